Context: an optimization exercise on an open-source flow, tuned for small area, a short achievable clock period and few clock cycles. The choices shown serve that exercise and are no tape-out recipe. At most, simulation tests tie the RTL to the original design; equivalence was not proved. Order is by start time. A run may have started before the one above it ended, and the first run may already hold edits. The series may have gaps, and a smaller design here may also do less where the tests do not look. Function not checked in runs 4, 5, 7, 9, 10, 12, 16, 21 to 24, 27, 28 and 41: the RTL went through the layout flow alone. Power is estimated from default activity; no workload was simulated.

==> flow/design.v <==
module JAM (
    input CLK,
    input RST,
    output reg [2:0] W,
    output reg [2:0] J,
    input [6:0] Cost,
    output reg [3:0] MatchCount,
    output reg [9:0] MinCost,
    output reg Valid );
reg [2:0] state;
parameter FindPivot = 0, MinusCost = 1, Change = 2, Flip = 3, CountCost = 4;
reg [2:0] arrange [0:7];
reg [2:0] findCount;
reg [2:0] pivot;
reg findPivot;
reg [2:0] minusCount;
reg [2:0] changeIndex;
reg [3:0] flipCount;
wire [2:0] flipBound;
assign flipBound = ((7 - pivot) >> 1) + 1;
reg [9:0] currCost;
reg [3:0] costCount;
always@(*) begin
    if (state == CountCost) begin
        W = costCount;
        J = arrange[costCount];  
    end
    else if (state == MinusCost) begin
        W = minusCount;
        J = arrange[minusCount];  
    end
    else begin
        W = 0;
        J = 0;
    end
end
always@(posedge CLK, posedge RST)begin
    if (RST) begin
        state <= CountCost;
        arrange[0] <= 0;
        arrange[1] <= 1;
        arrange[2] <= 2;
        arrange[3] <= 3;
        arrange[4] <= 4;
        arrange[5] <= 5;
        arrange[6] <= 6;
        arrange[7] <= 7;
        currCost <= 0;
        costCount <= 0;
        pivot <= 0;
        MatchCount <= 0;
        MinCost <= 10'd1023;
        Valid <= 0;
    end
    else if (state == CountCost) begin
        if (costCount <= 7) begin
            currCost <= currCost + Cost;
            costCount <= costCount + 1;
        end
        else begin
            state <= FindPivot;
            findCount <= 7;
            findPivot <= 0;
            if (currCost < MinCost) begin
                MinCost <= currCost;
                MatchCount <= 1;
            end
            else if (currCost == MinCost) begin
                MatchCount <= MatchCount + 1;
            end
        end
    end
    else if (state == FindPivot) begin
        if (findCount > 0) begin
            if (arrange[findCount] > arrange[findCount - 1]) begin
                state <= MinusCost;
                minusCount <= findCount - 1;
                pivot <= findCount - 1;
                changeIndex <= findCount;
                findCount <= 7;
            end
            else begin
                findCount <= findCount - 1;
            end
        end
        else begin
            Valid <= 1;
        end
    end 
    else if (state == MinusCost) begin
        if (minusCount < 7) begin
            currCost <= currCost - Cost;
            minusCount <= minusCount + 1;
        end
        else begin
            currCost <= currCost - Cost;
            state <= Change;
        end
    end  
    else if (state == Change) begin
        if (findCount > pivot) begin
            findCount <= findCount - 1;
            if (arrange[findCount] > arrange[pivot] && arrange[findCount] < arrange[changeIndex]) begin
                changeIndex <= findCount;
            end
        end
        else begin
            state <= Flip;
            flipCount <= 1;
            arrange[pivot] <= arrange[changeIndex];
            arrange[changeIndex] <= arrange[pivot];
        end
    end
    else if (state == Flip) begin
        if (flipCount < flipBound) begin
            arrange[pivot + flipCount] <= arrange[7 - flipCount + 1];
            arrange[7 - flipCount + 1] <= arrange[pivot + flipCount];
            flipCount <= flipCount + 1;
        end
        else begin
            state <= CountCost;
            costCount <= pivot;
        end
    end
end
endmodule
==> flow/run.sh <==
#!/bin/bash
# synth_recipe.tcl (not shown) runs the flow's synth.tcl, then flattens the netlist and writes it again
# the make line also repeats each setting of config.mk as NAME=value (left out here)
make -C /OpenROAD-flow-scripts/flow DESIGN_CONFIG=/design/flow/config.mk WORK_HOME=/design/flow/orfs CLKGATE_MAP_FILE= SYNTH_SCRIPT=/design/flow/synth_recipe.tcl finish
==> flow/config.mk <==
export PLATFORM = sky130hd
export DESIGN_NAME = JAM
export DESIGN_NICKNAME = JAM
export VERILOG_FILES = /design/flow/design.v
export SDC_FILE = /design/flow/constraint.sdc
export NUM_CORES = 4
export LEC_CHECK = 0
export CAP_MARGIN = 20
export CORE_MARGIN = 2
export CORE_UTILIZATION = 40
export PLACE_DENSITY = 0.6
export SLEW_MARGIN = 20
==> flow/constraint.sdc <==
create_clock -name core_clock -period 10.0 [get_ports {CLK}]
set_input_delay 2.0000 -clock core_clock [delete_from_list [all_inputs] [get_ports {CLK}]]
set_output_delay 2.0000 -clock core_clock [all_outputs]
set_load 0.01 [all_outputs]
==> flow_metrics.env, run 1 <==
export IMPL_insertion_delay_ps=350
export IMPL_syn_inst=901
export IMPL_synth_nets=971
export IMPL_drt_initial_drc_count=757
export IMPL_ys_warn_count=2
export IMPL_endpoint_kind="output pin"
export IMPL_slew_limit_headroom=0.379
export IMPL_drv_cap=0
export IMPL_final_cell_mix="nand2_1, nor2_1, ha_1"
export IMPL_postCtsSetupBuffers=0
export IMPL_grtUsageTotal=0.257
export IMPL_arrival_ps=3020
export IMPL_antenna_found_initial=0
export IMPL_cts_buffers=9
export IMPL_area_growth_pct=6.82
export IMPL_async_reset_ff_frac=0.819
export IMPL_drive_gt1_frac=0.118
export IMPL_crit_path_start_kind="register"
export IMPL_place_congestion=0.978
export IMPL_grt_overflow_total=0
export IMPL_io_buffers=29
export IMPL_fp_dieW_microns=142
export IMPL_grt_max_degree=49
export IMPL_fmax_mhz=199
export IMPL_status="finished clean"
export IMPL_clk_pin_slew_ps=60
export IMPL_clock_path_buffers=2
export IMPL_cts_sinks=72
export IMPL_synth_edf_count=13
export IMPL_dr_total_vias=7257
export IMPL_cts_htree_levels=3
export IMPL_setup_viol=0
export IMPL_wl_per_cell_microns=22.8
export IMPL_ys_seq_area_frac=0.249
export IMPL_worstPathRequired_ps=8000
export IMPL_synth_flop_cell="dfrtp_1"
export IMPL_worstSetupPathType="register to output pin"
export IMPL_cp_max_fo=11
export IMPL_grt_pass1_wl_microns=39800
export IMPL_syn_area_sq_um=7620
export IMPL_antenna_cells=0
export IMPL_hold_violations=0
export IMPL_core_sq_um=18700
export IMPL_nFillCells=1895
export IMPL_viasPerCell=6.51
export IMPL_yosysUniqueCellTypes=98
export IMPL_dr_pass1_iters=6
export IMPL_start_util=0.407
export IMPL_die_area_sq_um=20200
export IMPL_grt_pass1_vias=6804
export IMPL_dp_final_hpwl_microns=17900
export IMPL_slew_viol_final=0
export IMPL_rsz0062_at_grt="no"
export IMPL_min_period_over_period=0.502
export IMPL_ctsResizeCount=0
export IMPL_finalClockSkew_ps=7.02
export IMPL_worst_slew_pin_slew_ps=925
export IMPL_antenna_left=0
export IMPL_layout_nets=945
export IMPL_cts_tree="built"
export IMPL_final_common_cell="nand2_1"
export IMPL_fin_crit_ps=5020
export IMPL_drc=0
export IMPL_fin_setup_tns_ps=0
export IMPL_hold_buffers=0
export IMPL_chipHeight_microns=142
export IMPL_clk_root_buffer_cell="clkbuf_16"
export IMPL_io_pins=30
export IMPL_min_path_type="register to register"
export IMPL_routed_wl_microns=25500
export IMPL_syn_avg_cell_area_sq_um=8.46
export IMPL_num_rows=50
export IMPL_ys_ff_latch=72
## synthesized netlist by cell type (all sizes together), types with 18 or more instances
cell	count	area share
a21oi	47	0.031
a221oi	21	0.025
a22oi	18	0.018
buf	30	0.024
clkbuf	43	0.029
dfrtp	36	0.12
dfstp	23	0.079
ha	59	0.097
inv	50	0.025
mux2	23	0.034
mux2i	19	0.025
nand2	80	0.040
nand3	27	0.018
nor2	68	0.034
nor3	24	0.018
o21ai	56	0.038
## layer usage
layer / vias to the layer above / global-route usage / wire length (microns)
met5: - / 0 / 0
met4: 0 / 0.119 / 1190
met1: 3430 / 0.364 / 11300
met2: 412 / 0.376 / 10700
li1: 3331 / - / -
met3: 84 / 0.0498 / 2320
## cell families after synthesis
group                    share of synthesized area
AND/OR/NAND/NOR                              0.196
AO/OA/AOI/OAI                                0.273
buffers and inverters                       0.0793
flip-flops                                   0.249
adder cells (fa/ha/maj)                      0.102
multiplexers                                0.0678
XOR/XNOR                                    0.0324
## state kept, by name, summed over array words and instances, names as in the netlist
signal,flops
MatchCount,4
MinCost,10
Valid,1
arrange,24
changeIndex,3
costCount,4
currCost,10
findCount,3
flipCount,4
minusCount,3
pivot,3
state,3
## area by class of cell
cell class,count,area [sq um],share of cell area
inverter,50,188,0.0231
timing repair buffer,37,350,0.0431
multi-input combinational,705,5120,0.629
clock buffer,12,236,0.0291
clock inverter,4,55.1,0.00677
tap,234,293,0.0360
sequential,72,1900,0.233
## critical path, cell delays in order, from the launching register on
cell and delay [ps]:
edfxtp_1 570, inv_1 160, ha_1 270, or4_1 520, a21oi_1 220, a211oi_1 110
o22ai_1 240, clkdlybuf4s50_1 580
## per-stage QoR
stage          utilization  setup slack, ps  hold slack (ps)  std cells  area, sq um
2_1_floorplan            -             5990              471        901         7620
3_3_place_gp         0.419             5300              455       1098         7850
3_5_place_dp         0.419             5250              457       1098         7850
4_1_cts              0.435             5030              477       1114         8140
5_1_grt              0.435             4800              492       1114         8140
6_report             0.435             4980              478       1114         8140
## worst paths after layout
kind | startpoint | endpoint | slack [ps] | depth (start not counted)
worst max-delay path | minusCount[2]$_DFFE_PP_ | J[1] | 4980 | 7
max in group asynchronous | RST | MatchCount[0]$_DFFE_PP0P_ | 6880 | 3
worst min-delay path | Valid$_DFFE_PP0P_ | Valid$_DFFE_PP0P_ | 480 | 1
worst max register to register | pivot[2]$_DFFE_PP0P_ | changeIndex[2]$_DFFE_PP_ | 5670 | 10
min in group asynchronous | RST | pivot[2]$_DFFE_PP0P_ | 2160 | 2
worst min register to register | Valid$_DFFE_PP0P_ | Valid$_DFFE_PP0P_ | 480 | 1
Testbench counts, summed over its fixed seeds: cycles 6,007,164.
Power of run 1 is not shown: the default activity estimate is doubtful for this run.
==> inputs of run 2 (changes only) <==
==> flow/design.v (replaced) <==
module JAM (
    input CLK,
    input RST,
    output [2:0] W,
    output [2:0] J,
    input [6:0] Cost,
    output [3:0] MatchCount,
    output [9:0] MinCost,
    output reg Valid );
localparam SCAN1 = 2'd0, SCAN2 = 2'd1, SUM = 2'd2, DFS = 2'd3;
reg [1:0] state;
reg [2:0] d, cj;
reg [6:0] v [0:7];
reg [6:0] u [0:7];
reg [2:0] a [0:7];
reg [9:0] R [0:7];
reg [2:0] p [0:6];
reg [7:0] used;
reg adv;
reg [9:0] best;
reg [3:0] cnt;
assign W = d;
assign J = cj;
assign MinCost = best;
assign MatchCount = cnt;
function [3:0] lowest;           
    input [7:0] m;
    begin
        casez (m)
            8'b???????1: lowest = 4'b1000;
            8'b??????10: lowest = 4'b1001;
            8'b?????100: lowest = 4'b1010;
            8'b????1000: lowest = 4'b1011;
            8'b???10000: lowest = 4'b1100;
            8'b??100000: lowest = 4'b1101;
            8'b?1000000: lowest = 4'b1110;
            8'b10000000: lowest = 4'b1111;
            default:     lowest = 4'b0000;
        endcase
    end
endfunction
function [7:0] above;
    input [2:0] k;
    begin
        above = 8'hFE << k;
    end
endfunction
function [3:0] next_job;         
    input [7:0] fr;              
    input [2:0] s;
    input [2:0] cur;
    reg [7:0] lo, hi;
    reg [3:0] l1, l2;
    begin
        lo = ~(8'hFF << s);      
        if (cur >= s) begin
            hi = fr & above(cur);
            l1 = lowest(hi);
            l2 = lowest(fr & lo);
            next_job = l1[3] ? l1 : l2;
        end else begin
            next_job = lowest(fr & above(cur) & lo);
        end
    end
endfunction
function [3:0] first_job;
    input [7:0] fr;
    input [2:0] s;
    reg [3:0] l1, l2;
    begin
        l1 = lowest(fr & (8'hFF << s));
        l2 = lowest(fr);
        first_job = l1[3] ? l1 : l2;
    end
endfunction
wire [2:0] dm1 = d - 3'd1;
wire [2:0] dp1 = d + 3'd1;
wire [9:0] K = R[d] - {3'd0, u[d]} - {3'd0, v[cj]};
wire [9:0] S = K + {3'd0, Cost};
wire leaf = (d == 3'd7);
wire le = (S <= best);
wire lt = (S < best);
wire push = !adv && !leaf && le;
wire [7:0] bitcj = 8'd1 << cj;
wire [7:0] used_push = used | bitcj;
wire [3:0] f_push = first_job(~used_push, a[dp1]);
wire [3:0] n_here = next_job(~used, a[d], cj);
wire [7:0] used_pop = used & ~(8'd1 << p[dm1]);
wire [3:0] n_pop = next_job(~used_pop, a[dm1], p[dm1]);
wire [6:0] vc = v[cj];
wire [6:0] vmin = (d == 3'd0 || Cost < vc) ? Cost : vc;
wire [6:0] x = Cost - vc;
wire [6:0] ud = u[d];
wire [6:0] ud1 = u[dm1];
wire [9:0] addend = (d == 3'd0) ? {3'd0, vc} : (cj == 3'd0) ? {3'd0, ud1} : 10'd0;
integer i;
always @(posedge CLK or posedge RST) begin
    if (RST) begin
        state <= SCAN1;
        d <= 3'd0;
        cj <= 3'd0;
        best <= 10'h3FF;
        cnt <= 4'd0;
        Valid <= 1'b0;
        adv <= 1'b0;
        used <= 8'd0;
    end else begin
        case (state)
        SCAN1: begin
            v[cj] <= vmin;
            d <= dp1;
            if (d == 3'd7) begin
                cj <= cj + 3'd1;
                if (cj == 3'd7) state <= SCAN2;
            end
        end
        SCAN2: begin
            if (cj == 3'd0 || x < ud) begin
                u[d] <= x;
                a[d] <= cj;
            end
            R[0] <= ((d == 3'd0 && cj == 3'd0) ? 10'd0 : R[0]) + addend;
            cj <= cj + 3'd1;
            if (cj == 3'd7) begin
                d <= dp1;
                if (d == 3'd7) state <= SUM;
            end
        end
        SUM: begin
            R[0] <= R[0] + {3'd0, u[7]};
            state <= DFS;
            cj <= a[0];
            used <= 8'd0;
        end
        DFS: if (!Valid) begin
            if (!adv && leaf) begin
                if (lt) begin
                    best <= S;
                    cnt <= 4'd1;
                end else if (S == best) begin
                    cnt <= cnt + 4'd1;
                end
            end
            adv <= 1'b0;
            if (push) begin
                p[d] <= cj;
                for (i = 1; i < 8; i = i + 1)
                    if (dp1 == i) R[i] <= S;
                used <= used_push;
                d <= dp1;
                cj <= f_push[2:0];
            end else if (n_here[3]) begin
                cj <= n_here[2:0];
            end else if (d == 3'd0) begin
                Valid <= 1'b1;
            end else begin
                d <= dm1;
                used <= used_pop;
                if (n_pop[3]) begin
                    cj <= n_pop[2:0];
                end else begin
                    cj <= p[dm1];
                    adv <= 1'b1;
                end
            end
        end
        endcase
    end
end
endmodule
==> run 2 against run 1 <==
Effect of this change:
- still clean
- via count is 61% higher
- setup slack worse by 3800 ps
- maximum frequency decreased by 43%
- utilization increased by 2.0 points
- clock skew is 9.8 ps higher
- final area grew 110%
- non-clock buffer count grew 17
- critical endpoint is now R[6][0]$_DFFE_PP_
- largest cell class is now flip-flops and latches
- highest routed layer unchanged
==> flow_metrics.env, run 2 <==
export IMPL_rsz0062_at_grt="no"
export IMPL_async_reset_ff_frac=0.119
export IMPL_syn_inst=1381
export IMPL_cts_sinks=269
export IMPL_postCtsSetupBuffers=0
export IMPL_yosysUniqueCellTypes=97
export IMPL_drc=0
export IMPL_worstPathRequired_ps=10200
export IMPL_layout_nets=1497
export IMPL_yosysTopAreaCell="edfxtp_1"
export IMPL_dr_total_vias=11700
export IMPL_synth_top_area_share=0.461
export IMPL_status="finished clean"
export IMPL_fp_dieW_microns=200
export IMPL_synthXorXnorAreaFrac=0.0181
export IMPL_final_cell_mix="edfxtp_1, nand2_1, inv_1"
export IMPL_r2r_slack_ps=1140
export IMPL_ys_seq_area_frac=0.514
export IMPL_fmax_mhz=113
export IMPL_synth_nets=1483
export IMPL_dr_pass1_iters=9
export IMPL_worst_slew_pin_slew_ps=1080
export IMPL_clock_path_buffers=3
export IMPL_cp_slowest_stage_delay_ps=710
export IMPL_drt_initial_drc_count=1376
export IMPL_dp_cells=1874
export IMPL_clk_pin_slew_ps=60
export IMPL_worstSetupPathType="register to register"
export IMPL_synth_adder_area_share=0.0832
export IMPL_min_period_over_period=0.886
export IMPL_io_buffers=29
export IMPL_clk_root_buffer_cell="clkbuf_16"
export IMPL_wl_met3_microns=2990
export IMPL_routed_wl_met2_microns=21200
export IMPL_dp_final_hpwl_microns=32100
export IMPL_fin_util=0.455
export IMPL_cp_slowest_cell="ha_1"
export IMPL_setup_viol=0
export IMPL_hold_violations=0
export IMPL_synth_area_leaders="edfxtp_1, ha_1, dfrtp_1"
export IMPL_place_congestion=0.922
export IMPL_synthMuxAreaShare=0.0455
export IMPL_fin_crit_ps=8860
export IMPL_antenna_cells=0
export IMPL_core_sq_um=37800
export IMPL_arrival_ps=9060
export IMPL_endpoint_kind="register"
export IMPL_synth_commonest_cells="edfxtp_1, nand2_1, inv_1"
export IMPL_synth_flop_cell="edfxtp_1"
export IMPL_cts_htree_levels=1
export IMPL_synth_most_common_cell="edfxtp_1"
export IMPL_route_layer_met1_wl_microns=19000
export IMPL_reg_top3="R (80), u (56), v (56)"
export IMPL_grt_overflow_total=0
export IMPL_final_common_cell="edfxtp_1"
export IMPL_largest_reg_flops=80
export IMPL_antenna_found_initial=0
export IMPL_powerDensity_nw_per_um2=161
export IMPL_insertion_delay_ps=580
export IMPL_antenna_left=0
export IMPL_start_util=0.408
export IMPL_cp_common_cell="ha_1"
export IMPL_fin_cells=1929
export IMPL_routed_top_layer="met4"
export IMPL_routed_wl_microns=44800
export IMPL_syn_avg_cell_area_sq_um=11.2
export IMPL_io_pins=30
export IMPL_whs_ps=523
export IMPL_finalClockSkew_ps=16.9
export IMPL_wl_per_cell_microns=23.2
export IMPL_grtUsageTotal=0.220
export IMPL_drive_gt1_frac=0.123
export IMPL_vdd_drop_max_uv=144
export IMPL_ys_ff_latch=269
export IMPL_cts_buffers=30
export IMPL_hold_buffers=0
export IMPL_min_path_type="register to register"
export IMPL_chipHeight_microns=200
export IMPL_area_growth_pct=11.7
export IMPL_num_rows=71
export IMPL_fin_setup_tns_ps=0
export IMPL_crit_path_start_kind="register"
export IMPL_largest_register="R"
export IMPL_drv_cap=0
export IMPL_synth_edf_count=237
export IMPL_synth_compound_area_share=0.181
export IMPL_die_area_sq_um=40100
export IMPL_slew_limit_headroom=0.280
export IMPL_grt_pass1_wl_microns=69000
export IMPL_synth_top_family_by_area="compound AO/OA/AOI/OAI gates"
export IMPL_grt_max_degree=50
export IMPL_ys_warn_count=6
export IMPL_cts_tree="built"
export IMPL_syn_area_sq_um=15400
export IMPL_leakage_nw=6.41
export IMPL_cp_max_fo=40
export IMPL_viasPerCell=6.05
export IMPL_yosys_area_share_simple=0.111
export IMPL_fin_ws_ps=1140
export IMPL_ctsResizeCount=0
export IMPL_grt_pass1_vias=11500
export IMPL_dp_worst_setup_slack_ps=1250
export IMPL_slew_viol_final=0
run 2: changes by cell type in the layout (fill, tap and decap cells not counted), sizes merged, moves of 25 or more:
cell    change
edfxtp    +224
nand2      +66
inv        +46
o21ai      +36
a21oi      +27
a222oi     +25
mux2       +25
run 2: worst max-delay path, delay by kind of cell, from the launching register on:
kind,cells,cell delay (ps)
xor+xnor,2,490
flops,1,450
simple gates,9,2500
compound gates,11,2080
fa+ha+maj,7,2850
buf+inv,2,100
run 2: layer usage:
layer / up-vias / track usage
met5: - / 0
met4: 0 / 0.0788
met3: 99 / 0.0260
met2: 507 / 0.364
met1: 5767 / 0.299
li1: 5290 / -
run 2: through the flow:
step                      total power, mW  instance area [sq um]
after floorplan                      1.52                  15400
final                                2.77                  17200
after detailed placement             1.65                  16200
after global placement               1.64                  16200
after global routing                 2.88                  17200
after CTS                            2.79                  17200
run 2: path summary, 6_finish.rpt:
kind,startpoint,endpoint,depth (start not counted)
min in group asynchronous,RST,cj[0]$_DFFE_PP0P_,3
worst min-delay path,best[5]$_DFFE_PP1P_,best[5]$_DFFE_PP1P_,2
worst max-delay path,d[0]$_DFFE_PP0P_,R[6][0]$_DFFE_PP_,31
max in group asynchronous,RST,cj[2]$_DFFE_PP0P_,3
worst max register to register,d[0]$_DFFE_PP0P_,R[6][0]$_DFFE_PP_,31
worst min register to register,best[5]$_DFFE_PP1P_,best[5]$_DFFE_PP1P_,2
run 2: final cells by class:
class                      instances  area [sq um]
clock inverter                    20           254
inverter                          96           365
sequential                       269          7930
multi-input combinational        944          6790
timing repair buffer              54           478
fill                            3562         20600
tap                              511           639
clock buffer                      35           769
run 2: report_power, final:
group,internal (mW),switching (mW)
registers,1.29,0.00853
clock network,0.681,0.463
logic,0.116,0.219
total,2.08,0.690
run 2: cell families (layout without fill, tap and decap cells):
logic type,after synthesis,count (layout)
fa+ha+maj,93,93
buf+inv,168,205
compound gates,397,397
flops,269,269
mux,63,63
xor+xnor,31,31
simple gates,360,360
Testbench counts for the RTL of run 2, summed over its fixed seeds: cycles 6,802.
==> inputs of run 3 (changes only) <==
==> flow/design.v (replaced) <==
module JAM (
    input CLK,
    input RST,
    output [2:0] W,
    output [2:0] J,
    input [6:0] Cost,
    output [3:0] MatchCount,
    output [9:0] MinCost,
    output reg Valid );
localparam ROUND = 3'd0, SEL = 3'd1, FIN = 3'd2, UPASS = 3'd3, DFS = 3'd4;
reg [2:0] state;
reg [2:0] r;             
reg [2:0] i0;            
reg [2:0] cj;            
reg [3:0] j0;            
reg [8:0] base;           
reg first;
reg [7:0] mind;
reg [2:0] jmin;
reg [7:0] S;             
reg [7:0] dval;
reg [7:0] colFree;
reg [6:0] vp [0:7];
reg [7:0] dst [0:7];     
reg [3:0] way [0:7];
reg [2:0] rowOf [0:7];   
reg [3:0] ja;
reg augdone;
reg adv;
reg [9:0] mc;
reg [3:0] cnt;
assign MinCost = mc;
assign MatchCount = cnt;
function [3:0] lowest;           
    input [7:0] m;
    begin
        casez (m)
            8'b???????1: lowest = 4'b1000;
            8'b??????10: lowest = 4'b1001;
            8'b?????100: lowest = 4'b1010;
            8'b????1000: lowest = 4'b1011;
            8'b???10000: lowest = 4'b1100;
            8'b??100000: lowest = 4'b1101;
            8'b?1000000: lowest = 4'b1110;
            8'b10000000: lowest = 4'b1111;
            default:     lowest = 4'b0000;
        endcase
    end
endfunction
function [7:0] above;            
    input [2:0] k;
    begin
        above = 8'hFE << k;
    end
endfunction
wire [2:0] row_jmin = rowOf[jmin];
wire [2:0] row_cj = rowOf[cj];
assign W = (state == SEL) ? row_jmin : (state == UPASS) ? row_cj : i0;
assign J = (state == SEL) ? jmin : cj;
wire [6:0] vp_cj = colFree[cj] ? 7'd0 : vp[cj];
wire [6:0] vp_jmin = colFree[jmin] ? 7'd0 : vp[jmin];
wire [9:0] bv = {base[8], base} + {3'd0, vp_cj};
wire [9:0] cur_full = bv + {3'd0, Cost};
wire over = cur_full[9:8] != 2'b00;
wire [7:0] cur8 = over ? 8'd255 : cur_full[7:0];
wire [7:0] dst_cj = dst[cj];
wire better = !dval[cj] || (!over && cur_full[7:0] < dst_cj);
wire cur_lt_min = !over && cur_full[7:0] < mind;
wire dst_lt_min = dst_cj < mind;
wire take = first || (better ? cur_lt_min : dst_lt_min);
wire [7:0] nd = better ? cur8 : dst_cj;
wire [3:0] nxt_round = lowest(~S & above(cj));
wire [7:0] S_sel = S | (8'd1 << jmin);
wire [3:0] first_round = lowest(~S_sel);
wire [3:0] lS = lowest(S);
wire [2:0] ju = lS[2:0];
wire [7:0] dst_ju = dst[ju];
wire [3:0] j1 = way[ja[2:0]];
wire [7:0] S_fin = S & (S - 8'd1);
wire aug_last = j1[3];
wire [7:0] tsum = {1'b0, Cost} + {1'b0, vp_cj};
wire tight = !adv && (tsum == dst[i0]);
wire leaf = (i0 == 3'd7);
wire push = tight && !leaf;
wire [2:0] dm1 = i0 - 3'd1;
wire [7:0] used_push = S | (8'd1 << cj);
wire [3:0] f_push = lowest(~used_push);
wire [3:0] n_here = lowest(~S & above(cj));
wire [2:0] pd = rowOf[dm1];
wire [7:0] used_pop = S & ~(8'd1 << pd);
wire [3:0] n_pop = lowest(~used_pop & above(pd));
always @(posedge CLK or posedge RST) begin
    if (RST) begin
        state <= ROUND;
        r <= 3'd0;
        i0 <= 3'd0;
        cj <= 3'd0;
        j0 <= 4'd8;
        base <= 9'd0;
        first <= 1'b1;
        S <= 8'd0;
        dval <= 8'd0;
        colFree <= 8'hFF;
        mc <= 10'd0;
        cnt <= 4'd0;
        Valid <= 1'b0;
        adv <= 1'b0;
        augdone <= 1'b0;
    end else begin
        case (state)
        ROUND: begin
            if (better) begin
                dst[cj] <= cur8;
                way[cj] <= j0;
                dval[cj] <= 1'b1;
            end
            if (take) begin
                mind <= nd;
                jmin <= cj;
            end
            first <= 1'b0;
            if (nxt_round[3])
                cj <= nxt_round[2:0];
            else
                state <= SEL;
        end
        SEL: begin
            if (colFree[jmin]) begin
                mc <= mc + {2'd0, mind};
                colFree[jmin] <= 1'b0;
                vp[jmin] <= 7'd0;
                ja <= {1'b0, jmin};
                augdone <= 1'b0;
                state <= FIN;
            end else begin
                S <= S_sel;
                j0 <= {1'b0, jmin};
                i0 <= row_jmin;
                base <= {1'b0, mind} - {2'd0, Cost} - {2'd0, vp_jmin};
                cj <= first_round[2:0];
                first <= 1'b1;
                state <= ROUND;
            end
        end
        FIN: begin
            if (lS[3]) begin
                vp[ju] <= vp[ju] + (mind[6:0] - dst_ju[6:0]);
                S <= S_fin;
            end
            if (!augdone) begin
                if (aug_last) begin
                    rowOf[ja[2:0]] <= r;
                    augdone <= 1'b1;
                end else begin
                    rowOf[ja[2:0]] <= rowOf[j1[2:0]];
                    ja <= j1;
                end
            end
            if (S_fin == 8'd0 && (augdone || aug_last)) begin
                if (r == 3'd7) begin
                    state <= UPASS;
                    cj <= 3'd0;
                end else begin
                    state <= ROUND;
                    r <= r + 3'd1;
                    i0 <= r + 3'd1;
                    j0 <= 4'd8;
                    base <= 9'd0;
                    dval <= 8'd0;
                    cj <= 3'd0;
                    first <= 1'b1;
                end
            end
        end
        UPASS: begin
            dst[row_cj] <= tsum;
            cj <= cj + 3'd1;
            if (cj == 3'd7) begin
                state <= DFS;
                i0 <= 3'd0;
                S <= 8'd0;
                adv <= 1'b0;
            end
        end
        DFS: if (!Valid) begin
            if (tight && leaf)
                cnt <= cnt + 4'd1;
            adv <= 1'b0;
            if (push) begin
                rowOf[i0] <= cj;
                S <= used_push;
                i0 <= i0 + 3'd1;
                cj <= f_push[2:0];
            end else if (n_here[3]) begin
                cj <= n_here[2:0];
            end else if (i0 == 3'd0) begin
                Valid <= 1'b1;
            end else begin
                i0 <= dm1;
                S <= used_pop;
                if (n_pop[3]) begin
                    cj <= n_pop[2:0];
                end else begin
                    cj <= pd;
                    adv <= 1'b1;
                end
            end
        end
        default: state <= ROUND;
        endcase
    end
end
endmodule
==> run 3 against run 2 <==
Effect of this change:
- global-route usage rose by 6.7 points
- sequential share of layout area fell by 6.4 points
- via count rose by 26%
- final area rose by 8.3%
- register-to-register slack improved by 880 ps
- final cell count rose by 15%
- first-iteration DRC count rose by 73%
- area after synthesis rose by 9.1%
==> flow_metrics.env, run 3 <==
export IMPL_final_common_cell="edfxtp_1"
export IMPL_min_period_over_period=0.798
export IMPL_setup_viol=0
export IMPL_start_util=0.403
export IMPL_synth_top_family_by_area="compound AO/OA/AOI/OAI gates"
export IMPL_io_pins=30
export IMPL_clk_pin_slew_ps=60
export IMPL_viasPerCell=6.64
export IMPL_hold_violations=0
export IMPL_hold_buffers=0
export IMPL_drt_initial_drc_count=2385
export IMPL_grtUsageTotal=0.287
export IMPL_cp_slowest_cell="a211oi_2"
export IMPL_core_sq_um=41800
export IMPL_drc=0
export IMPL_cp_max_fo=16
export IMPL_synth_adder_area_share=0.0956
export IMPL_wl_per_cell_microns=28.6
export IMPL_grt_pass1_wl_microns=94000
export IMPL_ctsResizeCount=0
export IMPL_insertion_delay_ps=580
export IMPL_synth_commonest_cells="edfxtp_1, nand2_1, nor2_1"
export IMPL_cts_htree_levels=1
export IMPL_status="finished clean"
export IMPL_crit_chain="inv_1, ha_1, inv_1, nor2_1, a22oi_1, nand4_1, o21ai_0, nor2_1, fa_1, fa_1, a21o_1, a21oi_1, o21bai_1, a21oi_1, xnor2_1, ha_1, o2111ai_1, o21ai_0, o21ai_0, a21oi_1, a21oi_1, a211oi_2"
export IMPL_io_buffers=29
export IMPL_ys_ff_latch=257
export IMPL_grt_util_met2=0.444
export IMPL_worstPathRequired_ps=10200
export IMPL_routed_wl_microns=63400
export IMPL_chipHeight_microns=209
export IMPL_critPathTopFamily="compound AO/OA/AOI/OAI gates"
export IMPL_cts_tree="built"
export IMPL_endpoint_kind="register"
export IMPL_slew_limit_headroom=0.174
export IMPL_clock_path_buffers=3
export IMPL_fin_setup_tns_ps=0
export IMPL_cp_slowest_stage_delay_ps=830
export IMPL_whs_ps=463
export IMPL_antenna_left=0
export IMPL_cp_common_cell="a21oi_1"
export IMPL_synthXorXnorAreaFrac=0.0223
export IMPL_yosys_area_share_simple=0.121
export IMPL_crit_path_start_kind="register"
export IMPL_yosysUniqueCellTypes=77
export IMPL_fin_cells=2217
export IMPL_fin_util=0.447
export IMPL_dr_pass1_iters=9
export IMPL_clk_root_buffer_cell="clkbuf_16"
export IMPL_final_cell_mix="edfxtp_1, nand2_1, nor2_1"
export IMPL_dr_total_vias=14700
export IMPL_min_path_type="register to register"
export IMPL_worst_slew_pin_slew_ps=1230
export IMPL_worstSetupPathType="register to register"
export IMPL_postCtsSetupBuffers=0
export IMPL_slew_viol_final=0
export IMPL_area_growth_pct=10.9
export IMPL_grt_overflow_total=0
export IMPL_dp_final_hpwl_microns=46000
export IMPL_syn_area_sq_um=16800
export IMPL_synth_edf_count=190
export IMPL_rsz0062_at_grt="no"
export IMPL_ys_seq_area_frac=0.439
export IMPL_largest_reg_flops=64
export IMPL_synth_compound_area_share=0.223
export IMPL_fp_dieW_microns=209
export IMPL_grt_max_degree=70
export IMPL_synth_top_area_share=0.339
export IMPL_grt_use_met3=0.0627
export IMPL_largest_register="dst"
export IMPL_finalClockSkew_ps=18.7
export IMPL_reg_top3="dst (64), vp (56), way (32)"
export IMPL_syn_avg_cell_area_sq_um=10.2
export IMPL_fin_crit_ps=7980
export IMPL_grtUsageMet1=0.381
export IMPL_drive_gt1_frac=0.0954
export IMPL_grt_pass1_vias=14200
export IMPL_place_congestion=0.966
export IMPL_async_reset_ff_frac=0.261
export IMPL_cts_buffers=29
export IMPL_ys_warn_count=5
export IMPL_yosysTopAreaCell="edfxtp_1"
export IMPL_num_rows=75
export IMPL_antenna_found_initial=2
export IMPL_arrival_ps=8180
export IMPL_busiest_layer="met2"
export IMPL_synth_area_leaders="edfxtp_1, dfrtp_1, ha_1"
export IMPL_cts_sinks=257
export IMPL_synthMuxAreaShare=0.0575
export IMPL_layout_nets=1778
export IMPL_syn_inst=1656
export IMPL_synth_flop_cell="edfxtp_1"
export IMPL_synth_nets=1779
export IMPL_dp_cells=2163
export IMPL_synth_most_common_cell="edfxtp_1"
export IMPL_die_area_sq_um=43700
export IMPL_path_buf_inv=2
export IMPL_drv_cap=0
export IMPL_fmax_mhz=125
## run 3: cell types whose count changed after synthesis, moves of 19 or more
| cell | delta |
|---|---|
| nor2_1 | +56 |
| dfrtp_1 | +35 |
| clkbuf_1 | +33 |
| o21ai_0 | +25 |
| mux2i_1 | +31 |
| edfxtp_1 | -47 |
| a21oi_1 | +36 |
| a22o_1 | +19 |
## run 3: logic make-up after synthesis
kind of cell / after synthesis
adder cells (fa/ha/maj): 115
AND/OR/NAND/NOR: 446
multiplexers: 83
buffers and inverters: 176
AO/OA/AOI/OAI: 537
flip-flops: 257
XOR/XNOR: 42
## run 3: area by class of cell
cell class / instances / area (sq um)
sequential: 257 / 7390
timing repair buffer: 66 / 568
clock inverter: 15 / 110
multi-input combinational: 1223 / 8810
tap: 539 / 674
fill: 3927 / 23100
inverter: 78 / 293
antenna: 1 / 2.50
clock buffer: 38 / 801
## run 3: worst paths after layout
check	startpoint	slack [ps]	end	depth (start not counted)
setup / recovery	cj[1]$_DFFE_PP0P_	2020	mind[1]$_DFFE_PP_	22
hold / removal	colFree[0]$_DFFE_PP1P_	460	colFree[0]$_DFFE_PP1P_	2
setup reg to reg	cj[1]$_DFFE_PP0P_	2020	mind[1]$_DFFE_PP_	22
hold reg to reg	colFree[0]$_DFFE_PP1P_	460	colFree[0]$_DFFE_PP1P_	2
max in group asynchronous	RST	6930	base[2]$_DFFE_PP0P_	3
min in group asynchronous	RST	2460	S[6]$_DFFE_PP0P_	3
## run 3: per-layer routing
| metal | up-vias | routed length (microns) | share of wire |
|---|---|---|---|
| li1 | 6347 | - | - |
| met1 | 7153 | 25100 | 0.40 |
| met2 | 967 | 27900 | 0.44 |
| met3 | 250 | 6530 | 0.10 |
| met4 | 0 | 3890 | 0.061 |
| met5 | - | 0 | 0 |
## run 3: through the flow
| step | setup slack [ps] | cell area [sq um] |
|---|---|---|
| after detailed placement | 2170 | 17700 |
| final | 2020 | 18700 |
| after floorplan | 2940 | 16800 |
| after CTS | 2120 | 18600 |
| after global placement | 2360 | 17700 |
| after global routing | 1620 | 18700 |
## run 3: tightest hold or removal path: cells and delay by family, from the launching register on
| family | cells | cell delay, ps |
|---|---|---|
| flip-flops | 1 | 380 |
| buffers and inverters | 1 | 50 |
| AO/OA/AOI/OAI | 1 | 40 |
Testbench counts for the RTL of run 3, summed over its fixed seeds: cycles 3,413.
Power of run 3 is not shown: the default activity estimate is doubtful for this run.
==> inputs of run 4 (changes only) <==
==> flow/design.v (replaced) <==
module JAM (
    input CLK,
    input RST,
    output [2:0] W,
    output [2:0] J,
    input [6:0] Cost,
    output [3:0] MatchCount,
    output [9:0] MinCost,
    output reg Valid );
localparam ROUND = 3'd0, SEL = 3'd1, FIN = 3'd2, UPASS = 3'd3, DFS = 3'd4, PREP = 3'd5;
reg [2:0] state;
reg [2:0] r;             
reg [2:0] i0;            
reg [2:0] cj;            
reg [3:0] j0;            
reg [8:0] base;          
reg [9:0] bvr;           
reg first;
reg [7:0] mind;
reg [2:0] jmin;
reg [7:0] S;             
reg [7:0] dval;
reg [7:0] colFree;
reg [6:0] vp [0:7];
reg [7:0] dst [0:7];     
reg [3:0] way [0:7];
reg [2:0] rowOf [0:7];   
reg [3:0] ja;
reg augdone;
reg adv;
reg [9:0] mc;
reg [3:0] cnt;
assign MinCost = mc;
assign MatchCount = cnt;
function [3:0] lowest;           
    input [7:0] m;
    begin
        casez (m)
            8'b???????1: lowest = 4'b1000;
            8'b??????10: lowest = 4'b1001;
            8'b?????100: lowest = 4'b1010;
            8'b????1000: lowest = 4'b1011;
            8'b???10000: lowest = 4'b1100;
            8'b??100000: lowest = 4'b1101;
            8'b?1000000: lowest = 4'b1110;
            8'b10000000: lowest = 4'b1111;
            default:     lowest = 4'b0000;
        endcase
    end
endfunction
function [11:0] fadd;
    input [11:0] a;
    input [11:0] b;
    input cin;
    reg [12:0] g, p, G, P;
    integer i, l;
    begin
        g = {a & b, cin};
        p = {a ^ b, 1'b0};
        G = g;
        P = p;
        for (l = 1; l < 13; l = l * 2)
            for (i = 12; i >= l; i = i - 1) begin
                G[i] = G[i] | (P[i] & G[i-l]);
                P[i] = P[i] & P[i-l];
            end
        fadd = p[12:1] ^ G[11:0];
    end
endfunction
function flt8;
    input [7:0] a;
    input [7:0] b;
    reg [7:0] gt, lt;
    integer i, l;
    begin
        lt = ~a & b;
        gt = a & ~b;
        for (l = 1; l < 8; l = l * 2)
            for (i = 0; i < 8 - l; i = i + 1) begin
                lt[i] = lt[i+l] | (~gt[i+l] & lt[i]);
                gt[i] = gt[i+l] | (~lt[i+l] & gt[i]);
            end
        flt8 = lt[0];
    end
endfunction
function lt7;
    input [6:0] c;
    input [10:0] t;
    begin
        if (t[10])
            lt7 = 1'b0;
        else if (t[9:7] != 3'd0)
            lt7 = 1'b1;
        else
            lt7 = flt8({1'b0, c}, {1'b0, t[6:0]});
    end
endfunction
function [7:0] above;            
    input [2:0] k;
    begin
        above = 8'hFE << k;
    end
endfunction
wire [2:0] row_jmin = rowOf[jmin];
wire [2:0] row_cj = rowOf[cj];
assign W = (state == SEL) ? row_jmin : (state == UPASS) ? row_cj : i0;
assign J = (state == SEL) ? jmin : cj;
wire [6:0] vp_cj = colFree[cj] ? 7'd0 : vp[cj];
wire [6:0] vp_jmin = colFree[jmin] ? 7'd0 : vp[jmin];
wire [11:0] cur_f12 = fadd({{2{bvr[9]}}, bvr}, {5'd0, Cost}, 1'b0);
wire [9:0] cur_full = cur_f12[9:0];
wire over = cur_full[9:8] != 2'b00;
wire [7:0] cur8 = over ? 8'd255 : cur_full[7:0];
wire [7:0] dst_cj = dst[cj];
wire [11:0] thr_d12 = fadd({4'd0, dst_cj}, ~{{2{bvr[9]}}, bvr}, 1'b1);
wire [11:0] thr_m12 = fadd({4'd0, mind}, ~{{2{bvr[9]}}, bvr}, 1'b1);
wire [10:0] thr_d = thr_d12[10:0];
wire [10:0] thr_m = thr_m12[10:0];
wire better = !dval[cj] || lt7(Cost, thr_d);
wire cur_lt_min = lt7(Cost, thr_m);
wire dst_lt_min = flt8(dst_cj, mind);
wire take = first || (better ? cur_lt_min : dst_lt_min);
wire [3:0] nxt_round = lowest(~S & above(cj));
wire [2:0] nx = nxt_round[2:0];
wire [6:0] vp_nx = colFree[nx] ? 7'd0 : vp[nx];
wire [11:0] bvr_nx12 = fadd({{3{base[8]}}, base}, {5'd0, vp_nx}, 1'b0);
wire [9:0] bvr_nx = bvr_nx12[9:0];
wire [11:0] bvr_cur12 = fadd({{3{base[8]}}, base}, {5'd0, vp_cj}, 1'b0);
wire [9:0] bvr_nx_cur = bvr_cur12[9:0];
wire [7:0] S_sel = S | (8'd1 << jmin);
wire [3:0] first_round = lowest(~S_sel);
wire [11:0] mv12 = fadd({4'd0, mind}, ~{5'd0, vp_jmin}, 1'b1);
wire [11:0] base_sel12 = fadd(mv12, ~{5'd0, Cost}, 1'b1);
wire [8:0] base_sel = base_sel12[8:0];
wire [3:0] lS = lowest(S);
wire [2:0] ju = lS[2:0];
wire [7:0] dst_ju = dst[ju];
wire [3:0] j1 = way[ja[2:0]];
wire [7:0] S_fin = S & (S - 8'd1);
wire aug_last = j1[3];
wire [6:0] vp_upd = vp[ju] + (mind[6:0] - dst_ju[6:0]);
wire fin_done = (S_fin == 8'd0) && (augdone || aug_last);
wire [7:0] tsum = {1'b0, Cost} + {1'b0, vp_cj};
wire [11:0] tdiff12 = fadd({4'd0, dst[i0]}, ~{5'd0, vp_cj}, 1'b1);
wire [7:0] tdiff = tdiff12[7:0];
wire tight = !adv && !tdiff[7] && (tdiff[6:0] == Cost);
wire leaf = (i0 == 3'd7);
wire push = tight && !leaf;
wire [2:0] dm1 = i0 - 3'd1;
wire [7:0] used_push = S | (8'd1 << cj);
wire [3:0] f_push = lowest(~used_push);
wire [3:0] n_here = nxt_round;
wire [2:0] pd = rowOf[dm1];
wire [7:0] used_pop = S & ~(8'd1 << pd);
wire [3:0] n_pop = lowest(~used_pop & above(pd));
wire done_dfs = !n_here[3] && (i0 == 3'd0);
wire [2:0] adv_cj = n_here[3] ? n_here[2:0] : n_pop[3] ? n_pop[2:0] : pd;
wire [2:0] adv_i0 = n_here[3] ? i0 : dm1;
wire [7:0] adv_S = n_here[3] ? S : used_pop;
wire adv_adv = !n_here[3] && !n_pop[3];
always @(posedge CLK or posedge RST) begin
    if (RST) begin
        state <= ROUND;
        r <= 3'd0;
        i0 <= 3'd0;
        cj <= 3'd0;
        j0 <= 4'd8;
        base <= 9'd0;
        bvr <= 10'd0;
        first <= 1'b1;
        S <= 8'd0;
        dval <= 8'd0;
        colFree <= 8'hFF;
        mc <= 10'd0;
        cnt <= 4'd0;
        Valid <= 1'b0;
        adv <= 1'b0;
        augdone <= 1'b0;
    end else begin
        case (state)
        ROUND: begin
            if (better)
                dval[cj] <= 1'b1;
            first <= 1'b0;
            bvr <= bvr_nx;
            if (nxt_round[3])
                cj <= nx;
            else
                state <= SEL;
        end
        SEL: begin
            if (colFree[jmin]) begin
                mc <= mc + {2'd0, mind};
                colFree[jmin] <= 1'b0;
                augdone <= 1'b0;
                state <= FIN;
            end else begin
                S <= S_sel;
                j0 <= {1'b0, jmin};
                i0 <= row_jmin;
                base <= base_sel;
                cj <= first_round[2:0];
                first <= 1'b1;
                state <= PREP;
            end
        end
        PREP: begin
            bvr <= bvr_nx_cur;
            state <= ROUND;
        end
        FIN: begin
            if (lS[3])
                S <= S_fin;
            if (!augdone && aug_last)
                augdone <= 1'b1;
            if (fin_done) begin
                if (r == 3'd7) begin
                    state <= UPASS;
                    cj <= 3'd0;
                end else begin
                    state <= PREP;
                    r <= r + 3'd1;
                    i0 <= r + 3'd1;
                    j0 <= 4'd8;
                    base <= 9'd0;
                    dval <= 8'd0;
                    cj <= 3'd0;
                    first <= 1'b1;
                end
            end
        end
        UPASS: begin
            cj <= cj + 3'd1;
            if (cj == 3'd7) begin
                state <= DFS;
                i0 <= 3'd0;
                S <= 8'd0;
                adv <= 1'b0;
            end
        end
        DFS: if (!Valid) begin
            if (tight && leaf)
                cnt <= cnt + 4'd1;
            if (push) begin
                S <= used_push;
                i0 <= i0 + 3'd1;
                cj <= f_push[2:0];
                adv <= 1'b0;
            end else begin
                S <= adv_S;
                i0 <= adv_i0;
                cj <= adv_cj;
                adv <= adv_adv;
                if (done_dfs)
                    Valid <= 1'b1;
            end
        end
        default: state <= ROUND;
        endcase
    end
end
always @(posedge CLK) begin
    if (state == ROUND && take) begin
        mind <= better ? cur8 : dst_cj;
        jmin <= cj;
    end
    if (state == ROUND && better) begin
        dst[cj] <= cur8;
        way[cj] <= j0;
    end
    if (state == UPASS)
        dst[row_cj] <= tsum;
    if (state == SEL)
        ja <= {1'b0, jmin};
    if (state == SEL && colFree[jmin])
        vp[jmin] <= 7'd0;
    if (state == FIN && lS[3])
        vp[ju] <= vp_upd;
    if (state == FIN && !augdone) begin
        rowOf[ja[2:0]] <= aug_last ? r : rowOf[j1[2:0]];
        if (!aug_last)
            ja <= j1;
    end
    if (state == DFS && !Valid && push)
        rowOf[i0] <= cj;
end
endmodule
--- a/flow/config.mk
+++ b/flow/config.mk
@@ -9,4 +9,5 @@
 export CORE_MARGIN = 2
 export CORE_UTILIZATION = 40
 export PLACE_DENSITY = 0.6
+export SETUP_SLACK_MARGIN = 5
 export SLEW_MARGIN = 20
==> run 4 against run 3 <==
Effect of this change:
- wire length is 10% higher
- synthesized cell count is 13% higher
- clock skew is 1.6 ps higher
- final area is 24% higher
- via count is 13% higher
==> flow_metrics.env, run 4 <==
export IMPL_io_pins=30
export IMPL_worstSetupPathType="register to register"
export IMPL_fin_setup_tns_ps=0
export IMPL_grt_max_degree=56
export IMPL_largest_register="dst"
export IMPL_final_common_cell="edfxtp_1"
export IMPL_ys_seq_area_frac=0.385
export IMPL_cts_sinks=270
export IMPL_syn_area_sq_um=19900
export IMPL_syn_inst=1868
export IMPL_yosysUniqueCellTypes=99
export IMPL_dr_total_vias=16600
export IMPL_drv_cap=0
export IMPL_worstPathRequired_ps=10290
export IMPL_min_path_type="register to register"
export IMPL_cp_max_fo=14
export IMPL_grt_pass1_wl_microns=102000
export IMPL_setup_viol=0
export IMPL_rsz0062_at_grt="yes"
export IMPL_synth_nets=1996
export IMPL_arrival_ps=5230
export IMPL_dr_pass1_iters=5
export IMPL_fp_dieW_microns=227
export IMPL_finalClockSkew_ps=20.3
export IMPL_endpoint_kind="register"
export IMPL_die_area_sq_um=51600
export IMPL_synth_most_common_cell="edfxtp_1"
export IMPL_core_sq_um=49100
export IMPL_hold_violations=0
export IMPL_cp_slowest_cell="dfrtp_4"
export IMPL_drc=0
export IMPL_crit_chain="clkbuf_16, and2_4, o2bb2ai_1, a221o_2, or2_2, ha_1, o21a_1, nor2_1, xnor2_1, nor4_1, nand4_1, nor3_4, buf_12, and2_4, a31oi_1, nor2_2"
export IMPL_drt_initial_drc_count=2032
export IMPL_cp_slowest_stage_delay_ps=570
export IMPL_worst_slew_pin_slew_ps=1350
export IMPL_viasPerCell=6.36
export IMPL_grt_overflow_total=0
export IMPL_reg_top3="dst (64), vp (56), way (32)"
export IMPL_synth_flop_cell="edfxtp_1"
export IMPL_grt_pass1_vias=15600
export IMPL_antenna_found_initial=0
export IMPL_insertion_delay_ps=600
export IMPL_clk_pin_slew_ps=70
export IMPL_grtUsageTotal=0.265
export IMPL_largest_reg_flops=64
export IMPL_yosysTopAreaCell="edfxtp_1"
export IMPL_min_period_over_period=0.494
export IMPL_clock_path_buffers=3
export IMPL_syn_avg_cell_area_sq_um=10.7
export IMPL_chipHeight_microns=227
export IMPL_final_cell_mix="edfxtp_1, nand2_1, nor2_1"
export IMPL_synth_commonest_cells="edfxtp_1, nand2_1, nor2_1"
export IMPL_cts_buffers=31
export IMPL_layout_nets=2057
export IMPL_ys_ff_latch=270
export IMPL_slew_viol_final=0
export IMPL_ys_warn_count=1
export IMPL_start_util=0.406
export IMPL_slew_limit_headroom=0.0901
export IMPL_synth_edf_count=187
export IMPL_synth_top_area_share=0.282
export IMPL_cts_tree="built"
export IMPL_wl_per_cell_microns=26.6
export IMPL_synth_area_leaders="edfxtp_1, mux4_2, dfrtp_1"
export IMPL_hold_buffers=0
export IMPL_fin_crit_ps=4940
export IMPL_num_rows=81
export IMPL_fmax_mhz=203
export IMPL_cp_common_cell="and2_4"
export IMPL_cts_htree_levels=1
export IMPL_area_growth_pct=16.3
export IMPL_hold_path_startpoint="colFree[1]$_DFFE_PP1P_"
export IMPL_routed_wl_microns=69800
export IMPL_io_buffers=29
export IMPL_crit_path_start_kind="register"
export IMPL_place_congestion=0.956
export IMPL_status="finished clean"
export IMPL_antenna_left=0
export IMPL_async_reset_ff_frac=0.285
export IMPL_crit_path_start="cj[1]$_DFFE_PP0P_"
export IMPL_dp_final_hpwl_microns=49000
export IMPL_clk_root_buffer_cell="clkbuf_16"
export IMPL_r2r_start="cj[1]$_DFFE_PP0P_"
export IMPL_drive_gt1_frac=0.225
## run 4: path summary, 6_finish.rpt
path / cells after the start / slack, ps / end
worst max-delay path: 16 / 5060 / rowOf[6][1]$_DFFE_PP_
worst min-delay path: 2 / 470 / colFree[1]$_DFFE_PP1P_
worst max register to register: 16 / 5060 / rowOf[6][1]$_DFFE_PP_
worst min register to register: 2 / 470 / colFree[1]$_DFFE_PP1P_
max in group asynchronous: 3 / 7050 / cj[2]$_DFFE_PP0P_
min in group asynchronous: 2 / 1720 / S[1]$_DFFE_PP0P_
## run 4: timing repair
item,4_1_cts,5_1_grt
cloned,5,5
setup endpoints to repair,282,232
pin swaps,7,16
gates resized for setup,100,72
buffers inserted,18,42
## run 4: through the flow
| step | util | cells | cell area [sq um] | worst slack [ps] | hold slack (ps) |
|---|---|---|---|---|---|
| 2_1_floorplan | - | 1868 | 19900 | 5020 | 433 |
| 3_3_place_gp | 0.424 | 2488 | 20800 | 3910 | 450 |
| 3_5_place_dp | 0.424 | 2489 | 20800 | 3820 | 449 |
| 4_1_cts | 0.458 | 2570 | 22500 | 4920 | 460 |
| 5_1_grt | 0.472 | 2618 | 23200 | 4830 | 481 |
| 6_report | 0.472 | 2619 | 23200 | 5060 | 466 |
## run 4: per-layer routing
layer | track usage | wire [microns] | vias to the layer above
met4 | 0.107 | 3290 | 0
met5 | 0 | 0 | -
li1 | - | - | 7224
met1 | 0.379 | 29100 | 8271
met2 | 0.399 | 30400 | 963
met3 | 0.0467 | 7050 | 187
## run 4: cell families (layout without fill, tap and decap cells)
kind of cell               count (synthesis)  count (layout)  synth area share
and+or+nand+nor                          498             500             0.117
buffers and inverters                    196             280            0.0422
other                                      0               1                 0
adders and majority gates                124             124            0.0816
xor gates and xnor gates                  68              68            0.0310
AOI/OAI and AO/OA                        503             503             0.170
muxes                                    209             209             0.172
DFF                                      270             270             0.385
## run 4: worst max-delay path: cells and delay by family, from the launching register on
family | cells | cell delay [ps]
buffers and inverters | 2 | 410
adders and majority gates | 1 | 360
AOI/OAI and AO/OA | 4 | 880
DFF | 1 | 570
and+or+nand+nor | 8 | 2260
xor gates and xnor gates | 1 | 110
## run 4: cell type report
| type | count | area [sq um] |
|---|---|---|
| Antenna cell | 1 | 2.50 |
| Clock buffer | 35 | 791 |
| Clock inverter | 23 | 221 |
| Fill cell | 4553 | 25900 |
| Inverter | 95 | 365 |
| Multi-Input combinational cell | 1404 | 11900 |
| Sequential cell | 270 | 7700 |
| Tap cell | 664 | 831 |
| Timing Repair Buffer | 126 | 1350 |
| Timing Repair inverter | 1 | 7.51 |
Power of run 4 is left out: the tool's default activity adds up to more than one toggle a clock period on the data nets, which glitch-free logic cannot reach.
==> inputs of run 5 (changes only) <==
--- a/flow/design.v
+++ b/flow/design.v
@@ -48,41 +48,6 @@
         endcase
     end
 endfunction
-function [11:0] fadd;
-    input [11:0] a;
-    input [11:0] b;
-    input cin;
-    reg [12:0] g, p, G, P;
-    integer i, l;
-    begin
-        g = {a & b, cin};
-        p = {a ^ b, 1'b0};
-        G = g;
-        P = p;
-        for (l = 1; l < 13; l = l * 2)
-            for (i = 12; i >= l; i = i - 1) begin
-                G[i] = G[i] | (P[i] & G[i-l]);
-                P[i] = P[i] & P[i-l];
-            end
-        fadd = p[12:1] ^ G[11:0];
-    end
-endfunction
-function flt8;
-    input [7:0] a;
-    input [7:0] b;
-    reg [7:0] gt, lt;
-    integer i, l;
-    begin
-        lt = ~a & b;
-        gt = a & ~b;
-        for (l = 1; l < 8; l = l * 2)
-            for (i = 0; i < 8 - l; i = i + 1) begin
-                lt[i] = lt[i+l] | (~gt[i+l] & lt[i]);
-                gt[i] = gt[i+l] | (~lt[i+l] & gt[i]);
-            end
-        flt8 = lt[0];
-    end
-endfunction
 function lt7;
     input [6:0] c;
     input [10:0] t;
@@ -92,7 +57,7 @@
         else if (t[9:7] != 3'd0)
             lt7 = 1'b1;
         else
-            lt7 = flt8({1'b0, c}, {1'b0, t[6:0]});
+            lt7 = c < t[6:0];
     end
 endfunction
 function [7:0] above;            
@@ -107,31 +72,24 @@
 assign J = (state == SEL) ? jmin : cj;
 wire [6:0] vp_cj = colFree[cj] ? 7'd0 : vp[cj];
 wire [6:0] vp_jmin = colFree[jmin] ? 7'd0 : vp[jmin];
-wire [11:0] cur_f12 = fadd({{2{bvr[9]}}, bvr}, {5'd0, Cost}, 1'b0);
-wire [9:0] cur_full = cur_f12[9:0];
+wire [9:0] cur_full = bvr + {3'd0, Cost};
 wire over = cur_full[9:8] != 2'b00;
 wire [7:0] cur8 = over ? 8'd255 : cur_full[7:0];
 wire [7:0] dst_cj = dst[cj];
-wire [11:0] thr_d12 = fadd({4'd0, dst_cj}, ~{{2{bvr[9]}}, bvr}, 1'b1);
-wire [11:0] thr_m12 = fadd({4'd0, mind}, ~{{2{bvr[9]}}, bvr}, 1'b1);
-wire [10:0] thr_d = thr_d12[10:0];
-wire [10:0] thr_m = thr_m12[10:0];
+wire [10:0] thr_d = {3'd0, dst_cj} - {bvr[9], bvr};
+wire [10:0] thr_m = {3'd0, mind} - {bvr[9], bvr};
 wire better = !dval[cj] || lt7(Cost, thr_d);
 wire cur_lt_min = lt7(Cost, thr_m);
-wire dst_lt_min = flt8(dst_cj, mind);
+wire dst_lt_min = dst_cj < mind;
 wire take = first || (better ? cur_lt_min : dst_lt_min);
 wire [3:0] nxt_round = lowest(~S & above(cj));
 wire [2:0] nx = nxt_round[2:0];
 wire [6:0] vp_nx = colFree[nx] ? 7'd0 : vp[nx];
-wire [11:0] bvr_nx12 = fadd({{3{base[8]}}, base}, {5'd0, vp_nx}, 1'b0);
-wire [9:0] bvr_nx = bvr_nx12[9:0];
-wire [11:0] bvr_cur12 = fadd({{3{base[8]}}, base}, {5'd0, vp_cj}, 1'b0);
-wire [9:0] bvr_nx_cur = bvr_cur12[9:0];
+wire [9:0] bvr_nx = {base[8], base} + {3'd0, vp_nx};
+wire [9:0] bvr_nx_cur = {base[8], base} + {3'd0, vp_cj};
 wire [7:0] S_sel = S | (8'd1 << jmin);
 wire [3:0] first_round = lowest(~S_sel);
-wire [11:0] mv12 = fadd({4'd0, mind}, ~{5'd0, vp_jmin}, 1'b1);
-wire [11:0] base_sel12 = fadd(mv12, ~{5'd0, Cost}, 1'b1);
-wire [8:0] base_sel = base_sel12[8:0];
+wire [8:0] base_sel = {1'b0, mind} - {2'd0, vp_jmin} - {2'd0, Cost};
 wire [3:0] lS = lowest(S);
 wire [2:0] ju = lS[2:0];
 wire [7:0] dst_ju = dst[ju];
@@ -141,8 +99,7 @@
 wire [6:0] vp_upd = vp[ju] + (mind[6:0] - dst_ju[6:0]);
 wire fin_done = (S_fin == 8'd0) && (augdone || aug_last);
 wire [7:0] tsum = {1'b0, Cost} + {1'b0, vp_cj};
-wire [11:0] tdiff12 = fadd({4'd0, dst[i0]}, ~{5'd0, vp_cj}, 1'b1);
-wire [7:0] tdiff = tdiff12[7:0];
+wire [7:0] tdiff = dst[i0] - {1'b0, vp_cj};
 wire tight = !adv && !tdiff[7] && (tdiff[6:0] == Cost);
 wire leaf = (i0 == 3'd7);
 wire push = tight && !leaf;
==> run 5 against run 4 <==
Effect of this change:
- via count shrank 3.2%
- clock-buffer cell count down 2
- die area down 1.9%
- largest cell class unchanged
==> flow_metrics.env, run 5 <==
export IMPL_antenna_left=0
export IMPL_fin_setup_tns_ps=0
export IMPL_ys_warn_count=1
export IMPL_fin_crit_ps=4960
export IMPL_critPathTopFamily="compound AO/OA/AOI/OAI gates"
export IMPL_syn_avg_cell_area_sq_um=10.9
export IMPL_ff2ff_path_depth=18
export IMPL_holdPathEnd="cnt[3]$_DFFE_PP0P_"
export IMPL_syn_area_sq_um=19500
export IMPL_cts_buffers=31
export IMPL_clock_path_buffers=3
export IMPL_dp_final_hpwl_microns=47800
export IMPL_fin_cells=2514
export IMPL_rr_endpoint="dst[3][4]$_DFFE_PP_"
export IMPL_hold_violations=0
export IMPL_synth_nets=1939
export IMPL_insertion_delay_ps=600
export IMPL_core_sq_um=47900
export IMPL_status="finished clean"
export IMPL_r2r_slack_ps=5040
export IMPL_ys_seq_area_frac=0.393
export IMPL_synth_flop_cell="edfxtp_1"
export IMPL_syn_inst=1799
export IMPL_viasPerCell=6.41
export IMPL_endpoint_kind="register"
export IMPL_cts_htree_levels=1
export IMPL_yosysTopAreaCell="edfxtp_1"
export IMPL_drt_initial_drc_count=1911
export IMPL_largest_register="dst"
export IMPL_r2r_start="cj[2]$_DFFE_PP0P_"
export IMPL_grtUsageTotal=0.269
export IMPL_crit_path_start_kind="register"
export IMPL_min_path_type="register to register"
export IMPL_area_growth_pct=18.8
export IMPL_worstPathRequired_ps=10280
export IMPL_wl_per_cell_microns=27.3
export IMPL_chipHeight_microns=225
export IMPL_dr_pass1_iters=8
export IMPL_fin_util=0.484
export IMPL_synth_most_common_cell="edfxtp_1"
export IMPL_path_buf_inv=2
export IMPL_cp_slowest_stage_delay_ps=530
export IMPL_fmax_mhz=202
export IMPL_grt_max_degree=47
export IMPL_slew_viol_final=0
export IMPL_dp_cells=2374
export IMPL_grt_overflow_total=0
export IMPL_setup_viol=0
export IMPL_crit_chain="buf_12, mux2i_1, mux4_2, and2_4, ha_4, inv_1, fa_2, xnor2_1, ha_1, o21ai_0, a21oi_1, a2111o_1, a31oi_4, a211oi_2, o32ai_4, and2b_4, a22oi_2, nor2_4"
export IMPL_clk_pin_slew_ps=70
export IMPL_grt_pass1_wl_microns=101000
export IMPL_final_common_cell="edfxtp_1"
export IMPL_slew_limit_headroom=0.262
export IMPL_num_rows=80
export IMPL_layout_nets=2013
export IMPL_synth_area_leaders="edfxtp_1, mux4_2, dfrtp_1"
export IMPL_min_path_cells=1
export IMPL_grt_pass1_vias=15400
export IMPL_fp_dieW_microns=225
export IMPL_routed_wl_microns=68700
export IMPL_start_util=0.407
export IMPL_drive_gt1_frac=0.253
export IMPL_worst_slew_pin_slew_ps=1100
export IMPL_synth_edf_count=187
export IMPL_cts_sinks=270
export IMPL_worstSetupPathType="register to register"
export IMPL_reg_top3="dst (64), vp (56), way (32)"
export IMPL_finalClockSkew_ps=13.9
export IMPL_rsz0062_at_grt="yes"
export IMPL_crit_path_start="cj[2]$_DFFE_PP0P_"
export IMPL_yosysUniqueCellTypes=94
export IMPL_cp_max_fo=12
export IMPL_place_congestion=1.00
export IMPL_clk_root_buffer_cell="clkbuf_16"
export IMPL_drc=0
export IMPL_arrival_ps=5240
export IMPL_min_period_over_period=0.496
export IMPL_cts_tree="built"
export IMPL_drv_cap=0
export IMPL_synth_commonest_cells="edfxtp_1, nand2_1, nor2_1"
export IMPL_io_buffers=29
export IMPL_final_cell_mix="edfxtp_1, nand2_1, nor2_1"
export IMPL_cp_slowest_cell="dfrtp_4"
export IMPL_die_area_sq_um=50600
export IMPL_synth_top_area_share=0.288
export IMPL_io_pins=30
export IMPL_dr_total_vias=16100
export IMPL_async_reset_ff_frac=0.285
export IMPL_hold_path_startpoint="cnt[3]$_DFFE_PP0P_"
export IMPL_largest_reg_flops=64
export IMPL_antenna_found_initial=1
export IMPL_ys_ff_latch=270
## run 5: cells by family (layout without fill, tap and decap cells)
group / count (synthesis) / after routing / share of synthesized area
adder cells (fa/ha/maj): 131 / 131 / 0.0916
flip-flops: 270 / 270 / 0.393
multiplexers: 223 / 223 / 0.179
AND/OR/NAND/NOR: 466 / 466 / 0.108
AO/OA/AOI/OAI: 460 / 460 / 0.159
other: 0 / 1 / 0
buffers and inverters: 183 / 282 / 0.0393
XOR/XNOR: 66 / 66 / 0.0300
## run 5: how the worst max path moves through the flow
stage / cells after the start / endpoint
floorplan: 22 / dst[1][0]$_DFFE_PP_
global placement: 20 / dst[1][6]$_DFFE_PP_
detailed placement: 20 / way[2][0]$_DFFE_PP_
CTS: 19 / dst[1][5]$_DFFE_PP_
global route: 18 / rowOf[0][0]$_DFFE_PP_
finish: 18 / dst[3][4]$_DFFE_PP_
## run 5: cell type report
cell class / count / area, sq um
Clock inverter: 25 / 338
Clock buffer: 33 / 783
Multi-Input combinational cell: 1346 / 11800
Inverter: 87 / 348
Timing Repair Buffer: 137 / 1500
Sequential cell: 270 / 7690
Antenna cell: 1 / 2.50
Fill cell: 4251 / 24700
Tap cell: 615 / 769
## run 5: timing repair
action,4_1_cts,5_1_grt
pin swaps,13,28
hold buffers,0,0
gates cloned,6,1
setup endpoints to repair,305,250
gates resized for setup,122,67
buffers inserted,35,39
hold endpoints to repair,0,0
## run 5: per-stage QoR
stage	hold WS [ps]	worst slack, ps	area (sq um)
finish	476	5040	23200
CTS	473	4950	22600
detailed placement	465	3260	20500
global route	498	4900	23200
floorplan	432	5040	19700
global placement	456	3440	20500
## run 5: metal layers
| layer | wire [microns] | vias up | global-route usage |
|---|---|---|---|
| met5 | 0 | - | 0 |
| met4 | 3550 | 0 | 0.105 |
| met3 | 7680 | 248 | 0.0611 |
| met2 | 30400 | 1069 | 0.418 |
| met1 | 27100 | 7870 | 0.366 |
| li1 | - | 6933 | - |
Power of run 5 is not shown: the default activity estimate is doubtful for this run.
==> inputs of run 6 (changes only) <==
==> flow/design.v: back to that of run 3 <==
--- a/flow/config.mk
+++ b/flow/config.mk
@@ -9,5 +9,5 @@
 export CORE_MARGIN = 2
 export CORE_UTILIZATION = 40
 export PLACE_DENSITY = 0.6
-export SETUP_SLACK_MARGIN = 5
+export SETUP_SLACK_MARGIN = 4
 export SLEW_MARGIN = 20
==> run 6 against run 5 <==
Effect of this change:
- final area fell by 16%
- critical path type unchanged
- utilization fell by 1.6 points
- critical endpoint is now mind[3]$_DFFE_PP_
- wire length fell by 5.3%
- setup slack got worse by 1000 ps
- clock skew rose by 7.4 ps
- clock-buffer cell count rose by 4
- final cell count fell by 10%
- global-route usage rose by 2.1 points
==> flow_metrics.env, run 6 <==
export IMPL_seqCellArea_sq_um=7400
export IMPL_clk_pin_slew_ps=60
export IMPL_cp_slowest_cell="fa_1"
export IMPL_path_buf_inv=5
export IMPL_cts_buffers=30
export IMPL_die_area_sq_um=43700
export IMPL_rsz0062_at_grt="no"
export IMPL_worstSetupPathType="register to register"
export IMPL_rr_endpoint="mind[3]$_DFFE_PP_"
export IMPL_synth_top_area_share=0.339
export IMPL_drt_initial_drc_count=2657
export IMPL_syn_inst=1656
export IMPL_yosysUniqueCellTypes=77
export IMPL_grtUsageTotal=0.290
export IMPL_cts_htree_levels=1
export IMPL_place_congestion=0.981
export IMPL_dp_final_hpwl_microns=45800
export IMPL_r2r_start="cj[2]$_DFFE_PP0P_"
export IMPL_synth_commonest_cells="edfxtp_1, nand2_1, nor2_1"
export IMPL_r2r_slack_ps=4040
export IMPL_synth_nets=1779
export IMPL_slew_viol_final=0
export IMPL_core_sq_um=41800
export IMPL_grt_max_degree=69
export IMPL_critPathTopFamily="compound AO/OA/AOI/OAI gates"
export IMPL_grt_pass1_vias=14300
export IMPL_grt_use_met3=0.0562
export IMPL_drc=0
export IMPL_slew_limit_headroom=0.266
export IMPL_drv_cap=0
export IMPL_synth_most_common_cell="edfxtp_1"
export IMPL_dr_total_vias=15000
export IMPL_clk_root_buffer_cell="clkbuf_16"
export IMPL_clock_path_buffers=3
export IMPL_chipHeight_microns=209
export IMPL_area_growth_pct=16.0
export IMPL_fin_setup_tns_ps=0
export IMPL_fp_dieW_microns=209
export IMPL_viasPerCell=6.64
export IMPL_cp_slowest_stage_delay_ps=510
export IMPL_min_period_over_period=0.596
export IMPL_nFillCells=3810
export IMPL_status="finished clean"
export IMPL_arrival_ps=6260
export IMPL_ys_seq_area_frac=0.439
export IMPL_io_pins=30
export IMPL_drive_gt1_frac=0.149
export IMPL_crit_path_start_kind="register"
export IMPL_cp_max_fo=18
export IMPL_holdPathEnd="first$_DFFE_PP1P_"
export IMPL_ys_warn_count=5
export IMPL_endpoint_kind="register"
export IMPL_ys_ff_latch=257
export IMPL_ff2ff_path_depth=24
export IMPL_syn_avg_cell_area_sq_um=10.2
export IMPL_grt_pass1_wl_microns=94400
export IMPL_fin_crit_ps=5960
export IMPL_largest_reg_flops=64
export IMPL_synth_flop_cell="edfxtp_1"
export IMPL_start_util=0.403
export IMPL_multi_input_area_sq_um=9110
export IMPL_antenna_found_initial=2
export IMPL_busiest_layer="met2"
export IMPL_syn_area_sq_um=16800
export IMPL_largest_register="dst"
export IMPL_async_reset_ff_frac=0.261
export IMPL_min_path_cells=2
export IMPL_fmax_mhz=168
export IMPL_finalClockSkew_ps=21.3
export IMPL_grt_util_met2=0.466
export IMPL_hold_violations=0
export IMPL_wl_per_cell_microns=28.8
export IMPL_grt_overflow_total=0
export IMPL_num_rows=75
export IMPL_yosysTopAreaCell="edfxtp_1"
export IMPL_final_common_cell="edfxtp_1"
export IMPL_synth_area_leaders="edfxtp_1, dfrtp_1, ha_1"
export IMPL_worst_slew_pin_slew_ps=1100
export IMPL_reg_top3="dst (64), vp (56), way (32)"
export IMPL_setup_viol=0
export IMPL_cts_sinks=257
export IMPL_min_path_type="register to register"
export IMPL_crit_chain="buf_12, clkinvlp_4, buf_4, ha_1, buf_12, a222oi_1, o221ai_1, mux2i_2, nor2_2, fa_1, ha_4, a21oi_2, o21bai_1, a21oi_1, xnor2_1, ha_1, a21o_1, a21oi_2, nand2_1, o21ai_2, nor2_1, or4_4, a211oi_4, clkbuf_16"
export IMPL_final_cell_mix="edfxtp_1, nand2_1, nor2_1"
export IMPL_routed_wl_microns=65100
export IMPL_dr_pass1_iters=8
export IMPL_antenna_left=0
export IMPL_layout_nets=1822
export IMPL_antenna_cells=0
export IMPL_worstPathRequired_ps=10300
export IMPL_hold_path_startpoint="first$_DFFE_PP1P_"
export IMPL_grtUsageMet1=0.382
export IMPL_insertion_delay_ps=590
export IMPL_cts_tree="built"
export IMPL_synth_edf_count=190
export IMPL_io_buffers=29
run 6: changes by cell type after synthesis, sizes merged, moves of 16 or more:
cell,previous run,this run
a22oi,8,45
nand3,16,32
mux4,95,8
ha,111,91
nand2,169,148
clkbuf,47,75
xnor2,46,28
nor2,159,138
o211ai,27,9
mux2i,78,45
mux2,50,30
a222oi,0,53
buf,49,23
run 6: how the worst max path moves through the flow:
stage / to / startpoint / cells after the start / slack [ps]
3_5_place_dp: jmin[2]$_DFFE_PP_ / cj[0]$_DFFE_PP0P_ / 23 / 2370
5_1_grt: mind[5]$_DFFE_PP_ / cj[2]$_DFFE_PP0P_ / 24 / 3910
4_1_cts: jmin[2]$_DFFE_PP_ / cj[0]$_DFFE_PP0P_ / 24 / 4010
6_report: mind[3]$_DFFE_PP_ / cj[2]$_DFFE_PP0P_ / 24 / 4040
3_3_place_gp: way[2][0]$_DFFE_PP_ / cj[1]$_DFFE_PP0P_ / 23 / 2540
2_1_floorplan: jmin[0]$_DFFE_PP_ / cj[1]$_DFFE_PP0P_ / 25 / 4000
run 6: kinds of logic after synthesis:
| kind of cell | Yosys count | synth area share |
|---|---|---|
| multiplexers | 83 | 0.0575 |
| flip-flops | 257 | 0.439 |
| AO/OA/AOI/OAI | 537 | 0.223 |
| AND/OR/NAND/NOR | 446 | 0.121 |
| buffers and inverters | 176 | 0.0407 |
| adder cells (fa/ha/maj) | 115 | 0.0956 |
| XOR/XNOR | 42 | 0.0223 |
run 6: cell type report:
class,count,area share
clock inverters,18,0.00993
well taps,539,0.0345
clock buffers,37,0.0409
repair buffers,109,0.0536
flip-flops and latches,257,0.379
inverters,78,0.0159
multi-input cells,1223,0.466
run 6: what timing repair did:
item,CTS,global route
pin swaps,8,28
setup endpoints to repair,250,148
setup buffers,18,28
hold endpoints to repair,0,0
gates resized for setup,46,38
cloned,1,2
hold buffers,0,0
run 6: worst min-delay path: cells and delay by family (launching register included):
family           cells  cell delay (ps)
AND/OR/NAND/NOR      2              100
flip-flops           1              370
run 6: stage by stage:
stage               setup slack [ps]   util  instance area [sq um]  hold WS, ps  std cells
finish                          4040  0.468                  19500          467       2261
global route                    3910  0.468                  19500          484       2261
CTS                             4010  0.457                  19100          466       2231
detailed placement              2370  0.425                  17700          455       2157
global placement                2540  0.425                  17700          450       2157
floorplan                       4000      -                  16900          425       1656
run 6: routing by layer:
| metal | part of all wire | up-vias | wire [microns] |
|---|---|---|---|
| li1 | - | 6436 | - |
| met5 | 0.00018 | - | 12 |
| met2 | 0.46 | 1016 | 29800 |
| met1 | 0.39 | 7350 | 25100 |
| met4 | 0.050 | 2 | 3240 |
| met3 | 0.11 | 208 | 6920 |
Testbench counts for the RTL of run 6, summed over its fixed seeds: cycles 3,413.
Power of run 6 is not shown: the default activity estimate is doubtful for this run.
==> inputs of run 7 (changes only) <==
==> flow/design.v (replaced) <==
module JAM (
    input CLK,
    input RST,
    output [2:0] W,
    output [2:0] J,
    input [6:0] Cost,
    output [3:0] MatchCount,
    output [9:0] MinCost,
    output reg Valid );
localparam ROUND = 3'd0, TAIL = 3'd1, SEL = 3'd2, FIN = 3'd3, UPASS = 3'd4,
           UTAIL = 3'd5, DFS = 3'd6, DTAIL = 3'd7;
localparam EX_NONE = 2'd0, EX_RELAX = 2'd1, EX_U = 2'd2, EX_T = 2'd3;
reg [2:0] state;
reg [2:0] r;             
reg [2:0] i0;            
reg [2:0] cj;            
reg [3:0] j0;            
reg [8:0] base;          
reg fsel;                
reg [9:0] mvf;           
reg [8:0] mv;            
reg first;
reg [7:0] mind;
reg [2:0] jmin;
reg [7:0] S;             
reg [7:0] dval;
reg [7:0] colFree;
reg [6:0] vp [0:7];
reg [7:0] dst [0:7];     
reg [3:0] way [0:7];
reg [2:0] rowOf [0:7];   
reg [3:0] ja;
reg augdone;
reg adv;
reg [9:0] mc;
reg [3:0] cnt;
reg sbase;               
reg [6:0] costr;
reg [1:0] ek;
reg [2:0] ej;
reg [2:0] ed;
reg [9:0] ebvr;
reg efirst;
reg [7:0] etd;           
reg [7:0] eused;
assign MinCost = mc;
assign MatchCount = cnt;
function [3:0] lowest;           
    input [7:0] m;
    begin
        casez (m)
            8'b???????1: lowest = 4'b1000;
            8'b??????10: lowest = 4'b1001;
            8'b?????100: lowest = 4'b1010;
            8'b????1000: lowest = 4'b1011;
            8'b???10000: lowest = 4'b1100;
            8'b??100000: lowest = 4'b1101;
            8'b?1000000: lowest = 4'b1110;
            8'b10000000: lowest = 4'b1111;
            default:     lowest = 4'b0000;
        endcase
    end
endfunction
function [11:0] fadd;
    input [11:0] a;
    input [11:0] b;
    input cin;
    reg [12:0] g, p, G, P;
    integer i, l;
    begin
        g = {a & b, cin};
        p = {a ^ b, 1'b0};
        G = g;
        P = p;
        for (l = 1; l < 13; l = l * 2)
            for (i = 12; i >= l; i = i - 1) begin
                G[i] = G[i] | (P[i] & G[i-l]);
                P[i] = P[i] & P[i-l];
            end
        fadd = p[12:1] ^ G[11:0];
    end
endfunction
function flt8;
    input [7:0] a;
    input [7:0] b;
    reg [7:0] gt, lt;
    integer i, l;
    begin
        lt = ~a & b;
        gt = a & ~b;
        for (l = 1; l < 8; l = l * 2)
            for (i = 0; i < 8 - l; i = i + 1) begin
                lt[i] = lt[i+l] | (~gt[i+l] & lt[i]);
                gt[i] = gt[i+l] | (~lt[i+l] & gt[i]);
            end
        flt8 = lt[0];
    end
endfunction
function [7:0] above;            
    input [2:0] k;
    begin
        above = 8'hFE << k;
    end
endfunction
wire [2:0] row_jmin = rowOf[jmin];
wire [2:0] row_cj = rowOf[cj];
assign W = (state == SEL) ? row_jmin : (state == UPASS) ? row_cj : i0;
assign J = (state == SEL) ? jmin : cj;
wire [6:0] vp_cj = colFree[cj] ? 7'd0 : vp[cj];
wire [6:0] vp_jmin = colFree[jmin] ? 7'd0 : vp[jmin];
wire [11:0] cur12 = fadd({{2{ebvr[9]}}, ebvr}, {5'd0, costr}, 1'b0);
wire [9:0] cur_full = cur12[9:0];
wire over = cur_full[9:8] != 2'b00;
wire [7:0] cur8 = over ? 8'd255 : cur_full[7:0];
wire [7:0] dst_ej = dst[ej];
wire better = !dval[ej] || (!over && flt8(cur_full[7:0], dst_ej));
wire cur_lt_min = !over && flt8(cur_full[7:0], mind);
wire dst_lt_min = flt8(dst_ej, mind);
wire take = efirst || (better ? cur_lt_min : dst_lt_min);
wire x_relax = (ek == EX_RELAX);
wire [11:0] u12 = fadd({5'd0, costr}, {5'd0, vp[ej]}, 1'b0);
wire tight = (ek == EX_T) && !etd[7] && (etd[6:0] == costr);
wire tleaf = (ed == 3'd7);
wire redirect = tight && !tleaf;
wire [11:0] base12 = fadd({{3{mv[8]}}, mv}, ~{5'd0, costr}, 1'b1);
wire [11:0] bsel12 = fadd({{2{mvf[9]}}, mvf}, ~{5'd0, costr}, 1'b1);
wire [11:0] bvr12 = fadd({{3{base[8]}}, base}, {5'd0, vp_cj}, 1'b0);
wire [9:0] bvr_cj = fsel ? bsel12[9:0] : bvr12[9:0];
wire [3:0] nxt_round = lowest(~S & above(cj));
wire [7:0] S_sel = S | (8'd1 << jmin);
wire [3:0] first_round = lowest(~S_sel);
wire [2:0] fr = first_round[2:0];
wire [6:0] vp_fr = colFree[fr] ? 7'd0 : vp[fr];
wire [11:0] mv12 = fadd({4'd0, mind}, ~{5'd0, vp_jmin}, 1'b1);
wire [11:0] mvf12 = fadd(mv12, {5'd0, vp_fr}, 1'b0);
wire [3:0] lS = lowest(S);
wire [2:0] ju = lS[2:0];
wire [7:0] dst_ju = dst[ju];
wire [3:0] j1 = way[ja[2:0]];
wire [7:0] S_fin = S & (S - 8'd1);
wire aug_last = j1[3];
wire [6:0] vp_upd = vp[ju] + (mind[6:0] - dst_ju[6:0]);
wire fin_done = (S_fin == 8'd0) && (augdone || aug_last);
wire [11:0] td12 = fadd({4'd0, dst[i0]}, ~{5'd0, vp_cj}, 1'b1);
wire [2:0] dm1 = i0 - 3'd1;
wire [3:0] n_here = nxt_round;
wire [2:0] pd = rowOf[dm1];
wire [7:0] used_pop = S & ~(8'd1 << pd);
wire [3:0] n_pop = lowest(~used_pop & above(pd));
wire done_dfs = !adv ? (!n_here[3] && i0 == 3'd0) : (!n_here[3] && i0 == 3'd0);
wire [7:0] used_push = eused | (8'd1 << ej);
wire [3:0] f_push = lowest(~used_push);
always @(posedge CLK or posedge RST) begin
    if (RST) begin
        state <= ROUND;
        r <= 3'd0;
        i0 <= 3'd0;
        cj <= 3'd0;
        j0 <= 4'd8;
        base <= 9'd0;
        fsel <= 1'b0;
        first <= 1'b1;
        S <= 8'd0;
        dval <= 8'd0;
        colFree <= 8'hFF;
        mc <= 10'd0;
        cnt <= 4'd0;
        Valid <= 1'b0;
        adv <= 1'b0;
        augdone <= 1'b0;
        ek <= EX_NONE;
        sbase <= 1'b0;
    end else begin
        ek <= EX_NONE;
        sbase <= 1'b0;
        if (x_relax && better)
            dval[ej] <= 1'b1;
        if (sbase)
            base <= base12[8:0];
        case (state)
        ROUND: begin
            ek <= EX_RELAX;
            fsel <= 1'b0;
            first <= 1'b0;
            if (nxt_round[3])
                cj <= nxt_round[2:0];
            else
                state <= TAIL;
        end
        TAIL: state <= SEL;
        SEL: begin
            if (colFree[jmin]) begin
                mc <= mc + {2'd0, mind};
                colFree[jmin] <= 1'b0;
                augdone <= 1'b0;
                state <= FIN;
            end else begin
                sbase <= 1'b1;
                S <= S_sel;
                j0 <= {1'b0, jmin};
                i0 <= row_jmin;
                cj <= fr;
                fsel <= 1'b1;
                first <= 1'b1;
                state <= ROUND;
            end
        end
        FIN: begin
            if (lS[3])
                S <= S_fin;
            if (!augdone && aug_last)
                augdone <= 1'b1;
            if (fin_done) begin
                if (r == 3'd7) begin
                    state <= UPASS;
                    cj <= 3'd0;
                end else begin
                    state <= ROUND;
                    r <= r + 3'd1;
                    i0 <= r + 3'd1;
                    j0 <= 4'd8;
                    base <= 9'd0;
                    dval <= 8'd0;
                    cj <= 3'd0;
                    first <= 1'b1;
                end
            end
        end
        UPASS: begin
            ek <= EX_U;
            cj <= cj + 3'd1;
            if (cj == 3'd7)
                state <= UTAIL;
        end
        UTAIL: begin
            state <= DFS;
            i0 <= 3'd0;
            S <= 8'd0;
            adv <= 1'b0;
        end
        DFS, DTAIL: begin
            if (tight && tleaf)
                cnt <= cnt + 4'd1;
            if (redirect) begin
                state <= DFS;
                S <= used_push;
                i0 <= ed + 3'd1;
                cj <= f_push[2:0];
                adv <= 1'b0;
            end else if (state == DTAIL) begin
                Valid <= 1'b1;
            end else begin
                if (!adv)
                    ek <= EX_T;
                if (n_here[3]) begin
                    cj <= n_here[2:0];
                    adv <= 1'b0;
                end else if (i0 == 3'd0) begin
                    state <= DTAIL;
                end else begin
                    i0 <= dm1;
                    S <= used_pop;
                    cj <= n_pop[3] ? n_pop[2:0] : pd;
                    adv <= !n_pop[3];
                end
            end
        end
        endcase
    end
end
always @(posedge CLK) begin
    costr <= Cost;
    ej <= cj;
    ed <= (state == UPASS) ? row_cj : i0;
    ebvr <= bvr_cj;
    efirst <= first;
    etd <= td12[7:0];
    eused <= S;
    if (state == SEL) begin
        mv <= mv12[8:0];
        mvf <= mvf12[9:0];
    end
    if (x_relax && take) begin
        mind <= better ? cur8 : dst_ej;
        jmin <= ej;
    end
    if (x_relax && better) begin
        dst[ej] <= cur8;
        way[ej] <= j0;
    end
    if (ek == EX_U)
        dst[ed] <= u12[7:0];
    if (state == SEL)
        ja <= {1'b0, jmin};
    if (state == SEL && colFree[jmin])
        vp[jmin] <= 7'd0;
    if (state == FIN && lS[3])
        vp[ju] <= vp_upd;
    if (state == FIN && !augdone) begin
        rowOf[ja[2:0]] <= aug_last ? r : rowOf[j1[2:0]];
        if (!aug_last)
            ja <= j1;
    end
    if ((state == DFS || state == DTAIL) && redirect)
        rowOf[ed] <= ej;
end
endmodule
--- a/flow/config.mk
+++ b/flow/config.mk
@@ -9,5 +9,5 @@
 export CORE_MARGIN = 2
 export CORE_UTILIZATION = 40
 export PLACE_DENSITY = 0.6
-export SETUP_SLACK_MARGIN = 4
+export SETUP_SLACK_MARGIN = 5
 export SLEW_MARGIN = 20
==> run 7 against run 6 <==
Effect of this change:
- sequential share of layout area is 0.64 points higher
- utilization decreased by 1.6 points
- clock-buffer cell count grew 9
- setup slack gained 1100 ps
- critical path depth is 20 lower
- largest cell class unchanged
- final cell count up 13%
- wire length down 0.51%
- maximum frequency up 22%
==> flow_metrics.env, run 7 <==
export IMPL_status="finished clean"
export IMPL_fin_crit_ps=4900
export IMPL_cts_sinks=323
export IMPL_synth_commonest_cells="edfxtp_1, nor2_1, nand2_1"
export IMPL_final_cell_mix="edfxtp_1, nor2_1, nand2_1"
export IMPL_wl_per_cell_microns=25.2
export IMPL_finalClockSkew_ps=26.8
export IMPL_fin_setup_tns_ps=0
export IMPL_largest_register="dst"
export IMPL_layout_nets=1978
export IMPL_syn_avg_cell_area_sq_um=11.2
export IMPL_core_sq_um=51200
export IMPL_grt_pass1_vias=15400
export IMPL_yosysTopAreaCell="edfxtp_1"
export IMPL_syn_inst=1841
export IMPL_cts_buffers=37
export IMPL_synth_area_leaders="edfxtp_1, mux4_2, dfrtp_1"
export IMPL_place_congestion=0.934
export IMPL_dr_total_vias=15700
export IMPL_slew_limit_headroom=0.294
export IMPL_ys_warn_count=1
export IMPL_routed_wl_microns=64700
export IMPL_io_pins=30
export IMPL_place_area_sq_um=21700
export IMPL_cts_htree_levels=2
export IMPL_cts_tree="built"
export IMPL_dp_final_hpwl_microns=47000
export IMPL_synth_flop_cell="edfxtp_1"
export IMPL_worstSetupPathType="register to output pin"
export IMPL_final_area_sq_um=23100
export IMPL_synth_top_area_share=0.300
export IMPL_synth_nets=1961
export IMPL_die_area_sq_um=53400
export IMPL_ys_ff_latch=323
export IMPL_chipHeight_microns=231
export IMPL_slew_viol_final=0
export IMPL_start_util=0.403
export IMPL_rsz0062_at_grt="yes"
export IMPL_drt_initial_drc_count=1722
export IMPL_cp_max_fo=7
export IMPL_syn_area_sq_um=20600
export IMPL_crit_path_start_kind="register"
export IMPL_dr_pass1_iters=5
export IMPL_viasPerCell=6.12
export IMPL_num_rows=83
export IMPL_synth_edf_count=206
export IMPL_drv_cap=0
export IMPL_grtUsageTotal=0.243
export IMPL_worst_slew_pin_slew_ps=1050
export IMPL_arrival_ps=2900
export IMPL_grt_max_degree=72
export IMPL_antenna_found_initial=1
export IMPL_reg_top3="dst (64), vp (56), way (32)"
export IMPL_grt_pass1_wl_microns=97300
export IMPL_async_reset_ff_frac=0.220
export IMPL_clk_pin_slew_ps=60
export IMPL_antenna_left=0
export IMPL_ys_seq_area_frac=0.431
export IMPL_hold_violations=0
export IMPL_final_common_cell="edfxtp_1"
export IMPL_fp_dieW_microns=231
export IMPL_drive_gt1_frac=0.168
export IMPL_synth_most_common_cell="edfxtp_1"
export IMPL_drc=0
export IMPL_min_path_type="register to register"
export IMPL_clk_root_buffer_cell="clkbuf_16"
export IMPL_clock_path_buffers=3
export IMPL_setup_viol=0
export IMPL_grt_overflow_total=0
export IMPL_area_growth_pct=12.1
export IMPL_fin_util=0.452
export IMPL_endpoint_kind="output pin"
export IMPL_min_period_over_period=0.490
export IMPL_fmax_mhz=204
export IMPL_whs_ps=432
export IMPL_yosysUniqueCellTypes=73
export IMPL_largest_reg_flops=64
export IMPL_insertion_delay_ps=580
export IMPL_worstPathRequired_ps=8000
export IMPL_io_buffers=29
## run 7: area by class of cell
type                    count  area [sq um]
inverters                  99           399
fillers                  4715         28100
multi-input cells        1331         11100
clock buffers              46           960
diodes                      1          2.50
clock inverters            20           239
well taps                 680           851
flip-flops and latches    323          8910
repair buffers             66           626
## run 7: path summary, 6_finish.rpt
kind	startpoint	end	slack, ps	cells after the start
worst max-delay path	register	W[2]	5100	4
worst min-delay path	first$_DFFE_PP1P_	efirst$_DFF_P_	430	0
worst max register to register	jmin[1]$_DFFE_PP_	mvf[8]$_DFFE_PP_	5230	22
worst min register to register	first$_DFFE_PP1P_	efirst$_DFF_P_	430	0
max in group asynchronous	RST	colFree[6]$_DFFE_PP1P_	7600	4
min in group asynchronous	RST	cnt[2]$_DFFE_PP0P_	1780	3
## run 7: cell families (layout without fill, tap and decap cells)
family / after synthesis / in the layout / synth area share
AO/OA/AOI/OAI: 458 / 458 / 0.142
AND/OR/NAND/NOR: 448 / 448 / 0.0952
flip-flops: 323 / 323 / 0.431
multiplexers: 231 / 231 / 0.190
buffers and inverters: 187 / 231 / 0.0349
adder cells (fa/ha/maj): 116 / 116 / 0.0738
XOR/XNOR: 78 / 78 / 0.0331
other: 0 / 1 / 0
## run 7: per-layer routing
metal,global-route usage,up-vias,share of wire
li1,-,6975,-
met1,0.338,7797,0.42
met2,0.374,799,0.45
met3,0.0416,143,0.083
met4,0.104,0,0.044
met5,0,-,0
## run 7: timing repair
item / 4_1_cts / 5_1_grt
cloned: 0 / 1
gates resized for setup: 15 / 18
endpoints found under the setup margin: 41 / 85
hold buffers: 0 / 0
buffers inserted: 2 / 4
pin swaps: 0 / 3
## run 7: per-stage QoR
stage          setup slack, ps  std cells
2_1_floorplan             5150       1841
3_3_place_gp              4730       2490
3_5_place_dp              4680       2490
4_1_cts                   5000       2558
5_1_grt                   4980       2565
6_report                  5100       2566
## run 7: critical path, stage by stage (launching register included)
cell	delay (ps)
dfxtp_1	660
mux4_2	580
mux2_2	310
mux2_2	290
clkdlybuf4s50_1	480
Power of run 7 is not shown: the default activity estimate is doubtful for this run.
==> inputs of run 8 (changes only) <==
==> flow/design.v: back to that of run 3 <==
==> run 8 against run 7 <==
Effect of this change:
- wire length rose by 2.6%
- area after synthesis decreased by 18%
- clock-buffer cell count is 13 lower
- utilization up 5.1 points
- final cell count shrank 8.9%
- largest cell class unchanged
- highest routed layer unchanged
==> flow_metrics.env, run 8 <==
export IMPL_status="finished clean"
export IMPL_dp_cells=2163
export IMPL_ys_warn_count=5
export IMPL_drt_initial_drc_count=2675
export IMPL_worst_slew_pin_slew_ps=1060
export IMPL_synth_commonest_cells="edfxtp_1, nand2_1, nor2_1"
export IMPL_worstSetupPathType="register to register"
export IMPL_fin_setup_tns_ps=0
export IMPL_slew_viol_final=0
export IMPL_largest_reg_flops=64
export IMPL_synth_edf_count=190
export IMPL_layout_nets=1897
export IMPL_ys_ff_latch=257
export IMPL_hold_path_startpoint="colFree[0]$_DFFE_PP1P_"
export IMPL_synth_top_area_share=0.339
export IMPL_dp_final_hpwl_microns=45600
export IMPL_finalClockSkew_ps=25.8
export IMPL_final_area_sq_um=21000
export IMPL_syn_avg_cell_area_sq_um=10.2
export IMPL_min_path_cells=2
export IMPL_synth_most_common_cell="edfxtp_1"
export IMPL_min_period_over_period=0.571
export IMPL_dr_total_vias=15400
export IMPL_async_reset_ff_frac=0.261
export IMPL_synth_flop_cell="edfxtp_1"
export IMPL_final_common_cell="edfxtp_1"
export IMPL_cts_tree="built"
export IMPL_viasPerCell=6.58
export IMPL_largest_register="dst"
export IMPL_r2r_start="cj[0]$_DFFE_PP0P_"
export IMPL_drive_gt1_frac=0.244
export IMPL_cp_common_cell="a21oi_2"
export IMPL_reg_top3="dst (64), vp (56), way (32)"
export IMPL_cp_max_fo=8
export IMPL_fp_dieW_microns=209
export IMPL_grt_pass1_vias=14800
export IMPL_clk_root_buffer_cell="clkbuf_16"
export IMPL_clk_pin_slew_ps=60
export IMPL_place_congestion=0.970
export IMPL_worstSetupPathDepth=25
export IMPL_fin_crit_ps=5710
export IMPL_worstPathRequired_ps=10270
export IMPL_path_buf_inv=4
export IMPL_crit_path_start_kind="register"
export IMPL_endpoint_kind="register"
export IMPL_antenna_found_initial=0
export IMPL_setup_viol=0
export IMPL_num_rows=75
export IMPL_cts_htree_levels=1
export IMPL_final_cell_mix="edfxtp_1, nand2_1, nor2_1"
export IMPL_critPathTopFamily="compound AO/OA/AOI/OAI gates"
export IMPL_cts_sinks=257
export IMPL_syn_area_sq_um=16800
export IMPL_syn_inst=1656
export IMPL_area_growth_pct=24.7
export IMPL_yosysUniqueCellTypes=77
export IMPL_yosysTopAreaCell="edfxtp_1"
export IMPL_die_area_sq_um=43700
export IMPL_wl_per_cell_microns=28.4
export IMPL_chipHeight_microns=209
export IMPL_grtUsageTotal=0.296
export IMPL_drc=0
export IMPL_arrival_ps=5980
export IMPL_fin_cells=2337
export IMPL_io_pins=30
export IMPL_synth_nets=1779
export IMPL_place_area_sq_um=17900
export IMPL_antenna_left=0
export IMPL_ys_seq_area_frac=0.439
export IMPL_antenna_cells=0
export IMPL_rsz0062_at_grt="yes"
export IMPL_drv_cap=0
export IMPL_fmax_mhz=175
export IMPL_clock_path_buffers=3
export IMPL_hold_violations=0
export IMPL_routed_wl_microns=66400
export IMPL_synth_area_leaders="edfxtp_1, dfrtp_1, ha_1"
export IMPL_insertion_delay_ps=600
export IMPL_cp_slowest_stage_delay_ps=490
export IMPL_cts_buffers=30
export IMPL_min_path_type="register to register"
export IMPL_io_buffers=29
export IMPL_grt_pass1_wl_microns=96700
export IMPL_grt_overflow_total=0
export IMPL_ff2ff_path_depth=25
export IMPL_dr_pass1_iters=10
export IMPL_crit_path_start="cj[0]$_DFFE_PP0P_"
export IMPL_whs_ps=461
export IMPL_grt_max_degree=69
export IMPL_core_sq_um=41800
export IMPL_start_util=0.403
export IMPL_slew_limit_headroom=0.294
export IMPL_cp_slowest_cell="fa_1"
==> run 8: layout make-up <==
class | instances | area [sq um]
Timing Repair Buffer | 184 | 1810
Inverter | 78 | 320
Clock inverter | 23 | 243
Multi-Input combinational cell | 1223 | 9750
Sequential cell | 257 | 7410
Fill cell | 3696 | 20800
Clock buffer | 33 | 793
Tap cell | 539 | 674
==> run 8: through the flow <==
stage          setup WS [ps]  utilization
6_report                4290        0.503
5_1_grt                 4160        0.503
4_1_cts                 4400        0.487
3_5_place_dp            2710        0.430
3_3_place_gp            2930        0.430
2_1_floorplan           4180            -
==> run 8: tightest hold or removal path: stages (launching register included) <==
cell and delay, ps:
dfstp_2 380, inv_1 50, a31oi_1 30
==> run 8: final timing paths <==
path                                                to  slack [ps]
worst max-delay path               dst[0][4]$_DFFE_PP_        4290
worst min-delay path            colFree[0]$_DFFE_PP1P_         460
worst max register to register     dst[0][4]$_DFFE_PP_        4290
worst min register to register  colFree[0]$_DFFE_PP1P_         460
max in group asynchronous             S[1]$_DFFE_PP0P_        6960
min in group asynchronous             S[7]$_DFFE_PP0P_        2310
==> run 8: what timing repair did <==
item                       4_1_cts  5_1_grt
cloned                           5        1
pin swaps                       53       59
gates resized for setup        184       80
hold buffers                     0        0
setup buffers                   75       37
setup endpoints to repair      277      244
==> run 8: logic make-up after synthesis <==
logic type                 after synthesis  synth area share
AOI/OAI and AO/OA                      537             0.223
and+or+nand+nor                        446             0.121
DFF                                    257             0.439
buffers and inverters                  176            0.0407
adders and majority gates              115            0.0956
muxes                                   83            0.0575
xor gates and xnor gates                42            0.0223
==> run 8: routing by layer <==
layer / up-vias / wire [microns] / GRT usage
li1: 6607 / - / -
met1: 7396 / 25000 / 0.382
met5: - / 0 / 0
met2: 1074 / 29800 / 0.470
met3: 302 / 6890 / 0.0601
met4: 0 / 4720 / 0.163
Testbench counts for the RTL of run 8, summed over its fixed seeds: cycles 3,413.
Power of run 8 is not shown: the default activity estimate is doubtful for this run.
==> inputs of run 9 (changes only) <==
--- a/flow/design.v
+++ b/flow/design.v
@@ -12,19 +12,19 @@
 reg [2:0] r;             
 reg [2:0] i0;            
 reg [2:0] cj;            
-reg [3:0] j0;            
+reg [2:0] j0;            
 reg [8:0] base;           
 reg first;
 reg [7:0] mind;
 reg [2:0] jmin;
 reg [7:0] S;             
-reg [7:0] dval;
+reg rootr;               
 reg [7:0] colFree;
 reg [6:0] vp [0:7];
 reg [7:0] dst [0:7];     
-reg [3:0] way [0:7];
+reg [2:0] way [0:7];     
 reg [2:0] rowOf [0:7];   
-reg [3:0] ja;
+reg [2:0] ja;
 reg augdone;
 reg adv;
 reg [9:0] mc;
@@ -64,7 +64,7 @@
 wire over = cur_full[9:8] != 2'b00;
 wire [7:0] cur8 = over ? 8'd255 : cur_full[7:0];
 wire [7:0] dst_cj = dst[cj];
-wire better = !dval[cj] || (!over && cur_full[7:0] < dst_cj);
+wire better = rootr || (!over && cur_full[7:0] < dst_cj);
 wire cur_lt_min = !over && cur_full[7:0] < mind;
 wire dst_lt_min = dst_cj < mind;
 wire take = first || (better ? cur_lt_min : dst_lt_min);
@@ -75,9 +75,9 @@
 wire [3:0] lS = lowest(S);
 wire [2:0] ju = lS[2:0];
 wire [7:0] dst_ju = dst[ju];
-wire [3:0] j1 = way[ja[2:0]];
+wire [2:0] j1 = way[ja];
 wire [7:0] S_fin = S & (S - 8'd1);
-wire aug_last = j1[3];
+wire aug_last = (j1 == ja);
 wire [7:0] tsum = {1'b0, Cost} + {1'b0, vp_cj};
 wire tight = !adv && (tsum == dst[i0]);
 wire leaf = (i0 == 3'd7);
@@ -95,11 +95,11 @@
         r <= 3'd0;
         i0 <= 3'd0;
         cj <= 3'd0;
-        j0 <= 4'd8;
+        j0 <= 3'd0;
         base <= 9'd0;
         first <= 1'b1;
         S <= 8'd0;
-        dval <= 8'd0;
+        rootr <= 1'b1;
         colFree <= 8'hFF;
         mc <= 10'd0;
         cnt <= 4'd0;
@@ -111,8 +111,7 @@
         ROUND: begin
             if (better) begin
                 dst[cj] <= cur8;
-                way[cj] <= j0;
-                dval[cj] <= 1'b1;
+                way[cj] <= rootr ? cj : j0;
             end
             if (take) begin
                 mind <= nd;
@@ -129,12 +128,13 @@
                 mc <= mc + {2'd0, mind};
                 colFree[jmin] <= 1'b0;
                 vp[jmin] <= 7'd0;
-                ja <= {1'b0, jmin};
+                ja <= jmin;
                 augdone <= 1'b0;
                 state <= FIN;
             end else begin
                 S <= S_sel;
-                j0 <= {1'b0, jmin};
+                j0 <= jmin;
+                rootr <= 1'b0;
                 i0 <= row_jmin;
                 base <= {1'b0, mind} - {2'd0, Cost} - {2'd0, vp_jmin};
                 cj <= first_round[2:0];
@@ -149,10 +149,10 @@
             end
             if (!augdone) begin
                 if (aug_last) begin
-                    rowOf[ja[2:0]] <= r;
+                    rowOf[ja] <= r;
                     augdone <= 1'b1;
                 end else begin
-                    rowOf[ja[2:0]] <= rowOf[j1[2:0]];
+                    rowOf[ja] <= rowOf[j1];
                     ja <= j1;
                 end
             end
@@ -164,9 +164,8 @@
                     state <= ROUND;
                     r <= r + 3'd1;
                     i0 <= r + 3'd1;
-                    j0 <= 4'd8;
                     base <= 9'd0;
-                    dval <= 8'd0;
+                    rootr <= 1'b1;
                     cj <= 3'd0;
                     first <= 1'b1;
                 end
--- a/flow/config.mk
+++ b/flow/config.mk
@@ -9,5 +9,5 @@
 export CORE_MARGIN = 2
 export CORE_UTILIZATION = 40
 export PLACE_DENSITY = 0.6
-export SETUP_SLACK_MARGIN = 5
+export SETUP_SLACK_MARGIN = 4
 export SLEW_MARGIN = 20
==> run 9 against run 8 <==
Effect of this change:
- still clean
- maximum frequency down 5.2%
- setup slack worse by 310 ps
- sequential cell count down 16
- first-iteration DRC count about the same
- clock skew up 5.9 ps
- register-to-register slack worse by 310 ps
- global-route usage about the same
- hold slack better by 3.7 ps
- area after synthesis down 1.6%
- critical path type unchanged
==> flow_metrics.env, run 9 <==
export IMPL_rsz0062_at_grt="yes"
export IMPL_reg_top3="dst (64), vp (56)"
export IMPL_arrival_ps=6320
export IMPL_hold_violations=0
export IMPL_syn_avg_cell_area_sq_um=9.93
export IMPL_final_common_cell="edfxtp_1"
export IMPL_synth_edf_count=182
export IMPL_worstPathRequired_ps=10300
export IMPL_hold_buffers=0
export IMPL_synth_most_common_cell="edfxtp_1"
export IMPL_num_rows=74
export IMPL_viasPerCell=6.69
export IMPL_grt_pass1_wl_microns=96200
export IMPL_core_sq_um=40800
export IMPL_fp_dieW_microns=208
export IMPL_drc=0
export IMPL_fin_crit_ps=6020
export IMPL_clk_root_buffer_cell="clkbuf_16"
export IMPL_cts_htree_levels=1
export IMPL_ys_ff_latch=241
export IMPL_clk_pin_slew_ps=70
export IMPL_synth_top_area_share=0.330
export IMPL_fin_setup_tns_ps=0
export IMPL_min_period_over_period=0.602
export IMPL_layout_nets=1829
export IMPL_routed_wl_microns=66000
export IMPL_endpoint_kind="register"
export IMPL_synth_flop_cell="edfxtp_1"
export IMPL_place_congestion=1.08
export IMPL_antenna_left=0
export IMPL_largest_register="dst"
export IMPL_grt_overflow_total=0
export IMPL_slew_viol_final=0
export IMPL_ys_warn_count=5
export IMPL_synth_area_leaders="edfxtp_1, dfrtp_1, ha_1"
export IMPL_insertion_delay_ps=600
export IMPL_cts_sinks=241
export IMPL_drive_gt1_frac=0.172
export IMPL_status="finished clean"
export IMPL_worst_slew_pin_slew_ps=1090
export IMPL_grtUsageTotal=0.297
export IMPL_setup_viol=0
export IMPL_yosysTopAreaCell="edfxtp_1"
export IMPL_cts_buffers=29
export IMPL_min_path_type="register to register"
export IMPL_cp_max_fo=12
export IMPL_synth_commonest_cells="edfxtp_1, nand2_1, nor2_1"
export IMPL_final_cell_mix="edfxtp_1, nand2_1, nor2_1"
export IMPL_multi_input_area_sq_um=9340
export IMPL_nFillCells=3726
export IMPL_area_growth_pct=17.2
export IMPL_start_util=0.406
export IMPL_io_pins=30
export IMPL_seqCellArea_sq_um=6960
export IMPL_drv_cap=0
export IMPL_largest_reg_flops=64
export IMPL_dr_total_vias=15200
export IMPL_dp_final_hpwl_microns=46500
export IMPL_grt_max_degree=60
export IMPL_fmax_mhz=166
export IMPL_chipHeight_microns=208
export IMPL_cp_slowest_stage_delay_ps=540
export IMPL_ys_seq_area_frac=0.420
export IMPL_crit_path_start_kind="register"
export IMPL_grt_pass1_vias=14200
export IMPL_drt_initial_drc_count=2677
export IMPL_cp_slowest_cell="fa_1"
export IMPL_yosysUniqueCellTypes=91
export IMPL_antenna_found_initial=0
export IMPL_syn_area_sq_um=16600
export IMPL_worstSetupPathType="register to register"
export IMPL_dr_pass1_iters=9
export IMPL_antenna_cells=0
export IMPL_finalClockSkew_ps=31.7
export IMPL_wl_per_cell_microns=29.1
export IMPL_cts_tree="built"
export IMPL_io_buffers=29
export IMPL_clock_path_buffers=3
export IMPL_syn_inst=1669
export IMPL_synth_nets=1787
export IMPL_async_reset_ff_frac=0.245
export IMPL_slew_limit_headroom=0.273
export IMPL_die_area_sq_um=43100
[run 9: worst max-delay path: cells and delay by family, from the launching register on]
family	cells	cell delay [ps]
AO/OA/AOI/OAI	8	1590
XOR/XNOR	1	160
adder cells (fa/ha/maj)	4	1430
buffers and inverters	5	800
flip-flops	1	500
AND/OR/NAND/NOR	7	1240
[run 9: timing repair]
| action | in CTS | in global routing |
|---|---|---|
| pin swaps | 16 | 21 |
| endpoints found under the setup margin | 226 | 143 |
| resized for setup | 61 | 24 |
| buffers inserted | 34 | 27 |
| cloned | 2 | 1 |
[run 9: logic make-up after synthesis]
logic type | count (synthesis) | synth area share
compound gates | 531 | 0.229
simple gates | 480 | 0.138
flops | 241 | 0.420
buf+inv | 192 | 0.0455
fa+ha+maj | 110 | 0.0933
mux | 69 | 0.0498
xor+xnor | 46 | 0.0248
[run 9: area by class of cell]
type / count / area share
clock buffer: 33 / 0.0381
clock inverter: 20 / 0.0115
inverter: 79 / 0.0157
multi-input combinational: 1237 / 0.481
sequential: 241 / 0.358
tap: 532 / 0.0343
timing repair buffer: 123 / 0.0611
[run 9: stage by stage]
stage               hold slack [ps]  setup slack [ps]  instances  cell area, sq um   util
floorplan                       425              4000       1669             16800      -
global placement                454              2610       2148             17500  0.428
detailed placement              454              2380       2148             17500  0.428
CTS                             463              4000       2237             19100  0.467
global route                    482              3800       2265             19400  0.476
finish                          465              3980       2265             19400  0.476
[run 9: worst paths after layout]
kind / start / to / slack [ps] / depth (start not counted)
max: cj[2]$_DFFE_PP0P_ / jmin[2]$_DFFE_PP_ / 3980 / 25
min: colFree[3]$_DFFE_PP1P_ / colFree[3]$_DFFE_PP1P_ / 460 / 2
max reg2reg: cj[2]$_DFFE_PP0P_ / jmin[2]$_DFFE_PP_ / 3980 / 25
min reg2reg: colFree[3]$_DFFE_PP1P_ / colFree[3]$_DFFE_PP1P_ / 460 / 2
max in group asynchronous: RST / cj[2]$_DFFE_PP0P_ / 6640 / 3
min in group asynchronous: RST / r[0]$_DFFE_PP0P_ / 2680 / 3
[run 9: metal layers]
metal  vias up  GRT usage  wire, microns  share of wire
met3       246     0.0590           7550           0.11
met5         -          0              0              0
met2      1160      0.462          29300           0.44
met4         0      0.135           3490          0.053
met1      7298      0.400          25600           0.39
li1       6446          -              -              -
Power of run 9 is left out: the tool's default activity adds up to more than one toggle a clock period on the data nets, which glitch-free logic cannot reach.
==> inputs of run 10 (changes only) <==
--- a/flow/config.mk
+++ b/flow/config.mk
@@ -7,7 +7,7 @@
 export LEC_CHECK = 0
 export CAP_MARGIN = 20
 export CORE_MARGIN = 2
-export CORE_UTILIZATION = 40
-export PLACE_DENSITY = 0.6
+export CORE_UTILIZATION = 65
+export PLACE_DENSITY = 0.75
 export SETUP_SLACK_MARGIN = 4
 export SLEW_MARGIN = 20
==> run 10 against run 9 <==
Effect of this change:
- first-iteration DRC count up 26%
- critical path depth down 16
- clock skew down 10 ps
- final cell count down 9.5%
- setup slack better by 89 ps
- non-clock buffer count down 8
- wire length down 6.2%
- critical path type is now register to output pin
- highest routed layer unchanged
==> flow_metrics.env, run 10 <==
export IMPL_grtUsageMet1=0.623
export IMPL_drive_gt1_frac=0.165
export IMPL_fmax_mhz=169
export IMPL_slew_limit_headroom=0.269
export IMPL_start_util=0.660
export IMPL_dr_total_vias=15700
export IMPL_antenna_cells=0
export IMPL_reg_top3="dst (64), vp (56)"
export IMPL_final_common_cell="edfxtp_1"
export IMPL_clk_pin_slew_ps=60
export IMPL_syn_avg_cell_area_sq_um=9.93
export IMPL_arrival_ps=3930
export IMPL_io_buffers=29
export IMPL_yosysUniqueCellTypes=91
export IMPL_hold_buffers=0
export IMPL_fp_dieW_microns=164
export IMPL_setup_viol=0
export IMPL_num_rows=58
export IMPL_synth_nets=1787
export IMPL_grt_use_met3=0.128
export IMPL_yosysTopAreaCell="edfxtp_1"
export IMPL_synth_most_common_cell="edfxtp_1"
export IMPL_grt_pass1_vias=14700
export IMPL_drt_initial_drc_count=3378
export IMPL_worstSetupPathType="register to output pin"
export IMPL_nFillCells=1737
export IMPL_syn_area_sq_um=16600
export IMPL_core_sq_um=25100
export IMPL_layout_nets=1818
export IMPL_area_growth_pct=14.2
export IMPL_final_cell_mix="edfxtp_1, nand2_1, nor2_1"
export IMPL_cp_max_fo=15
export IMPL_dp_final_hpwl_microns=42400
export IMPL_status="finished clean"
export IMPL_crit_path_start_kind="register"
export IMPL_synth_adder_area_share=0.0933
export IMPL_grt_util_met2=0.660
export IMPL_drv_cap=0
export IMPL_io_pins=30
export IMPL_synth_commonest_cells="edfxtp_1, nand2_1, nor2_1"
export IMPL_synth_flop_cell="edfxtp_1"
export IMPL_fin_crit_ps=5930
export IMPL_antenna_left=0
export IMPL_finalClockSkew_ps=21.4
export IMPL_synth_edf_count=182
export IMPL_seqCellArea_sq_um=6960
export IMPL_worst_slew_pin_slew_ps=1090
export IMPL_worstPathRequired_ps=8000
export IMPL_synth_top_area_share=0.330
export IMPL_async_reset_ff_frac=0.245
export IMPL_synthMuxAreaShare=0.0498
export IMPL_syn_inst=1669
export IMPL_synth_top_family_by_area="compound AO/OA/AOI/OAI gates"
export IMPL_dr_pass1_iters=13
export IMPL_cts_htree_levels=1
export IMPL_fin_setup_tns_ps=0
export IMPL_clk_root_buffer_cell="clkbuf_16"
export IMPL_hold_violations=0
export IMPL_cts_sinks=241
export IMPL_clock_path_buffers=3
export IMPL_ys_warn_count=5
export IMPL_min_period_over_period=0.593
export IMPL_ys_ff_latch=241
export IMPL_grtUsageTotal=0.459
export IMPL_ys_seq_area_frac=0.420
export IMPL_endpoint_kind="output pin"
export IMPL_largest_register="dst"
export IMPL_viasPerCell=7.65
export IMPL_synth_compound_area_share=0.229
export IMPL_multi_input_area_sq_um=9270
export IMPL_grt_overflow_total=0
export IMPL_largest_reg_flops=64
export IMPL_synth_area_leaders="edfxtp_1, dfrtp_1, ha_1"
export IMPL_cts_tree="built"
export IMPL_grt_max_degree=60
export IMPL_place_congestion=1.03
export IMPL_drc=0
export IMPL_wl_per_cell_microns=30.2
export IMPL_grt_pass1_wl_microns=91300
export IMPL_yosys_area_share_simple=0.138
export IMPL_cts_buffers=26
export IMPL_busiest_layer="met2"
export IMPL_routed_wl_microns=61900
export IMPL_synthXorXnorAreaFrac=0.0248
export IMPL_insertion_delay_ps=550
export IMPL_slew_viol_final=0
export IMPL_die_area_sq_um=26800
export IMPL_min_path_type="register to register"
export IMPL_chipHeight_microns=164
export IMPL_rsz0062_at_grt="yes"
export IMPL_antenna_found_initial=0
==> run 10: cells by family after synthesis <==
group / Yosys count
AND/OR/NAND/NOR: 480
buffers and inverters: 192
adder cells (fa/ha/maj): 110
XOR/XNOR: 46
flip-flops: 241
AO/OA/AOI/OAI: 531
multiplexers: 69
==> run 10: critical path: stages (launching register included) <==
cell and delay (ps):
edfxtp_1 610, inv_1 190, ha_1 260, ha_1 190
buf_4 240, or4_1 650, a21oi_1 310, nor2_1 90
a31oi_1 260, clkdlybuf4s50_1 590
==> run 10: cell type report <==
| type | count | share of cell area |
|---|---|---|
| Timing Repair Buffer | 115 | 0.0552 |
| Multi-Input combinational cell | 1237 | 0.490 |
| Sequential cell | 241 | 0.368 |
| Inverter | 79 | 0.0161 |
| Tap cell | 330 | 0.0218 |
| Clock buffer | 35 | 0.0408 |
| Clock inverter | 13 | 0.00826 |
==> run 10: final timing paths <==
path	depth (start not counted)	start	slack [ps]	endpoint
worst max-delay path	9	jmin[1]$_DFFE_PP_	4070	W[2]
max in group asynchronous	3	RST	6730	cj[2]$_DFFE_PP0P_
worst max register to register	24	cj[0]$_DFFE_PP0P_	4080	way[0][0]$_DFFE_PP_
worst min-delay path	2	colFree[1]$_DFFE_PP1P_	480	colFree[1]$_DFFE_PP1P_
worst min register to register	2	colFree[1]$_DFFE_PP1P_	480	colFree[1]$_DFFE_PP1P_
min in group asynchronous	3	RST	2590	j0[0]$_DFFE_PP0P_
==> run 10: metal layers <==
layer,up-vias,part of all wire
met5,-,0
met4,0,0.079
met3,416,0.15
met2,1496,0.42
met1,7352,0.36
li1,6427,-
==> run 10: repair_timing <==
item                       4_1_cts  5_1_grt
resized for setup               53       20
setup buffers                   27       23
gates cloned                     1        0
pin swaps                       14       20
setup endpoints to repair      217      146
==> run 10: metrics by stage <==
| stage | hold WS [ps] | worst slack, ps | util | instances | instance area [sq um] |
|---|---|---|---|---|---|
| global placement | 438 | 2820 | 0.687 | 1951 | 17200 |
| CTS | 458 | 4020 | 0.743 | 2027 | 18700 |
| finish | 475 | 4070 | 0.754 | 2050 | 18900 |
| detailed placement | 447 | 2620 | 0.687 | 1951 | 17200 |
| floorplan | 425 | 4000 | - | 1669 | 16800 |
| global route | 484 | 3920 | 0.754 | 2050 | 18900 |
Power of run 10 is left out for the same reason.
==> inputs of run 11 (changes only) <==
--- a/flow/design.v
+++ b/flow/design.v
@@ -7,7 +7,7 @@
     output [3:0] MatchCount,
     output [9:0] MinCost,
     output reg Valid );
-localparam ROUND = 3'd0, SEL = 3'd1, FIN = 3'd2, UPASS = 3'd3, DFS = 3'd4;
+localparam ROUND = 3'd0, SEL = 3'd1, FIN = 3'd2, BUILD = 3'd3, COUNT = 3'd4;
 reg [2:0] state;
 reg [2:0] r;             
 reg [2:0] i0;            
@@ -26,7 +26,6 @@
 reg [2:0] rowOf [0:7];   
 reg [2:0] ja;
 reg augdone;
-reg adv;
 reg [9:0] mc;
 reg [3:0] cnt;
 assign MinCost = mc;
@@ -55,7 +54,7 @@
 endfunction
 wire [2:0] row_jmin = rowOf[jmin];
 wire [2:0] row_cj = rowOf[cj];
-assign W = (state == SEL) ? row_jmin : (state == UPASS) ? row_cj : i0;
+assign W = (state == SEL) ? row_jmin : i0;
 assign J = (state == SEL) ? jmin : cj;
 wire [6:0] vp_cj = colFree[cj] ? 7'd0 : vp[cj];
 wire [6:0] vp_jmin = colFree[jmin] ? 7'd0 : vp[jmin];
@@ -78,17 +77,32 @@
 wire [2:0] j1 = way[ja];
 wire [7:0] S_fin = S & (S - 8'd1);
 wire aug_last = (j1 == ja);
-wire [7:0] tsum = {1'b0, Cost} + {1'b0, vp_cj};
-wire tight = !adv && (tsum == dst[i0]);
-wire leaf = (i0 == 3'd7);
-wire push = tight && !leaf;
+wire cur_eq_min = (cur_full[7:0] == mind);
+wire [7:0] bitcj = 8'd1 << cj;
+wire newmin = (cj == 3'd0) || cur_lt_min;
+wire [7:0] tmask = newmin ? bitcj : cur_eq_min ? (S | bitcj) : S;
+wire [7:0] adj = dst[i0];
 wire [2:0] dm1 = i0 - 3'd1;
-wire [7:0] used_push = S | (8'd1 << cj);
-wire [3:0] f_push = lowest(~used_push);
-wire [3:0] n_here = lowest(~S & above(cj));
+wire [7:0] cand = adj & ~S & (first ? 8'hFF : above(rowOf[i0]));
+wire [3:0] lj = lowest(cand);
+wire [7:0] u2 = S | (8'd1 << lj[2:0]);
+reg ok;
+integer k;
+always @(*) begin
+    ok = 1'b1;
+    for (k = 1; k < 8; k = k + 1)
+        if (k > i0 && (dst[k] & ~u2) == 8'd0)
+            ok = 1'b0;
+end
+wire d6 = first && (i0 == 3'd6);
+wire [7:0] fx = ~S;
+wire [7:0] flo = fx & (~fx + 8'd1);
+wire [7:0] fhi = fx ^ flo;
+wire [7:0] m6 = dst[6] & fx;
+wire [7:0] m7 = dst[7] & fx;
+wire c1 = (|(m6 & flo)) && (|(m7 & fhi));
+wire c2 = (|(m6 & fhi)) && (|(m7 & flo));
 wire [2:0] pd = rowOf[dm1];
-wire [7:0] used_pop = S & ~(8'd1 << pd);
-wire [3:0] n_pop = lowest(~used_pop & above(pd));
 always @(posedge CLK or posedge RST) begin
     if (RST) begin
         state <= ROUND;
@@ -104,7 +118,6 @@
         mc <= 10'd0;
         cnt <= 4'd0;
         Valid <= 1'b0;
-        adv <= 1'b0;
         augdone <= 1'b0;
     end else begin
         case (state)
@@ -158,8 +171,10 @@
             end
             if (S_fin == 8'd0 && (augdone || aug_last)) begin
                 if (r == 3'd7) begin
-                    state <= UPASS;
+                    state <= BUILD;
+                    i0 <= 3'd0;
                     cj <= 3'd0;
+                    base <= 9'd0;
                 end else begin
                     state <= ROUND;
                     r <= r + 3'd1;
@@ -171,38 +186,42 @@
                 end
             end
         end
-        UPASS: begin
-            dst[row_cj] <= tsum;
+        BUILD: begin
+            S <= tmask;
+            if (newmin)
+                mind <= cur8;
             cj <= cj + 3'd1;
             if (cj == 3'd7) begin
-                state <= DFS;
-                i0 <= 3'd0;
-                S <= 8'd0;
-                adv <= 1'b0;
-            end
-        end
-        DFS: if (!Valid) begin
-            if (tight && leaf)
-                cnt <= cnt + 4'd1;
-            adv <= 1'b0;
-            if (push) begin
-                rowOf[i0] <= cj;
-                S <= used_push;
+                dst[i0] <= tmask;
                 i0 <= i0 + 3'd1;
-                cj <= f_push[2:0];
-            end else if (n_here[3]) begin
-                cj <= n_here[2:0];
+                if (i0 == 3'd7) begin
+                    state <= COUNT;
+                    S <= 8'd0;
+                    first <= 1'b1;
+                end
+            end
+        end
+        COUNT: if (!Valid) begin
+            if (d6) begin
+                cnt <= cnt + {3'd0, c1} + {3'd0, c2};
+                i0 <= dm1;
+                S <= S & ~(8'd1 << pd);
+                first <= 1'b0;
+            end else if (lj[3]) begin
+                rowOf[i0] <= lj[2:0];
+                if (ok) begin
+                    S <= u2;
+                    i0 <= i0 + 3'd1;
+                    first <= 1'b1;
+                end else begin
+                    first <= 1'b0;
+                end
             end else if (i0 == 3'd0) begin
                 Valid <= 1'b1;
             end else begin
                 i0 <= dm1;
-                S <= used_pop;
-                if (n_pop[3]) begin
-                    cj <= n_pop[2:0];
-                end else begin
-                    cj <= pd;
-                    adv <= 1'b1;
-                end
+                S <= S & ~(8'd1 << pd);
+                first <= 1'b0;
             end
         end
         default: state <= ROUND;
--- a/flow/config.mk
+++ b/flow/config.mk
@@ -7,7 +7,7 @@
 export LEC_CHECK = 0
 export CAP_MARGIN = 20
 export CORE_MARGIN = 2
-export CORE_UTILIZATION = 65
-export PLACE_DENSITY = 0.75
+export CORE_UTILIZATION = 40
+export PLACE_DENSITY = 0.6
 export SETUP_SLACK_MARGIN = 4
 export SLEW_MARGIN = 20
==> run 11 against run 10 <==
Effect of this change:
- utilization decreased by 28 points
- final area rose by 4.9%
- via count up 2.0%
- clock skew increased by 7.8 ps
- area after synthesis is 2.7% higher
- clock-buffer cell count down 1
- die area grew 65%
- wire length up 13%
- register-to-register slack hardly changed
- synthesized cell count up 4.1%
- setup slack improved by 17 ps
- global-route usage fell by 15 points
==> flow_metrics.env, run 11 <==
export IMPL_status="finished clean"
export IMPL_powerDensity_nw_per_um2=188
export IMPL_arrival_ps=6200
export IMPL_slew_limit_headroom=0.246
export IMPL_clk_pin_slew_ps=60
export IMPL_routed_wl_microns=69800
export IMPL_reg_top3="dst (64), vp (56)"
export IMPL_synth_commonest_cells="edfxtp_1, nand2_1, nor2_1"
export IMPL_cts_sinks=240
export IMPL_ys_warn_count=5
export IMPL_synth_top_area_share=0.321
export IMPL_syn_area_sq_um=17000
export IMPL_nFillCells=3870
export IMPL_num_rows=75
export IMPL_fin_util=0.473
export IMPL_largest_register="dst"
export IMPL_insertion_delay_ps=590
export IMPL_synth_top_family_by_area="compound AO/OA/AOI/OAI gates"
export IMPL_synth_nets=1849
export IMPL_endpoint_kind="register"
export IMPL_drive_gt1_frac=0.171
export IMPL_fp_dieW_microns=210
export IMPL_clock_path_buffers=3
export IMPL_cts_htree_levels=1
export IMPL_ys_ff_latch=240
export IMPL_drv_cap=0
export IMPL_worstPathRequired_ps=10290
export IMPL_cp_slowest_stage_delay_ps=440
export IMPL_synth_edf_count=182
export IMPL_ys_seq_area_frac=0.407
export IMPL_clk_root_buffer_cell="clkbuf_16"
export IMPL_layout_nets=1890
export IMPL_synthXorXnorAreaFrac=0.0170
export IMPL_chipHeight_microns=210
export IMPL_drt_initial_drc_count=2705
export IMPL_worst_slew_pin_slew_ps=1130
export IMPL_yosysUniqueCellTypes=91
export IMPL_antenna_found_initial=0
export IMPL_hold_buffers=0
export IMPL_die_area_sq_um=44200
export IMPL_final_common_cell="edfxtp_1"
export IMPL_dr_total_vias=16000
export IMPL_hold_violations=0
export IMPL_syn_inst=1738
export IMPL_dp_final_hpwl_microns=49400
export IMPL_cp_max_fo=12
export IMPL_dr_pass1_iters=10
export IMPL_cp_slowest_cell="dfrtp_2"
export IMPL_cts_buffers=28
export IMPL_rsz0062_at_grt="yes"
export IMPL_fin_crit_ps=5920
export IMPL_wl_per_cell_microns=29.9
export IMPL_slew_viol_final=0
export IMPL_grt_max_degree=59
export IMPL_min_path_type="register to register"
export IMPL_vdd_drop_max_uv=133
export IMPL_grt_overflow_total=0
export IMPL_grtUsageTotal=0.306
export IMPL_leakage_nw=7.50
export IMPL_async_reset_ff_frac=0.242
export IMPL_io_pins=30
export IMPL_fin_setup_tns_ps=0
export IMPL_place_congestion=0.996
export IMPL_synth_compound_area_share=0.248
export IMPL_drc=0
export IMPL_io_buffers=29
export IMPL_final_cell_mix="edfxtp_1, nand2_1, nor2_1, a21oi_1, o21ai_0"
export IMPL_antenna_cells=0
export IMPL_cts_tree="built"
export IMPL_start_util=0.406
export IMPL_core_sq_um=41900
export IMPL_grt_pass1_vias=15000
export IMPL_antenna_left=0
export IMPL_min_period_over_period=0.592
export IMPL_synth_flop_cell="edfxtp_1"
export IMPL_viasPerCell=6.85
export IMPL_fmax_mhz=169
export IMPL_crit_path_start_kind="register"
export IMPL_yosysTopAreaCell="edfxtp_1"
export IMPL_synth_adder_area_share=0.0863
export IMPL_setup_viol=0
export IMPL_grt_pass1_wl_microns=101000
export IMPL_worstSetupPathType="register to register"
export IMPL_yosys_area_share_simple=0.144
export IMPL_synth_area_leaders="edfxtp_1, dfrtp_1, ha_1"
export IMPL_finalClockSkew_ps=29.2
export IMPL_synthMuxAreaShare=0.0537
export IMPL_syn_avg_cell_area_sq_um=9.79
export IMPL_area_growth_pct=16.7
export IMPL_largest_reg_flops=64
-- run 11: cell count changes in the layout (fill, tap and decap cells not counted), sizes merged, moves of 11 or more --
cell,previous run,this run
nand2,156,182
a22oi,39,14
o211ai,4,22
nand3,17,34
nor2,140,123
mux2,37,52
a222oi,52,66
nor3,41,29
a22o,13,24
buf,86,97
xnor2,34,23
-- run 11: where the power goes --
part	total [mW]	switching, mW	internal [mW]
clock network	0.971	0.449	0.523
logic	1.42	0.786	0.634
registers	1.35	0.108	1.24
total	3.74	1.34	2.40
-- run 11: cell families (layout without fill, tap and decap cells) --
kind of cell             Yosys count  count (layout)
adder cells (fa/ha/maj)          104             104
XOR/XNOR                          33              33
flip-flops                       240             240
AO/OA/AOI/OAI                    584             584
multiplexers                      76              76
buffers and inverters            191             251
AND/OR/NAND/NOR                  510             510
-- run 11: stage by stage --
step | worst slack, ps | area [sq um] | power (mW) | cells | hold WS, ps
3_5_place_dp | 3050 | 18100 | 2.65 | 2240 | 472
4_1_cts | 4000 | 19400 | 3.68 | 2309 | 481
2_1_floorplan | 4000 | 17200 | 2.27 | 1738 | 458
3_3_place_gp | 3190 | 18100 | 2.63 | 2240 | 461
6_report | 4080 | 19900 | 3.74 | 2337 | 475
5_1_grt | 3870 | 19900 | 3.94 | 2337 | 503
-- run 11: cell type report --
| type | instances | area (sq um) | share of cell area |
|---|---|---|---|
| repair buffers | 129 | 1250 | 0.0629 |
| clock buffers | 34 | 723 | 0.0364 |
| well taps | 539 | 674 | 0.0340 |
| clock inverters | 15 | 128 | 0.00643 |
| inverters | 73 | 278 | 0.0140 |
| multi-input cells | 1307 | 9870 | 0.497 |
| flip-flops and latches | 240 | 6940 | 0.349 |
-- run 11: routing by layer --
| metal | up-vias | GRT usage | wire, microns |
|---|---|---|---|
| met5 | - | 0 | 0 |
| met4 | 0 | 0.154 | 4060 |
| met3 | 264 | 0.0685 | 8530 |
| met2 | 1209 | 0.468 | 30400 |
| met1 | 7703 | 0.410 | 26800 |
| li1 | 6830 | - | - |
-- run 11: path summary, 6_finish.rpt --
check	slack (ps)	from	end	depth (start not counted)
min in group asynchronous	1920	RST	mc[9]$_DFFE_PP0P_	2
setup reg to reg	4080	cj[0]$_DFFE_PP0P_	dst[4][2]$_DFFE_PP_	26
max in group asynchronous	6980	RST	cj[0]$_DFFE_PP0P_	3
hold / removal	480	mc[9]$_DFFE_PP0P_	mc[9]$_DFFE_PP0P_	1
setup / recovery	4080	cj[0]$_DFFE_PP0P_	dst[4][2]$_DFFE_PP_	26
hold reg to reg	480	mc[9]$_DFFE_PP0P_	mc[9]$_DFFE_PP0P_	1
-- run 11: what timing repair did --
action,4_1_cts,5_1_grt
cloned,1,2
pin swaps,13,27
endpoints found under the setup margin,213,194
gates resized for setup,46,42
buffers inserted,19,26
-- run 11: critical path, delay by kind of cell, from the launching register on --
kind | cells | cell delay [ps]
xor+xnor | 1 | 160
buf+inv | 4 | 880
compound gates | 8 | 1500
fa+ha+maj | 5 | 1640
simple gates | 8 | 950
flops | 1 | 440
Testbench counts for the RTL of run 11, summed over its fixed seeds: cycles 2,845.
==> inputs of run 12 (changes only) <==
--- a/flow/design.v
+++ b/flow/design.v
@@ -17,6 +17,8 @@
 reg first;
 reg [7:0] mind;
 reg [2:0] jmin;
+reg [6:0] vpc;           
+reg [6:0] vpj;           
 reg [7:0] S;             
 reg rootr;               
 reg [7:0] colFree;
@@ -52,38 +54,59 @@
         above = 8'hFE << k;
     end
 endfunction
-wire [2:0] row_jmin = rowOf[jmin];
-wire [2:0] row_cj = rowOf[cj];
-assign W = (state == SEL) ? row_jmin : i0;
-assign J = (state == SEL) ? jmin : cj;
-wire [6:0] vp_cj = colFree[cj] ? 7'd0 : vp[cj];
-wire [6:0] vp_jmin = colFree[jmin] ? 7'd0 : vp[jmin];
+wire [2:0] j1 = way[ja];
+wire [2:0] aR = (state == FIN) ? j1 : (state == COUNT) ? i0 : cj;
+wire [2:0] rA = rowOf[aR];
+assign W = (state == SEL) ? rA : i0;
+assign J = cj;
+wire [6:0] vpA = vpc;
+wire [6:0] vp_cj = vpc;
+wire [2:0] aD = (state == COUNT) ? i0 : cj;
+wire [7:0] dA = dst[aD];
+function lt7;
+    input [6:0] c;
+    input [10:0] t;
+    begin
+        if (t[10])
+            lt7 = 1'b0;
+        else if (t[9:7] != 3'd0)
+            lt7 = 1'b1;
+        else
+            lt7 = c < t[6:0];
+    end
+endfunction
 wire [9:0] bv = {base[8], base} + {3'd0, vp_cj};
 wire [9:0] cur_full = bv + {3'd0, Cost};
 wire over = cur_full[9:8] != 2'b00;
 wire [7:0] cur8 = over ? 8'd255 : cur_full[7:0];
-wire [7:0] dst_cj = dst[cj];
-wire better = rootr || (!over && cur_full[7:0] < dst_cj);
-wire cur_lt_min = !over && cur_full[7:0] < mind;
+wire [7:0] dst_cj = dA;
+wire [10:0] thr_d = {3'd0, dst_cj} - {bv[9], bv};
+wire [10:0] thr_m = {3'd0, mind} - {bv[9], bv};
+wire better = rootr || lt7(Cost, thr_d);
+wire cur_lt_min = lt7(Cost, thr_m);
 wire dst_lt_min = dst_cj < mind;
 wire take = first || (better ? cur_lt_min : dst_lt_min);
 wire [7:0] nd = better ? cur8 : dst_cj;
 wire [3:0] nxt_round = lowest(~S & above(cj));
-wire [7:0] S_sel = S | (8'd1 << jmin);
+wire [7:0] bitcj = 8'd1 << cj;
+wire [7:0] S_sel = S | bitcj;
 wire [3:0] first_round = lowest(~S_sel);
 wire [3:0] lS = lowest(S);
-wire [2:0] ju = lS[2:0];
-wire [7:0] dst_ju = dst[ju];
-wire [2:0] j1 = way[ja];
-wire [7:0] S_fin = S & (S - 8'd1);
+wire [7:0] S_fin = S & ~bitcj;
+wire [3:0] lSf = lowest(S_fin);
 wire aug_last = (j1 == ja);
-wire cur_eq_min = (cur_full[7:0] == mind);
-wire [7:0] bitcj = 8'd1 << cj;
+wire cur_eq_min = (thr_m[10:7] == 4'd0) && (thr_m[6:0] == Cost);
 wire newmin = (cj == 3'd0) || cur_lt_min;
 wire [7:0] tmask = newmin ? bitcj : cur_eq_min ? (S | bitcj) : S;
-wire [7:0] adj = dst[i0];
+wire [2:0] ncol = (state == ROUND) ? nxt_round[2:0] :
+                  (state == SEL) ? (colFree[cj] ? lS[2:0] : first_round[2:0]) :
+                  (state == FIN) ? lSf[2:0] : cj + 3'd1;
+wire [6:0] vpn = colFree[ncol] ? 7'd0 : vp[ncol];
+wire [6:0] vp_upd = vpc + (mind[6:0] - dA[6:0]);
+wire [6:0] vp0 = colFree[0] ? 7'd0 : vp[0];
+wire [7:0] adj = dA;
 wire [2:0] dm1 = i0 - 3'd1;
-wire [7:0] cand = adj & ~S & (first ? 8'hFF : above(rowOf[i0]));
+wire [7:0] cand = adj & ~S & (first ? 8'hFF : above(rA));
 wire [3:0] lj = lowest(cand);
 wire [7:0] u2 = S | (8'd1 << lj[2:0]);
 reg ok;
@@ -114,6 +137,7 @@
         first <= 1'b1;
         S <= 8'd0;
         rootr <= 1'b1;
+        vpc <= 7'd0;
         colFree <= 8'hFF;
         mc <= 10'd0;
         cnt <= 4'd0;
@@ -129,47 +153,60 @@
             if (take) begin
                 mind <= nd;
                 jmin <= cj;
+                vpj <= vpc;
             end
             first <= 1'b0;
-            if (nxt_round[3])
+            if (nxt_round[3]) begin
                 cj <= nxt_round[2:0];
-            else
+                vpc <= vpn;
+            end else begin
                 state <= SEL;
+                if (!take) begin
+                    cj <= jmin;
+                    vpc <= vpj;
+                end
+            end
         end
         SEL: begin
-            if (colFree[jmin]) begin
+            if (colFree[cj]) begin
                 mc <= mc + {2'd0, mind};
-                colFree[jmin] <= 1'b0;
-                vp[jmin] <= 7'd0;
-                ja <= jmin;
+                colFree[cj] <= 1'b0;
+                vp[cj] <= 7'd0;
+                ja <= cj;
+                cj <= lS[2:0];
+                vpc <= vpn;
                 augdone <= 1'b0;
                 state <= FIN;
             end else begin
                 S <= S_sel;
-                j0 <= jmin;
+                j0 <= cj;
                 rootr <= 1'b0;
-                i0 <= row_jmin;
-                base <= {1'b0, mind} - {2'd0, Cost} - {2'd0, vp_jmin};
+                i0 <= rA;
+                base <= {1'b0, mind} - {2'd0, Cost} - {2'd0, vpA};
                 cj <= first_round[2:0];
+                vpc <= vpn;
                 first <= 1'b1;
                 state <= ROUND;
             end
         end
         FIN: begin
-            if (lS[3]) begin
-                vp[ju] <= vp[ju] + (mind[6:0] - dst_ju[6:0]);
+            if (S != 8'd0) begin
+                vp[cj] <= vp_upd;
                 S <= S_fin;
+                cj <= lSf[2:0];
+                vpc <= vpn;
             end
             if (!augdone) begin
                 if (aug_last) begin
                     rowOf[ja] <= r;
                     augdone <= 1'b1;
                 end else begin
-                    rowOf[ja] <= rowOf[j1];
+                    rowOf[ja] <= rA;
                     ja <= j1;
                 end
             end
             if (S_fin == 8'd0 && (augdone || aug_last)) begin
+                vpc <= (S != 8'd0 && cj == 3'd0) ? vp_upd : vp0;
                 if (r == 3'd7) begin
                     state <= BUILD;
                     i0 <= 3'd0;
@@ -191,6 +228,7 @@
             if (newmin)
                 mind <= cur8;
             cj <= cj + 3'd1;
+            vpc <= vpn;
             if (cj == 3'd7) begin
                 dst[i0] <= tmask;
                 i0 <= i0 + 3'd1;
==> flow/config.mk (replaced) <==
export PLATFORM = sky130hd
export DESIGN_NAME = JAM
export DESIGN_NICKNAME = JAM
export VERILOG_FILES = /design/flow/design.v
export SDC_FILE = /design/flow/constraint.sdc
export NUM_CORES = 4
export LEC_CHECK = 0
export ABC_AREA = 1
export CAP_MARGIN = 20
export CORE_MARGIN = 2
export CORE_UTILIZATION = 50
export PLACE_DENSITY = 0.65
export SETUP_SLACK_MARGIN = 5
export SLEW_MARGIN = 20
==> run 12 against run 11 <==
Effect of this change:
- still clean
- hold slack worse by 10 ps
- final cell count increased by 17%
- maximum frequency rose by 15%
- global-route usage grew 2.1 points
- non-clock buffer count rose by 12
- critical path type unchanged
- largest cell class unchanged
==> flow_metrics.env, run 12 <==
export IMPL_status="finished clean"
export IMPL_ys_ff_latch=254
export IMPL_fin_setup_tns_ps=0
export IMPL_area_growth_pct=18.8
export IMPL_syn_avg_cell_area_sq_um=8.26
export IMPL_place_congestion=1.03
export IMPL_yosysTopAreaCell="edfxtp_1"
export IMPL_grt_pass1_vias=15300
export IMPL_slew_limit_headroom=0.297
export IMPL_cp_common_cell="inv_2"
export IMPL_synth_nets=2246
export IMPL_arrival_ps=5380
export IMPL_largest_reg_flops=64
export IMPL_synth_commonest_cells="nand2_1, inv_1, nor2_1"
export IMPL_syn_area_sq_um=17500
export IMPL_final_area_sq_um=20800
export IMPL_syn_inst=2120
export IMPL_cp_slowest_cell="dfrtp_2"
export IMPL_antenna_left=0
export IMPL_synth_top_area_share=0.324
export IMPL_worstPathRequired_ps=10230
export IMPL_cts_htree_levels=1
export IMPL_synth_most_common_cell="nand2_1"
export IMPL_cts_tree="built"
export IMPL_slew_viol_final=0
export IMPL_yosysUniqueCellTypes=70
export IMPL_insertion_delay_ps=590
export IMPL_cts_sinks=254
export IMPL_wl_per_cell_microns=22.1
export IMPL_fmax_mhz=194
export IMPL_drive_gt1_frac=0.170
export IMPL_die_area_sq_um=36500
export IMPL_dr_total_vias=16300
export IMPL_place_area_sq_um=18200
export IMPL_final_cell_mix="nand2_1, inv_1, edfxtp_1"
export IMPL_worstSetupPathType="register to register"
export IMPL_grt_max_degree=40
export IMPL_layout_nets=2372
export IMPL_path_buf_inv=6
export IMPL_ff2ff_path_depth=30
export IMPL_fin_cells=2725
export IMPL_hold_violations=0
export IMPL_crit_path_start_kind="register"
export IMPL_antenna_found_initial=0
export IMPL_cp_max_fo=8
export IMPL_cp_slowest_stage_delay_ps=450
export IMPL_grt_pass1_wl_microns=90300
export IMPL_drt_initial_drc_count=1817
export IMPL_cts_buffers=30
export IMPL_drv_cap=0
export IMPL_synth_edf_count=189
export IMPL_finalClockSkew_ps=21.5
export IMPL_fin_ws_ps=4850
export IMPL_worst_slew_pin_slew_ps=1050
export IMPL_io_pins=30
export IMPL_dr_pass1_iters=6
export IMPL_reg_top3="dst (64), vp (56)"
export IMPL_core_sq_um=34500
export IMPL_num_rows=68
export IMPL_grtUsageTotal=0.327
export IMPL_min_path_cells=1
export IMPL_clk_pin_slew_ps=60
export IMPL_grt_overflow_total=0
export IMPL_ys_warn_count=5
export IMPL_clock_path_buffers=3
export IMPL_dp_final_hpwl_microns=44500
export IMPL_viasPerCell=5.97
export IMPL_drc=0
export IMPL_min_period_over_period=0.515
export IMPL_rsz0062_at_grt="yes"
export IMPL_routed_wl_microns=60200
export IMPL_setup_viol=0
export IMPL_synth_area_leaders="edfxtp_1, nand2_1, dfrtp_1"
export IMPL_nFillCells=3086
export IMPL_chipHeight_microns=191
export IMPL_min_path_type="register to register"
export IMPL_worstSetupPathDepth=30
export IMPL_clk_root_buffer_cell="clkbuf_16"
export IMPL_fp_dieW_microns=191
export IMPL_antenna_cells=0
export IMPL_io_buffers=29
export IMPL_largest_register="dst"
export IMPL_dp_cells=2568
export IMPL_synth_flop_cell="edfxtp_1"
export IMPL_endpoint_kind="register"
export IMPL_critPathTopFamily="simple AND/OR/NAND/NOR gates"
export IMPL_start_util=0.507
export IMPL_ys_seq_area_frac=0.418
export IMPL_hold_buffers=0
export IMPL_fin_crit_ps=5150
export IMPL_async_reset_ff_frac=0.256
export IMPL_dp_worst_setup_slack_ps=3710
export IMPL_final_common_cell="nand2_1"
run 12: kinds of logic after synthesis:
kind of cell | count (synthesis) | synth area share
AOI/OAI and AO/OA | 401 | 0.138
and+or+nand+nor | 937 | 0.242
adders and majority gates | 117 | 0.0918
buffers and inverters | 361 | 0.0860
muxes | 2 | 0.00129
DFF | 254 | 0.418
xor gates and xnor gates | 48 | 0.0240
run 12: final timing paths:
check | startpoint | endpoint | slack [ps]
setup / recovery | state[0]$_DFFE_PP0P_ | dst[3][2]$_DFFE_PP_ | 4850
hold / removal | cnt[3]$_DFFE_PP0P_ | cnt[3]$_DFFE_PP0P_ | 470
setup reg to reg | state[0]$_DFFE_PP0P_ | dst[3][2]$_DFFE_PP_ | 4850
hold reg to reg | cnt[3]$_DFFE_PP0P_ | cnt[3]$_DFFE_PP0P_ | 470
max in group asynchronous | RST | mc[8]$_DFFE_PP0P_ | 6810
min in group asynchronous | RST | augdone$_DFFE_PP0P_ | 2130
run 12: final cells by class:
type	count	area (sq um)	area share
timing repair buffer	141	1230	0.0593
multi-input combinational	1510	9430	0.454
sequential	254	7330	0.352
clock buffer	42	877	0.0422
tap	455	569	0.0274
inverter	309	1200	0.0578
clock inverter	14	158	0.00758
run 12: through the flow:
| stage | hold slack [ps] | util |
|---|---|---|
| 2_1_floorplan | 443 | - |
| 3_3_place_gp | 459 | 0.526 |
| 6_report | 465 | 0.602 |
| 3_5_place_dp | 459 | 0.526 |
| 5_1_grt | 480 | 0.602 |
| 4_1_cts | 468 | 0.587 |
run 12: worst reg2reg max path: cells and delay by family (launching register included):
kind / cells / cell delay, ps
AND/OR/NAND/NOR: 10 / 1380
AO/OA/AOI/OAI: 10 / 1220
buffers and inverters: 6 / 700
adder cells (fa/ha/maj): 3 / 870
XOR/XNOR: 1 / 170
flip-flops: 1 / 450
run 12: what timing repair did:
item	4_1_cts	5_1_grt
gates cloned	4	2
pin swaps	32	19
resized for setup	150	63
setup buffers	64	31
endpoints found under the hold margin	0	0
endpoints found under the setup margin	254	254
run 12: routing by layer:
layer  wire length [microns]  up-vias  GRT usage  share of wire
met1                   25200     7744      0.446           0.42
met2                   27400      800      0.522           0.45
met4                    2900        0      0.138          0.048
li1                        -     7531          -              -
met5                       0        -          0              0
met3                    4760      185     0.0463          0.079
Power of run 12 is left out: the tool's default activity adds up to more than one toggle a clock period on the data nets, which glitch-free logic cannot reach.
==> inputs of run 13 (changes only) <==
--- a/flow/design.v
+++ b/flow/design.v
@@ -132,7 +132,6 @@
         r <= 3'd0;
         i0 <= 3'd0;
         cj <= 3'd0;
-        j0 <= 3'd0;
         base <= 9'd0;
         first <= 1'b1;
         S <= 8'd0;
@@ -146,15 +145,6 @@
     end else begin
         case (state)
         ROUND: begin
-            if (better) begin
-                dst[cj] <= cur8;
-                way[cj] <= rootr ? cj : j0;
-            end
-            if (take) begin
-                mind <= nd;
-                jmin <= cj;
-                vpj <= vpc;
-            end
             first <= 1'b0;
             if (nxt_round[3]) begin
                 cj <= nxt_round[2:0];
@@ -171,15 +161,12 @@
             if (colFree[cj]) begin
                 mc <= mc + {2'd0, mind};
                 colFree[cj] <= 1'b0;
-                vp[cj] <= 7'd0;
-                ja <= cj;
                 cj <= lS[2:0];
                 vpc <= vpn;
                 augdone <= 1'b0;
                 state <= FIN;
             end else begin
                 S <= S_sel;
-                j0 <= cj;
                 rootr <= 1'b0;
                 i0 <= rA;
                 base <= {1'b0, mind} - {2'd0, Cost} - {2'd0, vpA};
@@ -191,20 +178,12 @@
         end
         FIN: begin
             if (S != 8'd0) begin
-                vp[cj] <= vp_upd;
                 S <= S_fin;
                 cj <= lSf[2:0];
                 vpc <= vpn;
             end
-            if (!augdone) begin
-                if (aug_last) begin
-                    rowOf[ja] <= r;
-                    augdone <= 1'b1;
-                end else begin
-                    rowOf[ja] <= rA;
-                    ja <= j1;
-                end
-            end
+            if (!augdone && aug_last)
+                augdone <= 1'b1;
             if (S_fin == 8'd0 && (augdone || aug_last)) begin
                 vpc <= (S != 8'd0 && cj == 3'd0) ? vp_upd : vp0;
                 if (r == 3'd7) begin
@@ -225,12 +204,9 @@
         end
         BUILD: begin
             S <= tmask;
-            if (newmin)
-                mind <= cur8;
             cj <= cj + 3'd1;
             vpc <= vpn;
             if (cj == 3'd7) begin
-                dst[i0] <= tmask;
                 i0 <= i0 + 3'd1;
                 if (i0 == 3'd7) begin
                     state <= COUNT;
@@ -246,7 +222,6 @@
                 S <= S & ~(8'd1 << pd);
                 first <= 1'b0;
             end else if (lj[3]) begin
-                rowOf[i0] <= lj[2:0];
                 if (ok) begin
                     S <= u2;
                     i0 <= i0 + 3'd1;
@@ -266,4 +241,45 @@
         endcase
     end
 end
+always @(posedge CLK) begin
+    case (state)
+    ROUND: begin
+        if (better) begin
+            dst[cj] <= cur8;
+            way[cj] <= rootr ? cj : j0;
+        end
+        if (take) begin
+            mind <= nd;
+            jmin <= cj;
+            vpj <= vpc;
+        end
+    end
+    SEL: begin
+        j0 <= cj;
+        ja <= cj;
+        if (colFree[cj])
+            vp[cj] <= 7'd0;
+    end
+    FIN: begin
+        if (S != 8'd0)
+            vp[cj] <= vp_upd;
+        if (!augdone) begin
+            rowOf[ja] <= aug_last ? r : rA;
+            if (!aug_last)
+                ja <= j1;
+        end
+    end
+    BUILD: begin
+        if (newmin)
+            mind <= cur8;
+        if (cj == 3'd7)
+            dst[i0] <= tmask;
+    end
+    COUNT: begin
+        if (!Valid && !d6 && lj[3])
+            rowOf[i0] <= lj[2:0];
+    end
+    default: ;
+    endcase
+end
 endmodule
--- a/flow/config.mk
+++ b/flow/config.mk
@@ -10,5 +10,5 @@
 export CORE_MARGIN = 2
 export CORE_UTILIZATION = 50
 export PLACE_DENSITY = 0.65
-export SETUP_SLACK_MARGIN = 5
+export SETUP_SLACK_MARGIN = 4
 export SLEW_MARGIN = 20
==> run 13 against run 12 <==
Effect of this change:
- still clean on timing, DRC and antenna
- via count is 5.6% lower
- final cell count is 5.3% lower
- register-to-register slack got worse by 520 ps
- critical path depth decreased by 21
- area after synthesis fell by 2.5%
- global-route usage decreased by 1.8 points
- die area shrank 2.4%
- wire length decreased by 8.7%
- hold slack better by 4.6 ps
- setup slack worse by 730 ps
- clock skew decreased by 5.9 ps
- maximum frequency down 12%
==> flow_metrics.env, run 13 <==
export IMPL_status="finished clean"
export IMPL_synth_edf_count=192
export IMPL_layout_nets=2232
export IMPL_final_common_cell="nand2_1"
export IMPL_viasPerCell=5.95
export IMPL_largest_register="dst"
export IMPL_antenna_found_initial=0
export IMPL_drive_gt1_frac=0.0689
export IMPL_synth_area_leaders="edfxtp_1, nand2_1, dfrtp_1"
export IMPL_worst_slew_pin_slew_ps=1200
export IMPL_drt_initial_drc_count=1481
export IMPL_dr_total_vias=15300
export IMPL_crit_chain="inv_1, a21oi_2, inv_2, o21ai_2, inv_2, nand3_1, nand2_1, o21ai_0, clkdlybuf4s50_1"
export IMPL_multi_input_area_sq_um=8620
export IMPL_start_util=0.508
export IMPL_antenna_cells=0
export IMPL_cp_slowest_cell="dfrtp_2"
export IMPL_r2r_start="cj[2]$_DFFE_PP0P_"
export IMPL_wl_per_cell_microns=21.3
export IMPL_ys_ff_latch=257
export IMPL_syn_area_sq_um=17100
export IMPL_cp_common_cell="inv_2"
export IMPL_yosysUniqueCellTypes=61
export IMPL_async_reset_ff_frac=0.241
export IMPL_io_buffers=29
export IMPL_finalClockSkew_ps=15.6
export IMPL_yosysTopAreaCell="edfxtp_1"
export IMPL_antenna_left=0
export IMPL_cts_sinks=257
export IMPL_cts_buffers=28
export IMPL_cts_tree="built"
export IMPL_clock_path_buffers=3
export IMPL_reg_top3="dst (64), vp (56)"
export IMPL_endpoint_kind="output pin"
export IMPL_ys_warn_count=1
export IMPL_drc=0
export IMPL_place_congestion=1.00
export IMPL_arrival_ps=3880
export IMPL_rsz0062_at_grt="no"
export IMPL_routed_wl_microns=55000
export IMPL_worstPathRequired_ps=8000
export IMPL_grt_overflow_total=0
export IMPL_cp_max_fo=16
export IMPL_synth_flop_cell="edfxtp_1"
export IMPL_worstSetupPathType="register to output pin"
export IMPL_core_sq_um=33600
export IMPL_dp_final_hpwl_microns=41000
export IMPL_insertion_delay_ps=580
export IMPL_slew_limit_headroom=0.191
export IMPL_hold_path_startpoint="cnt[3]$_DFFE_PP0P_"
export IMPL_fmax_mhz=170
export IMPL_area_growth_pct=10.6
export IMPL_fin_crit_ps=5880
export IMPL_die_area_sq_um=35600
export IMPL_synth_most_common_cell="nand2_1"
export IMPL_setup_viol=0
export IMPL_hold_buffers=0
export IMPL_dp_cells=2523
export IMPL_grt_pass1_vias=14700
export IMPL_grtUsageTotal=0.309
export IMPL_drv_cap=0
export IMPL_final_cell_mix="nand2_1, inv_1, nor2_1"
export IMPL_hold_violations=0
export IMPL_fin_setup_tns_ps=0
export IMPL_nFillCells=3148
export IMPL_num_rows=67
export IMPL_syn_inst=2092
export IMPL_min_period_over_period=0.588
export IMPL_synth_top_area_share=0.338
export IMPL_syn_avg_cell_area_sq_um=8.16
export IMPL_io_pins=30
export IMPL_fin_util=0.562
export IMPL_crit_path_start_kind="register"
export IMPL_fin_cells=2580
export IMPL_fp_dieW_microns=189
export IMPL_min_path_type="register to register"
export IMPL_synth_nets=2214
export IMPL_synth_commonest_cells="nand2_1, inv_1, nor2_1"
export IMPL_seqCellArea_sq_um=7390
export IMPL_slew_viol_final=0
export IMPL_vdd_drop_max_uv=168
export IMPL_cts_htree_levels=1
export IMPL_cp_slowest_stage_delay_ps=580
export IMPL_grt_max_degree=63
export IMPL_crit_path_start="cj[2]$_DFFE_PP0P_"
export IMPL_clk_pin_slew_ps=60
export IMPL_chipHeight_microns=189
export IMPL_largest_reg_flops=64
export IMPL_leakage_nw=7.96
export IMPL_whs_ps=470
export IMPL_grt_pass1_wl_microns=84700
export IMPL_dr_pass1_iters=6
export IMPL_ys_seq_area_frac=0.433
export IMPL_powerDensity_nw_per_um2=253
export IMPL_clk_root_buffer_cell="clkbuf_16"
==> run 13: critical path, delay by kind of cell (launching register included) <==
kind                   cells  cell delay, ps
AOI/OAI and AO/OA          3            1150
buffers and inverters      4            1290
DFF                        1             580
and+or+nand+nor            2             270
==> run 13: layout make-up <==
type	instances	area share
Tap cell	448	0.0297
Clock buffer	42	0.0415
Multi-Input combinational cell	1530	0.457
Clock inverter	10	0.00769
Timing Repair Buffer	46	0.0228
Inverter	247	0.0500
Sequential cell	257	0.392
==> run 13: final timing paths <==
| path | cells after the start | slack [ps] | end |
|---|---|---|---|
| min in group asynchronous | 3 | 1990 | mc[9]$_DFFE_PP0P_ |
| setup reg to reg | 24 | 4330 | dst[6][5]$_DFFE_PP_ |
| hold / removal | 1 | 470 | cnt[3]$_DFFE_PP0P_ |
| max in group asynchronous | 3 | 7390 | cj[2]$_DFFE_PP0P_ |
| hold reg to reg | 1 | 470 | cnt[3]$_DFFE_PP0P_ |
| setup / recovery | 9 | 4120 | W[1] |
==> run 13: report_power, final <==
part           switching (mW)  total (mW)  internal [mW]
clock network           0.444        1.06          0.620
registers              0.0704        1.42           1.35
logic                    1.48        2.30          0.826
total                    1.99        4.78           2.79
==> run 13: metrics by stage <==
stage                     power, mW  cell area [sq um]  setup slack [ps]
after CTS                      4.75              18800              4060
final                          4.78              18900              4120
after floorplan                3.02              17100              5070
after global placement         3.61              17800              3320
after global routing           5.15              18900              3970
after detailed placement       3.66              17800              3080
==> run 13: metal layers <==
layer	GRT usage	wire length (microns)	share of wire	up-vias
met5	0	0	0	-
met4	0.121	2310	0.042	0
met3	0.0406	3900	0.071	139
met2	0.504	25400	0.46	662
met1	0.419	23300	0.42	7335
li1	-	-	-	7209
==> run 13: logic make-up (layout without fill, tap and decap cells) <==
group / after synthesis / in the layout / share of synthesized area
adder cells (fa/ha/maj): 113 / 113 / 0.0912
flip-flops: 257 / 257 / 0.433
multiplexers: 6 / 6 / 0.00396
AND/OR/NAND/NOR: 971 / 971 / 0.240
AO/OA/AOI/OAI: 396 / 397 / 0.140
XOR/XNOR: 43 / 43 / 0.0221
buffers and inverters: 306 / 345 / 0.0702
==> run 13: repair_timing <==
item	CTS	global route
setup buffers	4	0
pin swaps	2	1
endpoints found under the setup margin	127	149
resized for setup	24	17
gates cloned	1	0
Testbench counts for the RTL of run 13, summed over its fixed seeds: cycles 2,845.
==> inputs of run 14 (changes only) <==
--- a/flow/config.mk
+++ b/flow/config.mk
@@ -10,5 +10,5 @@
 export CORE_MARGIN = 2
 export CORE_UTILIZATION = 50
 export PLACE_DENSITY = 0.65
-export SETUP_SLACK_MARGIN = 4
+export SETUP_SLACK_MARGIN = 5
 export SLEW_MARGIN = 20
==> run 14 against run 13 <==
Effect of this change:
- still clean on timing, DRC and antenna
- clock power is essentially flat
- power rose by 11%
- sequential cell count unchanged
- utilization increased by 3.3 points
- area after synthesis unchanged
- critical path depth grew 25
- critical endpoint is now vpc[4]$_DFFE_PP0P_
==> flow_metrics.env, run 14 <==
export IMPL_synth_flop_cell="edfxtp_1"
export IMPL_synth_commonest_cells="nand2_1, inv_1, nor2_1"
export IMPL_rsz0062_at_grt="yes"
export IMPL_final_cell_mix="nand2_1, inv_1, nor2_1"
export IMPL_setup_viol=0
export IMPL_io_pins=30
export IMPL_slew_viol_final=0
export IMPL_area_growth_pct=17.0
export IMPL_grt_pass1_vias=15100
export IMPL_clk_pin_slew_ps=60
export IMPL_place_congestion=1.00
export IMPL_reg_top3="dst (64), vp (56)"
export IMPL_io_buffers=29
export IMPL_cts_sinks=257
export IMPL_drc=0
export IMPL_antenna_found_initial=0
export IMPL_holdPathEnd="cnt[3]$_DFFE_PP0P_"
export IMPL_slew_limit_headroom=0.292
export IMPL_fmax_mhz=202
export IMPL_powerDensity_nw_per_um2=266
export IMPL_num_rows=67
export IMPL_largest_reg_flops=64
export IMPL_min_period_over_period=0.496
export IMPL_largest_register="dst"
export IMPL_drt_initial_drc_count=1672
export IMPL_place_area_sq_um=17800
export IMPL_core_sq_um=33600
export IMPL_layout_nets=2301
export IMPL_min_path_type="register to register"
export IMPL_grt_overflow_total=0
export IMPL_dr_pass1_iters=6
export IMPL_arrival_ps=5400
export IMPL_min_path_cells=1
export IMPL_ys_warn_count=1
export IMPL_crit_path_start_kind="register"
export IMPL_drv_cap=0
export IMPL_rr_endpoint="vpc[4]$_DFFE_PP0P_"
export IMPL_cts_buffers=28
export IMPL_drive_gt1_frac=0.133
export IMPL_ff2ff_path_depth=34
export IMPL_status="finished clean"
export IMPL_antenna_cells=0
export IMPL_endpoint_kind="register"
export IMPL_dp_worst_setup_slack_ps=3080
export IMPL_dr_total_vias=15900
export IMPL_clk_root_buffer_cell="clkbuf_16"
export IMPL_clock_path_buffers=3
export IMPL_finalClockSkew_ps=18.6
export IMPL_cts_htree_levels=1
export IMPL_final_area_sq_um=20000
export IMPL_r2r_slack_ps=5040
export IMPL_hold_violations=0
export IMPL_synth_nets=2214
export IMPL_dp_final_hpwl_microns=41000
export IMPL_yosysTopAreaCell="edfxtp_1"
export IMPL_final_common_cell="nand2_1"
export IMPL_worst_slew_pin_slew_ps=1050
export IMPL_hold_path_startpoint="cnt[3]$_DFFE_PP0P_"
export IMPL_grt_max_degree=63
export IMPL_ys_seq_area_frac=0.433
export IMPL_leakage_nw=8.42
export IMPL_yosysUniqueCellTypes=61
export IMPL_r2r_start="state[0]$_DFFE_PP0P_"
export IMPL_vdd_drop_max_uv=197
export IMPL_cts_tree="built"
export IMPL_syn_avg_cell_area_sq_um=8.16
export IMPL_fin_crit_ps=4960
export IMPL_syn_area_sq_um=17100
export IMPL_worstPathRequired_ps=10450
export IMPL_cp_slowest_stage_delay_ps=430
export IMPL_chipHeight_microns=189
export IMPL_grtUsageTotal=0.317
export IMPL_die_area_sq_um=35600
export IMPL_ys_ff_latch=257
export IMPL_syn_inst=2092
export IMPL_viasPerCell=5.99
export IMPL_synth_top_area_share=0.338
export IMPL_antenna_left=0
export IMPL_fin_setup_tns_ps=0
export IMPL_synth_area_leaders="edfxtp_1, nand2_1, dfrtp_1"
export IMPL_start_util=0.508
export IMPL_grt_pass1_wl_microns=86800
export IMPL_fp_dieW_microns=189
export IMPL_worstSetupPathType="register to register"
export IMPL_fin_ws_ps=5040
export IMPL_cp_max_fo=8
export IMPL_synth_most_common_cell="nand2_1"
export IMPL_wl_per_cell_microns=21.6
export IMPL_insertion_delay_ps=580
export IMPL_synth_edf_count=192
export IMPL_routed_wl_microns=57100
export IMPL_cp_slowest_cell="dfrtp_2"
export IMPL_async_reset_ff_frac=0.241
## run 14: cell count changes in the layout (fill, tap and decap cells not counted), moves of 13 or more
| cell | previous run | this run |
|---|---|---|
| nand2_1 | 494 | 481 |
| inv_1 | 227 | 214 |
| o21ai_0 | 142 | 114 |
| buf_4 | 16 | 71 |
| o21ai_1 | 13 | 28 |
## run 14: timing repair
action / CTS / global route
buffers inserted: 31 / 36
endpoints found under the setup margin: 274 / 224
gates resized for setup: 119 / 84
pin swaps: 18 / 34
hold buffers: 0 / 0
gates cloned: 6 / 1
endpoints found under the hold margin: 0 / 0
## run 14: power by group
part           internal [mW]  total (mW)  switching (mW)
logic                   1.10        2.84            1.75
registers               1.34        1.41          0.0697
clock network          0.619        1.06           0.445
## run 14: layout make-up
type                            instances  area (sq um)
Timing Repair Buffer                  110           988
Multi-Input combinational cell       1532          9100
Fill cell                            3034         13600
Clock buffer                           42           783
Clock inverter                         10           145
Tap cell                              448           561
Sequential cell                       257          7400
Inverter                              247           981
Timing Repair inverter                  3          20.0
## run 14: per-stage QoR
stage	hold slack (ps)	utilization	std cells	power [mW]
floorplan	441	-	2092	3.02
global placement	455	0.528	2523	3.61
detailed placement	455	0.528	2523	3.66
CTS	465	0.578	2612	4.97
global route	492	0.594	2649	5.68
finish	470	0.594	2649	5.32
## run 14: cell families after synthesis
group           after synthesis  synth area share
fa+ha+maj                   113            0.0912
buf+inv                     306            0.0702
xor+xnor                     43            0.0221
flops                       257             0.433
simple gates                971             0.240
compound gates              396             0.140
mux                           6           0.00396
## run 14: worst max path at each step
stage	from	endpoint	slack, ps	depth (start not counted)
floorplan	state[0]$_DFFE_PP0P_	dst[4][0]$_DFFE_PP_	5070	31
global placement	state[0]$_DFFE_PP0P_	dst[6][1]$_DFFE_PP_	3320	29
detailed placement	state[0]$_DFFE_PP0P_	dst[6][1]$_DFFE_PP_	3080	29
CTS	state[1]$_DFFE_PP0P_	vpc[2]$_DFFE_PP0P_	5010	33
global route	state[0]$_DFFE_PP0P_	vpc[3]$_DFFE_PP0P_	4780	34
finish	state[0]$_DFFE_PP0P_	vpc[4]$_DFFE_PP0P_	5040	34
## run 14: worst max-delay path, delay by kind of cell (launching register included)
family | cells | cell delay (ps)
AO/OA/AOI/OAI | 12 | 1590
XOR/XNOR | 1 | 140
adder cells (fa/ha/maj) | 3 | 840
flip-flops | 1 | 430
AND/OR/NAND/NOR | 13 | 1340
buffers and inverters | 5 | 460
## run 14: layer usage
layer,vias to the layer above,part of all wire,routed length [microns],GRT usage
met5,-,0,0,0
met4,0,0.052,2980,0.145
met3,165,0.072,4130,0.0421
met2,752,0.46,26000,0.509
met1,7594,0.42,24000,0.428
li1,7352,-,-,-
==> inputs of run 15 (changes only) <==
==> flow/flow/run.sh (new file) <==
#!/bin/bash
# The standard layout (standard.sh: the standard synthesis, then ORFS to the
# final layout), with timing repair aiming at 6 ns of setup slack instead of
# config.mk's 5, so that it works further on the paths it shortens.
set -euo pipefail
sed 's/SETUP_SLACK_MARGIN=[0-9.]*/SETUP_SLACK_MARGIN=6/' standard.sh > standard_margin.sh
bash standard_margin.sh > standard.log 2>&1
==> flow/standard.sh (new file) <==
#!/bin/bash
# synth_recipe.tcl (not shown) runs the flow's synth.tcl, then flattens the netlist and writes it again
# the make line also repeats each setting of config.mk as NAME=value (left out here)
make -C /OpenROAD-flow-scripts/flow DESIGN_CONFIG=/design/flow/config.mk WORK_HOME=/design/flow/orfs CLKGATE_MAP_FILE= SYNTH_SCRIPT=/design/flow/synth_recipe.tcl "${@:-finish}"
removed: flow/run.sh
==> run 15 against run 14 <==
Effect of this change:
- sequential share of layout area down 3.6 points
- clock-buffer cell count down 10
- largest power group unchanged
- hold slack improved by 1.7 ps
- final cell count grew 3.2%
- die area unchanged
- wire length rose by 4.1%
- sequential cell count did not move
- synthesized cell count stayed put
- critical path depth increased by 2
- area after synthesis stayed put
- register-to-register slack lost 50 ps
- maximum frequency shrank 0.92%
==> flow_metrics.env, run 15 <==
export IMPL_arrival_ps=5470
export IMPL_drv_cap=0
export IMPL_grtUsageTotal=0.325
export IMPL_insertion_delay_ps=590
export IMPL_synth_area_leaders="edfxtp_1, nand2_1, dfrtp_1"
export IMPL_setup_viol=0
export IMPL_endpoint_kind="register"
export IMPL_yosysTopAreaCell="edfxtp_1"
export IMPL_largest_register="dst"
export IMPL_ys_warn_count=1
export IMPL_synth_commonest_cells="nand2_1, inv_1, nor2_1"
export IMPL_drc=0
export IMPL_grt_pass1_vias=15600
export IMPL_synth_edf_count=192
export IMPL_hold_buffers=0
export IMPL_yosysUniqueCellTypes=61
export IMPL_antenna_cells=0
export IMPL_leakage_nw=9.11
export IMPL_async_reset_ff_frac=0.241
export IMPL_min_path_cells=1
export IMPL_cts_tree="built"
export IMPL_wl_per_cell_microns=21.8
export IMPL_worstSetupPathType="register to register"
export IMPL_grt_max_degree=63
export IMPL_antenna_left=0
export IMPL_cp_max_fo=6
export IMPL_syn_inst=2092
export IMPL_syn_avg_cell_area_sq_um=8.16
export IMPL_viasPerCell=6.00
export IMPL_antenna_found_initial=0
export IMPL_seqCellArea_sq_um=7410
export IMPL_clk_pin_slew_ps=70
export IMPL_multi_input_area_sq_um=10200
export IMPL_fin_crit_ps=5000
export IMPL_vdd_drop_max_uv=199
export IMPL_fp_dieW_microns=189
export IMPL_ys_seq_area_frac=0.433
export IMPL_cts_buffers=30
export IMPL_slew_limit_headroom=0.319
export IMPL_grt_pass1_wl_microns=89300
export IMPL_ys_ff_latch=257
export IMPL_cp_slowest_cell="dfrtp_1"
export IMPL_fin_setup_tns_ps=0
export IMPL_core_sq_um=33600
export IMPL_num_rows=67
export IMPL_finalClockSkew_ps=17.5
export IMPL_min_path_type="register to register"
export IMPL_routed_wl_microns=59500
export IMPL_syn_area_sq_um=17100
export IMPL_reg_top3="dst (64), vp (56)"
export IMPL_status="finished clean"
export IMPL_area_growth_pct=29.6
export IMPL_cts_htree_levels=1
export IMPL_powerDensity_nw_per_um2=285
export IMPL_largest_reg_flops=64
export IMPL_io_pins=30
export IMPL_final_cell_mix="nand2_1, inv_1, edfxtp_1"
export IMPL_drive_gt1_frac=0.253
export IMPL_die_area_sq_um=35600
export IMPL_ff2ff_path_depth=36
export IMPL_cts_sinks=257
export IMPL_slew_viol_final=0
export IMPL_synth_top_area_share=0.338
export IMPL_clk_root_buffer_cell="clkbuf_16"
export IMPL_crit_path_start_kind="register"
export IMPL_start_util=0.508
export IMPL_hold_violations=0
export IMPL_place_congestion=0.981
export IMPL_synth_flop_cell="edfxtp_1"
export IMPL_dp_cells=2520
export IMPL_fmax_mhz=200
export IMPL_min_period_over_period=0.500
export IMPL_dp_final_hpwl_microns=41200
export IMPL_synth_most_common_cell="nand2_1"
export IMPL_layout_nets=2383
export IMPL_rsz0062_at_grt="yes"
export IMPL_dr_total_vias=16400
export IMPL_fin_cells=2733
export IMPL_dr_pass1_iters=6
export IMPL_worstPathRequired_ps=10470
export IMPL_cp_slowest_stage_delay_ps=420
export IMPL_io_buffers=29
export IMPL_worst_slew_pin_slew_ps=1020
export IMPL_nFillCells=2746
export IMPL_chipHeight_microns=189
export IMPL_clock_path_buffers=3
export IMPL_final_common_cell="nand2_1"
export IMPL_synth_nets=2214
export IMPL_grt_overflow_total=0
export IMPL_drt_initial_drc_count=1559
[run 15: kinds of logic after synthesis]
logic type / after synthesis / share of synthesized area
fa+ha+maj: 113 / 0.0912
buf+inv: 306 / 0.0702
xor+xnor: 43 / 0.0221
simple gates: 971 / 0.240
flops: 257 / 0.433
compound gates: 396 / 0.140
mux: 6 / 0.00396
[run 15: layer usage]
layer  wire [microns]  global-route usage
met1            24500               0.434
met2            27600               0.524
met3             4560              0.0469
met4             2800               0.150
met5                0                   0
[run 15: layout make-up]
class	count	share of cell area
Clock buffer	32	0.0343
Tap cell	448	0.0253
Timing Repair inverter	4	0.00164
Clock inverter	24	0.0109
Timing Repair Buffer	186	0.0833
Inverter	247	0.0468
Multi-Input combinational cell	1535	0.463
Sequential cell	257	0.335
[run 15: power by group]
group	leakage [nW]	internal [mW]	switching, mW
combinational	6.34	1.66	2.11
clock	0.488	0.635	0.476
sequential	2.29	1.34	0.0758
[run 15: critical path: cells and delay by family (launching register included)]
family	cells	cell delay, ps
and+or+nand+nor	12	1230
adders and majority gates	3	830
AOI/OAI and AO/OA	12	1430
buffers and inverters	8	790
DFF	1	420
xor gates and xnor gates	1	140
[run 15: worst paths after layout]
| path | start | endpoint | slack, ps |
|---|---|---|---|
| setup / recovery | state[1]$_DFFE_PP0P_ | vpc[4]$_DFFE_PP0P_ | 5000 |
| hold / removal | mc[9]$_DFFE_PP0P_ | mc[9]$_DFFE_PP0P_ | 470 |
| setup reg to reg | state[1]$_DFFE_PP0P_ | vpc[4]$_DFFE_PP0P_ | 5000 |
| hold reg to reg | mc[9]$_DFFE_PP0P_ | mc[9]$_DFFE_PP0P_ | 470 |
| max in group asynchronous | RST | S[2]$_DFFE_PP0P_ | 7320 |
| min in group asynchronous | RST | mc[9]$_DFFE_PP0P_ | 1990 |
[run 15: repair_timing]
action | CTS | global route
pin swaps | 54 | 100
gates cloned | 10 | 4
buffers inserted | 91 | 52
endpoints found under the setup margin | 304 | 289
gates resized for setup | 278 | 178
[run 15: metrics by stage]
step / utilization / setup WS [ps] / power (mW) / hold WS [ps] / cell area (sq um)
global route: 0.658 / 4610 / 6.68 / 489 / 22100
global placement: 0.537 / 3960 / 3.77 / 459 / 18000
finish: 0.658 / 5000 / 6.30 / 471 / 22100
CTS: 0.623 / 5140 / 5.89 / 473 / 21000
floorplan: - / 5530 / 3.21 / 441 / 17400
detailed placement: 0.537 / 3770 / 3.82 / 460 / 18000
==> inputs of run 16 (changes only) <==
--- a/flow/design.v
+++ b/flow/design.v
@@ -19,6 +19,7 @@
 reg [2:0] jmin;
 reg [6:0] vpc;           
 reg [6:0] vpj;           
+reg [7:0] dcj;           
 reg [7:0] S;             
 reg rootr;               
 reg [7:0] colFree;
@@ -55,14 +56,13 @@
     end
 endfunction
 wire [2:0] j1 = way[ja];
-wire [2:0] aR = (state == FIN) ? j1 : (state == COUNT) ? i0 : cj;
+wire [2:0] aR = (state == FIN) ? j1 : (state == COUNT) ? i0 : jmin;
 wire [2:0] rA = rowOf[aR];
 assign W = (state == SEL) ? rA : i0;
-assign J = cj;
+assign J = (state == SEL) ? jmin : cj;
 wire [6:0] vpA = vpc;
 wire [6:0] vp_cj = vpc;
-wire [2:0] aD = (state == COUNT) ? i0 : cj;
-wire [7:0] dA = dst[aD];
+wire [7:0] dA = dst[i0];
 function lt7;
     input [6:0] c;
     input [10:0] t;
@@ -79,7 +79,7 @@
 wire [9:0] cur_full = bv + {3'd0, Cost};
 wire over = cur_full[9:8] != 2'b00;
 wire [7:0] cur8 = over ? 8'd255 : cur_full[7:0];
-wire [7:0] dst_cj = dA;
+wire [7:0] dst_cj = dcj;
 wire [10:0] thr_d = {3'd0, dst_cj} - {bv[9], bv};
 wire [10:0] thr_m = {3'd0, mind} - {bv[9], bv};
 wire better = rootr || lt7(Cost, thr_d);
@@ -89,7 +89,7 @@
 wire [7:0] nd = better ? cur8 : dst_cj;
 wire [3:0] nxt_round = lowest(~S & above(cj));
 wire [7:0] bitcj = 8'd1 << cj;
-wire [7:0] S_sel = S | bitcj;
+wire [7:0] S_sel = S | (8'd1 << jmin);
 wire [3:0] first_round = lowest(~S_sel);
 wire [3:0] lS = lowest(S);
 wire [7:0] S_fin = S & ~bitcj;
@@ -99,10 +99,11 @@
 wire newmin = (cj == 3'd0) || cur_lt_min;
 wire [7:0] tmask = newmin ? bitcj : cur_eq_min ? (S | bitcj) : S;
 wire [2:0] ncol = (state == ROUND) ? nxt_round[2:0] :
-                  (state == SEL) ? (colFree[cj] ? lS[2:0] : first_round[2:0]) :
+                  (state == SEL) ? (colFree[jmin] ? lS[2:0] : first_round[2:0]) :
                   (state == FIN) ? lSf[2:0] : cj + 3'd1;
 wire [6:0] vpn = colFree[ncol] ? 7'd0 : vp[ncol];
-wire [6:0] vp_upd = vpc + (mind[6:0] - dA[6:0]);
+wire [6:0] vp_upd = vpc + (mind[6:0] - dcj[6:0]);
+wire [7:0] dstn = dst[ncol];
 wire [6:0] vp0 = colFree[0] ? 7'd0 : vp[0];
 wire [7:0] adj = dA;
 wire [2:0] dm1 = i0 - 3'd1;
@@ -149,29 +150,28 @@
             if (nxt_round[3]) begin
                 cj <= nxt_round[2:0];
                 vpc <= vpn;
+                dcj <= dstn;
             end else begin
                 state <= SEL;
-                if (!take) begin
-                    cj <= jmin;
-                    vpc <= vpj;
-                end
             end
         end
         SEL: begin
-            if (colFree[cj]) begin
+            if (colFree[jmin]) begin
                 mc <= mc + {2'd0, mind};
-                colFree[cj] <= 1'b0;
+                colFree[jmin] <= 1'b0;
                 cj <= lS[2:0];
                 vpc <= vpn;
+                dcj <= dstn;
                 augdone <= 1'b0;
                 state <= FIN;
             end else begin
                 S <= S_sel;
                 rootr <= 1'b0;
                 i0 <= rA;
-                base <= {1'b0, mind} - {2'd0, Cost} - {2'd0, vpA};
+                base <= {1'b0, mind} - {2'd0, Cost} - {2'd0, vpj};
                 cj <= first_round[2:0];
                 vpc <= vpn;
+                dcj <= dstn;
                 first <= 1'b1;
                 state <= ROUND;
             end
@@ -181,11 +181,13 @@
                 S <= S_fin;
                 cj <= lSf[2:0];
                 vpc <= vpn;
+                dcj <= dstn;
             end
             if (!augdone && aug_last)
                 augdone <= 1'b1;
             if (S_fin == 8'd0 && (augdone || aug_last)) begin
                 vpc <= (S != 8'd0 && cj == 3'd0) ? vp_upd : vp0;
+                dcj <= dst[0];
                 if (r == 3'd7) begin
                     state <= BUILD;
                     i0 <= 3'd0;
@@ -206,6 +208,7 @@
             S <= tmask;
             cj <= cj + 3'd1;
             vpc <= vpn;
+            dcj <= dstn;
             if (cj == 3'd7) begin
                 i0 <= i0 + 3'd1;
                 if (i0 == 3'd7) begin
@@ -255,10 +258,10 @@
         end
     end
     SEL: begin
-        j0 <= cj;
-        ja <= cj;
-        if (colFree[cj])
-            vp[cj] <= 7'd0;
+        j0 <= jmin;
+        ja <= jmin;
+        if (colFree[jmin])
+            vp[jmin] <= 7'd0;
     end
     FIN: begin
         if (S != 8'd0)
==> flow/run.sh (new file) <==
#!/bin/bash
# synth_recipe.tcl (not shown) runs the flow's synth.tcl, then flattens the netlist and writes it again
# the make line also repeats each setting of config.mk as NAME=value (left out here)
make -C /OpenROAD-flow-scripts/flow DESIGN_CONFIG=/design/flow/config.mk WORK_HOME=/design/flow/orfs CLKGATE_MAP_FILE= SYNTH_SCRIPT=/design/flow/synth_recipe.tcl finish
removed: flow/flow/run.sh
removed: flow/standard.sh
==> run 16 against run 15 <==
Effect of this change:
- sequential power hardly changed
- clock skew is 6.8 ps higher
- final cell count is 0.73% lower
- maximum frequency is 2.8% higher
- combinational power is about 50% lower
==> flow_metrics.env, run 16 <==
export IMPL_status="finished clean"
export IMPL_async_reset_ff_frac=0.234
export IMPL_dr_pass1_iters=6
export IMPL_synth_area_leaders="edfxtp_1, nand2_1, dfrtp_1"
export IMPL_viasPerCell=5.92
export IMPL_clockPowerShare=0.262
export IMPL_io_pins=30
export IMPL_num_rows=69
export IMPL_power_switching_mw=1.71
export IMPL_start_util=0.504
export IMPL_fin_crit_ps=4870
export IMPL_min_path_cells=2
export IMPL_final_common_cell="nand2_1"
export IMPL_wl_per_cell_microns=20.9
export IMPL_r2r_start="base[0]$_DFFE_PP0P_"
export IMPL_cts_sinks=265
export IMPL_dp_final_hpwl_microns=41300
export IMPL_cts_buffers=30
export IMPL_cts_tree="built"
export IMPL_hold_path_startpoint="colFree[5]$_DFFE_PP1P_"
export IMPL_synth_top_area_share=0.337
export IMPL_holdPathEnd="colFree[5]$_DFFE_PP1P_"
export IMPL_worst_slew_pin_slew_ps=1020
export IMPL_ys_seq_area_frac=0.428
export IMPL_syn_inst=2186
export IMPL_place_area_sq_um=18500
export IMPL_clk_pin_slew_ps=60
export IMPL_fmax_mhz=206
export IMPL_yosysTopAreaCell="edfxtp_1"
export IMPL_rsz0062_at_grt="yes"
export IMPL_fin_util=0.569
export IMPL_antenna_found_initial=0
export IMPL_swShare=0.379
export IMPL_drc=0
export IMPL_slew_limit_headroom=0.319
export IMPL_min_path_type="register to register"
export IMPL_vdd_drop_max_uv=195
export IMPL_syn_avg_cell_area_sq_um=8.15
export IMPL_synth_commonest_cells="nand2_1, inv_1, o21ai_0"
export IMPL_die_area_sq_um=37100
export IMPL_ff2ff_path_depth=18
export IMPL_r2r_slack_ps=5230
export IMPL_synth_most_common_cell="nand2_1"
export IMPL_grt_max_degree=80
export IMPL_layout_nets=2353
export IMPL_setup_viol=0
export IMPL_insertion_delay_ps=610
export IMPL_dr_total_vias=16100
export IMPL_drv_cap=0
export IMPL_largest_reg_flops=64
export IMPL_endpoint_kind="output pin"
export IMPL_syn_area_sq_um=17800
export IMPL_hold_violations=0
export IMPL_p_seq_frac=0.318
export IMPL_clock_path_buffers=3
export IMPL_grt_pass1_vias=14900
export IMPL_p_comb_frac=0.421
export IMPL_grt_pass1_wl_microns=85300
export IMPL_drt_initial_drc_count=1587
export IMPL_fin_setup_tns_ps=0
export IMPL_core_sq_um=35300
export IMPL_clk_root_buffer_cell="clkbuf_16"
export IMPL_min_period_over_period=0.487
export IMPL_ys_warn_count=1
export IMPL_synth_edf_count=200
export IMPL_ys_ff_latch=265
export IMPL_finalClockSkew_ps=24.2
export IMPL_crit_path_start_kind="register"
export IMPL_routed_wl_microns=56700
export IMPL_area_growth_pct=12.8
export IMPL_final_area_sq_um=20100
export IMPL_synth_flop_cell="edfxtp_1"
export IMPL_drive_gt1_frac=0.0906
export IMPL_fp_dieW_microns=193
export IMPL_reg_top3="dst (64), vp (56)"
export IMPL_grtUsageTotal=0.302
export IMPL_rr_endpoint="dst[1][7]$_DFFE_PP_"
export IMPL_worstPathRequired_ps=8000
export IMPL_cp_max_fo=11
export IMPL_leakage_nw=8.60
export IMPL_grt_overflow_total=0
export IMPL_largest_register="dst"
export IMPL_whs_ps=463
export IMPL_p_int_mw=2.80
export IMPL_arrival_ps=2870
export IMPL_antenna_cells=0
export IMPL_yosysUniqueCellTypes=65
export IMPL_powerDensity_nw_per_um2=224
export IMPL_place_congestion=0.982
export IMPL_cts_htree_levels=1
export IMPL_antenna_left=0
export IMPL_io_buffers=29
export IMPL_worstSetupPathType="register to output pin"
export IMPL_slew_viol_final=0
export IMPL_final_cell_mix="nand2_1, inv_1, edfxtp_1"
export IMPL_chipHeight_microns=193
export IMPL_synth_nets=2311
==> run 16: kinds of logic (layout without fill, tap and decap cells) <==
kind of cell	count (synthesis)	in the layout	synth area share
and+or+nand+nor	854	856	0.204
AOI/OAI and AO/OA	538	539	0.173
buffers and inverters	362	425	0.0797
DFF	265	265	0.428
adders and majority gates	116	116	0.0895
xor gates and xnor gates	47	47	0.0231
muxes	4	4	0.00253
==> run 16: power groups by stage <==
stage	clock, mW	combinational [mW]	sequential (mW)
CTS	1.19	1.76	1.43
floorplan	0	1.30	1.42
detailed placement	0	1.72	1.45
global placement	0	1.68	1.45
finish	1.18	1.90	1.43
global route	1.23	2.11	1.44
==> run 16: per-stage QoR <==
step | std cells | setup slack (ps) | total power [mW]
global placement | 2620 | 4160 | 3.13
floorplan | 2186 | 5360 | 2.73
CTS | 2690 | 4970 | 4.38
global route | 2713 | 4990 | 4.78
detailed placement | 2620 | 4140 | 3.17
finish | 2713 | 5130 | 4.51
==> run 16: repair_timing <==
item,4_1_cts,5_1_grt
pin swaps,5,10
buffers inserted,12,21
gates cloned,2,2
hold buffers,0,0
gates resized for setup,36,36
setup endpoints to repair,131,205
==> run 16: worst max path at each step <==
stage | from | to | slack, ps | cells after the start
after floorplan | Cost[2] | dst[0][0]$_DFFE_PP_ | 5360 | 16
after global placement | Cost[1] | dst[6][0]$_DFFE_PP_ | 4160 | 17
after detailed placement | Cost[1] | dst[0][0]$_DFFE_PP_ | 4140 | 17
after CTS | state[1]$_DFFE_PP0P_ | W[1] | 4970 | 12
after global routing | base[0]$_DFFE_PP0P_ | dst[3][3]$_DFFE_PP_ | 4990 | 22
final | state[2]$_DFFE_PP0P_ | W[2] | 5130 | 13
==> run 16: layer usage <==
metal  vias to the layer above  global-route usage  share of wire  routed length, microns
li1                       7530                   -              -                       -
met1                      7598               0.424           0.43                   24200
met2                       799               0.476           0.45                   25500
met3                       135              0.0511          0.092                    5250
met4                         0              0.0954          0.032                    1800
met5                         -                   0              0                       0
==> run 16: critical path, stage by stage (launching register included) <==
cell,delay [ps]
dfrtp_2,440
inv_2,140
nand3_4,180
inv_12,160
a21oi_4,60
o21ai_4,150
buf_4,180
nand3_1,80
nand3_1,110
nand2_1,60
nand2_1,70
nand2_2,120
o21ai_0,190
dlygate4sd2_1,290
==> run 16: area by class of cell <==
class,count,area (sq um)
clock buffer,33,762
timing repair inverter,1,8.76
fill,3194,15200
tap,461,577
sequential,265,7640
multi-input combinational,1562,8990
clock inverter,23,290
inverter,292,1130
timing repair buffer,76,702
==> inputs of run 17 (changes only) <==
--- a/flow/design.v
+++ b/flow/design.v
@@ -49,20 +49,6 @@
         endcase
     end
 endfunction
-function [7:0] above;            
-    input [2:0] k;
-    begin
-        above = 8'hFE << k;
-    end
-endfunction
-wire [2:0] j1 = way[ja];
-wire [2:0] aR = (state == FIN) ? j1 : (state == COUNT) ? i0 : jmin;
-wire [2:0] rA = rowOf[aR];
-assign W = (state == SEL) ? rA : i0;
-assign J = (state == SEL) ? jmin : cj;
-wire [6:0] vpA = vpc;
-wire [6:0] vp_cj = vpc;
-wire [7:0] dA = dst[i0];
 function lt7;
     input [6:0] c;
     input [10:0] t;
@@ -75,10 +61,28 @@
             lt7 = c < t[6:0];
     end
 endfunction
+function [7:0] above;            
+    input [2:0] k;
+    begin
+        above = 8'hFE << k;
+    end
+endfunction
+wire [2:0] j1 = way[ja];
+wire [2:0] aR = (state == FIN) ? j1 : (state == COUNT) ? i0 : jmin;
+wire [2:0] rA = rowOf[aR];
+assign W = (state == SEL) ? rA : i0;
+assign J = (state == SEL) ? jmin : cj;
+wire [6:0] vpA = vpc;
+wire [6:0] vp_cj = vpc;
+wire [7:0] dA = dst[i0];
 wire [9:0] bv = {base[8], base} + {3'd0, vp_cj};
-wire [9:0] cur_full = bv + {3'd0, Cost};
-wire over = cur_full[9:8] != 2'b00;
-wire [7:0] cur8 = over ? 8'd255 : cur_full[7:0];
+wire [10:0] thr_o = 11'd256 - {bv[9], bv};
+wire over = !lt7(Cost, thr_o);
+wire [4:0] cur_lo = {1'b0, bv[3:0]} + {1'b0, Cost[3:0]};
+wire [3:0] cur_h0 = bv[7:4] + {1'b0, Cost[6:4]};
+wire [3:0] cur_h1 = bv[7:4] + {1'b0, Cost[6:4]} + 4'd1;
+wire [7:0] cur_b = {cur_lo[4] ? cur_h1 : cur_h0, cur_lo[3:0]};
+wire [7:0] cur8 = over ? 8'd255 : cur_b;
 wire [7:0] dst_cj = dcj;
 wire [10:0] thr_d = {3'd0, dst_cj} - {bv[9], bv};
 wire [10:0] thr_m = {3'd0, mind} - {bv[9], bv};
==> run 17 against run 16 <==
Effect of this change:
- sequential share of layout area about the same
- setup slack lost 68 ps
- register-to-register slack improved by 100 ps
- final area about the same
- via count fell by 0.34%
- sequential power increased by 4%
- maximum frequency shrank 1.4%
- clock skew down 7.0 ps
- utilization fell by 0.093 points
- critical path type unchanged
- largest power group unchanged
==> flow_metrics.env, run 17 <==
export IMPL_final_common_cell="nand2_1"
export IMPL_crit_path_start_kind="register"
export IMPL_hold_path_startpoint="cnt[3]$_DFFE_PP0P_"
export IMPL_cp_slowest_stage_delay_ps=370
export IMPL_area_growth_pct=12.5
export IMPL_start_util=0.505
export IMPL_chipHeight_microns=193
export IMPL_fin_setup_tns_ps=0
export IMPL_yosysTopAreaCell="edfxtp_1"
export IMPL_die_area_sq_um=37300
export IMPL_rr_endpoint="dst[4][3]$_DFFE_PP_"
export IMPL_cts_tree="built"
export IMPL_slew_viol_final=0
export IMPL_setup_viol=0
export IMPL_vdd_drop_max_uv=202
export IMPL_routed_wl_microns=56700
export IMPL_drt_initial_drc_count=1876
export IMPL_synth_most_common_cell="nand2_1"
export IMPL_crit_chain="inv_4, nand2_1, nand2_1, nand2_1, nand3_1, nand3_4, buf_2, buf_4, buf_4, nand3_1, nand3_1, nand2_1, nand2_1, nand2_2, o21ai_0, dlygate4sd2_1"
export IMPL_rsz0062_at_grt="yes"
export IMPL_ff2ff_path_depth=21
export IMPL_holdPathEnd="cnt[3]$_DFFE_PP0P_"
export IMPL_leakage_nw=8.40
export IMPL_antenna_left=0
export IMPL_dr_total_vias=16000
export IMPL_num_rows=69
export IMPL_r2r_slack_ps=5330
export IMPL_fin_ws_ps=5070
export IMPL_synth_edf_count=200
export IMPL_synth_area_leaders="edfxtp_1, nand2_1, ha_1"
export IMPL_worstSetupPathType="register to output pin"
export IMPL_grt_max_degree=81
export IMPL_cts_sinks=265
export IMPL_syn_area_sq_um=17900
export IMPL_viasPerCell=5.93
export IMPL_dr_pass1_iters=8
export IMPL_drv_cap=0
export IMPL_r2r_start="vpc[0]$_DFFE_PP0P_"
export IMPL_place_congestion=0.977
export IMPL_insertion_delay_ps=570
export IMPL_final_cell_mix="nand2_1, inv_1, o21ai_0"
export IMPL_cp_common_cell="nand2_1"
export IMPL_synth_nets=2306
export IMPL_endpoint_kind="output pin"
export IMPL_grt_pass1_vias=15400
export IMPL_drc=0
export IMPL_hold_violations=0
export IMPL_drive_gt1_frac=0.0894
export IMPL_yosysUniqueCellTypes=59
export IMPL_cp_slowest_cell="dfxtp_4"
export IMPL_synth_top_area_share=0.336
export IMPL_grt_pass1_wl_microns=86900
export IMPL_clk_root_buffer_cell="clkbuf_16"
export IMPL_cts_htree_levels=1
export IMPL_clk_pin_slew_ps=70
export IMPL_async_reset_ff_frac=0.234
export IMPL_synth_flop_cell="edfxtp_1"
export IMPL_min_path_cells=1
export IMPL_reg_top3="dst (64), vp (56)"
export IMPL_ys_warn_count=1
export IMPL_worstPathRequired_ps=8000
export IMPL_min_period_over_period=0.493
export IMPL_io_buffers=29
export IMPL_grt_overflow_total=0
export IMPL_layout_nets=2348
export IMPL_finalClockSkew_ps=17.2
export IMPL_slew_limit_headroom=0.344
export IMPL_powerDensity_nw_per_um2=244
export IMPL_cts_buffers=30
export IMPL_fin_crit_ps=4930
export IMPL_nFillCells=3253
export IMPL_fmax_mhz=203
export IMPL_ys_ff_latch=265
export IMPL_largest_register="dst"
export IMPL_syn_avg_cell_area_sq_um=8.23
export IMPL_dp_final_hpwl_microns=42200
export IMPL_place_area_sq_um=18600
export IMPL_p_total_mw=4.91
export IMPL_wl_per_cell_microns=21.0
export IMPL_cp_max_fo=10
export IMPL_arrival_ps=2930
export IMPL_final_area_sq_um=20100
export IMPL_antenna_found_initial=0
export IMPL_largest_reg_flops=64
export IMPL_dp_worst_setup_slack_ps=4390
export IMPL_antenna_cells=0
export IMPL_fp_dieW_microns=193
export IMPL_ys_seq_area_frac=0.427
export IMPL_status="finished clean"
export IMPL_syn_inst=2171
export IMPL_core_sq_um=35400
export IMPL_synth_commonest_cells="nand2_1, inv_1, o21ai_0"
export IMPL_worst_slew_pin_slew_ps=974
export IMPL_clock_path_buffers=3
export IMPL_min_path_type="register to register"
export IMPL_hold_buffers=0
export IMPL_io_pins=30
export IMPL_grtUsageTotal=0.306
run 17: changes by cell type after synthesis, sizes merged, moves of 11 or more:
cell | previous run | this run
nand2 | 464 | 443
a22o | 11 | 0
o21ai | 225 | 238
o211ai | 16 | 28
a21oi | 190 | 169
inv | 286 | 261
run 17: cells by family (layout without fill, tap and decap cells):
logic type	Yosys count	in the layout	share of synthesized area
compound gates	542	543	0.174
xor+xnor	52	52	0.0255
fa+ha+maj	126	126	0.0966
buf+inv	335	400	0.0731
flops	265	265	0.427
mux	5	5	0.00315
simple gates	846	846	0.201
run 17: timing repair:
action	in CTS	in global routing
pin swaps	3	7
resized for setup	39	41
setup endpoints to repair	119	188
cloned	1	0
buffers inserted	17	13
run 17: power by group:
part / switching (mW) / internal, mW / total [mW] / leakage [nW]
clock network: 0.471 / 0.632 / 1.10 / 0.473
registers: 0.0763 / 1.41 / 1.49 / 2.54
logic: 1.42 / 0.893 / 2.32 / 5.39
total: 1.97 / 2.94 / 4.91 / 8.40
run 17: worst max-delay path: cells and delay by family (launching register included):
family / cells / cell delay [ps]
simple gates: 10 / 1010
buf+inv: 5 / 890
flops: 1 / 370
compound gates: 1 / 100
run 17: how the worst max path moves through the flow:
| stage | start | endpoint | cells past startpoint |
|---|---|---|---|
| floorplan | base[0]$_DFFE_PP0P_ | mind[0]$_DFFE_PP_ | 21 |
| global placement | Cost[6] | dst[0][0]$_DFFE_PP_ | 11 |
| detailed placement | Cost[2] | dst[0][6]$_DFFE_PP_ | 13 |
| CTS | state[1]$_DFFE_PP0P_ | W[0] | 12 |
| global route | register | W[1] | 16 |
| finish | register | W[2] | 16 |
run 17: routing by layer:
| metal | share of wire | global-route usage |
|---|---|---|
| met1 | 0.43 | 0.427 |
| met4 | 0.038 | 0.110 |
| met5 | 0 | 0 |
| met2 | 0.46 | 0.495 |
| met3 | 0.074 | 0.0349 |
run 17: area by class of cell:
cell class	instances	area [sq um]	area share
multi-input cells	1572	9190	0.457
clock inverters	16	160	0.00796
well taps	461	577	0.0287
flip-flops and latches	265	7640	0.380
inverters	270	1050	0.0520
repair buffers	74	679	0.0338
clock buffers	40	820	0.0407
run 17: metrics by stage:
stage | hold slack, ps | util | cells
2_1_floorplan | 429 | - | 2171
3_3_place_gp | 454 | 0.524 | 2611
3_5_place_dp | 460 | 0.525 | 2611
4_1_cts | 469 | 0.560 | 2685
5_1_grt | 500 | 0.568 | 2698
6_report | 467 | 0.568 | 2698
Testbench counts for the RTL of run 17, summed over its fixed seeds: cycles 2,845.
==> inputs of run 18 (changes only) <==
==> flow/flow/run.sh (new file) <==
#!/bin/bash
# The standard layout (standard.sh: the standard synthesis, then ORFS to the
# final layout), with timing repair aiming at 6.5 ns of setup slack instead of
# config.mk's 5, so that it works further on the paths it shortens.
set -euo pipefail
sed 's/SETUP_SLACK_MARGIN=[0-9.]*/SETUP_SLACK_MARGIN=6.5/' standard.sh > standard_margin.sh
bash standard_margin.sh > standard.log 2>&1
==> flow/standard.sh (new file) <==
#!/bin/bash
# synth_recipe.tcl (not shown) runs the flow's synth.tcl, then flattens the netlist and writes it again
# the make line also repeats each setting of config.mk as NAME=value (left out here)
make -C /OpenROAD-flow-scripts/flow DESIGN_CONFIG=/design/flow/config.mk WORK_HOME=/design/flow/orfs CLKGATE_MAP_FILE= SYNTH_SCRIPT=/design/flow/synth_recipe.tcl "${@:-finish}"
removed: flow/run.sh
==> run 18 against run 17 <==
Effect of this change:
- still clean on timing, DRC and antenna
- global-route usage is 6.0 points higher
- sequential share of layout area is 6.3 points lower
- final area is 20% higher
- wire length is 25% higher
- first-iteration DRC count is 16% higher
- critical endpoint is now W[0]
==> flow_metrics.env, run 18 <==
export IMPL_dp_final_hpwl_microns=45400
export IMPL_synth_area_leaders="edfxtp_1, nand2_1, ha_1"
export IMPL_nFillCells=2807
export IMPL_fin_setup_tns_ps=0
export IMPL_place_congestion=1.02
export IMPL_area_growth_pct=35.1
export IMPL_finalClockSkew_ps=28.6
export IMPL_cp_max_fo=8
export IMPL_endpoint_kind="output pin"
export IMPL_final_area_sq_um=24200
export IMPL_grt_overflow_total=0
export IMPL_syn_inst=2171
export IMPL_grt_pass1_vias=17000
export IMPL_synth_edf_count=200
export IMPL_layout_nets=2561
export IMPL_yosysTopAreaCell="edfxtp_1"
export IMPL_reg_top3="dst (64), vp (56)"
export IMPL_grtUsageTotal=0.366
export IMPL_io_pins=30
export IMPL_ys_warn_count=1
export IMPL_grt_pass1_wl_microns=102000
export IMPL_rsz0062_at_grt="yes"
export IMPL_drc=0
export IMPL_arrival_ps=2500
export IMPL_fin_crit_ps=4500
export IMPL_setup_viol=0
export IMPL_p_total_mw=5.70
export IMPL_num_rows=69
export IMPL_yosysUniqueCellTypes=59
export IMPL_wl_per_cell_microns=24.4
export IMPL_fin_cells=2911
export IMPL_status="finished clean"
export IMPL_fp_dieW_microns=193
export IMPL_drive_gt1_frac=0.296
export IMPL_syn_area_sq_um=17900
export IMPL_leakage_nw=10.0
export IMPL_die_area_sq_um=37300
export IMPL_synth_flop_cell="edfxtp_1"
export IMPL_clock_path_buffers=3
export IMPL_io_buffers=29
export IMPL_min_path_type="register to register"
export IMPL_synth_most_common_cell="nand2_1"
export IMPL_synth_top_area_share=0.336
export IMPL_fin_util=0.682
export IMPL_slew_viol_final=0
export IMPL_cts_sinks=265
export IMPL_largest_register="dst"
export IMPL_chipHeight_microns=193
export IMPL_worstPathRequired_ps=8000
export IMPL_synth_nets=2306
export IMPL_cts_htree_levels=1
export IMPL_synth_commonest_cells="nand2_1, inv_1, o21ai_0"
export IMPL_slew_limit_headroom=0.252
export IMPL_dp_cells=2612
export IMPL_worst_slew_pin_slew_ps=1110
export IMPL_drt_initial_drc_count=2181
export IMPL_clk_pin_slew_ps=60
export IMPL_antenna_cells=0
export IMPL_powerDensity_nw_per_um2=236
export IMPL_min_period_over_period=0.450
export IMPL_grt_max_degree=63
export IMPL_fmax_mhz=222
export IMPL_cts_buffers=31
export IMPL_async_reset_ff_frac=0.234
export IMPL_syn_avg_cell_area_sq_um=8.23
export IMPL_dr_pass1_iters=6
export IMPL_dr_total_vias=18200
export IMPL_cts_tree="built"
export IMPL_drv_cap=0
export IMPL_start_util=0.505
export IMPL_ys_ff_latch=265
export IMPL_final_common_cell="nand2_1"
export IMPL_largest_reg_flops=64
export IMPL_r2r_slack_ps=5570
export IMPL_vdd_drop_max_uv=311
export IMPL_place_area_sq_um=19000
export IMPL_viasPerCell=6.25
export IMPL_final_cell_mix="nand2_1, inv_1, edfxtp_1"
export IMPL_core_sq_um=35400
export IMPL_routed_wl_microns=71000
export IMPL_hold_buffers=0
export IMPL_hold_violations=0
export IMPL_crit_path_start_kind="register"
export IMPL_ys_seq_area_frac=0.427
export IMPL_clk_root_buffer_cell="clkbuf_16"
export IMPL_antenna_found_initial=0
export IMPL_insertion_delay_ps=620
export IMPL_antenna_left=0
export IMPL_worstSetupPathType="register to output pin"
## run 18: cell types whose count changed in the layout (fill, tap and decap cells not counted), moves of 26 or more
cell     change
nand2_2     +32
buf_4      +112
nand2_1     -66
nor2_4      +31
nor2_1      -56
nand2_4     +33
a21oi_2     +29
o21ai_0     -48
a21oi_1     -35
buf_6       +62
nand3_1     -26
inv_1       -27
## run 18: cell families after synthesis
kind of cell             after synthesis  synth area share
buffers and inverters                335            0.0731
AO/OA/AOI/OAI                        542             0.174
flip-flops                           265             0.427
XOR/XNOR                              52            0.0255
multiplexers                           5           0.00315
AND/OR/NAND/NOR                      846             0.201
adder cells (fa/ha/maj)              126            0.0966
## run 18: critical path, stage by stage, from the launching register on
cell and delay (ps):
dfxtp_4 410, buf_6 150, nand2_1 60, nand2_1 70
nand2_1 90, nand3_4 130, nand3_4 180, buf_12 190
nand3_1 80, nand3_2 90, nand2_1 80, nand2_1 80
nand2_4 100, o21ai_2 50, buf_2 130
## run 18: area by class of cell
cell class | count | area [sq um] | area share
Multi-Input combinational cell | 1577 | 11000 | 0.454
Sequential cell | 265 | 7660 | 0.317
Timing Repair Buffer | 276 | 2790 | 0.115
Inverter | 270 | 1120 | 0.0466
Clock buffer | 37 | 798 | 0.0330
Tap cell | 461 | 577 | 0.0239
Clock inverter | 20 | 194 | 0.00803
Timing Repair inverter | 5 | 45.0 | 0.00186
## run 18: final timing paths
path                                         start                  to  cells after the start
worst max-delay path                      register                W[0]                     14
worst min-delay path             mc[9]$_DFFE_PP0P_   mc[9]$_DFFE_PP0P_                      1
worst max register to register  vpc[0]$_DFFE_PP0P_    vpj[0]$_DFFE_PP_                     21
worst min register to register   mc[9]$_DFFE_PP0P_   mc[9]$_DFFE_PP0P_                      1
max in group asynchronous                      RST   i0[0]$_DFFE_PP0P_                      3
min in group asynchronous                      RST  vpc[4]$_DFFE_PP0P_                      3
## run 18: layer usage
layer  part of all wire  global-route usage  wire, microns
met5                  0                   0              0
met4              0.057               0.172           4060
met3               0.12              0.0943           8610
met2               0.43               0.553          30600
met1               0.39               0.494          27800
## run 18: repair_timing
action / in CTS / in global routing
resized for setup: 382 / 242
buffers inserted: 165 / 62
cloned: 14 / 1
setup endpoints to repair: 356 / 348
pin swaps: 113 / 130
## run 18: power by group
group | switching, mW | total, mW | internal [mW]
combinational | 1.75 | 3.08 | 1.34
clock | 0.485 | 1.13 | 0.647
sequential | 0.0673 | 1.48 | 1.41
## run 18: metrics by stage
| stage | worst slack, ps | hold slack, ps |
|---|---|---|
| global route | 5330 | 488 |
| finish | 5500 | 468 |
| global placement | 4920 | 453 |
| detailed placement | 4940 | 463 |
| floorplan | 6130 | 429 |
| CTS | 5530 | 470 |
==> inputs of run 19 (changes only) <==
==> flow/flow/run.sh (replaced) <==
#!/bin/bash
# The standard layout (standard.sh: the standard synthesis, then ORFS to the
# final layout), with timing repair aiming at 6 ns of setup slack instead of
# config.mk's 5, so that it works further on the paths it shortens.
set -euo pipefail
sed 's/SETUP_SLACK_MARGIN=[0-9.]*/SETUP_SLACK_MARGIN=6/' standard.sh > standard_margin.sh
bash standard_margin.sh > standard.log 2>&1
==> run 19 against run 18 <==
Effect of this change:
- still clean on timing, DRC and antenna
- wire length decreased by 13%
- critical path depth fell by 2
- first-iteration DRC count shrank 10%
- synthesized cell count is the same
- setup slack gained 65 ps
- die area is the same
- power increased by 2.7%
- global-route usage down 4.4 points
- final area shrank 6.9%
- critical endpoint is now W[2]
==> flow_metrics.env, run 19 <==
export IMPL_hold_buffers=0
export IMPL_io_pins=30
export IMPL_viasPerCell=6.10
export IMPL_drive_gt1_frac=0.223
export IMPL_vdd_drop_max_uv=236
export IMPL_largest_reg_flops=64
export IMPL_final_cell_mix="nand2_1, inv_1, edfxtp_1"
export IMPL_dr_total_vias=17100
export IMPL_die_area_sq_um=37300
export IMPL_io_buffers=29
export IMPL_yosysTopAreaCell="edfxtp_1"
export IMPL_fp_dieW_microns=193
export IMPL_cts_buffers=29
export IMPL_hold_violations=0
export IMPL_largest_register="dst"
export IMPL_drc=0
export IMPL_p_total_mw=5.85
export IMPL_worstSetupPathType="register to output pin"
export IMPL_reg_top3="dst (64), vp (56)"
export IMPL_min_period_over_period=0.443
export IMPL_worstPathRequired_ps=8000
export IMPL_clk_root_buffer_cell="clkbuf_16"
export IMPL_insertion_delay_ps=600
export IMPL_endpoint="W[2]"
export IMPL_min_path_type="register to register"
export IMPL_async_reset_ff_frac=0.234
export IMPL_synth_nets=2306
export IMPL_synth_most_common_cell="nand2_1"
export IMPL_slew_viol_final=0
export IMPL_setup_viol=0
export IMPL_final_common_cell="nand2_1"
export IMPL_dr_pass1_iters=6
export IMPL_synth_area_leaders="edfxtp_1, nand2_1, ha_1"
export IMPL_grt_overflow_total=0
export IMPL_syn_area_sq_um=17900
export IMPL_ys_warn_count=1
export IMPL_num_rows=69
export IMPL_crit_path_start="state[2]$_DFFE_PP0P_"
export IMPL_seqCellArea_sq_um=7650
export IMPL_layout_nets=2449
export IMPL_grt_pass1_wl_microns=91600
export IMPL_fin_setup_tns_ps=0
export IMPL_dp_final_hpwl_microns=42600
export IMPL_drt_initial_drc_count=1952
export IMPL_routed_wl_microns=61900
export IMPL_dp_worst_setup_slack_ps=4780
export IMPL_cts_tree="built"
export IMPL_antenna_left=0
export IMPL_cts_sinks=265
export IMPL_fmax_mhz=226
export IMPL_whs_ps=464
export IMPL_area_growth_pct=25.8
export IMPL_r2r_slack_ps=5690
export IMPL_clock_path_buffers=3
export IMPL_rsz0062_at_grt="yes"
export IMPL_ys_seq_area_frac=0.427
export IMPL_place_congestion=1.01
export IMPL_grt_max_degree=74
export IMPL_grtUsageTotal=0.323
export IMPL_ff2ff_path_depth=24
export IMPL_nFillCells=2906
export IMPL_fin_ws_ps=5570
export IMPL_rr_endpoint="dst[7][6]$_DFFE_PP_"
export IMPL_clk_pin_slew_ps=60
export IMPL_powerDensity_nw_per_um2=260
export IMPL_antenna_found_initial=0
export IMPL_worst_slew_pin_slew_ps=1010
export IMPL_start_util=0.505
export IMPL_chipHeight_microns=193
export IMPL_crit_path_start_kind="register"
export IMPL_r2r_start="vpc[2]$_DFFE_PP0P_"
export IMPL_finalClockSkew_ps=15.9
export IMPL_syn_inst=2171
export IMPL_multi_input_area_sq_um=10500
export IMPL_yosysUniqueCellTypes=59
export IMPL_arrival_ps=2430
export IMPL_wl_per_cell_microns=22.1
export IMPL_synth_top_area_share=0.336
export IMPL_slew_limit_headroom=0.320
export IMPL_leakage_nw=9.25
export IMPL_core_sq_um=35400
export IMPL_cp_max_fo=7
export IMPL_cts_htree_levels=1
export IMPL_synth_edf_count=200
export IMPL_syn_avg_cell_area_sq_um=8.23
export IMPL_ys_ff_latch=265
export IMPL_drv_cap=0
export IMPL_status="finished clean"
export IMPL_endpoint_kind="output pin"
export IMPL_antenna_cells=0
export IMPL_grt_pass1_vias=16000
export IMPL_synth_flop_cell="edfxtp_1"
export IMPL_fin_crit_ps=4430
export IMPL_synth_commonest_cells="nand2_1, inv_1, o21ai_0"
[run 19: cell counts after synthesis]
Identical to the previous run, type by type.
[run 19: power by group]
group | switching [mW] | total, mW | internal [mW]
clock network | 0.462 | 1.06 | 0.602
logic | 1.84 | 3.30 | 1.45
registers | 0.0760 | 1.49 | 1.41
total | 2.38 | 5.85 | 3.47
[run 19: stage by stage]
step	cells	area [sq um]	util
after floorplan	2171	18000	-
after global routing	2798	22500	0.635
after global placement	2608	18700	0.527
after detailed placement	2608	18700	0.527
final	2798	22500	0.635
after CTS	2746	21200	0.600
[run 19: repair_timing]
action / 4_1_cts / 5_1_grt
gates resized for setup: 269 / 207
setup buffers: 80 / 50
endpoints found under the setup margin: 332 / 331
cloned: 4 / 2
pin swaps: 79 / 115
[run 19: area by class of cell]
cell class	count	share of cell area
clock buffers	40	0.0350
repair buffers	172	0.0744
clock inverters	14	0.00590
repair inverters	1	0.000334
flip-flops and latches	265	0.340
multi-input cells	1575	0.468
inverters	270	0.0501
well taps	461	0.0257
[run 19: metal layers]
layer / up-vias / wire [microns] / track usage
met3: 188 / 5460 / 0.0471
li1: 7797 / - / -
met5: - / 0 / 0
met4: 0 / 2230 / 0.114
met2: 887 / 28500 / 0.518
met1: 8205 / 25800 / 0.447
[run 19: how the worst min path moves through the flow]
stage | depth (start not counted) | end | startpoint | slack [ps]
5_1_grt | 2 | colFree[5]$_DFFE_PP1P_ | colFree[5]$_DFFE_PP1P_ | 480
3_5_place_dp | 2 | colFree[5]$_DFFE_PP1P_ | colFree[5]$_DFFE_PP1P_ | 450
4_1_cts | 2 | colFree[5]$_DFFE_PP1P_ | colFree[5]$_DFFE_PP1P_ | 460
3_3_place_gp | 2 | colFree[5]$_DFFE_PP1P_ | colFree[5]$_DFFE_PP1P_ | 450
2_1_floorplan | 2 | colFree[5]$_DFFE_PP1P_ | colFree[5]$_DFFE_PP1P_ | 430
6_report | 2 | colFree[5]$_DFFE_PP1P_ | colFree[5]$_DFFE_PP1P_ | 460
[run 19: cells by family (layout without fill, tap and decap cells)]
group,after synthesis,count (layout),synth area share
compound gates,542,543,0.174
flops,265,265,0.427
xor+xnor,52,52,0.0255
buf+inv,335,497,0.0731
mux,5,5,0.00315
simple gates,846,849,0.201
fa+ha+maj,126,126,0.0966
[run 19: worst max-delay path, cell delays in order (launching register included)]
cell and delay, ps:
dfrtp_2 440, inv_2 90, nand3_4 110, inv_8 110, buf_4 170, nand2_1 130, o21ai_4 160, nand3_2 150
nand2_2 100, nand2_2 60, nand2_4 110, o21ai_2 50, buf_2 140
==> inputs of run 20 (changes only) <==
==> flow/flow/run.sh (replaced) <==
#!/bin/bash
# The standard layout (standard.sh: the standard synthesis, then ORFS to the
# final layout), with timing repair aiming at 5.6 ns of setup slack instead of
# config.mk's 5, so that it works further on the paths it shortens.
set -euo pipefail
sed 's/SETUP_SLACK_MARGIN=[0-9.]*/SETUP_SLACK_MARGIN=5.6/' standard.sh > standard_margin.sh
bash standard_margin.sh > standard.log 2>&1
==> run 20 against run 19 <==
Effect of this change:
- still clean on timing, DRC and antenna
- via count decreased by 2.6%
- clock skew grew 0.78 ps
- area after synthesis did not move
- non-clock buffer count shrank 40
- clock-buffer cell count shrank 3
- wire length is 2.9% lower
- highest routed layer is now met5
==> flow_metrics.env, run 20 <==
export IMPL_num_rows=69
export IMPL_p_total_mw=5.38
export IMPL_drc=0
export IMPL_cts_buffers=30
export IMPL_setup_viol=0
export IMPL_dp_cells=2611
export IMPL_grtUsageMet1=0.434
export IMPL_largest_reg_flops=64
export IMPL_hold_violations=0
export IMPL_fin_cells=2755
export IMPL_syn_inst=2171
export IMPL_worst_slew_pin_slew_ps=928
export IMPL_clock_path_buffers=3
export IMPL_rsz0062_at_grt="yes"
export IMPL_grt_util_met2=0.507
export IMPL_dr_total_vias=16600
export IMPL_busiest_layer="met2"
export IMPL_grt_use_met3=0.0518
export IMPL_antenna_left=0
export IMPL_syn_avg_cell_area_sq_um=8.23
export IMPL_synth_top_area_share=0.336
export IMPL_cp_slowest_stage_delay_ps=440
export IMPL_yosysUniqueCellTypes=59
export IMPL_status="finished clean"
export IMPL_endpoint_kind="output pin"
export IMPL_final_common_cell="nand2_1"
export IMPL_fin_util=0.601
export IMPL_cts_htree_levels=1
export IMPL_async_reset_ff_frac=0.234
export IMPL_clk_pin_slew_ps=60
export IMPL_worstSetupPathType="register to output pin"
export IMPL_slew_viol_final=0
export IMPL_yosysTopAreaCell="edfxtp_1"
export IMPL_wl_per_cell_microns=21.8
export IMPL_syn_area_sq_um=17900
export IMPL_min_period_over_period=0.449
export IMPL_slew_limit_headroom=0.375
export IMPL_grt_pass1_vias=15600
export IMPL_cts_sinks=265
export IMPL_core_sq_um=35400
export IMPL_arrival_ps=2490
export IMPL_synth_area_leaders="edfxtp_1, nand2_1, ha_1"
export IMPL_powerDensity_nw_per_um2=253
export IMPL_dp_final_hpwl_microns=42700
export IMPL_synth_adder_area_share=0.0966
export IMPL_ys_ff_latch=265
export IMPL_fmax_mhz=223
export IMPL_place_congestion=0.996
export IMPL_antenna_cells=0
export IMPL_drive_gt1_frac=0.160
export IMPL_grt_max_degree=80
export IMPL_io_buffers=29
export IMPL_antenna_found_initial=1
export IMPL_leakage_nw=8.96
export IMPL_reg_top3="dst (64), vp (56)"
export IMPL_ys_seq_area_frac=0.427
export IMPL_viasPerCell=6.04
export IMPL_cts_tree="built"
export IMPL_synthXorXnorAreaFrac=0.0255
export IMPL_hold_buffers=0
export IMPL_whs_ps=465
export IMPL_crit_path_start_kind="register"
export IMPL_synth_compound_area_share=0.174
export IMPL_synth_edf_count=200
export IMPL_synth_most_common_cell="nand2_1"
export IMPL_chipHeight_microns=193
export IMPL_synth_top_family_by_area="simple AND/OR/NAND/NOR gates"
export IMPL_routed_wl_microns=60100
export IMPL_die_area_sq_um=37300
export IMPL_vdd_drop_max_uv=175
export IMPL_synth_nets=2306
export IMPL_min_path_type="register to register"
export IMPL_cp_common_cell="buf_6"
export IMPL_layout_nets=2406
export IMPL_drt_initial_drc_count=1710
export IMPL_dr_pass1_iters=6
export IMPL_drv_cap=0
export IMPL_yosys_area_share_simple=0.201
export IMPL_io_pins=30
export IMPL_fin_crit_ps=4490
export IMPL_final_cell_mix="nand2_1, inv_1, edfxtp_1"
export IMPL_cp_slowest_cell="dfrtp_2"
export IMPL_cp_max_fo=6
export IMPL_synthMuxAreaShare=0.00315
export IMPL_ys_warn_count=1
export IMPL_grtUsageTotal=0.314
export IMPL_grt_overflow_total=0
export IMPL_synth_flop_cell="edfxtp_1"
export IMPL_insertion_delay_ps=590
export IMPL_crit_chain="buf_6, nand3_4, inv_8, a21oi_4, o21ai_4, nand2_4, buf_6, buf_6, nand2_2, nand3_2, nand2_1, nand2_1, nand2_2, o21ai_1, buf_2"
export IMPL_area_growth_pct=18.9
export IMPL_worstPathRequired_ps=8000
export IMPL_start_util=0.505
export IMPL_grt_pass1_wl_microns=89400
export IMPL_fin_setup_tns_ps=0
export IMPL_largest_register="dst"
export IMPL_finalClockSkew_ps=16.7
export IMPL_fp_dieW_microns=193
export IMPL_synth_commonest_cells="nand2_1, inv_1, o21ai_0"
export IMPL_clk_root_buffer_cell="clkbuf_16"
run 20: area by class of cell:
class | count | area [sq um]
fill | 3092 | 14100
multi-input combinational | 1572 | 9680
sequential | 265 | 7650
timing repair buffer | 132 | 1280
inverter | 270 | 1050
clock buffer | 37 | 787
tap | 461 | 577
clock inverter | 18 | 239
run 20: layer usage:
layer  part of all wire  routed length (microns)  vias up
li1                   -                        -     7687
met1               0.42                    25300     7955
met2               0.46                    27500      831
met3              0.085                     5120      162
met4              0.035                     2110        2
met5            0.00015                        9        -
run 20: timing repair:
action	CTS	global route
cloned	1	1
endpoints found under the setup margin	252	252
pin swaps	24	67
buffers inserted	45	42
resized for setup	113	145
run 20: per-stage QoR:
stage | area [sq um] | setup slack [ps]
after CTS | 20400 | 5450
after floorplan | 17900 | 5530
after detailed placement | 18600 | 4580
after global placement | 18600 | 4550
final | 21300 | 5510
after global routing | 21300 | 5420
run 20: logic make-up after synthesis:
group,Yosys count
adder cells (fa/ha/maj),126
AO/OA/AOI/OAI,542
multiplexers,5
AND/OR/NAND/NOR,846
flip-flops,265
buffers and inverters,335
XOR/XNOR,52
run 20: path summary, 6_finish.rpt:
kind                                         from                     end  slack, ps  cells after the start
min in group asynchronous                     RST      vpc[6]$_DFFE_PP0P_       2020                      3
hold reg to reg            colFree[5]$_DFFE_PP1P_  colFree[5]$_DFFE_PP1P_        460                      2
setup / recovery             state[1]$_DFFE_PP0P_                    W[0]       5510                     15
hold / removal             colFree[5]$_DFFE_PP1P_  colFree[5]$_DFFE_PP1P_        460                      2
max in group asynchronous                     RST       i0[0]$_DFFE_PP0P_       7200                      3
setup reg to reg               vpc[0]$_DFFE_PP0P_     dst[0][7]$_DFFE_PP_       5660                     22
run 20: critical path, delay by kind of cell, from the launching register on:
family | cells | cell delay [ps]
buffers and inverters | 5 | 550
AOI/OAI and AO/OA | 3 | 420
DFF | 1 | 440
and+or+nand+nor | 7 | 510
run 20: power breakdown:
group          internal [mW]  switching (mW)  total (mW)
logic                   1.15            1.58        2.74
registers               1.41          0.0743        1.49
clock network          0.689           0.473        1.16
total                   3.25            2.13        5.38
==> inputs of run 21 (changes only) <==
--- a/flow/design.v
+++ b/flow/design.v
@@ -20,6 +20,7 @@
 reg [6:0] vpc;           
 reg [6:0] vpj;           
 reg [7:0] dcj;           
+reg [2:0] rj;            
 reg [7:0] S;             
 reg rootr;               
 reg [7:0] colFree;
@@ -68,9 +69,9 @@
     end
 endfunction
 wire [2:0] j1 = way[ja];
-wire [2:0] aR = (state == FIN) ? j1 : (state == COUNT) ? i0 : jmin;
+wire [2:0] aR = (state == ROUND) ? cj : (state == FIN) ? j1 : i0;
 wire [2:0] rA = rowOf[aR];
-assign W = (state == SEL) ? rA : i0;
+assign W = (state == SEL) ? rj : i0;
 assign J = (state == SEL) ? jmin : cj;
 wire [6:0] vpA = vpc;
 wire [6:0] vp_cj = vpc;
@@ -171,7 +172,7 @@
             end else begin
                 S <= S_sel;
                 rootr <= 1'b0;
-                i0 <= rA;
+                i0 <= rj;
                 base <= {1'b0, mind} - {2'd0, Cost} - {2'd0, vpj};
                 cj <= first_round[2:0];
                 vpc <= vpn;
@@ -259,6 +260,7 @@
             mind <= nd;
             jmin <= cj;
             vpj <= vpc;
+            rj <= rA;
         end
     end
     SEL: begin
==> run 21 against run 20 <==
Effect of this change:
- still clean
- clock-buffer cell count is 1 lower
- synthesized cell count hardly changed
- final area decreased by 0.98%
- clock skew increased by 7.2 ps
- critical path type unchanged
- critical endpoint is now J[0]
- largest cell class unchanged
==> flow_metrics.env, run 21 <==
export IMPL_status="finished clean"
export IMPL_synth_area_leaders="edfxtp_1, nand2_1, ha_1"
export IMPL_clk_root_buffer_cell="clkbuf_16"
export IMPL_synth_nets=2307
export IMPL_grt_max_degree=82
export IMPL_synth_adder_area_share=0.0957
export IMPL_place_congestion=1.01
export IMPL_slew_viol_final=0
export IMPL_clk_pin_slew_ps=60
export IMPL_cts_htree_levels=1
export IMPL_yosysTopAreaCell="edfxtp_1"
export IMPL_fmax_mhz=229
export IMPL_setup_viol=0
export IMPL_arrival_ps=2370
export IMPL_insertion_delay_ps=580
export IMPL_num_rows=69
export IMPL_dp_final_hpwl_microns=43600
export IMPL_largest_register="dst"
export IMPL_synth_compound_area_share=0.170
export IMPL_layout_nets=2366
export IMPL_die_area_sq_um=37600
export IMPL_chipHeight_microns=194
export IMPL_worstPathRequired_ps=8000
export IMPL_async_reset_ff_frac=0.231
export IMPL_grt_pass1_vias=15400
export IMPL_syn_inst=2172
export IMPL_cts_buffers=30
export IMPL_cts_sinks=268
export IMPL_synth_top_area_share=0.338
export IMPL_routed_wl_microns=59100
export IMPL_io_pins=30
export IMPL_final_common_cell="nand2_1"
export IMPL_antenna_found_initial=0
export IMPL_grt_overflow_total=0
export IMPL_min_path_type="register to register"
export IMPL_ys_warn_count=1
export IMPL_min_period_over_period=0.437
export IMPL_ys_seq_area_frac=0.428
export IMPL_drive_gt1_frac=0.142
export IMPL_wl_per_cell_microns=21.8
export IMPL_grt_util_met2=0.488
export IMPL_worst_slew_pin_slew_ps=1130
export IMPL_crit_path_start_kind="register"
export IMPL_largest_reg_flops=64
export IMPL_syn_avg_cell_area_sq_um=8.31
export IMPL_start_util=0.507
export IMPL_cp_max_fo=16
export IMPL_drc=0
export IMPL_fin_crit_ps=4370
export IMPL_synth_flop_cell="edfxtp_1"
export IMPL_antenna_cells=0
export IMPL_viasPerCell=5.96
export IMPL_clock_path_buffers=3
export IMPL_busiest_layer="met2"
export IMPL_endpoint_kind="output pin"
export IMPL_synth_top_family_by_area="simple AND/OR/NAND/NOR gates"
export IMPL_hold_violations=0
export IMPL_syn_area_sq_um=18000
export IMPL_reg_top3="dst (64), vp (56)"
export IMPL_fp_dieW_microns=194
export IMPL_rsz0062_at_grt="yes"
export IMPL_antenna_left=0
export IMPL_io_buffers=29
export IMPL_ys_ff_latch=268
export IMPL_worstSetupPathType="register to output pin"
export IMPL_area_growth_pct=16.7
export IMPL_fin_setup_tns_ps=0
export IMPL_drt_initial_drc_count=1810
export IMPL_whs_ps=471
export IMPL_yosysUniqueCellTypes=60
export IMPL_synth_commonest_cells="nand2_1, inv_1, nor2_1"
export IMPL_synth_edf_count=203
export IMPL_yosys_area_share_simple=0.202
export IMPL_cts_tree="built"
export IMPL_grtUsageTotal=0.309
export IMPL_final_cell_mix="nand2_1, inv_1, edfxtp_1"
export IMPL_slew_limit_headroom=0.248
export IMPL_dr_pass1_iters=5
export IMPL_grt_use_met3=0.0529
export IMPL_finalClockSkew_ps=23.9
export IMPL_synth_most_common_cell="nand2_1"
export IMPL_grtUsageMet1=0.440
export IMPL_synthXorXnorAreaFrac=0.0248
export IMPL_core_sq_um=35600
export IMPL_drv_cap=0
export IMPL_grt_pass1_wl_microns=90400
export IMPL_dr_total_vias=16200
export IMPL_synthMuxAreaShare=0.00562
## run 21: cell families (layout without fill, tap and decap cells)
family                     Yosys count  after routing
DFF                                268            268
and+or+nand+nor                    851            852
xor gates and xnor gates            51             51
adders and majority gates          126            126
AOI/OAI and AO/OA                  528            528
buffers and inverters              339            420
muxes                                9              9
## run 21: critical path, cell delays in order, from the launching register on
cell and delay, ps:
dfrtp_1 400, buf_4 150, nor3_2 210, buf_6 210
nand2_1 60, o21ai_1 160, clkdlybuf4s50_1 610
## run 21: routing by layer
layer / wire length (microns) / vias to the layer above / part of all wire
met1: 25200 / 7675 / 0.43
met3: 5500 / 151 / 0.093
met2: 26500 / 761 / 0.45
li1: - / 7582 / -
met4: 1890 / 0 / 0.032
met5: 0 / - / 0
## run 21: final cells by class
cell class / instances / area (sq um)
clock inverter: 19 / 241
tap: 461 / 577
clock buffer: 36 / 805
sequential: 268 / 7730
multi-input combinational: 1566 / 9740
fill: 3141 / 14500
inverter: 268 / 1050
timing repair buffer: 97 / 903
## run 21: per-stage QoR
step | cells | area, sq um | utilization | setup slack, ps
floorplan | 2172 | 18000 | - | 5560
global placement | 2604 | 18700 | 0.526 | 4480
detailed placement | 2604 | 18700 | 0.526 | 4320
CTS | 2680 | 20400 | 0.574 | 5610
global route | 2715 | 21100 | 0.592 | 5430
finish | 2715 | 21100 | 0.592 | 5630
## run 21: final timing paths
check / endpoint / slack [ps] / start / cells after the start
worst max-delay path: J[0] / 5630 / state[1]$_DFFE_PP0P_ / 6
worst min register to register: colFree[4]$_DFFE_PP1P_ / 470 / colFree[4]$_DFFE_PP1P_ / 2
worst min-delay path: colFree[4]$_DFFE_PP1P_ / 470 / colFree[4]$_DFFE_PP1P_ / 2
worst max register to register: dst[5][5]$_DFFE_PP_ / 5660 / vpc[2]$_DFFE_PP0P_ / 20
min in group asynchronous: vpc[6]$_DFFE_PP0P_ / 2120 / RST / 3
max in group asynchronous: i0[1]$_DFFE_PP0P_ / 7200 / RST / 3
## run 21: timing repair
action	in CTS	in global routing
gates cloned	1	0
hold buffers	0	0
pin swaps	25	42
endpoints found under the hold margin	0	0
setup endpoints to repair	307	266
resized for setup	111	89
buffers inserted	20	35
Power of run 21 is left out: the tool's default activity adds up to more than one toggle a clock period on the data nets, which glitch-free logic cannot reach.
==> inputs of run 22 (changes only) <==
==> flow/flow/run.sh (replaced) <==
#!/bin/bash
# The standard layout (standard.sh: the standard synthesis, then ORFS to the
# final layout), with timing repair aiming at 5.3 ns of setup slack instead of
# config.mk's 5, so that it works further on the paths it shortens.
set -euo pipefail
sed 's/SETUP_SLACK_MARGIN=[0-9.]*/SETUP_SLACK_MARGIN=5.3/' standard.sh > standard_margin.sh
bash standard_margin.sh > standard.log 2>&1
==> run 22 against run 21 <==
Effect of this change:
- maximum frequency fell by 5.1%
- clock skew rose by 33 ps
- first-iteration DRC count rose by 6.3%
- utilization fell by 2.1 points
- non-clock buffer count fell by 31
- setup slack got worse by 230 ps
- area after synthesis did not move
- final cell count fell by 1.1%
- hold slack improved by 4.8 ps
- register-to-register slack got worse by 260 ps
- final area fell by 3.5%
- critical path type unchanged
- critical endpoint is now J[2]
==> flow_metrics.env, run 22 <==
export IMPL_syn_area_sq_um=18000
export IMPL_async_reset_ff_frac=0.231
export IMPL_ff2ff_path_depth=11
export IMPL_drv_cap=0
export IMPL_worstSetupPathType="register to output pin"
export IMPL_routed_wl_met2_microns=26700
export IMPL_dr_pass1_iters=6
export IMPL_grtUsageTotal=0.309
export IMPL_grt_pass1_wl_microns=90200
export IMPL_worstSetupPathDepth=3
export IMPL_drive_gt1_frac=0.109
export IMPL_start_util=0.507
export IMPL_route_layer_met1_wl_microns=25300
export IMPL_r2r_slack_ps=5400
export IMPL_fp_dieW_microns=194
export IMPL_synth_adder_area_share=0.0957
export IMPL_cts_buffers=30
export IMPL_cts_sinks=268
export IMPL_synth_edf_count=203
export IMPL_place_congestion=0.990
export IMPL_fin_util=0.571
export IMPL_reg_top3="dst (64), vp (56)"
export IMPL_synthMuxAreaShare=0.00562
export IMPL_r2r_start="jmin[1]$_DFFE_PP_"
export IMPL_endpoint="J[2]"
export IMPL_arrival_ps=2600
export IMPL_synth_nets=2307
export IMPL_antenna_left=0
export IMPL_fmax_mhz=217
export IMPL_ys_seq_area_frac=0.428
export IMPL_drt_initial_drc_count=1924
export IMPL_die_area_sq_um=37600
export IMPL_synth_area_leaders="edfxtp_1, nand2_1, ha_1"
export IMPL_min_period_over_period=0.460
export IMPL_drc=0
export IMPL_synth_top_area_share=0.338
export IMPL_grt_pass1_vias=15300
export IMPL_crit_chain="inv_1, o21ai_1, clkdlybuf4s50_1"
export IMPL_antenna_found_initial=0
export IMPL_ys_warn_count=1
export IMPL_clock_path_buffers=3
export IMPL_dp_cells=2603
export IMPL_synth_top_family_by_area="simple AND/OR/NAND/NOR gates"
export IMPL_rsz0062_at_grt="yes"
export IMPL_io_buffers=29
export IMPL_grt_overflow_total=0
export IMPL_synth_flop_cell="edfxtp_1"
export IMPL_status="finished clean"
export IMPL_core_sq_um=35600
export IMPL_num_rows=69
export IMPL_cts_htree_levels=1
export IMPL_clk_pin_slew_ps=70
export IMPL_io_pins=30
export IMPL_rr_endpoint="vp[6][5]$_DFFE_PP_"
export IMPL_path_buf_inv=2
export IMPL_fin_crit_ps=4600
export IMPL_syn_inst=2172
export IMPL_fin_setup_tns_ps=0
export IMPL_slew_limit_headroom=0.287
export IMPL_synth_commonest_cells="nand2_1, inv_1, nor2_1"
export IMPL_crit_path_start="cj[2]$_DFFE_PP0P_"
export IMPL_largest_reg_flops=64
export IMPL_cp_slowest_stage_delay_ps=670
export IMPL_area_growth_pct=12.6
export IMPL_hold_violations=0
export IMPL_slew_viol_final=0
export IMPL_setup_viol=0
export IMPL_worstPathRequired_ps=8000
export IMPL_final_cell_mix="nand2_1, inv_1, edfxtp_1"
export IMPL_dr_total_vias=16300
export IMPL_ys_ff_latch=268
export IMPL_synthXorXnorAreaFrac=0.0248
export IMPL_cp_slowest_cell="dfrtp_1"
export IMPL_insertion_delay_ps=610
export IMPL_routed_wl_microns=59000
export IMPL_cts_tree="built"
export IMPL_worst_slew_pin_slew_ps=1060
export IMPL_whs_ps=476
export IMPL_endpoint_kind="output pin"
export IMPL_syn_avg_cell_area_sq_um=8.31
export IMPL_yosysUniqueCellTypes=60
export IMPL_synth_most_common_cell="nand2_1"
export IMPL_fin_cells=2684
export IMPL_finalClockSkew_ps=56.6
export IMPL_critPathTopFamily="buffers and inverters"
export IMPL_wl_met3_microns=5050
export IMPL_hold_buffers=0
export IMPL_synth_compound_area_share=0.170
export IMPL_chipHeight_microns=194
export IMPL_yosys_area_share_simple=0.202
export IMPL_clk_root_buffer_cell="clkbuf_16"
export IMPL_grt_max_degree=82
export IMPL_routed_top_layer="met4"
export IMPL_crit_path_start_kind="register"
export IMPL_wl_per_cell_microns=22.0
export IMPL_largest_register="dst"
export IMPL_dp_final_hpwl_microns=44000
export IMPL_yosysTopAreaCell="edfxtp_1"
export IMPL_cp_max_fo=13
export IMPL_viasPerCell=6.07
export IMPL_final_common_cell="nand2_1"
export IMPL_min_path_type="register to register"
export IMPL_antenna_cells=0
export IMPL_layout_nets=2334
[run 22: cell counts after synthesis]
No cell type changed its count.
[run 22: through the flow]
| step | area [sq um] | setup slack [ps] |
|---|---|---|
| global route | 20300 | 5200 |
| finish | 20300 | 5400 |
| detailed placement | 18700 | 4350 |
| global placement | 18700 | 4410 |
| CTS | 20000 | 5300 |
| floorplan | 18000 | 5450 |
[run 22: cells by family after synthesis]
family	after synthesis
AND/OR/NAND/NOR	851
AO/OA/AOI/OAI	528
buffers and inverters	339
flip-flops	268
adder cells (fa/ha/maj)	126
XOR/XNOR	51
multiplexers	9
[run 22: timing repair]
action                                  4_1_cts  5_1_grt
setup buffers                                 7       16
pin swaps                                     8       14
endpoints found under the setup margin      238      267
resized for setup                            58       51
[run 22: tightest hold or removal path, stage by stage, from the launching register on]
cell	delay (ps)
dfstp_2	370
inv_1	60
a31oi_1	40
[run 22: metal layers]
| layer | global-route usage | up-vias |
|---|---|---|
| li1 | - | 7502 |
| met1 | 0.446 | 7802 |
| met2 | 0.487 | 835 |
| met3 | 0.0395 | 147 |
| met4 | 0.0943 | 0 |
| met5 | 0 | - |
[run 22: worst min path at each step]
stage / startpoint / to / slack [ps] / depth (start not counted)
after global routing: colFree[5]$_DFFE_PP1P_ / colFree[5]$_DFFE_PP1P_ / 480 / 2
final: colFree[5]$_DFFE_PP1P_ / colFree[5]$_DFFE_PP1P_ / 480 / 2
after global placement: colFree[4]$_DFFE_PP1P_ / colFree[4]$_DFFE_PP1P_ / 450 / 2
after floorplan: colFree[4]$_DFFE_PP1P_ / colFree[4]$_DFFE_PP1P_ / 440 / 2
after detailed placement: vpc[0]$_DFFE_PP0P_ / vpj[0]$_DFFE_PP_ / 460 / 0
after CTS: colFree[5]$_DFFE_PP1P_ / colFree[5]$_DFFE_PP1P_ / 470 / 2
[run 22: area by class of cell]
type	count	area (sq um)
flip-flops and latches	268	7730
well taps	461	577
repair buffers	66	601
clock inverters	21	220
inverters	268	1020
clock buffers	35	769
multi-input cells	1565	9400
fillers	3251	15300
Power of run 22 is left out for the same reason.
==> inputs of run 23 (changes only) <==
==> flow/flow/run.sh (replaced) <==
#!/bin/bash
# The standard layout (standard.sh: the standard synthesis, then ORFS to the
# final layout), with timing repair aiming at 5.9 ns of setup slack instead of
# config.mk's 5, so that it works further on the paths it shortens.
set -euo pipefail
sed 's/SETUP_SLACK_MARGIN=[0-9.]*/SETUP_SLACK_MARGIN=5.9/' standard.sh > standard_margin.sh
bash standard_margin.sh > standard.log 2>&1
==> run 23 against run 22 <==
Effect of this change:
- non-clock buffer count grew 93
- clock skew decreased by 41 ps
- clock-buffer cell count increased by 3
- wire length rose by 3.5%
- final cell count grew 3.6%
- setup slack improved by 270 ps
- die area did not move
- sequential share of layout area fell by 3.1 points
- first-iteration DRC count shrank 5.5%
- register-to-register slack improved by 270 ps
- critical path type is now register to register
==> flow_metrics.env, run 23 <==
export IMPL_grtUsageTotal=0.312
export IMPL_cts_buffers=31
export IMPL_synth_commonest_cells="nand2_1, inv_1, nor2_1"
export IMPL_drive_gt1_frac=0.195
export IMPL_antenna_found_initial=0
export IMPL_slew_viol_final=0
export IMPL_cp_slowest_cell="fa_2"
export IMPL_min_period_over_period=0.433
export IMPL_routed_wl_microns=61100
export IMPL_rsz0062_at_grt="yes"
export IMPL_synth_top_area_share=0.338
export IMPL_arrival_ps=4680
export IMPL_async_reset_ff_frac=0.231
export IMPL_clk_root_buffer_cell="clkbuf_16"
export IMPL_core_sq_um=35600
export IMPL_dr_total_vias=16700
export IMPL_ys_warn_count=1
export IMPL_crit_path_start_kind="register"
export IMPL_synth_nets=2307
export IMPL_fin_setup_tns_ps=0
export IMPL_final_cell_mix="nand2_1, inv_1, edfxtp_1"
export IMPL_syn_avg_cell_area_sq_um=8.31
export IMPL_synth_area_leaders="edfxtp_1, nand2_1, ha_1"
export IMPL_antenna_left=0
export IMPL_io_buffers=29
export IMPL_chipHeight_microns=194
export IMPL_drv_cap=0
export IMPL_insertion_delay_ps=600
export IMPL_grt_max_degree=82
export IMPL_ys_ff_latch=268
export IMPL_largest_reg_flops=64
export IMPL_min_path_type="register to register"
export IMPL_drc=0
export IMPL_clock_path_buffers=3
export IMPL_syn_inst=2172
export IMPL_io_pins=30
export IMPL_grt_pass1_wl_microns=91300
export IMPL_cts_sinks=268
export IMPL_fmax_mhz=231
export IMPL_start_util=0.507
export IMPL_synth_edf_count=203
export IMPL_reg_top3="dst (64), vp (56)"
export IMPL_syn_area_sq_um=18000
export IMPL_fp_dieW_microns=194
export IMPL_dr_pass1_iters=7
export IMPL_ys_seq_area_frac=0.428
export IMPL_crit_chain="buf_6, fa_2, xor2_4, inv_2, ha_4, buf_4, a21oi_2, o21ai_2, a21oi_2, o21bai_1, buf_4, xor2_1, ha_1, a21oi_2, o221ai_2, nand2_2, nand2_4, buf_4, nand2_1, nand2_1, nor2_1, a31oi_4, buf_12"
export IMPL_slew_limit_headroom=0.253
export IMPL_endpoint_kind="register"
export IMPL_place_congestion=1.03
export IMPL_grt_pass1_vias=15600
export IMPL_cp_slowest_stage_delay_ps=450
export IMPL_largest_register="dst"
export IMPL_num_rows=69
export IMPL_clk_pin_slew_ps=60
export IMPL_drt_initial_drc_count=1819
export IMPL_finalClockSkew_ps=15.6
export IMPL_hold_buffers=0
export IMPL_final_common_cell="nand2_1"
export IMPL_yosysTopAreaCell="edfxtp_1"
export IMPL_area_growth_pct=22.8
export IMPL_synth_most_common_cell="nand2_1"
export IMPL_hold_violations=0
export IMPL_fin_crit_ps=4330
export IMPL_synth_flop_cell="edfxtp_1"
export IMPL_cp_max_fo=8
export IMPL_cts_htree_levels=1
export IMPL_wl_per_cell_microns=22.0
export IMPL_dp_final_hpwl_microns=43400
export IMPL_grt_overflow_total=0
export IMPL_antenna_cells=0
export IMPL_viasPerCell=5.99
export IMPL_yosysUniqueCellTypes=60
export IMPL_status="finished clean"
export IMPL_worst_slew_pin_slew_ps=1110
export IMPL_worstPathRequired_ps=10350
export IMPL_layout_nets=2430
export IMPL_die_area_sq_um=37600
export IMPL_worstSetupPathType="register to register"
export IMPL_setup_viol=0
export IMPL_cts_tree="built"
[run 23: cell counts after synthesis]
Identical to the previous run, type by type.
[run 23: final timing paths]
kind	startpoint	endpoint	depth (start not counted)	slack (ps)
worst max-delay path	base[1]$_DFFE_PP0P_	dst[7][0]$_DFFE_PP_	23	5670
worst min-delay path	colFree[4]$_DFFE_PP1P_	colFree[4]$_DFFE_PP1P_	2	470
worst max register to register	base[1]$_DFFE_PP0P_	dst[7][0]$_DFFE_PP_	23	5670
max in group asynchronous	RST	i0[1]$_DFFE_PP0P_	3	7180
min in group asynchronous	RST	S[2]$_DFFE_PP0P_	3	2130
worst min register to register	colFree[4]$_DFFE_PP1P_	colFree[4]$_DFFE_PP1P_	2	470
[run 23: cells by family after synthesis]
logic type	share of synthesized area
DFF	0.428
and+or+nand+nor	0.202
AOI/OAI and AO/OA	0.170
adders and majority gates	0.0957
buffers and inverters	0.0737
muxes	0.00562
xor gates and xnor gates	0.0248
[run 23: through the flow]
| stage | hold slack [ps] | worst slack (ps) | cells | area, sq um | util |
|---|---|---|---|---|---|
| finish | 466 | 5670 | 2781 | 22200 | 0.623 |
| floorplan | 435 | 5900 | 2172 | 18100 | - |
| global route | 491 | 5540 | 2781 | 22200 | 0.623 |
| CTS | 462 | 5640 | 2723 | 21100 | 0.592 |
| global placement | 453 | 4760 | 2604 | 18800 | 0.527 |
| detailed placement | 453 | 4660 | 2604 | 18800 | 0.527 |
[run 23: layout make-up]
type                    instances  area [sq um]
well taps                     461           577
multi-input cells            1566         10100
inverters                     268          1060
flip-flops and latches        268          7740
fillers                      3035         13400
repair buffers                159          1530
clock inverters                20           265
repair inverters                1          11.3
clock buffers                  38           832
[run 23: what timing repair did]
action	in CTS	in global routing
pin swaps	44	79
cloned	1	1
endpoints found under the hold margin	0	0
resized for setup	169	155
buffers inserted	60	55
setup endpoints to repair	272	270
[run 23: per-layer routing]
metal,routed length [microns],global-route usage,vias up,part of all wire
li1,-,-,7719,-
met1,25800,0.440,7964,0.42
met2,27200,0.484,812,0.45
met3,5590,0.0564,163,0.091
met4,2510,0.115,0,0.041
met5,0,0,-,0
[run 23: worst max-delay path, delay by kind of cell, from the launching register on]
kind	cells	cell delay, ps
AOI/OAI and AO/OA	7	790
adders and majority gates	3	1030
and+or+nand+nor	5	600
DFF	1	440
buffers and inverters	6	860
xor gates and xnor gates	2	340
Power of run 23 is left out for the same reason.
==> inputs of run 24 (changes only) <==
==> flow/flow/run.sh (replaced) <==
#!/bin/bash
# The standard layout (standard.sh: the standard synthesis, then ORFS to the
# final layout), with timing repair aiming at 5.6 ns of setup slack instead of
# config.mk's 5, so that it works further on the paths it shortens.
set -euo pipefail
sed 's/SETUP_SLACK_MARGIN=[0-9.]*/SETUP_SLACK_MARGIN=5.6/' standard.sh > standard_margin.sh
bash standard_margin.sh > standard.log 2>&1
--- a/flow/config.mk
+++ b/flow/config.mk
@@ -8,7 +8,7 @@
 export ABC_AREA = 1
 export CAP_MARGIN = 20
 export CORE_MARGIN = 2
-export CORE_UTILIZATION = 50
-export PLACE_DENSITY = 0.65
+export CORE_UTILIZATION = 60
+export PLACE_DENSITY = 0.72
 export SETUP_SLACK_MARGIN = 5
 export SLEW_MARGIN = 20
==> run 24 against run 23 <==
Effect of this change:
- via count is 0.54% lower
- non-clock buffer count is 70 lower
- global-route usage is 5.3 points higher
- clock-buffer cell count is 4 lower
- final area is 6.1% lower
==> flow_metrics.env, run 24 <==
export IMPL_status="finished clean"
export IMPL_die_area_sq_um=31500
export IMPL_chipHeight_microns=177
export IMPL_worst_slew_pin_slew_ps=1120
export IMPL_hold_violations=0
export IMPL_slew_limit_headroom=0.248
export IMPL_drv_cap=0
export IMPL_largest_reg_flops=64
export IMPL_routed_wl_microns=58000
export IMPL_cts_buffers=29
export IMPL_nFillCells=2362
export IMPL_synth_top_area_share=0.338
export IMPL_synth_area_leaders="edfxtp_1, nand2_1, ha_1"
export IMPL_r2r_slack_ps=5620
export IMPL_cp_slowest_cell="dfrtp_2"
export IMPL_grt_pass1_wl_microns=88000
export IMPL_slew_viol_final=0
export IMPL_ff2ff_path_depth=21
export IMPL_hold_path_startpoint="colFree[5]$_DFFE_PP1P_"
export IMPL_cts_sinks=268
export IMPL_final_cell_mix="nand2_1, inv_1, edfxtp_1"
export IMPL_final_common_cell="nand2_1"
export IMPL_fin_setup_tns_ps=0
export IMPL_yosysUniqueCellTypes=60
export IMPL_ys_warn_count=1
export IMPL_synth_nets=2307
export IMPL_synth_edf_count=203
export IMPL_min_period_over_period=0.438
export IMPL_antenna_cells=0
export IMPL_syn_avg_cell_area_sq_um=8.31
export IMPL_cp_max_fo=8
export IMPL_worstPathRequired_ps=10240
export IMPL_clk_root_buffer_cell="clkbuf_16"
export IMPL_io_pins=30
export IMPL_largest_register="dst"
export IMPL_fin_crit_ps=4380
export IMPL_start_util=0.609
export IMPL_io_buffers=29
export IMPL_reg_top3="dst (64), vp (56)"
export IMPL_clock_path_buffers=3
export IMPL_num_rows=63
export IMPL_r2r_start="base[1]$_DFFE_PP0P_"
export IMPL_arrival_ps=4630
export IMPL_cts_tree="built"
export IMPL_wl_per_cell_microns=22.0
export IMPL_finalClockSkew_ps=16.8
export IMPL_area_growth_pct=15.4
export IMPL_crit_path_start_kind="register"
export IMPL_synth_flop_cell="edfxtp_1"
export IMPL_layout_nets=2358
export IMPL_drive_gt1_frac=0.136
export IMPL_insertion_delay_ps=570
export IMPL_crit_chain="buf_6, fa_2, xor2_2, inv_2, ha_4, nand2_2, o21ai_2, a21oi_2, o21bai_1, xnor2_1, ha_1, a21oi_1, o21ai_1, o2111ai_1, o21ai_1, nand2_1, inv_2, o21ai_4, buf_12, nand3_4, nor2_4"
export IMPL_fmax_mhz=228
export IMPL_rsz0062_at_grt="yes"
export IMPL_dp_final_hpwl_microns=42000
export IMPL_grt_pass1_vias=15600
export IMPL_min_path_cells=2
export IMPL_synth_commonest_cells="nand2_1, inv_1, nor2_1"
export IMPL_drc=0
export IMPL_antenna_left=0
export IMPL_hold_buffers=0
export IMPL_drt_initial_drc_count=2124
export IMPL_grt_max_degree=82
export IMPL_endpoint_kind="register"
export IMPL_min_path_type="register to register"
export IMPL_grtUsageTotal=0.365
export IMPL_holdPathEnd="colFree[5]$_DFFE_PP1P_"
export IMPL_dr_pass1_iters=6
export IMPL_setup_viol=0
export IMPL_viasPerCell=6.29
export IMPL_rr_endpoint="dst[5][1]$_DFFE_PP_"
export IMPL_cp_slowest_stage_delay_ps=440
export IMPL_synth_most_common_cell="nand2_1"
export IMPL_antenna_found_initial=0
export IMPL_clk_pin_slew_ps=60
export IMPL_syn_inst=2172
export IMPL_yosysTopAreaCell="edfxtp_1"
export IMPL_ys_ff_latch=268
export IMPL_core_sq_um=29600
export IMPL_fp_dieW_microns=177
export IMPL_async_reset_ff_frac=0.231
export IMPL_grt_overflow_total=0
export IMPL_worstSetupPathType="register to register"
export IMPL_dr_total_vias=16600
export IMPL_ys_seq_area_frac=0.428
export IMPL_syn_area_sq_um=18000
export IMPL_place_congestion=1.06
export IMPL_cts_htree_levels=1
-- run 24: changes by cell type in the layout (fill, tap and decap cells not counted), sizes merged, moves of 4 or more --
| cell | delta |
|---|---|
| buf | -70 |
| dlygate4sd2 | -8 |
| clkdlybuf4s50 | +7 |
| clkbuf | -4 |
-- run 24: kinds of logic (layout without fill, tap and decap cells) --
logic type,Yosys count,count (layout),share of synthesized area
buffers and inverters,339,411,0.0737
muxes,9,9,0.00562
AOI/OAI and AO/OA,528,528,0.170
and+or+nand+nor,851,853,0.202
adders and majority gates,126,126,0.0957
xor gates and xnor gates,51,51,0.0248
DFF,268,268,0.428
-- run 24: what timing repair did --
| item | in CTS | in global routing |
|---|---|---|
| endpoints found under the setup margin | 262 | 267 |
| pin swaps | 21 | 31 |
| gates resized for setup | 83 | 109 |
| hold endpoints to repair | 0 | 0 |
| cloned | 0 | 2 |
| buffers inserted | 22 | 24 |
-- run 24: final cells by class --
class	instances	area, sq um	area share
well taps	390	488	0.0234
clock inverters	20	244	0.0117
flip-flops and latches	268	7730	0.372
repair buffers	89	845	0.0406
inverters	268	1040	0.0498
clock buffers	34	744	0.0358
multi-input cells	1567	9720	0.467
-- run 24: critical path: cells and delay by family (launching register included) --
| family | cells | cell delay (ps) |
|---|---|---|
| adders and majority gates | 3 | 1000 |
| and+or+nand+nor | 4 | 530 |
| buffers and inverters | 4 | 490 |
| DFF | 1 | 440 |
| AOI/OAI and AO/OA | 8 | 1180 |
| xor gates and xnor gates | 2 | 410 |
-- run 24: worst max-delay path by stage --
stage / end / depth (start not counted) / start
final: dst[5][1]$_DFFE_PP_ / 21 / base[1]$_DFFE_PP0P_
after global routing: dst[5][1]$_DFFE_PP_ / 21 / base[1]$_DFFE_PP0P_
after CTS: vpc[2]$_DFFE_PP0P_ / 22 / cj[0]$_DFFE_PP0P_
after detailed placement: dst[5][7]$_DFFE_PP_ / 20 / vpc[0]$_DFFE_PP0P_
after global placement: dst[4][0]$_DFFE_PP_ / 11 / Cost[6]
after floorplan: dst[4][0]$_DFFE_PP_ / 20 / base[0]$_DFFE_PP0P_
-- run 24: per-stage QoR --
stage	worst slack (ps)	instance area, sq um	hold WS (ps)	utilization	instances
3_3_place_gp	4590	18600	455	0.628	2533
4_1_cts	5600	20200	468	0.680	2609
2_1_floorplan	5560	18000	435	-	2172
6_report	5620	20800	472	0.702	2636
5_1_grt	5480	20800	493	0.702	2636
3_5_place_dp	4360	18600	457	0.628	2533
-- run 24: routing by layer --
layer  share of wire  wire (microns)  track usage  up-vias
met4           0.049            2810        0.150        0
li1                -               -            -     7571
met3            0.10            6020       0.0638      206
met1            0.40           23300        0.506     7816
met2            0.44           25800        0.572      975
met5               0               0            0        -
Power of run 24 is left out for the same reason.
==> inputs of run 25 (changes only) <==
--- a/flow/design.v
+++ b/flow/design.v
@@ -13,7 +13,7 @@
 reg [2:0] i0;            
 reg [2:0] cj;            
 reg [2:0] j0;            
-reg [8:0] base;           
+reg [8:0] base;          
 reg first;
 reg [7:0] mind;
 reg [2:0] jmin;
@@ -73,7 +73,6 @@
 wire [2:0] rA = rowOf[aR];
 assign W = (state == SEL) ? rj : i0;
 assign J = (state == SEL) ? jmin : cj;
-wire [6:0] vpA = vpc;
 wire [6:0] vp_cj = vpc;
 wire [7:0] dA = dst[i0];
 wire [9:0] bv = {base[8], base} + {3'd0, vp_cj};
--- a/flow/config.mk
+++ b/flow/config.mk
@@ -8,7 +8,7 @@
 export ABC_AREA = 1
 export CAP_MARGIN = 20
 export CORE_MARGIN = 2
-export CORE_UTILIZATION = 60
-export PLACE_DENSITY = 0.72
+export CORE_UTILIZATION = 50
+export PLACE_DENSITY = 0.65
 export SETUP_SLACK_MARGIN = 5
 export SLEW_MARGIN = 20
==> run 25 against run 24 <==
Effect of this change:
- setup slack better by 35 ps
- area after synthesis did not move
- clock-buffer cell count rose by 2
- first-iteration DRC count is 9.8% lower
- critical path type is now register to output pin
- highest routed layer unchanged
==> flow_metrics.env, run 25 <==
export IMPL_path_buf_inv=3
export IMPL_yosysUniqueCellTypes=60
export IMPL_cts_buffers=30
export IMPL_antenna_left=0
export IMPL_crit_chain="buf_4, nor3_2, buf_6, nand2_1, o21ai_0, clkdlybuf4s50_1"
export IMPL_place_congestion=1.01
export IMPL_hold_buffers=0
export IMPL_drv_cap=0
export IMPL_cts_htree_levels=1
export IMPL_status="finished clean"
export IMPL_cts_tree="built"
export IMPL_final_area_sq_um=21100
export IMPL_grt_pass1_vias=15400
export IMPL_drive_gt1_frac=0.142
export IMPL_area_growth_pct=16.7
export IMPL_grt_overflow_total=0
export IMPL_syn_inst=2172
export IMPL_worstSetupPathType="register to output pin"
export IMPL_clk_root_buffer_cell="clkbuf_16"
export IMPL_arrival_ps=2350
export IMPL_fin_setup_tns_ps=0
export IMPL_fin_crit_ps=4350
export IMPL_min_period_over_period=0.435
export IMPL_synth_commonest_cells="nand2_1, inv_1, nor2_1"
export IMPL_synth_area_leaders="edfxtp_1, nand2_1, ha_1"
export IMPL_critPathTopFamily="buffers and inverters"
export IMPL_slew_viol_final=0
export IMPL_syn_avg_cell_area_sq_um=8.31
export IMPL_clock_path_buffers=3
export IMPL_viasPerCell=5.94
export IMPL_min_path_type="register to register"
export IMPL_largest_reg_flops=64
export IMPL_grt_max_degree=82
export IMPL_cp_slowest_cell="clkdlybuf4s50_1"
export IMPL_final_cell_mix="nand2_1, inv_1, edfxtp_1"
export IMPL_die_area_sq_um=37600
export IMPL_wl_per_cell_microns=21.7
export IMPL_synth_flop_cell="edfxtp_1"
export IMPL_yosysTopAreaCell="edfxtp_1"
export IMPL_fmax_mhz=230
export IMPL_rsz0062_at_grt="yes"
export IMPL_final_common_cell="nand2_1"
export IMPL_synth_top_area_share=0.338
export IMPL_routed_wl_microns=59000
export IMPL_drc=0
export IMPL_synth_edf_count=203
export IMPL_grtUsageTotal=0.309
export IMPL_worst_slew_pin_slew_ps=1110
export IMPL_antenna_cells=0
export IMPL_place_area_sq_um=18700
export IMPL_cp_max_fo=16
export IMPL_io_buffers=29
export IMPL_cp_slowest_stage_delay_ps=610
export IMPL_endpoint_kind="output pin"
export IMPL_ys_warn_count=1
export IMPL_finalClockSkew_ps=29.7
export IMPL_worstPathRequired_ps=8000
export IMPL_async_reset_ff_frac=0.231
export IMPL_num_rows=69
export IMPL_syn_area_sq_um=18000
export IMPL_cts_sinks=268
export IMPL_dr_pass1_iters=7
export IMPL_dp_worst_setup_slack_ps=4320
export IMPL_core_sq_um=35600
export IMPL_start_util=0.507
export IMPL_fin_ws_ps=5650
export IMPL_dp_final_hpwl_microns=43600
export IMPL_ys_seq_area_frac=0.428
export IMPL_antenna_found_initial=0
export IMPL_insertion_delay_ps=590
export IMPL_synth_most_common_cell="nand2_1"
export IMPL_synth_nets=2307
export IMPL_grt_pass1_wl_microns=90400
export IMPL_crit_path_start_kind="register"
export IMPL_fp_dieW_microns=194
export IMPL_ys_ff_latch=268
export IMPL_largest_register="dst"
export IMPL_setup_viol=0
export IMPL_io_pins=30
export IMPL_layout_nets=2366
export IMPL_clk_pin_slew_ps=60
export IMPL_drt_initial_drc_count=1915
export IMPL_chipHeight_microns=194
export IMPL_reg_top3="dst (64), vp (56)"
export IMPL_dr_total_vias=16100
export IMPL_hold_violations=0
export IMPL_slew_limit_headroom=0.257
## run 25: changes by cell type in the layout (fill, tap and decap cells not counted), sizes merged
| cell | delta |
|---|---|
| buf | +8 |
| clkbuf | +2 |
| clkdlybuf4s50 | -1 |
| clkinv | -1 |
| clkinvlp | +3 |
| dlygate4sd2 | +1 |
| inv | -3 |
| nand2 | -1 |
## run 25: final timing paths
kind / startpoint / endpoint / slack [ps] / depth (start not counted)
setup reg to reg: vpc[2]$_DFFE_PP0P_ / dst[5][5]$_DFFE_PP_ / 5670 / 20
hold reg to reg: colFree[4]$_DFFE_PP1P_ / colFree[4]$_DFFE_PP1P_ / 470 / 2
hold / removal: colFree[4]$_DFFE_PP1P_ / colFree[4]$_DFFE_PP1P_ / 470 / 2
max in group asynchronous: RST / i0[2]$_DFFE_PP0P_ / 7210 / 3
setup / recovery: state[1]$_DFFE_PP0P_ / W[2] / 5650 / 6
min in group asynchronous: RST / vpc[4]$_DFFE_PP0P_ / 2100 / 3
## run 25: metal layers
metal / vias up / GRT usage / share of wire
met5: - / 0 / 0
met4: 0 / 0.0881 / 0.034
met3: 159 / 0.0529 / 0.092
met2: 767 / 0.488 / 0.45
met1: 7639 / 0.440 / 0.42
li1: 7575 / - / -
## run 25: logic make-up after synthesis
kind of cell | after synthesis | synth area share
simple gates | 851 | 0.202
compound gates | 528 | 0.170
buf+inv | 339 | 0.0737
xor+xnor | 51 | 0.0248
fa+ha+maj | 126 | 0.0957
flops | 268 | 0.428
mux | 9 | 0.00562
## run 25: timing repair
action                                 4_1_cts  5_1_grt
pin swaps                                   25       42
endpoints found under the hold margin        0        0
gates resized for setup                    111       89
cloned                                       1        0
setup endpoints to repair                  307      266
setup buffers                               20       35
## run 25: cell type report
class | count | area (sq um)
Timing Repair Buffer | 97 | 903
Tap cell | 461 | 577
Sequential cell | 268 | 7730
Clock buffer | 36 | 805
Multi-Input combinational cell | 1566 | 9740
Inverter | 268 | 1050
Fill cell | 3141 | 14500
Clock inverter | 19 | 241
## run 25: stage by stage
step	instances	hold slack (ps)	util
2_1_floorplan	2172	435	-
3_3_place_gp	2604	455	0.526
3_5_place_dp	2604	462	0.526
4_1_cts	2680	471	0.574
5_1_grt	2715	502	0.592
6_report	2715	475	0.592
## run 25: worst register-to-register path, delay by kind of cell (launching register included)
family	cells	cell delay [ps]
AOI/OAI and AO/OA	6	860
and+or+nand+nor	9	1320
DFF	1	440
muxes	1	350
adders and majority gates	3	900
xor gates and xnor gates	1	160
Testbench counts for the RTL of run 25, summed over its fixed seeds: cycles 2,845.
Power of run 25 is left out for the same reason.
==> inputs of run 26 (changes only) <==
--- a/flow/config.mk
+++ b/flow/config.mk
@@ -9,6 +9,7 @@
 export CAP_MARGIN = 20
 export CORE_MARGIN = 2
 export CORE_UTILIZATION = 50
+export CTS_CLUSTER_SIZE = 28
 export PLACE_DENSITY = 0.65
 export SETUP_SLACK_MARGIN = 5
 export SLEW_MARGIN = 20
==> run 26 against run 25 <==
Effect of this change:
- still clean
- register-to-register slack about the same
- wire length unchanged
- maximum frequency unchanged
- critical path depth unchanged
- critical endpoint unchanged
==> flow_metrics.env, run 26 <==
export IMPL_crit_chain="buf_4, nor3_2, buf_6, nand2_1, o21ai_0, clkdlybuf4s50_1"
export IMPL_final_common_cell="nand2_1"
export IMPL_io_pins=30
export IMPL_cts_htree_levels=1
export IMPL_cts_sinks=268
export IMPL_area_growth_pct=16.7
export IMPL_hold_buffers=0
export IMPL_ys_warn_count=1
export IMPL_slew_viol_final=0
export IMPL_drive_gt1_frac=0.142
export IMPL_drt_initial_drc_count=1915
export IMPL_cp_max_fo=16
export IMPL_min_period_over_period=0.435
export IMPL_min_path_type="register to register"
export IMPL_die_area_sq_um=37600
export IMPL_setup_viol=0
export IMPL_r2r_slack_ps=5670
export IMPL_grtUsageMet1=0.440
export IMPL_slew_limit_headroom=0.257
export IMPL_cts_tree="built"
export IMPL_multi_input_area_sq_um=9740
export IMPL_grt_pass1_vias=15400
export IMPL_min_path_cells=2
export IMPL_antenna_cells=0
export IMPL_synth_most_common_cell="nand2_1"
export IMPL_clock_path_buffers=3
export IMPL_dr_total_vias=16100
export IMPL_clk_root_buffer_cell="clkbuf_16"
export IMPL_insertion_delay_ps=590
export IMPL_dp_final_hpwl_microns=43600
export IMPL_fmax_mhz=230
export IMPL_synth_top_area_share=0.338
export IMPL_yosysUniqueCellTypes=60
export IMPL_grt_overflow_total=0
export IMPL_busiest_layer="met2"
export IMPL_fin_ws_ps=5650
export IMPL_worstPathRequired_ps=8000
export IMPL_cts_buffers=30
export IMPL_grt_use_met3=0.0529
export IMPL_dr_pass1_iters=7
export IMPL_largest_reg_flops=64
export IMPL_syn_avg_cell_area_sq_um=8.31
export IMPL_fin_setup_tns_ps=0
export IMPL_worst_slew_pin_slew_ps=1110
export IMPL_nFillCells=3141
export IMPL_ff2ff_path_depth=20
export IMPL_grt_util_met2=0.488
export IMPL_place_congestion=1.01
export IMPL_num_rows=69
export IMPL_drv_cap=0
export IMPL_syn_inst=2172
export IMPL_yosysTopAreaCell="edfxtp_1"
export IMPL_start_util=0.507
export IMPL_synth_edf_count=203
export IMPL_hold_violations=0
export IMPL_ys_seq_area_frac=0.428
export IMPL_fin_crit_ps=4350
export IMPL_cp_slowest_cell="clkdlybuf4s50_1"
export IMPL_chipHeight_microns=194
export IMPL_async_reset_ff_frac=0.231
export IMPL_io_buffers=29
export IMPL_holdPathEnd="colFree[4]$_DFFE_PP1P_"
export IMPL_grt_pass1_wl_microns=90400
export IMPL_path_buf_inv=3
export IMPL_wl_per_cell_microns=21.7
export IMPL_layout_nets=2366
export IMPL_syn_area_sq_um=18000
export IMPL_grt_max_degree=82
export IMPL_synth_flop_cell="edfxtp_1"
export IMPL_finalClockSkew_ps=29.7
export IMPL_viasPerCell=5.94
export IMPL_core_sq_um=35600
export IMPL_cp_slowest_stage_delay_ps=610
export IMPL_drc=0
export IMPL_routed_wl_microns=59000
export IMPL_endpoint_kind="output pin"
export IMPL_arrival_ps=2350
export IMPL_dp_worst_setup_slack_ps=4320
export IMPL_clk_pin_slew_ps=60
export IMPL_rr_endpoint="dst[5][5]$_DFFE_PP_"
export IMPL_antenna_left=0
export IMPL_critPathTopFamily="buffers and inverters"
export IMPL_r2r_start="vpc[2]$_DFFE_PP0P_"
export IMPL_crit_path_start_kind="register"
export IMPL_synth_area_leaders="edfxtp_1, nand2_1, ha_1"
export IMPL_hold_path_startpoint="colFree[4]$_DFFE_PP1P_"
export IMPL_ys_ff_latch=268
export IMPL_final_cell_mix="nand2_1, inv_1, edfxtp_1"
export IMPL_seqCellArea_sq_um=7730
export IMPL_status="finished clean"
export IMPL_synth_commonest_cells="nand2_1, inv_1, nor2_1"
export IMPL_fp_dieW_microns=194
export IMPL_reg_top3="dst (64), vp (56)"
export IMPL_rsz0062_at_grt="yes"
export IMPL_antenna_found_initial=0
export IMPL_largest_register="dst"
export IMPL_synth_nets=2307
export IMPL_grtUsageTotal=0.309
export IMPL_worstSetupPathType="register to output pin"
[run 26: per-layer routing]
| metal | routed length [microns] | up-vias | part of all wire |
|---|---|---|---|
| li1 | - | 7575 | - |
| met1 | 25000 | 7639 | 0.42 |
| met2 | 26500 | 767 | 0.45 |
| met3 | 5420 | 159 | 0.092 |
| met4 | 2030 | 0 | 0.034 |
| met5 | 0 | - | 0 |
[run 26: kinds of logic (layout without fill, tap and decap cells)]
family | count (synthesis) | after routing | synth area share
DFF | 268 | 268 | 0.428
adders and majority gates | 126 | 126 | 0.0957
muxes | 9 | 9 | 0.00562
buffers and inverters | 339 | 420 | 0.0737
and+or+nand+nor | 851 | 852 | 0.202
AOI/OAI and AO/OA | 528 | 528 | 0.170
xor gates and xnor gates | 51 | 51 | 0.0248
[run 26: area by class of cell]
cell class / count / area share
inverters: 268 / 0.0500
clock buffers: 36 / 0.0382
flip-flops and latches: 268 / 0.367
well taps: 461 / 0.0274
clock inverters: 19 / 0.0115
repair buffers: 97 / 0.0429
multi-input cells: 1566 / 0.463
[run 26: worst min-delay path, delay by kind of cell, from the launching register on]
family / cells / cell delay [ps]
flops: 1 / 370
compound gates: 1 / 40
buf+inv: 1 / 60
[run 26: worst max-delay path by stage]
stage | depth (start not counted) | slack, ps | from | endpoint
2_1_floorplan | 20 | 5560 | base[0]$_DFFE_PP0P_ | dst[4][0]$_DFFE_PP_
3_3_place_gp | 20 | 4480 | vpc[0]$_DFFE_PP0P_ | dst[0][2]$_DFFE_PP_
3_5_place_dp | 20 | 4320 | base[0]$_DFFE_PP0P_ | dst[0][7]$_DFFE_PP_
4_1_cts | 5 | 5610 | state[2]$_DFFE_PP0P_ | J[0]
5_1_grt | 23 | 5430 | vpc[2]$_DFFE_PP0P_ | dst[4][1]$_DFFE_PP_
6_report | 6 | 5650 | state[1]$_DFFE_PP0P_ | W[2]
[run 26: through the flow]
step / hold WS (ps) / utilization / std cells / area [sq um]
2_1_floorplan: 435 / - / 2172 / 18000
3_3_place_gp: 455 / 0.526 / 2604 / 18700
3_5_place_dp: 462 / 0.526 / 2604 / 18700
4_1_cts: 471 / 0.574 / 2680 / 20400
5_1_grt: 502 / 0.592 / 2715 / 21100
6_report: 475 / 0.592 / 2715 / 21100
[run 26: what timing repair did]
action / 4_1_cts / 5_1_grt
resized for setup: 111 / 89
cloned: 1 / 0
pin swaps: 25 / 42
endpoints found under the setup margin: 307 / 266
setup buffers: 20 / 35
Power of run 26 is left out for the same reason.
==> inputs of run 27 (changes only) <==
--- a/flow/design.v
+++ b/flow/design.v
@@ -71,8 +71,8 @@
 wire [2:0] j1 = way[ja];
 wire [2:0] aR = (state == ROUND) ? cj : (state == FIN) ? j1 : i0;
 wire [2:0] rA = rowOf[aR];
-assign W = (state == SEL) ? rj : i0;
-assign J = (state == SEL) ? jmin : cj;
+assign W = i0;
+assign J = cj;
 wire [6:0] vp_cj = vpc;
 wire [7:0] dA = dst[i0];
 wire [9:0] bv = {base[8], base} + {3'd0, vp_cj};
@@ -157,6 +157,9 @@
                 dcj <= dstn;
             end else begin
                 state <= SEL;
+                i0 <= take ? rA : rj;
+                if (!take)
+                    cj <= jmin;
             end
         end
         SEL: begin
@@ -171,7 +174,6 @@
             end else begin
                 S <= S_sel;
                 rootr <= 1'b0;
-                i0 <= rj;
                 base <= {1'b0, mind} - {2'd0, Cost} - {2'd0, vpj};
                 cj <= first_round[2:0];
                 vpc <= vpn;
--- a/flow/config.mk
+++ b/flow/config.mk
@@ -9,7 +9,6 @@
 export CAP_MARGIN = 20
 export CORE_MARGIN = 2
 export CORE_UTILIZATION = 50
-export CTS_CLUSTER_SIZE = 28
 export PLACE_DENSITY = 0.65
 export SETUP_SLACK_MARGIN = 5
 export SLEW_MARGIN = 20
==> run 27 against run 26 <==
Effect of this change:
- wire length is 0.49% higher
- via count increased by 1.9%
- area after synthesis up 0.10%
- die area rose by 0.10%
- critical endpoint is now mind[1]$_DFFE_PP_
- maximum frequency is 1.3% lower
- clock-buffer cell count is 8 higher
- utilization rose by 0.056 points
- synthesized cell count rose by 2.1%
- final area about the same
- still clean on timing, DRC and antenna
==> flow_metrics.env, run 27 <==
export IMPL_cts_tree="built"
export IMPL_crit_chain="ha_1, a21oi_2, nand2_1, nand2_2, nand2_1, a21oi_2, xor2_2, ha_4, a21oi_2, o21ai_2, xnor2_1, ha_1, a21oi_2, o221ai_2, nand4_1, o21ai_1, and2_4, or2_4, nand3_4, inv_8, buf_4, o21ai_4"
export IMPL_grt_max_degree=87
export IMPL_syn_area_sq_um=18100
export IMPL_worstPathRequired_ps=10280
export IMPL_fin_setup_tns_ps=0
export IMPL_largest_reg_flops=64
export IMPL_insertion_delay_ps=600
export IMPL_viasPerCell=5.95
export IMPL_min_path_type="register to register"
export IMPL_dr_pass1_iters=8
export IMPL_slew_limit_headroom=0.318
export IMPL_drive_gt1_frac=0.136
export IMPL_fp_dieW_microns=194
export IMPL_cp_max_fo=8
export IMPL_clk_pin_slew_ps=70
export IMPL_crit_path_start_kind="register"
export IMPL_arrival_ps=4680
export IMPL_setup_viol=0
export IMPL_slew_viol_final=0
export IMPL_final_cell_mix="nand2_1, inv_1, edfxtp_1"
export IMPL_ys_ff_latch=268
export IMPL_synth_area_leaders="edfxtp_1, nand2_1, ha_1"
export IMPL_yosysUniqueCellTypes=62
export IMPL_clk_root_buffer_cell="clkbuf_16"
export IMPL_path_buf_inv=2
export IMPL_antenna_left=0
export IMPL_async_reset_ff_frac=0.231
export IMPL_reg_top3="dst (64), vp (56)"
export IMPL_drt_initial_drc_count=1769
export IMPL_cts_buffers=30
export IMPL_worstSetupPathType="register to register"
export IMPL_hold_buffers=0
export IMPL_ys_seq_area_frac=0.428
export IMPL_cts_htree_levels=1
export IMPL_rsz0062_at_grt="yes"
export IMPL_clock_path_buffers=3
export IMPL_layout_nets=2414
export IMPL_hold_violations=0
export IMPL_cp_slowest_cell="dfrtp_1"
export IMPL_fin_cells=2764
export IMPL_dp_cells=2655
export IMPL_io_buffers=29
export IMPL_min_period_over_period=0.440
export IMPL_chipHeight_microns=194
export IMPL_seqCellArea_sq_um=7730
export IMPL_synth_flop_cell="edfxtp_1"
export IMPL_synth_most_common_cell="nand2_1"
export IMPL_worst_slew_pin_slew_ps=1020
export IMPL_multi_input_area_sq_um=9650
export IMPL_die_area_sq_um=37700
export IMPL_synth_nets=2353
export IMPL_synth_edf_count=203
export IMPL_core_sq_um=35600
export IMPL_dr_total_vias=16500
export IMPL_endpoint_kind="register"
export IMPL_yosysTopAreaCell="edfxtp_1"
export IMPL_grt_pass1_vias=15400
export IMPL_synth_top_area_share=0.338
export IMPL_cp_slowest_stage_delay_ps=430
export IMPL_dp_final_hpwl_microns=42600
export IMPL_start_util=0.508
export IMPL_grt_pass1_wl_microns=89600
export IMPL_drv_cap=0
export IMPL_ys_warn_count=1
export IMPL_grt_overflow_total=0
export IMPL_syn_avg_cell_area_sq_um=8.14
export IMPL_critPathTopFamily="compound AO/OA/AOI/OAI gates"
export IMPL_wl_per_cell_microns=21.4
export IMPL_nFillCells=3146
export IMPL_syn_inst=2218
export IMPL_largest_register="dst"
export IMPL_antenna_cells=0
export IMPL_grtUsageTotal=0.306
export IMPL_synth_commonest_cells="nand2_1, inv_1, edfxtp_1"
export IMPL_fin_crit_ps=4400
export IMPL_routed_wl_microns=59300
export IMPL_r2r_slack_ps=5600
export IMPL_fmax_mhz=227
export IMPL_io_pins=30
export IMPL_finalClockSkew_ps=28.5
export IMPL_area_growth_pct=16.7
export IMPL_cts_sinks=268
export IMPL_num_rows=69
export IMPL_status="finished clean"
export IMPL_place_congestion=1.02
export IMPL_drc=0
export IMPL_antenna_found_initial=1
export IMPL_cp_common_cell="a21oi_2"
export IMPL_final_common_cell="nand2_1"
[run 27: worst register-to-register path, stage by stage, from the launching register on]
cell      delay [ps]
dfrtp_1          430
ha_1             260
a21oi_2          160
nand2_1          100
nand2_2           80
nand2_1           80
a21oi_2          220
xor2_2           300
ha_4             270
a21oi_2          150
o21ai_2           80
xnor2_1          130
ha_1             340
a21oi_2          160
o221ai_2         100
nand4_1           80
o21ai_1           80
and2_4           170
or2_4            240
nand3_4          150
inv_8             80
buf_4            150
o21ai_4          280
[run 27: final timing paths]
path	startpoint	to	depth (start not counted)
max reg2reg	base[1]$_DFFE_PP0P_	mind[1]$_DFFE_PP_	22
min in group asynchronous	RST	base[3]$_DFFE_PP0P_	3
max in group asynchronous	RST	cj[1]$_DFFE_PP0P_	3
min reg2reg	cnt[3]$_DFFE_PP0P_	cnt[3]$_DFFE_PP0P_	1
min	cnt[3]$_DFFE_PP0P_	cnt[3]$_DFFE_PP0P_	1
max	base[1]$_DFFE_PP0P_	mind[1]$_DFFE_PP_	22
[run 27: layer usage]
metal  global-route usage  share of wire  vias up
li1                     -              -     7660
met1                0.423           0.42     7768
met2                0.479           0.45      851
met3               0.0444          0.087      175
met4                0.135          0.048        0
met5                    0              0        -
[run 27: through the flow]
step	setup WS [ps]	utilization	hold WS (ps)	cell area (sq um)
3_3_place_gp	4460	0.527	454	18700
3_5_place_dp	4430	0.527	461	18700
2_1_floorplan	5630	-	443	18100
6_report	5600	0.592	468	21100
5_1_grt	5360	0.592	503	21100
4_1_cts	5580	0.570	469	20300
[run 27: cell families (layout without fill, tap and decap cells)]
kind of cell | after synthesis | after routing | synth area share
AND/OR/NAND/NOR | 884 | 885 | 0.205
adder cells (fa/ha/maj) | 126 | 126 | 0.0956
multiplexers | 6 | 6 | 0.00374
buffers and inverters | 365 | 449 | 0.0789
AO/OA/AOI/OAI | 519 | 519 | 0.165
flip-flops | 268 | 268 | 0.428
XOR/XNOR | 50 | 50 | 0.0243
[run 27: timing repair]
action / CTS / global route
pin swaps: 6 / 34
endpoints found under the setup margin: 253 / 249
hold endpoints to repair: 0 / 0
gates resized for setup: 84 / 121
setup buffers: 16 / 35
gates cloned: 0 / 1
[run 27: cell type report]
cell class                 count  area share
multi-input combinational   1586       0.458
tap                          461      0.0274
timing repair buffer          96      0.0419
clock inverter                12     0.00689
sequential                   268       0.367
inverter                     297      0.0550
clock buffer                  44      0.0439
Power of run 27 is left out for the same reason.
==> inputs of run 28 (changes only) <==
--- a/flow/design.v
+++ b/flow/design.v
@@ -99,6 +99,7 @@
 wire [7:0] S_fin = S & ~bitcj;
 wire [3:0] lSf = lowest(S_fin);
 wire aug_last = (j1 == ja);
+wire sel_done = (S == 8'd0) && (way[jmin] == jmin);
 wire cur_eq_min = (thr_m[10:7] == 4'd0) && (thr_m[6:0] == Cost);
 wire newmin = (cj == 3'd0) || cur_lt_min;
 wire [7:0] tmask = newmin ? bitcj : cur_eq_min ? (S | bitcj) : S;
@@ -163,7 +164,26 @@
             end
         end
         SEL: begin
-            if (colFree[jmin]) begin
+            if (colFree[jmin] && sel_done) begin
+                mc <= mc + {2'd0, mind};
+                colFree[jmin] <= 1'b0;
+                vpc <= vp0;
+                dcj <= dst[0];
+                if (r == 3'd7) begin
+                    state <= BUILD;
+                    i0 <= 3'd0;
+                    cj <= 3'd0;
+                    base <= 9'd0;
+                end else begin
+                    state <= ROUND;
+                    r <= r + 3'd1;
+                    i0 <= r + 3'd1;
+                    base <= 9'd0;
+                    rootr <= 1'b1;
+                    cj <= 3'd0;
+                    first <= 1'b1;
+                end
+            end else if (colFree[jmin]) begin
                 mc <= mc + {2'd0, mind};
                 colFree[jmin] <= 1'b0;
                 cj <= lS[2:0];
@@ -269,6 +289,8 @@
         ja <= jmin;
         if (colFree[jmin])
             vp[jmin] <= 7'd0;
+        if (colFree[jmin] && sel_done)
+            rowOf[jmin] <= r;
     end
     FIN: begin
         if (S != 8'd0)
==> run 28 against run 27 <==
Effect of this change:
- via count rose by 4.6%
- non-clock buffer count rose by 17
- die area rose by 2.7%
- setup slack got worse by 9.2 ps
- final area rose by 4.1%
- largest cell class unchanged
- sequential cell count rose by 3
- wire length rose by 6.8%
- clock-buffer cell count fell by 4
- highest routed layer unchanged
- hold slack got worse by 3.3 ps
- still clean on timing, DRC and antenna
- clock skew fell by 15 ps
- area after synthesis rose by 2.8%
- first-iteration DRC count rose by 18%
==> flow_metrics.env, run 28 <==
export IMPL_io_pins=30
export IMPL_synth_commonest_cells="nand2_1, inv_1, o21ai_0"
export IMPL_start_util=0.507
export IMPL_drt_initial_drc_count=2090
export IMPL_place_area_sq_um=19300
export IMPL_grt_overflow_total=0
export IMPL_num_rows=70
export IMPL_rr_endpoint="vpj[2]$_DFFE_PP_"
export IMPL_min_path_cells=1
export IMPL_fin_setup_tns_ps=0
export IMPL_slew_limit_headroom=0.300
export IMPL_worstSetupPathType="register to register"
export IMPL_ys_seq_area_frac=0.419
export IMPL_syn_inst=2274
export IMPL_clock_path_buffers=3
export IMPL_ff2ff_path_depth=20
export IMPL_holdPathEnd="cnt[3]$_DFFE_PP0P_"
export IMPL_fin_util=0.599
export IMPL_synth_top_area_share=0.328
export IMPL_insertion_delay_ps=550
export IMPL_synth_most_common_cell="nand2_1"
export IMPL_fmax_mhz=227
export IMPL_min_period_over_period=0.441
export IMPL_dr_total_vias=17200
export IMPL_cts_htree_levels=2
export IMPL_cts_tree="built"
export IMPL_io_buffers=29
export IMPL_reg_top3="dst (64), vp (56)"
export IMPL_nFillCells=3202
export IMPL_min_path_type="register to register"
export IMPL_drv_cap=0
export IMPL_dr_pass1_iters=8
export IMPL_slew_viol_final=0
export IMPL_drc=0
export IMPL_ys_warn_count=1
export IMPL_hold_path_startpoint="cnt[3]$_DFFE_PP0P_"
export IMPL_antenna_found_initial=0
export IMPL_chipHeight_microns=197
export IMPL_yosysTopAreaCell="edfxtp_1"
export IMPL_status="finished clean"
export IMPL_ys_ff_latch=271
export IMPL_grt_pass1_vias=16400
export IMPL_syn_avg_cell_area_sq_um=8.16
export IMPL_final_common_cell="nand2_1"
export IMPL_dp_final_hpwl_microns=45500
export IMPL_final_area_sq_um=21900
export IMPL_multi_input_area_sq_um=10200
export IMPL_r2r_slack_ps=5590
export IMPL_rsz0062_at_grt="yes"
export IMPL_synth_area_leaders="edfxtp_1, nand2_1, ha_1"
export IMPL_yosysUniqueCellTypes=68
export IMPL_syn_area_sq_um=18600
export IMPL_layout_nets=2488
export IMPL_cp_max_fo=7
export IMPL_viasPerCell=6.04
export IMPL_synth_nets=2409
export IMPL_hold_violations=0
export IMPL_synth_flop_cell="edfxtp_1"
export IMPL_largest_register="dst"
export IMPL_crit_path_start="vpc[0]$_DFFE_PP0P_"
export IMPL_die_area_sq_um=38700
export IMPL_fp_dieW_microns=197
export IMPL_fin_crit_ps=4410
export IMPL_endpoint_kind="register"
export IMPL_area_growth_pct=18.2
export IMPL_antenna_left=0
export IMPL_cts_buffers=34
export IMPL_clk_pin_slew_ps=60
export IMPL_core_sq_um=36600
export IMPL_setup_viol=0
export IMPL_grt_pass1_wl_microns=94900
export IMPL_grt_max_degree=78
export IMPL_seqCellArea_sq_um=7790
export IMPL_wl_per_cell_microns=22.3
export IMPL_worstPathRequired_ps=10270
export IMPL_finalClockSkew_ps=13.5
export IMPL_place_congestion=1.01
export IMPL_largest_reg_flops=64
export IMPL_cts_sinks=271
export IMPL_synth_edf_count=203
export IMPL_clk_root_buffer_cell="clkbuf_16"
export IMPL_grtUsageTotal=0.323
export IMPL_async_reset_ff_frac=0.229
export IMPL_routed_wl_microns=63300
export IMPL_antenna_cells=0
export IMPL_arrival_ps=4680
export IMPL_worst_slew_pin_slew_ps=1040
export IMPL_drive_gt1_frac=0.146
export IMPL_crit_path_start_kind="register"
export IMPL_final_cell_mix="nand2_1, inv_1, edfxtp_1"
export IMPL_hold_buffers=0
export IMPL_r2r_start="vpc[0]$_DFFE_PP0P_"
[run 28: changes by cell type after synthesis, sizes merged, moves of 12 or more]
cell    change
inv        -12
nor2       +12
nand2      -16
a21oi      -20
nor3       +12
o21ai      +18
o211ai     +32
[run 28: cell type report]
| cell class | instances | area share |
|---|---|---|
| Timing Repair Buffer | 113 | 0.0534 |
| Timing Repair inverter | 1 | 0.000285 |
| Sequential cell | 271 | 0.355 |
| Tap cell | 468 | 0.0267 |
| Clock inverter | 21 | 0.00918 |
| Multi-Input combinational cell | 1640 | 0.464 |
| Inverter | 292 | 0.0512 |
| Clock buffer | 40 | 0.0403 |
[run 28: logic make-up (layout without fill, tap and decap cells)]
family | Yosys count | in the layout | share of synthesized area
adders and majority gates | 126 | 126 | 0.0930
xor gates and xnor gates | 55 | 55 | 0.0260
AOI/OAI and AO/OA | 557 | 557 | 0.176
buffers and inverters | 364 | 467 | 0.0761
DFF | 271 | 271 | 0.419
muxes | 6 | 6 | 0.00364
and+or+nand+nor | 895 | 896 | 0.206
[run 28: metal layers]
| metal | wire (microns) | vias up | global-route usage |
|---|---|---|---|
| li1 | - | 7974 | - |
| met1 | 26800 | 8226 | 0.446 |
| met3 | 5630 | 177 | 0.0575 |
| met5 | 0 | - | 0 |
| met4 | 2740 | 0 | 0.144 |
| met2 | 28100 | 826 | 0.501 |
[run 28: repair_timing]
item                                    in CTS  in global routing
cloned                                       2                  2
endpoints found under the hold margin        0                  0
buffers inserted                            36                 29
endpoints found under the setup margin     259                269
pin swaps                                   40                 42
resized for setup                          108                108
[run 28: how the worst max path moves through the flow]
stage                                endpoint  cells past startpoint
after detailed placement  dst[7][1]$_DFFE_PP_                     12
after CTS                   i0[1]$_DFFE_PP0P_                     26
after global routing         vpj[2]$_DFFE_PP_                     25
after floorplan           dst[6][0]$_DFFE_PP_                     20
after global placement    dst[2][1]$_DFFE_PP_                     12
final                        vpj[2]$_DFFE_PP_                     20
[run 28: critical path, stage by stage (launching register included)]
cell	delay, ps
dfrtp_1	420
ha_4	180
fa_2	410
nand3_2	110
nand3_4	90
a21oi_2	150
o21bai_2	110
xor2_2	240
buf_4	160
buf_4	120
ha_4	200
xor2_2	180
ha_1	320
a21o_1	230
o21ai_4	200
nand2_1	100
or2_4	300
nand2_8	120
clkinvlp_4	140
nor2_4	180
buf_12	160
[run 28: through the flow]
step	hold slack, ps	std cells	setup slack (ps)
floorplan	441	2274	5550
global placement	456	2715	4100
detailed placement	462	2715	4020
CTS	469	2814	5530
global route	493	2846	5370
finish	465	2846	5590
Power of run 28 is left out for the same reason.
==> inputs of run 29 (changes only) <==
--- a/flow/design.v
+++ b/flow/design.v
@@ -71,8 +71,8 @@
 wire [2:0] j1 = way[ja];
 wire [2:0] aR = (state == ROUND) ? cj : (state == FIN) ? j1 : i0;
 wire [2:0] rA = rowOf[aR];
-assign W = i0;
-assign J = cj;
+assign W = (state == SEL) ? rj : i0;
+assign J = (state == SEL) ? jmin : cj;
 wire [6:0] vp_cj = vpc;
 wire [7:0] dA = dst[i0];
 wire [9:0] bv = {base[8], base} + {3'd0, vp_cj};
@@ -99,7 +99,6 @@
 wire [7:0] S_fin = S & ~bitcj;
 wire [3:0] lSf = lowest(S_fin);
 wire aug_last = (j1 == ja);
-wire sel_done = (S == 8'd0) && (way[jmin] == jmin);
 wire cur_eq_min = (thr_m[10:7] == 4'd0) && (thr_m[6:0] == Cost);
 wire newmin = (cj == 3'd0) || cur_lt_min;
 wire [7:0] tmask = newmin ? bitcj : cur_eq_min ? (S | bitcj) : S;
@@ -158,32 +157,10 @@
                 dcj <= dstn;
             end else begin
                 state <= SEL;
-                i0 <= take ? rA : rj;
-                if (!take)
-                    cj <= jmin;
             end
         end
         SEL: begin
-            if (colFree[jmin] && sel_done) begin
-                mc <= mc + {2'd0, mind};
-                colFree[jmin] <= 1'b0;
-                vpc <= vp0;
-                dcj <= dst[0];
-                if (r == 3'd7) begin
-                    state <= BUILD;
-                    i0 <= 3'd0;
-                    cj <= 3'd0;
-                    base <= 9'd0;
-                end else begin
-                    state <= ROUND;
-                    r <= r + 3'd1;
-                    i0 <= r + 3'd1;
-                    base <= 9'd0;
-                    rootr <= 1'b1;
-                    cj <= 3'd0;
-                    first <= 1'b1;
-                end
-            end else if (colFree[jmin]) begin
+            if (colFree[jmin]) begin
                 mc <= mc + {2'd0, mind};
                 colFree[jmin] <= 1'b0;
                 cj <= lS[2:0];
@@ -194,6 +171,7 @@
             end else begin
                 S <= S_sel;
                 rootr <= 1'b0;
+                i0 <= rj;
                 base <= {1'b0, mind} - {2'd0, Cost} - {2'd0, vpj};
                 cj <= first_round[2:0];
                 vpc <= vpn;
@@ -289,8 +267,6 @@
         ja <= jmin;
         if (colFree[jmin])
             vp[jmin] <= 7'd0;
-        if (colFree[jmin] && sel_done)
-            rowOf[jmin] <= r;
     end
     FIN: begin
         if (S != 8'd0)
--- a/flow/config.mk
+++ b/flow/config.mk
@@ -9,6 +9,6 @@
 export CAP_MARGIN = 20
 export CORE_MARGIN = 2
 export CORE_UTILIZATION = 50
-export PLACE_DENSITY = 0.65
+export PLACE_DENSITY = 0.75
 export SETUP_SLACK_MARGIN = 5
 export SLEW_MARGIN = 20
==> run 29 against run 28 <==
Effect of this change:
- sequential cell count decreased by 3
- first-iteration DRC count increased by 6.0%
- area after synthesis decreased by 2.8%
- clock skew increased by 17 ps
- critical path depth increased by 2
- final area decreased by 3.5%
- register-to-register slack got worse by 120 ps
- synthesized cell count decreased by 4.5%
- sequential share of layout area increased by 1.0 points
- non-clock buffer count decreased by 11
- clock-buffer cell count decreased by 9
- critical path type unchanged
==> flow_metrics.env, run 29 <==
export IMPL_layout_nets=2369
export IMPL_synth_flop_cell="edfxtp_1"
export IMPL_hold_violations=0
export IMPL_area_growth_pct=17.4
export IMPL_drive_gt1_frac=0.149
export IMPL_routed_wl_microns=59000
export IMPL_synth_edf_count=203
export IMPL_start_util=0.507
export IMPL_reg_top3="dst (64), vp (56)"
export IMPL_crit_path_start_kind="register"
export IMPL_ys_ff_latch=268
export IMPL_viasPerCell=6.12
export IMPL_arrival_ps=4770
export IMPL_num_rows=69
export IMPL_grt_max_degree=82
export IMPL_final_cell_mix="nand2_1, inv_1, edfxtp_1"
export IMPL_grtUsageTotal=0.303
export IMPL_synth_area_leaders="edfxtp_1, nand2_1, ha_1"
export IMPL_finalClockSkew_ps=30.5
export IMPL_r2r_slack_ps=5460
export IMPL_cp_max_fo=8
export IMPL_wl_per_cell_microns=21.7
export IMPL_yosysTopAreaCell="edfxtp_1"
export IMPL_worstSetupPathType="register to register"
export IMPL_setup_viol=0
export IMPL_ys_warn_count=1
export IMPL_cts_htree_levels=1
export IMPL_syn_area_sq_um=18000
export IMPL_synth_nets=2307
export IMPL_syn_avg_cell_area_sq_um=8.31
export IMPL_dr_total_vias=16600
export IMPL_nFillCells=2984
export IMPL_antenna_cells=0
export IMPL_io_buffers=29
export IMPL_final_common_cell="nand2_1"
export IMPL_io_pins=30
export IMPL_clk_root_buffer_cell="clkbuf_16"
export IMPL_worstPathRequired_ps=10240
export IMPL_drv_cap=0
export IMPL_yosysUniqueCellTypes=60
export IMPL_fmax_mhz=220
export IMPL_drc=0
export IMPL_hold_buffers=0
export IMPL_syn_inst=2172
export IMPL_ys_seq_area_frac=0.428
export IMPL_insertion_delay_ps=580
export IMPL_seqCellArea_sq_um=7740
export IMPL_cts_buffers=28
export IMPL_antenna_left=0
export IMPL_slew_limit_headroom=0.308
export IMPL_largest_reg_flops=64
export IMPL_clock_path_buffers=3
export IMPL_fin_crit_ps=4540
export IMPL_fp_dieW_microns=194
export IMPL_cts_tree="built"
export IMPL_grt_util_met2=0.485
export IMPL_dr_pass1_iters=6
export IMPL_endpoint_kind="register"
export IMPL_clk_pin_slew_ps=70
export IMPL_dp_final_hpwl_microns=42200
export IMPL_place_congestion=1.06
export IMPL_core_sq_um=35600
export IMPL_min_period_over_period=0.454
export IMPL_async_reset_ff_frac=0.231
export IMPL_drt_initial_drc_count=2216
export IMPL_die_area_sq_um=37600
export IMPL_cts_sinks=268
export IMPL_slew_viol_final=0
export IMPL_synth_top_area_share=0.338
export IMPL_antenna_found_initial=0
export IMPL_busiest_layer="met2"
export IMPL_status="finished clean"
export IMPL_fin_setup_tns_ps=0
export IMPL_chipHeight_microns=194
export IMPL_worst_slew_pin_slew_ps=1030
export IMPL_multi_input_area_sq_um=9860
export IMPL_synth_most_common_cell="nand2_1"
export IMPL_grt_overflow_total=0
export IMPL_synth_commonest_cells="nand2_1, inv_1, nor2_1"
export IMPL_rsz0062_at_grt="yes"
export IMPL_whs_ps=465
export IMPL_grt_pass1_vias=15700
export IMPL_grtUsageMet1=0.412
export IMPL_largest_register="dst"
export IMPL_min_path_type="register to register"
export IMPL_grt_pass1_wl_microns=89600
export IMPL_grt_use_met3=0.0485
run 29: changes by cell type in the layout (fill, tap and decap cells not counted), sizes merged, moves of 7 or more:
cell,previous run,this run
inv,283,258
nor2,212,227
o211ai,55,30
o21ai,225,216
nand2,488,442
clkbuf,42,32
nor3,32,20
o221ai,3,12
buf,82,72
clkinv,25,18
run 29: timing repair:
action | in CTS | in global routing
resized for setup | 107 | 104
setup buffers | 32 | 28
setup endpoints to repair | 308 | 251
pin swaps | 26 | 51
cloned | 1 | 0
run 29: path summary, 6_finish.rpt:
| kind | from | end | cells past startpoint |
|---|---|---|---|
| worst max-delay path | base[1]$_DFFE_PP0P_ | dst[4][5]$_DFFE_PP_ | 22 |
| worst min-delay path | colFree[5]$_DFFE_PP1P_ | colFree[5]$_DFFE_PP1P_ | 2 |
| worst max register to register | base[1]$_DFFE_PP0P_ | dst[4][5]$_DFFE_PP_ | 22 |
| worst min register to register | colFree[5]$_DFFE_PP1P_ | colFree[5]$_DFFE_PP1P_ | 2 |
| max in group asynchronous | RST | i0[1]$_DFFE_PP0P_ | 3 |
| min in group asynchronous | RST | vpc[5]$_DFFE_PP0P_ | 3 |
run 29: critical path: stages (launching register included):
cell	delay, ps
dfrtp_1	410
buf_4	170
fa_2	420
a21oi_2	170
o21ai_2	110
xor2_1	140
buf_4	160
buf_4	140
ha_4	270
a21oi_2	60
o21bai_1	250
xnor2_1	180
ha_1	300
a21oi_2	130
o21ai_1	80
o2111ai_2	210
o21ai_2	120
nand2_2	100
inv_4	70
o21ai_4	150
buf_12	170
nand3_4	100
nor2_4	280
run 29: logic make-up after synthesis:
logic type / Yosys count / synth area share
AOI/OAI and AO/OA: 528 / 0.170
DFF: 268 / 0.428
xor gates and xnor gates: 51 / 0.0248
muxes: 9 / 0.00562
buffers and inverters: 339 / 0.0737
and+or+nand+nor: 851 / 0.202
adders and majority gates: 126 / 0.0957
run 29: cell type report:
type                       instances  area share
timing repair buffer             102      0.0456
inverter                         268      0.0501
tap                              461      0.0272
clock inverter                    21      0.0121
multi-input combinational       1566       0.466
clock buffer                      31      0.0336
sequential                       268       0.365
run 29: per-stage QoR:
| stage | util | std cells | setup WS, ps | cell area [sq um] |
|---|---|---|---|---|
| 4_1_cts | 0.575 | 2687 | 5590 | 20400 |
| 6_report | 0.595 | 2717 | 5460 | 21200 |
| 5_1_grt | 0.595 | 2717 | 5320 | 21200 |
| 3_3_place_gp | 0.525 | 2602 | 4590 | 18700 |
| 3_5_place_dp | 0.525 | 2602 | 4370 | 18700 |
| 2_1_floorplan | - | 2172 | 5560 | 18000 |
run 29: per-layer routing:
layer | part of all wire | wire (microns)
met3 | 0.10 | 5930
met5 | 0 | 0
met4 | 0.047 | 2770
met1 | 0.39 | 23300
met2 | 0.46 | 27000
Testbench counts for the RTL of run 29, summed over its fixed seeds: cycles 2,845.
Power of run 29 is left out for the same reason.
==> inputs of run 30 (changes only) <==
--- a/flow/config.mk
+++ b/flow/config.mk
@@ -5,10 +5,10 @@
 export SDC_FILE = /design/flow/constraint.sdc
 export NUM_CORES = 4
 export LEC_CHECK = 0
-export ABC_AREA = 1
+export ABC_AREA = 0
 export CAP_MARGIN = 20
 export CORE_MARGIN = 2
 export CORE_UTILIZATION = 50
-export PLACE_DENSITY = 0.75
+export PLACE_DENSITY = 0.65
 export SETUP_SLACK_MARGIN = 5
 export SLEW_MARGIN = 20
==> run 30 against run 29 <==
Effect of this change:
- global-route usage fell by 0.15 points
- register-to-register slack got worse by 350 ps
- wire length rose by 1.7%
- clock-buffer cell count rose by 9
- critical path type unchanged
- critical endpoint is now S[5]$_DFFE_PP0P_
==> flow_metrics.env, run 30 <==
export IMPL_final_common_cell="edfxtp_1"
export IMPL_nFillCells=2978
export IMPL_fp_dieW_microns=197
export IMPL_ys_warn_count=1
export IMPL_drive_gt1_frac=0.263
export IMPL_wl_per_cell_microns=24.6
export IMPL_finalClockSkew_ps=14.3
export IMPL_clk_root_buffer_cell="clkbuf_16"
export IMPL_cts_buffers=29
export IMPL_synth_nets=1971
export IMPL_min_path_type="register to register"
export IMPL_dr_total_vias=15800
export IMPL_arrival_ps=5340
export IMPL_dr_pass1_iters=8
export IMPL_hold_buffers=0
export IMPL_synth_commonest_cells="edfxtp_1, nor2_1, a21oi_1"
export IMPL_multi_input_area_sq_um=11500
export IMPL_syn_inst=1836
export IMPL_ff2ff_path_depth=17
export IMPL_ys_ff_latch=268
export IMPL_worst_slew_pin_slew_ps=1050
export IMPL_drc=0
export IMPL_hold_path_startpoint="colFree[3]$_DFFE_PP1P_"
export IMPL_synth_top_area_share=0.327
export IMPL_area_growth_pct=22.0
export IMPL_largest_reg_flops=64
export IMPL_cts_htree_levels=1
export IMPL_endpoint_kind="register"
export IMPL_viasPerCell=6.47
export IMPL_min_path_cells=2
export IMPL_chipHeight_microns=197
export IMPL_reg_top3="dst (64), vp (56)"
export IMPL_slew_limit_headroom=0.294
export IMPL_fin_crit_ps=4880
export IMPL_antenna_left=0
export IMPL_cp_max_fo=6
export IMPL_io_pins=30
export IMPL_syn_area_sq_um=18600
export IMPL_cts_sinks=268
export IMPL_async_reset_ff_frac=0.231
export IMPL_die_area_sq_um=38800
export IMPL_drt_initial_drc_count=1832
export IMPL_place_congestion=0.982
export IMPL_holdPathEnd="colFree[3]$_DFFE_PP1P_"
export IMPL_worstSetupPathType="register to register"
export IMPL_clk_pin_slew_ps=60
export IMPL_antenna_found_initial=0
export IMPL_antenna_cells=0
export IMPL_grt_pass1_wl_microns=90200
export IMPL_fmax_mhz=205
export IMPL_dp_final_hpwl_microns=42600
export IMPL_grtUsageTotal=0.302
export IMPL_start_util=0.509
export IMPL_crit_path_start_kind="register"
export IMPL_insertion_delay_ps=580
export IMPL_yosysUniqueCellTypes=96
export IMPL_setup_viol=0
export IMPL_cts_tree="built"
export IMPL_status="finished clean"
export IMPL_core_sq_um=36600
export IMPL_rr_endpoint="S[5]$_DFFE_PP0P_"
export IMPL_layout_nets=2084
export IMPL_hold_violations=0
export IMPL_syn_avg_cell_area_sq_um=10.1
export IMPL_synth_flop_cell="edfxtp_1"
export IMPL_largest_register="dst"
export IMPL_grt_overflow_total=0
export IMPL_io_buffers=29
export IMPL_min_period_over_period=0.488
export IMPL_synth_area_leaders="edfxtp_1, ha_1, dfrtp_1"
export IMPL_worstPathRequired_ps=10460
export IMPL_final_cell_mix="edfxtp_1, nand2_1, nor2_1"
export IMPL_grt_max_degree=68
export IMPL_ys_seq_area_frac=0.414
export IMPL_seqCellArea_sq_um=7740
export IMPL_fin_setup_tns_ps=0
export IMPL_synth_edf_count=203
export IMPL_r2r_slack_ps=5120
export IMPL_synth_most_common_cell="edfxtp_1"
export IMPL_clock_path_buffers=3
export IMPL_drv_cap=0
export IMPL_num_rows=70
export IMPL_rsz0062_at_grt="yes"
export IMPL_slew_viol_final=0
export IMPL_routed_wl_microns=59900
export IMPL_yosysTopAreaCell="edfxtp_1"
export IMPL_grt_pass1_vias=15000
## run 30: worst max path at each step
| stage | end | startpoint |
|---|---|---|
| after CTS | S[5]$_DFFE_PP0P_ | register |
| after global routing | S[5]$_DFFE_PP0P_ | register |
| final | S[5]$_DFFE_PP0P_ | register |
| after global placement | dst[2][7]$_DFFE_PP_ | Cost[1] |
| after floorplan | dst[0][4]$_DFFE_PP_ | vpc[0]$_DFFE_PP0P_ |
| after detailed placement | dst[0][0]$_DFFE_PP_ | Cost[1] |
## run 30: cell type report
| type | count | area share |
|---|---|---|
| inverters | 115 | 0.0200 |
| well taps | 468 | 0.0258 |
| repair buffers | 166 | 0.0694 |
| clock buffers | 40 | 0.0351 |
| multi-input cells | 1369 | 0.505 |
| clock inverters | 13 | 0.00451 |
| flip-flops and latches | 268 | 0.341 |
## run 30: kinds of logic after synthesis
| logic type | share of synthesized area |
|---|---|
| xor gates and xnor gates | 0.0259 |
| adders and majority gates | 0.0927 |
| AOI/OAI and AO/OA | 0.188 |
| and+or+nand+nor | 0.126 |
| buffers and inverters | 0.0428 |
| DFF | 0.414 |
| muxes | 0.110 |
## run 30: timing repair
item                       in CTS  in global routing
setup endpoints to repair     263                253
resized for setup             172                128
setup buffers                  74                 44
pin swaps                      44                 65
gates cloned                    2                  3
## run 30: worst max-delay path, cell delays in order, from the launching register on
cell and delay (ps):
dfxtp_4 380, buf_6 140, mux2i_1 110, mux4_2 520, a221oi_4 420, and3b_4 290, a22oi_2 300, buf_4 190
a31oi_4 100, o21ai_2 260, and3_4 300, o21ai_4 80, and3_4 190, or4b_4 530, nand3_2 90, and4b_2 300
a21bo_4 270, mux2_4 300
## run 30: through the flow
stage / hold WS, ps / area, sq um / setup WS (ps) / utilization / cells
final: 456 / 22700 / 5120 / 0.621 / 2439
after global routing: 473 / 22700 / 5020 / 0.621 / 2439
after CTS: 452 / 21700 / 5220 / 0.594 / 2392
after detailed placement: 442 / 19600 / 4060 / 0.535 / 2263
after global placement: 442 / 19600 / 4140 / 0.535 / 2263
after floorplan: 426 / 18900 / 5540 / - / 1836
## run 30: routing by layer
| metal | track usage | wire length (microns) | vias up |
|---|---|---|---|
| met1 | 0.434 | 26100 | 7800 |
| met3 | 0.0522 | 5060 | 157 |
| met2 | 0.461 | 26600 | 773 |
| met4 | 0.107 | 2220 | 0 |
| li1 | - | - | 7056 |
| met5 | 0 | 0 | - |
Power of run 30 is left out for the same reason.
==> inputs of run 31 (changes only) <==
==> flow/flow/run.sh (replaced) <==
#!/bin/bash
# The standard layout (standard.sh: the standard synthesis, then ORFS to the
# final layout), with timing repair aiming at 5.5 ns of setup slack instead of
# config.mk's 5, so that it works further on the paths it shortens.
set -euo pipefail
sed 's/SETUP_SLACK_MARGIN=[0-9.]*/SETUP_SLACK_MARGIN=5.5/' standard.sh > standard_margin.sh
bash standard_margin.sh > standard.log 2>&1
--- a/flow/config.mk
+++ b/flow/config.mk
@@ -5,7 +5,7 @@
 export SDC_FILE = /design/flow/constraint.sdc
 export NUM_CORES = 4
 export LEC_CHECK = 0
-export ABC_AREA = 0
+export ABC_AREA = 1
 export CAP_MARGIN = 20
 export CORE_MARGIN = 2
 export CORE_UTILIZATION = 50
==> run 31 against run 30 <==
Effect of this change:
- highest routed layer unchanged
- wire length is essentially flat
- final cell count rose by 11%
- hold slack improved by 13 ps
- critical endpoint is now W[1]
- critical path type is now register to output pin
- register-to-register slack better by 460 ps
- global-route usage increased by 0.93 points
==> flow_metrics.env, run 31 <==
export IMPL_fp_dieW_microns=194
export IMPL_grtUsageTotal=0.311
export IMPL_routed_wl_microns=60000
export IMPL_ys_seq_area_frac=0.428
export IMPL_final_common_cell="nand2_1"
export IMPL_grt_pass1_wl_microns=90900
export IMPL_clock_path_buffers=3
export IMPL_arrival_ps=2450
export IMPL_syn_area_sq_um=18000
export IMPL_dp_worst_setup_slack_ps=4280
export IMPL_area_growth_pct=15.8
export IMPL_async_reset_ff_frac=0.231
export IMPL_synth_flop_cell="edfxtp_1"
export IMPL_crit_path_start_kind="register"
export IMPL_antenna_left=0
export IMPL_drt_initial_drc_count=1879
export IMPL_cp_slowest_cell="dfrtp_2"
export IMPL_drv_cap=0
export IMPL_final_cell_mix="nand2_1, inv_1, edfxtp_1"
export IMPL_synth_area_leaders="edfxtp_1, nand2_1, ha_1"
export IMPL_insertion_delay_ps=590
export IMPL_whs_ps=469
export IMPL_ys_warn_count=1
export IMPL_die_area_sq_um=37600
export IMPL_syn_inst=2172
export IMPL_hold_violations=0
export IMPL_antenna_cells=0
export IMPL_syn_avg_cell_area_sq_um=8.31
export IMPL_setup_viol=0
export IMPL_clk_pin_slew_ps=60
export IMPL_chipHeight_microns=194
export IMPL_worst_slew_pin_slew_ps=1080
export IMPL_yosysUniqueCellTypes=60
export IMPL_drive_gt1_frac=0.138
export IMPL_cp_max_fo=13
export IMPL_cts_htree_levels=1
export IMPL_fin_crit_ps=4450
export IMPL_place_congestion=1.01
export IMPL_viasPerCell=6.04
export IMPL_antenna_found_initial=0
export IMPL_endpoint_kind="output pin"
export IMPL_min_period_over_period=0.445
export IMPL_cts_buffers=29
export IMPL_drc=0
export IMPL_largest_register="dst"
export IMPL_ys_ff_latch=268
export IMPL_hold_path_startpoint="mc[9]$_DFFE_PP0P_"
export IMPL_layout_nets=2363
export IMPL_r2r_start="vpc[0]$_DFFE_PP0P_"
export IMPL_grt_pass1_vias=15600
export IMPL_start_util=0.507
export IMPL_cp_slowest_stage_delay_ps=580
export IMPL_min_path_type="register to register"
export IMPL_dr_pass1_iters=5
export IMPL_grt_max_degree=82
export IMPL_reg_top3="dst (64), vp (56)"
export IMPL_clk_root_buffer_cell="clkbuf_16"
export IMPL_synth_most_common_cell="nand2_1"
export IMPL_slew_limit_headroom=0.273
export IMPL_synth_nets=2307
export IMPL_worstPathRequired_ps=8000
export IMPL_dp_final_hpwl_microns=44200
export IMPL_yosysTopAreaCell="edfxtp_1"
export IMPL_io_pins=30
export IMPL_worstSetupPathType="register to output pin"
export IMPL_rsz0062_at_grt="yes"
export IMPL_fin_setup_tns_ps=0
export IMPL_wl_per_cell_microns=22.1
export IMPL_slew_viol_final=0
export IMPL_crit_path_start="i0[1]$_DFFE_PP0P_"
export IMPL_cts_sinks=268
export IMPL_largest_reg_flops=64
export IMPL_synth_top_area_share=0.338
export IMPL_io_buffers=29
export IMPL_cts_tree="built"
export IMPL_num_rows=69
export IMPL_finalClockSkew_ps=19.2
export IMPL_crit_chain="inv_1, o21ai_0, clkdlybuf4s50_1"
export IMPL_grt_overflow_total=0
export IMPL_dr_total_vias=16400
export IMPL_synth_commonest_cells="nand2_1, inv_1, nor2_1"
export IMPL_fmax_mhz=225
export IMPL_fin_ws_ps=5550
export IMPL_synth_edf_count=203
export IMPL_core_sq_um=35600
export IMPL_status="finished clean"
## run 31: cell count changes in the layout (fill, tap and decap cells not counted), sizes merged, moves of 26 or more
cell    before  now
o21ai      112  216
buf        136   65
mux4        26    0
mux2i       73    0
nand2      147  442
mux2        64    9
nor2       162  228
a21o        32    4
nand2b      26    0
nand3       30  114
inv        108  263
nor2b       39    0
## run 31: through the flow
stage               cells  utilization  area, sq um
floorplan            2172            -        18000
global placement     2603        0.525        18700
detailed placement   2604        0.525        18700
CTS                  2678        0.567        20200
global route         2712        0.587        20900
finish               2712        0.587        20900
## run 31: final timing paths
check	cells after the start	endpoint	slack, ps
max in group asynchronous	3	i0[1]$_DFFE_PP0P_	7230
min in group asynchronous	3	vpc[6]$_DFFE_PP0P_	2100
worst max-delay path	3	W[1]	5550
worst min register to register	1	mc[9]$_DFFE_PP0P_	470
worst max register to register	19	dst[2][5]$_DFFE_PP_	5580
worst min-delay path	1	mc[9]$_DFFE_PP0P_	470
## run 31: layer usage
metal | global-route usage | routed length (microns) | vias up
met3 | 0.0511 | 5870 | 164
met4 | 0.104 | 2200 | 0
met1 | 0.438 | 24900 | 7831
met5 | 0 | 0 | -
li1 | - | - | 7579
met2 | 0.492 | 27000 | 807
## run 31: timing repair
item | CTS | global route
buffers inserted | 20 | 30
hold buffers | 0 | 0
endpoints found under the hold margin | 0 | 0
endpoints found under the setup margin | 305 | 266
pin swaps | 19 | 47
gates resized for setup | 88 | 102
cloned | 0 | 3
## run 31: final cells by class
class	count	area, sq um
clock buffer	32	737
fill	3214	14700
inverter	268	1030
multi-input combinational	1567	9740
clock inverter	22	218
timing repair buffer	94	852
tap	461	577
sequential	268	7730
## run 31: worst max-delay path, delay by kind of cell, from the launching register on
kind | cells | cell delay [ps]
buf+inv | 2 | 950
flops | 1 | 580
compound gates | 1 | 330
## run 31: logic make-up (layout without fill, tap and decap cells)
logic type / Yosys count / after routing / share of synthesized area
compound gates: 528 / 528 / 0.170
xor+xnor: 51 / 51 / 0.0248
fa+ha+maj: 126 / 126 / 0.0957
buf+inv: 339 / 416 / 0.0737
flops: 268 / 268 / 0.428
mux: 9 / 9 / 0.00562
simple gates: 851 / 853 / 0.202
Power of run 31 is left out for the same reason.
==> inputs of run 32 (changes only) <==
==> flow/flow/run.sh (replaced) <==
#!/bin/bash
# The standard layout (standard.sh: the standard synthesis, then ORFS to the
# final layout), with timing repair aiming at 5.7 ns of setup slack instead of
# config.mk's 5, so that it works further on the paths it shortens.
set -euo pipefail
sed 's/SETUP_SLACK_MARGIN=[0-9.]*/SETUP_SLACK_MARGIN=5.7/' standard.sh > standard_margin.sh
bash standard_margin.sh > standard.log 2>&1
==> run 32 against run 31 <==
Effect of this change:
- still clean
- maximum frequency grew 1.5%
- synthesized cell count is the same
- setup slack gained 64 ps
- final area grew 2.2%
- sequential cell count is the same
- die area is the same
- area after synthesis is the same
- wire length grew 0.82%
- final cell count grew 0.77%
- non-clock buffer count grew 21
- highest routed layer unchanged
==> flow_metrics.env, run 32 <==
export IMPL_status="finished clean"
export IMPL_fin_crit_ps=4380
export IMPL_ys_seq_area_frac=0.428
export IMPL_finalClockSkew_ps=27.0
export IMPL_crit_path_start_kind="input pin"
export IMPL_slew_viol_final=0
export IMPL_final_common_cell="nand2_1"
export IMPL_worstPathRequired_ps=10300
export IMPL_clk_root_buffer_cell="clkbuf_16"
export IMPL_syn_area_sq_um=18000
export IMPL_yosysTopAreaCell="edfxtp_1"
export IMPL_clk_pin_slew_ps=60
export IMPL_ff2ff_path_depth=22
export IMPL_drive_gt1_frac=0.161
export IMPL_routed_wl_microns=60500
export IMPL_synth_flop_cell="edfxtp_1"
export IMPL_grtUsageTotal=0.314
export IMPL_layout_nets=2384
export IMPL_drc=0
export IMPL_num_rows=69
export IMPL_worst_slew_pin_slew_ps=1080
export IMPL_dp_final_hpwl_microns=43900
export IMPL_io_pins=30
export IMPL_worstSetupPathType="input pin to register"
export IMPL_antenna_cells=0
export IMPL_cts_htree_levels=1
export IMPL_insertion_delay_ps=590
export IMPL_min_period_over_period=0.438
export IMPL_antenna_found_initial=0
export IMPL_endpoint_kind="register"
export IMPL_syn_inst=2172
export IMPL_synth_top_area_share=0.338
export IMPL_synth_most_common_cell="nand2_1"
export IMPL_crit_path_start="Cost[4]"
export IMPL_rsz0062_at_grt="yes"
export IMPL_grt_pass1_vias=15500
export IMPL_viasPerCell=5.95
export IMPL_r2r_start="vpc[2]$_DFFE_PP0P_"
export IMPL_area_growth_pct=18.4
export IMPL_cts_tree="built"
export IMPL_grt_pass1_wl_microns=91600
export IMPL_hold_violations=0
export IMPL_arrival_ps=4690
export IMPL_clock_path_buffers=3
export IMPL_ys_ff_latch=268
export IMPL_dr_pass1_iters=6
export IMPL_core_sq_um=35600
export IMPL_cts_buffers=30
export IMPL_synth_nets=2307
export IMPL_final_cell_mix="nand2_1, inv_1, edfxtp_1"
export IMPL_yosysUniqueCellTypes=60
export IMPL_cp_max_fo=8
export IMPL_reg_top3="dst (64), vp (56)"
export IMPL_synth_area_leaders="edfxtp_1, nand2_1, ha_1"
export IMPL_grt_overflow_total=0
export IMPL_die_area_sq_um=37600
export IMPL_ys_warn_count=1
export IMPL_antenna_left=0
export IMPL_rr_endpoint="dst[4][3]$_DFFE_PP_"
export IMPL_dr_total_vias=16300
export IMPL_wl_per_cell_microns=22.1
export IMPL_place_congestion=0.993
export IMPL_grt_max_degree=82
export IMPL_largest_reg_flops=64
export IMPL_fin_setup_tns_ps=0
export IMPL_r2r_slack_ps=5720
export IMPL_cts_sinks=268
export IMPL_hold_buffers=0
export IMPL_synth_commonest_cells="nand2_1, inv_1, nor2_1"
export IMPL_min_path_type="register to register"
export IMPL_synth_edf_count=203
export IMPL_io_buffers=29
export IMPL_fp_dieW_microns=194
export IMPL_drv_cap=0
export IMPL_setup_viol=0
export IMPL_start_util=0.507
export IMPL_syn_avg_cell_area_sq_um=8.31
export IMPL_endpoint="dst[4][7]$_DFFE_PP_"
export IMPL_slew_limit_headroom=0.272
export IMPL_drt_initial_drc_count=1586
export IMPL_chipHeight_microns=194
export IMPL_fmax_mhz=228
export IMPL_async_reset_ff_frac=0.231
export IMPL_largest_register="dst"
[run 32: cell count changes in the layout (fill, tap and decap cells not counted), moves of 6 or more]
cell        change
nor2_4         +14
buf_4          +11
buf_6          +10
inv_1           -8
nor2_1          -8
nor2_2          -7
clkinvlp_4      +6
[run 32: cells by family (layout without fill, tap and decap cells)]
group,after synthesis,after routing,synth area share
simple gates,851,852,0.202
compound gates,528,528,0.170
buf+inv,339,438,0.0737
flops,268,268,0.428
fa+ha+maj,126,126,0.0957
xor+xnor,51,51,0.0248
mux,9,9,0.00562
[run 32: cell type report]
cell class / count / area [sq um]
Fill cell: 3139 / 14200
Timing Repair Buffer: 115 / 1070
Tap cell: 461 / 577
Clock inverter: 19 / 156
Inverter: 268 / 1070
Multi-Input combinational cell: 1566 / 9940
Clock buffer: 36 / 803
Sequential cell: 268 / 7740
[run 32: worst min-delay path by stage]
stage	startpoint	to	slack, ps	cells after the start
floorplan	colFree[4]$_DFFE_PP1P_	colFree[4]$_DFFE_PP1P_	440	2
global placement	colFree[4]$_DFFE_PP1P_	colFree[4]$_DFFE_PP1P_	450	2
detailed placement	colFree[4]$_DFFE_PP1P_	colFree[4]$_DFFE_PP1P_	450	2
CTS	colFree[5]$_DFFE_PP1P_	colFree[5]$_DFFE_PP1P_	470	2
global route	colFree[4]$_DFFE_PP1P_	colFree[4]$_DFFE_PP1P_	490	2
finish	colFree[5]$_DFFE_PP1P_	colFree[5]$_DFFE_PP1P_	470	2
[run 32: critical path, stage by stage]
cell             delay, ps
clkdlybuf4s50_1        550
ha_1                   300
fa_1                   610
inv_1                   90
nor3_1                 210
nand2_1                120
xnor2_2                170
xnor2_2                260
nand3_1                130
o21a_2                 260
[run 32: metrics by stage]
step           worst slack [ps]  area, sq um  utilization  instances  hold WS (ps)
6_report                   5620        21400        0.600       2733           471
5_1_grt                    5500        21400        0.600       2733           491
4_1_cts                    5510        20600        0.580       2703           471
3_5_place_dp               4430        18700        0.526       2603           454
3_3_place_gp               4520        18700        0.526       2603           455
2_1_floorplan              5610        18100            -       2172           435
[run 32: metal layers]
layer | GRT usage | share of wire
met5 | 0 | 0
met4 | 0.109 | 0.038
met3 | 0.0503 | 0.091
met2 | 0.490 | 0.45
met1 | 0.448 | 0.43
[run 32: timing repair]
item	CTS	global route
endpoints found under the setup margin	312	257
gates resized for setup	150	115
pin swaps	48	44
setup buffers	43	29
cloned	2	0
Power of run 32 is left out for the same reason.
==> inputs of run 33 (changes only) <==
--- a/flow/design.v
+++ b/flow/design.v
@@ -71,12 +71,13 @@
 wire [2:0] j1 = way[ja];
 wire [2:0] aR = (state == ROUND) ? cj : (state == FIN) ? j1 : i0;
 wire [2:0] rA = rowOf[aR];
-assign W = (state == SEL) ? rj : i0;
-assign J = (state == SEL) ? jmin : cj;
+assign W = i0;
+assign J = cj;
 wire [6:0] vp_cj = vpc;
 wire [7:0] dA = dst[i0];
 wire [9:0] bv = {base[8], base} + {3'd0, vp_cj};
-wire [10:0] thr_o = 11'd256 - {bv[9], bv};
+wire [10:0] base11 = {{2{base[8]}}, base};
+wire [10:0] thr_o = 11'd256 - base11 - {4'd0, vp_cj};
 wire over = !lt7(Cost, thr_o);
 wire [4:0] cur_lo = {1'b0, bv[3:0]} + {1'b0, Cost[3:0]};
 wire [3:0] cur_h0 = bv[7:4] + {1'b0, Cost[6:4]};
@@ -84,8 +85,8 @@
 wire [7:0] cur_b = {cur_lo[4] ? cur_h1 : cur_h0, cur_lo[3:0]};
 wire [7:0] cur8 = over ? 8'd255 : cur_b;
 wire [7:0] dst_cj = dcj;
-wire [10:0] thr_d = {3'd0, dst_cj} - {bv[9], bv};
-wire [10:0] thr_m = {3'd0, mind} - {bv[9], bv};
+wire [10:0] thr_d = {3'd0, dst_cj} - base11 - {4'd0, vp_cj};
+wire [10:0] thr_m = {3'd0, mind} - base11 - {4'd0, vp_cj};
 wire better = rootr || lt7(Cost, thr_d);
 wire cur_lt_min = lt7(Cost, thr_m);
 wire dst_lt_min = dst_cj < mind;
@@ -157,6 +158,9 @@
                 dcj <= dstn;
             end else begin
                 state <= SEL;
+                i0 <= take ? rA : rj;
+                if (!take)
+                    cj <= jmin;
             end
         end
         SEL: begin
@@ -171,7 +175,6 @@
             end else begin
                 S <= S_sel;
                 rootr <= 1'b0;
-                i0 <= rj;
                 base <= {1'b0, mind} - {2'd0, Cost} - {2'd0, vpj};
                 cj <= first_round[2:0];
                 vpc <= vpn;
==> flow/flow/run.sh (replaced) <==
#!/bin/bash
# The standard layout (standard.sh: the standard synthesis, then ORFS to the
# final layout), with timing repair aiming at 5.6 ns of setup slack instead of
# config.mk's 5, so that it works further on the paths it shortens.
set -euo pipefail
sed 's/SETUP_SLACK_MARGIN=[0-9.]*/SETUP_SLACK_MARGIN=5.6/' standard.sh > standard_margin.sh
bash standard_margin.sh > standard.log 2>&1
==> run 33 against run 32 <==
Effect of this change:
- setup slack better by 140 ps
- still clean on timing, DRC and antenna
- critical path depth is 8 higher
- register-to-register slack better by 30 ps
- sequential cell count stayed put
- utilization is 2.5 points lower
- sequential share of layout area is 0.46 points higher
- maximum frequency is 3.2% higher
- wire length is 1.8% higher
==> flow_metrics.env, run 33 <==
export IMPL_synth_compound_area_share=0.164
export IMPL_dp_final_hpwl_microns=46100
export IMPL_viasPerCell=6.00
export IMPL_fmax_mhz=235
export IMPL_antenna_left=0
export IMPL_critPathTopFamily="compound AO/OA/AOI/OAI gates"
export IMPL_wl_per_cell_microns=22.2
export IMPL_reg_top3="dst (64), vp (56)"
export IMPL_worstPathRequired_ps=10350
export IMPL_endpoint_kind="register"
export IMPL_rsz0062_at_grt="yes"
export IMPL_synthMuxAreaShare=0.00303
export IMPL_slew_limit_headroom=0.311
export IMPL_synth_top_family_by_area="simple AND/OR/NAND/NOR gates"
export IMPL_fp_dieW_microns=197
export IMPL_worst_slew_pin_slew_ps=1030
export IMPL_seqCellArea_sq_um=7730
export IMPL_clock_path_buffers=3
export IMPL_finalClockSkew_ps=14.5
export IMPL_nFillCells=3250
export IMPL_drc=0
export IMPL_syn_area_sq_um=18600
export IMPL_antenna_found_initial=1
export IMPL_worstSetupPathType="register to register"
export IMPL_cp_max_fo=9
export IMPL_cp_slowest_stage_delay_ps=510
export IMPL_hold_path_startpoint="colFree[6]$_DFFE_PP1P_"
export IMPL_io_buffers=29
export IMPL_setup_viol=0
export IMPL_cts_tree="built"
export IMPL_drt_initial_drc_count=1692
export IMPL_insertion_delay_ps=600
export IMPL_fin_setup_tns_ps=0
export IMPL_whs_ps=480
export IMPL_slew_viol_final=0
export IMPL_yosys_area_share_simple=0.197
export IMPL_final_cell_mix="nand2_1, inv_1, edfxtp_1"
export IMPL_synthXorXnorAreaFrac=0.0231
export IMPL_ys_warn_count=1
export IMPL_die_area_sq_um=38800
export IMPL_path_buf_inv=1
export IMPL_crit_path_start="mind[2]$_DFFE_PP_"
export IMPL_routed_wl_microns=61600
export IMPL_min_path_type="register to register"
export IMPL_dp_worst_setup_slack_ps=4380
export IMPL_fin_ws_ps=5750
export IMPL_grt_pass1_vias=15700
export IMPL_hold_violations=0
export IMPL_ys_ff_latch=268
export IMPL_clk_pin_slew_ps=70
export IMPL_crit_chain="fa_1, ha_1, nand3_1, nand2_1, a21oi_1, o21ai_0, a21o_1, a21oi_1, xor2_1, nor3_2, o21ai_0, nand2_1, nand2_4, a21oi_4, o22ai_1, nor2_1, a31oi_4, buf_12"
export IMPL_synth_adder_area_share=0.122
export IMPL_grtUsageTotal=0.315
export IMPL_place_congestion=0.990
export IMPL_syn_avg_cell_area_sq_um=8.27
export IMPL_drv_cap=0
export IMPL_ys_seq_area_frac=0.415
export IMPL_cts_sinks=268
export IMPL_num_rows=70
export IMPL_start_util=0.508
export IMPL_yosysTopAreaCell="edfxtp_1"
export IMPL_drive_gt1_frac=0.105
export IMPL_synth_nets=2421
export IMPL_yosysUniqueCellTypes=60
export IMPL_chipHeight_microns=197
export IMPL_min_period_over_period=0.425
export IMPL_synth_top_area_share=0.328
export IMPL_final_common_cell="nand2_1"
export IMPL_largest_reg_flops=64
export IMPL_cts_htree_levels=1
export IMPL_synth_area_leaders="edfxtp_1, nand2_1, ha_1"
export IMPL_dr_total_vias=16700
export IMPL_status="finished clean"
export IMPL_fin_crit_ps=4250
export IMPL_multi_input_area_sq_um=9810
export IMPL_async_reset_ff_frac=0.231
export IMPL_cp_slowest_cell="edfxtp_1"
export IMPL_largest_register="dst"
export IMPL_io_pins=30
export IMPL_layout_nets=2455
export IMPL_antenna_cells=0
export IMPL_arrival_ps=4590
export IMPL_crit_path_start_kind="register"
export IMPL_area_growth_pct=13.2
export IMPL_syn_inst=2251
export IMPL_grt_max_degree=63
export IMPL_grt_overflow_total=0
export IMPL_synth_commonest_cells="nand2_1, inv_1, o21ai_0"
export IMPL_dr_pass1_iters=6
export IMPL_clk_root_buffer_cell="clkbuf_16"
export IMPL_core_sq_um=36600
export IMPL_grt_pass1_wl_microns=93200
export IMPL_synth_edf_count=203
export IMPL_cts_buffers=31
export IMPL_r2r_start="mind[2]$_DFFE_PP_"
export IMPL_synth_flop_cell="edfxtp_1"
export IMPL_synth_most_common_cell="nand2_1"
[run 33: timing repair]
action,CTS,global route
pin swaps,4,8
setup endpoints to repair,212,263
cloned,1,0
gates resized for setup,67,56
hold buffers,0,0
buffers inserted,12,14
[run 33: cell type report]
class / count / area share
repair buffers: 70 / 0.0312
multi-input cells: 1617 / 0.466
clock inverters: 25 / 0.0165
flip-flops and latches: 268 / 0.367
repair inverters: 1 / 0.000238
clock buffers: 33 / 0.0372
inverters: 296 / 0.0544
well taps: 468 / 0.0278
[run 33: stage by stage]
step           instance area [sq um]   util  cells
5_1_grt                        21100  0.575   2778
6_report                       21100  0.575   2778
3_5_place_dp                   19300  0.527   2693
2_1_floorplan                  18600      -   2251
4_1_cts                        20700  0.566   2764
3_3_place_gp                   19300  0.527   2693
[run 33: routing by layer]
layer	track usage	wire (microns)
met1	0.439	26100
met2	0.507	28100
met3	0.0539	5400
met4	0.0947	1900
met5	0	0
[run 33: cell families (layout without fill, tap and decap cells)]
kind of cell,count (synthesis),after routing
flops,268,268
mux,5,5
buf+inv,366,425
simple gates,868,868
compound gates,534,534
fa+ha+maj,161,161
xor+xnor,49,49
[run 33: path summary, 6_finish.rpt]
kind,endpoint,slack [ps],depth (start not counted)
setup / recovery,dst[3][6]$_DFFE_PP_,5750,18
hold / removal,colFree[6]$_DFFE_PP1P_,480,2
setup reg to reg,dst[3][6]$_DFFE_PP_,5750,18
hold reg to reg,colFree[6]$_DFFE_PP1P_,480,2
max in group asynchronous,cj[1]$_DFFE_PP0P_,7130,3
min in group asynchronous,S[6]$_DFFE_PP0P_,2190,3
[run 33: worst min-delay path: stages, from the launching register on]
cell and delay [ps]:
dfstp_2 360, inv_1 70, a21oi_1 50
Testbench counts for the RTL of run 33, summed over its fixed seeds: cycles 2,845.
Power of run 33 is left out for the same reason.
==> inputs of run 34 (changes only) <==
==> flow/flow/run.sh (replaced) <==
#!/bin/bash
# The standard layout (standard.sh: the standard synthesis, then ORFS to the
# final layout), with timing repair aiming at 6.3 ns of setup slack instead of
# config.mk's 5, so that it works further on the paths it shortens.
set -euo pipefail
sed 's/SETUP_SLACK_MARGIN=[0-9.]*/SETUP_SLACK_MARGIN=6.3/' standard.sh > standard_margin.sh
bash standard_margin.sh > standard.log 2>&1
==> run 34 against run 33 <==
Effect of this change:
- die area unchanged
- first-iteration DRC count up 10%
- still clean
- register-to-register slack better by 270 ps
- sequential cell count unchanged
- largest cell class unchanged
- global-route usage up 1.5 points
==> flow_metrics.env, run 34 <==
export IMPL_status="finished clean"
export IMPL_syn_avg_cell_area_sq_um=8.27
export IMPL_ys_seq_area_frac=0.415
export IMPL_viasPerCell=6.10
export IMPL_worst_slew_pin_slew_ps=1020
export IMPL_fin_crit_ps=3980
export IMPL_io_pins=30
export IMPL_synth_top_area_share=0.328
export IMPL_async_reset_ff_frac=0.231
export IMPL_endpoint_kind="register"
export IMPL_final_cell_mix="nand2_1, inv_1, edfxtp_1"
export IMPL_slew_limit_headroom=0.322
export IMPL_grtUsageTotal=0.331
export IMPL_fmax_mhz=251
export IMPL_ff2ff_path_depth=23
export IMPL_dr_pass1_iters=6
export IMPL_min_path_cells=1
export IMPL_cts_tree="built"
export IMPL_arrival_ps=4510
export IMPL_synth_most_common_cell="nand2_1"
export IMPL_num_rows=70
export IMPL_slew_viol_final=0
export IMPL_yosysTopAreaCell="edfxtp_1"
export IMPL_reg_top3="dst (64), vp (56)"
export IMPL_fp_dieW_microns=197
export IMPL_cp_max_fo=6
export IMPL_dp_final_hpwl_microns=44900
export IMPL_grt_overflow_total=0
export IMPL_multi_input_area_sq_um=11000
export IMPL_largest_register="dst"
export IMPL_dr_total_vias=17600
export IMPL_rsz0062_at_grt="yes"
export IMPL_drive_gt1_frac=0.226
export IMPL_wl_per_cell_microns=22.9
export IMPL_syn_inst=2251
export IMPL_place_congestion=1.01
export IMPL_synth_area_leaders="edfxtp_1, nand2_1, ha_1"
export IMPL_clock_path_buffers=3
export IMPL_area_growth_pct=25.1
export IMPL_min_path_type="register to register"
export IMPL_clk_root_buffer_cell="clkbuf_16"
export IMPL_grt_max_degree=63
export IMPL_synth_commonest_cells="nand2_1, inv_1, o21ai_0"
export IMPL_chipHeight_microns=197
export IMPL_synth_nets=2421
export IMPL_nFillCells=3029
export IMPL_worstSetupPathType="register to register"
export IMPL_antenna_left=0
export IMPL_syn_area_sq_um=18600
export IMPL_finalClockSkew_ps=29.3
export IMPL_cts_sinks=268
export IMPL_cts_htree_levels=1
export IMPL_worstPathRequired_ps=10530
export IMPL_ys_warn_count=1
export IMPL_die_area_sq_um=38800
export IMPL_largest_reg_flops=64
export IMPL_synth_flop_cell="edfxtp_1"
export IMPL_routed_wl_microns=66100
export IMPL_clk_pin_slew_ps=60
export IMPL_drv_cap=0
export IMPL_hold_violations=0
export IMPL_crit_path_start_kind="register"
export IMPL_grt_pass1_wl_microns=97500
export IMPL_insertion_delay_ps=600
export IMPL_final_common_cell="nand2_1"
export IMPL_seqCellArea_sq_um=7740
export IMPL_cts_buffers=31
export IMPL_min_period_over_period=0.398
export IMPL_synth_edf_count=203
export IMPL_setup_viol=0
export IMPL_layout_nets=2562
export IMPL_ys_ff_latch=268
export IMPL_fin_setup_tns_ps=0
export IMPL_io_buffers=29
export IMPL_grt_pass1_vias=16500
export IMPL_drc=0
export IMPL_drt_initial_drc_count=1866
export IMPL_start_util=0.508
export IMPL_antenna_found_initial=1
export IMPL_yosysUniqueCellTypes=60
export IMPL_core_sq_um=36600
==> run 34: cell counts after synthesis <==
Identical to the previous run, type by type.
==> run 34: worst max-delay path: stages, from the launching register on <==
cell and delay [ps]:
edfxtp_1 470, fa_1 550, ha_4 340, nand2_2 60
o21ai_2 130, nand2_1 70, nand2_1 80, a21oi_2 80
xor2_1 170, ha_1 280, a21o_1 130, a21oi_2 70
o32ai_2 320, nand2_1 160, buf_6 150, nand2_4 80
nand3_4 160, inv_8 160, nand2_4 50, o21ai_2 60
nor2_1 50, a21oi_1 140, nand3_1 100, nand2_1 80
==> run 34: kinds of logic after synthesis <==
kind of cell | synth area share
AO/OA/AOI/OAI | 0.164
XOR/XNOR | 0.0231
adder cells (fa/ha/maj) | 0.122
buffers and inverters | 0.0765
flip-flops | 0.415
multiplexers | 0.00303
AND/OR/NAND/NOR | 0.197
==> run 34: final timing paths <==
| kind | startpoint | end | slack, ps |
|---|---|---|---|
| worst max register to register | dcj[2]$_DFFE_PP_ | i0[2]$_DFFE_PP0P_ | 6020 |
| min in group asynchronous | RST | base[0]$_DFFE_PP0P_ | 2070 |
| worst max-delay path | dcj[2]$_DFFE_PP_ | i0[2]$_DFFE_PP0P_ | 6020 |
| worst min-delay path | mc[9]$_DFFE_PP0P_ | mc[9]$_DFFE_PP0P_ | 470 |
| max in group asynchronous | RST | cj[1]$_DFFE_PP0P_ | 7160 |
| worst min register to register | mc[9]$_DFFE_PP0P_ | mc[9]$_DFFE_PP0P_ | 470 |
==> run 34: through the flow <==
| stage | setup slack, ps | area, sq um | hold slack [ps] | instances | utilization |
|---|---|---|---|---|---|
| 2_1_floorplan | 6130 | 18900 | 443 | 2251 | - |
| 3_3_place_gp | 4990 | 19600 | 454 | 2689 | 0.535 |
| 3_5_place_dp | 4900 | 19600 | 464 | 2689 | 0.535 |
| 4_1_cts | 6110 | 22100 | 475 | 2823 | 0.605 |
| 5_1_grt | 5800 | 23300 | 484 | 2881 | 0.636 |
| 6_report | 6020 | 23300 | 466 | 2882 | 0.636 |
==> run 34: layout make-up <==
type	count	area share
multi-input cells	1622	0.473
flip-flops and latches	268	0.333
repair buffers	171	0.0760
inverters	296	0.0514
clock buffers	36	0.0341
well taps	468	0.0252
clock inverters	18	0.00720
repair inverters	2	0.000591
diodes	1	0.000108
==> run 34: what timing repair did <==
item	4_1_cts	5_1_grt
setup endpoints to repair	337	345
gates cloned	11	2
pin swaps	67	67
setup buffers	69	56
hold buffers	0	0
resized for setup	247	175
==> run 34: per-layer routing <==
layer  routed length (microns)  global-route usage  vias to the layer above
met2                     29900               0.524                      997
met4                      3350               0.144                        0
met5                         0                   0                        -
li1                          -                   -                     7997
met3                      6260              0.0515                      235
met1                     26600               0.452                     8356
Power of run 34 is left out for the same reason.
==> inputs of run 35 (changes only) <==
==> flow/flow/run.sh (replaced) <==
#!/bin/bash
# The standard layout (standard.sh: the standard synthesis, then ORFS to the
# final layout), with timing repair aiming at 6.0 ns of setup slack instead of
# config.mk's 5, so that it works further on the paths it shortens.
set -euo pipefail
sed 's/SETUP_SLACK_MARGIN=[0-9.]*/SETUP_SLACK_MARGIN=6.0/' standard.sh > standard_margin.sh
bash standard_margin.sh > standard.log 2>&1
==> run 35 against run 34 <==
Effect of this change:
- area after synthesis did not move
- hold slack barely moved
- utilization fell by 3.6 points
- sequential share of layout area rose by 2.0 points
- non-clock buffer count fell by 62
- critical endpoint is now dst[1][6]$_DFFE_PP_
- largest cell class unchanged
==> flow_metrics.env, run 35 <==
export IMPL_syn_area_sq_um=18600
export IMPL_drv_cap=0
export IMPL_grt_pass1_wl_microns=93100
export IMPL_fin_setup_tns_ps=0
export IMPL_dr_total_vias=17000
export IMPL_grtUsageTotal=0.313
export IMPL_synth_area_leaders="edfxtp_1, nand2_1, ha_1"
export IMPL_fin_crit_ps=3990
export IMPL_setup_viol=0
export IMPL_async_reset_ff_frac=0.231
export IMPL_die_area_sq_um=38800
export IMPL_finalClockSkew_ps=20.5
export IMPL_antenna_left=0
export IMPL_cts_htree_levels=1
export IMPL_clock_path_buffers=3
export IMPL_area_growth_pct=17.9
export IMPL_cts_sinks=268
export IMPL_cp_slowest_stage_delay_ps=590
export IMPL_final_cell_mix="nand2_1, inv_1, edfxtp_1"
export IMPL_viasPerCell=6.05
export IMPL_synth_edf_count=203
export IMPL_cts_tree="built"
export IMPL_num_rows=70
export IMPL_yosysTopAreaCell="edfxtp_1"
export IMPL_slew_viol_final=0
export IMPL_ys_ff_latch=268
export IMPL_fmax_mhz=251
export IMPL_cp_max_fo=5
export IMPL_drc=0
export IMPL_cp_slowest_cell="fa_1"
export IMPL_fin_cells=2814
export IMPL_core_sq_um=36600
export IMPL_reg_top3="dst (64), vp (56)"
export IMPL_io_pins=30
export IMPL_min_period_over_period=0.399
export IMPL_endpoint_kind="register"
export IMPL_worstSetupPathType="register to register"
export IMPL_io_buffers=29
export IMPL_grt_pass1_vias=16000
export IMPL_worst_slew_pin_slew_ps=1090
export IMPL_grt_overflow_total=0
export IMPL_yosysUniqueCellTypes=60
export IMPL_crit_path_start_kind="register"
export IMPL_synth_top_area_share=0.328
export IMPL_layout_nets=2492
export IMPL_slew_limit_headroom=0.269
export IMPL_synth_flop_cell="edfxtp_1"
export IMPL_dp_cells=2691
export IMPL_drt_initial_drc_count=1869
export IMPL_wl_per_cell_microns=21.8
export IMPL_clk_root_buffer_cell="clkbuf_16"
export IMPL_fp_dieW_microns=197
export IMPL_insertion_delay_ps=590
export IMPL_status="finished clean"
export IMPL_syn_inst=2251
export IMPL_ys_warn_count=1
export IMPL_grt_max_degree=71
export IMPL_largest_reg_flops=64
export IMPL_nFillCells=3171
export IMPL_final_common_cell="nand2_1"
export IMPL_r2r_slack_ps=6010
export IMPL_dr_pass1_iters=6
export IMPL_cts_buffers=30
export IMPL_synth_nets=2421
export IMPL_crit_chain="fa_1, ha_4, a21oi_4, o21ai_2, nand2_1, nand2_2, a21oi_4, xor2_2, ha_1, a21o_1, a21oi_2, o32ai_2, nand2_1, inv_2, o21ai_4, nand2_4, nor2_4, buf_12"
export IMPL_whs_ps=466
export IMPL_clk_pin_slew_ps=60
export IMPL_syn_avg_cell_area_sq_um=8.27
export IMPL_place_congestion=1.00
export IMPL_fin_util=0.599
export IMPL_hold_buffers=0
export IMPL_routed_wl_microns=61500
export IMPL_arrival_ps=4290
export IMPL_antenna_cells=0
export IMPL_min_path_type="register to register"
export IMPL_hold_violations=0
export IMPL_chipHeight_microns=197
export IMPL_synth_most_common_cell="nand2_1"
export IMPL_antenna_found_initial=0
export IMPL_worstPathRequired_ps=10300
export IMPL_largest_register="dst"
export IMPL_ys_seq_area_frac=0.415
export IMPL_dp_final_hpwl_microns=44300
export IMPL_drive_gt1_frac=0.158
export IMPL_start_util=0.508
export IMPL_rsz0062_at_grt="yes"
export IMPL_synth_commonest_cells="nand2_1, inv_1, o21ai_0"
-- run 35: cell count changes in the layout (fill, tap and decap cells not counted), moves of 8 or more --
cell	before	now
a21oi_1	149	165
a21oi_2	26	13
buf_12	21	10
buf_4	100	53
ha_1	108	116
inv_1	251	262
nand2_1	402	434
nand2_2	47	27
nand2_4	33	16
nand3_1	127	135
nor2_1	140	153
nor2_4	34	23
o21ai_0	165	178
-- run 35: cell type report --
cell class                      instances  area, sq um  share of cell area
Clock buffer                           42          856              0.0390
Tap cell                              468          586              0.0267
Sequential cell                       268         7740               0.353
Timing Repair Buffer                  109         1080              0.0492
Inverter                              296         1160              0.0529
Clock inverter                         14          149             0.00679
Multi-Input combinational cell       1617        10400               0.473
-- run 35: repair_timing --
action	CTS	global route
pin swaps	19	42
setup endpoints to repair	306	271
gates cloned	0	1
gates resized for setup	141	149
endpoints found under the hold margin	0	0
setup buffers	38	28
-- run 35: through the flow --
stage          setup slack (ps)  area, sq um
2_1_floorplan              5990        18700
3_3_place_gp               4600        19300
3_5_place_dp               4490        19300
4_1_cts                    5980        21200
5_1_grt                    5820        21900
6_report                   6010        21900
-- run 35: critical path: cells and delay by family (launching register included) --
kind                     cells  cell delay, ps
AO/OA/AOI/OAI                7            1130
XOR/XNOR                     1             180
adder cells (fa/ha/maj)      3            1070
buffers and inverters        2             230
flip-flops                   1             480
AND/OR/NAND/NOR              5             600
-- run 35: worst paths after layout --
| check | from | end | cells past startpoint |
|---|---|---|---|
| setup / recovery | dcj[2]$_DFFE_PP_ | dst[1][6]$_DFFE_PP_ | 18 |
| hold / removal | mc[9]$_DFFE_PP0P_ | mc[9]$_DFFE_PP0P_ | 1 |
| setup reg to reg | dcj[2]$_DFFE_PP_ | dst[1][6]$_DFFE_PP_ | 18 |
| hold reg to reg | mc[9]$_DFFE_PP0P_ | mc[9]$_DFFE_PP0P_ | 1 |
| max in group asynchronous | RST | cj[1]$_DFFE_PP0P_ | 3 |
| min in group asynchronous | RST | base[0]$_DFFE_PP0P_ | 2 |
-- run 35: cells by family (layout without fill, tap and decap cells) --
logic type	after synthesis	count (layout)	share of synthesized area
buffers and inverters	366	461	0.0765
xor gates and xnor gates	49	49	0.0231
and+or+nand+nor	868	868	0.197
DFF	268	268	0.415
AOI/OAI and AO/OA	534	534	0.164
adders and majority gates	161	161	0.122
muxes	5	5	0.00303
-- run 35: routing by layer --
metal	global-route usage	wire length, microns
met1	0.441	25900
met4	0.113	2220
met3	0.0450	5450
met5	0	0
met2	0.493	27900
Power of run 35 is left out for the same reason.
==> inputs of run 36 (changes only) <==
--- a/flow/config.mk
+++ b/flow/config.mk
@@ -8,7 +8,7 @@
 export ABC_AREA = 1
 export CAP_MARGIN = 20
 export CORE_MARGIN = 2
-export CORE_UTILIZATION = 50
-export PLACE_DENSITY = 0.65
+export CORE_UTILIZATION = 60
+export PLACE_DENSITY = 0.72
 export SETUP_SLACK_MARGIN = 5
 export SLEW_MARGIN = 20
==> run 36 against run 35 <==
Effect of this change:
- still clean on timing, DRC and antenna
- die area decreased by 16%
- sequential share of layout area increased by 0.17 points
- maximum frequency decreased by 1.4%
- register-to-register slack got worse by 50 ps
- critical path depth decreased by 7
==> flow_metrics.env, run 36 <==
export IMPL_hold_violations=0
export IMPL_reg_top3="dst (64), vp (56)"
export IMPL_antenna_left=0
export IMPL_synth_most_common_cell="nand2_1"
export IMPL_synth_area_leaders="edfxtp_1, nand2_1, ha_1"
export IMPL_dr_total_vias=17200
export IMPL_synth_flop_cell="edfxtp_1"
export IMPL_antenna_found_initial=1
export IMPL_layout_nets=2496
export IMPL_ys_warn_count=1
export IMPL_cts_buffers=29
export IMPL_setup_viol=0
export IMPL_grt_max_degree=73
export IMPL_dp_final_hpwl_microns=44500
export IMPL_async_reset_ff_frac=0.231
export IMPL_slew_limit_headroom=0.283
export IMPL_viasPerCell=6.29
export IMPL_clk_root_buffer_cell="clkbuf_16"
export IMPL_synth_compound_area_share=0.164
export IMPL_route_layer_met1_wl_microns=25100
export IMPL_yosysTopAreaCell="edfxtp_1"
export IMPL_min_path_cells=1
export IMPL_ys_ff_latch=268
export IMPL_worstSetupPathType="register to register"
export IMPL_start_util=0.608
export IMPL_fin_crit_ps=4050
export IMPL_yosys_area_share_simple=0.197
export IMPL_io_pins=30
export IMPL_routed_wl_microns=62400
export IMPL_yosysUniqueCellTypes=60
export IMPL_crit_path_start_kind="register"
export IMPL_cp_slowest_cell="o21ai_0"
export IMPL_finalClockSkew_ps=27.1
export IMPL_hold_buffers=0
export IMPL_chipHeight_microns=180
export IMPL_wl_per_cell_microns=22.8
export IMPL_largest_reg_flops=64
export IMPL_clock_path_buffers=3
export IMPL_synth_top_area_share=0.328
export IMPL_fin_setup_tns_ps=0
export IMPL_place_congestion=0.998
export IMPL_wl_met3_microns=6800
export IMPL_whs_ps=470
export IMPL_final_cell_mix="nand2_1, inv_1, edfxtp_1"
export IMPL_min_period_over_period=0.405
export IMPL_synth_top_family_by_area="simple AND/OR/NAND/NOR gates"
export IMPL_status="finished clean"
export IMPL_cts_tree="built"
export IMPL_rsz0062_at_grt="yes"
export IMPL_clk_pin_slew_ps=60
export IMPL_synthXorXnorAreaFrac=0.0231
export IMPL_r2r_slack_ps=5950
export IMPL_slew_viol_final=0
export IMPL_insertion_delay_ps=600
export IMPL_io_buffers=29
export IMPL_ff2ff_path_depth=11
export IMPL_arrival_ps=4390
export IMPL_cts_htree_levels=1
export IMPL_drv_cap=0
export IMPL_dr_pass1_iters=7
export IMPL_drc=0
export IMPL_cp_max_fo=15
export IMPL_syn_inst=2251
export IMPL_syn_area_sq_um=18600
export IMPL_largest_register="dst"
export IMPL_syn_avg_cell_area_sq_um=8.27
export IMPL_cp_common_cell="inv_1"
export IMPL_cts_sinks=268
export IMPL_num_rows=64
export IMPL_fmax_mhz=247
export IMPL_drt_initial_drc_count=1988
export IMPL_core_sq_um=30600
export IMPL_cp_slowest_stage_delay_ps=840
export IMPL_endpoint_kind="register"
export IMPL_min_path_type="register to register"
export IMPL_fin_util=0.713
export IMPL_synth_commonest_cells="nand2_1, inv_1, o21ai_0"
export IMPL_routed_top_layer="met4"
export IMPL_antenna_cells=0
export IMPL_ys_seq_area_frac=0.415
export IMPL_drive_gt1_frac=0.157
export IMPL_synthMuxAreaShare=0.00303
export IMPL_worst_slew_pin_slew_ps=1080
export IMPL_synth_nets=2421
export IMPL_area_growth_pct=17.2
export IMPL_worstPathRequired_ps=10350
export IMPL_grt_pass1_wl_microns=92200
export IMPL_crit_chain="buf_4, nor2_1, buf_4, inv_1, nor2_1, inv_1, o21ai_0, inv_1, nand2_4, nor2_4, buf_12"
export IMPL_grt_pass1_vias=16100
export IMPL_grtUsageTotal=0.366
export IMPL_synth_edf_count=203
export IMPL_die_area_sq_um=32400
export IMPL_final_common_cell="nand2_1"
export IMPL_grt_overflow_total=0
export IMPL_fp_dieW_microns=180
export IMPL_routed_wl_met2_microns=27700
export IMPL_synth_adder_area_share=0.122
==> run 36: cell counts after synthesis <==
Identical to the previous run, type by type.
==> run 36: through the flow <==
step | cell area [sq um] | std cells | worst slack [ps]
3_3_place_gp | 19300 | 2623 | 4750
6_report | 21800 | 2741 | 5950
3_5_place_dp | 19300 | 2623 | 4550
5_1_grt | 21800 | 2741 | 5850
4_1_cts | 21000 | 2703 | 5940
2_1_floorplan | 18700 | 2251 | 5990
==> run 36: cells by family after synthesis <==
logic type	count (synthesis)
AOI/OAI and AO/OA	534
DFF	268
adders and majority gates	161
xor gates and xnor gates	49
muxes	5
buffers and inverters	366
and+or+nand+nor	868
==> run 36: cell type report <==
class                   count  area, sq um
flip-flops and latches    268         7730
repair buffers            111         1100
multi-input cells        1620        10300
fillers                  2353         8780
well taps                 396          495
clock inverters            19          231
clock buffers              31          733
inverters                 296         1180
==> run 36: final timing paths <==
| path | from | end |
|---|---|---|
| max | state[2]$_DFFE_PP0P_ | dst[2][6]$_DFFE_PP_ |
| min | cnt[3]$_DFFE_PP0P_ | cnt[3]$_DFFE_PP0P_ |
| max reg2reg | state[2]$_DFFE_PP0P_ | dst[2][6]$_DFFE_PP_ |
| min reg2reg | cnt[3]$_DFFE_PP0P_ | cnt[3]$_DFFE_PP0P_ |
| max in group asynchronous | RST | cj[1]$_DFFE_PP0P_ |
| min in group asynchronous | RST | base[1]$_DFFE_PP0P_ |
==> run 36: repair_timing <==
item                                    CTS  global route
pin swaps                                22            48
endpoints found under the hold margin     0             0
gates resized for setup                 134           147
endpoints found under the setup margin  273           266
cloned                                    0             5
buffers inserted                         30            33
==> run 36: worst max-delay path: cells and delay by family, from the launching register on <==
kind                   cells  cell delay, ps
and+or+nand+nor            4            1030
AOI/OAI and AO/OA          1             840
buffers and inverters      6            1460
DFF                        1             450
==> run 36: layer usage <==
metal	vias to the layer above	global-route usage
li1	7837	-
met1	8170	0.514
met2	1032	0.572
met3	199	0.0667
met4	0	0.136
met5	-	0
Power of run 36 is left out for the same reason.
==> inputs of run 37 (changes only) <==
==> flow/flow/run.sh (replaced) <==
#!/bin/bash
# The standard layout (standard.sh: the standard synthesis, then ORFS to the
# final layout), with timing repair aiming at 5.8 ns of setup slack instead of
# config.mk's 5, so that it works further on the paths it shortens.
set -euo pipefail
sed 's/SETUP_SLACK_MARGIN=[0-9.]*/SETUP_SLACK_MARGIN=5.8/' standard.sh > standard_margin.sh
bash standard_margin.sh > standard.log 2>&1
--- a/flow/config.mk
+++ b/flow/config.mk
@@ -8,7 +8,7 @@
 export ABC_AREA = 1
 export CAP_MARGIN = 20
 export CORE_MARGIN = 2
-export CORE_UTILIZATION = 60
-export PLACE_DENSITY = 0.72
+export CORE_UTILIZATION = 50
+export PLACE_DENSITY = 0.65
 export SETUP_SLACK_MARGIN = 5
 export SLEW_MARGIN = 20
==> run 37 against run 36 <==
Effect of this change:
- final area fell by 1.7%
- clock skew fell by 11 ps
- final cell count rose by 1.7%
- critical path depth rose by 17
- register-to-register slack got worse by 60 ps
- sequential cell count did not move
- hold slack improved by 8.8 ps
- die area rose by 20%
==> flow_metrics.env, run 37 <==
export IMPL_drt_initial_drc_count=1807
export IMPL_finalClockSkew_ps=16.5
export IMPL_crit_path_start="state[1]$_DFFE_PP0P_"
export IMPL_worst_slew_pin_slew_ps=1040
export IMPL_fp_dieW_microns=197
export IMPL_dp_final_hpwl_microns=46100
export IMPL_dr_pass1_iters=6
export IMPL_grt_use_met3=0.0486
export IMPL_cts_sinks=268
export IMPL_synth_commonest_cells="nand2_1, inv_1, o21ai_0"
export IMPL_rr_endpoint="rowOf[0][0]$_DFFE_PP_"
export IMPL_cp_slowest_cell="dfrtp_1"
export IMPL_ys_ff_latch=268
export IMPL_synth_nets=2421
export IMPL_crit_path_start_kind="register"
export IMPL_synth_flop_cell="edfxtp_1"
export IMPL_r2r_slack_ps=5900
export IMPL_cp_common_cell="nand2_1"
export IMPL_viasPerCell=6.06
export IMPL_num_rows=70
export IMPL_grtUsageTotal=0.317
export IMPL_syn_avg_cell_area_sq_um=8.27
export IMPL_busiest_layer="met2"
export IMPL_io_buffers=29
export IMPL_cts_htree_levels=1
export IMPL_grt_pass1_vias=15800
export IMPL_ys_seq_area_frac=0.415
export IMPL_largest_reg_flops=64
export IMPL_endpoint="rowOf[0][0]$_DFFE_PP_"
export IMPL_fin_crit_ps=4100
export IMPL_routed_wl_microns=62300
export IMPL_setup_viol=0
export IMPL_cts_tree="built"
export IMPL_grt_pass1_wl_microns=93600
export IMPL_wl_per_cell_microns=22.3
export IMPL_grt_max_degree=63
export IMPL_synth_area_leaders="edfxtp_1, nand2_1, ha_1"
export IMPL_status="finished clean"
export IMPL_rsz0062_at_grt="yes"
export IMPL_hold_violations=0
export IMPL_antenna_left=0
export IMPL_yosysTopAreaCell="edfxtp_1"
export IMPL_final_cell_mix="nand2_1, inv_1, edfxtp_1"
export IMPL_antenna_found_initial=1
export IMPL_chipHeight_microns=197
export IMPL_synth_edf_count=203
export IMPL_async_reset_ff_frac=0.231
export IMPL_insertion_delay_ps=600
export IMPL_drive_gt1_frac=0.121
export IMPL_core_sq_um=36600
export IMPL_fmax_mhz=244
export IMPL_ff2ff_path_depth=28
export IMPL_grtUsageMet1=0.444
export IMPL_slew_limit_headroom=0.307
export IMPL_io_pins=30
export IMPL_synth_top_area_share=0.328
export IMPL_cts_buffers=31
export IMPL_slew_viol_final=0
export IMPL_syn_area_sq_um=18600
export IMPL_whs_ps=479
export IMPL_area_growth_pct=15.2
export IMPL_clk_root_buffer_cell="clkbuf_16"
export IMPL_grt_util_met2=0.512
export IMPL_drv_cap=0
export IMPL_clk_pin_slew_ps=60
export IMPL_ys_warn_count=1
export IMPL_cp_slowest_stage_delay_ps=400
export IMPL_endpoint_kind="register"
export IMPL_synth_most_common_cell="nand2_1"
export IMPL_layout_nets=2463
export IMPL_cp_max_fo=24
export IMPL_r2r_start="state[1]$_DFFE_PP0P_"
export IMPL_clock_path_buffers=3
export IMPL_grt_overflow_total=0
export IMPL_start_util=0.508
export IMPL_min_period_over_period=0.410
export IMPL_worstPathRequired_ps=10310
export IMPL_syn_inst=2251
export IMPL_worstSetupPathType="register to register"
export IMPL_final_common_cell="nand2_1"
export IMPL_largest_register="dst"
export IMPL_die_area_sq_um=38800
export IMPL_reg_top3="dst (64), vp (56)"
export IMPL_dr_total_vias=16900
export IMPL_place_congestion=0.990
export IMPL_drc=0
export IMPL_arrival_ps=4410
export IMPL_yosysUniqueCellTypes=60
export IMPL_min_path_type="register to register"
export IMPL_fin_setup_tns_ps=0
run 37: cell counts after synthesis:
No cell type changed its count.
run 37: per-stage QoR:
step / instances / area [sq um] / setup WS, ps / util
2_1_floorplan: 2251 / 18600 / 5810 / -
3_3_place_gp: 2693 / 19300 / 4130 / 0.527
3_5_place_dp: 2693 / 19300 / 4380 / 0.527
4_1_cts: 2771 / 20900 / 5800 / 0.572
5_1_grt: 2786 / 21400 / 5620 / 0.585
6_report: 2787 / 21400 / 5900 / 0.585
run 37: area by class of cell:
type | count | area, sq um
Timing Repair inverter | 1 | 5.00
Clock inverter | 25 | 347
Sequential cell | 268 | 7740
Fill cell | 3200 | 15200
Tap cell | 468 | 586
Clock buffer | 33 | 783
Timing Repair Buffer | 78 | 817
Multi-Input combinational cell | 1617 | 10000
Inverter | 296 | 1160
Antenna cell | 1 | 2.50
run 37: what timing repair did:
| action | in CTS | in global routing |
|---|---|---|
| gates cloned | 1 | 0 |
| resized for setup | 93 | 96 |
| setup buffers | 19 | 15 |
| hold buffers | 0 | 0 |
| pin swaps | 9 | 12 |
| setup endpoints to repair | 261 | 265 |
run 37: cells by family (layout without fill, tap and decap cells):
logic type / Yosys count / in the layout / synth area share
fa+ha+maj: 161 / 161 / 0.122
xor+xnor: 49 / 49 / 0.0231
mux: 5 / 5 / 0.00303
simple gates: 868 / 868 / 0.197
buf+inv: 366 / 433 / 0.0765
compound gates: 534 / 534 / 0.164
flops: 268 / 268 / 0.415
other cells: 0 / 1 / 0
run 37: routing by layer:
metal | routed length [microns] | up-vias
met5 | 0 | -
met1 | 26000 | 8075
li1 | - | 7776
met3 | 5630 | 156
met2 | 28600 | 891
met4 | 2020 | 0
run 37: how the worst min path moves through the flow:
stage                                start                      to  slack [ps]  depth (start not counted)
floorplan           colFree[1]$_DFFE_PP1P_  colFree[1]$_DFFE_PP1P_         440                          2
global placement        cnt[3]$_DFFE_PP0P_      cnt[3]$_DFFE_PP0P_         450                          1
detailed placement  colFree[6]$_DFFE_PP1P_  colFree[6]$_DFFE_PP1P_         470                          2
CTS                 colFree[6]$_DFFE_PP1P_  colFree[6]$_DFFE_PP1P_         480                          2
global route        colFree[6]$_DFFE_PP1P_  colFree[6]$_DFFE_PP1P_         500                          2
finish                   mc[9]$_DFFE_PP0P_       mc[9]$_DFFE_PP0P_         480                          1
run 37: critical path: cells and delay by family (launching register included):
| family | cells | cell delay (ps) |
|---|---|---|
| AO/OA/AOI/OAI | 2 | 280 |
| buffers and inverters | 6 | 740 |
| flip-flops | 1 | 400 |
| AND/OR/NAND/NOR | 20 | 2330 |
Power of run 37 is left out for the same reason.
==> inputs of run 38 (changes only) <==
==> flow/flow/run.sh (replaced) <==
#!/bin/bash
# The standard layout (standard.sh: the standard synthesis, then ORFS to the
# final layout), with timing repair aiming at 6.15 ns of setup slack instead of
# config.mk's 5, so that it works further on the paths it shortens.
set -euo pipefail
sed 's/SETUP_SLACK_MARGIN=[0-9.]*/SETUP_SLACK_MARGIN=6.15/' standard.sh > standard_margin.sh
bash standard_margin.sh > standard.log 2>&1
==> run 38 against run 37 <==
Effect of this change:
- clock-buffer cell count down 2
- die area unchanged
- setup slack better by 93 ps
- critical path type unchanged
- critical endpoint is now dst[5][3]$_DFFE_PP_
- highest routed layer unchanged
==> flow_metrics.env, run 38 <==
export IMPL_status="finished clean"
export IMPL_wl_per_cell_microns=22.3
export IMPL_largest_reg_flops=64
export IMPL_worstPathRequired_ps=10290
export IMPL_area_growth_pct=23.8
export IMPL_chipHeight_microns=197
export IMPL_grt_pass1_vias=16000
export IMPL_rsz0062_at_grt="yes"
export IMPL_drive_gt1_frac=0.210
export IMPL_hold_violations=0
export IMPL_reg_top3="dst (64), vp (56)"
export IMPL_dp_worst_setup_slack_ps=4940
export IMPL_syn_avg_cell_area_sq_um=8.27
export IMPL_ys_warn_count=1
export IMPL_arrival_ps=4300
export IMPL_grt_pass1_wl_microns=93800
export IMPL_grtUsageTotal=0.318
export IMPL_io_buffers=29
export IMPL_synth_flop_cell="edfxtp_1"
export IMPL_viasPerCell=6.00
export IMPL_cp_max_fo=7
export IMPL_grt_overflow_total=0
export IMPL_synth_top_area_share=0.328
export IMPL_final_cell_mix="nand2_1, inv_1, edfxtp_1"
export IMPL_hold_buffers=0
export IMPL_clock_path_buffers=3
export IMPL_routed_wl_microns=63900
export IMPL_yosysTopAreaCell="edfxtp_1"
export IMPL_core_sq_um=36600
export IMPL_synth_area_leaders="edfxtp_1, nand2_1, ha_1"
export IMPL_clk_root_buffer_cell="clkbuf_16"
export IMPL_fp_dieW_microns=197
export IMPL_fin_crit_ps=4010
export IMPL_nFillCells=3082
export IMPL_place_congestion=0.981
export IMPL_synth_edf_count=203
export IMPL_largest_register="dst"
export IMPL_crit_path_start_kind="register"
export IMPL_antenna_found_initial=1
export IMPL_syn_inst=2251
export IMPL_yosysUniqueCellTypes=60
export IMPL_final_common_cell="nand2_1"
export IMPL_finalClockSkew_ps=10.5
export IMPL_endpoint_kind="register"
export IMPL_drv_cap=0
export IMPL_fin_ws_ps=5990
export IMPL_io_pins=30
export IMPL_layout_nets=2547
export IMPL_slew_limit_headroom=0.275
export IMPL_min_period_over_period=0.401
export IMPL_synth_nets=2421
export IMPL_fin_util=0.629
export IMPL_dp_final_hpwl_microns=44800
export IMPL_min_path_type="register to register"
export IMPL_setup_viol=0
export IMPL_cts_tree="built"
export IMPL_antenna_left=0
export IMPL_syn_area_sq_um=18600
export IMPL_drc=0
export IMPL_synth_most_common_cell="nand2_1"
export IMPL_cts_sinks=268
export IMPL_async_reset_ff_frac=0.231
export IMPL_fmax_mhz=250
export IMPL_dr_total_vias=17200
export IMPL_start_util=0.508
export IMPL_cts_buffers=30
export IMPL_worstSetupPathType="register to register"
export IMPL_insertion_delay_ps=580
export IMPL_synth_commonest_cells="nand2_1, inv_1, o21ai_0"
export IMPL_drt_initial_drc_count=1834
export IMPL_fin_setup_tns_ps=0
export IMPL_dr_pass1_iters=6
export IMPL_worst_slew_pin_slew_ps=1090
export IMPL_ys_ff_latch=268
export IMPL_grt_max_degree=73
export IMPL_ys_seq_area_frac=0.415
export IMPL_cts_htree_levels=1
export IMPL_clk_pin_slew_ps=60
export IMPL_num_rows=70
export IMPL_die_area_sq_um=38800
export IMPL_slew_viol_final=0
run 38: changes by cell type in the layout (fill, tap and decap cells not counted), sizes merged:
cell,delta
buf,+80
clkinv,+4
nand2,+4
dlymetal6s2s,-3
clkdlybuf4s50,-2
bufinv,-1
clkbuf,-1
clkdlybuf4s15,+1
dlygate4sd2,+1
inv,-1
nand3,+1
run 38: cell type report:
type                            count  area [sq um]  share of cell area
Multi-Input combinational cell   1622         10900               0.471
Sequential cell                   268          7740               0.336
Timing Repair Buffer              156          1560              0.0678
Inverter                          296          1170              0.0509
Clock buffer                       31           764              0.0332
Tap cell                          468           586              0.0254
Clock inverter                     25           327              0.0142
Timing Repair inverter              3          18.8            0.000815
Antenna cell                        1          2.50            0.000109
run 38: path summary, 6_finish.rpt:
path,start,to,slack [ps],depth (start not counted)
hold reg to reg,cnt[3]$_DFFE_PP0P_,cnt[3]$_DFFE_PP0P_,470,1
setup reg to reg,dcj[2]$_DFFE_PP_,dst[5][3]$_DFFE_PP_,5990,19
hold / removal,cnt[3]$_DFFE_PP0P_,cnt[3]$_DFFE_PP0P_,470,1
min in group asynchronous,RST,vpc[0]$_DFFE_PP0P_,2090,3
setup / recovery,dcj[2]$_DFFE_PP_,dst[5][3]$_DFFE_PP_,5990,19
max in group asynchronous,RST,cj[1]$_DFFE_PP0P_,7150,3
run 38: per-layer routing:
| metal | vias up | global-route usage | part of all wire |
|---|---|---|---|
| met2 | 921 | 0.507 | 0.46 |
| met5 | - | 0 | 0 |
| met4 | 0 | 0.110 | 0.043 |
| met3 | 187 | 0.0483 | 0.089 |
| met1 | 8178 | 0.445 | 0.41 |
| li1 | 7946 | - | - |
run 38: worst max-delay path, stage by stage, from the launching register on:
cell	delay [ps]
edfxtp_1	470
fa_1	560
ha_4	220
buf_4	140
nand3_1	80
nand3_2	100
xnor2_1	140
ha_1	300
a21oi_1	130
nand2_1	70
a21o_1	190
a21oi_2	170
o32ai_2	130
nand2_2	110
buf_6	120
inv_6	40
o21ai_4	280
nand2_4	140
nor2_4	170
buf_12	140
run 38: repair_timing:
action,CTS,global route
pin swaps,49,76
setup endpoints to repair,334,325
resized for setup,212,192
setup buffers,53,57
gates cloned,5,5
run 38: metrics by stage:
stage / hold slack (ps) / instances / cell area [sq um]
finish: 475 / 2870 / 23000
floorplan: 443 / 2251 / 18800
global route: 502 / 2869 / 23000
global placement: 460 / 2693 / 19500
CTS: 481 / 2807 / 21700
detailed placement: 458 / 2693 / 19500
run 38: logic make-up after synthesis:
group	share of synthesized area
adders and majority gates	0.122
muxes	0.00303
DFF	0.415
AOI/OAI and AO/OA	0.164
buffers and inverters	0.0765
and+or+nand+nor	0.197
xor gates and xnor gates	0.0231
Power of run 38 is left out for the same reason.
==> inputs of run 39 (changes only) <==
==> flow/flow/run.sh (replaced) <==
#!/bin/bash
# The standard layout (standard.sh: the standard synthesis, then ORFS to the
# final layout), with timing repair aiming at 6.0 ns of setup slack instead of
# config.mk's 5, so that it works further on the paths it shortens.
set -euo pipefail
sed 's/SETUP_SLACK_MARGIN=[0-9.]*/SETUP_SLACK_MARGIN=6.0/' standard.sh > standard_margin.sh
bash standard_margin.sh > standard.log 2>&1
--- a/flow/config.mk
+++ b/flow/config.mk
@@ -9,6 +9,7 @@
 export CAP_MARGIN = 20
 export CORE_MARGIN = 2
 export CORE_UTILIZATION = 50
+export GPL_ROUTABILITY_DRIVEN = 0
 export PLACE_DENSITY = 0.65
 export SETUP_SLACK_MARGIN = 5
 export SLEW_MARGIN = 20
==> run 39 against run 38 <==
Effect of this change:
- sequential cell count did not move
- maximum frequency is 0.97% lower
- global-route usage decreased by 1.0 points
- critical path depth unchanged
==> flow_metrics.env, run 39 <==
export IMPL_min_period_over_period=0.405
export IMPL_ys_warn_count=1
export IMPL_fin_setup_tns_ps=0
export IMPL_cts_htree_levels=1
export IMPL_nFillCells=3113
export IMPL_cts_buffers=29
export IMPL_fmax_mhz=247
export IMPL_synth_most_common_cell="nand2_1"
export IMPL_clock_path_buffers=3
export IMPL_grt_overflow_total=0
export IMPL_routed_wl_microns=62100
export IMPL_hold_violations=0
export IMPL_die_area_sq_um=38800
export IMPL_endpoint_kind="register"
export IMPL_io_buffers=29
export IMPL_io_pins=30
export IMPL_status="finished clean"
export IMPL_final_cell_mix="nand2_1, inv_1, edfxtp_1"
export IMPL_syn_area_sq_um=18600
export IMPL_yosysTopAreaCell="edfxtp_1"
export IMPL_drv_cap=0
export IMPL_ys_ff_latch=268
export IMPL_fin_cells=2837
export IMPL_finalClockSkew_ps=27.1
export IMPL_grt_pass1_wl_microns=91800
export IMPL_grt_max_degree=71
export IMPL_arrival_ps=4290
export IMPL_clk_root_buffer_cell="clkbuf_16"
export IMPL_antenna_cells=0
export IMPL_largest_register="dst"
export IMPL_cts_sinks=268
export IMPL_synth_area_leaders="edfxtp_1, nand2_1, ha_1"
export IMPL_dr_pass1_iters=8
export IMPL_antenna_found_initial=1
export IMPL_synth_top_area_share=0.328
export IMPL_antenna_left=0
export IMPL_grtUsageTotal=0.308
export IMPL_syn_avg_cell_area_sq_um=8.27
export IMPL_wl_per_cell_microns=21.9
export IMPL_drt_initial_drc_count=1999
export IMPL_whs_ps=471
export IMPL_synth_nets=2421
export IMPL_grt_pass1_vias=15900
export IMPL_min_path_type="register to register"
export IMPL_synth_edf_count=203
export IMPL_insertion_delay_ps=590
export IMPL_clk_pin_slew_ps=60
export IMPL_chipHeight_microns=197
export IMPL_cp_max_fo=8
export IMPL_area_growth_pct=19.9
export IMPL_slew_viol_final=0
export IMPL_num_rows=70
export IMPL_viasPerCell=6.09
export IMPL_fp_dieW_microns=197
export IMPL_ys_seq_area_frac=0.415
export IMPL_r2r_slack_ps=5950
export IMPL_final_common_cell="nand2_1"
export IMPL_drive_gt1_frac=0.177
export IMPL_cts_tree="built"
export IMPL_core_sq_um=36600
export IMPL_rsz0062_at_grt="yes"
export IMPL_dp_cells=2689
export IMPL_slew_limit_headroom=0.285
export IMPL_fin_crit_ps=4050
export IMPL_yosysUniqueCellTypes=60
export IMPL_setup_viol=0
export IMPL_async_reset_ff_frac=0.231
export IMPL_worst_slew_pin_slew_ps=1070
export IMPL_layout_nets=2516
export IMPL_syn_inst=2251
export IMPL_dp_final_hpwl_microns=43400
export IMPL_dr_total_vias=17300
export IMPL_largest_reg_flops=64
export IMPL_crit_path_start_kind="register"
export IMPL_reg_top3="dst (64), vp (56)"
export IMPL_worstPathRequired_ps=10240
export IMPL_hold_buffers=0
export IMPL_start_util=0.508
export IMPL_drc=0
export IMPL_synth_commonest_cells="nand2_1, inv_1, o21ai_0"
export IMPL_worstSetupPathType="register to register"
export IMPL_fin_util=0.609
export IMPL_synth_flop_cell="edfxtp_1"
[run 39: layout make-up]
type                       instances  area (sq um)  area share
clock buffer                      38           779      0.0349
clock inverter                    16           186     0.00836
inverter                         296          1180      0.0528
multi-input combinational       1621         10600       0.476
sequential                       268          7740       0.347
tap                              468           586      0.0262
timing repair buffer             129          1220      0.0545
timing repair inverter             1          11.3    0.000505
[run 39: final timing paths]
| path | startpoint | endpoint | cells after the start |
|---|---|---|---|
| max | vpc[2]$_DFFE_PP0P_ | mind[7]$_DFFE_PP_ | 19 |
| min in group asynchronous | RST | base[0]$_DFFE_PP0P_ | 3 |
| max reg2reg | vpc[2]$_DFFE_PP0P_ | mind[7]$_DFFE_PP_ | 19 |
| min reg2reg | cnt[3]$_DFFE_PP0P_ | cnt[3]$_DFFE_PP0P_ | 1 |
| min | cnt[3]$_DFFE_PP0P_ | cnt[3]$_DFFE_PP0P_ | 1 |
| max in group asynchronous | RST | cj[1]$_DFFE_PP0P_ | 3 |
[run 39: through the flow]
step                setup WS (ps)  area, sq um
floorplan                    5990        18700
global placement             4660        19300
detailed placement           4530        19300
CTS                          5970        21000
global route                 5840        22300
finish                       5950        22300
[run 39: routing by layer]
layer,global-route usage,share of wire,vias up
li1,-,-,7882
met1,0.424,0.40,8174
met2,0.477,0.44,986
met3,0.0541,0.10,222
met4,0.139,0.051,2
met5,0,0.00021,-
[run 39: timing repair]
| item | in CTS | in global routing |
|---|---|---|
| setup buffers | 27 | 61 |
| endpoints found under the setup margin | 330 | 272 |
| gates resized for setup | 126 | 206 |
| gates cloned | 2 | 4 |
| pin swaps | 21 | 68 |
[run 39: critical path, stage by stage, from the launching register on]
cell and delay (ps):
dfrtp_1 360, inv_2 60, buf_6 130, fa_1 580
ha_4 230, a21oi_2 150, o21ai_1 100, a21oi_2 210
xor2_1 170, ha_1 280, a21oi_2 200, o22ai_4 100
o21ai_2 140, nand2_2 120, inv_1 100, nand2_2 100
nand3_4 190, inv_8 80, buf_12 130, o21ai_4 280
[run 39: kinds of logic (layout without fill, tap and decap cells)]
| kind of cell | after synthesis | in the layout | share of synthesized area |
|---|---|---|---|
| AOI/OAI and AO/OA | 534 | 534 | 0.164 |
| muxes | 5 | 5 | 0.00303 |
| xor gates and xnor gates | 49 | 49 | 0.0231 |
| adders and majority gates | 161 | 161 | 0.122 |
| DFF | 268 | 268 | 0.415 |
| buffers and inverters | 366 | 480 | 0.0765 |
| and+or+nand+nor | 868 | 872 | 0.197 |
Power of run 39 is left out for the same reason.
==> inputs of run 40 (changes only) <==
--- a/flow/config.mk
+++ b/flow/config.mk
@@ -8,8 +8,7 @@
 export ABC_AREA = 1
 export CAP_MARGIN = 20
 export CORE_MARGIN = 2
-export CORE_UTILIZATION = 50
-export GPL_ROUTABILITY_DRIVEN = 0
-export PLACE_DENSITY = 0.65
+export CORE_UTILIZATION = 45
+export PLACE_DENSITY = 0.6
 export SETUP_SLACK_MARGIN = 5
 export SLEW_MARGIN = 20
==> run 40 against run 39 <==
Effect of this change:
- final area up 1.2%
- synthesized cell count stayed put
- critical endpoint is now S[7]$_DFFE_PP0P_
- critical path type unchanged
- area after synthesis unchanged
- critical path depth is 6 higher
==> flow_metrics.env, run 40 <==
export IMPL_drv_cap=0
export IMPL_ys_warn_count=1
export IMPL_io_pins=30
export IMPL_synth_flop_cell="edfxtp_1"
export IMPL_syn_avg_cell_area_sq_um=8.27
export IMPL_ff2ff_path_depth=25
export IMPL_ys_ff_latch=268
export IMPL_clock_path_buffers=3
export IMPL_cts_sinks=268
export IMPL_largest_reg_flops=64
export IMPL_finalClockSkew_ps=49.9
export IMPL_chipHeight_microns=207
export IMPL_hold_buffers=0
export IMPL_hold_violations=0
export IMPL_setup_viol=0
export IMPL_rr_endpoint="S[7]$_DFFE_PP0P_"
export IMPL_syn_area_sq_um=18600
export IMPL_ys_seq_area_frac=0.415
export IMPL_crit_path_start="cj[0]$_DFFE_PP0P_"
export IMPL_grt_overflow_total=0
export IMPL_worst_slew_pin_slew_ps=948
export IMPL_r2r_start="cj[0]$_DFFE_PP0P_"
export IMPL_dr_total_vias=17100
export IMPL_start_util=0.456
export IMPL_synth_most_common_cell="nand2_1"
export IMPL_synth_top_area_share=0.328
export IMPL_drc=0
export IMPL_io_buffers=29
export IMPL_viasPerCell=5.88
export IMPL_status="finished clean"
export IMPL_cts_tree="built"
export IMPL_worstPathRequired_ps=10500
export IMPL_min_period_over_period=0.396
export IMPL_endpoint_kind="register"
export IMPL_arrival_ps=4460
export IMPL_synth_commonest_cells="nand2_1, inv_1, o21ai_0"
export IMPL_drt_initial_drc_count=1960
export IMPL_dr_pass1_iters=5
export IMPL_fin_util=0.553
export IMPL_slew_limit_headroom=0.368
export IMPL_core_sq_um=40800
export IMPL_layout_nets=2520
export IMPL_synth_area_leaders="edfxtp_1, nand2_1, ha_1"
export IMPL_slew_viol_final=0
export IMPL_insertion_delay_ps=610
export IMPL_antenna_left=0
export IMPL_r2r_slack_ps=6040
export IMPL_antenna_found_initial=1
export IMPL_fin_ws_ps=6040
export IMPL_rsz0062_at_grt="yes"
export IMPL_grtUsageTotal=0.288
export IMPL_clk_root_buffer_cell="clkbuf_16"
export IMPL_grt_pass1_vias=16200
export IMPL_yosysUniqueCellTypes=60
export IMPL_synth_nets=2421
export IMPL_whs_ps=468
export IMPL_area_growth_pct=21.3
export IMPL_synth_edf_count=203
export IMPL_cts_buffers=31
export IMPL_clk_pin_slew_ps=60
export IMPL_num_rows=74
export IMPL_fin_setup_tns_ps=0
export IMPL_reg_top3="dst (64), vp (56)"
export IMPL_die_area_sq_um=43000
export IMPL_drive_gt1_frac=0.181
export IMPL_grt_pass1_wl_microns=96000
export IMPL_final_common_cell="nand2_1"
export IMPL_worstSetupPathType="register to register"
export IMPL_async_reset_ff_frac=0.231
export IMPL_endpoint="S[7]$_DFFE_PP0P_"
export IMPL_fmax_mhz=252
export IMPL_final_cell_mix="nand2_1, inv_1, edfxtp_1"
export IMPL_fin_crit_ps=3960
export IMPL_yosysTopAreaCell="edfxtp_1"
export IMPL_fp_dieW_microns=207
export IMPL_largest_register="dst"
export IMPL_min_path_type="register to register"
export IMPL_cp_max_fo=14
export IMPL_place_congestion=1.02
export IMPL_routed_wl_microns=65100
export IMPL_cts_htree_levels=1
export IMPL_dp_final_hpwl_microns=46900
export IMPL_crit_path_start_kind="register"
export IMPL_syn_inst=2251
export IMPL_grt_max_degree=63
export IMPL_wl_per_cell_microns=22.4
export IMPL_dp_worst_setup_slack_ps=4470
==> run 40: cell count changes in the layout (fill, tap and decap cells not counted), moves of 5 or more <==
cell        before  now
buf_6            6   19
clkinvlp_4       3   13
o21ai_0        176  168
nor2_4          26   33
buf_4           77   71
clkbuf_16       29   35
o21ai_1         23   29
clkinv_1         7    2
nor2_2          16   11
==> run 40: routing by layer <==
metal / up-vias / part of all wire / global-route usage
met5: - / 0 / 0
met4: 0 / 0.053 / 0.133
met3: 192 / 0.10 / 0.0490
met2: 940 / 0.44 / 0.440
met1: 8083 / 0.41 / 0.399
li1: 7878 / - / -
==> run 40: worst max-delay path: stages, from the launching register on <==
cell	delay, ps
dfrtp_1	320
buf_4	270
clkinvlp_4	300
buf_4	230
nand2_4	160
nand2_4	130
nand2_1	90
nand3_1	70
nand3_1	150
nand2_4	120
nor2_4	130
nand2_1	70
nand2_2	120
nand2_4	80
nor2_8	220
nand2_2	140
nand2_2	170
o21ai_1	80
nor2_1	170
nand4_1	110
nand2_1	140
nand2_2	120
nand3_4	130
nand2_2	130
nand3_1	90
nand2_1	70
==> run 40: worst min-delay path by stage <==
stage,to,slack [ps],start,cells past startpoint
floorplan,colFree[1]$_DFFE_PP1P_,440,colFree[1]$_DFFE_PP1P_,2
global placement,cnt[3]$_DFFE_PP0P_,460,cnt[3]$_DFFE_PP0P_,1
detailed placement,cnt[3]$_DFFE_PP0P_,460,cnt[3]$_DFFE_PP0P_,1
CTS,cnt[3]$_DFFE_PP0P_,470,cnt[3]$_DFFE_PP0P_,1
global route,cnt[3]$_DFFE_PP0P_,480,cnt[3]$_DFFE_PP0P_,1
finish,mc[9]$_DFFE_PP0P_,470,mc[9]$_DFFE_PP0P_,1
==> run 40: final cells by class <==
class | count | area (sq um)
clock buffers | 34 | 787
repair buffers | 134 | 1330
clock inverters | 24 | 310
multi-input cells | 1619 | 10600
well taps | 532 | 666
flip-flops and latches | 268 | 7730
inverters | 296 | 1170
fillers | 3701 | 18300
diodes | 2 | 5.00
==> run 40: repair_timing <==
item | 4_1_cts | 5_1_grt
resized for setup | 167 | 183
gates cloned | 1 | 5
buffers inserted | 44 | 36
endpoints found under the hold margin | 0 | 0
endpoints found under the setup margin | 273 | 271
pin swaps | 31 | 55
==> run 40: cells by family (layout without fill, tap and decap cells) <==
| kind of cell | count (synthesis) | count (layout) | share of synthesized area |
|---|---|---|---|
| and+or+nand+nor | 868 | 870 | 0.197 |
| buffers and inverters | 366 | 488 | 0.0765 |
| other | 0 | 2 | 0 |
| muxes | 5 | 5 | 0.00303 |
| AOI/OAI and AO/OA | 534 | 534 | 0.164 |
| xor gates and xnor gates | 49 | 49 | 0.0231 |
| DFF | 268 | 268 | 0.415 |
| adders and majority gates | 161 | 161 | 0.122 |
==> run 40: through the flow <==
stage	instance area, sq um	instances
finish	22600	2909
global route	22600	2907
CTS	21500	2866
detailed placement	19500	2763
global placement	19500	2762
floorplan	18700	2251
Power of run 40 is left out for the same reason.
==> inputs of run 41 (changes only) <==
--- a/flow/design.v
+++ b/flow/design.v
@@ -68,8 +68,11 @@
         above = 8'hFE << k;
     end
 endfunction
-wire [2:0] j1 = way[ja];
-wire [2:0] aR = (state == ROUND) ? cj : (state == FIN) ? j1 : i0;
+wire fins = (state == FIN) || (state == SEL && colFree[jmin]);
+wire [2:0] jax = (state == SEL) ? jmin : ja;
+wire augd = (state == SEL) ? 1'b0 : augdone;
+wire [2:0] j1 = way[jax];
+wire [2:0] aR = (state == ROUND) ? cj : (state == FIN || state == SEL) ? j1 : i0;
 wire [2:0] rA = rowOf[aR];
 assign W = i0;
 assign J = cj;
@@ -97,14 +100,15 @@
 wire [7:0] S_sel = S | (8'd1 << jmin);
 wire [3:0] first_round = lowest(~S_sel);
 wire [3:0] lS = lowest(S);
-wire [7:0] S_fin = S & ~bitcj;
+wire [7:0] S_fin = S & (S - 8'd1);
 wire [3:0] lSf = lowest(S_fin);
-wire aug_last = (j1 == ja);
+wire aug_last = (j1 == jax);
+wire fin_exit = (S_fin == 8'd0) && (augd || aug_last);
 wire cur_eq_min = (thr_m[10:7] == 4'd0) && (thr_m[6:0] == Cost);
 wire newmin = (cj == 3'd0) || cur_lt_min;
 wire [7:0] tmask = newmin ? bitcj : cur_eq_min ? (S | bitcj) : S;
-wire [2:0] ncol = (state == ROUND) ? nxt_round[2:0] :
-                  (state == SEL) ? (colFree[jmin] ? lS[2:0] : first_round[2:0]) :
+wire [2:0] ncol = (state == ROUND) ? (nxt_round[3] ? nxt_round[2:0] : lS[2:0]) :
+                  (state == SEL) ? (colFree[jmin] ? lSf[2:0] : first_round[2:0]) :
                   (state == FIN) ? lSf[2:0] : cj + 3'd1;
 wire [6:0] vpn = colFree[ncol] ? 7'd0 : vp[ncol];
 wire [6:0] vp_upd = vpc + (mind[6:0] - dcj[6:0]);
@@ -161,15 +165,14 @@
                 i0 <= take ? rA : rj;
                 if (!take)
                     cj <= jmin;
+                vpc <= vpn;
+                dcj <= dstn;
             end
         end
         SEL: begin
             if (colFree[jmin]) begin
                 mc <= mc + {2'd0, mind};
                 colFree[jmin] <= 1'b0;
-                cj <= lS[2:0];
-                vpc <= vpn;
-                dcj <= dstn;
                 augdone <= 1'b0;
                 state <= FIN;
             end else begin
@@ -183,17 +186,18 @@
                 state <= ROUND;
             end
         end
-        FIN: begin
-            if (S != 8'd0) begin
-                S <= S_fin;
-                cj <= lSf[2:0];
-                vpc <= vpn;
-                dcj <= dstn;
-            end
-            if (!augdone && aug_last)
+        FIN, BUILD, COUNT: ;
+        default: state <= ROUND;
+        endcase
+        if (fins) begin
+            S <= S_fin;
+            cj <= lSf[2:0];
+            vpc <= vpn;
+            dcj <= dstn;
+            if (!augd && aug_last)
                 augdone <= 1'b1;
-            if (S_fin == 8'd0 && (augdone || aug_last)) begin
-                vpc <= (S != 8'd0 && cj == 3'd0) ? vp_upd : vp0;
+            if (fin_exit) begin
+                vpc <= (S != 8'd0 && lS[2:0] == 3'd0) ? vp_upd : vp0;
                 dcj <= dst[0];
                 if (r == 3'd7) begin
                     state <= BUILD;
@@ -211,6 +215,7 @@
                 end
             end
         end
+        case (state)
         BUILD: begin
             S <= tmask;
             cj <= cj + 3'd1;
@@ -247,7 +252,7 @@
                 first <= 1'b0;
             end
         end
-        default: state <= ROUND;
+        default: ;
         endcase
     end
 end
@@ -265,21 +270,22 @@
             rj <= rA;
         end
     end
-    SEL: begin
+    SEL:
         j0 <= jmin;
-        ja <= jmin;
-        if (colFree[jmin])
-            vp[jmin] <= 7'd0;
-    end
-    FIN: begin
+    default: ;
+    endcase
+    if (state == ROUND && colFree[cj])
+        vp[cj] <= 7'd0;
+    if (fins) begin
         if (S != 8'd0)
-            vp[cj] <= vp_upd;
-        if (!augdone) begin
-            rowOf[ja] <= aug_last ? r : rA;
+            vp[lS[2:0]] <= vp_upd;
+        if (!augd) begin
+            rowOf[jax] <= aug_last ? r : rA;
             if (!aug_last)
                 ja <= j1;
         end
     end
+    case (state)
     BUILD: begin
         if (newmin)
             mind <= cur8;
--- a/flow/config.mk
+++ b/flow/config.mk
@@ -8,7 +8,7 @@
 export ABC_AREA = 1
 export CAP_MARGIN = 20
 export CORE_MARGIN = 2
-export CORE_UTILIZATION = 45
-export PLACE_DENSITY = 0.6
+export CORE_UTILIZATION = 50
+export PLACE_DENSITY = 0.65
 export SETUP_SLACK_MARGIN = 5
 export SLEW_MARGIN = 20
==> run 41 against run 40 <==
Effect of this change:
- hold slack gained 11 ps
- register-to-register slack lost 490 ps
- maximum frequency shrank 11%
- final cell count grew 4.3%
- global-route usage grew 4.5 points
- wire length grew 3.3%
- largest cell class unchanged
- setup slack lost 490 ps
- clock-buffer cell count grew 1
- non-clock buffer count grew 37
- area after synthesis grew 3.0%
- final area grew 6.3%
==> flow_metrics.env, run 41 <==
export IMPL_rr_endpoint="i0[2]$_DFF_PP0_"
export IMPL_cts_sinks=265
export IMPL_min_path_cells=1
export IMPL_io_pins=30
export IMPL_dp_final_hpwl_microns=46100
export IMPL_synth_flop_cell="edfxtp_1"
export IMPL_place_congestion=0.992
export IMPL_syn_inst=2370
export IMPL_final_common_cell="nand2_1"
export IMPL_insertion_delay_ps=580
export IMPL_ys_seq_area_frac=0.395
export IMPL_setup_viol=0
export IMPL_grt_pass1_vias=17500
export IMPL_synth_area_leaders="edfxtp_1, nand2_1, ha_1"
export IMPL_grt_pass1_wl_microns=101000
export IMPL_io_buffers=29
export IMPL_antenna_left=0
export IMPL_r2r_slack_ps=5550
export IMPL_start_util=0.509
export IMPL_crit_path_start_kind="register"
export IMPL_clk_pin_slew_ps=60
export IMPL_dr_pass1_iters=8
export IMPL_cp_slowest_stage_delay_ps=580
export IMPL_synth_nets=2540
export IMPL_worst_slew_pin_slew_ps=991
export IMPL_cp_max_fo=8
export IMPL_num_rows=71
export IMPL_drv_cap=0
export IMPL_ys_ff_latch=265
export IMPL_wl_per_cell_microns=22.2
export IMPL_r2r_start="dcj[2]$_DFFE_PP_"
export IMPL_largest_reg_flops=64
export IMPL_cts_buffers=30
export IMPL_grt_max_degree=82
export IMPL_arrival_ps=4910
export IMPL_async_reset_ff_frac=0.234
export IMPL_status="finished clean"
export IMPL_synth_top_area_share=0.306
export IMPL_holdPathEnd="cnt[3]$_DFFE_PP0P_"
export IMPL_synth_edf_count=195
export IMPL_fin_setup_tns_ps=0
export IMPL_hold_violations=0
export IMPL_dr_total_vias=18400
export IMPL_whs_ps=479
export IMPL_yosysUniqueCellTypes=64
export IMPL_drc=0
export IMPL_die_area_sq_um=39900
export IMPL_syn_avg_cell_area_sq_um=8.09
export IMPL_synth_commonest_cells="nand2_1, inv_1, o21ai_0"
export IMPL_synth_most_common_cell="nand2_1"
export IMPL_min_path_type="register to register"
export IMPL_area_growth_pct=25.2
export IMPL_fp_dieW_microns=200
export IMPL_ys_warn_count=1
export IMPL_final_area_sq_um=24000
export IMPL_endpoint_kind="register"
export IMPL_core_sq_um=37700
export IMPL_worstPathRequired_ps=10460
export IMPL_cp_slowest_cell="fa_1"
export IMPL_slew_limit_headroom=0.333
export IMPL_worstSetupPathType="register to register"
export IMPL_reg_top3="dst (64), vp (56)"
export IMPL_grtUsageTotal=0.332
export IMPL_drt_initial_drc_count=1948
export IMPL_finalClockSkew_ps=11.2
export IMPL_slew_viol_final=0
export IMPL_layout_nets=2669
export IMPL_hold_buffers=0
export IMPL_place_area_sq_um=20000
export IMPL_fmax_mhz=225
export IMPL_min_period_over_period=0.445
export IMPL_cp_common_cell="nand2_1"
export IMPL_routed_wl_microns=67300
export IMPL_chipHeight_microns=200
export IMPL_grt_overflow_total=0
export IMPL_largest_register="dst"
export IMPL_viasPerCell=6.06
export IMPL_fin_util=0.637
export IMPL_clk_root_buffer_cell="clkbuf_16"
export IMPL_fin_crit_ps=4450
export IMPL_syn_area_sq_um=19200
export IMPL_antenna_cells=0
export IMPL_cts_tree="built"
export IMPL_yosysTopAreaCell="edfxtp_1"
export IMPL_antenna_found_initial=1
export IMPL_drive_gt1_frac=0.215
export IMPL_hold_path_startpoint="cnt[3]$_DFFE_PP0P_"
export IMPL_clock_path_buffers=3
export IMPL_rsz0062_at_grt="yes"
export IMPL_cts_htree_levels=1
export IMPL_final_cell_mix="nand2_1, inv_1, edfxtp_1"
export IMPL_ff2ff_path_depth=27
==> run 41: cell types whose count changed in the layout (fill, tap and decap cells not counted), sizes merged, moves of 8 or more <==
| cell | delta |
|---|---|
| nand2 | +20 |
| o21ai | +18 |
| buf | +37 |
| edfxtp | -8 |
| nor2 | +33 |
| o211ai | +29 |
| a22oi | -8 |
| clkinv | +10 |
| a21oi | -30 |
==> run 41: repair_timing <==
| item | in CTS | in global routing |
|---|---|---|
| cloned | 5 | 4 |
| endpoints found under the hold margin | 0 | 0 |
| pin swaps | 92 | 71 |
| resized for setup | 344 | 115 |
| endpoints found under the setup margin | 375 | 316 |
| buffers inserted | 85 | 38 |
==> run 41: through the flow <==
stage / cells / setup WS [ps]
floorplan: 2370 / 5860
global placement: 2845 / 4410
CTS: 2990 / 5610
detailed placement: 2845 / 4340
finish: 3033 / 5550
global route: 3033 / 5370
==> run 41: kinds of logic (layout without fill, tap and decap cells) <==
logic type / Yosys count / in the layout / synth area share
simple gates: 941 / 946 / 0.207
compound gates: 560 / 560 / 0.173
buf+inv: 392 / 539 / 0.0833
flops: 265 / 265 / 0.395
fa+ha+maj: 161 / 161 / 0.118
xor+xnor: 48 / 48 / 0.0219
mux: 3 / 3 / 0.00170
==> run 41: critical path: cells and delay by family (launching register included) <==
family / cells / cell delay, ps
compound gates: 11 / 1510
fa+ha+maj: 3 / 1100
simple gates: 9 / 850
flops: 1 / 490
buf+inv: 3 / 270
xor+xnor: 1 / 120
==> run 41: how the worst max path moves through the flow <==
stage	from	endpoint	slack [ps]	cells past startpoint
floorplan	Cost[6]	i0[1]$_DFF_PP0_	5860	21
global placement	Cost[1]	dst[7][2]$_DFFE_PP_	4410	17
detailed placement	Cost[1]	mind[2]$_DFF_P_	4340	15
CTS	dcj[0]$_DFFE_PP_	i0[2]$_DFF_PP0_	5610	28
global route	vpc[2]$_DFFE_PP0P_	i0[2]$_DFF_PP0_	5370	28
finish	dcj[2]$_DFFE_PP_	i0[2]$_DFF_PP0_	5550	27
==> run 41: area by class of cell <==
type	instances	area, sq um
sequential	265	7600
tap	511	639
timing repair buffer	171	1740
clock inverter	20	220
inverter	312	1230
timing repair inverter	1	11.3
multi-input combinational	1718	11800
clock buffer	35	769
fill	3190	13700
==> run 41: routing by layer <==
metal	global-route usage	up-vias	part of all wire	wire, microns
met4	0.140	0	0.047	3160
met2	0.527	969	0.45	30300
met3	0.0593	208	0.091	6150
li1	-	8386	-	-
met1	0.449	8825	0.41	27700
met5	0	-	0	0
Power of run 41 is left out for the same reason.

[afterwards: timing with drivers on the ports]
The flow's constraints put no driver on any port. The routed layouts listed below were extracted and timed again, unchanged, in two steps. Step 1 assumes that a clkbuf_16 drives the clock port and a buf_2 every other input. Step 2 times the ports against the registers' clock, not the clock port: input delays grow and output delays shrink by t, the midpoint of the rising clock arrivals with the driver on. Slacks: no drivers / after step 1 / after step 2; pairs: no drivers / after step 1.
run	t, ns	setup WS [ns]	slew at the worst register clock pin (ns)
run 1	0.386	4.979 / 4.934 / 5.202	0.06 / 0.06
run 2	0.621	1.136 / 1.136 / 1.136	0.07 / 0.07
run 3	0.633	2.019 / 2.019 / 2.019	0.07 / 0.07
run 4	0.653	5.063 / 5.061 / 4.526	0.07 / 0.07
run 5	0.654	5.043 / 4.994 / 4.571	0.07 / 0.07
run 6	0.633	4.040 / 4.040 / 3.553	0.07 / 0.07
run 7	0.625	5.101 / 5.045 / 5.227	0.06 / 0.06
run 8	0.638	4.289 / 4.289 / 3.695	0.07 / 0.07
run 9	0.639	3.977 / 3.977 / 3.459	0.07 / 0.07
run 10	0.591	4.066 / 4.015 / 3.551	0.07 / 0.07
run 11	0.631	4.082 / 4.082 / 3.535	0.07 / 0.07
run 12	0.637	4.851 / 4.851 / 4.528	0.06 / 0.06
run 13	0.623	4.125 / 4.074 / 3.952	0.07 / 0.07
run 14	0.627	5.045 / 5.002 / 4.564	0.07 / 0.07
run 15	0.633	4.999 / 4.999 / 4.999	0.07 / 0.07
run 16	0.651	5.134 / 5.078 / 4.611	0.07 / 0.07
run 17	0.618	5.067 / 5.013 / 4.935	0.07 / 0.07
run 18	0.665	5.504 / 5.445 / 5.381	0.07 / 0.07
run 19	0.641	5.568 / 5.517 / 5.265	0.07 / 0.07
run 20	0.629	5.508 / 5.456 / 5.214	0.07 / 0.07
run 21	0.619	5.633 / 5.582 / 5.236	0.07 / 0.07
run 22	0.631	5.400 / 5.350 / 4.851	0.07 / 0.07
run 23	0.646	5.668 / 5.668 / 5.227	0.07 / 0.07
run 24	0.619	5.618 / 5.580 / 5.096	0.07 / 0.07
run 25	0.621	5.653 / 5.602 / 5.241	0.07 / 0.07
run 26	0.621	5.653 / 5.602 / 5.241	0.07 / 0.07
run 27	0.639	5.597 / 5.597 / 5.076	0.07 / 0.07
run 28	0.603	5.588 / 5.588 / 5.105	0.07 / 0.07
run 29	0.619	5.464 / 5.464 / 5.099	0.07 / 0.07
run 30	0.629	5.117 / 5.117 / 4.998	0.07 / 0.07
run 31	0.629	5.551 / 5.500 / 5.136	0.07 / 0.07
run 32	0.627	5.616 / 5.647 / 5.020	0.07 / 0.07
run 33	0.648	5.752 / 5.752 / 5.169	0.07 / 0.07
run 34	0.643	6.020 / 6.020 / 5.452	0.07 / 0.07
run 35	0.637	6.010 / 6.010 / 5.426	0.08 / 0.08
run 36	0.645	5.955 / 5.955 / 5.444	0.07 / 0.07
run 37	0.648	5.899 / 5.899 / 5.324	0.07 / 0.07
run 38	0.631	5.992 / 5.992 / 5.455	0.07 / 0.07
run 39	0.625	5.953 / 5.953 / 5.449	0.08 / 0.08
run 40	0.643	6.036 / 6.036 / 5.434	0.07 / 0.07
run 41	0.633	5.549 / 5.549 / 5.128	0.06 / 0.06
After both steps setup and hold are still met in every run listed. For run 40, which loses most, drivers alone change the setup slack by 0.000 ns; drivers and shift together by -0.602 ns.
